This is an optimization exercise on Yosys and OpenROAD, whose aim is small area and a short achievable clock period, not a production implementation. At most, simulation tests tie the RTL to the original design; equivalence was not proved. Runs are listed by start time; runs that overlapped did not see each other's results, and the first one shown may already differ from the original design. Some runs may be left out. An edit can pass the tests and still lose a function that they never use. No functional check of the RTL was part of runs 5, 6, 8 and 9. No activity file was given, so power comes from the tool's default toggle rates.

### config.mk
export PLATFORM = sky130hd
export DESIGN_NAME = ALU
export DESIGN_NICKNAME = ALU
export VERILOG_FILES = /design/flow/design.v
export SDC_FILE = /design/flow/constraint.sdc
export NUM_CORES = 4
export LEC_CHECK = 0
export CAP_MARGIN = 20
export CORE_MARGIN = 2
export CORE_UTILIZATION = 40
export SLEW_MARGIN = 20
### constraint.sdc
create_clock -name core_clock -period 10.5 [get_ports {CLK}]
set_input_delay 2.1000 -clock core_clock [delete_from_list [all_inputs] [get_ports {CLK}]]
set_output_delay 2.1000 -clock core_clock [all_outputs]
set_load 0.01 [all_outputs]
### design.v
module ALU(
    input logic CLK,
    input logic RST,
    input logic ACT,
    input logic[3:0]  OP,
    input logic[1:0]  MOVI,
    input logic[31:0] REG_A,
    input logic[31:0] REG_B,
    input logic[31:0] MEM,
    input logic[31:0] IMM,
    output logic[31:0] DATA,
    output logic       RDY,
    output logic       VLD
);
    typedef enum logic [1:0] {
        INIT,
        FIRST_STAGE,
        MUL_FIRST_STAGE,
        MUL_SECOND_STAGE
    } state_type;
    state_type state_curr;
    state_type state_next;
    logic[31:0] operand_A;
    logic[31:0] operand_B;
    logic[31:0] norm_res;
    logic[31:0] norm_reg;
    logic[63:0] mult_res;
    logic       mult_req;
    always_comb begin
        case (state_curr)
            INIT:
                if (ACT) begin
                    if (mult_req)
                        state_next = MUL_FIRST_STAGE;
                    else
                        state_next = FIRST_STAGE;
                end else
                     state_next = INIT;
            FIRST_STAGE:      state_next = INIT;
            MUL_FIRST_STAGE:  state_next = MUL_SECOND_STAGE;
            MUL_SECOND_STAGE: state_next = INIT;
        endcase
    end
    always_ff @(posedge CLK) begin
        if (RST) begin
            state_curr  <= INIT;
        end else begin
            state_curr <= state_next;
            if (state_next == MUL_FIRST_STAGE)
                mult_res <= operand_A * operand_B;
            if (state_next == FIRST_STAGE)
                norm_reg <= norm_res;
        end
    end
    always_comb begin
        case (state_curr)
            INIT:             DATA = 32'b0;
            FIRST_STAGE:      DATA = norm_reg;
            MUL_FIRST_STAGE:  DATA = mult_res[31:0];
            MUL_SECOND_STAGE: DATA = mult_res[63:32];
        endcase
    end
    assign operand_A = REG_A;
    assign VLD = (state_curr != INIT) & ~RST;
    assign RDY = state_curr == INIT;
    always_comb begin
        case (MOVI)
            2'b00:   operand_B = REG_B;
            2'b01:   operand_B = MEM;
            2'b10:   operand_B = IMM;
            default: operand_B = '0;
        endcase
    end
    always_comb begin
        norm_res = 32'b0;
        mult_req = 0;
        if (RDY) begin
            case (OP)
                4'b0000: norm_res = operand_A + operand_B;             
                4'b0001: norm_res = operand_A - operand_B;             
                4'b0010: mult_req = 1;                                 
                4'b0011: norm_res = {1'b0, operand_B[31:1]};           
                4'b0100: norm_res = {operand_B[30:0], 1'b0};           
                4'b0101: norm_res = {operand_B[0], operand_B[31:1]};   
                4'b0110: norm_res = {operand_B[30:0], operand_B[31]};  
                4'b0111: norm_res = ~operand_B;                        
                4'b1000: norm_res = operand_A & operand_B;             
                4'b1001: norm_res = operand_A | operand_B;             
                4'b1010: norm_res = operand_A ^ operand_B;             
                4'b1011: norm_res = ~(operand_A & operand_B);          
                4'b1100: norm_res = ~(operand_A | operand_B);          
                4'b1101: norm_res = ~(operand_A ^ operand_B);          
                4'b1110: norm_res = operand_B + 1;                     
                4'b1111: norm_res = operand_B - 1;                     
            endcase
        end
    end
endmodule
### run.sh
#!/bin/bash
# synth_recipe.tcl (not shown) runs the flow's synth.tcl, then flattens the netlist and writes it again
# the make line also repeats each setting of config.mk as NAME=value (left out here)
make -C /OpenROAD-flow-scripts/flow DESIGN_CONFIG=/design/flow/config.mk WORK_HOME=/design/flow/orfs CLKGATE_MAP_FILE= SYNTH_SCRIPT=/design/flow/synth_recipe.tcl finish
==> results of run 1 <==
-- worst max-delay path, delay by kind of cell --
kind,cells,cell delay (ns)
simple gates,2,0.16
buf+inv,8,1.60
mux,1,0.12
fa+ha+maj,9,4.27
compound gates,10,2.02
-- routing by layer --
layer / part of all wire [%] / wire (µm) / GRT usage [%]
met3: 8.5 / 15500 / 5.17
met1: 40 / 72100 / 42.9
met4: 7.4 / 13500 / 18.6
met5: 0.033 / 60 / 0
met2: 45 / 81300 / 51.4
-- metrics by stage --
stage	setup slack (ns)	utilization (%)	TNS, ns
floorplan	0.0117	-	0
global placement	-0.117	46.5	-0.231
CTS	0.152	46.8	0
finish	0.303	46.9	0
detailed placement	-0.195	46.5	-0.408
global route	0.0490	46.9	0
-- Yosys cell counts, types with 5 or more instances --
library cell	n	area, µm²
inv_1	955	3580
fa_1	897	18000
nor2_1	745	2800
nand2_1	575	2160
ha_1	392	4900
clkbuf_1	270	1010
a21oi_1	186	931
o21ai_0	165	826
xnor2_1	110	963
edfxtp_1	96	2880
mux2i_1	56	561
a21o_1	55	413
buf_1	44	165
a22o_1	33	289
mux2_2	33	372
a211oi_1	32	240
nand3_1	32	160
nor3_1	32	160
xor2_1	31	272
a221oi_1	29	254
o22ai_1	27	169
a31oi_1	23	144
o21bai_1	21	158
a22oi_1	20	150
nor2b_1	20	125
nand4_1	19	119
o21ai_1	19	95.1
clkinv_1	18	67.6
o211ai_1	17	128
nand2b_1	15	93.8
or3_1	15	93.8
o21a_1	14	105
a221o_1	12	120
nor4_1	12	75.1
o31ai_1	11	82.6
a311oi_1	9	78.8
o221ai_1	9	78.8
and3_1	8	50.1
o31a_1	8	70.1
a21boi_0	7	52.6
a32oi_1	5	43.8
a41oi_1	5	43.8
inv_2	5	18.8
-- worst paths after layout --
check                              to                startpoint
min          state_curr[0]$_SDFF_PP0_  state_curr[1]$_SDFF_PP0_
min reg2reg  state_curr[0]$_SDFF_PP0_  state_curr[1]$_SDFF_PP0_
max            mult_res[60]$_DFFE_PP_                   MEM[19]
max reg2reg    mult_res[28]$_DFFE_PP_  state_curr[1]$_SDFF_PP0_
-- cells by family after synthesis --
| group | count (synthesis) | synth area share (%) |
|---|---|---|
| buffers and inverters | 1294 | 11.1 |
| XOR/XNOR | 141 | 2.82 |
| flip-flops | 98 | 6.68 |
| multiplexers | 90 | 2.18 |
| adder cells (fa/ha/maj) | 1289 | 52.2 |
| AND/OR/NAND/NOR | 1502 | 13.9 |
| AO/OA/AOI/OAI | 747 | 11.1 |
-- cells in the final DEF (no fill, tap or decap), drive strengths merged, types with 55 or more instances in the layout --
| cell type | instances |
|---|---|
| a21oi | 187 |
| o21ai | 186 |
| a21o | 55 |
| mux2i | 56 |
| buf | 508 |
| xnor2 | 110 |
| inv | 961 |
| edfxtp | 96 |
| clkdlybuf4s50 | 164 |
| fa | 897 |
| ha | 392 |
| nand2 | 575 |
| nor2 | 745 |
-- layout make-up --
type	count	area (µm²)
timing repair buffer	672	6140
fill	10671	57700
inverter	978	3680
clock buffer	10	229
clock inverter	6	50.0
multi-input combinational	3769	36200
sequential	98	2920
antenna	4	10.0
tap	1414	1770
-- timing repair --
action | 4_1_cts | 5_1_grt
gates resized for setup | 0 | 11
setup buffers | 0 | 2
hold buffers | 0 | 0
setup endpoints to repair | 0 | 5
==> flow_summary.toml, run 1 <==
[status]
outcome = "no timing/DRC/antenna violations"

[timing]
relSlewSlack_pct = 27.1
finalCritPeriodShare_pct = 97.1
max_freq_mhz = 98.1
min_period_ns = 10.20
worst_pin_slew_ns = 1.09
drv_slew = 0
setup_violations = 0
finClkSkew_ns = 0.00481
hold_viol = 0
rsz0062_at_grt = "false"
hold_ws_ns = 0.786

[global_route]
grt_max_degree = 61
grt_usage_pct = 32.7
overflow = 0
first_global_vias = 40177
grt_pass1_wl_um = 267000
antenna_found_initial = 7

[die]
die_y_um = 335
start_util_pct = 40.3
rows = 121
placeableCoreArea_um2 = 109000
die_w_um = 335
io_pins = 171
dieArea_um2 = 112000

[place]
gp_congestion = 1.03
port_buffers = 170
place_area_um2 = 50600
dp_hpwl_um = 153000
placed_cells = 6927

[logic_synthesis]
synthFlopType = "edfxtp_1"
syn_inst = 5161
synth_area_um2 = 43800
ys_types = 84
syn_avg_cell_area_um2 = 8.48
async_flop_share_pct = 0
ys_seq_area_share_pct = 6.68
ys_ff_latch = 98
synth-edff-count = 96
yosysWarnings = 1

[clock_network]
htreeDepth = 3
clk_pin_slew_ns = 0.07
cts_max_path_buffers = 2
cts_sinks = 98
numCtsBuffers = 9
cts_tree = "done"
clk_latency_ns = 0.36
cts-root-buf = "clkbuf_16"

[routing]
drc = 0
routed_wl_um = 182000
vias_per_cell = 5.66
routed_wire_length_per_instance_um = 26.2
drtIter0Drc = 3817
first_pass_iters = 10
ant_nets = 0
num_vias = 39328

[final_layout]
stdcell_area_um2 = 51000
syn_to_final_growth_pct = 16.4
drive_gt1_share_pct = 11.2
fin_cells = 6951
nets = 6954
largest_register_ffs = 64

[worst_setup_path]
required_ns = 10.62
cp-start-kind = "primary input"
reg2reg_depth = 5
arrival_ns = 10.31
crit_type = "primary input to register"
crit_slowest_cell = "fa_1"
cp-end-kind = "register"
rrSetupSlack_ns = 7.27
cp_common_cell = "fa_1"
max_stage_delay_ns = 0.58
cp_max_fo = 10

[min_path]
worst_hold_path_type = "register to register"
hold_depth = 3

[run]
cap_violations = 0
Power of run 1 is left out: the tool's default activity adds up to more than one toggle a clock period on the data nets, which glitch-free logic cannot reach.
==> run 2, diff against run 1 <==
==> design.v (replaced) <==
module ALU(
    input logic CLK,
    input logic RST,
    input logic ACT,
    input logic[3:0]  OP,
    input logic[1:0]  MOVI,
    input logic[31:0] REG_A,
    input logic[31:0] REG_B,
    input logic[31:0] MEM,
    input logic[31:0] IMM,
    output logic[31:0] DATA,
    output logic       RDY,
    output logic       VLD
);
    localparam logic [1:0] INIT = 2'd0, FIRST_STAGE = 2'd1,
                           MUL_FIRST_STAGE = 2'd2, MUL_SECOND_STAGE = 2'd3;
    logic [1:0]  state_curr;
    logic [31:0] operand_B;
    assign RDY = state_curr == INIT;
    assign VLD = (state_curr != INIT) & ~RST;
    always_comb begin
        case (MOVI)
            2'b00:   operand_B = REG_B;
            2'b01:   operand_B = MEM;
            2'b10:   operand_B = IMM;
            default: operand_B = '0;
        endcase
    end
    wire is_mul = OP == 4'b0010;
    wire [31:0] a = REG_A;
    wire [31:0] bm = is_mul ? operand_B : 32'b0;
    logic [31:0] e1, e2;
    logic        c0;
    always_comb begin
        e2 = 32'b0;
        c0 = 1'b0;
        case (OP)
            4'b0000: begin e1 = a; e2 = operand_B; end                  
            4'b0001: begin e1 = a; e2 = ~operand_B; c0 = 1'b1; end      
            4'b0010: e1 = 32'b0;                                        
            4'b0011: e1 = {1'b0, operand_B[31:1]};                      
            4'b0100: e1 = {operand_B[30:0], 1'b0};                      
            4'b0101: e1 = {operand_B[0], operand_B[31:1]};              
            4'b0110: e1 = {operand_B[30:0], operand_B[31]};             
            4'b0111: e1 = ~operand_B;                                   
            4'b1000: e1 = a & operand_B;
            4'b1001: e1 = a | operand_B;
            4'b1010: e1 = a ^ operand_B;
            4'b1011: e1 = ~(a & operand_B);
            4'b1100: e1 = ~(a | operand_B);
            4'b1101: e1 = ~(a ^ operand_B);
            4'b1110: begin e1 = operand_B; c0 = 1'b1; end               
            default: begin e1 = operand_B; e2 = 32'hFFFF_FFFF; end      
        endcase
    end
    wire [33:0] bext = {2'b00, bm};
    wire [32:0] bx [0:15];
    wire [15:0] bneg;
    wire [32:0] a2 = {a, 1'b0};
    wire [32:0] a1 = {1'b0, a};
    genvar gi;
    generate
        for (gi = 0; gi < 16; gi = gi + 1) begin : g_booth
            wire b_hi = bext[2*gi+1];
            wire b_md = bext[2*gi];
            wire b_lo;
            if (gi == 0) begin : g_lo0
                assign b_lo = 1'b0;
            end else begin : g_lon
                assign b_lo = bext[2*gi-1];
            end
            wire one = b_md ^ b_lo;
            wire two = (b_hi & ~b_md & ~b_lo) | (~b_hi & b_md & b_lo);
            assign bneg[gi] = b_hi;
            assign bx[gi] = (({33{one}} & a1) | ({33{two}} & a2)) ^ {33{b_hi}};
        end
    endgenerate
    wire [31:0] bh16 = {32{bm[31]}} & a;
    wire s1 = bx[0][20] ^ bx[1][18];
    wire c2 = bx[0][20] & bx[1][18];
    wire s3 = bx[0][21] ^ bx[1][19];
    wire c4 = bx[0][21] & bx[1][19];
    wire s5 = bx[0][22] ^ bx[1][20] ^ bx[2][18];
    wire c6 = (bx[0][22] & bx[1][20]) | (bx[0][22] & bx[2][18]) | (bx[1][20] & bx[2][18]);
    wire s7 = bx[3][16] ^ bx[4][14];
    wire c8 = bx[3][16] & bx[4][14];
    wire s9 = bx[0][23] ^ bx[1][21] ^ bx[2][19];
    wire c10 = (bx[0][23] & bx[1][21]) | (bx[0][23] & bx[2][19]) | (bx[1][21] & bx[2][19]);
    wire s11 = bx[3][17] ^ bx[4][15];
    wire c12 = bx[3][17] & bx[4][15];
    wire s13 = bx[0][24] ^ bx[1][22] ^ bx[2][20];
    wire c14 = (bx[0][24] & bx[1][22]) | (bx[0][24] & bx[2][20]) | (bx[1][22] & bx[2][20]);
    wire s15 = bx[3][18] ^ bx[4][16] ^ bx[5][14];
    wire c16 = (bx[3][18] & bx[4][16]) | (bx[3][18] & bx[5][14]) | (bx[4][16] & bx[5][14]);
    wire s17 = bx[6][12] ^ bx[7][10];
    wire c18 = bx[6][12] & bx[7][10];
    wire s19 = bx[0][25] ^ bx[1][23] ^ bx[2][21];
    wire c20 = (bx[0][25] & bx[1][23]) | (bx[0][25] & bx[2][21]) | (bx[1][23] & bx[2][21]);
    wire s21 = bx[3][19] ^ bx[4][17] ^ bx[5][15];
    wire c22 = (bx[3][19] & bx[4][17]) | (bx[3][19] & bx[5][15]) | (bx[4][17] & bx[5][15]);
    wire s23 = bx[6][13] ^ bx[7][11];
    wire c24 = bx[6][13] & bx[7][11];
    wire s25 = bx[0][26] ^ bx[1][24] ^ bx[2][22];
    wire c26 = (bx[0][26] & bx[1][24]) | (bx[0][26] & bx[2][22]) | (bx[1][24] & bx[2][22]);
    wire s27 = bx[3][20] ^ bx[4][18] ^ bx[5][16];
    wire c28 = (bx[3][20] & bx[4][18]) | (bx[3][20] & bx[5][16]) | (bx[4][18] & bx[5][16]);
    wire s29 = bx[6][14] ^ bx[7][12] ^ bx[8][10];
    wire c30 = (bx[6][14] & bx[7][12]) | (bx[6][14] & bx[8][10]) | (bx[7][12] & bx[8][10]);
    wire s31 = bx[9][8] ^ bx[10][6];
    wire c32 = bx[9][8] & bx[10][6];
    wire s33 = bx[0][27] ^ bx[1][25] ^ bx[2][23];
    wire c34 = (bx[0][27] & bx[1][25]) | (bx[0][27] & bx[2][23]) | (bx[1][25] & bx[2][23]);
    wire s35 = bx[3][21] ^ bx[4][19] ^ bx[5][17];
    wire c36 = (bx[3][21] & bx[4][19]) | (bx[3][21] & bx[5][17]) | (bx[4][19] & bx[5][17]);
    wire s37 = bx[6][15] ^ bx[7][13] ^ bx[8][11];
    wire c38 = (bx[6][15] & bx[7][13]) | (bx[6][15] & bx[8][11]) | (bx[7][13] & bx[8][11]);
    wire s39 = bx[9][9] ^ bx[10][7];
    wire c40 = bx[9][9] & bx[10][7];
    wire s41 = bx[0][28] ^ bx[1][26] ^ bx[2][24];
    wire c42 = (bx[0][28] & bx[1][26]) | (bx[0][28] & bx[2][24]) | (bx[1][26] & bx[2][24]);
    wire s43 = bx[3][22] ^ bx[4][20] ^ bx[5][18];
    wire c44 = (bx[3][22] & bx[4][20]) | (bx[3][22] & bx[5][18]) | (bx[4][20] & bx[5][18]);
    wire s45 = bx[6][16] ^ bx[7][14] ^ bx[8][12];
    wire c46 = (bx[6][16] & bx[7][14]) | (bx[6][16] & bx[8][12]) | (bx[7][14] & bx[8][12]);
    wire s47 = bx[9][10] ^ bx[10][8] ^ bx[11][6];
    wire c48 = (bx[9][10] & bx[10][8]) | (bx[9][10] & bx[11][6]) | (bx[10][8] & bx[11][6]);
    wire s49 = bx[12][4] ^ bx[13][2];
    wire c50 = bx[12][4] & bx[13][2];
    wire s51 = bx[0][29] ^ bx[1][27] ^ bx[2][25];
    wire c52 = (bx[0][29] & bx[1][27]) | (bx[0][29] & bx[2][25]) | (bx[1][27] & bx[2][25]);
    wire s53 = bx[3][23] ^ bx[4][21] ^ bx[5][19];
    wire c54 = (bx[3][23] & bx[4][21]) | (bx[3][23] & bx[5][19]) | (bx[4][21] & bx[5][19]);
    wire s55 = bx[6][17] ^ bx[7][15] ^ bx[8][13];
    wire c56 = (bx[6][17] & bx[7][15]) | (bx[6][17] & bx[8][13]) | (bx[7][15] & bx[8][13]);
    wire s57 = bx[9][11] ^ bx[10][9] ^ bx[11][7];
    wire c58 = (bx[9][11] & bx[10][9]) | (bx[9][11] & bx[11][7]) | (bx[10][9] & bx[11][7]);
    wire s59 = bx[12][5] ^ bx[13][3];
    wire c60 = bx[12][5] & bx[13][3];
    wire s61 = bx[0][30] ^ bx[1][28] ^ bx[2][26];
    wire c62 = (bx[0][30] & bx[1][28]) | (bx[0][30] & bx[2][26]) | (bx[1][28] & bx[2][26]);
    wire s63 = bx[3][24] ^ bx[4][22] ^ bx[5][20];
    wire c64 = (bx[3][24] & bx[4][22]) | (bx[3][24] & bx[5][20]) | (bx[4][22] & bx[5][20]);
    wire s65 = bx[6][18] ^ bx[7][16] ^ bx[8][14];
    wire c66 = (bx[6][18] & bx[7][16]) | (bx[6][18] & bx[8][14]) | (bx[7][16] & bx[8][14]);
    wire s67 = bx[9][12] ^ bx[10][10] ^ bx[11][8];
    wire c68 = (bx[9][12] & bx[10][10]) | (bx[9][12] & bx[11][8]) | (bx[10][10] & bx[11][8]);
    wire s69 = bx[12][6] ^ bx[13][4] ^ bx[14][2];
    wire c70 = (bx[12][6] & bx[13][4]) | (bx[12][6] & bx[14][2]) | (bx[13][4] & bx[14][2]);
    wire s71 = bx[15][0] ^ bneg[15];
    wire c72 = bx[15][0] & bneg[15];
    wire s73 = bx[0][31] ^ bx[1][29] ^ bx[2][27];
    wire c74 = (bx[0][31] & bx[1][29]) | (bx[0][31] & bx[2][27]) | (bx[1][29] & bx[2][27]);
    wire s75 = bx[3][25] ^ bx[4][23] ^ bx[5][21];
    wire c76 = (bx[3][25] & bx[4][23]) | (bx[3][25] & bx[5][21]) | (bx[4][23] & bx[5][21]);
    wire s77 = bx[6][19] ^ bx[7][17] ^ bx[8][15];
    wire c78 = (bx[6][19] & bx[7][17]) | (bx[6][19] & bx[8][15]) | (bx[7][17] & bx[8][15]);
    wire s79 = bx[9][13] ^ bx[10][11] ^ bx[11][9];
    wire c80 = (bx[9][13] & bx[10][11]) | (bx[9][13] & bx[11][9]) | (bx[10][11] & bx[11][9]);
    wire s81 = bx[12][7] ^ bx[13][5] ^ bx[14][3];
    wire c82 = (bx[12][7] & bx[13][5]) | (bx[12][7] & bx[14][3]) | (bx[13][5] & bx[14][3]);
    wire s83 = bx[15][1] ^ e1[31];
    wire c84 = bx[15][1] & e1[31];
    wire s85 = bx[0][32] ^ bx[1][30] ^ bx[2][28];
    wire c86 = (bx[0][32] & bx[1][30]) | (bx[0][32] & bx[2][28]) | (bx[1][30] & bx[2][28]);
    wire s87 = bx[3][26] ^ bx[4][24] ^ bx[5][22];
    wire c88 = (bx[3][26] & bx[4][24]) | (bx[3][26] & bx[5][22]) | (bx[4][24] & bx[5][22]);
    wire s89 = bx[6][20] ^ bx[7][18] ^ bx[8][16];
    wire c90 = (bx[6][20] & bx[7][18]) | (bx[6][20] & bx[8][16]) | (bx[7][18] & bx[8][16]);
    wire s91 = bx[9][14] ^ bx[10][12] ^ bx[11][10];
    wire c92 = (bx[9][14] & bx[10][12]) | (bx[9][14] & bx[11][10]) | (bx[10][12] & bx[11][10]);
    wire s93 = bx[12][8] ^ bx[13][6] ^ bx[14][4];
    wire c94 = (bx[12][8] & bx[13][6]) | (bx[12][8] & bx[14][4]) | (bx[13][6] & bx[14][4]);
    wire s95 = ~(~bneg[0] ^ bx[1][31]);
    wire c96 = ~bneg[0] | bx[1][31];
    wire s97 = bx[2][29] ^ bx[3][27] ^ bx[4][25];
    wire c98 = (bx[2][29] & bx[3][27]) | (bx[2][29] & bx[4][25]) | (bx[3][27] & bx[4][25]);
    wire s99 = bx[5][23] ^ bx[6][21] ^ bx[7][19];
    wire c100 = (bx[5][23] & bx[6][21]) | (bx[5][23] & bx[7][19]) | (bx[6][21] & bx[7][19]);
    wire s101 = bx[8][17] ^ bx[9][15] ^ bx[10][13];
    wire c102 = (bx[8][17] & bx[9][15]) | (bx[8][17] & bx[10][13]) | (bx[9][15] & bx[10][13]);
    wire s103 = bx[11][11] ^ bx[12][9] ^ bx[13][7];
    wire c104 = (bx[11][11] & bx[12][9]) | (bx[11][11] & bx[13][7]) | (bx[12][9] & bx[13][7]);
    wire s105 = ~(bx[1][32] ^ bx[2][30]);
    wire c106 = bx[1][32] | bx[2][30];
    wire s107 = bx[3][28] ^ bx[4][26] ^ bx[5][24];
    wire c108 = (bx[3][28] & bx[4][26]) | (bx[3][28] & bx[5][24]) | (bx[4][26] & bx[5][24]);
    wire s109 = bx[6][22] ^ bx[7][20] ^ bx[8][18];
    wire c110 = (bx[6][22] & bx[7][20]) | (bx[6][22] & bx[8][18]) | (bx[7][20] & bx[8][18]);
    wire s111 = bx[9][16] ^ bx[10][14] ^ bx[11][12];
    wire c112 = (bx[9][16] & bx[10][14]) | (bx[9][16] & bx[11][12]) | (bx[10][14] & bx[11][12]);
    wire s113 = bx[12][10] ^ bx[13][8];
    wire c114 = bx[12][10] & bx[13][8];
    wire s115 = ~bneg[1] ^ bx[2][31] ^ bx[3][29];
    wire c116 = (~bneg[1] & bx[2][31]) | (~bneg[1] & bx[3][29]) | (bx[2][31] & bx[3][29]);
    wire s117 = bx[4][27] ^ bx[5][25] ^ bx[6][23];
    wire c118 = (bx[4][27] & bx[5][25]) | (bx[4][27] & bx[6][23]) | (bx[5][25] & bx[6][23]);
    wire s119 = bx[7][21] ^ bx[8][19] ^ bx[9][17];
    wire c120 = (bx[7][21] & bx[8][19]) | (bx[7][21] & bx[9][17]) | (bx[8][19] & bx[9][17]);
    wire s121 = bx[10][15] ^ bx[11][13] ^ bx[12][11];
    wire c122 = (bx[10][15] & bx[11][13]) | (bx[10][15] & bx[12][11]) | (bx[11][13] & bx[12][11]);
    wire s123 = ~(bx[2][32] ^ bx[3][30]);
    wire c124 = bx[2][32] | bx[3][30];
    wire s125 = bx[4][28] ^ bx[5][26] ^ bx[6][24];
    wire c126 = (bx[4][28] & bx[5][26]) | (bx[4][28] & bx[6][24]) | (bx[5][26] & bx[6][24]);
    wire s127 = bx[7][22] ^ bx[8][20] ^ bx[9][18];
    wire c128 = (bx[7][22] & bx[8][20]) | (bx[7][22] & bx[9][18]) | (bx[8][20] & bx[9][18]);
    wire s129 = bx[10][16] ^ bx[11][14];
    wire c130 = bx[10][16] & bx[11][14];
    wire s131 = ~bneg[2] ^ bx[3][31] ^ bx[4][29];
    wire c132 = (~bneg[2] & bx[3][31]) | (~bneg[2] & bx[4][29]) | (bx[3][31] & bx[4][29]);
    wire s133 = bx[5][27] ^ bx[6][25] ^ bx[7][23];
    wire c134 = (bx[5][27] & bx[6][25]) | (bx[5][27] & bx[7][23]) | (bx[6][25] & bx[7][23]);
    wire s135 = bx[8][21] ^ bx[9][19] ^ bx[10][17];
    wire c136 = (bx[8][21] & bx[9][19]) | (bx[8][21] & bx[10][17]) | (bx[9][19] & bx[10][17]);
    wire s137 = ~(bx[3][32] ^ bx[4][30]);
    wire c138 = bx[3][32] | bx[4][30];
    wire s139 = bx[5][28] ^ bx[6][26] ^ bx[7][24];
    wire c140 = (bx[5][28] & bx[6][26]) | (bx[5][28] & bx[7][24]) | (bx[6][26] & bx[7][24]);
    wire s141 = bx[8][22] ^ bx[9][20];
    wire c142 = bx[8][22] & bx[9][20];
    wire s143 = ~bneg[3] ^ bx[4][31] ^ bx[5][29];
    wire c144 = (~bneg[3] & bx[4][31]) | (~bneg[3] & bx[5][29]) | (bx[4][31] & bx[5][29]);
    wire s145 = bx[6][27] ^ bx[7][25] ^ bx[8][23];
    wire c146 = (bx[6][27] & bx[7][25]) | (bx[6][27] & bx[8][23]) | (bx[7][25] & bx[8][23]);
    wire s147 = ~(bx[4][32] ^ bx[5][30]);
    wire c148 = bx[4][32] | bx[5][30];
    wire s149 = bx[6][28] ^ bx[7][26];
    wire c150 = bx[6][28] & bx[7][26];
    wire s151 = ~bneg[4] ^ bx[5][31] ^ bx[6][29];
    wire c152 = (~bneg[4] & bx[5][31]) | (~bneg[4] & bx[6][29]) | (bx[5][31] & bx[6][29]);
    wire s153 = ~bx[5][32];
    wire c154 = bx[5][32];
    wire s155 = bx[0][12] ^ bx[1][10];
    wire c156 = bx[0][12] & bx[1][10];
    wire s157 = bx[0][13] ^ bx[1][11];
    wire c158 = bx[0][13] & bx[1][11];
    wire s159 = bx[0][14] ^ bx[1][12] ^ bx[2][10];
    wire c160 = (bx[0][14] & bx[1][12]) | (bx[0][14] & bx[2][10]) | (bx[1][12] & bx[2][10]);
    wire s161 = bx[3][8] ^ bx[4][6];
    wire c162 = bx[3][8] & bx[4][6];
    wire s163 = bx[0][15] ^ bx[1][13] ^ bx[2][11];
    wire c164 = (bx[0][15] & bx[1][13]) | (bx[0][15] & bx[2][11]) | (bx[1][13] & bx[2][11]);
    wire s165 = bx[3][9] ^ bx[4][7];
    wire c166 = bx[3][9] & bx[4][7];
    wire s167 = bx[0][16] ^ bx[1][14] ^ bx[2][12];
    wire c168 = (bx[0][16] & bx[1][14]) | (bx[0][16] & bx[2][12]) | (bx[1][14] & bx[2][12]);
    wire s169 = bx[3][10] ^ bx[4][8] ^ bx[5][6];
    wire c170 = (bx[3][10] & bx[4][8]) | (bx[3][10] & bx[5][6]) | (bx[4][8] & bx[5][6]);
    wire s171 = bx[6][4] ^ bx[7][2];
    wire c172 = bx[6][4] & bx[7][2];
    wire s173 = bx[0][17] ^ bx[1][15] ^ bx[2][13];
    wire c174 = (bx[0][17] & bx[1][15]) | (bx[0][17] & bx[2][13]) | (bx[1][15] & bx[2][13]);
    wire s175 = bx[3][11] ^ bx[4][9] ^ bx[5][7];
    wire c176 = (bx[3][11] & bx[4][9]) | (bx[3][11] & bx[5][7]) | (bx[4][9] & bx[5][7]);
    wire s177 = bx[6][5] ^ bx[7][3];
    wire c178 = bx[6][5] & bx[7][3];
    wire s179 = bx[0][18] ^ bx[1][16] ^ bx[2][14];
    wire c180 = (bx[0][18] & bx[1][16]) | (bx[0][18] & bx[2][14]) | (bx[1][16] & bx[2][14]);
    wire s181 = bx[3][12] ^ bx[4][10] ^ bx[5][8];
    wire c182 = (bx[3][12] & bx[4][10]) | (bx[3][12] & bx[5][8]) | (bx[4][10] & bx[5][8]);
    wire s183 = bx[6][6] ^ bx[7][4] ^ bx[8][2];
    wire c184 = (bx[6][6] & bx[7][4]) | (bx[6][6] & bx[8][2]) | (bx[7][4] & bx[8][2]);
    wire s185 = bx[9][0] ^ bneg[9];
    wire c186 = bx[9][0] & bneg[9];
    wire s187 = bx[0][19] ^ bx[1][17] ^ bx[2][15];
    wire c188 = (bx[0][19] & bx[1][17]) | (bx[0][19] & bx[2][15]) | (bx[1][17] & bx[2][15]);
    wire s189 = bx[3][13] ^ bx[4][11] ^ bx[5][9];
    wire c190 = (bx[3][13] & bx[4][11]) | (bx[3][13] & bx[5][9]) | (bx[4][11] & bx[5][9]);
    wire s191 = bx[6][7] ^ bx[7][5] ^ bx[8][3];
    wire c192 = (bx[6][7] & bx[7][5]) | (bx[6][7] & bx[8][3]) | (bx[7][5] & bx[8][3]);
    wire s193 = bx[9][1] ^ e1[19];
    wire c194 = bx[9][1] & e1[19];
    wire s195 = bx[2][16] ^ bx[3][14] ^ bx[4][12];
    wire c196 = (bx[2][16] & bx[3][14]) | (bx[2][16] & bx[4][12]) | (bx[3][14] & bx[4][12]);
    wire s197 = bx[5][10] ^ bx[6][8] ^ bx[7][6];
    wire c198 = (bx[5][10] & bx[6][8]) | (bx[5][10] & bx[7][6]) | (bx[6][8] & bx[7][6]);
    wire s199 = bx[8][4] ^ bx[9][2] ^ bx[10][0];
    wire c200 = (bx[8][4] & bx[9][2]) | (bx[8][4] & bx[10][0]) | (bx[9][2] & bx[10][0]);
    wire s201 = bneg[10] ^ e1[20] ^ e2[20];
    wire c202 = (bneg[10] & e1[20]) | (bneg[10] & e2[20]) | (e1[20] & e2[20]);
    wire s203 = bx[2][17] ^ bx[3][15] ^ bx[4][13];
    wire c204 = (bx[2][17] & bx[3][15]) | (bx[2][17] & bx[4][13]) | (bx[3][15] & bx[4][13]);
    wire s205 = bx[5][11] ^ bx[6][9] ^ bx[7][7];
    wire c206 = (bx[5][11] & bx[6][9]) | (bx[5][11] & bx[7][7]) | (bx[6][9] & bx[7][7]);
    wire s207 = bx[8][5] ^ bx[9][3] ^ bx[10][1];
    wire c208 = (bx[8][5] & bx[9][3]) | (bx[8][5] & bx[10][1]) | (bx[9][3] & bx[10][1]);
    wire s209 = e1[21] ^ e2[21] ^ s3;
    wire c210 = (e1[21] & e2[21]) | (e1[21] & s3) | (e2[21] & s3);
    wire s211 = bx[5][12] ^ bx[6][10] ^ bx[7][8];
    wire c212 = (bx[5][12] & bx[6][10]) | (bx[5][12] & bx[7][8]) | (bx[6][10] & bx[7][8]);
    wire s213 = bx[8][6] ^ bx[9][4] ^ bx[10][2];
    wire c214 = (bx[8][6] & bx[9][4]) | (bx[8][6] & bx[10][2]) | (bx[9][4] & bx[10][2]);
    wire s215 = bx[11][0] ^ bneg[11] ^ e1[22];
    wire c216 = (bx[11][0] & bneg[11]) | (bx[11][0] & e1[22]) | (bneg[11] & e1[22]);
    wire s217 = e2[22] ^ s5 ^ s7;
    wire c218 = (e2[22] & s5) | (e2[22] & s7) | (s5 & s7);
    wire s219 = bx[5][13] ^ bx[6][11] ^ bx[7][9];
    wire c220 = (bx[5][13] & bx[6][11]) | (bx[5][13] & bx[7][9]) | (bx[6][11] & bx[7][9]);
    wire s221 = bx[8][7] ^ bx[9][5] ^ bx[10][3];
    wire c222 = (bx[8][7] & bx[9][5]) | (bx[8][7] & bx[10][3]) | (bx[9][5] & bx[10][3]);
    wire s223 = bx[11][1] ^ e1[23] ^ e2[23];
    wire c224 = (bx[11][1] & e1[23]) | (bx[11][1] & e2[23]) | (e1[23] & e2[23]);
    wire s225 = s9 ^ s11 ^ c6;
    wire c226 = (s9 & s11) | (s9 & c6) | (s11 & c6);
    wire s227 = bx[8][8] ^ bx[9][6] ^ bx[10][4];
    wire c228 = (bx[8][8] & bx[9][6]) | (bx[8][8] & bx[10][4]) | (bx[9][6] & bx[10][4]);
    wire s229 = bx[11][2] ^ bx[12][0] ^ bneg[12];
    wire c230 = (bx[11][2] & bx[12][0]) | (bx[11][2] & bneg[12]) | (bx[12][0] & bneg[12]);
    wire s231 = e1[24] ^ e2[24] ^ s13;
    wire c232 = (e1[24] & e2[24]) | (e1[24] & s13) | (e2[24] & s13);
    wire s233 = s15 ^ s17 ^ c10;
    wire c234 = (s15 & s17) | (s15 & c10) | (s17 & c10);
    wire s235 = bx[8][9] ^ bx[9][7] ^ bx[10][5];
    wire c236 = (bx[8][9] & bx[9][7]) | (bx[8][9] & bx[10][5]) | (bx[9][7] & bx[10][5]);
    wire s237 = bx[11][3] ^ bx[12][1] ^ e1[25];
    wire c238 = (bx[11][3] & bx[12][1]) | (bx[11][3] & e1[25]) | (bx[12][1] & e1[25]);
    wire s239 = e2[25] ^ s19 ^ s21;
    wire c240 = (e2[25] & s19) | (e2[25] & s21) | (s19 & s21);
    wire s241 = s23 ^ c14 ^ c16;
    wire c242 = (s23 & c14) | (s23 & c16) | (c14 & c16);
    wire s243 = bx[11][4] ^ bx[12][2] ^ bx[13][0];
    wire c244 = (bx[11][4] & bx[12][2]) | (bx[11][4] & bx[13][0]) | (bx[12][2] & bx[13][0]);
    wire s245 = bneg[13] ^ e1[26] ^ e2[26];
    wire c246 = (bneg[13] & e1[26]) | (bneg[13] & e2[26]) | (e1[26] & e2[26]);
    wire s247 = s25 ^ s27 ^ s29;
    wire c248 = (s25 & s27) | (s25 & s29) | (s27 & s29);
    wire s249 = s31 ^ c20 ^ c22;
    wire c250 = (s31 & c20) | (s31 & c22) | (c20 & c22);
    wire s251 = bx[11][5] ^ bx[12][3] ^ bx[13][1];
    wire c252 = (bx[11][5] & bx[12][3]) | (bx[11][5] & bx[13][1]) | (bx[12][3] & bx[13][1]);
    wire s253 = e1[27] ^ e2[27] ^ s33;
    wire c254 = (e1[27] & e2[27]) | (e1[27] & s33) | (e2[27] & s33);
    wire s255 = s35 ^ s37 ^ s39;
    wire c256 = (s35 & s37) | (s35 & s39) | (s37 & s39);
    wire s257 = c26 ^ c28 ^ c30;
    wire c258 = (c26 & c28) | (c26 & c30) | (c28 & c30);
    wire s259 = bx[14][0] ^ bneg[14] ^ e1[28];
    wire c260 = (bx[14][0] & bneg[14]) | (bx[14][0] & e1[28]) | (bneg[14] & e1[28]);
    wire s261 = e2[28] ^ s41 ^ s43;
    wire c262 = (e2[28] & s41) | (e2[28] & s43) | (s41 & s43);
    wire s263 = s45 ^ s47 ^ s49;
    wire c264 = (s45 & s47) | (s45 & s49) | (s47 & s49);
    wire s265 = c34 ^ c36 ^ c38;
    wire c266 = (c34 & c36) | (c34 & c38) | (c36 & c38);
    wire s267 = bx[14][1] ^ e1[29] ^ e2[29];
    wire c268 = (bx[14][1] & e1[29]) | (bx[14][1] & e2[29]) | (e1[29] & e2[29]);
    wire s269 = s51 ^ s53 ^ s55;
    wire c270 = (s51 & s53) | (s51 & s55) | (s53 & s55);
    wire s271 = s57 ^ s59 ^ c42;
    wire c272 = (s57 & s59) | (s57 & c42) | (s59 & c42);
    wire s273 = c44 ^ c46 ^ c48;
    wire c274 = (c44 & c46) | (c44 & c48) | (c46 & c48);
    wire s275 = e1[30] ^ e2[30] ^ s61;
    wire c276 = (e1[30] & e2[30]) | (e1[30] & s61) | (e2[30] & s61);
    wire s277 = s63 ^ s65 ^ s67;
    wire c278 = (s63 & s65) | (s63 & s67) | (s65 & s67);
    wire s279 = s69 ^ s71 ^ c52;
    wire c280 = (s69 & s71) | (s69 & c52) | (s71 & c52);
    wire s281 = c54 ^ c56 ^ c58;
    wire c282 = (c54 & c56) | (c54 & c58) | (c56 & c58);
    wire s283 = e2[31] ^ s73 ^ s75;
    wire c284 = (e2[31] & s73) | (e2[31] & s75) | (s73 & s75);
    wire s285 = s77 ^ s79 ^ s81;
    wire c286 = (s77 & s79) | (s77 & s81) | (s79 & s81);
    wire s287 = s83 ^ c62 ^ c64;
    wire c288 = (s83 & c62) | (s83 & c64) | (c62 & c64);
    wire s289 = c66 ^ c68 ^ c70;
    wire c290 = (c66 & c68) | (c66 & c70) | (c68 & c70);
    wire s291 = bx[15][2] ^ bh16[0] ^ s85;
    wire c292 = (bx[15][2] & bh16[0]) | (bx[15][2] & s85) | (bh16[0] & s85);
    wire s293 = s87 ^ s89 ^ s91;
    wire c294 = (s87 & s89) | (s87 & s91) | (s89 & s91);
    wire s295 = s93 ^ c74 ^ c76;
    wire c296 = (s93 & c74) | (s93 & c76) | (c74 & c76);
    wire s297 = c78 ^ c80 ^ c82;
    wire c298 = (c78 & c80) | (c78 & c82) | (c80 & c82);
    wire s299 = bx[14][5] ^ bx[15][3] ^ bh16[1];
    wire c300 = (bx[14][5] & bx[15][3]) | (bx[14][5] & bh16[1]) | (bx[15][3] & bh16[1]);
    wire s301 = s95 ^ s97 ^ s99;
    wire c302 = (s95 & s97) | (s95 & s99) | (s97 & s99);
    wire s303 = s101 ^ s103 ^ c86;
    wire c304 = (s101 & s103) | (s101 & c86) | (s103 & c86);
    wire s305 = c88 ^ c90 ^ c92;
    wire c306 = (c88 & c90) | (c88 & c92) | (c90 & c92);
    wire s307 = bx[14][6] ^ bx[15][4] ^ bh16[2];
    wire c308 = (bx[14][6] & bx[15][4]) | (bx[14][6] & bh16[2]) | (bx[15][4] & bh16[2]);
    wire s309 = s105 ^ s107 ^ s109;
    wire c310 = (s105 & s107) | (s105 & s109) | (s107 & s109);
    wire s311 = s111 ^ s113 ^ c96;
    wire c312 = (s111 & s113) | (s111 & c96) | (s113 & c96);
    wire s313 = c98 ^ c100 ^ c102;
    wire c314 = (c98 & c100) | (c98 & c102) | (c100 & c102);
    wire s315 = bx[13][9] ^ bx[14][7] ^ bx[15][5];
    wire c316 = (bx[13][9] & bx[14][7]) | (bx[13][9] & bx[15][5]) | (bx[14][7] & bx[15][5]);
    wire s317 = bh16[3] ^ s115 ^ s117;
    wire c318 = (bh16[3] & s115) | (bh16[3] & s117) | (s115 & s117);
    wire s319 = s119 ^ s121 ^ c106;
    wire c320 = (s119 & s121) | (s119 & c106) | (s121 & c106);
    wire s321 = c108 ^ c110 ^ c112;
    wire c322 = (c108 & c110) | (c108 & c112) | (c110 & c112);
    wire s323 = bx[12][12] ^ bx[13][10] ^ bx[14][8];
    wire c324 = (bx[12][12] & bx[13][10]) | (bx[12][12] & bx[14][8]) | (bx[13][10] & bx[14][8]);
    wire s325 = bx[15][6] ^ bh16[4] ^ s123;
    wire c326 = (bx[15][6] & bh16[4]) | (bx[15][6] & s123) | (bh16[4] & s123);
    wire s327 = s125 ^ s127 ^ s129;
    wire c328 = (s125 & s127) | (s125 & s129) | (s127 & s129);
    wire s329 = c116 ^ c118 ^ c120;
    wire c330 = (c116 & c118) | (c116 & c120) | (c118 & c120);
    wire s331 = bx[11][15] ^ bx[12][13] ^ bx[13][11];
    wire c332 = (bx[11][15] & bx[12][13]) | (bx[11][15] & bx[13][11]) | (bx[12][13] & bx[13][11]);
    wire s333 = bx[14][9] ^ bx[15][7] ^ bh16[5];
    wire c334 = (bx[14][9] & bx[15][7]) | (bx[14][9] & bh16[5]) | (bx[15][7] & bh16[5]);
    wire s335 = s131 ^ s133 ^ s135;
    wire c336 = (s131 & s133) | (s131 & s135) | (s133 & s135);
    wire s337 = c124 ^ c126 ^ c128;
    wire c338 = (c124 & c126) | (c124 & c128) | (c126 & c128);
    wire s339 = bx[10][18] ^ bx[11][16] ^ bx[12][14];
    wire c340 = (bx[10][18] & bx[11][16]) | (bx[10][18] & bx[12][14]) | (bx[11][16] & bx[12][14]);
    wire s341 = bx[13][12] ^ bx[14][10] ^ bx[15][8];
    wire c342 = (bx[13][12] & bx[14][10]) | (bx[13][12] & bx[15][8]) | (bx[14][10] & bx[15][8]);
    wire s343 = bh16[6] ^ s137 ^ s139;
    wire c344 = (bh16[6] & s137) | (bh16[6] & s139) | (s137 & s139);
    wire s345 = s141 ^ c132 ^ c134;
    wire c346 = (s141 & c132) | (s141 & c134) | (c132 & c134);
    wire s347 = bx[9][21] ^ bx[10][19] ^ bx[11][17];
    wire c348 = (bx[9][21] & bx[10][19]) | (bx[9][21] & bx[11][17]) | (bx[10][19] & bx[11][17]);
    wire s349 = bx[12][15] ^ bx[13][13] ^ bx[14][11];
    wire c350 = (bx[12][15] & bx[13][13]) | (bx[12][15] & bx[14][11]) | (bx[13][13] & bx[14][11]);
    wire s351 = bx[15][9] ^ bh16[7] ^ s143;
    wire c352 = (bx[15][9] & bh16[7]) | (bx[15][9] & s143) | (bh16[7] & s143);
    wire s353 = s145 ^ c138 ^ c140;
    wire c354 = (s145 & c138) | (s145 & c140) | (c138 & c140);
    wire s355 = bx[8][24] ^ bx[9][22] ^ bx[10][20];
    wire c356 = (bx[8][24] & bx[9][22]) | (bx[8][24] & bx[10][20]) | (bx[9][22] & bx[10][20]);
    wire s357 = bx[11][18] ^ bx[12][16] ^ bx[13][14];
    wire c358 = (bx[11][18] & bx[12][16]) | (bx[11][18] & bx[13][14]) | (bx[12][16] & bx[13][14]);
    wire s359 = bx[14][12] ^ bx[15][10] ^ bh16[8];
    wire c360 = (bx[14][12] & bx[15][10]) | (bx[14][12] & bh16[8]) | (bx[15][10] & bh16[8]);
    wire s361 = s147 ^ s149 ^ c144;
    wire c362 = (s147 & s149) | (s147 & c144) | (s149 & c144);
    wire s363 = bx[7][27] ^ bx[8][25] ^ bx[9][23];
    wire c364 = (bx[7][27] & bx[8][25]) | (bx[7][27] & bx[9][23]) | (bx[8][25] & bx[9][23]);
    wire s365 = bx[10][21] ^ bx[11][19] ^ bx[12][17];
    wire c366 = (bx[10][21] & bx[11][19]) | (bx[10][21] & bx[12][17]) | (bx[11][19] & bx[12][17]);
    wire s367 = bx[13][15] ^ bx[14][13] ^ bx[15][11];
    wire c368 = (bx[13][15] & bx[14][13]) | (bx[13][15] & bx[15][11]) | (bx[14][13] & bx[15][11]);
    wire s369 = bh16[9] ^ s151 ^ c148;
    wire c370 = (bh16[9] & s151) | (bh16[9] & c148) | (s151 & c148);
    wire s371 = bx[6][30] ^ bx[7][28] ^ bx[8][26];
    wire c372 = (bx[6][30] & bx[7][28]) | (bx[6][30] & bx[8][26]) | (bx[7][28] & bx[8][26]);
    wire s373 = bx[9][24] ^ bx[10][22] ^ bx[11][20];
    wire c374 = (bx[9][24] & bx[10][22]) | (bx[9][24] & bx[11][20]) | (bx[10][22] & bx[11][20]);
    wire s375 = bx[12][18] ^ bx[13][16] ^ bx[14][14];
    wire c376 = (bx[12][18] & bx[13][16]) | (bx[12][18] & bx[14][14]) | (bx[13][16] & bx[14][14]);
    wire s377 = bx[15][12] ^ bh16[10] ^ s153;
    wire c378 = (bx[15][12] & bh16[10]) | (bx[15][12] & s153) | (bh16[10] & s153);
    wire s379 = ~bneg[5] ^ bx[6][31] ^ bx[7][29];
    wire c380 = (~bneg[5] & bx[6][31]) | (~bneg[5] & bx[7][29]) | (bx[6][31] & bx[7][29]);
    wire s381 = bx[8][27] ^ bx[9][25] ^ bx[10][23];
    wire c382 = (bx[8][27] & bx[9][25]) | (bx[8][27] & bx[10][23]) | (bx[9][25] & bx[10][23]);
    wire s383 = bx[11][21] ^ bx[12][19] ^ bx[13][17];
    wire c384 = (bx[11][21] & bx[12][19]) | (bx[11][21] & bx[13][17]) | (bx[12][19] & bx[13][17]);
    wire s385 = bx[14][15] ^ bx[15][13] ^ bh16[11];
    wire c386 = (bx[14][15] & bx[15][13]) | (bx[14][15] & bh16[11]) | (bx[15][13] & bh16[11]);
    wire s387 = ~(bx[6][32] ^ bx[7][30]);
    wire c388 = bx[6][32] | bx[7][30];
    wire s389 = bx[8][28] ^ bx[9][26] ^ bx[10][24];
    wire c390 = (bx[8][28] & bx[9][26]) | (bx[8][28] & bx[10][24]) | (bx[9][26] & bx[10][24]);
    wire s391 = bx[11][22] ^ bx[12][20] ^ bx[13][18];
    wire c392 = (bx[11][22] & bx[12][20]) | (bx[11][22] & bx[13][18]) | (bx[12][20] & bx[13][18]);
    wire s393 = bx[14][16] ^ bx[15][14];
    wire c394 = bx[14][16] & bx[15][14];
    wire s395 = ~bneg[6] ^ bx[7][31] ^ bx[8][29];
    wire c396 = (~bneg[6] & bx[7][31]) | (~bneg[6] & bx[8][29]) | (bx[7][31] & bx[8][29]);
    wire s397 = bx[9][27] ^ bx[10][25] ^ bx[11][23];
    wire c398 = (bx[9][27] & bx[10][25]) | (bx[9][27] & bx[11][23]) | (bx[10][25] & bx[11][23]);
    wire s399 = bx[12][21] ^ bx[13][19] ^ bx[14][17];
    wire c400 = (bx[12][21] & bx[13][19]) | (bx[12][21] & bx[14][17]) | (bx[13][19] & bx[14][17]);
    wire s401 = ~(bx[7][32] ^ bx[8][30]);
    wire c402 = bx[7][32] | bx[8][30];
    wire s403 = bx[9][28] ^ bx[10][26] ^ bx[11][24];
    wire c404 = (bx[9][28] & bx[10][26]) | (bx[9][28] & bx[11][24]) | (bx[10][26] & bx[11][24]);
    wire s405 = bx[12][22] ^ bx[13][20];
    wire c406 = bx[12][22] & bx[13][20];
    wire s407 = ~bneg[7] ^ bx[8][31] ^ bx[9][29];
    wire c408 = (~bneg[7] & bx[8][31]) | (~bneg[7] & bx[9][29]) | (bx[8][31] & bx[9][29]);
    wire s409 = bx[10][27] ^ bx[11][25] ^ bx[12][23];
    wire c410 = (bx[10][27] & bx[11][25]) | (bx[10][27] & bx[12][23]) | (bx[11][25] & bx[12][23]);
    wire s411 = ~(bx[8][32] ^ bx[9][30]);
    wire c412 = bx[8][32] | bx[9][30];
    wire s413 = bx[10][28] ^ bx[11][26];
    wire c414 = bx[10][28] & bx[11][26];
    wire s415 = ~bneg[8] ^ bx[9][31] ^ bx[10][29];
    wire c416 = (~bneg[8] & bx[9][31]) | (~bneg[8] & bx[10][29]) | (bx[9][31] & bx[10][29]);
    wire s417 = ~bx[9][32];
    wire c418 = bx[9][32];
    wire s419 = bx[0][6] ^ bx[1][4];
    wire c420 = bx[0][6] & bx[1][4];
    wire s421 = bx[0][7] ^ bx[1][5];
    wire c422 = bx[0][7] & bx[1][5];
    wire s423 = bx[0][8] ^ bx[1][6] ^ bx[2][4];
    wire c424 = (bx[0][8] & bx[1][6]) | (bx[0][8] & bx[2][4]) | (bx[1][6] & bx[2][4]);
    wire s425 = bx[3][2] ^ bx[4][0];
    wire c426 = bx[3][2] & bx[4][0];
    wire s427 = bx[0][9] ^ bx[1][7] ^ bx[2][5];
    wire c428 = (bx[0][9] & bx[1][7]) | (bx[0][9] & bx[2][5]) | (bx[1][7] & bx[2][5]);
    wire s429 = bx[3][3] ^ bx[4][1];
    wire c430 = bx[3][3] & bx[4][1];
    wire s431 = bx[0][10] ^ bx[1][8] ^ bx[2][6];
    wire c432 = (bx[0][10] & bx[1][8]) | (bx[0][10] & bx[2][6]) | (bx[1][8] & bx[2][6]);
    wire s433 = bx[3][4] ^ bx[4][2] ^ bx[5][0];
    wire c434 = (bx[3][4] & bx[4][2]) | (bx[3][4] & bx[5][0]) | (bx[4][2] & bx[5][0]);
    wire s435 = bneg[5] ^ e1[10];
    wire c436 = bneg[5] & e1[10];
    wire s437 = bx[0][11] ^ bx[1][9] ^ bx[2][7];
    wire c438 = (bx[0][11] & bx[1][9]) | (bx[0][11] & bx[2][7]) | (bx[1][9] & bx[2][7]);
    wire s439 = bx[3][5] ^ bx[4][3] ^ bx[5][1];
    wire c440 = (bx[3][5] & bx[4][3]) | (bx[3][5] & bx[5][1]) | (bx[4][3] & bx[5][1]);
    wire s441 = e1[11] ^ e2[11];
    wire c442 = e1[11] & e2[11];
    wire s443 = bx[2][8] ^ bx[3][6] ^ bx[4][4];
    wire c444 = (bx[2][8] & bx[3][6]) | (bx[2][8] & bx[4][4]) | (bx[3][6] & bx[4][4]);
    wire s445 = bx[5][2] ^ bx[6][0] ^ bneg[6];
    wire c446 = (bx[5][2] & bx[6][0]) | (bx[5][2] & bneg[6]) | (bx[6][0] & bneg[6]);
    wire s447 = e1[12] ^ e2[12] ^ s155;
    wire c448 = (e1[12] & e2[12]) | (e1[12] & s155) | (e2[12] & s155);
    wire s449 = bx[2][9] ^ bx[3][7] ^ bx[4][5];
    wire c450 = (bx[2][9] & bx[3][7]) | (bx[2][9] & bx[4][5]) | (bx[3][7] & bx[4][5]);
    wire s451 = bx[5][3] ^ bx[6][1] ^ e1[13];
    wire c452 = (bx[5][3] & bx[6][1]) | (bx[5][3] & e1[13]) | (bx[6][1] & e1[13]);
    wire s453 = e2[13] ^ s157 ^ c156;
    wire c454 = (e2[13] & s157) | (e2[13] & c156) | (s157 & c156);
    wire s455 = bx[5][4] ^ bx[6][2] ^ bx[7][0];
    wire c456 = (bx[5][4] & bx[6][2]) | (bx[5][4] & bx[7][0]) | (bx[6][2] & bx[7][0]);
    wire s457 = bneg[7] ^ e1[14] ^ e2[14];
    wire c458 = (bneg[7] & e1[14]) | (bneg[7] & e2[14]) | (e1[14] & e2[14]);
    wire s459 = s159 ^ s161 ^ c158;
    wire c460 = (s159 & s161) | (s159 & c158) | (s161 & c158);
    wire s461 = bx[5][5] ^ bx[6][3] ^ bx[7][1];
    wire c462 = (bx[5][5] & bx[6][3]) | (bx[5][5] & bx[7][1]) | (bx[6][3] & bx[7][1]);
    wire s463 = e1[15] ^ e2[15] ^ s163;
    wire c464 = (e1[15] & e2[15]) | (e1[15] & s163) | (e2[15] & s163);
    wire s465 = s165 ^ c160 ^ c162;
    wire c466 = (s165 & c160) | (s165 & c162) | (c160 & c162);
    wire s467 = bx[8][0] ^ bneg[8] ^ e1[16];
    wire c468 = (bx[8][0] & bneg[8]) | (bx[8][0] & e1[16]) | (bneg[8] & e1[16]);
    wire s469 = e2[16] ^ s167 ^ s169;
    wire c470 = (e2[16] & s167) | (e2[16] & s169) | (s167 & s169);
    wire s471 = s171 ^ c164 ^ c166;
    wire c472 = (s171 & c164) | (s171 & c166) | (c164 & c166);
    wire s473 = bx[8][1] ^ e1[17] ^ e2[17];
    wire c474 = (bx[8][1] & e1[17]) | (bx[8][1] & e2[17]) | (e1[17] & e2[17]);
    wire s475 = s173 ^ s175 ^ s177;
    wire c476 = (s173 & s175) | (s173 & s177) | (s175 & s177);
    wire s477 = c168 ^ c170 ^ c172;
    wire c478 = (c168 & c170) | (c168 & c172) | (c170 & c172);
    wire s479 = e1[18] ^ e2[18] ^ s179;
    wire c480 = (e1[18] & e2[18]) | (e1[18] & s179) | (e2[18] & s179);
    wire s481 = s181 ^ s183 ^ s185;
    wire c482 = (s181 & s183) | (s181 & s185) | (s183 & s185);
    wire s483 = c174 ^ c176 ^ c178;
    wire c484 = (c174 & c176) | (c174 & c178) | (c176 & c178);
    wire s485 = e2[19] ^ s187 ^ s189;
    wire c486 = (e2[19] & s187) | (e2[19] & s189) | (s187 & s189);
    wire s487 = s191 ^ s193 ^ c180;
    wire c488 = (s191 & s193) | (s191 & c180) | (s193 & c180);
    wire s489 = c182 ^ c184 ^ c186;
    wire c490 = (c182 & c184) | (c182 & c186) | (c184 & c186);
    wire s491 = s1 ^ s195 ^ s197;
    wire c492 = (s1 & s195) | (s1 & s197) | (s195 & s197);
    wire s493 = s199 ^ s201 ^ c188;
    wire c494 = (s199 & s201) | (s199 & c188) | (s201 & c188);
    wire s495 = c190 ^ c192 ^ c194;
    wire c496 = (c190 & c192) | (c190 & c194) | (c192 & c194);
    wire s497 = c2 ^ s203 ^ s205;
    wire c498 = (c2 & s203) | (c2 & s205) | (s203 & s205);
    wire s499 = s207 ^ s209 ^ c196;
    wire c500 = (s207 & s209) | (s207 & c196) | (s209 & c196);
    wire s501 = c198 ^ c200 ^ c202;
    wire c502 = (c198 & c200) | (c198 & c202) | (c200 & c202);
    wire s503 = c4 ^ s211 ^ s213;
    wire c504 = (c4 & s211) | (c4 & s213) | (s211 & s213);
    wire s505 = s215 ^ s217 ^ c204;
    wire c506 = (s215 & s217) | (s215 & c204) | (s217 & c204);
    wire s507 = c206 ^ c208 ^ c210;
    wire c508 = (c206 & c208) | (c206 & c210) | (c208 & c210);
    wire s509 = c8 ^ s219 ^ s221;
    wire c510 = (c8 & s219) | (c8 & s221) | (s219 & s221);
    wire s511 = s223 ^ s225 ^ c212;
    wire c512 = (s223 & s225) | (s223 & c212) | (s225 & c212);
    wire s513 = c214 ^ c216 ^ c218;
    wire c514 = (c214 & c216) | (c214 & c218) | (c216 & c218);
    wire s515 = c12 ^ s227 ^ s229;
    wire c516 = (c12 & s227) | (c12 & s229) | (s227 & s229);
    wire s517 = s231 ^ s233 ^ c220;
    wire c518 = (s231 & s233) | (s231 & c220) | (s233 & c220);
    wire s519 = c222 ^ c224 ^ c226;
    wire c520 = (c222 & c224) | (c222 & c226) | (c224 & c226);
    wire s521 = c18 ^ s235 ^ s237;
    wire c522 = (c18 & s235) | (c18 & s237) | (s235 & s237);
    wire s523 = s239 ^ s241 ^ c228;
    wire c524 = (s239 & s241) | (s239 & c228) | (s241 & c228);
    wire s525 = c230 ^ c232 ^ c234;
    wire c526 = (c230 & c232) | (c230 & c234) | (c232 & c234);
    wire s527 = c24 ^ s243 ^ s245;
    wire c528 = (c24 & s243) | (c24 & s245) | (s243 & s245);
    wire s529 = s247 ^ s249 ^ c236;
    wire c530 = (s247 & s249) | (s247 & c236) | (s249 & c236);
    wire s531 = c238 ^ c240 ^ c242;
    wire c532 = (c238 & c240) | (c238 & c242) | (c240 & c242);
    wire s533 = c32 ^ s251 ^ s253;
    wire c534 = (c32 & s251) | (c32 & s253) | (s251 & s253);
    wire s535 = s255 ^ s257 ^ c244;
    wire c536 = (s255 & s257) | (s255 & c244) | (s257 & c244);
    wire s537 = c246 ^ c248 ^ c250;
    wire c538 = (c246 & c248) | (c246 & c250) | (c248 & c250);
    wire s539 = c40 ^ s259 ^ s261;
    wire c540 = (c40 & s259) | (c40 & s261) | (s259 & s261);
    wire s541 = s263 ^ s265 ^ c252;
    wire c542 = (s263 & s265) | (s263 & c252) | (s265 & c252);
    wire s543 = c254 ^ c256 ^ c258;
    wire c544 = (c254 & c256) | (c254 & c258) | (c256 & c258);
    wire s545 = c50 ^ s267 ^ s269;
    wire c546 = (c50 & s267) | (c50 & s269) | (s267 & s269);
    wire s547 = s271 ^ s273 ^ c260;
    wire c548 = (s271 & s273) | (s271 & c260) | (s273 & c260);
    wire s549 = c262 ^ c264 ^ c266;
    wire c550 = (c262 & c264) | (c262 & c266) | (c264 & c266);
    wire s551 = c60 ^ s275 ^ s277;
    wire c552 = (c60 & s275) | (c60 & s277) | (s275 & s277);
    wire s553 = s279 ^ s281 ^ c268;
    wire c554 = (s279 & s281) | (s279 & c268) | (s281 & c268);
    wire s555 = c270 ^ c272 ^ c274;
    wire c556 = (c270 & c272) | (c270 & c274) | (c272 & c274);
    wire s557 = c72 ^ s283 ^ s285;
    wire c558 = (c72 & s283) | (c72 & s285) | (s283 & s285);
    wire s559 = s287 ^ s289 ^ c276;
    wire c560 = (s287 & s289) | (s287 & c276) | (s289 & c276);
    wire s561 = c278 ^ c280 ^ c282;
    wire c562 = (c278 & c280) | (c278 & c282) | (c280 & c282);
    wire s563 = c84 ^ s291 ^ s293;
    wire c564 = (c84 & s291) | (c84 & s293) | (s291 & s293);
    wire s565 = s295 ^ s297 ^ c284;
    wire c566 = (s295 & s297) | (s295 & c284) | (s297 & c284);
    wire s567 = c286 ^ c288 ^ c290;
    wire c568 = (c286 & c288) | (c286 & c290) | (c288 & c290);
    wire s569 = c94 ^ s299 ^ s301;
    wire c570 = (c94 & s299) | (c94 & s301) | (s299 & s301);
    wire s571 = s303 ^ s305 ^ c292;
    wire c572 = (s303 & s305) | (s303 & c292) | (s305 & c292);
    wire s573 = c294 ^ c296 ^ c298;
    wire c574 = (c294 & c296) | (c294 & c298) | (c296 & c298);
    wire s575 = c104 ^ s307 ^ s309;
    wire c576 = (c104 & s307) | (c104 & s309) | (s307 & s309);
    wire s577 = s311 ^ s313 ^ c300;
    wire c578 = (s311 & s313) | (s311 & c300) | (s313 & c300);
    wire s579 = c302 ^ c304 ^ c306;
    wire c580 = (c302 & c304) | (c302 & c306) | (c304 & c306);
    wire s581 = c114 ^ s315 ^ s317;
    wire c582 = (c114 & s315) | (c114 & s317) | (s315 & s317);
    wire s583 = s319 ^ s321 ^ c308;
    wire c584 = (s319 & s321) | (s319 & c308) | (s321 & c308);
    wire s585 = c310 ^ c312 ^ c314;
    wire c586 = (c310 & c312) | (c310 & c314) | (c312 & c314);
    wire s587 = c122 ^ s323 ^ s325;
    wire c588 = (c122 & s323) | (c122 & s325) | (s323 & s325);
    wire s589 = s327 ^ s329 ^ c316;
    wire c590 = (s327 & s329) | (s327 & c316) | (s329 & c316);
    wire s591 = c318 ^ c320 ^ c322;
    wire c592 = (c318 & c320) | (c318 & c322) | (c320 & c322);
    wire s593 = c130 ^ s331 ^ s333;
    wire c594 = (c130 & s331) | (c130 & s333) | (s331 & s333);
    wire s595 = s335 ^ s337 ^ c324;
    wire c596 = (s335 & s337) | (s335 & c324) | (s337 & c324);
    wire s597 = c326 ^ c328 ^ c330;
    wire c598 = (c326 & c328) | (c326 & c330) | (c328 & c330);
    wire s599 = c136 ^ s339 ^ s341;
    wire c600 = (c136 & s339) | (c136 & s341) | (s339 & s341);
    wire s601 = s343 ^ s345 ^ c332;
    wire c602 = (s343 & s345) | (s343 & c332) | (s345 & c332);
    wire s603 = c334 ^ c336 ^ c338;
    wire c604 = (c334 & c336) | (c334 & c338) | (c336 & c338);
    wire s605 = c142 ^ s347 ^ s349;
    wire c606 = (c142 & s347) | (c142 & s349) | (s347 & s349);
    wire s607 = s351 ^ s353 ^ c340;
    wire c608 = (s351 & s353) | (s351 & c340) | (s353 & c340);
    wire s609 = c342 ^ c344 ^ c346;
    wire c610 = (c342 & c344) | (c342 & c346) | (c344 & c346);
    wire s611 = c146 ^ s355 ^ s357;
    wire c612 = (c146 & s355) | (c146 & s357) | (s355 & s357);
    wire s613 = s359 ^ s361 ^ c348;
    wire c614 = (s359 & s361) | (s359 & c348) | (s361 & c348);
    wire s615 = c350 ^ c352 ^ c354;
    wire c616 = (c350 & c352) | (c350 & c354) | (c352 & c354);
    wire s617 = c150 ^ s363 ^ s365;
    wire c618 = (c150 & s363) | (c150 & s365) | (s363 & s365);
    wire s619 = s367 ^ s369 ^ c356;
    wire c620 = (s367 & s369) | (s367 & c356) | (s369 & c356);
    wire s621 = c358 ^ c360 ^ c362;
    wire c622 = (c358 & c360) | (c358 & c362) | (c360 & c362);
    wire s623 = c152 ^ s371 ^ s373;
    wire c624 = (c152 & s371) | (c152 & s373) | (s371 & s373);
    wire s625 = s375 ^ s377 ^ c364;
    wire c626 = (s375 & s377) | (s375 & c364) | (s377 & c364);
    wire s627 = c366 ^ c368 ^ c370;
    wire c628 = (c366 & c368) | (c366 & c370) | (c368 & c370);
    wire s629 = c154 ^ s379 ^ s381;
    wire c630 = (c154 & s379) | (c154 & s381) | (s379 & s381);
    wire s631 = s383 ^ s385 ^ c372;
    wire c632 = (s383 & s385) | (s383 & c372) | (s385 & c372);
    wire s633 = c374 ^ c376 ^ c378;
    wire c634 = (c374 & c376) | (c374 & c378) | (c376 & c378);
    wire s635 = bh16[12] ^ s387 ^ s389;
    wire c636 = (bh16[12] & s387) | (bh16[12] & s389) | (s387 & s389);
    wire s637 = s391 ^ s393 ^ c380;
    wire c638 = (s391 & s393) | (s391 & c380) | (s393 & c380);
    wire s639 = c382 ^ c384 ^ c386;
    wire c640 = (c382 & c384) | (c382 & c386) | (c384 & c386);
    wire s641 = bx[15][15] ^ bh16[13] ^ s395;
    wire c642 = (bx[15][15] & bh16[13]) | (bx[15][15] & s395) | (bh16[13] & s395);
    wire s643 = s397 ^ s399 ^ c388;
    wire c644 = (s397 & s399) | (s397 & c388) | (s399 & c388);
    wire s645 = c390 ^ c392 ^ c394;
    wire c646 = (c390 & c392) | (c390 & c394) | (c392 & c394);
    wire s647 = bx[14][18] ^ bx[15][16] ^ bh16[14];
    wire c648 = (bx[14][18] & bx[15][16]) | (bx[14][18] & bh16[14]) | (bx[15][16] & bh16[14]);
    wire s649 = s401 ^ s403 ^ s405;
    wire c650 = (s401 & s403) | (s401 & s405) | (s403 & s405);
    wire s651 = c396 ^ c398 ^ c400;
    wire c652 = (c396 & c398) | (c396 & c400) | (c398 & c400);
    wire s653 = bx[13][21] ^ bx[14][19] ^ bx[15][17];
    wire c654 = (bx[13][21] & bx[14][19]) | (bx[13][21] & bx[15][17]) | (bx[14][19] & bx[15][17]);
    wire s655 = bh16[15] ^ s407 ^ s409;
    wire c656 = (bh16[15] & s407) | (bh16[15] & s409) | (s407 & s409);
    wire s657 = c402 ^ c404 ^ c406;
    wire c658 = (c402 & c404) | (c402 & c406) | (c404 & c406);
    wire s659 = bx[12][24] ^ bx[13][22] ^ bx[14][20];
    wire c660 = (bx[12][24] & bx[13][22]) | (bx[12][24] & bx[14][20]) | (bx[13][22] & bx[14][20]);
    wire s661 = bx[15][18] ^ bh16[16] ^ s411;
    wire c662 = (bx[15][18] & bh16[16]) | (bx[15][18] & s411) | (bh16[16] & s411);
    wire s663 = s413 ^ c408 ^ c410;
    wire c664 = (s413 & c408) | (s413 & c410) | (c408 & c410);
    wire s665 = bx[11][27] ^ bx[12][25] ^ bx[13][23];
    wire c666 = (bx[11][27] & bx[12][25]) | (bx[11][27] & bx[13][23]) | (bx[12][25] & bx[13][23]);
    wire s667 = bx[14][21] ^ bx[15][19] ^ bh16[17];
    wire c668 = (bx[14][21] & bx[15][19]) | (bx[14][21] & bh16[17]) | (bx[15][19] & bh16[17]);
    wire s669 = s415 ^ c412 ^ c414;
    wire c670 = (s415 & c412) | (s415 & c414) | (c412 & c414);
    wire s671 = bx[10][30] ^ bx[11][28] ^ bx[12][26];
    wire c672 = (bx[10][30] & bx[11][28]) | (bx[10][30] & bx[12][26]) | (bx[11][28] & bx[12][26]);
    wire s673 = bx[13][24] ^ bx[14][22] ^ bx[15][20];
    wire c674 = (bx[13][24] & bx[14][22]) | (bx[13][24] & bx[15][20]) | (bx[14][22] & bx[15][20]);
    wire s675 = bh16[18] ^ s417 ^ c416;
    wire c676 = (bh16[18] & s417) | (bh16[18] & c416) | (s417 & c416);
    wire s677 = ~bneg[9] ^ bx[10][31] ^ bx[11][29];
    wire c678 = (~bneg[9] & bx[10][31]) | (~bneg[9] & bx[11][29]) | (bx[10][31] & bx[11][29]);
    wire s679 = bx[12][27] ^ bx[13][25] ^ bx[14][23];
    wire c680 = (bx[12][27] & bx[13][25]) | (bx[12][27] & bx[14][23]) | (bx[13][25] & bx[14][23]);
    wire s681 = bx[15][21] ^ bh16[19] ^ c418;
    wire c682 = (bx[15][21] & bh16[19]) | (bx[15][21] & c418) | (bh16[19] & c418);
    wire s683 = ~(bx[10][32] ^ bx[11][30]);
    wire c684 = bx[10][32] | bx[11][30];
    wire s685 = bx[12][28] ^ bx[13][26] ^ bx[14][24];
    wire c686 = (bx[12][28] & bx[13][26]) | (bx[12][28] & bx[14][24]) | (bx[13][26] & bx[14][24]);
    wire s687 = bx[15][22] ^ bh16[20];
    wire c688 = bx[15][22] & bh16[20];
    wire s689 = ~bneg[10] ^ bx[11][31] ^ bx[12][29];
    wire c690 = (~bneg[10] & bx[11][31]) | (~bneg[10] & bx[12][29]) | (bx[11][31] & bx[12][29]);
    wire s691 = bx[13][27] ^ bx[14][25] ^ bx[15][23];
    wire c692 = (bx[13][27] & bx[14][25]) | (bx[13][27] & bx[15][23]) | (bx[14][25] & bx[15][23]);
    wire s693 = ~(bx[11][32] ^ bx[12][30]);
    wire c694 = bx[11][32] | bx[12][30];
    wire s695 = bx[13][28] ^ bx[14][26];
    wire c696 = bx[13][28] & bx[14][26];
    wire s697 = ~bneg[11] ^ bx[12][31] ^ bx[13][29];
    wire c698 = (~bneg[11] & bx[12][31]) | (~bneg[11] & bx[13][29]) | (bx[12][31] & bx[13][29]);
    wire s699 = ~bx[12][32];
    wire c700 = bx[12][32];
    wire s701 = bx[0][0] ^ bneg[0];
    wire c702 = bx[0][0] & bneg[0];
    wire s703 = bx[0][2] ^ bx[1][0];
    wire c704 = bx[0][2] & bx[1][0];
    wire s705 = bx[0][3] ^ bx[1][1];
    wire c706 = bx[0][3] & bx[1][1];
    wire s707 = bx[0][4] ^ bx[1][2] ^ bx[2][0];
    wire c708 = (bx[0][4] & bx[1][2]) | (bx[0][4] & bx[2][0]) | (bx[1][2] & bx[2][0]);
    wire s709 = bneg[2] ^ e1[4];
    wire c710 = bneg[2] & e1[4];
    wire s711 = bx[0][5] ^ bx[1][3] ^ bx[2][1];
    wire c712 = (bx[0][5] & bx[1][3]) | (bx[0][5] & bx[2][1]) | (bx[1][3] & bx[2][1]);
    wire s713 = e1[5] ^ e2[5];
    wire c714 = e1[5] & e2[5];
    wire s715 = bx[2][2] ^ bx[3][0] ^ bneg[3];
    wire c716 = (bx[2][2] & bx[3][0]) | (bx[2][2] & bneg[3]) | (bx[3][0] & bneg[3]);
    wire s717 = e1[6] ^ e2[6] ^ s419;
    wire c718 = (e1[6] & e2[6]) | (e1[6] & s419) | (e2[6] & s419);
    wire s719 = bx[2][3] ^ bx[3][1] ^ e1[7];
    wire c720 = (bx[2][3] & bx[3][1]) | (bx[2][3] & e1[7]) | (bx[3][1] & e1[7]);
    wire s721 = e2[7] ^ s421 ^ c420;
    wire c722 = (e2[7] & s421) | (e2[7] & c420) | (s421 & c420);
    wire s723 = bneg[4] ^ e1[8] ^ e2[8];
    wire c724 = (bneg[4] & e1[8]) | (bneg[4] & e2[8]) | (e1[8] & e2[8]);
    wire s725 = s423 ^ s425 ^ c422;
    wire c726 = (s423 & s425) | (s423 & c422) | (s425 & c422);
    wire s727 = e1[9] ^ e2[9] ^ s427;
    wire c728 = (e1[9] & e2[9]) | (e1[9] & s427) | (e2[9] & s427);
    wire s729 = s429 ^ c424 ^ c426;
    wire c730 = (s429 & c424) | (s429 & c426) | (c424 & c426);
    wire s731 = e2[10] ^ s431 ^ s433;
    wire c732 = (e2[10] & s431) | (e2[10] & s433) | (s431 & s433);
    wire s733 = s435 ^ c428 ^ c430;
    wire c734 = (s435 & c428) | (s435 & c430) | (c428 & c430);
    wire s735 = s437 ^ s439 ^ s441;
    wire c736 = (s437 & s439) | (s437 & s441) | (s439 & s441);
    wire s737 = c432 ^ c434 ^ c436;
    wire c738 = (c432 & c434) | (c432 & c436) | (c434 & c436);
    wire s739 = s443 ^ s445 ^ s447;
    wire c740 = (s443 & s445) | (s443 & s447) | (s445 & s447);
    wire s741 = c438 ^ c440 ^ c442;
    wire c742 = (c438 & c440) | (c438 & c442) | (c440 & c442);
    wire s743 = s449 ^ s451 ^ s453;
    wire c744 = (s449 & s451) | (s449 & s453) | (s451 & s453);
    wire s745 = c444 ^ c446 ^ c448;
    wire c746 = (c444 & c446) | (c444 & c448) | (c446 & c448);
    wire s747 = s455 ^ s457 ^ s459;
    wire c748 = (s455 & s457) | (s455 & s459) | (s457 & s459);
    wire s749 = c450 ^ c452 ^ c454;
    wire c750 = (c450 & c452) | (c450 & c454) | (c452 & c454);
    wire s751 = s461 ^ s463 ^ s465;
    wire c752 = (s461 & s463) | (s461 & s465) | (s463 & s465);
    wire s753 = c456 ^ c458 ^ c460;
    wire c754 = (c456 & c458) | (c456 & c460) | (c458 & c460);
    wire s755 = s467 ^ s469 ^ s471;
    wire c756 = (s467 & s469) | (s467 & s471) | (s469 & s471);
    wire s757 = c462 ^ c464 ^ c466;
    wire c758 = (c462 & c464) | (c462 & c466) | (c464 & c466);
    wire s759 = s473 ^ s475 ^ s477;
    wire c760 = (s473 & s475) | (s473 & s477) | (s475 & s477);
    wire s761 = c468 ^ c470 ^ c472;
    wire c762 = (c468 & c470) | (c468 & c472) | (c470 & c472);
    wire s763 = s479 ^ s481 ^ s483;
    wire c764 = (s479 & s481) | (s479 & s483) | (s481 & s483);
    wire s765 = c474 ^ c476 ^ c478;
    wire c766 = (c474 & c476) | (c474 & c478) | (c476 & c478);
    wire s767 = s485 ^ s487 ^ s489;
    wire c768 = (s485 & s487) | (s485 & s489) | (s487 & s489);
    wire s769 = c480 ^ c482 ^ c484;
    wire c770 = (c480 & c482) | (c480 & c484) | (c482 & c484);
    wire s771 = s491 ^ s493 ^ s495;
    wire c772 = (s491 & s493) | (s491 & s495) | (s493 & s495);
    wire s773 = c486 ^ c488 ^ c490;
    wire c774 = (c486 & c488) | (c486 & c490) | (c488 & c490);
    wire s775 = s497 ^ s499 ^ s501;
    wire c776 = (s497 & s499) | (s497 & s501) | (s499 & s501);
    wire s777 = c492 ^ c494 ^ c496;
    wire c778 = (c492 & c494) | (c492 & c496) | (c494 & c496);
    wire s779 = s503 ^ s505 ^ s507;
    wire c780 = (s503 & s505) | (s503 & s507) | (s505 & s507);
    wire s781 = c498 ^ c500 ^ c502;
    wire c782 = (c498 & c500) | (c498 & c502) | (c500 & c502);
    wire s783 = s509 ^ s511 ^ s513;
    wire c784 = (s509 & s511) | (s509 & s513) | (s511 & s513);
    wire s785 = c504 ^ c506 ^ c508;
    wire c786 = (c504 & c506) | (c504 & c508) | (c506 & c508);
    wire s787 = s515 ^ s517 ^ s519;
    wire c788 = (s515 & s517) | (s515 & s519) | (s517 & s519);
    wire s789 = c510 ^ c512 ^ c514;
    wire c790 = (c510 & c512) | (c510 & c514) | (c512 & c514);
    wire s791 = s521 ^ s523 ^ s525;
    wire c792 = (s521 & s523) | (s521 & s525) | (s523 & s525);
    wire s793 = c516 ^ c518 ^ c520;
    wire c794 = (c516 & c518) | (c516 & c520) | (c518 & c520);
    wire s795 = s527 ^ s529 ^ s531;
    wire c796 = (s527 & s529) | (s527 & s531) | (s529 & s531);
    wire s797 = c522 ^ c524 ^ c526;
    wire c798 = (c522 & c524) | (c522 & c526) | (c524 & c526);
    wire s799 = s533 ^ s535 ^ s537;
    wire c800 = (s533 & s535) | (s533 & s537) | (s535 & s537);
    wire s801 = c528 ^ c530 ^ c532;
    wire c802 = (c528 & c530) | (c528 & c532) | (c530 & c532);
    wire s803 = s539 ^ s541 ^ s543;
    wire c804 = (s539 & s541) | (s539 & s543) | (s541 & s543);
    wire s805 = c534 ^ c536 ^ c538;
    wire c806 = (c534 & c536) | (c534 & c538) | (c536 & c538);
    wire s807 = s545 ^ s547 ^ s549;
    wire c808 = (s545 & s547) | (s545 & s549) | (s547 & s549);
    wire s809 = c540 ^ c542 ^ c544;
    wire c810 = (c540 & c542) | (c540 & c544) | (c542 & c544);
    wire s811 = s551 ^ s553 ^ s555;
    wire c812 = (s551 & s553) | (s551 & s555) | (s553 & s555);
    wire s813 = c546 ^ c548 ^ c550;
    wire c814 = (c546 & c548) | (c546 & c550) | (c548 & c550);
    wire s815 = s557 ^ s559 ^ s561;
    wire c816 = (s557 & s559) | (s557 & s561) | (s559 & s561);
    wire s817 = c552 ^ c554 ^ c556;
    wire c818 = (c552 & c554) | (c552 & c556) | (c554 & c556);
    wire s819 = s563 ^ s565 ^ s567;
    wire c820 = (s563 & s565) | (s563 & s567) | (s565 & s567);
    wire s821 = c558 ^ c560 ^ c562;
    wire c822 = (c558 & c560) | (c558 & c562) | (c560 & c562);
    wire s823 = s569 ^ s571 ^ s573;
    wire c824 = (s569 & s571) | (s569 & s573) | (s571 & s573);
    wire s825 = c564 ^ c566 ^ c568;
    wire c826 = (c564 & c566) | (c564 & c568) | (c566 & c568);
    wire s827 = s575 ^ s577 ^ s579;
    wire c828 = (s575 & s577) | (s575 & s579) | (s577 & s579);
    wire s829 = c570 ^ c572 ^ c574;
    wire c830 = (c570 & c572) | (c570 & c574) | (c572 & c574);
    wire s831 = s581 ^ s583 ^ s585;
    wire c832 = (s581 & s583) | (s581 & s585) | (s583 & s585);
    wire s833 = c576 ^ c578 ^ c580;
    wire c834 = (c576 & c578) | (c576 & c580) | (c578 & c580);
    wire s835 = s587 ^ s589 ^ s591;
    wire c836 = (s587 & s589) | (s587 & s591) | (s589 & s591);
    wire s837 = c582 ^ c584 ^ c586;
    wire c838 = (c582 & c584) | (c582 & c586) | (c584 & c586);
    wire s839 = s593 ^ s595 ^ s597;
    wire c840 = (s593 & s595) | (s593 & s597) | (s595 & s597);
    wire s841 = c588 ^ c590 ^ c592;
    wire c842 = (c588 & c590) | (c588 & c592) | (c590 & c592);
    wire s843 = s599 ^ s601 ^ s603;
    wire c844 = (s599 & s601) | (s599 & s603) | (s601 & s603);
    wire s845 = c594 ^ c596 ^ c598;
    wire c846 = (c594 & c596) | (c594 & c598) | (c596 & c598);
    wire s847 = s605 ^ s607 ^ s609;
    wire c848 = (s605 & s607) | (s605 & s609) | (s607 & s609);
    wire s849 = c600 ^ c602 ^ c604;
    wire c850 = (c600 & c602) | (c600 & c604) | (c602 & c604);
    wire s851 = s611 ^ s613 ^ s615;
    wire c852 = (s611 & s613) | (s611 & s615) | (s613 & s615);
    wire s853 = c606 ^ c608 ^ c610;
    wire c854 = (c606 & c608) | (c606 & c610) | (c608 & c610);
    wire s855 = s617 ^ s619 ^ s621;
    wire c856 = (s617 & s619) | (s617 & s621) | (s619 & s621);
    wire s857 = c612 ^ c614 ^ c616;
    wire c858 = (c612 & c614) | (c612 & c616) | (c614 & c616);
    wire s859 = s623 ^ s625 ^ s627;
    wire c860 = (s623 & s625) | (s623 & s627) | (s625 & s627);
    wire s861 = c618 ^ c620 ^ c622;
    wire c862 = (c618 & c620) | (c618 & c622) | (c620 & c622);
    wire s863 = s629 ^ s631 ^ s633;
    wire c864 = (s629 & s631) | (s629 & s633) | (s631 & s633);
    wire s865 = c624 ^ c626 ^ c628;
    wire c866 = (c624 & c626) | (c624 & c628) | (c626 & c628);
    wire s867 = s635 ^ s637 ^ s639;
    wire c868 = (s635 & s637) | (s635 & s639) | (s637 & s639);
    wire s869 = c630 ^ c632 ^ c634;
    wire c870 = (c630 & c632) | (c630 & c634) | (c632 & c634);
    wire s871 = s641 ^ s643 ^ s645;
    wire c872 = (s641 & s643) | (s641 & s645) | (s643 & s645);
    wire s873 = c636 ^ c638 ^ c640;
    wire c874 = (c636 & c638) | (c636 & c640) | (c638 & c640);
    wire s875 = s647 ^ s649 ^ s651;
    wire c876 = (s647 & s649) | (s647 & s651) | (s649 & s651);
    wire s877 = c642 ^ c644 ^ c646;
    wire c878 = (c642 & c644) | (c642 & c646) | (c644 & c646);
    wire s879 = s653 ^ s655 ^ s657;
    wire c880 = (s653 & s655) | (s653 & s657) | (s655 & s657);
    wire s881 = c648 ^ c650 ^ c652;
    wire c882 = (c648 & c650) | (c648 & c652) | (c650 & c652);
    wire s883 = s659 ^ s661 ^ s663;
    wire c884 = (s659 & s661) | (s659 & s663) | (s661 & s663);
    wire s885 = c654 ^ c656 ^ c658;
    wire c886 = (c654 & c656) | (c654 & c658) | (c656 & c658);
    wire s887 = s665 ^ s667 ^ s669;
    wire c888 = (s665 & s667) | (s665 & s669) | (s667 & s669);
    wire s889 = c660 ^ c662 ^ c664;
    wire c890 = (c660 & c662) | (c660 & c664) | (c662 & c664);
    wire s891 = s671 ^ s673 ^ s675;
    wire c892 = (s671 & s673) | (s671 & s675) | (s673 & s675);
    wire s893 = c666 ^ c668 ^ c670;
    wire c894 = (c666 & c668) | (c666 & c670) | (c668 & c670);
    wire s895 = s677 ^ s679 ^ s681;
    wire c896 = (s677 & s679) | (s677 & s681) | (s679 & s681);
    wire s897 = c672 ^ c674 ^ c676;
    wire c898 = (c672 & c674) | (c672 & c676) | (c674 & c676);
    wire s899 = s683 ^ s685 ^ s687;
    wire c900 = (s683 & s685) | (s683 & s687) | (s685 & s687);
    wire s901 = c678 ^ c680 ^ c682;
    wire c902 = (c678 & c680) | (c678 & c682) | (c680 & c682);
    wire s903 = bh16[21] ^ s689 ^ s691;
    wire c904 = (bh16[21] & s689) | (bh16[21] & s691) | (s689 & s691);
    wire s905 = c684 ^ c686 ^ c688;
    wire c906 = (c684 & c686) | (c684 & c688) | (c686 & c688);
    wire s907 = bx[15][24] ^ bh16[22] ^ s693;
    wire c908 = (bx[15][24] & bh16[22]) | (bx[15][24] & s693) | (bh16[22] & s693);
    wire s909 = s695 ^ c690 ^ c692;
    wire c910 = (s695 & c690) | (s695 & c692) | (c690 & c692);
    wire s911 = bx[14][27] ^ bx[15][25] ^ bh16[23];
    wire c912 = (bx[14][27] & bx[15][25]) | (bx[14][27] & bh16[23]) | (bx[15][25] & bh16[23]);
    wire s913 = s697 ^ c694 ^ c696;
    wire c914 = (s697 & c694) | (s697 & c696) | (c694 & c696);
    wire s915 = bx[13][30] ^ bx[14][28] ^ bx[15][26];
    wire c916 = (bx[13][30] & bx[14][28]) | (bx[13][30] & bx[15][26]) | (bx[14][28] & bx[15][26]);
    wire s917 = bh16[24] ^ s699 ^ c698;
    wire c918 = (bh16[24] & s699) | (bh16[24] & c698) | (s699 & c698);
    wire s919 = ~bneg[12] ^ bx[13][31] ^ bx[14][29];
    wire c920 = (~bneg[12] & bx[13][31]) | (~bneg[12] & bx[14][29]) | (bx[13][31] & bx[14][29]);
    wire s921 = bx[15][27] ^ bh16[25] ^ c700;
    wire c922 = (bx[15][27] & bh16[25]) | (bx[15][27] & c700) | (bh16[25] & c700);
    wire s923 = ~(bx[13][32] ^ bx[14][30]);
    wire c924 = bx[13][32] | bx[14][30];
    wire s925 = bx[15][28] ^ bh16[26];
    wire c926 = bx[15][28] & bh16[26];
    wire s927 = ~bneg[13] ^ bx[14][31] ^ bx[15][29];
    wire c928 = (~bneg[13] & bx[14][31]) | (~bneg[13] & bx[15][29]) | (bx[14][31] & bx[15][29]);
    wire s929 = ~bx[14][32];
    wire c930 = bx[14][32];
    wire s931 = e1[0] ^ e2[0];
    wire c932 = e1[0] & e2[0];
    wire s933 = bx[0][1] ^ e1[1] ^ e2[1];
    wire c934 = (bx[0][1] & e1[1]) | (bx[0][1] & e2[1]) | (e1[1] & e2[1]);
    wire s935 = bneg[1] ^ e1[2] ^ e2[2];
    wire c936 = (bneg[1] & e1[2]) | (bneg[1] & e2[2]) | (e1[2] & e2[2]);
    wire s937 = e1[3] ^ e2[3] ^ s705;
    wire c938 = (e1[3] & e2[3]) | (e1[3] & s705) | (e2[3] & s705);
    wire s939 = e2[4] ^ s707 ^ s709;
    wire c940 = (e2[4] & s707) | (e2[4] & s709) | (s707 & s709);
    wire s941 = s711 ^ s713 ^ c708;
    wire c942 = (s711 & s713) | (s711 & c708) | (s713 & c708);
    wire s943 = s715 ^ s717 ^ c712;
    wire c944 = (s715 & s717) | (s715 & c712) | (s717 & c712);
    wire s945 = s719 ^ s721 ^ c716;
    wire c946 = (s719 & s721) | (s719 & c716) | (s721 & c716);
    wire s947 = s723 ^ s725 ^ c720;
    wire c948 = (s723 & s725) | (s723 & c720) | (s725 & c720);
    wire s949 = s727 ^ s729 ^ c724;
    wire c950 = (s727 & s729) | (s727 & c724) | (s729 & c724);
    wire s951 = s731 ^ s733 ^ c728;
    wire c952 = (s731 & s733) | (s731 & c728) | (s733 & c728);
    wire s953 = s735 ^ s737 ^ c732;
    wire c954 = (s735 & s737) | (s735 & c732) | (s737 & c732);
    wire s955 = s739 ^ s741 ^ c736;
    wire c956 = (s739 & s741) | (s739 & c736) | (s741 & c736);
    wire s957 = s743 ^ s745 ^ c740;
    wire c958 = (s743 & s745) | (s743 & c740) | (s745 & c740);
    wire s959 = s747 ^ s749 ^ c744;
    wire c960 = (s747 & s749) | (s747 & c744) | (s749 & c744);
    wire s961 = s751 ^ s753 ^ c748;
    wire c962 = (s751 & s753) | (s751 & c748) | (s753 & c748);
    wire s963 = s755 ^ s757 ^ c752;
    wire c964 = (s755 & s757) | (s755 & c752) | (s757 & c752);
    wire s965 = s759 ^ s761 ^ c756;
    wire c966 = (s759 & s761) | (s759 & c756) | (s761 & c756);
    wire s967 = s763 ^ s765 ^ c760;
    wire c968 = (s763 & s765) | (s763 & c760) | (s765 & c760);
    wire s969 = s767 ^ s769 ^ c764;
    wire c970 = (s767 & s769) | (s767 & c764) | (s769 & c764);
    wire s971 = s771 ^ s773 ^ c768;
    wire c972 = (s771 & s773) | (s771 & c768) | (s773 & c768);
    wire s973 = s775 ^ s777 ^ c772;
    wire c974 = (s775 & s777) | (s775 & c772) | (s777 & c772);
    wire s975 = s779 ^ s781 ^ c776;
    wire c976 = (s779 & s781) | (s779 & c776) | (s781 & c776);
    wire s977 = s783 ^ s785 ^ c780;
    wire c978 = (s783 & s785) | (s783 & c780) | (s785 & c780);
    wire s979 = s787 ^ s789 ^ c784;
    wire c980 = (s787 & s789) | (s787 & c784) | (s789 & c784);
    wire s981 = s791 ^ s793 ^ c788;
    wire c982 = (s791 & s793) | (s791 & c788) | (s793 & c788);
    wire s983 = s795 ^ s797 ^ c792;
    wire c984 = (s795 & s797) | (s795 & c792) | (s797 & c792);
    wire s985 = s799 ^ s801 ^ c796;
    wire c986 = (s799 & s801) | (s799 & c796) | (s801 & c796);
    wire s987 = s803 ^ s805 ^ c800;
    wire c988 = (s803 & s805) | (s803 & c800) | (s805 & c800);
    wire s989 = s807 ^ s809 ^ c804;
    wire c990 = (s807 & s809) | (s807 & c804) | (s809 & c804);
    wire s991 = s811 ^ s813 ^ c808;
    wire c992 = (s811 & s813) | (s811 & c808) | (s813 & c808);
    wire s993 = s815 ^ s817 ^ c812;
    wire c994 = (s815 & s817) | (s815 & c812) | (s817 & c812);
    wire s995 = s819 ^ s821 ^ c816;
    wire c996 = (s819 & s821) | (s819 & c816) | (s821 & c816);
    wire s997 = s823 ^ s825 ^ c820;
    wire c998 = (s823 & s825) | (s823 & c820) | (s825 & c820);
    wire s999 = s827 ^ s829 ^ c824;
    wire c1000 = (s827 & s829) | (s827 & c824) | (s829 & c824);
    wire s1001 = s831 ^ s833 ^ c828;
    wire c1002 = (s831 & s833) | (s831 & c828) | (s833 & c828);
    wire s1003 = s835 ^ s837 ^ c832;
    wire c1004 = (s835 & s837) | (s835 & c832) | (s837 & c832);
    wire s1005 = s839 ^ s841 ^ c836;
    wire c1006 = (s839 & s841) | (s839 & c836) | (s841 & c836);
    wire s1007 = s843 ^ s845 ^ c840;
    wire c1008 = (s843 & s845) | (s843 & c840) | (s845 & c840);
    wire s1009 = s847 ^ s849 ^ c844;
    wire c1010 = (s847 & s849) | (s847 & c844) | (s849 & c844);
    wire s1011 = s851 ^ s853 ^ c848;
    wire c1012 = (s851 & s853) | (s851 & c848) | (s853 & c848);
    wire s1013 = s855 ^ s857 ^ c852;
    wire c1014 = (s855 & s857) | (s855 & c852) | (s857 & c852);
    wire s1015 = s859 ^ s861 ^ c856;
    wire c1016 = (s859 & s861) | (s859 & c856) | (s861 & c856);
    wire s1017 = s863 ^ s865 ^ c860;
    wire c1018 = (s863 & s865) | (s863 & c860) | (s865 & c860);
    wire s1019 = s867 ^ s869 ^ c864;
    wire c1020 = (s867 & s869) | (s867 & c864) | (s869 & c864);
    wire s1021 = s871 ^ s873 ^ c868;
    wire c1022 = (s871 & s873) | (s871 & c868) | (s873 & c868);
    wire s1023 = s875 ^ s877 ^ c872;
    wire c1024 = (s875 & s877) | (s875 & c872) | (s877 & c872);
    wire s1025 = s879 ^ s881 ^ c876;
    wire c1026 = (s879 & s881) | (s879 & c876) | (s881 & c876);
    wire s1027 = s883 ^ s885 ^ c880;
    wire c1028 = (s883 & s885) | (s883 & c880) | (s885 & c880);
    wire s1029 = s887 ^ s889 ^ c884;
    wire c1030 = (s887 & s889) | (s887 & c884) | (s889 & c884);
    wire s1031 = s891 ^ s893 ^ c888;
    wire c1032 = (s891 & s893) | (s891 & c888) | (s893 & c888);
    wire s1033 = s895 ^ s897 ^ c892;
    wire c1034 = (s895 & s897) | (s895 & c892) | (s897 & c892);
    wire s1035 = s899 ^ s901 ^ c896;
    wire c1036 = (s899 & s901) | (s899 & c896) | (s901 & c896);
    wire s1037 = s903 ^ s905 ^ c900;
    wire c1038 = (s903 & s905) | (s903 & c900) | (s905 & c900);
    wire s1039 = s907 ^ s909 ^ c904;
    wire c1040 = (s907 & s909) | (s907 & c904) | (s909 & c904);
    wire s1041 = s911 ^ s913 ^ c908;
    wire c1042 = (s911 & s913) | (s911 & c908) | (s913 & c908);
    wire s1043 = s915 ^ s917 ^ c912;
    wire c1044 = (s915 & s917) | (s915 & c912) | (s917 & c912);
    wire s1045 = s919 ^ s921 ^ c916;
    wire c1046 = (s919 & s921) | (s919 & c916) | (s921 & c916);
    wire s1047 = s923 ^ s925 ^ c920;
    wire c1048 = (s923 & s925) | (s923 & c920) | (s925 & c920);
    wire s1049 = bh16[27] ^ s927 ^ c924;
    wire c1050 = (bh16[27] & s927) | (bh16[27] & c924) | (s927 & c924);
    wire s1051 = bx[15][30] ^ bh16[28] ^ s929;
    wire c1052 = (bx[15][30] & bh16[28]) | (bx[15][30] & s929) | (bh16[28] & s929);
    wire s1053 = ~bneg[14] ^ bx[15][31] ^ bh16[29];
    wire c1054 = (~bneg[14] & bx[15][31]) | (~bneg[14] & bh16[29]) | (bx[15][31] & bh16[29]);
    wire s1055 = ~bx[15][32];
    wire c1056 = bx[15][32];
    wire s1057 = c0 ^ s701;
    wire c1058 = c0 & s701;
    wire s1059 = c702 ^ s933 ^ c932;
    wire c1060 = (c702 & s933) | (c702 & c932) | (s933 & c932);
    wire s1061 = s703 ^ s935 ^ c934;
    wire c1062 = (s703 & s935) | (s703 & c934) | (s935 & c934);
    wire s1063 = c704 ^ s937 ^ c936;
    wire c1064 = (c704 & s937) | (c704 & c936) | (s937 & c936);
    wire s1065 = c706 ^ s939 ^ c938;
    wire c1066 = (c706 & s939) | (c706 & c938) | (s939 & c938);
    wire s1067 = c710 ^ s941 ^ c940;
    wire c1068 = (c710 & s941) | (c710 & c940) | (s941 & c940);
    wire s1069 = c714 ^ s943 ^ c942;
    wire c1070 = (c714 & s943) | (c714 & c942) | (s943 & c942);
    wire s1071 = c718 ^ s945 ^ c944;
    wire c1072 = (c718 & s945) | (c718 & c944) | (s945 & c944);
    wire s1073 = c722 ^ s947 ^ c946;
    wire c1074 = (c722 & s947) | (c722 & c946) | (s947 & c946);
    wire s1075 = c726 ^ s949 ^ c948;
    wire c1076 = (c726 & s949) | (c726 & c948) | (s949 & c948);
    wire s1077 = c730 ^ s951 ^ c950;
    wire c1078 = (c730 & s951) | (c730 & c950) | (s951 & c950);
    wire s1079 = c734 ^ s953 ^ c952;
    wire c1080 = (c734 & s953) | (c734 & c952) | (s953 & c952);
    wire s1081 = c738 ^ s955 ^ c954;
    wire c1082 = (c738 & s955) | (c738 & c954) | (s955 & c954);
    wire s1083 = c742 ^ s957 ^ c956;
    wire c1084 = (c742 & s957) | (c742 & c956) | (s957 & c956);
    wire s1085 = c746 ^ s959 ^ c958;
    wire c1086 = (c746 & s959) | (c746 & c958) | (s959 & c958);
    wire s1087 = c750 ^ s961 ^ c960;
    wire c1088 = (c750 & s961) | (c750 & c960) | (s961 & c960);
    wire s1089 = c754 ^ s963 ^ c962;
    wire c1090 = (c754 & s963) | (c754 & c962) | (s963 & c962);
    wire s1091 = c758 ^ s965 ^ c964;
    wire c1092 = (c758 & s965) | (c758 & c964) | (s965 & c964);
    wire s1093 = c762 ^ s967 ^ c966;
    wire c1094 = (c762 & s967) | (c762 & c966) | (s967 & c966);
    wire s1095 = c766 ^ s969 ^ c968;
    wire c1096 = (c766 & s969) | (c766 & c968) | (s969 & c968);
    wire s1097 = c770 ^ s971 ^ c970;
    wire c1098 = (c770 & s971) | (c770 & c970) | (s971 & c970);
    wire s1099 = c774 ^ s973 ^ c972;
    wire c1100 = (c774 & s973) | (c774 & c972) | (s973 & c972);
    wire s1101 = c778 ^ s975 ^ c974;
    wire c1102 = (c778 & s975) | (c778 & c974) | (s975 & c974);
    wire s1103 = c782 ^ s977 ^ c976;
    wire c1104 = (c782 & s977) | (c782 & c976) | (s977 & c976);
    wire s1105 = c786 ^ s979 ^ c978;
    wire c1106 = (c786 & s979) | (c786 & c978) | (s979 & c978);
    wire s1107 = c790 ^ s981 ^ c980;
    wire c1108 = (c790 & s981) | (c790 & c980) | (s981 & c980);
    wire s1109 = c794 ^ s983 ^ c982;
    wire c1110 = (c794 & s983) | (c794 & c982) | (s983 & c982);
    wire s1111 = c798 ^ s985 ^ c984;
    wire c1112 = (c798 & s985) | (c798 & c984) | (s985 & c984);
    wire s1113 = c802 ^ s987 ^ c986;
    wire c1114 = (c802 & s987) | (c802 & c986) | (s987 & c986);
    wire s1115 = c806 ^ s989 ^ c988;
    wire c1116 = (c806 & s989) | (c806 & c988) | (s989 & c988);
    wire s1117 = c810 ^ s991 ^ c990;
    wire c1118 = (c810 & s991) | (c810 & c990) | (s991 & c990);
    wire s1119 = c814 ^ s993 ^ c992;
    wire c1120 = (c814 & s993) | (c814 & c992) | (s993 & c992);
    wire s1121 = c818 ^ s995 ^ c994;
    wire c1122 = (c818 & s995) | (c818 & c994) | (s995 & c994);
    wire s1123 = c822 ^ s997 ^ c996;
    wire c1124 = (c822 & s997) | (c822 & c996) | (s997 & c996);
    wire s1125 = c826 ^ s999 ^ c998;
    wire c1126 = (c826 & s999) | (c826 & c998) | (s999 & c998);
    wire s1127 = c830 ^ s1001 ^ c1000;
    wire c1128 = (c830 & s1001) | (c830 & c1000) | (s1001 & c1000);
    wire s1129 = c834 ^ s1003 ^ c1002;
    wire c1130 = (c834 & s1003) | (c834 & c1002) | (s1003 & c1002);
    wire s1131 = c838 ^ s1005 ^ c1004;
    wire c1132 = (c838 & s1005) | (c838 & c1004) | (s1005 & c1004);
    wire s1133 = c842 ^ s1007 ^ c1006;
    wire c1134 = (c842 & s1007) | (c842 & c1006) | (s1007 & c1006);
    wire s1135 = c846 ^ s1009 ^ c1008;
    wire c1136 = (c846 & s1009) | (c846 & c1008) | (s1009 & c1008);
    wire s1137 = c850 ^ s1011 ^ c1010;
    wire c1138 = (c850 & s1011) | (c850 & c1010) | (s1011 & c1010);
    wire s1139 = c854 ^ s1013 ^ c1012;
    wire c1140 = (c854 & s1013) | (c854 & c1012) | (s1013 & c1012);
    wire s1141 = c858 ^ s1015 ^ c1014;
    wire c1142 = (c858 & s1015) | (c858 & c1014) | (s1015 & c1014);
    wire s1143 = c862 ^ s1017 ^ c1016;
    wire c1144 = (c862 & s1017) | (c862 & c1016) | (s1017 & c1016);
    wire s1145 = c866 ^ s1019 ^ c1018;
    wire c1146 = (c866 & s1019) | (c866 & c1018) | (s1019 & c1018);
    wire s1147 = c870 ^ s1021 ^ c1020;
    wire c1148 = (c870 & s1021) | (c870 & c1020) | (s1021 & c1020);
    wire s1149 = c874 ^ s1023 ^ c1022;
    wire c1150 = (c874 & s1023) | (c874 & c1022) | (s1023 & c1022);
    wire s1151 = c878 ^ s1025 ^ c1024;
    wire c1152 = (c878 & s1025) | (c878 & c1024) | (s1025 & c1024);
    wire s1153 = c882 ^ s1027 ^ c1026;
    wire c1154 = (c882 & s1027) | (c882 & c1026) | (s1027 & c1026);
    wire s1155 = c886 ^ s1029 ^ c1028;
    wire c1156 = (c886 & s1029) | (c886 & c1028) | (s1029 & c1028);
    wire s1157 = c890 ^ s1031 ^ c1030;
    wire c1158 = (c890 & s1031) | (c890 & c1030) | (s1031 & c1030);
    wire s1159 = c894 ^ s1033 ^ c1032;
    wire c1160 = (c894 & s1033) | (c894 & c1032) | (s1033 & c1032);
    wire s1161 = c898 ^ s1035 ^ c1034;
    wire c1162 = (c898 & s1035) | (c898 & c1034) | (s1035 & c1034);
    wire s1163 = c902 ^ s1037 ^ c1036;
    wire c1164 = (c902 & s1037) | (c902 & c1036) | (s1037 & c1036);
    wire s1165 = c906 ^ s1039 ^ c1038;
    wire c1166 = (c906 & s1039) | (c906 & c1038) | (s1039 & c1038);
    wire s1167 = c910 ^ s1041 ^ c1040;
    wire c1168 = (c910 & s1041) | (c910 & c1040) | (s1041 & c1040);
    wire s1169 = c914 ^ s1043 ^ c1042;
    wire c1170 = (c914 & s1043) | (c914 & c1042) | (s1043 & c1042);
    wire s1171 = c918 ^ s1045 ^ c1044;
    wire c1172 = (c918 & s1045) | (c918 & c1044) | (s1045 & c1044);
    wire s1173 = c922 ^ s1047 ^ c1046;
    wire c1174 = (c922 & s1047) | (c922 & c1046) | (s1047 & c1046);
    wire s1175 = c926 ^ s1049 ^ c1048;
    wire c1176 = (c926 & s1049) | (c926 & c1048) | (s1049 & c1048);
    wire s1177 = c928 ^ s1051 ^ c1050;
    wire c1178 = (c928 & s1051) | (c928 & c1050) | (s1051 & c1050);
    wire s1179 = c930 ^ s1053 ^ c1052;
    wire c1180 = (c930 & s1053) | (c930 & c1052) | (s1053 & c1052);
    wire s1181 = bh16[30] ^ s1055 ^ c1054;
    wire c1182 = (bh16[30] & s1055) | (bh16[30] & c1054) | (s1055 & c1054);
    wire s1183 = ~bneg[15] ^ bh16[31] ^ c1056;
    wire c1184 = (~bneg[15] & bh16[31]) | (~bneg[15] & c1056) | (bh16[31] & c1056);
    wire [63:0] tree_s = {s1183, s1181, s1179, s1177, s1175, s1173, s1171, s1169, s1167, s1165, s1163, s1161, s1159, s1157, s1155, s1153, s1151, s1149, s1147, s1145, s1143, s1141, s1139, s1137, s1135, s1133, s1131, s1129, s1127, s1125, s1123, s1121, s1119, s1117, s1115, s1113, s1111, s1109, s1107, s1105, s1103, s1101, s1099, s1097, s1095, s1093, s1091, s1089, s1087, s1085, s1083, s1081, s1079, s1077, s1075, s1073, s1071, s1069, s1067, s1065, s1063, s1061, s1059, s931};
    wire [63:0] tree_c = {c1182, c1180, c1178, c1176, c1174, c1172, c1170, c1168, c1166, c1164, c1162, c1160, c1158, c1156, c1154, c1152, c1150, c1148, c1146, c1144, c1142, c1140, c1138, c1136, c1134, c1132, c1130, c1128, c1126, c1124, c1122, c1120, c1118, c1116, c1114, c1112, c1110, c1108, c1106, c1104, c1102, c1100, c1098, c1096, c1094, c1092, c1090, c1088, c1086, c1084, c1082, c1080, c1078, c1076, c1074, c1072, c1070, c1068, c1066, c1064, c1062, c1060, c1058, s1057};
    logic [31:0] s_lo, c_lo, s_hi, c_hi;
    logic        cy;
    always_ff @(posedge CLK) begin
        if (RST)
            state_curr <= INIT;
        else begin
            case (state_curr)
                INIT:             if (ACT) state_curr <= is_mul ? MUL_FIRST_STAGE : FIRST_STAGE;
                FIRST_STAGE:      state_curr <= INIT;
                MUL_FIRST_STAGE:  state_curr <= MUL_SECOND_STAGE;
                default:          state_curr <= INIT;
            endcase
        end
    end
    wire sel_hi = state_curr == MUL_SECOND_STAGE;
    wire [32:0] osum = {1'b0, sel_hi ? s_hi : s_lo} + {1'b0, sel_hi ? c_hi : c_lo} + {32'b0, sel_hi & cy};
    always_ff @(posedge CLK) begin
        s_lo <= tree_s[31:0];
        c_lo <= tree_c[31:0];
        if (RDY) begin
            s_hi <= tree_s[63:32];
            c_hi <= tree_c[63:32];
        end
        cy <= osum[32];
    end
    assign DATA = osum[31:0];
endmodule
--- a/config.mk
+++ b/config.mk
@@ -8,4 +8,5 @@
 export CAP_MARGIN = 20
 export CORE_MARGIN = 2
 export CORE_UTILIZATION = 40
+export SETUP_SLACK_MARGIN = 2.5
 export SLEW_MARGIN = 20
==> run 2 against run 1 <==
Compared with the run above: synthesized area decreased by 19%; die area decreased by 19%; final cell count decreased by 26%; worst setup slack improved by 2.2 ns; global-route usage increased by 4.3 points; non-clock buffer count decreased by 338; fmax increased by 28%; via count decreased by 16%; highest routed layer unchanged.
==> flow_summary.toml, run 2 <==
[die]
dieArea_um2 = 90800
die_w_um = 301
start_util_pct = 40.2
die_y_um = 301
rows = 109
io_pins = 171
placeableCoreArea_um2 = 88000

[timing]
relSlewSlack_pct = 23.7
drv_slew = 0
finalCritPeriodShare_pct = 75.8
min_period_ns = 7.96
rsz0062_at_grt = "true"
timing.setup.tns_ns = 0
setup_violations = 0
max_freq_mhz = 126
finClkSkew_ns = 0.0226
hold_viol = 0
layout_setup_ws_ns = 2.54
worst_pin_slew_ns = 1.14

[worst_setup_path]
cp_cell_sequence = "buf_2 -> buf_6 -> mux2i_1 -> o21ai_2 -> inv_1 -> nor2_4 -> buf_4 -> xor2_1 -> fa_1 -> fa_1 -> inv_1 -> fa_1 -> inv_1 -> fa_1 -> fa_1 -> inv_1 -> fa_1"
crit_slowest_cell = "fa_1"
cp-startpoint = "MOVI[0]"
cp-start-kind = "primary input"
crit_family = "adder cells"
cp-end-kind = "register"
crit_type = "primary input to register"
path_buf_inv = 7
r2r-end = "cy$_DFF_P_"
cp_max_fo = 32
rrSetupSlack_ns = 6.15
crit_end = "s_hi[0]$_DFFE_PP_"
crit_cells = 17
arrival_ns = 8.18
required_ns = 10.72
r2r-start = "state_curr[0]$_SDFFE_PP0P_"
cp_common_cell = "fa_1"
reg2reg_depth = 11
max_stage_delay_ns = 0.56

[logic_synthesis]
ys_types = 88
yosys.area.top_type = "fa_1"
syn_inst = 3975
ys_ff_latch = 131
yosysMostFrequentCell = "fa_1"
netlist_top_cells_count = "fa_1 (528), inv_1 (464), xnor2_1 (415)"
yosysTopAreaCellShare_pct = 29.9
synth_area_leaders = "fa_1 (30%), xnor2_1 (10%), a22oi_1 (6.9%)"
yosysWarnings = 1
ys_seq_area_share_pct = 9.22
async_flop_share_pct = 0
syn_avg_cell_area_um2 = 8.90
synth-edff-count = 64
synthFlopType = "dfxtp_1"
synth_area_um2 = 35400

[clock_network]
numCtsBuffers = 17
hold_buffers = 0
clk_pin_slew_ns = 0.09
cts_tree = "done"
htreeDepth = 4
cts_max_path_buffers = 2
clk_latency_ns = 0.47
cts-root-buf = "clkbuf_16"
cts_sinks = 131

[global_route]
antenna_found_initial = 22
grt_max_degree = 85
overflow = 0
grt_usage_pct = 37.0
first_global_vias = 32564
grt_pass1_wl_um = 240000

[final_layout]
layout_commonest_cell = "fa_1"
nFillCells = 8609
drive_gt1_share_pct = 10.4
finish.utilization_pct = 44.1
final_cell_mix = "fa_1 (528), inv_1 (463), xnor2_1 (415)"
nets = 4745
syn_to_final_growth_pct = 9.63

[routing]
vias_per_cell = 6.48
drtIter0Drc = 5840
first_pass_iters = 9
routed_wire_length_per_instance_um = 33.2
drc = 0
num_vias = 33191
routed_wl_um = 170000
ant_nets = 0

[power]
irDropWorstVdd_v = 0.000130
power_mw = 4.51
p_per_area_nw_per_um2 = 116
leakagePower_nw = 13.7

[place]
port_buffers = 170
preCtsSetupSlack_ns = 1.63
gp_congestion = 1.03
dp_hpwl_um = 121000

[run]
cap_violations = 0

[min_path]
worst_hold_path_type = "register to register"
hold_depth = 1

[status]
outcome = "no timing/DRC/antenna violations"
## run 2: cell families (layout without fill, tap and decap cells)
logic type                 Yosys count  after routing  share of synthesized area, %
AOI/OAI and AO/OA                 1085           1089                          21.9
xor gates and xnor gates           489            489                          12.1
adders and majority gates          676            676                          35.1
buffers and inverters              890            856                          10.8
DFF                                131            131                          9.22
muxes                              114            114                          3.48
other                                0             10                             0
and+or+nand+nor                    590            590                          7.34
## run 2: how the worst min path moves through the flow
| stage | endpoint | start |
|---|---|---|
| floorplan | state_curr[0]$_SDFFE_PP0P_ | state_curr[0]$_SDFFE_PP0P_ |
| global placement | state_curr[0]$_SDFFE_PP0P_ | state_curr[0]$_SDFFE_PP0P_ |
| detailed placement | state_curr[1]$_SDFFE_PP0P_ | state_curr[0]$_SDFFE_PP0P_ |
| CTS | state_curr[0]$_SDFFE_PP0P_ | state_curr[0]$_SDFFE_PP0P_ |
| global route | state_curr[0]$_SDFFE_PP0P_ | state_curr[0]$_SDFFE_PP0P_ |
| finish | state_curr[0]$_SDFFE_PP0P_ | state_curr[0]$_SDFFE_PP0P_ |
## run 2: worst reg2reg max path, delay by kind of cell, from the launching register on
kind,cells,cell delay [ns]
simple gates,1,0.42
buf+inv,1,0.61
compound gates,7,2.03
flops,1,0.37
fa+ha+maj,1,0.35
mux,1,0.48
## run 2: layout make-up
type                       instances  area, µm²  share of cell area [%]
antenna                           10       25.0                  0.0645
clock buffer                      17        425                    1.10
clock inverter                    15        179                   0.461
inverter                         490       1850                    4.77
multi-input combinational       2958      28600                    73.7
sequential                       131       3260                    8.41
tap                             1165       1460                    3.76
timing repair buffer             334       3000                    7.74
## run 2: what timing repair did
action | 4_1_cts | 5_1_grt
setup buffers | 5 | 22
setup endpoints to repair | 52 | 64
cloned | 1 | 3
gates resized for setup | 14 | 25
endpoints found under the hold margin | 0 | 0
pin swaps | 2 | 6
## run 2: routing by layer
layer | track usage [%] | vias to the layer above | wire (µm)
met5 | 0 | - | 222
met4 | 25.5 | 28 | 15100
met3 | 14.8 | 769 | 26000
met2 | 50.7 | 2839 | 66600
met1 | 47.4 | 16137 | 61900
li1 | - | 13418 | -
## run 2: report_power, final
| part | internal, mW | switching [mW] |
|---|---|---|
| clock | 0.323 | 0.321 |
| combinational | 1.15 | 1.78 |
| sequential | 0.768 | 0.166 |
| total | 2.24 | 2.27 |
## run 2: stage by stage
| stage | cell area (µm²) | instances | hold WS (ns) |
|---|---|---|---|
| 2_1_floorplan | 35400 | 3975 | 0.459 |
| 3_3_place_gp | 37700 | 5046 | 0.559 |
| 3_5_place_dp | 37700 | 5047 | 0.566 |
| 4_1_cts | 38400 | 5085 | 0.578 |
| 5_1_grt | 38800 | 5113 | 0.613 |
| 6_report | 38800 | 5120 | 0.579 |
==> run 3, diff against run 2 <==
--- a/config.mk
+++ b/config.mk
@@ -8,5 +8,4 @@
 export CAP_MARGIN = 20
 export CORE_MARGIN = 2
 export CORE_UTILIZATION = 40
-export SETUP_SLACK_MARGIN = 2.5
 export SLEW_MARGIN = 20
==> run 3 against run 2 <==
Compared with the run above: global-route usage shrank 0.076 points; first-iteration DRC count shrank 5.0%; highest routed layer unchanged; synthesized area is the same; hold slack lost 0.0011 ns; power shrank 0.60%; still clean on timing, DRC and antenna; routed wire length shrank 0.96%.
==> flow_summary.toml, run 3 <==
[logic_synthesis]
ys_seq_area_share_pct = 9.22
yosysTopAreaCellShare_pct = 29.9
ys_types = 88
synthFlopType = "dfxtp_1"
synth_area_leaders = "fa_1 (30%), xnor2_1 (10%), a22oi_1 (6.9%)"
syn_inst = 3975
syn_avg_cell_area_um2 = 8.90
ys_ff_latch = 131
async_flop_share_pct = 0
yosys.area.top_type = "fa_1"
synth-edff-count = 64
yosysWarnings = 1
synth_area_um2 = 35400
yosysMostFrequentCell = "fa_1"
netlist_top_cells_count = "fa_1 (528), inv_1 (464), xnor2_1 (415)"

[place]
preCtsSetupSlack_ns = 1.63
port_buffers = 170
dp_hpwl_um = 121000
placed_cells = 5047
gp_congestion = 1.03
place_area_um2 = 37700

[worst_setup_path]
cp-end-kind = "register"
crit_slowest_cell = "nand2_1"
cp_cell_sequence = "clkdlybuf4s50_1 -> buf_4 -> nor3_4 -> buf_4 -> nand2_1 -> o21ai_0 -> a21oi_1 -> a311o_1 -> fa_1 -> fa_1 -> fa_1 -> fa_1 -> fa_1 -> inv_1 -> fa_1"
crit_type = "primary input to register"
required_ns = 10.73
r2r-start = "state_curr[0]$_SDFFE_PP0P_"
crit_family = "adder cells"
arrival_ns = 8.82
cp_max_fo = 42
cp-start-kind = "primary input"
max_stage_delay_ns = 0.84
cp_common_cell = "fa_1"
r2r-end = "cy$_DFF_P_"
path_buf_inv = 4
reg2reg_depth = 11
rrSetupSlack_ns = 6.18

[timing]
worst_pin_slew_ns = 1.30
drv_slew = 0
finClkSkew_ns = 0.0231
setup_violations = 0
finalCritPeriodShare_pct = 81.8
hold_viol = 0
relSlewSlack_pct = 13.4
min_period_ns = 8.59
timing.setup.tns_ns = 0
max_freq_mhz = 116
layout_setup_ws_ns = 1.91
rsz0062_at_grt = "false"

[power]
leakagePower_nw = 13.5
irDropWorstVdd_v = 0.000130
p_per_area_nw_per_um2 = 117

[final_layout]
syn_to_final_growth_pct = 8.29
nFillCells = 8624
multiInputGateArea_um2 = 28400
layout.area.seq_um2 = 3260
fin_cells = 5086
drive_gt1_share_pct = 9.45
nets = 4714
finish.utilization_pct = 43.5
stdcell_area_um2 = 38300
final_cell_mix = "fa_1 (528), inv_1 (464), xnor2_1 (415)"
layout_commonest_cell = "fa_1"

[routing]
routed_wl_um = 168000
first_pass_iters = 10
num_vias = 32775
drc = 0
drtIter0Drc = 5547
routed_wire_length_per_instance_um = 33.1
ant_nets = 0
vias_per_cell = 6.44

[die]
rows = 109
die_y_um = 301
die_w_um = 301
start_util_pct = 40.2
io_pins = 171
dieArea_um2 = 90800
placeableCoreArea_um2 = 88000

[clock_network]
hold_buffers = 0
postCtsSetupBuffers = 0
numCtsBuffers = 17
cts_max_path_buffers = 2
clk_latency_ns = 0.48
cts-root-buf = "clkbuf_16"
post_cts_resize_count = 0
cts_sinks = 131
htreeDepth = 4
clk_pin_slew_ns = 0.09
cts_tree = "done"

[global_route]
overflow = 0
grt_pass1_wl_um = 239000
antenna_found_initial = 17
grt_max_degree = 85
first_global_vias = 32443
grt_usage_pct = 37.0

[min_path]
worst_hold_path_type = "register to register"
whs_endpoint = "state_curr[0]$_SDFFE_PP0P_"
hold_depth = 1
min_from = "state_curr[0]$_SDFFE_PP0P_"

[status]
outcome = "no timing/DRC/antenna violations"

[run]
cap_violations = 0
==> run 3: cell count changes in the layout (fill, tap and decap cells not counted), sizes merged, moves of 2 or more <==
| cell | delta |
|---|---|
| clkbuf | -2 |
| o21ai | -2 |
| diode | -3 |
| buf | -25 |
==> run 3: how the worst max path moves through the flow <==
stage | to | start | cells after the start | slack [ns]
detailed placement | s_hi[0]$_DFFE_PP_ | MOVI[0] | 18 | 1.63
global route | s_hi[0]$_DFFE_PP_ | MOVI[0] | 18 | 1.81
CTS | s_hi[0]$_DFFE_PP_ | MOVI[0] | 18 | 2.14
floorplan | s_hi[0]$_DFFE_PP_ | MOVI[0] | 23 | 3.12
finish | s_hi[0]$_DFFE_PP_ | OP[3] | 15 | 1.91
global placement | s_hi[3]$_DFFE_PP_ | MOVI[0] | 19 | 1.67
==> run 3: logic make-up (layout without fill, tap and decap cells) <==
logic type	Yosys count	after routing	share of synthesized area, %
compound gates	1085	1085	21.9
other cells	0	7	0
xor+xnor	489	489	12.1
simple gates	590	590	7.34
buf+inv	890	829	10.8
fa+ha+maj	676	676	35.1
flops	131	131	9.22
mux	114	114	3.48
==> run 3: cell type report <==
cell class	count	share of cell area (%)
Clock inverter	15	0.467
Tap cell	1165	3.81
Sequential cell	131	8.52
Inverter	490	4.81
Timing Repair Buffer	307	7.05
Antenna cell	7	0.0457
Multi-Input combinational cell	2954	74.2
Clock buffer	17	1.11
==> run 3: metrics by stage <==
| stage | hold slack [ns] | power [mW] |
|---|---|---|
| 3_5_place_dp | 0.566 | 3.77 |
| 5_1_grt | 0.613 | 4.79 |
| 3_3_place_gp | 0.559 | 3.75 |
| 4_1_cts | 0.578 | 4.43 |
| 2_1_floorplan | 0.459 | 2.69 |
| 6_report | 0.577 | 4.48 |
==> run 3: layer usage <==
layer  global-route usage, %  vias up  wire length, µm
li1                        -    13341                -
met1                    47.3    16116            62400
met2                    50.6     2625            66400
met3                    14.6      671            25100
met4                    25.5       22            14100
met5                       0        -              160
==> run 3: power by group <==
part / internal [mW] / switching (mW) / leakage, nW
clock: 0.323 / 0.322 / 0.297
combinational: 1.14 / 1.76 / 12.0
sequential: 0.768 / 0.164 / 1.22
## Run 4: large edit since run 3, in outline
design.v: 1291 -> 1238 lines; modules unchanged: 0
  ALU: edited, 1291 -> 1238 lines, shown in part
==> module ALU, changes in run 4, first 44 of 2374 lines <==
@@ -29,14 +29,15 @@
     wire is_mul = OP == 4'b0010;
     wire [31:0] a = REG_A;
     wire [31:0] bm = is_mul ? operand_B : 32'b0;
-    logic [31:0] e1, e2;
+    wire addsub = (OP == 4'b0000) | (OP == 4'b0001);
+    wire is_dec = OP == 4'b1111;
+    logic [31:0] e1;
     logic        c0;
     always_comb begin
-        e2 = 32'b0;
         c0 = 1'b0;
         case (OP)
-            4'b0000: begin e1 = a; e2 = operand_B; end                  
-            4'b0001: begin e1 = a; e2 = ~operand_B; c0 = 1'b1; end      
+            4'b0000: e1 = operand_B;                                    
+            4'b0001: begin e1 = ~operand_B; c0 = 1'b1; end              
             4'b0010: e1 = 32'b0;                                        
             4'b0011: e1 = {1'b0, operand_B[31:1]};                      
             4'b0100: e1 = {operand_B[30:0], 1'b0};                      
@@ -50,7 +51,7 @@
             4'b1100: e1 = ~(a | operand_B);
             4'b1101: e1 = ~(a ^ operand_B);
             4'b1110: begin e1 = operand_B; c0 = 1'b1; end               
-            default: begin e1 = operand_B; e2 = 32'hFFFF_FFFF; end      
+            default: e1 = operand_B;                                    
         endcase
     end
     wire [33:0] bext = {2'b00, bm};
@@ -58,7 +59,7 @@
     wire [15:0] bneg;
     wire [32:0] a2 = {a, 1'b0};
     wire [32:0] a1 = {1'b0, a};
-    genvar gi;
+    genvar gi, gj;
     generate
         for (gi = 0; gi < 16; gi = gi + 1) begin : g_booth
             wire b_hi = bext[2*gi+1];
@@ -69,1199 +70,1145 @@
             end else begin : g_lon
                 assign b_lo = bext[2*gi-1];
             end
-            wire one = b_md ^ b_lo;
-            wire two = (b_hi & ~b_md & ~b_lo) | (~b_hi & b_md & b_lo);
--- a/config.mk
+++ b/config.mk
@@ -8,4 +8,5 @@
 export CAP_MARGIN = 20
 export CORE_MARGIN = 2
 export CORE_UTILIZATION = 40
+export SETUP_SLACK_MARGIN = 4
 export SLEW_MARGIN = 20
==> run 4 against run 3 <==
Compared with the run above: global-route usage is 2.1 points lower; die area is 4.5% lower; critical path depth up 5; hold slack gained 0.070 ns; first-iteration DRC count decreased by 7.0%; worst setup slack improved by 1.7 ns; sequential cell count unchanged; non-clock buffer count increased by 337; sequential power down 11%; clock-buffer cell count is 2 higher; register-to-register slack gained 0.87 ns; highest routed layer unchanged.
==> flow_summary.toml, run 4 <==
[worst_setup_path]
cp-startpoint = "MOVI[0]"
r2r-start = "state_curr[0]$_SDFFE_PP0P_"
cp_max_fo = 5
crit_type = "primary input to register"
cp-end-kind = "register"
arrival_ns = 7.36
cp-start-kind = "primary input"
required_ns = 10.94

[clock_network]
htreeDepth = 4
cts_tree = "done"
clk_latency_ns = 0.53
clk_pin_slew_ns = 0.06
numCtsBuffers = 17
cts-root-buf = "clkbuf_16"
cts_max_path_buffers = 2
cts_sinks = 131

[die]
rows = 106
die_y_um = 294
die_w_um = 294
io_pins = 171
start_util_pct = 40.4
dieArea_um2 = 86700
placeableCoreArea_um2 = 83600

[routing]
ant_nets = 0
vias_per_cell = 6.43
routed_wl_um = 152000
drc = 0
routed_wire_length_per_instance_um = 30.1
drtIter0Drc = 5159
num_vias = 32534
first_pass_iters = 7

[timing]
hold_viol = 0
finalCritPeriodShare_pct = 65.9
min_period_ns = 6.92
setup_violations = 0
rsz0062_at_grt = "true"
max_freq_mhz = 145
relSlewSlack_pct = 10.5
layout_setup_ws_ns = 3.58
worst_pin_slew_ns = 1.34
drv_slew = 0
finClkSkew_ns = 0.0268
timing.setup.tns_ns = 0

[place]
place_area_um2 = 36400
dp_hpwl_um = 96100
port_buffers = 170
gp_congestion = 0.956
preCtsSetupSlack_ns = 1.97

[logic_synthesis]
ys_seq_area_share_pct = 9.67
synth_area_um2 = 33800
yosysTopAreaCellShare_pct = 29.3
netlist_top_cells_count = "a22oi_1 (516), fa_1 (494), xnor2_1 (453)"
synthFlopType = "dfxtp_1"
yosys.area.top_type = "fa_1"
synth_area_leaders = "fa_1 (29%), xnor2_1 (12%), a22oi_1 (11%)"
syn_avg_cell_area_um2 = 9.15
syn_inst = 3691
synth-edff-count = 64
ys_ff_latch = 131
yosysMostFrequentCell = "a22oi_1"
yosysWarnings = 1
async_flop_share_pct = 0
ys_types = 88

[min_path]
worst_hold_path_type = "register to register"
min_from = "state_curr[0]$_SDFFE_PP0P_"

[final_layout]
nets = 4742
stdcell_area_um2 = 43400
drive_gt1_share_pct = 26.5
layout_commonest_cell = "a22oi_1"
syn_to_final_growth_pct = 28.7
final_cell_mix = "a22oi_1 (449), xnor2_1 (413), fa_1 (411)"

[power]
leakagePower_nw = 16.0
p_per_area_nw_per_um2 = 103
irDropWorstVdd_v = 0.000123
power_mw = 4.48

[global_route]
grt_pass1_wl_um = 220000
overflow = 0
first_global_vias = 32677
grt_usage_pct = 34.8
grt_max_degree = 51
antenna_found_initial = 6

[status]
outcome = "no timing/DRC/antenna violations"

[run]
cap_violations = 0
-- run 4: cell count changes after synthesis, moves of 23 or more --
cell,change
o21ai_0,-37
a21oi_1,-44
inv_1,-32
nor2_1,-48
xnor2_1,+38
a311o_1,-23
o22ai_1,-81
a22oi_1,+193
nand2_1,-84
nor3_1,-39
fa_1,-34
-- run 4: critical path, stage by stage --
cell and delay, ns:
buf_12 0.13, nor2b_4 0.20, buf_6 0.14, buf_6 0.10, o2bb2ai_4 0.17, buf_6 0.15
buf_6 0.10, nand3_4 0.07, a21oi_4 0.20, buf_12 0.15, buf_4 0.12, a22oi_1 0.10
xnor2_1 0.35, fa_1 0.51, fa_1 0.51, fa_1 0.54, fa_1 0.45, fa_2 0.66
inv_2 0.06, fa_2 0.52
-- run 4: area by class of cell --
cell class / count / area (µm²)
Sequential cell: 131 / 3270
Clock inverter: 13 / 123
Inverter: 462 / 1860
Timing Repair Buffer: 644 / 7200
Fill cell: 7371 / 40100
Tap cell: 1080 / 1350
Multi-Input combinational cell: 2706 / 29100
Antenna cell: 5 / 12.5
Clock buffer: 19 / 464
-- run 4: timing repair --
item | 4_1_cts | 5_1_grt
gates cloned | 19 | 8
gates resized for setup | 466 | 213
hold buffers | 0 | 0
pin swaps | 212 | 131
endpoints found under the setup margin | 131 | 99
buffers inserted | 273 | 52
-- run 4: path summary, 6_finish.rpt --
kind | depth (start not counted) | endpoint | slack [ns]
worst max register to register | 15 | cy$_DFF_P_ | 7.05
worst min-delay path | 2 | state_curr[0]$_SDFFE_PP0P_ | 0.65
worst min register to register | 2 | state_curr[0]$_SDFFE_PP0P_ | 0.65
worst max-delay path | 20 | s_lo[30]$_DFF_P_ | 3.58
-- run 4: metal layers --
| metal | vias to the layer above | GRT usage (%) | wire length [µm] |
|---|---|---|---|
| li1 | 13107 | - | - |
| met4 | 4 | 23.5 | 12800 |
| met2 | 2694 | 50.9 | 63500 |
| met3 | 766 | 14.4 | 21700 |
| met5 | - | 0.227 | 61 |
| met1 | 15963 | 41.8 | 54300 |
-- run 4: logic make-up after synthesis --
family	share of synthesized area (%)
AOI/OAI and AO/OA	21.5
xor gates and xnor gates	14.3
adders and majority gates	34.8
buffers and inverters	10.9
DFF	9.67
muxes	3.52
and+or+nand+nor	5.31
-- run 4: through the flow --
| step | instances | utilization [%] | hold slack [ns] |
|---|---|---|---|
| 2_1_floorplan | 3691 | - | 0.458 |
| 3_3_place_gp | 4670 | 43.6 | 0.595 |
| 3_5_place_dp | 4670 | 43.6 | 0.600 |
| 4_1_cts | 4994 | 50.2 | 0.631 |
| 5_1_grt | 5056 | 52.0 | 0.649 |
| 6_report | 5060 | 52.0 | 0.648 |
-- run 4: where the power goes --
group / leakage, nW / total (mW) / switching [mW] / internal [mW]
Clock: 0.278 / 0.647 / 0.299 / 0.348
Combinational: 14.5 / 3.01 / 1.73 / 1.28
Sequential: 1.23 / 0.826 / 0.0623 / 0.764
Total: 16.0 / 4.48 / 2.09 / 2.39
==> run 5, diff against run 4 <==
==> design.v (replaced) <==
module ALU(
    input logic CLK,
    input logic RST,
    input logic ACT,
    input logic[3:0]  OP,
    input logic[1:0]  MOVI,
    input logic[31:0] REG_A,
    input logic[31:0] REG_B,
    input logic[31:0] MEM,
    input logic[31:0] IMM,
    output logic[31:0] DATA,
    output logic       RDY,
    output logic       VLD
);
    logic        st_first, st_mul1, st_mul2;
    logic [31:0] operand_B;
    assign RDY = ~(st_first | st_mul1 | st_mul2);
    assign VLD = ~RDY & ~RST;
    always_comb begin
        case (MOVI)
            2'b00:   operand_B = REG_B;
            2'b01:   operand_B = MEM;
            2'b10:   operand_B = IMM;
            default: operand_B = '0;
        endcase
    end
    wire is_mul = OP == 4'b0010;
    wire [31:0] a = REG_A;
    wire [31:0] bm = is_mul ? operand_B : 32'b0;
    wire addsub = (OP == 4'b0000) | (OP == 4'b0001);
    wire is_dec = OP == 4'b1111;
    logic [31:0] e1;
    logic        c0;
    always_comb begin
        c0 = 1'b0;
        case (OP)
            4'b0000: e1 = operand_B;                                    
            4'b0001: begin e1 = ~operand_B; c0 = 1'b1; end              
            4'b0010: e1 = 32'b0;                                        
            4'b0011: e1 = {1'b0, operand_B[31:1]};                      
            4'b0100: e1 = {operand_B[30:0], 1'b0};                      
            4'b0101: e1 = {operand_B[0], operand_B[31:1]};              
            4'b0110: e1 = {operand_B[30:0], operand_B[31]};             
            4'b0111: e1 = ~operand_B;                                   
            4'b1000: e1 = a & operand_B;
            4'b1001: e1 = a | operand_B;
            4'b1010: e1 = a ^ operand_B;
            4'b1011: e1 = ~(a & operand_B);
            4'b1100: e1 = ~(a | operand_B);
            4'b1101: e1 = ~(a ^ operand_B);
            4'b1110: begin e1 = operand_B; c0 = 1'b1; end               
            default: e1 = operand_B;                                    
        endcase
    end
    wire [33:0] bext = {2'b00, bm};
    wire [32:0] bx [0:15];
    wire [15:0] bneg;
    wire [32:0] a2 = {a, 1'b0};
    wire [32:0] a1 = {1'b0, a};
    genvar gi, gj;
    generate
        for (gi = 0; gi < 16; gi = gi + 1) begin : g_booth
            wire b_hi = bext[2*gi+1];
            wire b_md = bext[2*gi];
            wire b_lo;
            if (gi == 0) begin : g_lo0
                assign b_lo = 1'b0;
            end else begin : g_lon
                assign b_lo = bext[2*gi-1];
            end
            wire one, two;
            if (gi == 0) begin : g_d0
                assign one = b_md | addsub;
                assign two = b_hi & ~b_md;
                assign bneg[gi] = b_hi | is_dec;
            end else begin : g_dn
                assign one = b_md ^ b_lo;
                assign two = (b_hi & ~b_md & ~b_lo) | (~b_hi & b_md & b_lo);
                assign bneg[gi] = b_hi;
            end
            for (gj = 0; gj < 33; gj = gj + 1) begin : g_sel
                alu_bsel u_sel (.a1(a1[gj]), .a2(a2[gj]), .one(one), .two(two), .neg(bneg[gi]), .x(bx[gi][gj]));
            end
        end
    endgenerate
    wire [31:0] bh16 = {32{bm[31]}} & a;
    wire negbit0 = bm[1];
    wire s1, c2;
    alu_ha u_s1 (.a(bx[0][22]), .b(bx[1][20]), .s(s1), .co(c2));
    wire s3, c4;
    alu_ha u_s3 (.a(bx[0][23]), .b(bx[1][21]), .s(s3), .co(c4));
    wire s5, c6;
    alu_fa u_s5 (.a(bx[0][24]), .b(bx[1][22]), .c(bx[2][20]), .s(s5), .co(c6));
    wire s7, c8;
    alu_ha u_s7 (.a(bx[3][18]), .b(bx[4][16]), .s(s7), .co(c8));
    wire s9, c10;
    alu_fa u_s9 (.a(bx[0][25]), .b(bx[1][23]), .c(bx[2][21]), .s(s9), .co(c10));
    wire s11, c12;
    alu_ha u_s11 (.a(bx[3][19]), .b(bx[4][17]), .s(s11), .co(c12));
    wire s13, c14;
    alu_fa u_s13 (.a(bx[0][26]), .b(bx[1][24]), .c(bx[2][22]), .s(s13), .co(c14));
    wire s15, c16;
    alu_fa u_s15 (.a(bx[3][20]), .b(bx[4][18]), .c(bx[5][16]), .s(s15), .co(c16));
    wire s17, c18;
    alu_ha u_s17 (.a(bx[6][14]), .b(bx[7][12]), .s(s17), .co(c18));
    wire s19, c20;
    alu_fa u_s19 (.a(bx[0][27]), .b(bx[1][25]), .c(bx[2][23]), .s(s19), .co(c20));
    wire s21, c22;
    alu_fa u_s21 (.a(bx[3][21]), .b(bx[4][19]), .c(bx[5][17]), .s(s21), .co(c22));
    wire s23, c24;
    alu_ha u_s23 (.a(bx[6][15]), .b(bx[7][13]), .s(s23), .co(c24));
    wire s25, c26;
    alu_fa u_s25 (.a(bx[0][28]), .b(bx[1][26]), .c(bx[2][24]), .s(s25), .co(c26));
    wire s27, c28;
    alu_fa u_s27 (.a(bx[3][22]), .b(bx[4][20]), .c(bx[5][18]), .s(s27), .co(c28));
    wire s29, c30;
    alu_fa u_s29 (.a(bx[6][16]), .b(bx[7][14]), .c(bx[8][12]), .s(s29), .co(c30));
    wire s31, c32;
    alu_ha u_s31 (.a(bx[9][10]), .b(bx[10][8]), .s(s31), .co(c32));
    wire s33, c34;
    alu_fa u_s33 (.a(bx[0][29]), .b(bx[1][27]), .c(bx[2][25]), .s(s33), .co(c34));
    wire s35, c36;
    alu_fa u_s35 (.a(bx[3][23]), .b(bx[4][21]), .c(bx[5][19]), .s(s35), .co(c36));
    wire s37, c38;
    alu_fa u_s37 (.a(bx[6][17]), .b(bx[7][15]), .c(bx[8][13]), .s(s37), .co(c38));
    wire s39, c40;
    alu_ha u_s39 (.a(bx[9][11]), .b(bx[10][9]), .s(s39), .co(c40));
    wire s41, c42;
    alu_fa u_s41 (.a(bx[0][30]), .b(bx[1][28]), .c(bx[2][26]), .s(s41), .co(c42));
    wire s43, c44;
    alu_fa u_s43 (.a(bx[3][24]), .b(bx[4][22]), .c(bx[5][20]), .s(s43), .co(c44));
    wire s45, c46;
    alu_fa u_s45 (.a(bx[6][18]), .b(bx[7][16]), .c(bx[8][14]), .s(s45), .co(c46));
    wire s47, c48;
    alu_fa u_s47 (.a(bx[9][12]), .b(bx[10][10]), .c(bx[11][8]), .s(s47), .co(c48));
    wire s49, c50;
    alu_ha u_s49 (.a(bx[12][6]), .b(bx[13][4]), .s(s49), .co(c50));
    wire s51, c52;
    alu_fa u_s51 (.a(bx[0][31]), .b(bx[1][29]), .c(bx[2][27]), .s(s51), .co(c52));
    wire s53, c54;
    alu_fa u_s53 (.a(bx[3][25]), .b(bx[4][23]), .c(bx[5][21]), .s(s53), .co(c54));
    wire s55, c56;
    alu_fa u_s55 (.a(bx[6][19]), .b(bx[7][17]), .c(bx[8][15]), .s(s55), .co(c56));
    wire s57, c58;
    alu_fa u_s57 (.a(bx[9][13]), .b(bx[10][11]), .c(bx[11][9]), .s(s57), .co(c58));
    wire s59, c60;
    alu_ha u_s59 (.a(bx[12][7]), .b(bx[13][5]), .s(s59), .co(c60));
    wire s61, c62;
    alu_fa u_s61 (.a(bx[0][32]), .b(bx[1][30]), .c(bx[2][28]), .s(s61), .co(c62));
    wire s63, c64;
    alu_fa u_s63 (.a(bx[3][26]), .b(bx[4][24]), .c(bx[5][22]), .s(s63), .co(c64));
    wire s65, c66;
    alu_fa u_s65 (.a(bx[6][20]), .b(bx[7][18]), .c(bx[8][16]), .s(s65), .co(c66));
    wire s67, c68;
    alu_fa u_s67 (.a(bx[9][14]), .b(bx[10][12]), .c(bx[11][10]), .s(s67), .co(c68));
    wire s69, c70;
    alu_ha u_s69 (.a(bx[12][8]), .b(bx[13][6]), .s(s69), .co(c70));
    wire s71 = ~(~bneg[0] ^ bx[1][31]);
    wire c72 = ~bneg[0] | bx[1][31];
    wire s73, c74;
    alu_fa u_s73 (.a(bx[2][29]), .b(bx[3][27]), .c(bx[4][25]), .s(s73), .co(c74));
    wire s75, c76;
    alu_fa u_s75 (.a(bx[5][23]), .b(bx[6][21]), .c(bx[7][19]), .s(s75), .co(c76));
    wire s77, c78;
    alu_fa u_s77 (.a(bx[8][17]), .b(bx[9][15]), .c(bx[10][13]), .s(s77), .co(c78));
    wire s79, c80;
    alu_fa u_s79 (.a(bx[11][11]), .b(bx[12][9]), .c(bx[13][7]), .s(s79), .co(c80));
    wire s81 = ~(bx[1][32] ^ bx[2][30]);
    wire c82 = bx[1][32] | bx[2][30];
    wire s83, c84;
    alu_fa u_s83 (.a(bx[3][28]), .b(bx[4][26]), .c(bx[5][24]), .s(s83), .co(c84));
    wire s85, c86;
    alu_fa u_s85 (.a(bx[6][22]), .b(bx[7][20]), .c(bx[8][18]), .s(s85), .co(c86));
    wire s87, c88;
    alu_fa u_s87 (.a(bx[9][16]), .b(bx[10][14]), .c(bx[11][12]), .s(s87), .co(c88));
    wire s89, c90;
    alu_ha u_s89 (.a(bx[12][10]), .b(bx[13][8]), .s(s89), .co(c90));
    wire s91, c92;
    alu_fa u_s91 (.a(~bneg[1]), .b(bx[2][31]), .c(bx[3][29]), .s(s91), .co(c92));
    wire s93, c94;
    alu_fa u_s93 (.a(bx[4][27]), .b(bx[5][25]), .c(bx[6][23]), .s(s93), .co(c94));
    wire s95, c96;
    alu_fa u_s95 (.a(bx[7][21]), .b(bx[8][19]), .c(bx[9][17]), .s(s95), .co(c96));
    wire s97, c98;
    alu_fa u_s97 (.a(bx[10][15]), .b(bx[11][13]), .c(bx[12][11]), .s(s97), .co(c98));
    wire s99 = ~(bx[2][32] ^ bx[3][30]);
    wire c100 = bx[2][32] | bx[3][30];
    wire s101, c102;
    alu_fa u_s101 (.a(bx[4][28]), .b(bx[5][26]), .c(bx[6][24]), .s(s101), .co(c102));
    wire s103, c104;
    alu_fa u_s103 (.a(bx[7][22]), .b(bx[8][20]), .c(bx[9][18]), .s(s103), .co(c104));
    wire s105, c106;
    alu_ha u_s105 (.a(bx[10][16]), .b(bx[11][14]), .s(s105), .co(c106));
    wire s107, c108;
    alu_fa u_s107 (.a(~bneg[2]), .b(bx[3][31]), .c(bx[4][29]), .s(s107), .co(c108));
    wire s109, c110;
    alu_fa u_s109 (.a(bx[5][27]), .b(bx[6][25]), .c(bx[7][23]), .s(s109), .co(c110));
    wire s111, c112;
    alu_fa u_s111 (.a(bx[8][21]), .b(bx[9][19]), .c(bx[10][17]), .s(s111), .co(c112));
    wire s113 = ~(bx[3][32] ^ bx[4][30]);
    wire c114 = bx[3][32] | bx[4][30];
    wire s115, c116;
    alu_fa u_s115 (.a(bx[5][28]), .b(bx[6][26]), .c(bx[7][24]), .s(s115), .co(c116));
    wire s117, c118;
    alu_ha u_s117 (.a(bx[8][22]), .b(bx[9][20]), .s(s117), .co(c118));
    wire s119, c120;
    alu_fa u_s119 (.a(~bneg[3]), .b(bx[4][31]), .c(bx[5][29]), .s(s119), .co(c120));
    wire s121, c122;
    alu_fa u_s121 (.a(bx[6][27]), .b(bx[7][25]), .c(bx[8][23]), .s(s121), .co(c122));
    wire s123 = ~(bx[4][32] ^ bx[5][30]);
    wire c124 = bx[4][32] | bx[5][30];
    wire s125, c126;
    alu_ha u_s125 (.a(bx[6][28]), .b(bx[7][26]), .s(s125), .co(c126));
    wire s127, c128;
    alu_fa u_s127 (.a(~bneg[4]), .b(bx[5][31]), .c(bx[6][29]), .s(s127), .co(c128));
    wire s129 = ~bx[5][32];
    wire c130 = bx[5][32];
    wire s131, c132;
    alu_ha u_s131 (.a(bx[0][14]), .b(bx[1][12]), .s(s131), .co(c132));
    wire s133, c134;
    alu_ha u_s133 (.a(bx[0][15]), .b(bx[1][13]), .s(s133), .co(c134));
    wire s135, c136;
    alu_fa u_s135 (.a(bx[0][16]), .b(bx[1][14]), .c(bx[2][12]), .s(s135), .co(c136));
    wire s137, c138;
    alu_ha u_s137 (.a(bx[3][10]), .b(bx[4][8]), .s(s137), .co(c138));
    wire s139, c140;
    alu_fa u_s139 (.a(bx[0][17]), .b(bx[1][15]), .c(bx[2][13]), .s(s139), .co(c140));
    wire s141, c142;
    alu_ha u_s141 (.a(bx[3][11]), .b(bx[4][9]), .s(s141), .co(c142));
    wire s143, c144;
    alu_fa u_s143 (.a(bx[0][18]), .b(bx[1][16]), .c(bx[2][14]), .s(s143), .co(c144));
    wire s145, c146;
    alu_fa u_s145 (.a(bx[3][12]), .b(bx[4][10]), .c(bx[5][8]), .s(s145), .co(c146));
    wire s147, c148;
    alu_ha u_s147 (.a(bx[6][6]), .b(bx[7][4]), .s(s147), .co(c148));
    wire s149, c150;
    alu_fa u_s149 (.a(bx[0][19]), .b(bx[1][17]), .c(bx[2][15]), .s(s149), .co(c150));
    wire s151, c152;
    alu_fa u_s151 (.a(bx[3][13]), .b(bx[4][11]), .c(bx[5][9]), .s(s151), .co(c152));
    wire s153, c154;
    alu_ha u_s153 (.a(bx[6][7]), .b(bx[7][5]), .s(s153), .co(c154));
    wire s155, c156;
    alu_fa u_s155 (.a(bx[0][20]), .b(bx[1][18]), .c(bx[2][16]), .s(s155), .co(c156));
    wire s157, c158;
    alu_fa u_s157 (.a(bx[3][14]), .b(bx[4][12]), .c(bx[5][10]), .s(s157), .co(c158));
    wire s159, c160;
    alu_fa u_s159 (.a(bx[6][8]), .b(bx[7][6]), .c(bx[8][4]), .s(s159), .co(c160));
    wire s161, c162;
    alu_ha u_s161 (.a(bx[9][2]), .b(bx[10][0]), .s(s161), .co(c162));
    wire s163, c164;
    alu_fa u_s163 (.a(bx[0][21]), .b(bx[1][19]), .c(bx[2][17]), .s(s163), .co(c164));
    wire s165, c166;
    alu_fa u_s165 (.a(bx[3][15]), .b(bx[4][13]), .c(bx[5][11]), .s(s165), .co(c166));
    wire s167, c168;
    alu_fa u_s167 (.a(bx[6][9]), .b(bx[7][7]), .c(bx[8][5]), .s(s167), .co(c168));
    wire s169, c170;
    alu_ha u_s169 (.a(bx[9][3]), .b(bx[10][1]), .s(s169), .co(c170));
    wire s171, c172;
    alu_fa u_s171 (.a(bx[2][18]), .b(bx[3][16]), .c(bx[4][14]), .s(s171), .co(c172));
    wire s173, c174;
    alu_fa u_s173 (.a(bx[5][12]), .b(bx[6][10]), .c(bx[7][8]), .s(s173), .co(c174));
    wire s175, c176;
    alu_fa u_s175 (.a(bx[8][6]), .b(bx[9][4]), .c(bx[10][2]), .s(s175), .co(c176));
    wire s177, c178;
    alu_fa u_s177 (.a(bx[11][0]), .b(bneg[11]), .c(e1[22]), .s(s177), .co(c178));
    wire s179, c180;
    alu_fa u_s179 (.a(bx[2][19]), .b(bx[3][17]), .c(bx[4][15]), .s(s179), .co(c180));
    wire s181, c182;
    alu_fa u_s181 (.a(bx[5][13]), .b(bx[6][11]), .c(bx[7][9]), .s(s181), .co(c182));
    wire s183, c184;
    alu_fa u_s183 (.a(bx[8][7]), .b(bx[9][5]), .c(bx[10][3]), .s(s183), .co(c184));
    wire s185, c186;
    alu_fa u_s185 (.a(bx[11][1]), .b(e1[23]), .c(s3), .s(s185), .co(c186));
    wire s187, c188;
    alu_fa u_s187 (.a(bx[5][14]), .b(bx[6][12]), .c(bx[7][10]), .s(s187), .co(c188));
    wire s189, c190;
    alu_fa u_s189 (.a(bx[8][8]), .b(bx[9][6]), .c(bx[10][4]), .s(s189), .co(c190));
    wire s191, c192;
    alu_fa u_s191 (.a(bx[11][2]), .b(bx[12][0]), .c(bneg[12]), .s(s191), .co(c192));
    wire s193, c194;
    alu_fa u_s193 (.a(e1[24]), .b(s5), .c(s7), .s(s193), .co(c194));
    wire s195, c196;
    alu_fa u_s195 (.a(bx[5][15]), .b(bx[6][13]), .c(bx[7][11]), .s(s195), .co(c196));
    wire s197, c198;
    alu_fa u_s197 (.a(bx[8][9]), .b(bx[9][7]), .c(bx[10][5]), .s(s197), .co(c198));
    wire s199, c200;
    alu_fa u_s199 (.a(bx[11][3]), .b(bx[12][1]), .c(e1[25]), .s(s199), .co(c200));
    wire s201, c202;
    alu_fa u_s201 (.a(s9), .b(s11), .c(c6), .s(s201), .co(c202));
    wire s203, c204;
    alu_fa u_s203 (.a(bx[8][10]), .b(bx[9][8]), .c(bx[10][6]), .s(s203), .co(c204));
    wire s205, c206;
    alu_fa u_s205 (.a(bx[11][4]), .b(bx[12][2]), .c(bx[13][0]), .s(s205), .co(c206));
    wire s207, c208;
    alu_fa u_s207 (.a(bneg[13]), .b(e1[26]), .c(s13), .s(s207), .co(c208));
    wire s209, c210;
    alu_fa u_s209 (.a(s15), .b(s17), .c(c10), .s(s209), .co(c210));
    wire s211, c212;
    alu_fa u_s211 (.a(bx[8][11]), .b(bx[9][9]), .c(bx[10][7]), .s(s211), .co(c212));
    wire s213, c214;
    alu_fa u_s213 (.a(bx[11][5]), .b(bx[12][3]), .c(bx[13][1]), .s(s213), .co(c214));
    wire s215, c216;
    alu_fa u_s215 (.a(e1[27]), .b(s19), .c(s21), .s(s215), .co(c216));
    wire s217, c218;
    alu_fa u_s217 (.a(s23), .b(c14), .c(c16), .s(s217), .co(c218));
    wire s219, c220;
    alu_fa u_s219 (.a(bx[11][6]), .b(bx[12][4]), .c(bx[13][2]), .s(s219), .co(c220));
    wire s221, c222;
    alu_fa u_s221 (.a(bx[14][0]), .b(bneg[14]), .c(e1[28]), .s(s221), .co(c222));
    wire s223, c224;
    alu_fa u_s223 (.a(s25), .b(s27), .c(s29), .s(s223), .co(c224));
    wire s225, c226;
    alu_fa u_s225 (.a(s31), .b(c20), .c(c22), .s(s225), .co(c226));
    wire s227, c228;
    alu_fa u_s227 (.a(bx[11][7]), .b(bx[12][5]), .c(bx[13][3]), .s(s227), .co(c228));
    wire s229, c230;
    alu_fa u_s229 (.a(bx[14][1]), .b(e1[29]), .c(s33), .s(s229), .co(c230));
    wire s231, c232;
    alu_fa u_s231 (.a(s35), .b(s37), .c(s39), .s(s231), .co(c232));
    wire s233, c234;
    alu_fa u_s233 (.a(c26), .b(c28), .c(c30), .s(s233), .co(c234));
    wire s235, c236;
    alu_fa u_s235 (.a(bx[14][2]), .b(bx[15][0]), .c(bneg[15]), .s(s235), .co(c236));
    wire s237, c238;
    alu_fa u_s237 (.a(e1[30]), .b(s41), .c(s43), .s(s237), .co(c238));
    wire s239, c240;
    alu_fa u_s239 (.a(s45), .b(s47), .c(s49), .s(s239), .co(c240));
    wire s241, c242;
    alu_fa u_s241 (.a(c34), .b(c36), .c(c38), .s(s241), .co(c242));
    wire s243, c244;
    alu_fa u_s243 (.a(bx[14][3]), .b(bx[15][1]), .c(e1[31]), .s(s243), .co(c244));
    wire s245, c246;
    alu_fa u_s245 (.a(s51), .b(s53), .c(s55), .s(s245), .co(c246));
    wire s247, c248;
    alu_fa u_s247 (.a(s57), .b(s59), .c(c42), .s(s247), .co(c248));
    wire s249, c250;
    alu_fa u_s249 (.a(c44), .b(c46), .c(c48), .s(s249), .co(c250));
    wire s251, c252;
    alu_fa u_s251 (.a(bx[14][4]), .b(bx[15][2]), .c(bh16[0]), .s(s251), .co(c252));
    wire s253, c254;
    alu_fa u_s253 (.a(s61), .b(s63), .c(s65), .s(s253), .co(c254));
    wire s255, c256;
    alu_fa u_s255 (.a(s67), .b(s69), .c(c52), .s(s255), .co(c256));
    wire s257, c258;
    alu_fa u_s257 (.a(c54), .b(c56), .c(c58), .s(s257), .co(c258));
    wire s259, c260;
    alu_fa u_s259 (.a(bx[14][5]), .b(bx[15][3]), .c(bh16[1]), .s(s259), .co(c260));
    wire s261, c262;
    alu_fa u_s261 (.a(s71), .b(s73), .c(s75), .s(s261), .co(c262));
    wire s263, c264;
    alu_fa u_s263 (.a(s77), .b(s79), .c(c62), .s(s263), .co(c264));
    wire s265, c266;
    alu_fa u_s265 (.a(c64), .b(c66), .c(c68), .s(s265), .co(c266));
    wire s267, c268;
    alu_fa u_s267 (.a(bx[14][6]), .b(bx[15][4]), .c(bh16[2]), .s(s267), .co(c268));
    wire s269, c270;
    alu_fa u_s269 (.a(s81), .b(s83), .c(s85), .s(s269), .co(c270));
    wire s271, c272;
    alu_fa u_s271 (.a(s87), .b(s89), .c(c72), .s(s271), .co(c272));
    wire s273, c274;
    alu_fa u_s273 (.a(c74), .b(c76), .c(c78), .s(s273), .co(c274));
    wire s275, c276;
    alu_fa u_s275 (.a(bx[13][9]), .b(bx[14][7]), .c(bx[15][5]), .s(s275), .co(c276));
    wire s277, c278;
    alu_fa u_s277 (.a(bh16[3]), .b(s91), .c(s93), .s(s277), .co(c278));
    wire s279, c280;
    alu_fa u_s279 (.a(s95), .b(s97), .c(c82), .s(s279), .co(c280));
    wire s281, c282;
    alu_fa u_s281 (.a(c84), .b(c86), .c(c88), .s(s281), .co(c282));
    wire s283, c284;
    alu_fa u_s283 (.a(bx[12][12]), .b(bx[13][10]), .c(bx[14][8]), .s(s283), .co(c284));
    wire s285, c286;
    alu_fa u_s285 (.a(bx[15][6]), .b(bh16[4]), .c(s99), .s(s285), .co(c286));
    wire s287, c288;
    alu_fa u_s287 (.a(s101), .b(s103), .c(s105), .s(s287), .co(c288));
    wire s289, c290;
    alu_fa u_s289 (.a(c92), .b(c94), .c(c96), .s(s289), .co(c290));
    wire s291, c292;
    alu_fa u_s291 (.a(bx[11][15]), .b(bx[12][13]), .c(bx[13][11]), .s(s291), .co(c292));
    wire s293, c294;
    alu_fa u_s293 (.a(bx[14][9]), .b(bx[15][7]), .c(bh16[5]), .s(s293), .co(c294));
    wire s295, c296;
    alu_fa u_s295 (.a(s107), .b(s109), .c(s111), .s(s295), .co(c296));
    wire s297, c298;
    alu_fa u_s297 (.a(c100), .b(c102), .c(c104), .s(s297), .co(c298));
    wire s299, c300;
    alu_fa u_s299 (.a(bx[10][18]), .b(bx[11][16]), .c(bx[12][14]), .s(s299), .co(c300));
    wire s301, c302;
    alu_fa u_s301 (.a(bx[13][12]), .b(bx[14][10]), .c(bx[15][8]), .s(s301), .co(c302));
    wire s303, c304;
    alu_fa u_s303 (.a(bh16[6]), .b(s113), .c(s115), .s(s303), .co(c304));
    wire s305, c306;
    alu_fa u_s305 (.a(s117), .b(c108), .c(c110), .s(s305), .co(c306));
    wire s307, c308;
    alu_fa u_s307 (.a(bx[9][21]), .b(bx[10][19]), .c(bx[11][17]), .s(s307), .co(c308));
    wire s309, c310;
    alu_fa u_s309 (.a(bx[12][15]), .b(bx[13][13]), .c(bx[14][11]), .s(s309), .co(c310));
    wire s311, c312;
    alu_fa u_s311 (.a(bx[15][9]), .b(bh16[7]), .c(s119), .s(s311), .co(c312));
    wire s313, c314;
    alu_fa u_s313 (.a(s121), .b(c114), .c(c116), .s(s313), .co(c314));
    wire s315, c316;
    alu_fa u_s315 (.a(bx[8][24]), .b(bx[9][22]), .c(bx[10][20]), .s(s315), .co(c316));
    wire s317, c318;
    alu_fa u_s317 (.a(bx[11][18]), .b(bx[12][16]), .c(bx[13][14]), .s(s317), .co(c318));
    wire s319, c320;
    alu_fa u_s319 (.a(bx[14][12]), .b(bx[15][10]), .c(bh16[8]), .s(s319), .co(c320));
    wire s321, c322;
    alu_fa u_s321 (.a(s123), .b(s125), .c(c120), .s(s321), .co(c322));
    wire s323, c324;
    alu_fa u_s323 (.a(bx[7][27]), .b(bx[8][25]), .c(bx[9][23]), .s(s323), .co(c324));
    wire s325, c326;
    alu_fa u_s325 (.a(bx[10][21]), .b(bx[11][19]), .c(bx[12][17]), .s(s325), .co(c326));
    wire s327, c328;
    alu_fa u_s327 (.a(bx[13][15]), .b(bx[14][13]), .c(bx[15][11]), .s(s327), .co(c328));
    wire s329, c330;
    alu_fa u_s329 (.a(bh16[9]), .b(s127), .c(c124), .s(s329), .co(c330));
    wire s331, c332;
    alu_fa u_s331 (.a(bx[6][30]), .b(bx[7][28]), .c(bx[8][26]), .s(s331), .co(c332));
    wire s333, c334;
    alu_fa u_s333 (.a(bx[9][24]), .b(bx[10][22]), .c(bx[11][20]), .s(s333), .co(c334));
    wire s335, c336;
    alu_fa u_s335 (.a(bx[12][18]), .b(bx[13][16]), .c(bx[14][14]), .s(s335), .co(c336));
    wire s337, c338;
    alu_fa u_s337 (.a(bx[15][12]), .b(bh16[10]), .c(s129), .s(s337), .co(c338));
    wire s339, c340;
    alu_fa u_s339 (.a(~bneg[5]), .b(bx[6][31]), .c(bx[7][29]), .s(s339), .co(c340));
    wire s341, c342;
    alu_fa u_s341 (.a(bx[8][27]), .b(bx[9][25]), .c(bx[10][23]), .s(s341), .co(c342));
    wire s343, c344;
    alu_fa u_s343 (.a(bx[11][21]), .b(bx[12][19]), .c(bx[13][17]), .s(s343), .co(c344));
    wire s345, c346;
    alu_fa u_s345 (.a(bx[14][15]), .b(bx[15][13]), .c(bh16[11]), .s(s345), .co(c346));
    wire s347 = ~(bx[6][32] ^ bx[7][30]);
    wire c348 = bx[6][32] | bx[7][30];
    wire s349, c350;
    alu_fa u_s349 (.a(bx[8][28]), .b(bx[9][26]), .c(bx[10][24]), .s(s349), .co(c350));
    wire s351, c352;
    alu_fa u_s351 (.a(bx[11][22]), .b(bx[12][20]), .c(bx[13][18]), .s(s351), .co(c352));
    wire s353, c354;
    alu_ha u_s353 (.a(bx[14][16]), .b(bx[15][14]), .s(s353), .co(c354));
    wire s355, c356;
    alu_fa u_s355 (.a(~bneg[6]), .b(bx[7][31]), .c(bx[8][29]), .s(s355), .co(c356));
    wire s357, c358;
    alu_fa u_s357 (.a(bx[9][27]), .b(bx[10][25]), .c(bx[11][23]), .s(s357), .co(c358));
    wire s359, c360;
    alu_fa u_s359 (.a(bx[12][21]), .b(bx[13][19]), .c(bx[14][17]), .s(s359), .co(c360));
    wire s361 = ~(bx[7][32] ^ bx[8][30]);
    wire c362 = bx[7][32] | bx[8][30];
    wire s363, c364;
    alu_fa u_s363 (.a(bx[9][28]), .b(bx[10][26]), .c(bx[11][24]), .s(s363), .co(c364));
    wire s365, c366;
    alu_ha u_s365 (.a(bx[12][22]), .b(bx[13][20]), .s(s365), .co(c366));
    wire s367, c368;
    alu_fa u_s367 (.a(~bneg[7]), .b(bx[8][31]), .c(bx[9][29]), .s(s367), .co(c368));
    wire s369, c370;
    alu_fa u_s369 (.a(bx[10][27]), .b(bx[11][25]), .c(bx[12][23]), .s(s369), .co(c370));
    wire s371 = ~(bx[8][32] ^ bx[9][30]);
    wire c372 = bx[8][32] | bx[9][30];
    wire s373, c374;
    alu_ha u_s373 (.a(bx[10][28]), .b(bx[11][26]), .s(s373), .co(c374));
    wire s375, c376;
    alu_fa u_s375 (.a(~bneg[8]), .b(bx[9][31]), .c(bx[10][29]), .s(s375), .co(c376));
    wire s377 = ~bx[9][32];
    wire c378 = bx[9][32];
    wire s379, c380;
    alu_ha u_s379 (.a(bx[0][8]), .b(bx[1][6]), .s(s379), .co(c380));
    wire s381, c382;
    alu_ha u_s381 (.a(bx[0][9]), .b(bx[1][7]), .s(s381), .co(c382));
    wire s383, c384;
    alu_fa u_s383 (.a(bx[0][10]), .b(bx[1][8]), .c(bx[2][6]), .s(s383), .co(c384));
    wire s385, c386;
    alu_ha u_s385 (.a(bx[3][4]), .b(bx[4][2]), .s(s385), .co(c386));
    wire s387, c388;
    alu_fa u_s387 (.a(bx[0][11]), .b(bx[1][9]), .c(bx[2][7]), .s(s387), .co(c388));
    wire s389, c390;
    alu_ha u_s389 (.a(bx[3][5]), .b(bx[4][3]), .s(s389), .co(c390));
    wire s391, c392;
    alu_fa u_s391 (.a(bx[0][12]), .b(bx[1][10]), .c(bx[2][8]), .s(s391), .co(c392));
    wire s393, c394;
    alu_fa u_s393 (.a(bx[3][6]), .b(bx[4][4]), .c(bx[5][2]), .s(s393), .co(c394));
    wire s395, c396;
    alu_ha u_s395 (.a(bx[6][0]), .b(bneg[6]), .s(s395), .co(c396));
    wire s397, c398;
    alu_fa u_s397 (.a(bx[0][13]), .b(bx[1][11]), .c(bx[2][9]), .s(s397), .co(c398));
    wire s399, c400;
    alu_fa u_s399 (.a(bx[3][7]), .b(bx[4][5]), .c(bx[5][3]), .s(s399), .co(c400));
    wire s401, c402;
    alu_ha u_s401 (.a(bx[6][1]), .b(e1[13]), .s(s401), .co(c402));
    wire s403, c404;
    alu_fa u_s403 (.a(bx[2][10]), .b(bx[3][8]), .c(bx[4][6]), .s(s403), .co(c404));
    wire s405, c406;
    alu_fa u_s405 (.a(bx[5][4]), .b(bx[6][2]), .c(bx[7][0]), .s(s405), .co(c406));
    wire s407, c408;
    alu_fa u_s407 (.a(bneg[7]), .b(e1[14]), .c(s131), .s(s407), .co(c408));
    wire s409, c410;
    alu_fa u_s409 (.a(bx[2][11]), .b(bx[3][9]), .c(bx[4][7]), .s(s409), .co(c410));
    wire s411, c412;
    alu_fa u_s411 (.a(bx[5][5]), .b(bx[6][3]), .c(bx[7][1]), .s(s411), .co(c412));
    wire s413, c414;
    alu_fa u_s413 (.a(e1[15]), .b(s133), .c(c132), .s(s413), .co(c414));
    wire s415, c416;
    alu_fa u_s415 (.a(bx[5][6]), .b(bx[6][4]), .c(bx[7][2]), .s(s415), .co(c416));
    wire s417, c418;
    alu_fa u_s417 (.a(bx[8][0]), .b(bneg[8]), .c(e1[16]), .s(s417), .co(c418));
    wire s419, c420;
    alu_fa u_s419 (.a(s135), .b(s137), .c(c134), .s(s419), .co(c420));
    wire s421, c422;
    alu_fa u_s421 (.a(bx[5][7]), .b(bx[6][5]), .c(bx[7][3]), .s(s421), .co(c422));
    wire s423, c424;
    alu_fa u_s423 (.a(bx[8][1]), .b(e1[17]), .c(s139), .s(s423), .co(c424));
    wire s425, c426;
    alu_fa u_s425 (.a(s141), .b(c136), .c(c138), .s(s425), .co(c426));
    wire s427, c428;
    alu_fa u_s427 (.a(bx[8][2]), .b(bx[9][0]), .c(bneg[9]), .s(s427), .co(c428));
    wire s429, c430;
    alu_fa u_s429 (.a(e1[18]), .b(s143), .c(s145), .s(s429), .co(c430));
    wire s431, c432;
    alu_fa u_s431 (.a(s147), .b(c140), .c(c142), .s(s431), .co(c432));
    wire s433, c434;
    alu_fa u_s433 (.a(bx[8][3]), .b(bx[9][1]), .c(e1[19]), .s(s433), .co(c434));
    wire s435, c436;
    alu_fa u_s435 (.a(s149), .b(s151), .c(s153), .s(s435), .co(c436));
    wire s437, c438;
    alu_fa u_s437 (.a(c144), .b(c146), .c(c148), .s(s437), .co(c438));
    wire s439, c440;
    alu_fa u_s439 (.a(bneg[10]), .b(e1[20]), .c(s155), .s(s439), .co(c440));
    wire s441, c442;
    alu_fa u_s441 (.a(s157), .b(s159), .c(s161), .s(s441), .co(c442));
    wire s443, c444;
    alu_fa u_s443 (.a(c150), .b(c152), .c(c154), .s(s443), .co(c444));
    wire s445, c446;
    alu_fa u_s445 (.a(e1[21]), .b(s163), .c(s165), .s(s445), .co(c446));
    wire s447, c448;
    alu_fa u_s447 (.a(s167), .b(s169), .c(c156), .s(s447), .co(c448));
    wire s449, c450;
    alu_fa u_s449 (.a(c158), .b(c160), .c(c162), .s(s449), .co(c450));
    wire s451, c452;
    alu_fa u_s451 (.a(s1), .b(s171), .c(s173), .s(s451), .co(c452));
    wire s453, c454;
    alu_fa u_s453 (.a(s175), .b(s177), .c(c164), .s(s453), .co(c454));
    wire s455, c456;
    alu_fa u_s455 (.a(c166), .b(c168), .c(c170), .s(s455), .co(c456));
    wire s457, c458;
    alu_fa u_s457 (.a(c2), .b(s179), .c(s181), .s(s457), .co(c458));
    wire s459, c460;
    alu_fa u_s459 (.a(s183), .b(s185), .c(c172), .s(s459), .co(c460));
    wire s461, c462;
    alu_fa u_s461 (.a(c174), .b(c176), .c(c178), .s(s461), .co(c462));
    wire s463, c464;
    alu_fa u_s463 (.a(c4), .b(s187), .c(s189), .s(s463), .co(c464));
    wire s465, c466;
    alu_fa u_s465 (.a(s191), .b(s193), .c(c180), .s(s465), .co(c466));
    wire s467, c468;
    alu_fa u_s467 (.a(c182), .b(c184), .c(c186), .s(s467), .co(c468));
    wire s469, c470;
    alu_fa u_s469 (.a(c8), .b(s195), .c(s197), .s(s469), .co(c470));
    wire s471, c472;
    alu_fa u_s471 (.a(s199), .b(s201), .c(c188), .s(s471), .co(c472));
    wire s473, c474;
    alu_fa u_s473 (.a(c190), .b(c192), .c(c194), .s(s473), .co(c474));
    wire s475, c476;
    alu_fa u_s475 (.a(c12), .b(s203), .c(s205), .s(s475), .co(c476));
    wire s477, c478;
    alu_fa u_s477 (.a(s207), .b(s209), .c(c196), .s(s477), .co(c478));
    wire s479, c480;
    alu_fa u_s479 (.a(c198), .b(c200), .c(c202), .s(s479), .co(c480));
    wire s481, c482;
    alu_fa u_s481 (.a(c18), .b(s211), .c(s213), .s(s481), .co(c482));
    wire s483, c484;
    alu_fa u_s483 (.a(s215), .b(s217), .c(c204), .s(s483), .co(c484));
    wire s485, c486;
    alu_fa u_s485 (.a(c206), .b(c208), .c(c210), .s(s485), .co(c486));
    wire s487, c488;
    alu_fa u_s487 (.a(c24), .b(s219), .c(s221), .s(s487), .co(c488));
    wire s489, c490;
    alu_fa u_s489 (.a(s223), .b(s225), .c(c212), .s(s489), .co(c490));
    wire s491, c492;
    alu_fa u_s491 (.a(c214), .b(c216), .c(c218), .s(s491), .co(c492));
    wire s493, c494;
    alu_fa u_s493 (.a(c32), .b(s227), .c(s229), .s(s493), .co(c494));
    wire s495, c496;
    alu_fa u_s495 (.a(s231), .b(s233), .c(c220), .s(s495), .co(c496));
    wire s497, c498;
    alu_fa u_s497 (.a(c222), .b(c224), .c(c226), .s(s497), .co(c498));
    wire s499, c500;
    alu_fa u_s499 (.a(c40), .b(s235), .c(s237), .s(s499), .co(c500));
    wire s501, c502;
    alu_fa u_s501 (.a(s239), .b(s241), .c(c228), .s(s501), .co(c502));
    wire s503, c504;
    alu_fa u_s503 (.a(c230), .b(c232), .c(c234), .s(s503), .co(c504));
    wire s505, c506;
    alu_fa u_s505 (.a(c50), .b(s243), .c(s245), .s(s505), .co(c506));
    wire s507, c508;
    alu_fa u_s507 (.a(s247), .b(s249), .c(c236), .s(s507), .co(c508));
    wire s509, c510;
    alu_fa u_s509 (.a(c238), .b(c240), .c(c242), .s(s509), .co(c510));
    wire s511, c512;
    alu_fa u_s511 (.a(c60), .b(s251), .c(s253), .s(s511), .co(c512));
    wire s513, c514;
    alu_fa u_s513 (.a(s255), .b(s257), .c(c244), .s(s513), .co(c514));
    wire s515, c516;
    alu_fa u_s515 (.a(c246), .b(c248), .c(c250), .s(s515), .co(c516));
    wire s517, c518;
    alu_fa u_s517 (.a(c70), .b(s259), .c(s261), .s(s517), .co(c518));
    wire s519, c520;
    alu_fa u_s519 (.a(s263), .b(s265), .c(c252), .s(s519), .co(c520));
    wire s521, c522;
    alu_fa u_s521 (.a(c254), .b(c256), .c(c258), .s(s521), .co(c522));
    wire s523, c524;
    alu_fa u_s523 (.a(c80), .b(s267), .c(s269), .s(s523), .co(c524));
    wire s525, c526;
    alu_fa u_s525 (.a(s271), .b(s273), .c(c260), .s(s525), .co(c526));
    wire s527, c528;
    alu_fa u_s527 (.a(c262), .b(c264), .c(c266), .s(s527), .co(c528));
    wire s529, c530;
    alu_fa u_s529 (.a(c90), .b(s275), .c(s277), .s(s529), .co(c530));
    wire s531, c532;
    alu_fa u_s531 (.a(s279), .b(s281), .c(c268), .s(s531), .co(c532));
    wire s533, c534;
    alu_fa u_s533 (.a(c270), .b(c272), .c(c274), .s(s533), .co(c534));
    wire s535, c536;
    alu_fa u_s535 (.a(c98), .b(s283), .c(s285), .s(s535), .co(c536));
    wire s537, c538;
    alu_fa u_s537 (.a(s287), .b(s289), .c(c276), .s(s537), .co(c538));
    wire s539, c540;
    alu_fa u_s539 (.a(c278), .b(c280), .c(c282), .s(s539), .co(c540));
    wire s541, c542;
    alu_fa u_s541 (.a(c106), .b(s291), .c(s293), .s(s541), .co(c542));
    wire s543, c544;
    alu_fa u_s543 (.a(s295), .b(s297), .c(c284), .s(s543), .co(c544));
    wire s545, c546;
    alu_fa u_s545 (.a(c286), .b(c288), .c(c290), .s(s545), .co(c546));
    wire s547, c548;
    alu_fa u_s547 (.a(c112), .b(s299), .c(s301), .s(s547), .co(c548));
    wire s549, c550;
    alu_fa u_s549 (.a(s303), .b(s305), .c(c292), .s(s549), .co(c550));
    wire s551, c552;
    alu_fa u_s551 (.a(c294), .b(c296), .c(c298), .s(s551), .co(c552));
    wire s553, c554;
    alu_fa u_s553 (.a(c118), .b(s307), .c(s309), .s(s553), .co(c554));
    wire s555, c556;
    alu_fa u_s555 (.a(s311), .b(s313), .c(c300), .s(s555), .co(c556));
    wire s557, c558;
    alu_fa u_s557 (.a(c302), .b(c304), .c(c306), .s(s557), .co(c558));
    wire s559, c560;
    alu_fa u_s559 (.a(c122), .b(s315), .c(s317), .s(s559), .co(c560));
    wire s561, c562;
    alu_fa u_s561 (.a(s319), .b(s321), .c(c308), .s(s561), .co(c562));
    wire s563, c564;
    alu_fa u_s563 (.a(c310), .b(c312), .c(c314), .s(s563), .co(c564));
    wire s565, c566;
    alu_fa u_s565 (.a(c126), .b(s323), .c(s325), .s(s565), .co(c566));
    wire s567, c568;
    alu_fa u_s567 (.a(s327), .b(s329), .c(c316), .s(s567), .co(c568));
    wire s569, c570;
    alu_fa u_s569 (.a(c318), .b(c320), .c(c322), .s(s569), .co(c570));
    wire s571, c572;
    alu_fa u_s571 (.a(c128), .b(s331), .c(s333), .s(s571), .co(c572));
    wire s573, c574;
    alu_fa u_s573 (.a(s335), .b(s337), .c(c324), .s(s573), .co(c574));
    wire s575, c576;
    alu_fa u_s575 (.a(c326), .b(c328), .c(c330), .s(s575), .co(c576));
    wire s577, c578;
    alu_fa u_s577 (.a(c130), .b(s339), .c(s341), .s(s577), .co(c578));
    wire s579, c580;
    alu_fa u_s579 (.a(s343), .b(s345), .c(c332), .s(s579), .co(c580));
    wire s581, c582;
    alu_fa u_s581 (.a(c334), .b(c336), .c(c338), .s(s581), .co(c582));
    wire s583, c584;
    alu_fa u_s583 (.a(bh16[12]), .b(s347), .c(s349), .s(s583), .co(c584));
    wire s585, c586;
    alu_fa u_s585 (.a(s351), .b(s353), .c(c340), .s(s585), .co(c586));
    wire s587, c588;
    alu_fa u_s587 (.a(c342), .b(c344), .c(c346), .s(s587), .co(c588));
    wire s589, c590;
    alu_fa u_s589 (.a(bx[15][15]), .b(bh16[13]), .c(s355), .s(s589), .co(c590));
    wire s591, c592;
    alu_fa u_s591 (.a(s357), .b(s359), .c(c348), .s(s591), .co(c592));
    wire s593, c594;
    alu_fa u_s593 (.a(c350), .b(c352), .c(c354), .s(s593), .co(c594));
    wire s595, c596;
    alu_fa u_s595 (.a(bx[14][18]), .b(bx[15][16]), .c(bh16[14]), .s(s595), .co(c596));
    wire s597, c598;
    alu_fa u_s597 (.a(s361), .b(s363), .c(s365), .s(s597), .co(c598));
    wire s599, c600;
    alu_fa u_s599 (.a(c356), .b(c358), .c(c360), .s(s599), .co(c600));
    wire s601, c602;
    alu_fa u_s601 (.a(bx[13][21]), .b(bx[14][19]), .c(bx[15][17]), .s(s601), .co(c602));
    wire s603, c604;
    alu_fa u_s603 (.a(bh16[15]), .b(s367), .c(s369), .s(s603), .co(c604));
    wire s605, c606;
    alu_fa u_s605 (.a(c362), .b(c364), .c(c366), .s(s605), .co(c606));
    wire s607, c608;
    alu_fa u_s607 (.a(bx[12][24]), .b(bx[13][22]), .c(bx[14][20]), .s(s607), .co(c608));
    wire s609, c610;
    alu_fa u_s609 (.a(bx[15][18]), .b(bh16[16]), .c(s371), .s(s609), .co(c610));
    wire s611, c612;
    alu_fa u_s611 (.a(s373), .b(c368), .c(c370), .s(s611), .co(c612));
    wire s613, c614;
    alu_fa u_s613 (.a(bx[11][27]), .b(bx[12][25]), .c(bx[13][23]), .s(s613), .co(c614));
    wire s615, c616;
    alu_fa u_s615 (.a(bx[14][21]), .b(bx[15][19]), .c(bh16[17]), .s(s615), .co(c616));
    wire s617, c618;
    alu_fa u_s617 (.a(s375), .b(c372), .c(c374), .s(s617), .co(c618));
    wire s619, c620;
    alu_fa u_s619 (.a(bx[10][30]), .b(bx[11][28]), .c(bx[12][26]), .s(s619), .co(c620));
    wire s621, c622;
    alu_fa u_s621 (.a(bx[13][24]), .b(bx[14][22]), .c(bx[15][20]), .s(s621), .co(c622));
    wire s623, c624;
    alu_fa u_s623 (.a(bh16[18]), .b(s377), .c(c376), .s(s623), .co(c624));
    wire s625, c626;
    alu_fa u_s625 (.a(~bneg[9]), .b(bx[10][31]), .c(bx[11][29]), .s(s625), .co(c626));
    wire s627, c628;
    alu_fa u_s627 (.a(bx[12][27]), .b(bx[13][25]), .c(bx[14][23]), .s(s627), .co(c628));
    wire s629, c630;
    alu_fa u_s629 (.a(bx[15][21]), .b(bh16[19]), .c(c378), .s(s629), .co(c630));
    wire s631 = ~(bx[10][32] ^ bx[11][30]);
    wire c632 = bx[10][32] | bx[11][30];
    wire s633, c634;
    alu_fa u_s633 (.a(bx[12][28]), .b(bx[13][26]), .c(bx[14][24]), .s(s633), .co(c634));
    wire s635, c636;
    alu_ha u_s635 (.a(bx[15][22]), .b(bh16[20]), .s(s635), .co(c636));
    wire s637, c638;
    alu_fa u_s637 (.a(~bneg[10]), .b(bx[11][31]), .c(bx[12][29]), .s(s637), .co(c638));
    wire s639, c640;
    alu_fa u_s639 (.a(bx[13][27]), .b(bx[14][25]), .c(bx[15][23]), .s(s639), .co(c640));
    wire s641 = ~(bx[11][32] ^ bx[12][30]);
    wire c642 = bx[11][32] | bx[12][30];
    wire s643, c644;
    alu_ha u_s643 (.a(bx[13][28]), .b(bx[14][26]), .s(s643), .co(c644));
    wire s645, c646;
    alu_fa u_s645 (.a(~bneg[11]), .b(bx[12][31]), .c(bx[13][29]), .s(s645), .co(c646));
    wire s647 = ~bx[12][32];
    wire c648 = bx[12][32];
    wire s649, c650;
    alu_ha u_s649 (.a(bx[0][4]), .b(bx[1][2]), .s(s649), .co(c650));
    wire s651, c652;
    alu_ha u_s651 (.a(bx[0][5]), .b(bx[1][3]), .s(s651), .co(c652));
    wire s653, c654;
    alu_fa u_s653 (.a(bx[0][6]), .b(bx[1][4]), .c(bx[2][2]), .s(s653), .co(c654));
    wire s655, c656;
    alu_ha u_s655 (.a(bx[3][0]), .b(bneg[3]), .s(s655), .co(c656));
    wire s657, c658;
    alu_fa u_s657 (.a(bx[0][7]), .b(bx[1][5]), .c(bx[2][3]), .s(s657), .co(c658));
    wire s659, c660;
    alu_ha u_s659 (.a(bx[3][1]), .b(e1[7]), .s(s659), .co(c660));
    wire s661, c662;
    alu_fa u_s661 (.a(bx[2][4]), .b(bx[3][2]), .c(bx[4][0]), .s(s661), .co(c662));
    wire s663, c664;
    alu_fa u_s663 (.a(bneg[4]), .b(e1[8]), .c(s379), .s(s663), .co(c664));
    wire s665, c666;
    alu_fa u_s665 (.a(bx[2][5]), .b(bx[3][3]), .c(bx[4][1]), .s(s665), .co(c666));
    wire s667, c668;
    alu_fa u_s667 (.a(e1[9]), .b(s381), .c(c380), .s(s667), .co(c668));
    wire s669, c670;
    alu_fa u_s669 (.a(bx[5][0]), .b(bneg[5]), .c(e1[10]), .s(s669), .co(c670));
    wire s671, c672;
    alu_fa u_s671 (.a(s383), .b(s385), .c(c382), .s(s671), .co(c672));
    wire s673, c674;
    alu_fa u_s673 (.a(bx[5][1]), .b(e1[11]), .c(s387), .s(s673), .co(c674));
    wire s675, c676;
    alu_fa u_s675 (.a(s389), .b(c384), .c(c386), .s(s675), .co(c676));
    wire s677, c678;
    alu_fa u_s677 (.a(e1[12]), .b(s391), .c(s393), .s(s677), .co(c678));
    wire s679, c680;
    alu_fa u_s679 (.a(s395), .b(c388), .c(c390), .s(s679), .co(c680));
    wire s681, c682;
    alu_fa u_s681 (.a(s397), .b(s399), .c(s401), .s(s681), .co(c682));
    wire s683, c684;
    alu_fa u_s683 (.a(c392), .b(c394), .c(c396), .s(s683), .co(c684));
    wire s685, c686;
    alu_fa u_s685 (.a(s403), .b(s405), .c(s407), .s(s685), .co(c686));
    wire s687, c688;
    alu_fa u_s687 (.a(c398), .b(c400), .c(c402), .s(s687), .co(c688));
    wire s689, c690;
    alu_fa u_s689 (.a(s409), .b(s411), .c(s413), .s(s689), .co(c690));
    wire s691, c692;
    alu_fa u_s691 (.a(c404), .b(c406), .c(c408), .s(s691), .co(c692));
    wire s693, c694;
    alu_fa u_s693 (.a(s415), .b(s417), .c(s419), .s(s693), .co(c694));
    wire s695, c696;
    alu_fa u_s695 (.a(c410), .b(c412), .c(c414), .s(s695), .co(c696));
    wire s697, c698;
    alu_fa u_s697 (.a(s421), .b(s423), .c(s425), .s(s697), .co(c698));
    wire s699, c700;
    alu_fa u_s699 (.a(c416), .b(c418), .c(c420), .s(s699), .co(c700));
    wire s701, c702;
    alu_fa u_s701 (.a(s427), .b(s429), .c(s431), .s(s701), .co(c702));
    wire s703, c704;
    alu_fa u_s703 (.a(c422), .b(c424), .c(c426), .s(s703), .co(c704));
    wire s705, c706;
    alu_fa u_s705 (.a(s433), .b(s435), .c(s437), .s(s705), .co(c706));
    wire s707, c708;
    alu_fa u_s707 (.a(c428), .b(c430), .c(c432), .s(s707), .co(c708));
    wire s709, c710;
    alu_fa u_s709 (.a(s439), .b(s441), .c(s443), .s(s709), .co(c710));
    wire s711, c712;
    alu_fa u_s711 (.a(c434), .b(c436), .c(c438), .s(s711), .co(c712));
    wire s713, c714;
    alu_fa u_s713 (.a(s445), .b(s447), .c(s449), .s(s713), .co(c714));
    wire s715, c716;
    alu_fa u_s715 (.a(c440), .b(c442), .c(c444), .s(s715), .co(c716));
    wire s717, c718;
    alu_fa u_s717 (.a(s451), .b(s453), .c(s455), .s(s717), .co(c718));
    wire s719, c720;
    alu_fa u_s719 (.a(c446), .b(c448), .c(c450), .s(s719), .co(c720));
    wire s721, c722;
    alu_fa u_s721 (.a(s457), .b(s459), .c(s461), .s(s721), .co(c722));
    wire s723, c724;
    alu_fa u_s723 (.a(c452), .b(c454), .c(c456), .s(s723), .co(c724));
    wire s725, c726;
    alu_fa u_s725 (.a(s463), .b(s465), .c(s467), .s(s725), .co(c726));
    wire s727, c728;
    alu_fa u_s727 (.a(c458), .b(c460), .c(c462), .s(s727), .co(c728));
    wire s729, c730;
    alu_fa u_s729 (.a(s469), .b(s471), .c(s473), .s(s729), .co(c730));
    wire s731, c732;
    alu_fa u_s731 (.a(c464), .b(c466), .c(c468), .s(s731), .co(c732));
    wire s733, c734;
    alu_fa u_s733 (.a(s475), .b(s477), .c(s479), .s(s733), .co(c734));
    wire s735, c736;
    alu_fa u_s735 (.a(c470), .b(c472), .c(c474), .s(s735), .co(c736));
    wire s737, c738;
    alu_fa u_s737 (.a(s481), .b(s483), .c(s485), .s(s737), .co(c738));
    wire s739, c740;
    alu_fa u_s739 (.a(c476), .b(c478), .c(c480), .s(s739), .co(c740));
    wire s741, c742;
    alu_fa u_s741 (.a(s487), .b(s489), .c(s491), .s(s741), .co(c742));
    wire s743, c744;
    alu_fa u_s743 (.a(c482), .b(c484), .c(c486), .s(s743), .co(c744));
    wire s745, c746;
    alu_fa u_s745 (.a(s493), .b(s495), .c(s497), .s(s745), .co(c746));
    wire s747, c748;
    alu_fa u_s747 (.a(c488), .b(c490), .c(c492), .s(s747), .co(c748));
    wire s749, c750;
    alu_fa u_s749 (.a(s499), .b(s501), .c(s503), .s(s749), .co(c750));
    wire s751, c752;
    alu_fa u_s751 (.a(c494), .b(c496), .c(c498), .s(s751), .co(c752));
    wire s753, c754;
    alu_fa u_s753 (.a(s505), .b(s507), .c(s509), .s(s753), .co(c754));
    wire s755, c756;
    alu_fa u_s755 (.a(c500), .b(c502), .c(c504), .s(s755), .co(c756));
    wire s757, c758;
    alu_fa u_s757 (.a(s511), .b(s513), .c(s515), .s(s757), .co(c758));
    wire s759, c760;
    alu_fa u_s759 (.a(c506), .b(c508), .c(c510), .s(s759), .co(c760));
    wire s761, c762;
    alu_fa u_s761 (.a(s517), .b(s519), .c(s521), .s(s761), .co(c762));
    wire s763, c764;
    alu_fa u_s763 (.a(c512), .b(c514), .c(c516), .s(s763), .co(c764));
    wire s765, c766;
    alu_fa u_s765 (.a(s523), .b(s525), .c(s527), .s(s765), .co(c766));
    wire s767, c768;
    alu_fa u_s767 (.a(c518), .b(c520), .c(c522), .s(s767), .co(c768));
    wire s769, c770;
    alu_fa u_s769 (.a(s529), .b(s531), .c(s533), .s(s769), .co(c770));
    wire s771, c772;
    alu_fa u_s771 (.a(c524), .b(c526), .c(c528), .s(s771), .co(c772));
    wire s773, c774;
    alu_fa u_s773 (.a(s535), .b(s537), .c(s539), .s(s773), .co(c774));
    wire s775, c776;
    alu_fa u_s775 (.a(c530), .b(c532), .c(c534), .s(s775), .co(c776));
    wire s777, c778;
    alu_fa u_s777 (.a(s541), .b(s543), .c(s545), .s(s777), .co(c778));
    wire s779, c780;
    alu_fa u_s779 (.a(c536), .b(c538), .c(c540), .s(s779), .co(c780));
    wire s781, c782;
    alu_fa u_s781 (.a(s547), .b(s549), .c(s551), .s(s781), .co(c782));
    wire s783, c784;
    alu_fa u_s783 (.a(c542), .b(c544), .c(c546), .s(s783), .co(c784));
    wire s785, c786;
    alu_fa u_s785 (.a(s553), .b(s555), .c(s557), .s(s785), .co(c786));
    wire s787, c788;
    alu_fa u_s787 (.a(c548), .b(c550), .c(c552), .s(s787), .co(c788));
    wire s789, c790;
    alu_fa u_s789 (.a(s559), .b(s561), .c(s563), .s(s789), .co(c790));
    wire s791, c792;
    alu_fa u_s791 (.a(c554), .b(c556), .c(c558), .s(s791), .co(c792));
    wire s793, c794;
    alu_fa u_s793 (.a(s565), .b(s567), .c(s569), .s(s793), .co(c794));
    wire s795, c796;
    alu_fa u_s795 (.a(c560), .b(c562), .c(c564), .s(s795), .co(c796));
    wire s797, c798;
    alu_fa u_s797 (.a(s571), .b(s573), .c(s575), .s(s797), .co(c798));
    wire s799, c800;
    alu_fa u_s799 (.a(c566), .b(c568), .c(c570), .s(s799), .co(c800));
    wire s801, c802;
    alu_fa u_s801 (.a(s577), .b(s579), .c(s581), .s(s801), .co(c802));
    wire s803, c804;
    alu_fa u_s803 (.a(c572), .b(c574), .c(c576), .s(s803), .co(c804));
    wire s805, c806;
    alu_fa u_s805 (.a(s583), .b(s585), .c(s587), .s(s805), .co(c806));
    wire s807, c808;
    alu_fa u_s807 (.a(c578), .b(c580), .c(c582), .s(s807), .co(c808));
    wire s809, c810;
    alu_fa u_s809 (.a(s589), .b(s591), .c(s593), .s(s809), .co(c810));
    wire s811, c812;
    alu_fa u_s811 (.a(c584), .b(c586), .c(c588), .s(s811), .co(c812));
    wire s813, c814;
    alu_fa u_s813 (.a(s595), .b(s597), .c(s599), .s(s813), .co(c814));
    wire s815, c816;
    alu_fa u_s815 (.a(c590), .b(c592), .c(c594), .s(s815), .co(c816));
    wire s817, c818;
    alu_fa u_s817 (.a(s601), .b(s603), .c(s605), .s(s817), .co(c818));
    wire s819, c820;
    alu_fa u_s819 (.a(c596), .b(c598), .c(c600), .s(s819), .co(c820));
    wire s821, c822;
    alu_fa u_s821 (.a(s607), .b(s609), .c(s611), .s(s821), .co(c822));
    wire s823, c824;
    alu_fa u_s823 (.a(c602), .b(c604), .c(c606), .s(s823), .co(c824));
    wire s825, c826;
    alu_fa u_s825 (.a(s613), .b(s615), .c(s617), .s(s825), .co(c826));
    wire s827, c828;
    alu_fa u_s827 (.a(c608), .b(c610), .c(c612), .s(s827), .co(c828));
    wire s829, c830;
    alu_fa u_s829 (.a(s619), .b(s621), .c(s623), .s(s829), .co(c830));
    wire s831, c832;
    alu_fa u_s831 (.a(c614), .b(c616), .c(c618), .s(s831), .co(c832));
    wire s833, c834;
    alu_fa u_s833 (.a(s625), .b(s627), .c(s629), .s(s833), .co(c834));
    wire s835, c836;
    alu_fa u_s835 (.a(c620), .b(c622), .c(c624), .s(s835), .co(c836));
    wire s837, c838;
    alu_fa u_s837 (.a(s631), .b(s633), .c(s635), .s(s837), .co(c838));
    wire s839, c840;
    alu_fa u_s839 (.a(c626), .b(c628), .c(c630), .s(s839), .co(c840));
    wire s841, c842;
    alu_fa u_s841 (.a(bh16[21]), .b(s637), .c(s639), .s(s841), .co(c842));
    wire s843, c844;
    alu_fa u_s843 (.a(c632), .b(c634), .c(c636), .s(s843), .co(c844));
    wire s845, c846;
    alu_fa u_s845 (.a(bx[15][24]), .b(bh16[22]), .c(s641), .s(s845), .co(c846));
    wire s847, c848;
    alu_fa u_s847 (.a(s643), .b(c638), .c(c640), .s(s847), .co(c848));
    wire s849, c850;
    alu_fa u_s849 (.a(bx[14][27]), .b(bx[15][25]), .c(bh16[23]), .s(s849), .co(c850));
    wire s851, c852;
    alu_fa u_s851 (.a(s645), .b(c642), .c(c644), .s(s851), .co(c852));
    wire s853, c854;
    alu_fa u_s853 (.a(bx[13][30]), .b(bx[14][28]), .c(bx[15][26]), .s(s853), .co(c854));
    wire s855, c856;
    alu_fa u_s855 (.a(bh16[24]), .b(s647), .c(c646), .s(s855), .co(c856));
    wire s857, c858;
    alu_fa u_s857 (.a(~bneg[12]), .b(bx[13][31]), .c(bx[14][29]), .s(s857), .co(c858));
    wire s859, c860;
    alu_fa u_s859 (.a(bx[15][27]), .b(bh16[25]), .c(c648), .s(s859), .co(c860));
    wire s861 = ~(bx[13][32] ^ bx[14][30]);
    wire c862 = bx[13][32] | bx[14][30];
    wire s863, c864;
    alu_ha u_s863 (.a(bx[15][28]), .b(bh16[26]), .s(s863), .co(c864));
    wire s865, c866;
    alu_fa u_s865 (.a(~bneg[13]), .b(bx[14][31]), .c(bx[15][29]), .s(s865), .co(c866));
    wire s867 = ~bx[14][32];
    wire c868 = bx[14][32];
    wire s869, c870;
    alu_ha u_s869 (.a(bx[0][0]), .b(negbit0), .s(s869), .co(c870));
    wire s871, c872;
    alu_ha u_s871 (.a(bx[0][2]), .b(bx[1][0]), .s(s871), .co(c872));
    wire s873, c874;
    alu_ha u_s873 (.a(bx[0][3]), .b(bx[1][1]), .s(s873), .co(c874));
    wire s875, c876;
    alu_fa u_s875 (.a(bx[2][0]), .b(bneg[2]), .c(e1[4]), .s(s875), .co(c876));
    wire s877, c878;
    alu_fa u_s877 (.a(bx[2][1]), .b(e1[5]), .c(s651), .s(s877), .co(c878));
    wire s879, c880;
    alu_fa u_s879 (.a(e1[6]), .b(s653), .c(s655), .s(s879), .co(c880));
    wire s881, c882;
    alu_fa u_s881 (.a(s657), .b(s659), .c(c654), .s(s881), .co(c882));
    wire s883, c884;
    alu_fa u_s883 (.a(s661), .b(s663), .c(c658), .s(s883), .co(c884));
    wire s885, c886;
    alu_fa u_s885 (.a(s665), .b(s667), .c(c662), .s(s885), .co(c886));
    wire s887, c888;
    alu_fa u_s887 (.a(s669), .b(s671), .c(c666), .s(s887), .co(c888));
    wire s889, c890;
    alu_fa u_s889 (.a(s673), .b(s675), .c(c670), .s(s889), .co(c890));
    wire s891, c892;
    alu_fa u_s891 (.a(s677), .b(s679), .c(c674), .s(s891), .co(c892));
    wire s893, c894;
    alu_fa u_s893 (.a(s681), .b(s683), .c(c678), .s(s893), .co(c894));
    wire s895, c896;
    alu_fa u_s895 (.a(s685), .b(s687), .c(c682), .s(s895), .co(c896));
    wire s897, c898;
    alu_fa u_s897 (.a(s689), .b(s691), .c(c686), .s(s897), .co(c898));
    wire s899, c900;
    alu_fa u_s899 (.a(s693), .b(s695), .c(c690), .s(s899), .co(c900));
    wire s901, c902;
    alu_fa u_s901 (.a(s697), .b(s699), .c(c694), .s(s901), .co(c902));
    wire s903, c904;
    alu_fa u_s903 (.a(s701), .b(s703), .c(c698), .s(s903), .co(c904));
    wire s905, c906;
    alu_fa u_s905 (.a(s705), .b(s707), .c(c702), .s(s905), .co(c906));
    wire s907, c908;
    alu_fa u_s907 (.a(s709), .b(s711), .c(c706), .s(s907), .co(c908));
    wire s909, c910;
    alu_fa u_s909 (.a(s713), .b(s715), .c(c710), .s(s909), .co(c910));
    wire s911, c912;
    alu_fa u_s911 (.a(s717), .b(s719), .c(c714), .s(s911), .co(c912));
    wire s913, c914;
    alu_fa u_s913 (.a(s721), .b(s723), .c(c718), .s(s913), .co(c914));
    wire s915, c916;
    alu_fa u_s915 (.a(s725), .b(s727), .c(c722), .s(s915), .co(c916));
    wire s917, c918;
    alu_fa u_s917 (.a(s729), .b(s731), .c(c726), .s(s917), .co(c918));
    wire s919, c920;
    alu_fa u_s919 (.a(s733), .b(s735), .c(c730), .s(s919), .co(c920));
    wire s921, c922;
    alu_fa u_s921 (.a(s737), .b(s739), .c(c734), .s(s921), .co(c922));
    wire s923, c924;
    alu_fa u_s923 (.a(s741), .b(s743), .c(c738), .s(s923), .co(c924));
    wire s925, c926;
    alu_fa u_s925 (.a(s745), .b(s747), .c(c742), .s(s925), .co(c926));
    wire s927, c928;
    alu_fa u_s927 (.a(s749), .b(s751), .c(c746), .s(s927), .co(c928));
    wire s929, c930;
    alu_fa u_s929 (.a(s753), .b(s755), .c(c750), .s(s929), .co(c930));
    wire s931, c932;
    alu_fa u_s931 (.a(s757), .b(s759), .c(c754), .s(s931), .co(c932));
    wire s933, c934;
    alu_fa u_s933 (.a(s761), .b(s763), .c(c758), .s(s933), .co(c934));
    wire s935, c936;
    alu_fa u_s935 (.a(s765), .b(s767), .c(c762), .s(s935), .co(c936));
    wire s937, c938;
    alu_fa u_s937 (.a(s769), .b(s771), .c(c766), .s(s937), .co(c938));
    wire s939, c940;
    alu_fa u_s939 (.a(s773), .b(s775), .c(c770), .s(s939), .co(c940));
    wire s941, c942;
    alu_fa u_s941 (.a(s777), .b(s779), .c(c774), .s(s941), .co(c942));
    wire s943, c944;
    alu_fa u_s943 (.a(s781), .b(s783), .c(c778), .s(s943), .co(c944));
    wire s945, c946;
    alu_fa u_s945 (.a(s785), .b(s787), .c(c782), .s(s945), .co(c946));
    wire s947, c948;
    alu_fa u_s947 (.a(s789), .b(s791), .c(c786), .s(s947), .co(c948));
    wire s949, c950;
    alu_fa u_s949 (.a(s793), .b(s795), .c(c790), .s(s949), .co(c950));
    wire s951, c952;
    alu_fa u_s951 (.a(s797), .b(s799), .c(c794), .s(s951), .co(c952));
    wire s953, c954;
    alu_fa u_s953 (.a(s801), .b(s803), .c(c798), .s(s953), .co(c954));
    wire s955, c956;
    alu_fa u_s955 (.a(s805), .b(s807), .c(c802), .s(s955), .co(c956));
    wire s957, c958;
    alu_fa u_s957 (.a(s809), .b(s811), .c(c806), .s(s957), .co(c958));
    wire s959, c960;
    alu_fa u_s959 (.a(s813), .b(s815), .c(c810), .s(s959), .co(c960));
    wire s961, c962;
    alu_fa u_s961 (.a(s817), .b(s819), .c(c814), .s(s961), .co(c962));
    wire s963, c964;
    alu_fa u_s963 (.a(s821), .b(s823), .c(c818), .s(s963), .co(c964));
    wire s965, c966;
    alu_fa u_s965 (.a(s825), .b(s827), .c(c822), .s(s965), .co(c966));
    wire s967, c968;
    alu_fa u_s967 (.a(s829), .b(s831), .c(c826), .s(s967), .co(c968));
    wire s969, c970;
    alu_fa u_s969 (.a(s833), .b(s835), .c(c830), .s(s969), .co(c970));
    wire s971, c972;
    alu_fa u_s971 (.a(s837), .b(s839), .c(c834), .s(s971), .co(c972));
    wire s973, c974;
    alu_fa u_s973 (.a(s841), .b(s843), .c(c838), .s(s973), .co(c974));
    wire s975, c976;
    alu_fa u_s975 (.a(s845), .b(s847), .c(c842), .s(s975), .co(c976));
    wire s977, c978;
    alu_fa u_s977 (.a(s849), .b(s851), .c(c846), .s(s977), .co(c978));
    wire s979, c980;
    alu_fa u_s979 (.a(s853), .b(s855), .c(c850), .s(s979), .co(c980));
    wire s981, c982;
    alu_fa u_s981 (.a(s857), .b(s859), .c(c854), .s(s981), .co(c982));
    wire s983, c984;
    alu_fa u_s983 (.a(s861), .b(s863), .c(c858), .s(s983), .co(c984));
    wire s985, c986;
    alu_fa u_s985 (.a(bh16[27]), .b(s865), .c(c862), .s(s985), .co(c986));
    wire s987, c988;
    alu_fa u_s987 (.a(bx[15][30]), .b(bh16[28]), .c(s867), .s(s987), .co(c988));
    wire s989, c990;
    alu_fa u_s989 (.a(~bneg[14]), .b(bx[15][31]), .c(bh16[29]), .s(s989), .co(c990));
    wire s991 = ~bx[15][32];
    wire c992 = bx[15][32];
    wire s993, c994;
    alu_ha u_s993 (.a(e1[0]), .b(c0), .s(s993), .co(c994));
    wire s995, c996;
    alu_fa u_s995 (.a(bx[0][1]), .b(e1[1]), .c(c870), .s(s995), .co(c996));
    wire s997, c998;
    alu_fa u_s997 (.a(bneg[1]), .b(e1[2]), .c(s871), .s(s997), .co(c998));
    wire s999, c1000;
    alu_fa u_s999 (.a(e1[3]), .b(s873), .c(c872), .s(s999), .co(c1000));
    wire s1001, c1002;
    alu_fa u_s1001 (.a(s649), .b(s875), .c(c874), .s(s1001), .co(c1002));
    wire s1003, c1004;
    alu_fa u_s1003 (.a(c650), .b(s877), .c(c876), .s(s1003), .co(c1004));
    wire s1005, c1006;
    alu_fa u_s1005 (.a(c652), .b(s879), .c(c878), .s(s1005), .co(c1006));
    wire s1007, c1008;
    alu_fa u_s1007 (.a(c656), .b(s881), .c(c880), .s(s1007), .co(c1008));
    wire s1009, c1010;
    alu_fa u_s1009 (.a(c660), .b(s883), .c(c882), .s(s1009), .co(c1010));
    wire s1011, c1012;
    alu_fa u_s1011 (.a(c664), .b(s885), .c(c884), .s(s1011), .co(c1012));
    wire s1013, c1014;
    alu_fa u_s1013 (.a(c668), .b(s887), .c(c886), .s(s1013), .co(c1014));
    wire s1015, c1016;
    alu_fa u_s1015 (.a(c672), .b(s889), .c(c888), .s(s1015), .co(c1016));
    wire s1017, c1018;
    alu_fa u_s1017 (.a(c676), .b(s891), .c(c890), .s(s1017), .co(c1018));
    wire s1019, c1020;
    alu_fa u_s1019 (.a(c680), .b(s893), .c(c892), .s(s1019), .co(c1020));
    wire s1021, c1022;
    alu_fa u_s1021 (.a(c684), .b(s895), .c(c894), .s(s1021), .co(c1022));
    wire s1023, c1024;
    alu_fa u_s1023 (.a(c688), .b(s897), .c(c896), .s(s1023), .co(c1024));
    wire s1025, c1026;
    alu_fa u_s1025 (.a(c692), .b(s899), .c(c898), .s(s1025), .co(c1026));
    wire s1027, c1028;
    alu_fa u_s1027 (.a(c696), .b(s901), .c(c900), .s(s1027), .co(c1028));
    wire s1029, c1030;
    alu_fa u_s1029 (.a(c700), .b(s903), .c(c902), .s(s1029), .co(c1030));
    wire s1031, c1032;
    alu_fa u_s1031 (.a(c704), .b(s905), .c(c904), .s(s1031), .co(c1032));
    wire s1033, c1034;
    alu_fa u_s1033 (.a(c708), .b(s907), .c(c906), .s(s1033), .co(c1034));
    wire s1035, c1036;
    alu_fa u_s1035 (.a(c712), .b(s909), .c(c908), .s(s1035), .co(c1036));
    wire s1037, c1038;
    alu_fa u_s1037 (.a(c716), .b(s911), .c(c910), .s(s1037), .co(c1038));
    wire s1039, c1040;
    alu_fa u_s1039 (.a(c720), .b(s913), .c(c912), .s(s1039), .co(c1040));
    wire s1041, c1042;
    alu_fa u_s1041 (.a(c724), .b(s915), .c(c914), .s(s1041), .co(c1042));
    wire s1043, c1044;
    alu_fa u_s1043 (.a(c728), .b(s917), .c(c916), .s(s1043), .co(c1044));
    wire s1045, c1046;
    alu_fa u_s1045 (.a(c732), .b(s919), .c(c918), .s(s1045), .co(c1046));
    wire s1047, c1048;
    alu_fa u_s1047 (.a(c736), .b(s921), .c(c920), .s(s1047), .co(c1048));
    wire s1049, c1050;
    alu_fa u_s1049 (.a(c740), .b(s923), .c(c922), .s(s1049), .co(c1050));
    wire s1051, c1052;
    alu_fa u_s1051 (.a(c744), .b(s925), .c(c924), .s(s1051), .co(c1052));
    wire s1053, c1054;
    alu_fa u_s1053 (.a(c748), .b(s927), .c(c926), .s(s1053), .co(c1054));
    wire s1055, c1056;
    alu_fa u_s1055 (.a(c752), .b(s929), .c(c928), .s(s1055), .co(c1056));
    wire s1057, c1058;
    alu_fa u_s1057 (.a(c756), .b(s931), .c(c930), .s(s1057), .co(c1058));
    wire s1059, c1060;
    alu_fa u_s1059 (.a(c760), .b(s933), .c(c932), .s(s1059), .co(c1060));
    wire s1061, c1062;
    alu_fa u_s1061 (.a(c764), .b(s935), .c(c934), .s(s1061), .co(c1062));
    wire s1063, c1064;
    alu_fa u_s1063 (.a(c768), .b(s937), .c(c936), .s(s1063), .co(c1064));
    wire s1065, c1066;
    alu_fa u_s1065 (.a(c772), .b(s939), .c(c938), .s(s1065), .co(c1066));
    wire s1067, c1068;
    alu_fa u_s1067 (.a(c776), .b(s941), .c(c940), .s(s1067), .co(c1068));
    wire s1069, c1070;
    alu_fa u_s1069 (.a(c780), .b(s943), .c(c942), .s(s1069), .co(c1070));
    wire s1071, c1072;
    alu_fa u_s1071 (.a(c784), .b(s945), .c(c944), .s(s1071), .co(c1072));
    wire s1073, c1074;
    alu_fa u_s1073 (.a(c788), .b(s947), .c(c946), .s(s1073), .co(c1074));
    wire s1075, c1076;
    alu_fa u_s1075 (.a(c792), .b(s949), .c(c948), .s(s1075), .co(c1076));
    wire s1077, c1078;
    alu_fa u_s1077 (.a(c796), .b(s951), .c(c950), .s(s1077), .co(c1078));
    wire s1079, c1080;
    alu_fa u_s1079 (.a(c800), .b(s953), .c(c952), .s(s1079), .co(c1080));
    wire s1081, c1082;
    alu_fa u_s1081 (.a(c804), .b(s955), .c(c954), .s(s1081), .co(c1082));
    wire s1083, c1084;
    alu_fa u_s1083 (.a(c808), .b(s957), .c(c956), .s(s1083), .co(c1084));
    wire s1085, c1086;
    alu_fa u_s1085 (.a(c812), .b(s959), .c(c958), .s(s1085), .co(c1086));
    wire s1087, c1088;
    alu_fa u_s1087 (.a(c816), .b(s961), .c(c960), .s(s1087), .co(c1088));
    wire s1089, c1090;
    alu_fa u_s1089 (.a(c820), .b(s963), .c(c962), .s(s1089), .co(c1090));
    wire s1091, c1092;
    alu_fa u_s1091 (.a(c824), .b(s965), .c(c964), .s(s1091), .co(c1092));
    wire s1093, c1094;
    alu_fa u_s1093 (.a(c828), .b(s967), .c(c966), .s(s1093), .co(c1094));
    wire s1095, c1096;
    alu_fa u_s1095 (.a(c832), .b(s969), .c(c968), .s(s1095), .co(c1096));
    wire s1097, c1098;
    alu_fa u_s1097 (.a(c836), .b(s971), .c(c970), .s(s1097), .co(c1098));
    wire s1099, c1100;
    alu_fa u_s1099 (.a(c840), .b(s973), .c(c972), .s(s1099), .co(c1100));
    wire s1101, c1102;
    alu_fa u_s1101 (.a(c844), .b(s975), .c(c974), .s(s1101), .co(c1102));
    wire s1103, c1104;
    alu_fa u_s1103 (.a(c848), .b(s977), .c(c976), .s(s1103), .co(c1104));
    wire s1105, c1106;
    alu_fa u_s1105 (.a(c852), .b(s979), .c(c978), .s(s1105), .co(c1106));
    wire s1107, c1108;
    alu_fa u_s1107 (.a(c856), .b(s981), .c(c980), .s(s1107), .co(c1108));
    wire s1109, c1110;
    alu_fa u_s1109 (.a(c860), .b(s983), .c(c982), .s(s1109), .co(c1110));
    wire s1111, c1112;
    alu_fa u_s1111 (.a(c864), .b(s985), .c(c984), .s(s1111), .co(c1112));
    wire s1113, c1114;
    alu_fa u_s1113 (.a(c866), .b(s987), .c(c986), .s(s1113), .co(c1114));
    wire s1115, c1116;
    alu_fa u_s1115 (.a(c868), .b(s989), .c(c988), .s(s1115), .co(c1116));
    wire s1117, c1118;
    alu_fa u_s1117 (.a(bh16[30]), .b(s991), .c(c990), .s(s1117), .co(c1118));
    wire s1119, c1120;
    alu_fa u_s1119 (.a(~bneg[15]), .b(bh16[31]), .c(c992), .s(s1119), .co(c1120));
    wire [63:0] tree_s = {s1119, s1117, s1115, s1113, s1111, s1109, s1107, s1105, s1103, s1101, s1099, s1097, s1095, s1093, s1091, s1089, s1087, s1085, s1083, s1081, s1079, s1077, s1075, s1073, s1071, s1069, s1067, s1065, s1063, s1061, s1059, s1057, s1055, s1053, s1051, s1049, s1047, s1045, s1043, s1041, s1039, s1037, s1035, s1033, s1031, s1029, s1027, s1025, s1023, s1021, s1019, s1017, s1015, s1013, s1011, s1009, s1007, s1005, s1003, s1001, s999, s997, s995, s869};
    wire [63:0] tree_c = {c1118, c1116, c1114, c1112, c1110, c1108, c1106, c1104, c1102, c1100, c1098, c1096, c1094, c1092, c1090, c1088, c1086, c1084, c1082, c1080, c1078, c1076, c1074, c1072, c1070, c1068, c1066, c1064, c1062, c1060, c1058, c1056, c1054, c1052, c1050, c1048, c1046, c1044, c1042, c1040, c1038, c1036, c1034, c1032, c1030, c1028, c1026, c1024, c1022, c1020, c1018, c1016, c1014, c1012, c1010, c1008, c1006, c1004, c1002, c1000, c998, c996, c994, s993};
    logic [31:0] s_lo, c_lo, s_hi, c_hi;
    logic        cy;
    always_ff @(posedge CLK) begin
        if (RST) begin
            st_first <= 1'b0;
            st_mul1  <= 1'b0;
            st_mul2  <= 1'b0;
        end else begin
            st_first <= RDY & ACT & ~is_mul;
            st_mul1  <= RDY & ACT & is_mul;
            st_mul2  <= st_mul1;
        end
    end
    wire sel_hi = st_mul2;
    wire [32:0] osum = {1'b0, sel_hi ? s_hi : s_lo} + {1'b0, sel_hi ? c_hi : c_lo} + {32'b0, sel_hi & cy};
    always_ff @(posedge CLK) begin
        s_lo <= tree_s[31:0];
        c_lo <= tree_c[31:0];
        if (RDY) begin
            s_hi <= tree_s[63:32];
            c_hi <= tree_c[63:32];
        end
        cy <= osum[32];
    end
    assign DATA = osum[31:0];
endmodule
module alu_fa(input logic a, input logic b, input logic c, output logic s, output logic co);
    assign s = a ^ b ^ c;
    assign co = (a & b) | (a & c) | (b & c);
endmodule
module alu_bsel(input logic a1, input logic a2, input logic one, input logic two, input logic neg, output logic x);
    assign x = ((one & a1) | (two & a2)) ^ neg;
endmodule
module alu_ha(input logic a, input logic b, output logic s, output logic co);
    assign s = a ^ b;
    assign co = a & b;
endmodule
--- a/config.mk
+++ b/config.mk
@@ -8,5 +8,7 @@
 export CAP_MARGIN = 20
 export CORE_MARGIN = 2
 export CORE_UTILIZATION = 40
-export SETUP_SLACK_MARGIN = 4
+export SETUP_SLACK_MARGIN = 2.5
 export SLEW_MARGIN = 20
+export SYNTH_HIERARCHICAL = 1
+export SYNTH_MINIMUM_KEEP_SIZE = 0
==> run 5 against run 4 <==
Compared with the run above: synthesized area decreased by 0.12%; still clean on timing, DRC and antenna; combinational power decreased by 9.6%; hold slack got worse by 0.18 ns; largest power group unchanged; critical endpoint unchanged; non-clock buffer count decreased by 269; highest routed layer unchanged; final area decreased by 10%; sequential power increased by 16%; worst setup slack got worse by 0.95 ns; sequential cell count increased by 1; power decreased by 3.9%; final cell count decreased by 12%; routed wire length decreased by 5.1%; die area decreased by 0.12%.
==> flow_summary.toml, run 5 <==
[status]
outcome = "no timing/DRC/antenna violations"

[clock_network]
numCtsBuffers = 17
cts-root-buf = "clkbuf_16"
cts_tree = "done"
cts_max_path_buffers = 2
htreeDepth = 4
cts_sinks = 132
hold_buffers = 0
clk_latency_ns = 0.50
clk_pin_slew_ns = 0.06

[power]
leakagePower_nw = 14.7
pwr-share-comb_pct = 63.1
seqPwrFrac_pct = 22.2
power_mw = 4.31
irDropWorstVdd_v = 0.000128
netSwitchingFraction_pct = 46.8
p_per_area_nw_per_um2 = 111
p_switching_mw = 2.02
clockPowerShare_pct = 14.7
p_int_mw = 2.29

[logic_synthesis]
ys_types = 71
ys_ff_latch = 132
yosys.area.top_type = "fa_1"
syn_avg_cell_area_um2 = 10.9
synth_area_leaders = "fa_1 (30%), a22oi_2 (20%), xnor2_1 (14%)"
ys_seq_area_share_pct = 9.74
syn_inst = 3079
yosysMostFrequentCell = "xnor2_1"
synthFlopType = "dfxtp_1"
yosysTopAreaCellShare_pct = 29.9
synth-edff-count = 64
netlist_top_cells_count = "xnor2_1 (548), a22oi_2 (528), fa_1 (503)"
yosysWarnings = 7
async_flop_share_pct = 0
synth_area_um2 = 33700

[final_layout]
final_cell_mix = "xnor2_1 (548), a22oi_2 (528), fa_1 (489)"
drive_gt1_share_pct = 28.2
stdcell_area_um2 = 38900
syn_to_final_growth_pct = 15.5
layout_commonest_cell = "xnor2_1"
nets = 4171

[worst_setup_path]
arrival_ns = 8.24
cp-startpoint = "REG_B[19]"
required_ns = 10.87
cp-start-kind = "primary input"
cp-end-kind = "register"
r2r-start = "st_mul2$_SDFF_PP0_"
cp_max_fo = 22
crit_type = "primary input to register"
crit_end = "s_lo[30]$_DFF_P_"
reg2reg_depth = 13
r2r-end = "cy$_DFF_P_"
rrSetupSlack_ns = 5.96

[routing]
routed_wire_length_per_instance_um = 32.3
drc = 0
num_vias = 28839
routed_wl_um = 145000
vias_per_cell = 6.44
ant_nets = 0
drtIter0Drc = 3428
first_pass_iters = 9

[global_route]
antenna_found_initial = 11
grt_usage_pct = 33.5
overflow = 0
first_global_vias = 28772
grt_max_degree = 67
grt_pass1_wl_um = 208000

[timing]
hold_viol = 0
setup_violations = 0
finClkSkew_ns = 0.00925
worst_pin_slew_ns = 1.13
rsz0062_at_grt = "false"
max_freq_mhz = 127
finalCritPeriodShare_pct = 74.9
relSlewSlack_pct = 24.3
drv_slew = 0
timing.setup.tns_ns = 0
min_period_ns = 7.87

[place]
place_area_um2 = 37800
port_buffers = 170
dp_hpwl_um = 110000
gp_congestion = 1.04

[run]
cap_violations = 0

[die]
io_pins = 171
placeableCoreArea_um2 = 83600
start_util_pct = 40.4
dieArea_um2 = 86600
die_w_um = 294
rows = 106
die_y_um = 294

[min_path]
worst_hold_path_type = "register to register"
==> run 5: metal layers <==
| layer | track usage [%] | wire length [µm] | vias to the layer above |
|---|---|---|---|
| met5 | 0 | 69 | - |
| met4 | 17.9 | 8920 | 10 |
| met3 | 10.3 | 16900 | 404 |
| met2 | 49.7 | 62100 | 1925 |
| met1 | 43.6 | 56500 | 14722 |
| li1 | - | - | 11778 |
==> run 5: Yosys stat by module (local to each module, per instance) <==
module    flip-flops and latches  times used  cell area (µm²)  cells
alu_fa                         0         501             20.0      1
alu_bsel                       0         528             21.3      2
ALU                          132           1            11900   1479
alu_ha                         0          43             12.5      1
==> run 5: metrics by stage <==
step                hold WS [ns]  setup slack, ns  utilization (%)  std cells
finish                     0.471             2.63             46.6       4477
global route               0.489             2.51             46.6       4475
CTS                        0.472             2.51             46.1       4440
detailed placement         0.463             1.78             45.2       4396
global placement           0.457             1.82             45.2       4395
floorplan                  0.439             1.99                -       3110
==> run 5: power groups by stage <==
stage	sequential, mW	clock, mW	combinational (mW)
after global routing	0.956	0.656	2.95
after CTS	0.929	0.642	2.68
final	0.955	0.632	2.72
after global placement	0.936	0	2.62
after detailed placement	0.939	0	2.67
after floorplan	0.806	0	1.78
==> run 5: kinds of logic after synthesis <==
family	Yosys count	share of synthesized area, %
AO/OA/AOI/OAI	970	28.3
flip-flops	132	9.74
AND/OR/NAND/NOR	373	4.63
adder cells (fa/ha/maj)	652	35.4
XOR/XNOR	558	14.5
buffers and inverters	264	3.37
multiplexers	129	4.07
other	1	0.0111
==> run 5: worst min-delay path by stage <==
stage	startpoint	end	slack, ns	depth (start not counted)
after global routing	st_mul1$_SDFF_PP0_	st_mul2$_SDFF_PP0_	0.49	1
final	st_mul1$_SDFF_PP0_	st_mul2$_SDFF_PP0_	0.47	1
after detailed placement	st_mul1$_SDFF_PP0_	st_mul2$_SDFF_PP0_	0.46	1
after floorplan	st_mul1$_SDFF_PP0_	st_mul2$_SDFF_PP0_	0.44	1
after CTS	st_mul1$_SDFF_PP0_	st_mul2$_SDFF_PP0_	0.47	1
after global placement	st_mul1$_SDFF_PP0_	st_mul2$_SDFF_PP0_	0.46	1
==> run 5: repair_timing <==
item                                    4_1_cts  5_1_grt
setup buffers                                12       35
endpoints found under the setup margin       35       73
pin swaps                                     5        7
gates resized for setup                       0       13
==> run 5: final cells by class <==
| type | count | area [µm²] |
|---|---|---|
| fill | 7834 | 44600 |
| multi-input combinational | 2714 | 29900 |
| sequential | 132 | 3290 |
| timing repair buffer | 375 | 3260 |
| tap | 1080 | 1350 |
| inverter | 142 | 544 |
| clock buffer | 19 | 464 |
| clock inverter | 13 | 130 |
| antenna | 2 | 5.00 |
==> run 5: worst max-delay path, cell delays in order <==
cell	delay (ns)
clkdlybuf4s50_1	0.46
mux2i_1	0.06
nor2_1	0.10
a21oi_1	0.15
nor2_1	0.69
nand2_1	0.52
inv_2	0.76
xnor2_1	0.21
fa_1	0.66
fa_1	0.47
fa_1	0.57
fa_1	0.45
fa_1	0.60
fa_2	0.45
==> run 6, diff against run 5 <==
==> design.v (replaced) <==
module ALU(
    input logic CLK,
    input logic RST,
    input logic ACT,
    input logic[3:0]  OP,
    input logic[1:0]  MOVI,
    input logic[31:0] REG_A,
    input logic[31:0] REG_B,
    input logic[31:0] MEM,
    input logic[31:0] IMM,
    output logic[31:0] DATA,
    output logic       RDY,
    output logic       VLD
);
    logic        st_first, st_mul1, st_mul2;
    logic [31:0] operand_B;
    assign RDY = ~(st_first | st_mul1 | st_mul2);
    assign VLD = ~RDY & ~RST;
    always_comb begin
        case (MOVI)
            2'b00:   operand_B = REG_B;
            2'b01:   operand_B = MEM;
            2'b10:   operand_B = IMM;
            default: operand_B = '0;
        endcase
    end
    wire is_mul = OP == 4'b0010;
    wire addsub = (OP == 4'b0000) | (OP == 4'b0001);
    wire is_dec = OP == 4'b1111;
    logic [31:0] e1;
    logic        c0;
    always_comb begin
        c0 = 1'b0;
        case (OP)
            4'b0000: e1 = operand_B;                                    
            4'b0001: begin e1 = ~operand_B; c0 = 1'b1; end              
            4'b0010: e1 = 32'b0;                                        
            4'b0011: e1 = {1'b0, operand_B[31:1]};                      
            4'b0100: e1 = {operand_B[30:0], 1'b0};                      
            4'b0101: e1 = {operand_B[0], operand_B[31:1]};              
            4'b0110: e1 = {operand_B[30:0], operand_B[31]};             
            4'b0111: e1 = ~operand_B;                                   
            4'b1000: e1 = REG_A & operand_B;
            4'b1001: e1 = REG_A | operand_B;
            4'b1010: e1 = REG_A ^ operand_B;
            4'b1011: e1 = ~(REG_A & operand_B);
            4'b1100: e1 = ~(REG_A | operand_B);
            4'b1101: e1 = ~(REG_A ^ operand_B);
            4'b1110: begin e1 = operand_B; c0 = 1'b1; end               
            default: e1 = operand_B;                                    
        endcase
    end
    wire [15:0] d_lo = is_mul ? operand_B[15:0] : {15'b0, addsub};
    function automatic logic [15:0] negs(input logic [15:0] c);
        for (int i = 0; i < 8; i++) begin
            negs[2*i]   = c[2*i+1];
            negs[2*i+1] = 1'b0;
        end
    endfunction
    function automatic logic [23:0] benc(input logic [16:0] w);
        logic [7:0] one, two, neg;
        for (int i = 0; i < 8; i++) begin
            one[i] = w[2*i+1] ^ w[2*i];
            two[i] = (w[2*i+2] & ~w[2*i+1] & ~w[2*i]) | (~w[2*i+2] & w[2*i+1] & w[2*i]);
            neg[i] = w[2*i+2];
        end
        benc = {one, two, neg};
    endfunction
    wire [23:0] enc_lo = benc({d_lo, 1'b0});
    wire [23:0] enc_hi = benc(operand_B[31:15]);
    wire [7:0] dh_one_w = enc_hi[23:16], dh_two_w = enc_hi[15:8], dh_neg_w = enc_hi[7:0];
    wire [15:0] qa1 = REG_A[15:0];
    wire [15:0] qa2 = {REG_A[14:0], 1'b0};
    wire [15:0] qx [0:7];
    genvar qi, qj;
    generate
        for (qi = 0; qi < 8; qi = qi + 1) begin : g_qsel
            for (qj = 0; qj < 16 - 2*qi; qj = qj + 1) begin : g_qb
                alu_bsel u_qsel (.a1(qa1[qj]), .a2(qa2[qj]), .one(dh_one_w[qi]), .two(dh_two_w[qi]), .neg(dh_neg_w[qi]), .x(qx[qi][qj]));
            end
        end
    endgenerate
    function automatic logic [15:0] negs8(input logic [7:0] n);
        for (int i = 0; i < 8; i++) begin
            negs8[2*i]   = n[i];
            negs8[2*i+1] = 1'b0;
        end
    endfunction
    logic [31:0] a_reg;
    logic [7:0]  dg_one, dg_two, dg_neg, dh_one, dh_two, dh_neg;
    logic [31:0] xa;
    logic [15:0] zh;
    logic        cb0, b31_q;
    wire [32:0] bx [0:7];
    wire [7:0]  bneg;
    wire [32:0] a2 = {a_reg, 1'b0};
    wire [32:0] a1 = {1'b0, a_reg};
    genvar gi, gj;
    generate
        for (gi = 0; gi < 8; gi = gi + 1) begin : g_booth
            wire one = dg_one[gi];
            wire two = dg_two[gi];
            assign bneg[gi] = dg_neg[gi];
            for (gj = 0; gj < 33; gj = gj + 1) begin : g_sel
                alu_bsel u_sel (.a1(a1[gj]), .a2(a2[gj]), .one(one), .two(two), .neg(bneg[gi]), .x(bx[gi][gj]));
            end
        end
    endgenerate
    wire [31:0] zr = ({32{b31_q}} & a_reg) | {16'b0, zh};
    wire s1, c2;
    alu_ha u_s1 (.a(bx[0][10]), .b(bx[1][8]), .s(s1), .co(c2));
    wire s3, c4;
    alu_fa u_s3 (.a(bx[0][11]), .b(bx[1][9]), .c(bx[2][7]), .s(s3), .co(c4));
    wire s5, c6;
    alu_fa u_s5 (.a(bx[0][12]), .b(bx[1][10]), .c(bx[2][8]), .s(s5), .co(c6));
    wire s7, c8;
    alu_ha u_s7 (.a(bx[3][6]), .b(bx[4][4]), .s(s7), .co(c8));
    wire s9, c10;
    alu_fa u_s9 (.a(bx[0][13]), .b(bx[1][11]), .c(bx[2][9]), .s(s9), .co(c10));
    wire s11, c12;
    alu_fa u_s11 (.a(bx[3][7]), .b(bx[4][5]), .c(bx[5][3]), .s(s11), .co(c12));
    wire s13, c14;
    alu_fa u_s13 (.a(bx[0][14]), .b(bx[1][12]), .c(bx[2][10]), .s(s13), .co(c14));
    wire s15, c16;
    alu_fa u_s15 (.a(bx[3][8]), .b(bx[4][6]), .c(bx[5][4]), .s(s15), .co(c16));
    wire s17, c18;
    alu_ha u_s17 (.a(bx[6][2]), .b(bx[7][0]), .s(s17), .co(c18));
    wire s19, c20;
    alu_fa u_s19 (.a(bx[0][15]), .b(bx[1][13]), .c(bx[2][11]), .s(s19), .co(c20));
    wire s21, c22;
    alu_fa u_s21 (.a(bx[3][9]), .b(bx[4][7]), .c(bx[5][5]), .s(s21), .co(c22));
    wire s23, c24;
    alu_fa u_s23 (.a(bx[6][3]), .b(bx[7][1]), .c(xa[15]), .s(s23), .co(c24));
    wire s25, c26;
    alu_fa u_s25 (.a(bx[0][16]), .b(bx[1][14]), .c(bx[2][12]), .s(s25), .co(c26));
    wire s27, c28;
    alu_fa u_s27 (.a(bx[3][10]), .b(bx[4][8]), .c(bx[5][6]), .s(s27), .co(c28));
    wire s29, c30;
    alu_fa u_s29 (.a(bx[6][4]), .b(bx[7][2]), .c(xa[16]), .s(s29), .co(c30));
    wire s31, c32;
    alu_fa u_s31 (.a(bx[0][17]), .b(bx[1][15]), .c(bx[2][13]), .s(s31), .co(c32));
    wire s33, c34;
    alu_fa u_s33 (.a(bx[3][11]), .b(bx[4][9]), .c(bx[5][7]), .s(s33), .co(c34));
    wire s35, c36;
    alu_fa u_s35 (.a(bx[6][5]), .b(bx[7][3]), .c(xa[17]), .s(s35), .co(c36));
    wire s37, c38;
    alu_fa u_s37 (.a(bx[0][18]), .b(bx[1][16]), .c(bx[2][14]), .s(s37), .co(c38));
    wire s39, c40;
    alu_fa u_s39 (.a(bx[3][12]), .b(bx[4][10]), .c(bx[5][8]), .s(s39), .co(c40));
    wire s41, c42;
    alu_fa u_s41 (.a(bx[6][6]), .b(bx[7][4]), .c(xa[18]), .s(s41), .co(c42));
    wire s43, c44;
    alu_fa u_s43 (.a(bx[0][19]), .b(bx[1][17]), .c(bx[2][15]), .s(s43), .co(c44));
    wire s45, c46;
    alu_fa u_s45 (.a(bx[3][13]), .b(bx[4][11]), .c(bx[5][9]), .s(s45), .co(c46));
    wire s47, c48;
    alu_fa u_s47 (.a(bx[6][7]), .b(bx[7][5]), .c(xa[19]), .s(s47), .co(c48));
    wire s49, c50;
    alu_fa u_s49 (.a(bx[0][20]), .b(bx[1][18]), .c(bx[2][16]), .s(s49), .co(c50));
    wire s51, c52;
    alu_fa u_s51 (.a(bx[3][14]), .b(bx[4][12]), .c(bx[5][10]), .s(s51), .co(c52));
    wire s53, c54;
    alu_fa u_s53 (.a(bx[6][8]), .b(bx[7][6]), .c(xa[20]), .s(s53), .co(c54));
    wire s55, c56;
    alu_fa u_s55 (.a(bx[0][21]), .b(bx[1][19]), .c(bx[2][17]), .s(s55), .co(c56));
    wire s57, c58;
    alu_fa u_s57 (.a(bx[3][15]), .b(bx[4][13]), .c(bx[5][11]), .s(s57), .co(c58));
    wire s59, c60;
    alu_fa u_s59 (.a(bx[6][9]), .b(bx[7][7]), .c(xa[21]), .s(s59), .co(c60));
    wire s61, c62;
    alu_fa u_s61 (.a(bx[0][22]), .b(bx[1][20]), .c(bx[2][18]), .s(s61), .co(c62));
    wire s63, c64;
    alu_fa u_s63 (.a(bx[3][16]), .b(bx[4][14]), .c(bx[5][12]), .s(s63), .co(c64));
    wire s65, c66;
    alu_fa u_s65 (.a(bx[6][10]), .b(bx[7][8]), .c(xa[22]), .s(s65), .co(c66));
    wire s67, c68;
    alu_fa u_s67 (.a(bx[0][23]), .b(bx[1][21]), .c(bx[2][19]), .s(s67), .co(c68));
    wire s69, c70;
    alu_fa u_s69 (.a(bx[3][17]), .b(bx[4][15]), .c(bx[5][13]), .s(s69), .co(c70));
    wire s71, c72;
    alu_fa u_s71 (.a(bx[6][11]), .b(bx[7][9]), .c(xa[23]), .s(s71), .co(c72));
    wire s73, c74;
    alu_fa u_s73 (.a(bx[0][24]), .b(bx[1][22]), .c(bx[2][20]), .s(s73), .co(c74));
    wire s75, c76;
    alu_fa u_s75 (.a(bx[3][18]), .b(bx[4][16]), .c(bx[5][14]), .s(s75), .co(c76));
    wire s77, c78;
    alu_fa u_s77 (.a(bx[6][12]), .b(bx[7][10]), .c(xa[24]), .s(s77), .co(c78));
    wire s79, c80;
    alu_fa u_s79 (.a(bx[0][25]), .b(bx[1][23]), .c(bx[2][21]), .s(s79), .co(c80));
    wire s81, c82;
    alu_fa u_s81 (.a(bx[3][19]), .b(bx[4][17]), .c(bx[5][15]), .s(s81), .co(c82));
    wire s83, c84;
    alu_fa u_s83 (.a(bx[6][13]), .b(bx[7][11]), .c(xa[25]), .s(s83), .co(c84));
    wire s85, c86;
    alu_fa u_s85 (.a(bx[0][26]), .b(bx[1][24]), .c(bx[2][22]), .s(s85), .co(c86));
    wire s87, c88;
    alu_fa u_s87 (.a(bx[3][20]), .b(bx[4][18]), .c(bx[5][16]), .s(s87), .co(c88));
    wire s89, c90;
    alu_fa u_s89 (.a(bx[6][14]), .b(bx[7][12]), .c(xa[26]), .s(s89), .co(c90));
    wire s91, c92;
    alu_fa u_s91 (.a(bx[0][27]), .b(bx[1][25]), .c(bx[2][23]), .s(s91), .co(c92));
    wire s93, c94;
    alu_fa u_s93 (.a(bx[3][21]), .b(bx[4][19]), .c(bx[5][17]), .s(s93), .co(c94));
    wire s95, c96;
    alu_fa u_s95 (.a(bx[6][15]), .b(bx[7][13]), .c(xa[27]), .s(s95), .co(c96));
    wire s97, c98;
    alu_fa u_s97 (.a(bx[0][28]), .b(bx[1][26]), .c(bx[2][24]), .s(s97), .co(c98));
    wire s99, c100;
    alu_fa u_s99 (.a(bx[3][22]), .b(bx[4][20]), .c(bx[5][18]), .s(s99), .co(c100));
    wire s101, c102;
    alu_fa u_s101 (.a(bx[6][16]), .b(bx[7][14]), .c(xa[28]), .s(s101), .co(c102));
    wire s103, c104;
    alu_fa u_s103 (.a(bx[0][29]), .b(bx[1][27]), .c(bx[2][25]), .s(s103), .co(c104));
    wire s105, c106;
    alu_fa u_s105 (.a(bx[3][23]), .b(bx[4][21]), .c(bx[5][19]), .s(s105), .co(c106));
    wire s107, c108;
    alu_fa u_s107 (.a(bx[6][17]), .b(bx[7][15]), .c(xa[29]), .s(s107), .co(c108));
    wire s109, c110;
    alu_fa u_s109 (.a(bx[0][30]), .b(bx[1][28]), .c(bx[2][26]), .s(s109), .co(c110));
    wire s111, c112;
    alu_fa u_s111 (.a(bx[3][24]), .b(bx[4][22]), .c(bx[5][20]), .s(s111), .co(c112));
    wire s113, c114;
    alu_fa u_s113 (.a(bx[6][18]), .b(bx[7][16]), .c(xa[30]), .s(s113), .co(c114));
    wire s115, c116;
    alu_fa u_s115 (.a(bx[0][31]), .b(bx[1][29]), .c(bx[2][27]), .s(s115), .co(c116));
    wire s117, c118;
    alu_fa u_s117 (.a(bx[3][25]), .b(bx[4][23]), .c(bx[5][21]), .s(s117), .co(c118));
    wire s119, c120;
    alu_fa u_s119 (.a(bx[6][19]), .b(bx[7][17]), .c(xa[31]), .s(s119), .co(c120));
    wire s121, c122;
    alu_fa u_s121 (.a(bx[0][32]), .b(bx[1][30]), .c(bx[2][28]), .s(s121), .co(c122));
    wire s123, c124;
    alu_fa u_s123 (.a(bx[3][26]), .b(bx[4][24]), .c(bx[5][22]), .s(s123), .co(c124));
    wire s125, c126;
    alu_fa u_s125 (.a(bx[6][20]), .b(bx[7][18]), .c(zr[0]), .s(s125), .co(c126));
    wire s127, c128;
    alu_fa u_s127 (.a(bx[1][31]), .b(bx[2][29]), .c(bx[3][27]), .s(s127), .co(c128));
    wire s129, c130;
    alu_fa u_s129 (.a(bx[4][25]), .b(bx[5][23]), .c(bx[6][21]), .s(s129), .co(c130));
    wire s131, c132;
    alu_fa u_s131 (.a(bx[7][19]), .b(zr[1]), .c(bneg[0]), .s(s131), .co(c132));
    wire s133, c134;
    alu_fa u_s133 (.a(bx[1][32]), .b(bx[2][30]), .c(bx[3][28]), .s(s133), .co(c134));
    wire s135, c136;
    alu_fa u_s135 (.a(bx[4][26]), .b(bx[5][24]), .c(bx[6][22]), .s(s135), .co(c136));
    wire s137, c138;
    alu_fa u_s137 (.a(bx[7][20]), .b(zr[2]), .c(bneg[0]), .s(s137), .co(c138));
    wire s139, c140;
    alu_fa u_s139 (.a(~bneg[1]), .b(bx[2][31]), .c(bx[3][29]), .s(s139), .co(c140));
    wire s141, c142;
    alu_fa u_s141 (.a(bx[4][27]), .b(bx[5][25]), .c(bx[6][23]), .s(s141), .co(c142));
    wire s143, c144;
    alu_fa u_s143 (.a(bx[7][21]), .b(zr[3]), .c(~bneg[0]), .s(s143), .co(c144));
    wire s145 = ~(bx[2][32] ^ bx[3][30]);
    wire c146 = bx[2][32] | bx[3][30];
    wire s147, c148;
    alu_fa u_s147 (.a(bx[4][28]), .b(bx[5][26]), .c(bx[6][24]), .s(s147), .co(c148));
    wire s149, c150;
    alu_ha u_s149 (.a(bx[7][22]), .b(zr[4]), .s(s149), .co(c150));
    wire s151, c152;
    alu_fa u_s151 (.a(~bneg[2]), .b(bx[3][31]), .c(bx[4][29]), .s(s151), .co(c152));
    wire s153, c154;
    alu_fa u_s153 (.a(bx[5][27]), .b(bx[6][25]), .c(bx[7][23]), .s(s153), .co(c154));
    wire s155 = ~(bx[3][32] ^ bx[4][30]);
    wire c156 = bx[3][32] | bx[4][30];
    wire s157, c158;
    alu_ha u_s157 (.a(bx[5][28]), .b(bx[6][26]), .s(s157), .co(c158));
    wire s159, c160;
    alu_fa u_s159 (.a(~bneg[3]), .b(bx[4][31]), .c(bx[5][29]), .s(s159), .co(c160));
    wire s161 = ~bx[4][32];
    wire c162 = bx[4][32];
    wire s163, c164;
    alu_ha u_s163 (.a(bx[0][6]), .b(bx[1][4]), .s(s163), .co(c164));
    wire s165, c166;
    alu_fa u_s165 (.a(bx[0][7]), .b(bx[1][5]), .c(bx[2][3]), .s(s165), .co(c166));
    wire s167, c168;
    alu_fa u_s167 (.a(bx[0][8]), .b(bx[1][6]), .c(bx[2][4]), .s(s167), .co(c168));
    wire s169, c170;
    alu_ha u_s169 (.a(bx[3][2]), .b(bx[4][0]), .s(s169), .co(c170));
    wire s171, c172;
    alu_fa u_s171 (.a(bx[0][9]), .b(bx[1][7]), .c(bx[2][5]), .s(s171), .co(c172));
    wire s173, c174;
    alu_fa u_s173 (.a(bx[3][3]), .b(bx[4][1]), .c(xa[9]), .s(s173), .co(c174));
    wire s175, c176;
    alu_fa u_s175 (.a(bx[2][6]), .b(bx[3][4]), .c(bx[4][2]), .s(s175), .co(c176));
    wire s177, c178;
    alu_fa u_s177 (.a(bx[5][0]), .b(xa[10]), .c(s1), .s(s177), .co(c178));
    wire s179, c180;
    alu_fa u_s179 (.a(bx[3][5]), .b(bx[4][3]), .c(bx[5][1]), .s(s179), .co(c180));
    wire s181, c182;
    alu_fa u_s181 (.a(xa[11]), .b(s3), .c(c2), .s(s181), .co(c182));
    wire s183, c184;
    alu_fa u_s183 (.a(bx[5][2]), .b(bx[6][0]), .c(xa[12]), .s(s183), .co(c184));
    wire s185, c186;
    alu_fa u_s185 (.a(s5), .b(s7), .c(c4), .s(s185), .co(c186));
    wire s187, c188;
    alu_fa u_s187 (.a(bx[6][1]), .b(xa[13]), .c(s9), .s(s187), .co(c188));
    wire s189, c190;
    alu_fa u_s189 (.a(s11), .b(c6), .c(c8), .s(s189), .co(c190));
    wire s191, c192;
    alu_fa u_s191 (.a(xa[14]), .b(s13), .c(s15), .s(s191), .co(c192));
    wire s193, c194;
    alu_fa u_s193 (.a(s17), .b(c10), .c(c12), .s(s193), .co(c194));
    wire s195, c196;
    alu_fa u_s195 (.a(s19), .b(s21), .c(s23), .s(s195), .co(c196));
    wire s197, c198;
    alu_fa u_s197 (.a(c14), .b(c16), .c(c18), .s(s197), .co(c198));
    wire s199, c200;
    alu_fa u_s199 (.a(s25), .b(s27), .c(s29), .s(s199), .co(c200));
    wire s201, c202;
    alu_fa u_s201 (.a(c20), .b(c22), .c(c24), .s(s201), .co(c202));
    wire s203, c204;
    alu_fa u_s203 (.a(s31), .b(s33), .c(s35), .s(s203), .co(c204));
    wire s205, c206;
    alu_fa u_s205 (.a(c26), .b(c28), .c(c30), .s(s205), .co(c206));
    wire s207, c208;
    alu_fa u_s207 (.a(s37), .b(s39), .c(s41), .s(s207), .co(c208));
    wire s209, c210;
    alu_fa u_s209 (.a(c32), .b(c34), .c(c36), .s(s209), .co(c210));
    wire s211, c212;
    alu_fa u_s211 (.a(s43), .b(s45), .c(s47), .s(s211), .co(c212));
    wire s213, c214;
    alu_fa u_s213 (.a(c38), .b(c40), .c(c42), .s(s213), .co(c214));
    wire s215, c216;
    alu_fa u_s215 (.a(s49), .b(s51), .c(s53), .s(s215), .co(c216));
    wire s217, c218;
    alu_fa u_s217 (.a(c44), .b(c46), .c(c48), .s(s217), .co(c218));
    wire s219, c220;
    alu_fa u_s219 (.a(s55), .b(s57), .c(s59), .s(s219), .co(c220));
    wire s221, c222;
    alu_fa u_s221 (.a(c50), .b(c52), .c(c54), .s(s221), .co(c222));
    wire s223, c224;
    alu_fa u_s223 (.a(s61), .b(s63), .c(s65), .s(s223), .co(c224));
    wire s225, c226;
    alu_fa u_s225 (.a(c56), .b(c58), .c(c60), .s(s225), .co(c226));
    wire s227, c228;
    alu_fa u_s227 (.a(s67), .b(s69), .c(s71), .s(s227), .co(c228));
    wire s229, c230;
    alu_fa u_s229 (.a(c62), .b(c64), .c(c66), .s(s229), .co(c230));
    wire s231, c232;
    alu_fa u_s231 (.a(s73), .b(s75), .c(s77), .s(s231), .co(c232));
    wire s233, c234;
    alu_fa u_s233 (.a(c68), .b(c70), .c(c72), .s(s233), .co(c234));
    wire s235, c236;
    alu_fa u_s235 (.a(s79), .b(s81), .c(s83), .s(s235), .co(c236));
    wire s237, c238;
    alu_fa u_s237 (.a(c74), .b(c76), .c(c78), .s(s237), .co(c238));
    wire s239, c240;
    alu_fa u_s239 (.a(s85), .b(s87), .c(s89), .s(s239), .co(c240));
    wire s241, c242;
    alu_fa u_s241 (.a(c80), .b(c82), .c(c84), .s(s241), .co(c242));
    wire s243, c244;
    alu_fa u_s243 (.a(s91), .b(s93), .c(s95), .s(s243), .co(c244));
    wire s245, c246;
    alu_fa u_s245 (.a(c86), .b(c88), .c(c90), .s(s245), .co(c246));
    wire s247, c248;
    alu_fa u_s247 (.a(s97), .b(s99), .c(s101), .s(s247), .co(c248));
    wire s249, c250;
    alu_fa u_s249 (.a(c92), .b(c94), .c(c96), .s(s249), .co(c250));
    wire s251, c252;
    alu_fa u_s251 (.a(s103), .b(s105), .c(s107), .s(s251), .co(c252));
    wire s253, c254;
    alu_fa u_s253 (.a(c98), .b(c100), .c(c102), .s(s253), .co(c254));
    wire s255, c256;
    alu_fa u_s255 (.a(s109), .b(s111), .c(s113), .s(s255), .co(c256));
    wire s257, c258;
    alu_fa u_s257 (.a(c104), .b(c106), .c(c108), .s(s257), .co(c258));
    wire s259, c260;
    alu_fa u_s259 (.a(s115), .b(s117), .c(s119), .s(s259), .co(c260));
    wire s261, c262;
    alu_fa u_s261 (.a(c110), .b(c112), .c(c114), .s(s261), .co(c262));
    wire s263, c264;
    alu_fa u_s263 (.a(s121), .b(s123), .c(s125), .s(s263), .co(c264));
    wire s265, c266;
    alu_fa u_s265 (.a(c116), .b(c118), .c(c120), .s(s265), .co(c266));
    wire s267, c268;
    alu_fa u_s267 (.a(s127), .b(s129), .c(s131), .s(s267), .co(c268));
    wire s269, c270;
    alu_fa u_s269 (.a(c122), .b(c124), .c(c126), .s(s269), .co(c270));
    wire s271, c272;
    alu_fa u_s271 (.a(s133), .b(s135), .c(s137), .s(s271), .co(c272));
    wire s273, c274;
    alu_fa u_s273 (.a(c128), .b(c130), .c(c132), .s(s273), .co(c274));
    wire s275, c276;
    alu_fa u_s275 (.a(s139), .b(s141), .c(s143), .s(s275), .co(c276));
    wire s277, c278;
    alu_fa u_s277 (.a(c134), .b(c136), .c(c138), .s(s277), .co(c278));
    wire s279, c280;
    alu_fa u_s279 (.a(s145), .b(s147), .c(s149), .s(s279), .co(c280));
    wire s281, c282;
    alu_fa u_s281 (.a(c140), .b(c142), .c(c144), .s(s281), .co(c282));
    wire s283, c284;
    alu_fa u_s283 (.a(zr[5]), .b(s151), .c(s153), .s(s283), .co(c284));
    wire s285, c286;
    alu_fa u_s285 (.a(c146), .b(c148), .c(c150), .s(s285), .co(c286));
    wire s287, c288;
    alu_fa u_s287 (.a(bx[7][24]), .b(zr[6]), .c(s155), .s(s287), .co(c288));
    wire s289, c290;
    alu_fa u_s289 (.a(s157), .b(c152), .c(c154), .s(s289), .co(c290));
    wire s291, c292;
    alu_fa u_s291 (.a(bx[6][27]), .b(bx[7][25]), .c(zr[7]), .s(s291), .co(c292));
    wire s293, c294;
    alu_fa u_s293 (.a(s159), .b(c156), .c(c158), .s(s293), .co(c294));
    wire s295, c296;
    alu_fa u_s295 (.a(bx[5][30]), .b(bx[6][28]), .c(bx[7][26]), .s(s295), .co(c296));
    wire s297, c298;
    alu_fa u_s297 (.a(zr[8]), .b(s161), .c(c160), .s(s297), .co(c298));
    wire s299, c300;
    alu_fa u_s299 (.a(~bneg[4]), .b(bx[5][31]), .c(bx[6][29]), .s(s299), .co(c300));
    wire s301, c302;
    alu_fa u_s301 (.a(bx[7][27]), .b(zr[9]), .c(c162), .s(s301), .co(c302));
    wire s303 = ~(bx[5][32] ^ bx[6][30]);
    wire c304 = bx[5][32] | bx[6][30];
    wire s305, c306;
    alu_ha u_s305 (.a(bx[7][28]), .b(zr[10]), .s(s305), .co(c306));
    wire s307, c308;
    alu_fa u_s307 (.a(~bneg[5]), .b(bx[6][31]), .c(bx[7][29]), .s(s307), .co(c308));
    wire s309 = ~bx[6][32];
    wire c310 = bx[6][32];
    wire s311, c312;
    alu_ha u_s311 (.a(bx[0][4]), .b(bx[1][2]), .s(s311), .co(c312));
    wire s313, c314;
    alu_fa u_s313 (.a(bx[0][5]), .b(bx[1][3]), .c(bx[2][1]), .s(s313), .co(c314));
    wire s315, c316;
    alu_fa u_s315 (.a(bx[2][2]), .b(bx[3][0]), .c(xa[6]), .s(s315), .co(c316));
    wire s317, c318;
    alu_fa u_s317 (.a(bx[3][1]), .b(xa[7]), .c(s165), .s(s317), .co(c318));
    wire s319, c320;
    alu_fa u_s319 (.a(xa[8]), .b(s167), .c(s169), .s(s319), .co(c320));
    wire s321, c322;
    alu_fa u_s321 (.a(s171), .b(s173), .c(c168), .s(s321), .co(c322));
    wire s323, c324;
    alu_fa u_s323 (.a(s175), .b(s177), .c(c172), .s(s323), .co(c324));
    wire s325, c326;
    alu_fa u_s325 (.a(s179), .b(s181), .c(c176), .s(s325), .co(c326));
    wire s327, c328;
    alu_fa u_s327 (.a(s183), .b(s185), .c(c180), .s(s327), .co(c328));
    wire s329, c330;
    alu_fa u_s329 (.a(s187), .b(s189), .c(c184), .s(s329), .co(c330));
    wire s331, c332;
    alu_fa u_s331 (.a(s191), .b(s193), .c(c188), .s(s331), .co(c332));
    wire s333, c334;
    alu_fa u_s333 (.a(s195), .b(s197), .c(c192), .s(s333), .co(c334));
    wire s335, c336;
    alu_fa u_s335 (.a(s199), .b(s201), .c(c196), .s(s335), .co(c336));
    wire s337, c338;
    alu_fa u_s337 (.a(s203), .b(s205), .c(c200), .s(s337), .co(c338));
    wire s339, c340;
    alu_fa u_s339 (.a(s207), .b(s209), .c(c204), .s(s339), .co(c340));
    wire s341, c342;
    alu_fa u_s341 (.a(s211), .b(s213), .c(c208), .s(s341), .co(c342));
    wire s343, c344;
    alu_fa u_s343 (.a(s215), .b(s217), .c(c212), .s(s343), .co(c344));
    wire s345, c346;
    alu_fa u_s345 (.a(s219), .b(s221), .c(c216), .s(s345), .co(c346));
    wire s347, c348;
    alu_fa u_s347 (.a(s223), .b(s225), .c(c220), .s(s347), .co(c348));
    wire s349, c350;
    alu_fa u_s349 (.a(s227), .b(s229), .c(c224), .s(s349), .co(c350));
    wire s351, c352;
    alu_fa u_s351 (.a(s231), .b(s233), .c(c228), .s(s351), .co(c352));
    wire s353, c354;
    alu_fa u_s353 (.a(s235), .b(s237), .c(c232), .s(s353), .co(c354));
    wire s355, c356;
    alu_fa u_s355 (.a(s239), .b(s241), .c(c236), .s(s355), .co(c356));
    wire s357, c358;
    alu_fa u_s357 (.a(s243), .b(s245), .c(c240), .s(s357), .co(c358));
    wire s359, c360;
    alu_fa u_s359 (.a(s247), .b(s249), .c(c244), .s(s359), .co(c360));
    wire s361, c362;
    alu_fa u_s361 (.a(s251), .b(s253), .c(c248), .s(s361), .co(c362));
    wire s363, c364;
    alu_fa u_s363 (.a(s255), .b(s257), .c(c252), .s(s363), .co(c364));
    wire s365, c366;
    alu_fa u_s365 (.a(s259), .b(s261), .c(c256), .s(s365), .co(c366));
    wire s367, c368;
    alu_fa u_s367 (.a(s263), .b(s265), .c(c260), .s(s367), .co(c368));
    wire s369, c370;
    alu_fa u_s369 (.a(s267), .b(s269), .c(c264), .s(s369), .co(c370));
    wire s371, c372;
    alu_fa u_s371 (.a(s271), .b(s273), .c(c268), .s(s371), .co(c372));
    wire s373, c374;
    alu_fa u_s373 (.a(s275), .b(s277), .c(c272), .s(s373), .co(c374));
    wire s375, c376;
    alu_fa u_s375 (.a(s279), .b(s281), .c(c276), .s(s375), .co(c376));
    wire s377, c378;
    alu_fa u_s377 (.a(s283), .b(s285), .c(c280), .s(s377), .co(c378));
    wire s379, c380;
    alu_fa u_s379 (.a(s287), .b(s289), .c(c284), .s(s379), .co(c380));
    wire s381, c382;
    alu_fa u_s381 (.a(s291), .b(s293), .c(c288), .s(s381), .co(c382));
    wire s383, c384;
    alu_fa u_s383 (.a(s295), .b(s297), .c(c292), .s(s383), .co(c384));
    wire s385, c386;
    alu_fa u_s385 (.a(s299), .b(s301), .c(c296), .s(s385), .co(c386));
    wire s387, c388;
    alu_fa u_s387 (.a(s303), .b(s305), .c(c300), .s(s387), .co(c388));
    wire s389, c390;
    alu_fa u_s389 (.a(zr[11]), .b(s307), .c(c304), .s(s389), .co(c390));
    wire s391, c392;
    alu_fa u_s391 (.a(bx[7][30]), .b(zr[12]), .c(s309), .s(s391), .co(c392));
    wire s393, c394;
    alu_fa u_s393 (.a(~bneg[6]), .b(bx[7][31]), .c(zr[13]), .s(s393), .co(c394));
    wire s395 = ~bx[7][32];
    wire c396 = bx[7][32];
    wire s397, c398;
    alu_ha u_s397 (.a(bx[0][0]), .b(xa[0]), .s(s397), .co(c398));
    wire s399, c400;
    alu_ha u_s399 (.a(bx[0][1]), .b(xa[1]), .s(s399), .co(c400));
    wire s401, c402;
    alu_fa u_s401 (.a(bx[0][2]), .b(bx[1][0]), .c(xa[2]), .s(s401), .co(c402));
    wire s403, c404;
    alu_fa u_s403 (.a(bx[0][3]), .b(bx[1][1]), .c(xa[3]), .s(s403), .co(c404));
    wire s405, c406;
    alu_fa u_s405 (.a(bx[2][0]), .b(xa[4]), .c(s311), .s(s405), .co(c406));
    wire s407, c408;
    alu_fa u_s407 (.a(xa[5]), .b(s313), .c(c312), .s(s407), .co(c408));
    wire s409, c410;
    alu_fa u_s409 (.a(s163), .b(s315), .c(c314), .s(s409), .co(c410));
    wire s411, c412;
    alu_fa u_s411 (.a(c164), .b(s317), .c(c316), .s(s411), .co(c412));
    wire s413, c414;
    alu_fa u_s413 (.a(c166), .b(s319), .c(c318), .s(s413), .co(c414));
    wire s415, c416;
    alu_fa u_s415 (.a(c170), .b(s321), .c(c320), .s(s415), .co(c416));
    wire s417, c418;
    alu_fa u_s417 (.a(c174), .b(s323), .c(c322), .s(s417), .co(c418));
    wire s419, c420;
    alu_fa u_s419 (.a(c178), .b(s325), .c(c324), .s(s419), .co(c420));
    wire s421, c422;
    alu_fa u_s421 (.a(c182), .b(s327), .c(c326), .s(s421), .co(c422));
    wire s423, c424;
    alu_fa u_s423 (.a(c186), .b(s329), .c(c328), .s(s423), .co(c424));
    wire s425, c426;
    alu_fa u_s425 (.a(c190), .b(s331), .c(c330), .s(s425), .co(c426));
    wire s427, c428;
    alu_fa u_s427 (.a(c194), .b(s333), .c(c332), .s(s427), .co(c428));
    wire s429, c430;
    alu_fa u_s429 (.a(c198), .b(s335), .c(c334), .s(s429), .co(c430));
    wire s431, c432;
    alu_fa u_s431 (.a(c202), .b(s337), .c(c336), .s(s431), .co(c432));
    wire s433, c434;
    alu_fa u_s433 (.a(c206), .b(s339), .c(c338), .s(s433), .co(c434));
    wire s435, c436;
    alu_fa u_s435 (.a(c210), .b(s341), .c(c340), .s(s435), .co(c436));
    wire s437, c438;
    alu_fa u_s437 (.a(c214), .b(s343), .c(c342), .s(s437), .co(c438));
    wire s439, c440;
    alu_fa u_s439 (.a(c218), .b(s345), .c(c344), .s(s439), .co(c440));
    wire s441, c442;
    alu_fa u_s441 (.a(c222), .b(s347), .c(c346), .s(s441), .co(c442));
    wire s443, c444;
    alu_fa u_s443 (.a(c226), .b(s349), .c(c348), .s(s443), .co(c444));
    wire s445, c446;
    alu_fa u_s445 (.a(c230), .b(s351), .c(c350), .s(s445), .co(c446));
    wire s447, c448;
    alu_fa u_s447 (.a(c234), .b(s353), .c(c352), .s(s447), .co(c448));
    wire s449, c450;
    alu_fa u_s449 (.a(c238), .b(s355), .c(c354), .s(s449), .co(c450));
    wire s451, c452;
    alu_fa u_s451 (.a(c242), .b(s357), .c(c356), .s(s451), .co(c452));
    wire s453, c454;
    alu_fa u_s453 (.a(c246), .b(s359), .c(c358), .s(s453), .co(c454));
    wire s455, c456;
    alu_fa u_s455 (.a(c250), .b(s361), .c(c360), .s(s455), .co(c456));
    wire s457, c458;
    alu_fa u_s457 (.a(c254), .b(s363), .c(c362), .s(s457), .co(c458));
    wire s459, c460;
    alu_fa u_s459 (.a(c258), .b(s365), .c(c364), .s(s459), .co(c460));
    wire s461, c462;
    alu_fa u_s461 (.a(c262), .b(s367), .c(c366), .s(s461), .co(c462));
    wire s463, c464;
    alu_fa u_s463 (.a(c266), .b(s369), .c(c368), .s(s463), .co(c464));
    wire s465, c466;
    alu_fa u_s465 (.a(c270), .b(s371), .c(c370), .s(s465), .co(c466));
    wire s467, c468;
    alu_fa u_s467 (.a(c274), .b(s373), .c(c372), .s(s467), .co(c468));
    wire s469, c470;
    alu_fa u_s469 (.a(c278), .b(s375), .c(c374), .s(s469), .co(c470));
    wire s471, c472;
    alu_fa u_s471 (.a(c282), .b(s377), .c(c376), .s(s471), .co(c472));
    wire s473, c474;
    alu_fa u_s473 (.a(c286), .b(s379), .c(c378), .s(s473), .co(c474));
    wire s475, c476;
    alu_fa u_s475 (.a(c290), .b(s381), .c(c380), .s(s475), .co(c476));
    wire s477, c478;
    alu_fa u_s477 (.a(c294), .b(s383), .c(c382), .s(s477), .co(c478));
    wire s479, c480;
    alu_fa u_s479 (.a(c298), .b(s385), .c(c384), .s(s479), .co(c480));
    wire s481, c482;
    alu_fa u_s481 (.a(c302), .b(s387), .c(c386), .s(s481), .co(c482));
    wire s483, c484;
    alu_fa u_s483 (.a(c306), .b(s389), .c(c388), .s(s483), .co(c484));
    wire s485, c486;
    alu_fa u_s485 (.a(c308), .b(s391), .c(c390), .s(s485), .co(c486));
    wire s487, c488;
    alu_fa u_s487 (.a(c310), .b(s393), .c(c392), .s(s487), .co(c488));
    wire s489, c490;
    alu_fa u_s489 (.a(zr[14]), .b(s395), .c(c394), .s(s489), .co(c490));
    wire s491, c492;
    alu_fa u_s491 (.a(~bneg[7]), .b(zr[15]), .c(c396), .s(s491), .co(c492));
    wire s493 = ~zr[16];
    wire c494 = zr[16];
    wire s495 = ~zr[17];
    wire c496 = zr[17];
    wire s497 = ~zr[18];
    wire c498 = zr[18];
    wire s499 = ~zr[19];
    wire c500 = zr[19];
    wire s501 = ~zr[20];
    wire c502 = zr[20];
    wire s503 = ~zr[21];
    wire c504 = zr[21];
    wire s505 = ~zr[22];
    wire c506 = zr[22];
    wire s507 = ~zr[23];
    wire c508 = zr[23];
    wire s509 = ~zr[24];
    wire c510 = zr[24];
    wire s511 = ~zr[25];
    wire c512 = zr[25];
    wire s513 = ~zr[26];
    wire c514 = zr[26];
    wire s515 = ~zr[27];
    wire c516 = zr[27];
    wire s517 = ~zr[28];
    wire c518 = zr[28];
    wire s519 = ~zr[29];
    wire c520 = zr[29];
    wire s521 = ~zr[30];
    wire c522 = zr[30];
    wire s523 = ~zr[31];
    wire c524 = zr[31];
    wire s525, c526;
    alu_ha u_s525 (.a(qx[0][10]), .b(qx[1][8]), .s(s525), .co(c526));
    wire s527, c528;
    alu_ha u_s527 (.a(qx[0][11]), .b(qx[1][9]), .s(s527), .co(c528));
    wire s529, c530;
    alu_fa u_s529 (.a(qx[0][12]), .b(qx[1][10]), .c(qx[2][8]), .s(s529), .co(c530));
    wire s531, c532;
    alu_ha u_s531 (.a(qx[3][6]), .b(qx[4][4]), .s(s531), .co(c532));
    wire s533, c534;
    alu_fa u_s533 (.a(qx[0][13]), .b(qx[1][11]), .c(qx[2][9]), .s(s533), .co(c534));
    wire s535, c536;
    alu_ha u_s535 (.a(qx[3][7]), .b(qx[4][5]), .s(s535), .co(c536));
    wire s537, c538;
    alu_fa u_s537 (.a(qx[0][14]), .b(qx[1][12]), .c(qx[2][10]), .s(s537), .co(c538));
    wire s539, c540;
    alu_fa u_s539 (.a(qx[3][8]), .b(qx[4][6]), .c(qx[5][4]), .s(s539), .co(c540));
    wire s541, c542;
    alu_ha u_s541 (.a(qx[6][2]), .b(qx[7][0]), .s(s541), .co(c542));
    wire s543, c544;
    alu_fa u_s543 (.a(qx[0][15]), .b(qx[1][13]), .c(qx[2][11]), .s(s543), .co(c544));
    wire s545, c546;
    alu_fa u_s545 (.a(qx[3][9]), .b(qx[4][7]), .c(qx[5][5]), .s(s545), .co(c546));
    wire s547, c548;
    alu_ha u_s547 (.a(qx[6][3]), .b(qx[7][1]), .s(s547), .co(c548));
    wire s549, c550;
    alu_ha u_s549 (.a(qx[0][6]), .b(qx[1][4]), .s(s549), .co(c550));
    wire s551, c552;
    alu_ha u_s551 (.a(qx[0][7]), .b(qx[1][5]), .s(s551), .co(c552));
    wire s553, c554;
    alu_fa u_s553 (.a(qx[0][8]), .b(qx[1][6]), .c(qx[2][4]), .s(s553), .co(c554));
    wire s555, c556;
    alu_ha u_s555 (.a(qx[3][2]), .b(qx[4][0]), .s(s555), .co(c556));
    wire s557, c558;
    alu_fa u_s557 (.a(qx[0][9]), .b(qx[1][7]), .c(qx[2][5]), .s(s557), .co(c558));
    wire s559, c560;
    alu_ha u_s559 (.a(qx[3][3]), .b(qx[4][1]), .s(s559), .co(c560));
    wire s561, c562;
    alu_fa u_s561 (.a(qx[2][6]), .b(qx[3][4]), .c(qx[4][2]), .s(s561), .co(c562));
    wire s563, c564;
    alu_fa u_s563 (.a(qx[5][0]), .b(dh_neg_w[5]), .c(s525), .s(s563), .co(c564));
    wire s565, c566;
    alu_fa u_s565 (.a(qx[2][7]), .b(qx[3][5]), .c(qx[4][3]), .s(s565), .co(c566));
    wire s567, c568;
    alu_fa u_s567 (.a(qx[5][1]), .b(s527), .c(c526), .s(s567), .co(c568));
    wire s569, c570;
    alu_fa u_s569 (.a(qx[5][2]), .b(qx[6][0]), .c(dh_neg_w[6]), .s(s569), .co(c570));
    wire s571, c572;
    alu_fa u_s571 (.a(s529), .b(s531), .c(c528), .s(s571), .co(c572));
    wire s573, c574;
    alu_fa u_s573 (.a(qx[5][3]), .b(qx[6][1]), .c(s533), .s(s573), .co(c574));
    wire s575, c576;
    alu_fa u_s575 (.a(s535), .b(c530), .c(c532), .s(s575), .co(c576));
    wire s577, c578;
    alu_fa u_s577 (.a(dh_neg_w[7]), .b(s537), .c(s539), .s(s577), .co(c578));
    wire s579, c580;
    alu_fa u_s579 (.a(s541), .b(c534), .c(c536), .s(s579), .co(c580));
    wire s581, c582;
    alu_fa u_s581 (.a(s543), .b(s545), .c(s547), .s(s581), .co(c582));
    wire s583, c584;
    alu_fa u_s583 (.a(c538), .b(c540), .c(c542), .s(s583), .co(c584));
    wire s585, c586;
    alu_ha u_s585 (.a(qx[0][4]), .b(qx[1][2]), .s(s585), .co(c586));
    wire s587, c588;
    alu_ha u_s587 (.a(qx[0][5]), .b(qx[1][3]), .s(s587), .co(c588));
    wire s589, c590;
    alu_fa u_s589 (.a(qx[2][2]), .b(qx[3][0]), .c(dh_neg_w[3]), .s(s589), .co(c590));
    wire s591, c592;
    alu_fa u_s591 (.a(qx[2][3]), .b(qx[3][1]), .c(s551), .s(s591), .co(c592));
    wire s593, c594;
    alu_fa u_s593 (.a(dh_neg_w[4]), .b(s553), .c(s555), .s(s593), .co(c594));
    wire s595, c596;
    alu_fa u_s595 (.a(s557), .b(s559), .c(c554), .s(s595), .co(c596));
    wire s597, c598;
    alu_fa u_s597 (.a(s561), .b(s563), .c(c558), .s(s597), .co(c598));
    wire s599, c600;
    alu_fa u_s599 (.a(s565), .b(s567), .c(c562), .s(s599), .co(c600));
    wire s601, c602;
    alu_fa u_s601 (.a(s569), .b(s571), .c(c566), .s(s601), .co(c602));
    wire s603, c604;
    alu_fa u_s603 (.a(s573), .b(s575), .c(c570), .s(s603), .co(c604));
    wire s605, c606;
    alu_fa u_s605 (.a(s577), .b(s579), .c(c574), .s(s605), .co(c606));
    wire s607, c608;
    alu_fa u_s607 (.a(s581), .b(s583), .c(c578), .s(s607), .co(c608));
    wire s609, c610;
    alu_ha u_s609 (.a(qx[0][2]), .b(qx[1][0]), .s(s609), .co(c610));
    wire s611, c612;
    alu_ha u_s611 (.a(qx[0][3]), .b(qx[1][1]), .s(s611), .co(c612));
    wire s613, c614;
    alu_fa u_s613 (.a(qx[2][0]), .b(dh_neg_w[2]), .c(s585), .s(s613), .co(c614));
    wire s615, c616;
    alu_fa u_s615 (.a(qx[2][1]), .b(s587), .c(c586), .s(s615), .co(c616));
    wire s617, c618;
    alu_fa u_s617 (.a(s549), .b(s589), .c(c588), .s(s617), .co(c618));
    wire s619, c620;
    alu_fa u_s619 (.a(c550), .b(s591), .c(c590), .s(s619), .co(c620));
    wire s621, c622;
    alu_fa u_s621 (.a(c552), .b(s593), .c(c592), .s(s621), .co(c622));
    wire s623, c624;
    alu_fa u_s623 (.a(c556), .b(s595), .c(c594), .s(s623), .co(c624));
    wire s625, c626;
    alu_fa u_s625 (.a(c560), .b(s597), .c(c596), .s(s625), .co(c626));
    wire s627, c628;
    alu_fa u_s627 (.a(c564), .b(s599), .c(c598), .s(s627), .co(c628));
    wire s629, c630;
    alu_fa u_s629 (.a(c568), .b(s601), .c(c600), .s(s629), .co(c630));
    wire s631, c632;
    alu_fa u_s631 (.a(c572), .b(s603), .c(c602), .s(s631), .co(c632));
    wire s633, c634;
    alu_fa u_s633 (.a(c576), .b(s605), .c(c604), .s(s633), .co(c634));
    wire s635, c636;
    alu_fa u_s635 (.a(c580), .b(s607), .c(c606), .s(s635), .co(c636));
    wire [15:0] q = {s635, s633, s631, s629, s627, s625, s623, s621, s619, s617, s615, s613, s611, dh_neg_w[1], qx[0][1], qx[0][0]} + {c634, c632, c630, c628, c626, c624, c622, c620, c618, c616, c614, c612, c610, s609, 1'b0, dh_neg_w[0]};
    wire [63:0] tree_s = {s523, s521, s519, s517, s515, s513, s511, s509, s507, s505, s503, s501, s499, s497, s495, s493, s491, s489, s487, s485, s483, s481, s479, s477, s475, s473, s471, s469, s467, s465, s463, s461, s459, s457, s455, s453, s451, s449, s447, s445, s443, s441, s439, s437, s435, s433, s431, s429, s427, s425, s423, s421, s419, s417, s415, s413, s411, s409, s407, s405, s403, s401, s399, cb0};
    wire [63:0] tree_c = {c522, c520, c518, c516, c514, c512, c510, c508, c506, c504, c502, c500, c498, c496, c494, c492, c490, c488, c486, c484, c482, c480, c478, c476, c474, c472, c470, c468, c466, c464, c462, c460, c458, c456, c454, c452, c450, c448, c446, c444, c442, c440, c438, c436, c434, c432, c430, c428, c426, c424, c422, c420, c418, c416, c414, c412, c410, c408, c406, c404, c402, c400, c398, s397};
    wire [63:0] sum = tree_s + tree_c;
    always_ff @(posedge CLK) begin
        if (RST) begin
            st_first <= 1'b0;
            st_mul1  <= 1'b0;
            st_mul2  <= 1'b0;
        end else begin
            st_first <= RDY & ACT & ~is_mul;
            st_mul1  <= RDY & ACT & is_mul;
            st_mul2  <= st_mul1;
        end
    end
    always_ff @(posedge CLK) begin
        if (RDY)
            a_reg <= REG_A;
        {dh_one, dh_two, dh_neg} <= enc_hi;
        if (RDY)
            {dg_one, dg_two, dg_neg} <= {enc_lo[23:1], enc_lo[0] | is_dec};
        else
            {dg_one, dg_two, dg_neg} <= {dh_one, dh_two, dh_neg};
        b31_q  <= RDY & is_mul & operand_B[31];
        xa     <= RDY ? (e1 | (is_mul ? {q, negs(operand_B[15:0])} : 32'b0))
                      : {sum[47:32], negs8(dh_neg)};
        zh     <= RDY ? 16'b0 : sum[63:48];
        cb0    <= RDY & c0;
    end
    assign DATA = st_mul2 ? sum[47:16] : sum[31:0];
endmodule
module alu_fa(input logic a, input logic b, input logic c, output logic s, output logic co);
    assign s = a ^ b ^ c;
    assign co = (a & b) | (a & c) | (b & c);
endmodule
module alu_bsel(input logic a1, input logic a2, input logic one, input logic two, input logic neg, output logic x);
    assign x = ((one & a1) | (two & a2)) ^ neg;
endmodule
module alu_ha(input logic a, input logic b, output logic s, output logic co);
    assign s = a ^ b;
    assign co = a & b;
endmodule
--- a/config.mk
+++ b/config.mk
@@ -8,7 +8,7 @@
 export CAP_MARGIN = 20
 export CORE_MARGIN = 2
 export CORE_UTILIZATION = 40
-export SETUP_SLACK_MARGIN = 2.5
+export SETUP_SLACK_MARGIN = 1.0
 export SLEW_MARGIN = 20
 export SYNTH_HIERARCHICAL = 1
 export SYNTH_MINIMUM_KEEP_SIZE = 0
==> run 6 against run 5 <==
Compared with the run above: global-route usage decreased by 2.3 points; worst setup slack got worse by 1.6 ns; fmax shrank 17%; largest cell class unchanged.
==> flow_summary.toml, run 6 <==
[clock_network]
numCtsBuffers = 17
hold_buffers = 0
cts_sinks = 133
htreeDepth = 4
cts_tree = "done"
clk_pin_slew_ns = 0.08
cts-root-buf = "clkbuf_16"
cts_max_path_buffers = 2
clk_latency_ns = 0.48

[logic_synthesis]
synth-edff-count = 32
ys_types = 81
syn_avg_cell_area_um2 = 9.50
netlist_top_cells_count = "xnor2_1 (388), a22oi_2 (336), fa_1 (272)"
yosysMostFrequentCell = "xnor2_1"
syn_inst = 2770
ys_seq_area_share_pct = 11.3
yosys.area.top_type = "fa_1"
synth_area_leaders = "fa_1 (21%), a22oi_2 (16%), xnor2_1 (13%)"
synthFlopType = "dfxtp_1"
yosysWarnings = 7
async_flop_share_pct = 0
synth_area_um2 = 26300
yosysTopAreaCellShare_pct = 20.7
ys_ff_latch = 133

[worst_setup_path]
rrSetupSlack_ns = 3.82
reg2reg_depth = 17
cp-start-kind = "register"
crit_end = "DATA[28]"
crit_type = "register to output port"
crit_family = "adder cells"
crit_cells = 19
cp_common_cell = "fa_1"
r2r-end = "zh[13]$_SDFF_PP0_"
cp_max_fo = 18
r2r-start = "a_reg[25]$_DFFE_PP_"
cp-startpoint = "dg_neg[6]$_DFF_P_"
cp-end-kind = "output port"
path_buf_inv = 3
cp_cell_sequence = "buf_4 -> xnor2_1 -> fa_1 -> fa_1 -> fa_1 -> fa_1 -> ha_1 -> nand2_1 -> nor3_1 -> nand3_1 -> a2111oi_4 -> o2111ai_1 -> a21boi_2 -> buf_4 -> nor2_1 -> xnor2_2 -> nand2_1 -> o21ai_0 -> clkdlybuf4s50_1"
max_stage_delay_ns = 0.63
required_ns = 8.40
arrival_ns = 7.37
crit_slowest_cell = "dfxtp_4"

[place]
port_buffers = 170
gp_congestion = 0.988
placed_cells = 3831
preCtsSetupSlack_ns = 0.772
dp_hpwl_um = 81900

[routing]
num_vias = 24452
routed_wire_length_per_instance_um = 27.2
drtIter0Drc = 2916
first_pass_iters = 6
vias_per_cell = 6.26
routed_wl_um = 106000
drc = 0
ant_nets = 0

[global_route]
first_global_vias = 24292
overflow = 0
antenna_found_initial = 3
grt_pass1_wl_um = 158000
grt_usage_pct = 31.2
grtUsageMet1_pct = 42.3
grt_max_degree = 60
grt_util_met3_pct = 6.62
grtUsageMet2_pct = 47.7
gr-max-usage-layer = "met2"

[die]
io_pins = 171
dieArea_um2 = 67800
start_util_pct = 40.2
rows = 94
die_w_um = 260
die_y_um = 260
placeableCoreArea_um2 = 65400

[final_layout]
final_cell_mix = "xnor2_1 (384), a22oi_2 (336), fa_1 (272)"
multiInputGateArea_um2 = 22600
fin_cells = 3904
drive_gt1_share_pct = 19.8
layout.area.seq_um2 = 3060
layout_commonest_cell = "xnor2_1"
nets = 3605
nFillCells = 6294
syn_to_final_growth_pct = 17.1

[timing]
layout_setup_ws_ns = 1.03
drv_slew = 0
timing.setup.tns_ns = 0
relSlewSlack_pct = 20.1
min_period_ns = 9.47
hold_viol = 0
setup_violations = 0
max_freq_mhz = 106
rsz0062_at_grt = "true"
finalCritPeriodShare_pct = 90.2
finClkSkew_ns = 0.0230
worst_pin_slew_ns = 1.19

[run]
cap_violations = 0

[status]
outcome = "no timing/DRC/antenna violations"

[min_path]
worst_hold_path_type = "register to register"
## run 6: cell types whose count changed after synthesis, moves of 19 or more
cell,change
buf_4,-33
o21ai_0,+59
mux2_2,-57
a22oi_2,-192
xnor2_1,-160
ha_1,+21
fa_1,-231
a21oi_1,+89
edfxtp_1,-32
xor2_1,+19
nand2_1,+67
dfxtp_1,+33
## run 6: repair_timing
action,4_1_cts,5_1_grt
hold endpoints to repair,0,0
buffers inserted,26,14
resized for setup,18,7
pin swaps,0,1
setup endpoints to repair,5,6
## run 6: stage by stage
| step | hold slack, ns | cell area [µm²] | util [%] |
|---|---|---|---|
| finish | 0.426 | 30800 | 47.1 |
| global route | 0.456 | 30800 | 47.1 |
| CTS | 0.430 | 30700 | 46.9 |
| detailed placement | 0.437 | 29700 | 45.4 |
| global placement | 0.440 | 29600 | 45.3 |
| floorplan | 0.392 | 26400 | - |
## run 6: area by class of cell
class                   count  share of cell area, %
well taps                 864                   3.51
inverters                 131                   1.60
clock buffers              19                   1.54
clock inverters            13                  0.467
diodes                      1                0.00812
flip-flops and latches    133                   9.92
multi-input cells        2418                   73.2
repair buffers            325                   9.74
## run 6: how the worst min path moves through the flow
stage,from,endpoint,slack (ns),cells after the start
floorplan,dh_two[0]$_DFF_P_,dg_two[0]$_DFF_P_,0.39,2
global placement,dh_two[0]$_DFF_P_,dg_two[0]$_DFF_P_,0.44,2
CTS,dh_two[0]$_DFF_P_,dg_two[0]$_DFF_P_,0.43,2
finish,dh_two[0]$_DFF_P_,dg_two[0]$_DFF_P_,0.43,2
detailed placement,dh_two[0]$_DFF_P_,dg_two[0]$_DFF_P_,0.44,2
global route,dh_two[0]$_DFF_P_,dg_two[0]$_DFF_P_,0.46,2
## run 6: kinds of logic (layout without fill, tap and decap cells)
logic type | after synthesis | after routing | synth area share, %
AO/OA/AOI/OAI | 995 | 995 | 32.1
AND/OR/NAND/NOR | 476 | 476 | 7.81
adder cells (fa/ha/maj) | 442 | 442 | 28.8
XOR/XNOR | 417 | 417 | 13.9
buffers and inverters | 242 | 488 | 3.54
flip-flops | 133 | 133 | 11.3
multiplexers | 64 | 64 | 2.49
other | 1 | 25 | 0.0143
## run 6: per-module statistics from Yosys, one instance, submodules excluded
module	cell area, µm²	cells
alu_bsel	21.3	2
alu_fa	20.0	1
ALU	13400	1802
alu_ha	12.5	1
## run 6: per-layer routing
metal / wire (µm) / up-vias
met2: 46100 / 1468
met4: 5020 / 2
met3: 10500 / 255
li1: - / 10630
met1: 44500 / 12097
met5: 12 / -
## run 6: worst reg2reg max path, stage by stage, from the launching register on
cell	delay, ns
edfxtp_1	0.86
buf_4	0.31
a22oi_2	0.08
xnor2_1	0.33
fa_1	0.49
fa_1	0.50
fa_1	0.59
fa_1	0.47
ha_1	0.40
a21o_1	0.23
a221o_1	0.37
a211oi_1	0.30
o41a_1	0.30
a21oi_1	0.17
o21ai_0	0.57
o221ai_1	0.27
xnor2_1	0.24
nor2_1	0.08
Power of run 6 is not shown: the default activity estimate is doubtful for this run.
==> run 7, diff against run 6 <==
==> design.v: back to that of run 4 <==
--- a/config.mk
+++ b/config.mk
@@ -8,7 +8,5 @@
 export CAP_MARGIN = 20
 export CORE_MARGIN = 2
 export CORE_UTILIZATION = 40
-export SETUP_SLACK_MARGIN = 1.0
+export SETUP_SLACK_MARGIN = 2.5
 export SLEW_MARGIN = 20
-export SYNTH_HIERARCHICAL = 1
-export SYNTH_MINIMUM_KEEP_SIZE = 0
==> run 7 against run 6 <==
Compared with the run above: core utilization decreased by 3.1 points; worst setup slack improved by 1.6 ns; synthesized cell count increased by 33%; clock-buffer cell count decreased by 2; hold slack improved by 0.23 ns; non-clock buffer count decreased by 17; final area increased by 19%; global-route usage increased by 0.96 points; first-iteration DRC count increased by 35%; register-to-register slack improved by 2.0 ns; highest routed layer unchanged.
==> flow_summary.toml, run 7 <==
[status]
outcome = "no timing/DRC/antenna violations"

[logic_synthesis]
async_flop_share_pct = 0
yosysMostFrequentCell = "a22oi_1"
synth-edff-count = 64
yosys.area.top_type = "fa_1"
yosysWarnings = 1
synth_area_leaders = "fa_1 (29%), xnor2_1 (12%), a22oi_1 (11%)"
yosysTopAreaCellShare_pct = 29.3
synthFlopType = "dfxtp_1"
ys_ff_latch = 131
synth_area_um2 = 33800
netlist_top_cells_count = "a22oi_1 (516), fa_1 (494), xnor2_1 (453)"
ys_seq_area_share_pct = 9.67
syn_avg_cell_area_um2 = 9.15
syn_inst = 3691
ys_types = 88

[final_layout]
nets = 4402
drive_gt1_share_pct = 10.4
finish.utilization_pct = 44.0
nFillCells = 8209
syn_to_final_growth_pct = 8.89
fin_cells = 4716
layout_commonest_cell = "a22oi_1"
final_cell_mix = "a22oi_1 (516), fa_1 (494), xnor2_1 (453)"

[global_route]
grt_pass1_wl_um = 203000
overflow = 0
grt_max_degree = 75
antenna_found_initial = 7
first_global_vias = 30025
grt_usage_pct = 32.1

[power]
p_per_area_nw_per_um2 = 112
leakagePower_nw = 13.1
irDropWorstVdd_v = 0.000132

[min_path]
min_from = "state_curr[1]$_SDFFE_PP0P_"
worst_hold_path_type = "register to register"
hold_depth = 2
whs_endpoint = "state_curr[0]$_SDFFE_PP0P_"

[clock_network]
htreeDepth = 4
numCtsBuffers = 17
cts_sinks = 131
cts_max_path_buffers = 2
cts_tree = "done"
cts-root-buf = "clkbuf_16"
clk_pin_slew_ns = 0.07
hold_buffers = 0
clk_latency_ns = 0.51

[timing]
finClkSkew_ns = 0.0207
hold_ws_ns = 0.659
max_freq_mhz = 127
drv_slew = 0
timing.setup.tns_ns = 0
rsz0062_at_grt = "false"
min_period_ns = 7.87
worst_pin_slew_ns = 1.32
relSlewSlack_pct = 11.5
setup_violations = 0
finalCritPeriodShare_pct = 74.9
hold_viol = 0

[die]
rows = 106
dieArea_um2 = 86700
placeableCoreArea_um2 = 83600
io_pins = 171
start_util_pct = 40.4
die_w_um = 294
die_y_um = 294

[worst_setup_path]
cp-end-kind = "register"
cp_cell_sequence = "clkbuf_4 -> nor2b_4 -> nand2_1 -> o21ai_2 -> nand3_1 -> a21oi_4 -> a22oi_1 -> xnor2_1 -> fa_1 -> fa_1 -> fa_1 -> fa_1 -> fa_1 -> inv_1 -> fa_1"
crit_type = "primary input to register"
arrival_ns = 8.23
path_buf_inv = 2
r2r-start = "state_curr[0]$_SDFFE_PP0P_"
cp-start-kind = "primary input"
crit_family = "adder cells"
r2r-end = "cy$_DFF_P_"
crit_slowest_cell = "a21oi_4"
cp_max_fo = 23
rrSetupSlack_ns = 5.81
reg2reg_depth = 12
max_stage_delay_ns = 0.75
required_ns = 10.86
cp_common_cell = "fa_1"

[routing]
ant_nets = 0
drc = 0
first_pass_iters = 7
drtIter0Drc = 3938
num_vias = 29679
routed_wl_um = 139000
vias_per_cell = 6.29
routed_wire_length_per_instance_um = 29.6

[place]
gp_congestion = 1.00
dp_hpwl_um = 98700
placed_cells = 4672
port_buffers = 170

[run]
cap_violations = 0
[run 7: layout make-up]
cell class	count	area, µm²	area share (%)
multi-input combinational	2702	27100	73.7
sequential	131	3260	8.88
timing repair buffer	308	2730	7.42
inverter	462	1750	4.77
tap	1080	1350	3.68
clock buffer	17	425	1.16
clock inverter	15	151	0.412
antenna	1	2.50	0.00681
[run 7: kinds of logic after synthesis]
group           count (synthesis)  share of synthesized area (%)
xor+xnor                      545                           14.3
mux                           110                           3.52
simple gates                  402                           5.31
fa+ha+maj                     643                           34.8
buf+inv                       861                           10.9
flops                         131                           9.67
compound gates                999                           21.5
[run 7: worst max-delay path by stage]
stage                 start                end  slack, ns  cells after the start
finish              MOVI[0]   s_lo[29]$_DFF_P_       2.63                     15
global route        MOVI[0]   s_lo[28]$_DFF_P_       2.50                     15
CTS                   OP[1]  s_hi[7]$_DFFE_PP_       2.49                     13
detailed placement  MOVI[0]   s_lo[25]$_DFF_P_       1.92                     17
global placement    MOVI[0]   s_lo[25]$_DFF_P_       1.97                     17
floorplan           MOVI[1]  s_hi[2]$_DFFE_PP_       3.42                     20
[run 7: layer usage]
layer,up-vias,routed length [µm],track usage [%]
li1,12361,-,-
met1,14684,53300,41.6
met2,2116,58900,47.6
met3,508,17200,8.60
met4,10,9960,19.8
met5,-,64,0
[run 7: repair_timing]
action / 4_1_cts / 5_1_grt
cloned: 0 / 3
endpoints found under the setup margin: 7 / 46
gates resized for setup: 2 / 14
buffers inserted: 0 / 6
pin swaps: 0 / 4
[run 7: power breakdown]
part	total, mW	internal (mW)	switching, mW
clock	0.610	0.318	0.292
sequential	0.826	0.764	0.0623
combinational	2.67	1.08	1.59
[run 7: worst min-delay path, stage by stage, from the launching register on]
cell and delay (ns):
dfxtp_1 0.41, a21oi_1 0.16, nor3_1 0.05
[run 7: stage by stage]
step	setup slack, ns	area, µm²	power (mW)
after CTS	2.49	36500	4.09
after detailed placement	1.92	36000	3.46
after global placement	1.97	36000	3.43
final	2.63	36800	4.10
after global routing	2.50	36800	4.43
after floorplan	3.42	33800	2.59
==> run 8, diff against run 7 <==
==> design.v: back to that of run 6 <==
--- a/config.mk
+++ b/config.mk
@@ -8,5 +8,6 @@
 export CAP_MARGIN = 20
 export CORE_MARGIN = 2
 export CORE_UTILIZATION = 40
-export SETUP_SLACK_MARGIN = 2.5
 export SLEW_MARGIN = 20
+export SYNTH_HIERARCHICAL = 1
+export SYNTH_MINIMUM_KEEP_SIZE = 5
==> run 8 against run 7 <==
Compared with the run above: synthesized area fell by 24%; first-iteration DRC count down 17%; critical path depth increased by 6; highest routed layer unchanged.
==> flow_summary.toml, run 8 <==
[place]
place_area_um2 = 27900
dp_hpwl_um = 83200
gp_congestion = 1.02
preCtsSetupSlack_ns = 1.01
port_buffers = 170

[die]
placeableCoreArea_um2 = 63100
die_w_um = 257
rows = 92
die_y_um = 257
io_pins = 171
start_util_pct = 40.5
dieArea_um2 = 65800

[timing]
hold_viol = 0
min_period_ns = 10.15
finalCritPeriodShare_pct = 96.6
relSlewSlack_pct = 25.3
timing.setup.tns_ns = 0
layout_setup_ws_ns = 0.354
max_freq_mhz = 98.6
worst_pin_slew_ns = 1.12
finClkSkew_ns = 0.0181
setup_violations = 0
drv_slew = 0
rsz0062_at_grt = "false"

[final_layout]
drive_gt1_share_pct = 5.87
final_cell_mix = "xnor2_1 (354), a22oi_1 (321), fa_1 (272)"
nFillCells = 6232
stdcell_area_um2 = 28600
layout_commonest_cell = "xnor2_1"
nets = 3612
antenna_cells = 0
syn_to_final_growth_pct = 11.9

[routing]
num_vias = 24654
drc = 0
drtIter0Drc = 3287
vias_per_cell = 6.33
routed_wl_um = 108000
routed_wire_length_per_instance_um = 27.7
first_pass_iters = 6
ant_nets = 0

[logic_synthesis]
netlist_top_cells_count = "xnor2_1 (354), a22oi_1 (321), fa_1 (272)"
syn_inst = 3033
ys_ff_latch = 133
synth_area_um2 = 25500
synthFlopType = "dfxtp_1"
ys_types = 75
yosysTopAreaCellShare_pct = 21.3
synth-edff-count = 32
yosysWarnings = 7
yosysMostFrequentCell = "xnor2_1"
yosys.area.top_type = "fa_1"
ys_seq_area_share_pct = 11.7
async_flop_share_pct = 0
synth_area_leaders = "fa_1 (21%), xnor2_1 (12%), a22oi_1 (9.4%)"
syn_avg_cell_area_um2 = 8.41

[clock_network]
post_cts_resize_count = 0
cts_tree = "done"
htreeDepth = 4
cts_max_path_buffers = 2
clk_pin_slew_ns = 0.07
cts_sinks = 133
hold_buffers = 0
clk_latency_ns = 0.49
cts-root-buf = "clkbuf_16"
numCtsBuffers = 17
postCtsSetupBuffers = 0

[worst_setup_path]
reg2reg_depth = 16
cp-start-kind = "register"
cp_max_fo = 24
r2r-start = "dg_two[2]$_DFF_P_"
cp-end-kind = "output port"
crit_end = "DATA[26]"
arrival_ns = 8.05
cp-startpoint = "dg_two[2]$_DFF_P_"
crit_type = "register to output port"
rrSetupSlack_ns = 3.20
required_ns = 8.40
r2r-end = "zh[12]$_SDFF_PP0_"

[run]
cap_violations = 0

[global_route]
grt_max_degree = 63
antenna_found_initial = 7
overflow = 0
grt_usage_pct = 32.2
first_global_vias = 24405
grt_pass1_wl_um = 160000

[status]
outcome = "no timing/DRC/antenna violations"

[min_path]
worst_hold_path_type = "register to register"
-- run 8: modules after synthesis, one instance, submodules excluded --
module	area [µm²]	flops+latches	cells
alu_fa	20.0	0	1
ALU	20100	133	2762
-- run 8: kinds of logic (layout without fill, tap and decap cells) --
group / Yosys count / after routing / share of synthesized area, %
compound gates: 1045 / 1045 / 27.4
xor+xnor: 379 / 379 / 13.1
fa+ha+maj: 441 / 441 / 29.6
buf+inv: 415 / 429 / 6.21
flops: 133 / 133 / 11.7
mux: 67 / 67 / 2.68
simple gates: 553 / 553 / 9.32
-- run 8: area by class of cell --
| type | count | area [µm²] | share of cell area, % |
|---|---|---|---|
| clock buffer | 17 | 425 | 1.49 |
| clock inverter | 15 | 201 | 0.705 |
| timing repair buffer | 271 | 2440 | 8.54 |
| inverter | 126 | 478 | 1.67 |
| multi-input combinational | 2485 | 21000 | 73.4 |
| tap | 846 | 1060 | 3.71 |
| sequential | 133 | 2990 | 10.5 |
-- run 8: metal layers --
metal	part of all wire [%]	vias to the layer above	GRT usage (%)
met5	0.15	-	1.61
met4	5.4	4	15.9
met3	10	257	7.19
met2	42	1557	47.6
met1	42	12037	44.1
li1	-	10799	-
-- run 8: worst max-delay path: stages (launching register included) --
cell and delay, ns:
dfxtp_1 1.04, buf_4 0.33, a22oi_1 0.10, xnor2_1 0.23, fa_1 0.50, fa_1 0.52, fa_1 0.58, fa_1 0.44
ha_1 0.38, a21o_1 0.23, a21o_1 0.18, a21oi_1 0.23, o21ai_0 0.15, a31oi_1 0.59, inv_1 0.09, a31oi_1 0.27
o21a_1 0.19, o21ai_0 0.28, xnor2_1 0.25, buf_4 0.20, mux2_2 0.26, clkdlybuf4s50_1 0.48
-- run 8: per-stage QoR --
step	hold slack (ns)	util, %	instances
2_1_floorplan	0.392	-	3033
3_3_place_gp	0.442	44.3	3860
3_5_place_dp	0.437	44.3	3861
4_1_cts	0.455	45.3	3893
5_1_grt	0.478	45.3	3893
6_report	0.451	45.3	3893
-- run 8: worst min-delay path by stage --
stage / cells after the start / endpoint / start
floorplan: 2 / dg_two[0]$_DFF_P_ / dh_two[0]$_DFF_P_
global placement: 1 / dg_two[1]$_DFF_P_ / dh_two[1]$_DFF_P_
detailed placement: 2 / dg_one[0]$_DFF_P_ / dh_one[0]$_DFF_P_
CTS: 2 / dg_one[0]$_DFF_P_ / dh_one[0]$_DFF_P_
global route: 2 / dg_one[0]$_DFF_P_ / dh_one[0]$_DFF_P_
finish: 2 / dg_two[0]$_DFF_P_ / dh_two[0]$_DFF_P_
Power of run 8 is not shown: the default activity estimate is doubtful for this run.
==> run 9, diff against run 8 <==
==> flow/run.sh (new file) <==
#!/bin/bash
# The standard layout, with plain buffers (not delay cells) on the ports.
cp standard.sh standard_sh_copy.log
export BUFFER_PORTS_ARGS="-buffer_cell sky130_fd_sc_hd__buf_2"
bash standard.sh > standard.log 2>&1
==> standard.sh (new file) <==
#!/bin/bash
# synth_recipe.tcl (not shown) runs the flow's synth.tcl, then flattens the netlist and writes it again
# the make line also repeats each setting of config.mk as NAME=value (left out here)
make -C /OpenROAD-flow-scripts/flow DESIGN_CONFIG=/design/flow/config.mk WORK_HOME=/design/flow/orfs CLKGATE_MAP_FILE= SYNTH_SCRIPT=/design/flow/synth_recipe.tcl "${@:-finish}"
removed: run.sh
==> run 9 against run 8 <==
Compared with the run above: global-route usage barely moved; core utilization shrank 1.6 points; hold slack got worse by 0.023 ns; critical endpoint is now DATA[31]; first-iteration DRC count up 12%; final area is 3.5% lower; sequential cell count did not move; fmax is 0.22% higher; synthesized cell count unchanged.
==> flow_summary.toml, run 9 <==
[worst_setup_path]
crit_type = "register to output port"
max_stage_delay_ns = 1.05
crit_slowest_cell = "dfxtp_1"
cp_common_cell = "fa_1"
cp_cell_sequence = "buf_4 -> a22oi_1 -> xnor2_1 -> fa_1 -> fa_1 -> fa_1 -> fa_1 -> ha_1 -> and2_1 -> nand3_1 -> nor2_1 -> nand2_1 -> a211oi_1 -> o2111ai_1 -> a2111oi_0 -> buf_4 -> nor2_1 -> xnor2_1 -> mux2_2 -> buf_2"
cp-start-kind = "register"
required_ns = 8.40
arrival_ns = 8.02
path_buf_inv = 3
crit_family = "adder cells"
cp_max_fo = 25
cp-end-kind = "output port"

[clock_network]
hold_buffers = 0
numCtsBuffers = 17
cts_max_path_buffers = 2
post_cts_resize_count = 0
htreeDepth = 4
postCtsSetupBuffers = 0
clk_pin_slew_ns = 0.07
cts_sinks = 133
clk_latency_ns = 0.48
cts-root-buf = "clkbuf_16"
cts_tree = "done"

[timing]
setup_violations = 0
rsz0062_at_grt = "false"
hold_viol = 0
worst_pin_slew_ns = 1.17
drv_slew = 0
finalCritPeriodShare_pct = 96.4
timing.setup.tns_ns = 0
max_freq_mhz = 98.8
min_period_ns = 10.12
relSlewSlack_pct = 22.2
finClkSkew_ns = 0.0129

[place]
dp_hpwl_um = 80800
placed_cells = 3846
gp_congestion = 1.04
port_buffers = 170

[die]
placeableCoreArea_um2 = 63100
dieArea_um2 = 65800
io_pins = 171
die_w_um = 257
rows = 92
start_util_pct = 40.5
die_y_um = 257

[routing]
drc = 0
ant_nets = 0
drtIter0Drc = 3668
num_vias = 25163
routed_wire_length_per_instance_um = 27.9
routed_wl_um = 108000
vias_per_cell = 6.48
first_pass_iters = 9

[final_layout]
syn_to_final_growth_pct = 8.06
final_cell_mix = "xnor2_1 (354), a22oi_1 (321), fa_1 (272)"
fin_cells = 3881
nets = 3597
layout_commonest_cell = "xnor2_1"
drive_gt1_share_pct = 10.9

[global_route]
overflow = 0
grt_usage_pct = 32.2
antenna_found_initial = 4
grt_pass1_wl_um = 160000
first_global_vias = 24518
grt_max_degree = 63

[logic_synthesis]
synth_area_leaders = "fa_1 (21%), xnor2_1 (12%), a22oi_1 (9.4%)"
netlist_top_cells_count = "xnor2_1 (354), a22oi_1 (321), fa_1 (272)"
syn_avg_cell_area_um2 = 8.41
synthFlopType = "dfxtp_1"
synth_area_um2 = 25500
yosysTopAreaCellShare_pct = 21.3
yosys.area.top_type = "fa_1"
ys_seq_area_share_pct = 11.7
async_flop_share_pct = 0
syn_inst = 3033
ys_types = 75
yosysWarnings = 7
synth-edff-count = 32
ys_ff_latch = 133
yosysMostFrequentCell = "xnor2_1"

[run]
cap_violations = 0

[status]
outcome = "no timing/DRC/antenna violations"

[min_path]
worst_hold_path_type = "register to register"
-- run 9: per-stage QoR --
stage,instance area (µm²),setup slack (ns),util (%),hold slack [ns]
after CTS,27600,0.545,43.7,0.433
after global routing,27600,0.0166,43.7,0.464
final,27600,0.376,43.7,0.428
after detailed placement,27000,0.903,42.8,0.428
after floorplan,25500,2.70,-,0.392
after global placement,27000,0.728,42.8,0.408
-- run 9: path summary, 6_finish.rpt --
check / from / to / slack (ns) / depth (start not counted)
worst max-delay path: dg_two[1]$_DFF_P_ / DATA[31] / 0.38 / 20
worst min-delay path: dh_two[0]$_DFF_P_ / dg_two[0]$_DFF_P_ / 0.43 / 2
worst max register to register: dg_two[1]$_DFF_P_ / xa[31]$_DFF_P_ / 2.97 / 20
worst min register to register: dh_two[0]$_DFF_P_ / dg_two[0]$_DFF_P_ / 0.43 / 2
-- run 9: layer usage --
layer | vias to the layer above | global-route usage [%] | part of all wire (%)
li1 | 10774 | - | -
met1 | 12236 | 43.5 | 41
met2 | 1816 | 48.2 | 42
met3 | 337 | 7.39 | 11
met4 | 0 | 16.4 | 5.7
met5 | - | 0 | 0
-- run 9: Yosys stat by module (local to each module, per instance) --
module / cells / cell area (µm²) / copies in the design
ALU: 2762 / 20100 / 1
alu_fa: 1 / 20.0 / 271
-- run 9: worst register-to-register path, delay by kind of cell, from the launching register on --
kind / cells / cell delay [ns]
adders and majority gates: 5 / 2.49
AOI/OAI and AO/OA: 5 / 1.63
DFF: 1 / 1.05
xor gates and xnor gates: 2 / 0.94
and+or+nand+nor: 6 / 0.77
buffers and inverters: 2 / 0.56
-- run 9: cells by family (layout without fill, tap and decap cells) --
logic type / count (synthesis) / after routing / share of synthesized area, %
mux: 67 / 67 / 2.68
compound gates: 1045 / 1045 / 27.4
xor+xnor: 379 / 379 / 13.1
buf+inv: 415 / 414 / 6.21
simple gates: 553 / 553 / 9.32
fa+ha+maj: 441 / 441 / 29.6
flops: 133 / 133 / 11.7
other cells: 0 / 3 / 0
-- run 9: cell type report --
class                   count  area [µm²]
clock buffers              18         450
flip-flops and latches    133        2990
fillers                  6341       35500
inverters                 126         478
multi-input cells        2485       21000
clock inverters            14         128
repair buffers            256        1500
well taps                 846        1060
diodes                      3        7.51
Power of run 9 is not shown: the default activity estimate is doubtful for this run.
--- run 10: outline of the changes from run 9 ---
design.v: 787 -> 1237 lines; modules unchanged: 0
  ALU: edited, 776 -> 1237 lines, shown in part
  removed: alu_fa, alu_bsel, alu_ha
==> module ALU, changes in run 10, first 36 of 1930 lines <==
@@ -25,728 +25,1192 @@
         endcase
     end
     wire is_mul = OP == 4'b0010;
-    wire addsub = (OP == 4'b0000) | (OP == 4'b0001);
+    wire is_add = OP == 4'b0000;
+    wire is_sub = OP == 4'b0001;
+    wire is_inc = OP == 4'b1110;
     wire is_dec = OP == 4'b1111;
+    wire [31:0] a = REG_A;
+    wire [31:0] b = operand_B;
     logic [31:0] e1;
     logic        c0;
     always_comb begin
         c0 = 1'b0;
         case (OP)
-            4'b0000: e1 = operand_B;                                    
-            4'b0001: begin e1 = ~operand_B; c0 = 1'b1; end              
+            4'b0000: e1 = a;                                            
+            4'b0001: e1 = a;                                            
             4'b0010: e1 = 32'b0;                                        
-            4'b0011: e1 = {1'b0, operand_B[31:1]};                      
-            4'b0100: e1 = {operand_B[30:0], 1'b0};                      
-            4'b0101: e1 = {operand_B[0], operand_B[31:1]};              
-            4'b0110: e1 = {operand_B[30:0], operand_B[31]};             
-            4'b0111: e1 = ~operand_B;                                   
-            4'b1000: e1 = REG_A & operand_B;
-            4'b1001: e1 = REG_A | operand_B;
-            4'b1010: e1 = REG_A ^ operand_B;
-            4'b1011: e1 = ~(REG_A & operand_B);
-            4'b1100: e1 = ~(REG_A | operand_B);
-            4'b1101: e1 = ~(REG_A ^ operand_B);
-            4'b1110: begin e1 = operand_B; c0 = 1'b1; end               
-            default: e1 = operand_B;                                    
+            4'b0011: e1 = {1'b0, b[31:1]};                              
+            4'b0100: e1 = {b[30:0], 1'b0};                              
==> flow/run.sh (replaced) <==
#!/bin/bash
# The standard layout, with plain buffers (not delay cells) on the ports.
export BUFFER_PORTS_ARGS="-buffer_cell sky130_fd_sc_hd__buf_2"
bash standard.sh > standard.log 2>&1
--- a/config.mk
+++ b/config.mk
@@ -8,6 +8,5 @@
 export CAP_MARGIN = 20
 export CORE_MARGIN = 2
 export CORE_UTILIZATION = 40
+export SETUP_SLACK_MARGIN = 2.5
 export SLEW_MARGIN = 20
-export SYNTH_HIERARCHICAL = 1
-export SYNTH_MINIMUM_KEEP_SIZE = 5
==> run 10 against run 9 <==
Compared with the run above: die area up 26%; critical path depth down 3; register-to-register slack better by 3.1 ns; sequential cell count down 1; fmax up 28%; first-iteration DRC count down 0.46%; final area up 25%; global-route usage down 0.79 points; via count up 14%; synthesized cell count up 19%; highest routed layer is now met5.
==> flow_summary.toml, run 10 <==
[power]
p_per_area_nw_per_um2 = 115
irDropWorstVdd_v = 0.0000937
leakagePower_nw = 12.9

[routing]
ant_nets = 0
drc = 0
routed_wire_length_per_instance_um = 28.4
drtIter0Drc = 3651
vias_per_cell = 6.23
routed_wl_um = 130000
first_pass_iters = 7
num_vias = 28630

[worst_setup_path]
crit_type = "primary input to register"
r2r-start = "st_mul2$_SDFF_PP0_"
cp_common_cell = "fa_1"
reg2reg_depth = 11
rrSetupSlack_ns = 6.08
r2r-end = "cy$_DFF_P_"
cp-start-kind = "primary input"
crit_slowest_cell = "nand2_1"
cp-end-kind = "register"
cp_cell_sequence = "buf_2 -> nand2b_2 -> nor3_4 -> buf_4 -> nand2_1 -> buf_4 -> o22ai_1 -> xor2_1 -> fa_1 -> inv_1 -> fa_1 -> inv_1 -> fa_1 -> fa_1 -> fa_1 -> inv_1 -> fa_1"
arrival_ns = 8.15
required_ns = 10.74
max_stage_delay_ns = 0.70
cp_max_fo = 20

[clock_network]
cts-root-buf = "clkbuf_16"
hold_buffers = 0
htreeDepth = 4
cts_max_path_buffers = 2
clk_latency_ns = 0.50
numCtsBuffers = 17
cts_sinks = 132
clk_pin_slew_ns = 0.07
cts_tree = "done"

[timing]
rsz0062_at_grt = "false"
worst_pin_slew_ns = 1.22
drv_slew = 0
setup_violations = 0
relSlewSlack_pct = 18.4
timing.setup.tns_ns = 0
layout_setup_ws_ns = 2.59
max_freq_mhz = 126
finClkSkew_ns = 0.0224
finalCritPeriodShare_pct = 75.4
hold_viol = 0
min_period_ns = 7.91

[final_layout]
layout_commonest_cell = "o22ai_1"
stdcell_area_um2 = 34400
nets = 4295
syn_to_final_growth_pct = 6.78
fin_cells = 4592
finish.utilization_pct = 42.9
nFillCells = 7884
drive_gt1_share_pct = 13.3
final_cell_mix = "o22ai_1 (506), fa_1 (494), inv_1 (463)"

[die]
die_w_um = 288
die_y_um = 288
placeableCoreArea_um2 = 80000
dieArea_um2 = 82700
start_util_pct = 40.2
rows = 104
io_pins = 171

[place]
dp_hpwl_um = 91400
gp_congestion = 0.977
placed_cells = 4552
preCtsSetupSlack_ns = 1.99
port_buffers = 170
place_area_um2 = 33700

[logic_synthesis]
syn_avg_cell_area_um2 = 8.95
synth_area_um2 = 32200
async_flop_share_pct = 0
syn_inst = 3595
yosys.area.top_type = "fa_1"
yosysTopAreaCellShare_pct = 30.7
ys_seq_area_share_pct = 10.2
ys_ff_latch = 132
yosysMostFrequentCell = "o22ai_1"
ys_types = 76
netlist_top_cells_count = "o22ai_1 (506), fa_1 (494), inv_1 (463)"
yosysWarnings = 1
synth-edff-count = 64
synthFlopType = "dfxtp_1"
synth_area_leaders = "fa_1 (31%), xnor2_1 (13%), o22ai_1 (9.8%)"

[min_path]
whs_endpoint = "st_mul2$_SDFF_PP0_"
hold_depth = 1
min_from = "st_mul1$_SDFF_PP0_"
worst_hold_path_type = "register to register"

[global_route]
grt_max_degree = 68
grt_usage_pct = 31.4
antenna_found_initial = 7
grt_pass1_wl_um = 191000
first_global_vias = 29073
overflow = 0

[run]
cap_violations = 0

[status]
outcome = "no timing/DRC/antenna violations"
-- run 10: through the flow --
stage | power [mW] | hold WS [ns]
4_1_cts | 3.91 | 0.473
3_3_place_gp | 3.22 | 0.465
3_5_place_dp | 3.26 | 0.463
6_report | 3.94 | 0.477
2_1_floorplan | 2.50 | 0.439
5_1_grt | 4.22 | 0.484
-- run 10: how the worst max path moves through the flow --
stage | startpoint | endpoint | cells past startpoint
floorplan | st_mul2$_SDFF_PP0_ | VLD | 3
global placement | MOVI[1] | s_hi[1]$_DFFE_PP_ | 16
detailed placement | MOVI[1] | s_hi[1]$_DFFE_PP_ | 16
CTS | OP[0] | s_hi[7]$_DFFE_PP_ | 17
global route | OP[0] | s_hi[8]$_DFFE_PP_ | 17
finish | OP[0] | s_hi[7]$_DFFE_PP_ | 17
-- run 10: logic make-up (layout without fill, tap and decap cells) --
family | after synthesis | count (layout) | share of synthesized area, %
AO/OA/AOI/OAI | 888 | 888 | 17.7
XOR/XNOR | 560 | 560 | 15.2
adder cells (fa/ha/maj) | 642 | 642 | 36.5
buffers and inverters | 856 | 790 | 11.1
flip-flops | 132 | 132 | 10.2
multiplexers | 102 | 102 | 3.43
other | 0 | 3 | 0
AND/OR/NAND/NOR | 415 | 415 | 5.76
-- run 10: area by class of cell --
class	count	area, µm²	share of cell area, %
Clock inverter	14	148	0.430
Antenna cell	3	7.51	0.0219
Clock buffer	18	450	1.31
Inverter	479	1800	5.23
Tap cell	1060	1330	3.86
Timing Repair Buffer	279	1670	4.86
Sequential cell	132	3280	9.56
Multi-Input combinational cell	2607	25700	74.7
-- run 10: critical path, delay by kind of cell --
kind / cells / cell delay, ns
XOR/XNOR: 1 / 0.11
AO/OA/AOI/OAI: 1 / 0.21
AND/OR/NAND/NOR: 3 / 1.56
buffers and inverters: 6 / 1.17
adder cells (fa/ha/maj): 6 / 2.98
-- run 10: per-layer routing --
layer / vias up / track usage (%) / wire [µm]
li1: 11852 / - / -
met1: 14026 / 39.1 / 48400
met2: 2183 / 45.3 / 53900
met3: 559 / 12.5 / 18600
met4: 10 / 19.8 / 9260
met5: - / 0 / 62
-- run 10: power by group --
part / internal, mW / switching, mW
Combinational: 0.901 / 1.57
Clock: 0.332 / 0.298
Sequential: 0.763 / 0.0728
-- run 10: timing repair --
| item | CTS | global route |
|---|---|---|
| resized for setup | 0 | 2 |
| buffers inserted | 3 | 0 |
| setup endpoints to repair | 1 | 4 |
| pin swaps | 0 | 0 |
==> run 11, diff against run 10 <==
==> run.sh (new file) <==
#!/bin/bash
# synth_recipe.tcl (not shown) runs the flow's synth.tcl, then flattens the netlist and writes it again
# the make line also repeats each setting of config.mk as NAME=value (left out here)
make -C /OpenROAD-flow-scripts/flow DESIGN_CONFIG=/design/flow/config.mk WORK_HOME=/design/flow/orfs CLKGATE_MAP_FILE= SYNTH_SCRIPT=/design/flow/synth_recipe.tcl finish
removed: flow/run.sh
removed: standard.sh
==> run 11 against run 10 <==
Compared with the run above: first-iteration DRC count up 9.9%; register-to-register slack better by 0.19 ns; critical path depth fell by 4; worst setup slack improved by 0.041 ns; sequential share of layout area decreased by 0.23 points; power rose by 2.8%; clock-buffer cell count down 1; via count down 0.49%; combinational power increased by 5%; global-route usage fell by 0.27 points; critical path type unchanged.
==> flow_summary.toml, run 11 <==
[timing]
finClkSkew_ns = 0.00851
worst_pin_slew_ns = 1.24
max_freq_mhz = 127
finalCritPeriodShare_pct = 75.0
min_period_ns = 7.87
setup_violations = 0
timing.setup.tns_ns = 0
rsz0062_at_grt = "false"
drv_slew = 0
relSlewSlack_pct = 16.7
hold_viol = 0

[clock_network]
cts-root-buf = "clkbuf_16"
clk_latency_ns = 0.49
numCtsBuffers = 17
cts_sinks = 132
hold_buffers = 0
htreeDepth = 4
clk_pin_slew_ns = 0.07
cts_max_path_buffers = 2
cts_tree = "done"

[logic_synthesis]
synth_area_um2 = 32200
ys_types = 76
async_flop_share_pct = 0
synthFlopType = "dfxtp_1"
ys_seq_area_share_pct = 10.2
yosysTopAreaCellShare_pct = 30.7
syn_avg_cell_area_um2 = 8.95
yosysMostFrequentCell = "o22ai_1"
synth_area_leaders = "fa_1 (31%), xnor2_1 (13%), o22ai_1 (9.8%)"
syn_inst = 3595
ys_ff_latch = 132
yosysWarnings = 1
netlist_top_cells_count = "o22ai_1 (506), fa_1 (494), inv_1 (463)"
synth-edff-count = 64
yosys.area.top_type = "fa_1"

[die]
rows = 104
die_w_um = 288
start_util_pct = 40.2
placeableCoreArea_um2 = 80000
die_y_um = 288
io_pins = 171
dieArea_um2 = 82700

[power]
clockPowerShare_pct = 15.6
seqPwrFrac_pct = 20.5
p_per_area_nw_per_um2 = 115
power_mw = 4.05
netSwitchingFraction_pct = 46.6
p_switching_mw = 1.88
pwr-share-comb_pct = 63.9
p_int_mw = 2.16
irDropWorstVdd_v = 0.000129
leakagePower_nw = 12.8

[place]
port_buffers = 170
placed_cells = 4557
gp_congestion = 0.969
dp_hpwl_um = 91100

[routing]
drtIter0Drc = 4014
routed_wl_um = 129000
ant_nets = 0
vias_per_cell = 6.20
num_vias = 28489
drc = 0
routed_wire_length_per_instance_um = 28.1
first_pass_iters = 7

[min_path]
hold_depth = 1
worst_hold_path_type = "register to register"

[final_layout]
nets = 4301
drive_gt1_share_pct = 8.63
nFillCells = 7850
layout_commonest_cell = "o22ai_1"
final_cell_mix = "o22ai_1 (506), fa_1 (494), inv_1 (463)"
syn_to_final_growth_pct = 9.43
fin_cells = 4596

[global_route]
grt_pass1_wl_um = 191000
grt_max_degree = 68
antenna_found_initial = 1
grt_usage_pct = 31.2
overflow = 0
first_global_vias = 29095

[run]
cap_violations = 0

[worst_setup_path]
arrival_ns = 8.10
cp_max_fo = 23
required_ns = 10.73
cp-start-kind = "primary input"
cp-end-kind = "register"
crit_type = "primary input to register"
reg2reg_depth = 9
rrSetupSlack_ns = 6.27

[status]
outcome = "no timing/DRC/antenna violations"
run 11: logic make-up (layout without fill, tap and decap cells):
kind of cell	Yosys count	count (layout)	synth area share (%)
and+or+nand+nor	415	415	5.76
DFF	132	132	10.2
buffers and inverters	856	795	11.1
AOI/OAI and AO/OA	888	889	17.7
xor gates and xnor gates	560	560	15.2
muxes	102	102	3.43
other	0	1	0
adders and majority gates	642	642	36.5
run 11: metrics by stage:
step           worst slack, ns  util (%)  cell area (µm²)  hold WS, ns
6_report                  2.63      44.0            35200        0.469
4_1_cts                   2.69      43.9            35100        0.471
2_1_floorplan             2.77         -            32200        0.439
3_3_place_gp              2.07      43.2            34600        0.458
3_5_place_dp              1.98      43.2            34600        0.464
5_1_grt                   2.57      44.0            35200        0.486
run 11: layer usage:
layer	up-vias	wire (µm)	GRT usage, %	part of all wire (%)
met5	-	13	0	0.010
met4	2	8420	18.2	6.5
met3	489	17500	11.3	14
met2	2107	54600	45.7	42
met1	14042	48400	39.5	38
li1	11849	-	-	-
run 11: layout make-up:
cell class,count,area (µm²),share of cell area (%)
antenna,1,2.50,0.00711
clock buffer,17,425,1.21
clock inverter,15,164,0.466
inverter,479,1800,5.11
multi-input combinational,2608,25700,72.9
sequential,132,3280,9.33
tap,1060,1330,3.77
timing repair buffer,284,2540,7.20
run 11: worst paths after layout:
kind	startpoint	end
setup / recovery	REG_A[17]	s_hi[0]$_DFFE_PP_
hold / removal	st_mul1$_SDFF_PP0_	st_mul2$_SDFF_PP0_
setup reg to reg	st_mul2$_SDFF_PP0_	cy$_DFF_P_
hold reg to reg	st_mul1$_SDFF_PP0_	st_mul2$_SDFF_PP0_
run 11: timing repair:
item | in CTS | in global routing
gates cloned | 0 | 1
setup endpoints to repair | 1 | 17
pin swaps | 0 | 1
setup buffers | 0 | 5
gates resized for setup | 1 | 1
run 11: power by group through the flow:
stage          Combinational (mW)  Clock, mW  Sequential [mW]
6_report                     2.59      0.629            0.831
5_1_grt                      2.83      0.654            0.843
4_1_cts                      2.56      0.642            0.832
3_5_place_dp                 2.54          0            0.842
3_3_place_gp                 2.51          0            0.840
2_1_floorplan                1.70          0            0.797
run 11: critical path: stages:
cell,delay (ns)
clkdlybuf4s50_1,0.65
nand2_1,0.82
clkinv_2,0.83
xnor2_1,0.51
fa_1,0.49
fa_1,0.60
inv_1,0.07
fa_1,0.52
inv_1,0.04
fa_1,0.40
fa_1,0.55
inv_1,0.05
fa_1,0.45
--- run 12: outline of the changes from run 11 ---
design.v: 1237 -> 1248 lines; modules unchanged: 0
  ALU: edited, 1237 -> 1237 lines, shown in part
  alu_fa: new, 4 lines
  alu_bsel: new, 3 lines
  alu_ha: new, 4 lines
==> module ALU as of run 12, first 51 of 1237 lines <==
module ALU(
    input logic CLK,
    input logic RST,
    input logic ACT,
    input logic[3:0]  OP,
    input logic[1:0]  MOVI,
    input logic[31:0] REG_A,
    input logic[31:0] REG_B,
    input logic[31:0] MEM,
    input logic[31:0] IMM,
    output logic[31:0] DATA,
    output logic       RDY,
    output logic       VLD
);
    logic        st_first, st_mul1, st_mul2;
    logic [31:0] operand_B;
    assign RDY = ~(st_first | st_mul1 | st_mul2);
    assign VLD = ~RDY & ~RST;
    always_comb begin
        case (MOVI)
            2'b00:   operand_B = REG_B;
            2'b01:   operand_B = MEM;
            2'b10:   operand_B = IMM;
            default: operand_B = '0;
        endcase
    end
    wire is_mul = OP == 4'b0010;
    wire is_add = OP == 4'b0000;
    wire is_sub = OP == 4'b0001;
    wire is_inc = OP == 4'b1110;
    wire is_dec = OP == 4'b1111;
    wire [31:0] a = REG_A;
    wire [31:0] b = operand_B;
    logic [31:0] e1;
    logic        c0;
    always_comb begin
        c0 = 1'b0;
        case (OP)
            4'b0000: e1 = a;                                            
            4'b0001: e1 = a;                                            
            4'b0010: e1 = 32'b0;                                        
            4'b0011: e1 = {1'b0, b[31:1]};                              
            4'b0100: e1 = {b[30:0], 1'b0};                              
            4'b0101: e1 = {b[0], b[31:1]};                              
            4'b0110: e1 = {b[30:0], b[31]};                             
            4'b0111: e1 = ~b;                                           
            4'b1000: e1 = a & b;
            4'b1001: e1 = a | b;
            4'b1010: e1 = a ^ b;
            4'b1011: e1 = ~(a & b);
            4'b1100: e1 = ~(a | b);
==> module alu_fa as of run 12 <==
module alu_fa(input logic a, input logic b, input logic c, output logic s, output logic co);
    assign s = a ^ b ^ c;
    assign co = (a & b) | (a & c) | (b & c);
endmodule
==> module alu_bsel as of run 12 <==
module alu_bsel(input logic a1, input logic a2, input logic one, input logic two, input logic neg, output logic x);
    assign x = ((one & a1) | (two & a2)) ^ neg;
endmodule
==> module alu_ha as of run 12 <==
module alu_ha(input logic a, input logic b, output logic s, output logic co);
    assign s = a ^ b;
    assign co = a & b;
endmodule
removed: run.sh
==> flow/run.sh (new file) <==
#!/bin/bash
# The standard layout, with plain buffers (not delay cells) on the ports.
export BUFFER_PORTS_ARGS="-buffer_cell sky130_fd_sc_hd__buf_2"
bash standard.sh > standard.log 2>&1
==> standard.sh (new file) <==
#!/bin/bash
# synth_recipe.tcl (not shown) runs the flow's synth.tcl, then flattens the netlist and writes it again
# the make line also repeats each setting of config.mk as NAME=value (left out here)
make -C /OpenROAD-flow-scripts/flow DESIGN_CONFIG=/design/flow/config.mk WORK_HOME=/design/flow/orfs CLKGATE_MAP_FILE= SYNTH_SCRIPT=/design/flow/synth_recipe.tcl "${@:-finish}"
--- a/config.mk
+++ b/config.mk
@@ -8,5 +8,8 @@
 export CAP_MARGIN = 20
 export CORE_MARGIN = 2
 export CORE_UTILIZATION = 40
-export SETUP_SLACK_MARGIN = 2.5
+export SETUP_SLACK_MARGIN = 3.0
 export SLEW_MARGIN = 20
+export SYNTH_HIERARCHICAL = 1
+export SYNTH_MINIMUM_KEEP_SIZE = 5
+export TNS_END_PERCENT = 0
==> run 12 against run 11 <==
Compared with the run above: final area fell by 5.6%; critical path type unchanged; worst setup slack improved by 0.26 ns; highest routed layer unchanged; still clean on timing, DRC and antenna; core utilization fell by 0.89 points; critical endpoint is now c_hi[0]$_DFFE_PP_; global-route usage fell by 0.27 points; sequential cell count did not move; final cell count fell by 8.8%.
==> flow_summary.toml, run 12 <==
[final_layout]
layout.area.seq_um2 = 3290
nets = 3921
layout_commonest_cell = "o22ai_1"
nFillCells = 7542
multiInputGateArea_um2 = 25900
stdcell_area_um2 = 33200
finish.utilization_pct = 43.1
drive_gt1_share_pct = 14.9
syn_to_final_growth_pct = 7.36
final_cell_mix = "o22ai_1 (510), fa_1 (503), xnor2_1 (496)"

[die]
io_pins = 171
placeableCoreArea_um2 = 77100
die_w_um = 282
start_util_pct = 40.2
dieArea_um2 = 79600
die_y_um = 282
rows = 102

[logic_synthesis]
synthFlopType = "dfxtp_1"
yosysWarnings = 7
syn_avg_cell_area_um2 = 9.57
ys_seq_area_share_pct = 10.6
syn_inst = 3235
netlist_top_cells_count = "o22ai_1 (510), fa_1 (503), xnor2_1 (496)"
yosysMostFrequentCell = "o22ai_1"
async_flop_share_pct = 0
synth-edff-count = 64
synth_area_um2 = 31000
synth_area_leaders = "fa_1 (33%), xnor2_1 (14%), o22ai_1 (10%)"
ys_ff_latch = 132
ys_types = 73
yosysTopAreaCellShare_pct = 32.5
yosys.area.top_type = "fa_1"

[clock_network]
clk_latency_ns = 0.49
clk_pin_slew_ns = 0.07
htreeDepth = 4
cts_sinks = 132
cts-root-buf = "clkbuf_16"
cts_tree = "done"
numCtsBuffers = 17
cts_max_path_buffers = 2

[power]
clockPowerShare_pct = 16.5
p_int_mw = 2.15
irDropWorstVdd_v = 0.000116
pwr-share-comb_pct = 62.6
p_switching_mw = 1.84
seqPwrFrac_pct = 20.9
netSwitchingFraction_pct = 46.2
p_per_area_nw_per_um2 = 120
leakagePower_nw = 14.0

[place]
port_buffers = 170
gp_congestion = 0.982
place_area_um2 = 32400
dp_hpwl_um = 84800

[timing]
drv_slew = 0
max_freq_mhz = 131
relSlewSlack_pct = 18.7
finalCritPeriodShare_pct = 72.5
timing.setup.tns_ns = 0
setup_violations = 0
min_period_ns = 7.61
hold_viol = 0
finClkSkew_ns = 0.0207
rsz0062_at_grt = "true"
hold_ws_ns = 0.507
worst_pin_slew_ns = 1.22

[worst_setup_path]
crit_slowest_cell = "nor2_1"
cp-start-kind = "primary input"
max_stage_delay_ns = 0.85
cp-end-kind = "register"
arrival_ns = 7.84
cp_max_fo = 29
crit_type = "primary input to register"
required_ns = 10.73
cp_common_cell = "fa_1"
cp_cell_sequence = "buf_2 -> buf_4 -> mux2i_1 -> nor2_1 -> a21oi_4 -> buf_4 -> ha_1 -> o21bai_1 -> a221oi_1 -> o21ai_0 -> fa_1 -> fa_1 -> fa_1 -> fa_1 -> fa_1"

[routing]
ant_nets = 0
drtIter0Drc = 3496
num_vias = 27116
drc = 0
routed_wl_um = 125000
first_pass_iters = 8
vias_per_cell = 6.47
routed_wire_length_per_instance_um = 29.7

[global_route]
grt_max_degree = 67
grt_pass1_wl_um = 181000
first_global_vias = 27666
grt_usage_pct = 30.9
overflow = 0
antenna_found_initial = 1

[status]
outcome = "no timing/DRC/antenna violations"

[min_path]
worst_hold_path_type = "register to register"

[run]
cap_violations = 0
==> run 12: kinds of logic (layout without fill, tap and decap cells) <==
kind of cell	after synthesis	count (layout)	share of synthesized area (%)
compound gates	890	893	18.5
mux	120	120	4.13
xor+xnor	555	555	15.7
flops	132	132	10.6
other cells	0	1	0
fa+ha+maj	647	647	38.4
simple gates	380	380	5.29
buf+inv	511	423	7.46
==> run 12: final cells by class <==
| cell class | instances | area share [%] |
|---|---|---|
| clock inverters | 13 | 0.546 |
| repair buffers | 276 | 5.06 |
| inverters | 115 | 1.30 |
| flip-flops and latches | 132 | 9.89 |
| clock buffers | 19 | 1.30 |
| diodes | 1 | 0.00753 |
| multi-input cells | 2595 | 78.0 |
| well taps | 1040 | 3.92 |
==> run 12: modules after synthesis, one instance, submodules excluded <==
module | area (µm²) | cells inside | copies in the design | flops+latches
ALU | 20900 | 2734 | 1 | 132
alu_fa | 20.0 | 1 | 501 | 0
==> run 12: power by group through the flow <==
stage                     registers, mW  logic (mW)  clock network [mW]
after detailed placement          0.846        2.44                   0
after global routing              0.848        2.73               0.685
after global placement            0.842        2.42                   0
final                             0.836        2.50               0.659
after floorplan                   0.800        1.80                   0
after CTS                         0.835        2.46               0.662
==> run 12: path summary, 6_finish.rpt <==
| path | cells after the start | slack, ns | endpoint | from |
|---|---|---|---|---|
| hold / removal | 1 | 0.51 | st_mul2$_SDFF_PP0_ | st_mul1$_SDFF_PP0_ |
| setup reg to reg | 11 | 6.24 | cy$_DFF_P_ | st_mul2$_SDFF_PP0_ |
| hold reg to reg | 1 | 0.51 | st_mul2$_SDFF_PP0_ | st_mul1$_SDFF_PP0_ |
| setup / recovery | 15 | 2.89 | c_hi[0]$_DFFE_PP_ | MOVI[1] |
==> run 12: critical path: cells and delay by family <==
family	cells	cell delay, ns
adders and majority gates	6	2.79
muxes	1	0.17
buffers and inverters	3	0.95
and+or+nand+nor	1	0.85
AOI/OAI and AO/OA	4	0.94
==> run 12: routing by layer <==
metal  vias to the layer above  part of all wire [%]  global-route usage (%)
met5                         -                 0.047                       0
met4                         4                   6.7                    16.0
met3                       557                    14                    11.9
met2                      2108                    42                    46.0
met1                     13381                    37                    38.9
li1                      11066                     -                       -
==> run 12: repair_timing <==
item                       in CTS  in global routing
pin swaps                       0                  1
hold buffers                    0                  0
resized for setup               4                 17
setup endpoints to repair      42                 65
setup buffers                   3                  6
gates cloned                    0                  3
==> run 12: stage by stage <==
stage / setup WS (ns) / instances / power [mW]
floorplan: 3.75 / 3235 / 2.60
global placement: 2.23 / 4145 / 3.26
detailed placement: 2.21 / 4145 / 3.29
CTS: 2.84 / 4180 / 3.96
global route: 2.79 / 4190 / 4.26
finish: 2.89 / 4191 / 3.99
==> run 13, diff against run 12 <==
--- a/config.mk
+++ b/config.mk
@@ -12,4 +12,3 @@
 export SLEW_MARGIN = 20
 export SYNTH_HIERARCHICAL = 1
 export SYNTH_MINIMUM_KEEP_SIZE = 5
-export TNS_END_PERCENT = 0
==> run 13 against run 12 <==
Compared with the run above: die area unchanged; critical path type unchanged; still clean; sequential power about the same; hold slack got worse by 0.0022 ns; clock power about the same; largest power group unchanged; clock skew increased by 0.00098 ns; largest cell class unchanged; global-route usage increased by 0.48 points; sequential cell count unchanged; non-clock buffer count increased by 24; first-iteration DRC count increased by 3.0%; clock-buffer cell count unchanged; core utilization increased by 0.31 points.
==> flow_summary.toml, run 13 <==
[logic_synthesis]
ys_types = 73
netlist_top_cells_count = "o22ai_1 (510), fa_1 (503), xnor2_1 (496)"
yosysWarnings = 7
synthFlopType = "dfxtp_1"
async_flop_share_pct = 0
yosys.area.top_type = "fa_1"
ys_ff_latch = 132
synth_area_um2 = 31000
yosysTopAreaCellShare_pct = 32.5
yosysMostFrequentCell = "o22ai_1"
synth_area_leaders = "fa_1 (33%), xnor2_1 (14%), o22ai_1 (10%)"
synth-edff-count = 64
syn_avg_cell_area_um2 = 9.57
syn_inst = 3235
ys_seq_area_share_pct = 10.6

[timing]
timing.setup.tns_ns = 0
drv_slew = 0
relSlewSlack_pct = 22.3
worst_pin_slew_ns = 1.15
max_freq_mhz = 136
min_period_ns = 7.35
setup_violations = 0
finalCritPeriodShare_pct = 70.0
hold_ws_ns = 0.505
finClkSkew_ns = 0.0217
rsz0062_at_grt = "false"
hold_viol = 0

[power]
p_int_mw = 2.16
seqPwrFrac_pct = 20.8
p_switching_mw = 1.85
leakagePower_nw = 14.1
p_per_area_nw_per_um2 = 120
pwr-share-comb_pct = 62.8
power_mw = 4.02
irDropWorstVdd_v = 0.000117
clockPowerShare_pct = 16.4
netSwitchingFraction_pct = 46.2

[clock_network]
clk_pin_slew_ns = 0.07
cts_tree = "done"
hold_buffers = 0
clk_latency_ns = 0.49
cts_sinks = 132
cts-root-buf = "clkbuf_16"
numCtsBuffers = 17
cts_max_path_buffers = 2
htreeDepth = 4

[final_layout]
syn_to_final_growth_pct = 8.14
nets = 3947
layout_commonest_cell = "o22ai_1"
finish.utilization_pct = 43.4
stdcell_area_um2 = 33500
final_cell_mix = "o22ai_1 (510), fa_1 (503), xnor2_1 (496)"
drive_gt1_share_pct = 15.6

[die]
dieArea_um2 = 79600
io_pins = 171
die_y_um = 282
start_util_pct = 40.2
rows = 102
placeableCoreArea_um2 = 77100
die_w_um = 282

[worst_setup_path]
arrival_ns = 7.73
required_ns = 10.87
cp-end-kind = "register"
rrSetupSlack_ns = 6.24
crit_type = "primary input to register"
cp-start-kind = "primary input"
cp_cell_sequence = "buf_2 -> buf_4 -> mux2i_1 -> nor2_1 -> a21oi_4 -> buf_4 -> o22ai_1 -> xnor2_1 -> fa_1 -> fa_1 -> fa_1 -> fa_1 -> fa_1 -> fa_1"
crit_slowest_cell = "a21oi_4"
r2r-start = "st_mul2$_SDFF_PP0_"
r2r-end = "cy$_DFF_P_"
max_stage_delay_ns = 0.75
reg2reg_depth = 11
cp_common_cell = "fa_1"
cp_max_fo = 29

[routing]
first_pass_iters = 6
vias_per_cell = 6.48
routed_wire_length_per_instance_um = 30.0
drtIter0Drc = 3601
num_vias = 27340
drc = 0
ant_nets = 0
routed_wl_um = 126000

[min_path]
hold_depth = 1
worst_hold_path_type = "register to register"
whs_endpoint = "st_mul2$_SDFF_PP0_"
min_from = "st_mul1$_SDFF_PP0_"

[global_route]
grt_pass1_wl_um = 184000
first_global_vias = 27664
grt_usage_pct = 31.4
grt_max_degree = 67
antenna_found_initial = 2
overflow = 0

[place]
place_area_um2 = 32400
dp_hpwl_um = 84800
port_buffers = 170
gp_congestion = 0.982

[status]
outcome = "no timing/DRC/antenna violations"

[run]
cap_violations = 0
## run 13: area by class of cell
cell class / count / area [µm²]
clock buffer: 19 / 433
timing repair buffer: 300 / 1920
sequential: 132 / 3290
antenna: 1 / 2.50
tap: 1040 / 1300
multi-input combinational: 2597 / 25900
inverter: 115 / 432
clock inverter: 13 / 181
fill: 7525 / 43600
## run 13: power groups by stage
stage	clock network, mW	registers, mW	logic, mW
4_1_cts	0.662	0.835	2.47
6_report	0.659	0.837	2.52
3_5_place_dp	0	0.846	2.44
2_1_floorplan	0	0.800	1.80
3_3_place_gp	0	0.842	2.42
5_1_grt	0.685	0.847	2.75
## run 13: what timing repair did
item	CTS	global route
pin swaps	0	2
setup endpoints to repair	42	55
setup buffers	3	30
gates cloned	2	3
resized for setup	13	5
## run 13: metal layers
layer  track usage [%]  share of wire (%)  up-vias
met1              39.1                 37    13508
li1                  -                  -    11111
met3              12.4                 14      519
met2              46.4                 42     2196
met5              1.22               0.16        -
met4              17.2                6.8        6
## run 13: logic make-up after synthesis
group | share of synthesized area [%]
AO/OA/AOI/OAI | 18.5
adder cells (fa/ha/maj) | 38.4
XOR/XNOR | 15.7
buffers and inverters | 7.46
AND/OR/NAND/NOR | 5.29
flip-flops | 10.6
multiplexers | 4.13
## run 13: worst max-delay path, delay by kind of cell
family	cells	cell delay [ns]
multiplexers	1	0.24
XOR/XNOR	1	0.19
AO/OA/AOI/OAI	2	0.88
buffers and inverters	3	1.04
AND/OR/NAND/NOR	1	0.09
adder cells (fa/ha/maj)	6	3.12
## run 13: per-stage QoR
| stage | cells | worst slack (ns) |
|---|---|---|
| floorplan | 3235 | 3.75 |
| global placement | 4145 | 2.23 |
| detailed placement | 4145 | 2.21 |
| CTS | 4182 | 2.98 |
| global route | 4216 | 3.04 |
| finish | 4217 | 3.15 |
## run 13: how the worst max path moves through the flow
stage | from | end | slack [ns] | cells after the start
global route | MOVI[1] | s_lo[30]$_DFF_P_ | 3.04 | 14
global placement | OP[3] | s_lo[28]$_DFF_P_ | 2.23 | 13
CTS | OP[3] | s_lo[28]$_DFF_P_ | 2.98 | 14
detailed placement | OP[3] | s_lo[28]$_DFF_P_ | 2.21 | 13
floorplan | MOVI[1] | s_lo[24]$_DFF_P_ | 3.75 | 16
finish | MOVI[1] | s_lo[30]$_DFF_P_ | 3.15 | 14
## run 13: modules after synthesis, one instance, submodules excluded
module | flops+latches | times used | cells | area [µm²]
ALU | 132 | 1 | 2734 | 20900
alu_fa | 0 | 501 | 1 | 20.0
==> run 14, diff against run 13 <==
--- a/config.mk
+++ b/config.mk
@@ -8,7 +8,7 @@
 export CAP_MARGIN = 20
 export CORE_MARGIN = 2
 export CORE_UTILIZATION = 40
-export SETUP_SLACK_MARGIN = 3.0
+export SETUP_SLACK_MARGIN = 4.0
 export SLEW_MARGIN = 20
 export SYNTH_HIERARCHICAL = 1
 export SYNTH_MINIMUM_KEEP_SIZE = 5
==> run 14 against run 13 <==
Compared with the run above: non-clock buffer count is 144 higher; die area stayed put; global-route usage is 2.2 points higher; hold slack better by 0.026 ns; register-to-register slack better by 0.44 ns; combinational power is 8.3% higher; first-iteration DRC count is 30% higher; largest power group unchanged; sequential cell count stayed put; clock power is 5.6% higher; synthesized area stayed put; final cell count is 3.7% higher; still clean.
==> flow_summary.toml, run 14 <==
[timing]
hold_viol = 0
max_freq_mhz = 151
setup_violations = 0
finClkSkew_ns = 0.0280
drv_slew = 0
rsz0062_at_grt = "true"
timing.setup.tns_ns = 0
relSlewSlack_pct = 19.2
worst_pin_slew_ns = 1.20
finalCritPeriodShare_pct = 63.2
min_period_ns = 6.63
layout_setup_ws_ns = 3.87

[clock_network]
clk_pin_slew_ns = 0.08
hold_buffers = 0
cts_max_path_buffers = 2
htreeDepth = 4
numCtsBuffers = 17
cts_tree = "done"
cts-root-buf = "clkbuf_16"
clk_latency_ns = 0.49
cts_sinks = 132

[worst_setup_path]
arrival_ns = 6.85
max_stage_delay_ns = 0.59
required_ns = 10.72
crit_type = "primary input to register"
cp-start-kind = "primary input"
cp-end-kind = "register"
cp_cell_sequence = "buf_2 -> nand2b_4 -> nor3_4 -> buf_4 -> buf_4 -> buf_16 -> buf_12 -> nand2_4 -> o22ai_2 -> xnor2_1 -> fa_1 -> fa_1 -> fa_1 -> fa_2 -> fa_1 -> fa_1"
cp_common_cell = "fa_1"
crit_slowest_cell = "fa_1"
cp_max_fo = 8

[logic_synthesis]
synth_area_um2 = 31000
synth-edff-count = 64
yosys.area.top_type = "fa_1"
ys_types = 73
yosysWarnings = 7
synth_area_leaders = "fa_1 (33%), xnor2_1 (14%), o22ai_1 (10%)"
async_flop_share_pct = 0
ys_ff_latch = 132
yosysTopAreaCellShare_pct = 32.5
yosysMostFrequentCell = "o22ai_1"
netlist_top_cells_count = "o22ai_1 (510), fa_1 (503), xnor2_1 (496)"
ys_seq_area_share_pct = 10.6
syn_avg_cell_area_um2 = 9.57
syn_inst = 3235
synthFlopType = "dfxtp_1"

[die]
die_w_um = 282
rows = 102
io_pins = 171
dieArea_um2 = 79600
die_y_um = 282
start_util_pct = 40.2
placeableCoreArea_um2 = 77100

[place]
place_area_um2 = 32500
dp_hpwl_um = 85400
port_buffers = 170
preCtsSetupSlack_ns = 2.14
gp_congestion = 0.972

[final_layout]
nets = 4104
drive_gt1_share_pct = 22.7
antenna_cells = 0
finish.utilization_pct = 47.9
stdcell_area_um2 = 36900
layout_commonest_cell = "fa_1"
nFillCells = 7082
final_cell_mix = "fa_1 (496), o22ai_1 (475), xnor2_1 (474)"
syn_to_final_growth_pct = 19.3

[routing]
ant_nets = 0
vias_per_cell = 6.69
first_pass_iters = 7
drc = 0
routed_wire_length_per_instance_um = 31.8
drtIter0Drc = 4690
num_vias = 29251
routed_wl_um = 139000

[global_route]
grt_max_degree = 67
overflow = 0
antenna_found_initial = 4
first_global_vias = 28101
grt_util_met3_pct = 16.7
gr-max-usage-layer = "met2"
grtUsageMet1_pct = 40.0
grt_usage_pct = 33.6
grt_pass1_wl_um = 194000
grtUsageMet2_pct = 47.9

[min_path]
worst_hold_path_type = "register to register"

[power]
leakagePower_nw = 15.7
irDropWorstVdd_v = 0.000131
p_per_area_nw_per_um2 = 115

[run]
cap_violations = 0

[status]
outcome = "no timing/DRC/antenna violations"
==> run 14: what timing repair did <==
action	CTS	global route
buffers inserted	87	68
gates cloned	20	15
pin swaps	17	73
setup endpoints to repair	122	70
gates resized for setup	162	197
==> run 14: per-module statistics from Yosys, one instance, submodules excluded <==
| module | flip-flops and latches | times used | cells | area, µm² |
|---|---|---|---|---|
| alu_fa | 0 | 501 | 1 | 20.0 |
| ALU | 132 | 1 | 2734 | 20900 |
==> run 14: per-layer routing <==
| metal | share of wire (%) | wire (µm) |
|---|---|---|
| met5 | 0.13 | 178 |
| met4 | 9.0 | 12500 |
| met3 | 16 | 22400 |
| met2 | 40 | 56300 |
| met1 | 34 | 47700 |
==> run 14: final cells by class <==
type	count	area, µm²	share of cell area, %
Clock inverter	14	226	0.614
Sequential cell	132	3290	8.90
Timing Repair Buffer	444	4210	11.4
Inverter	115	439	1.19
Multi-Input combinational cell	2610	27000	73.2
Clock buffer	18	429	1.16
Tap cell	1040	1300	3.53
==> run 14: metrics by stage <==
stage                     hold slack, ns  cells  power, mW
after floorplan                    0.455   3235       2.62
after global placement             0.481   4151       3.26
after detailed placement           0.484   4151       3.29
after CTS                          0.498   4290       4.12
after global routing               0.523   4373       4.50
final                              0.531   4373       4.26
==> run 14: kinds of logic after synthesis <==
group | Yosys count | share of synthesized area, %
compound gates | 890 | 18.5
fa+ha+maj | 647 | 38.4
xor+xnor | 555 | 15.7
buf+inv | 511 | 7.46
simple gates | 380 | 5.29
flops | 132 | 10.6
mux | 120 | 4.13
==> run 14: power breakdown <==
group          switching, mW  internal [mW]  total (mW)
logic                   1.63           1.11        2.73
clock network          0.271          0.425       0.696
registers             0.0632          0.766       0.829
==> run 14: worst max-delay path, delay by kind of cell <==
family	cells	cell delay [ns]
compound gates	1	0.22
xor+xnor	1	0.17
fa+ha+maj	6	2.98
buf+inv	5	0.75
simple gates	3	0.60
==> run 14: worst paths after layout <==
kind,slack [ns],endpoint,startpoint,depth (start not counted)
worst min register to register,0.53,st_mul2$_SDFF_PP0_,st_mul1$_SDFF_PP0_,1
worst max register to register,6.68,cy$_DFF_P_,st_mul2$_SDFF_PP0_,13
worst min-delay path,0.53,st_mul2$_SDFF_PP0_,st_mul1$_SDFF_PP0_,1
worst max-delay path,3.87,s_hi[1]$_DFFE_PP_,OP[0],16
==> run 15, diff against run 14 <==
--- a/config.mk
+++ b/config.mk
@@ -8,7 +8,7 @@
 export CAP_MARGIN = 20
 export CORE_MARGIN = 2
 export CORE_UTILIZATION = 40
-export SETUP_SLACK_MARGIN = 4.0
+export SETUP_SLACK_MARGIN = 3.5
 export SLEW_MARGIN = 20
 export SYNTH_HIERARCHICAL = 1
 export SYNTH_MINIMUM_KEEP_SIZE = 5
==> run 15 against run 14 <==
Compared with the run above: power decreased by 4.5%; core utilization decreased by 3.7 points; clock skew decreased by 0.011 ns; sequential power increased by 0.8%; clock-buffer cell count increased by 1; fmax decreased by 5.0%; largest cell class unchanged.
==> flow_summary.toml, run 15 <==
[die]
start_util_pct = 40.2
die_y_um = 282
die_w_um = 282
dieArea_um2 = 79600
placeableCoreArea_um2 = 77100
rows = 102
io_pins = 171

[logic_synthesis]
ys_seq_area_share_pct = 10.6
yosysTopAreaCellShare_pct = 32.5
synth-edff-count = 64
synthFlopType = "dfxtp_1"
yosys.area.top_type = "fa_1"
yosysWarnings = 7
syn_inst = 3235
yosysMostFrequentCell = "o22ai_1"
netlist_top_cells_count = "o22ai_1 (510), fa_1 (503), xnor2_1 (496)"
ys_ff_latch = 132
async_flop_share_pct = 0
syn_avg_cell_area_um2 = 9.57
ys_types = 73
synth_area_um2 = 31000
synth_area_leaders = "fa_1 (33%), xnor2_1 (14%), o22ai_1 (10%)"

[timing]
timing.setup.tns_ns = 0
finClkSkew_ns = 0.0169
hold_viol = 0
min_period_ns = 6.98
setup_violations = 0
worst_pin_slew_ns = 1.22
finalCritPeriodShare_pct = 66.5
max_freq_mhz = 143
rsz0062_at_grt = "true"
relSlewSlack_pct = 17.6
layout_setup_ws_ns = 3.52
hold_ws_ns = 0.508
drv_slew = 0

[routing]
drtIter0Drc = 3720
drc = 0
routed_wire_length_per_instance_um = 31.0
vias_per_cell = 6.55
num_vias = 27829
first_pass_iters = 8
ant_nets = 0
routed_wl_um = 132000

[clock_network]
hold_buffers = 0
htreeDepth = 4
cts_sinks = 132
cts_tree = "done"
cts-root-buf = "clkbuf_16"
clk_pin_slew_ns = 0.07
clk_latency_ns = 0.48
cts_max_path_buffers = 2
numCtsBuffers = 17

[worst_setup_path]
cp-start-kind = "primary input"
crit_type = "primary input to register"
arrival_ns = 7.20
rrSetupSlack_ns = 6.49
max_stage_delay_ns = 0.71
required_ns = 10.72
r2r-end = "cy$_DFF_P_"
cp-end-kind = "register"
cp_cell_sequence = "buf_2 -> nand2_1 -> o21ai_1 -> nand2_2 -> o22ai_1 -> xnor2_1 -> fa_1 -> fa_1 -> fa_1 -> fa_1 -> fa_1 -> fa_1"
reg2reg_depth = 11
crit_slowest_cell = "o21ai_1"
r2r-start = "st_mul2$_SDFF_PP0_"
cp_max_fo = 14
cp_common_cell = "fa_1"

[final_layout]
final_cell_mix = "o22ai_1 (509), fa_1 (503), xnor2_1 (495)"
layout_commonest_cell = "o22ai_1"
finish.utilization_pct = 44.2
fin_cells = 4251
nFillCells = 7474
syn_to_final_growth_pct = 10.1
nets = 3978
drive_gt1_share_pct = 16.7

[min_path]
whs_endpoint = "st_mul2$_SDFF_PP0_"
worst_hold_path_type = "register to register"
hold_depth = 1
min_from = "st_mul1$_SDFF_PP0_"

[global_route]
grt_max_degree = 67
first_global_vias = 28000
grt_pass1_wl_um = 191000
grt_usage_pct = 33.0
antenna_found_initial = 5
overflow = 0

[power]
p_per_area_nw_per_um2 = 119
irDropWorstVdd_v = 0.000118
leakagePower_nw = 14.4

[run]
cap_violations = 0

[place]
port_buffers = 170
placed_cells = 4145
gp_congestion = 0.982
dp_hpwl_um = 84800
preCtsSetupSlack_ns = 2.21

[status]
outcome = "no timing/DRC/antenna violations"
run 15: cell counts after synthesis:
Identical to the previous run, type by type.
run 15: worst max-delay path by stage:
stage          startpoint                end
2_1_floorplan     MOVI[1]   s_lo[24]$_DFF_P_
3_3_place_gp        OP[3]   s_lo[28]$_DFF_P_
3_5_place_dp        OP[3]   s_lo[28]$_DFF_P_
4_1_cts             OP[0]  s_hi[2]$_DFFE_PP_
5_1_grt         REG_A[23]  s_hi[1]$_DFFE_PP_
6_report        REG_A[23]  s_hi[1]$_DFFE_PP_
run 15: timing repair:
| action | CTS | global route |
|---|---|---|
| pin swaps | 4 | 1 |
| gates cloned | 8 | 3 |
| setup endpoints to repair | 77 | 53 |
| resized for setup | 30 | 46 |
| setup buffers | 55 | 4 |
run 15: where the power goes:
| part | internal, mW | switching, mW |
|---|---|---|
| Clock | 0.396 | 0.264 |
| Combinational | 1.02 | 1.55 |
| Sequential | 0.766 | 0.0698 |
| Total | 2.18 | 1.89 |
run 15: cell families after synthesis:
logic type,synth area share [%]
muxes,4.13
DFF,10.6
adders and majority gates,38.4
AOI/OAI and AO/OA,18.5
buffers and inverters,7.46
and+or+nand+nor,5.29
xor gates and xnor gates,15.7
run 15: stage by stage:
step | cell area (µm²) | total power [mW]
floorplan | 31000 | 2.60
global placement | 32400 | 3.26
detailed placement | 32400 | 3.29
CTS | 33800 | 4.02
global route | 34100 | 4.33
finish | 34100 | 4.07
run 15: area by class of cell:
class                      instances  area (µm²)  area share, %
antenna                            4        10.0         0.0294
clock buffer                      19         433           1.27
clock inverter                    13         181          0.533
inverter                         115         435           1.28
multi-input combinational       2602       26100           76.7
sequential                       132        3290           9.65
tap                             1040        1300           3.82
timing repair buffer             326        2290           6.71
run 15: per-module statistics from Yosys (local to each module, per instance):
module	cells inside	times used	flip-flops and latches	cell area, µm²
ALU	2734	1	132	20900
alu_fa	1	501	0	20.0
run 15: metal layers:
metal  up-vias  share of wire (%)  global-route usage [%]
met1     13703                 36                    40.0
met3       601                 15                    15.1
met4         4                7.8                    20.6
met5         -               0.11                    1.16
met2      2330                 41                    47.2
li1      11191                  -                       -
run 15: critical path, delay by kind of cell:
family	cells	cell delay [ns]
buffers and inverters	1	0.23
xor gates and xnor gates	1	0.17
AOI/OAI and AO/OA	2	1.01
and+or+nand+nor	2	0.61
adders and majority gates	6	3.06
==> run 16, diff against run 15 <==
--- a/config.mk
+++ b/config.mk
@@ -7,7 +7,8 @@
 export LEC_CHECK = 0
 export CAP_MARGIN = 20
 export CORE_MARGIN = 2
-export CORE_UTILIZATION = 40
+export CORE_UTILIZATION = 55
+export PLACE_DENSITY = 0.7
 export SETUP_SLACK_MARGIN = 3.5
 export SLEW_MARGIN = 20
 export SYNTH_HIERARCHICAL = 1
==> run 16 against run 15 <==
Compared with the run above: still clean; synthesized cell count did not move; synthesized area did not move; worst setup slack lost 0.022 ns; die area decreased by 27%; routed wire length grew 1.8%; core utilization increased by 16 points; via count increased by 4.2%; global-route usage increased by 13 points; critical path depth is 2 higher; first-iteration DRC count increased by 17%; clock skew down 0.0045 ns; final cell count is 6.8% lower; largest cell class unchanged; largest power group unchanged; highest routed layer unchanged.
==> flow_summary.toml, run 16 <==
[status]
outcome = "no timing/DRC/antenna violations"

[place]
port_buffers = 170
placed_cells = 3857
dp_hpwl_um = 83600
preCtsSetupSlack_ns = 1.82
gp_congestion = 0.996

[global_route]
grt_max_degree = 67
overflow = 0
antenna_found_initial = 7
grt_pass1_wl_um = 193000
grt_usage_pct = 46.2
first_global_vias = 29473

[logic_synthesis]
synth_area_um2 = 31000
async_flop_share_pct = 0
netlist_top_cells_count = "o22ai_1 (510), fa_1 (503), xnor2_1 (496)"
ys_ff_latch = 132
synth-edff-count = 64
synth_area_leaders = "fa_1 (33%), xnor2_1 (14%), o22ai_1 (10%)"
yosys.area.top_type = "fa_1"
synthFlopType = "dfxtp_1"
syn_avg_cell_area_um2 = 9.57
ys_seq_area_share_pct = 10.6
yosysTopAreaCellShare_pct = 32.5
ys_types = 73
yosysWarnings = 7
syn_inst = 3235
yosysMostFrequentCell = "o22ai_1"

[clock_network]
cts_tree = "done"
htreeDepth = 4
clk_latency_ns = 0.49
numCtsBuffers = 17
hold_buffers = 0
cts-root-buf = "clkbuf_16"
cts_sinks = 132
cts_max_path_buffers = 2
clk_pin_slew_ns = 0.07

[worst_setup_path]
cp-startpoint = "MOVI[1]"
r2r-start = "st_mul2$_SDFF_PP0_"
cp-start-kind = "primary input"
cp-end-kind = "register"
arrival_ns = 7.22
cp_max_fo = 32
crit_type = "primary input to register"
required_ns = 10.72

[timing]
relSlewSlack_pct = 14.5
finalCritPeriodShare_pct = 66.7
timing.setup.tns_ns = 0
setup_violations = 0
layout_setup_ws_ns = 3.50
drv_slew = 0
finClkSkew_ns = 0.0124
max_freq_mhz = 143
hold_viol = 0
rsz0062_at_grt = "true"
worst_pin_slew_ns = 1.28
min_period_ns = 7.00

[final_layout]
finish.utilization_pct = 60.6
layout_commonest_cell = "o22ai_1"
drive_gt1_share_pct = 16.8
nets = 3983
syn_to_final_growth_pct = 8.55
fin_cells = 3962
final_cell_mix = "o22ai_1 (508), fa_1 (503), xnor2_1 (496)"

[power]
p_per_area_nw_per_um2 = 120
clockPowerShare_pct = 13.9
power_mw = 4.04
leakagePower_nw = 14.3
pwr-share-comb_pct = 65.6
netSwitchingFraction_pct = 47.9
p_int_mw = 2.11
seqPwrFrac_pct = 20.6
p_switching_mw = 1.93
irDropWorstVdd_v = 0.000119

[routing]
routed_wl_um = 134000
first_pass_iters = 8
vias_per_cell = 7.32
drc = 0
drtIter0Drc = 4357
routed_wire_length_per_instance_um = 33.9
ant_nets = 0
num_vias = 29006

[die]
die_y_um = 241
placeableCoreArea_um2 = 55400
die_w_um = 241
io_pins = 171
rows = 86
start_util_pct = 55.9
dieArea_um2 = 58200

[min_path]
worst_hold_path_type = "register to register"
min_from = "st_mul1$_SDFF_PP0_"

[run]
cap_violations = 0
[run 16: cell counts after synthesis]
No cell type changed its count.
[run 16: layer usage]
metal / wire, µm / up-vias / track usage, %
met5: 322 / - / 1.35
li1: - / 11213 / -
met3: 23200 / 890 / 23.9
met2: 54000 / 2842 / 64.8
met1: 43900 / 14045 / 53.4
met4: 12900 / 16 / 35.0
[run 16: area by class of cell]
cell class	count	area, µm²
clock inverter	14	91.3
multi-input combinational	2609	26100
timing repair buffer	324	2290
sequential	132	3290
clock buffer	18	429
inverter	115	432
fill	4650	21800
tap	748	936
antenna	2	5.00
[run 16: cells by family (layout without fill, tap and decap cells)]
| kind of cell | count (synthesis) | count (layout) | share of synthesized area (%) |
|---|---|---|---|
| xor gates and xnor gates | 555 | 555 | 15.7 |
| other | 0 | 2 | 0 |
| and+or+nand+nor | 380 | 380 | 5.29 |
| DFF | 132 | 132 | 10.6 |
| adders and majority gates | 647 | 647 | 38.4 |
| buffers and inverters | 511 | 471 | 7.46 |
| AOI/OAI and AO/OA | 890 | 907 | 18.5 |
| muxes | 120 | 120 | 4.13 |
[run 16: power by group through the flow]
stage	clock [mW]	sequential, mW	combinational (mW)
2_1_floorplan	0	0.800	1.80
3_3_place_gp	0	0.833	2.39
3_5_place_dp	0	0.838	2.46
4_1_cts	0.560	0.828	2.55
5_1_grt	0.580	0.843	2.82
6_report	0.559	0.832	2.65
[run 16: through the flow]
stage               instance area (µm²)  hold slack (ns)
floorplan                         31000            0.455
global placement                  32100            0.487
detailed placement                32100            0.495
CTS                               33300            0.509
global route                      33600            0.525
finish                            33600            0.507
[run 16: final timing paths]
| kind | cells past startpoint | end | slack, ns |
|---|---|---|---|
| worst max-delay path | 14 | s_hi[3]$_DFFE_PP_ | 3.50 |
| worst min-delay path | 1 | st_mul2$_SDFF_PP0_ | 0.51 |
| worst max register to register | 11 | cy$_DFF_P_ | 6.44 |
| worst min register to register | 1 | st_mul2$_SDFF_PP0_ | 0.51 |
[run 16: critical path, stage by stage]
cell and delay [ns]:
buf_2 0.15, buf_12 0.25, mux2i_1 0.11, nor2_1 0.64, a21oi_4 0.16, buf_4 0.29
o22ai_1 0.22, xnor2_1 0.18, fa_1 0.51, fa_1 0.54, fa_1 0.58, fa_1 0.47
fa_1 0.58, fa_1 0.42
[run 16: repair_timing]
action / in CTS / in global routing
gates cloned: 15 / 3
gates resized for setup: 37 / 36
setup endpoints to repair: 84 / 50
setup buffers: 43 / 10
pin swaps: 1 / 1
[run 16: Yosys stat by module (local to each module, per instance)]
| module | copies in the design | area, µm² | cells inside | flops+latches |
|---|---|---|---|---|
| ALU | 1 | 20900 | 2734 | 132 |
| alu_fa | 501 | 20.0 | 1 | 0 |
==> run 17, diff against run 16 <==
--- a/config.mk
+++ b/config.mk
@@ -7,9 +7,8 @@
 export LEC_CHECK = 0
 export CAP_MARGIN = 20
 export CORE_MARGIN = 2
-export CORE_UTILIZATION = 55
-export PLACE_DENSITY = 0.7
-export SETUP_SLACK_MARGIN = 3.5
+export CORE_UTILIZATION = 40
+export SETUP_SLACK_MARGIN = 3.25
 export SLEW_MARGIN = 20
 export SYNTH_HIERARCHICAL = 1
 export SYNTH_MINIMUM_KEEP_SIZE = 5
==> run 17 against run 16 <==
Compared with the run above: via count down 4.3%; highest routed layer unchanged; power up 0.39%; sequential share of layout area about the same; largest power group unchanged; hold slack worse by 0.0026 ns.
==> flow_summary.toml, run 17 <==
[status]
outcome = "no timing/DRC/antenna violations"

[final_layout]
stdcell_area_um2 = 33700
syn_to_final_growth_pct = 9.03
fin_cells = 4240
final_cell_mix = "o22ai_1 (510), fa_1 (503), xnor2_1 (496)"
nets = 3968
drive_gt1_share_pct = 16.3
layout_commonest_cell = "o22ai_1"

[clock_network]
htreeDepth = 4
cts_sinks = 132
cts-root-buf = "clkbuf_16"
cts_tree = "done"
clk_latency_ns = 0.48
cts_max_path_buffers = 2
numCtsBuffers = 17
clk_pin_slew_ns = 0.07

[logic_synthesis]
yosys.area.top_type = "fa_1"
yosysMostFrequentCell = "o22ai_1"
netlist_top_cells_count = "o22ai_1 (510), fa_1 (503), xnor2_1 (496)"
synth_area_leaders = "fa_1 (33%), xnor2_1 (14%), o22ai_1 (10%)"
yosysWarnings = 7
synthFlopType = "dfxtp_1"
yosysTopAreaCellShare_pct = 32.5
synth_top_family_by_area = "adder cells"
syn_inst = 3235
synth-edff-count = 64
async_flop_share_pct = 0
ys_ff_latch = 132
synth.mux.area_fraction_pct = 4.13
synth_xor_area_share_pct = 15.7
ys_types = 73
syn_avg_cell_area_um2 = 9.57
synth_compound_area_share_pct = 18.5
ys_seq_area_share_pct = 10.6
post_synth_and_or_nand_nor_area_fraction_pct = 5.29
synth_area_um2 = 31000
yosys.area_share.adder_pct = 38.4

[worst_setup_path]
cp_max_fo = 38
cp_cell_sequence = "buf_2 -> nand2b_1 -> nor3_4 -> clkbuf_8 -> o21ai_2 -> buf_4 -> o22ai_1 -> xnor2_1 -> fa_1 -> fa_1 -> fa_1 -> fa_1 -> fa_1 -> fa_1"
crit_family = "adder cells"
cp_common_cell = "fa_1"
max_stage_delay_ns = 0.58
required_ns = 10.72
crit_slowest_cell = "fa_1"
rrSetupSlack_ns = 6.33
path_buf_inv = 3
cp-end-kind = "register"
cp-start-kind = "primary input"
crit_type = "primary input to register"
arrival_ns = 7.39

[power]
irDropWorstVdd_v = 0.000118
p_per_area_nw_per_um2 = 120
leakagePower_nw = 14.2

[routing]
first_pass_iters = 9
routed_wl_um = 131000
routed_wire_length_per_instance_um = 30.9
vias_per_cell = 6.55
drtIter0Drc = 3740
num_vias = 27772
drc = 0
ant_nets = 0

[place]
port_buffers = 170
dp_hpwl_um = 84800
gp_congestion = 0.982
place_area_um2 = 32400
preCtsSetupSlack_ns = 2.21
placed_cells = 4145

[global_route]
grt_usage_pct = 32.4
grt_max_degree = 67
first_global_vias = 27946
antenna_found_initial = 3
grt_pass1_wl_um = 188000
overflow = 0

[die]
placeableCoreArea_um2 = 77100
io_pins = 171
dieArea_um2 = 79600
die_y_um = 282
start_util_pct = 40.2
die_w_um = 282
rows = 102

[timing]
min_period_ns = 7.17
finalCritPeriodShare_pct = 68.3
relSlewSlack_pct = 14.1
hold_viol = 0
hold_ws_ns = 0.504
timing.setup.tns_ns = 0
finClkSkew_ns = 0.0159
worst_pin_slew_ns = 1.27
rsz0062_at_grt = "false"
setup_violations = 0
max_freq_mhz = 140
layout_setup_ws_ns = 3.33
drv_slew = 0

[min_path]
worst_hold_path_type = "register to register"

[run]
cap_violations = 0
[run 17: changes by cell type in the layout (fill, tap and decap cells not counted), moves of 7 or more]
cell / previous run / this run
nand2_2: 13 / 29
a21oi_2: 16 / 9
nand2_1: 95 / 87
nand2_4: 13 / 5
[run 17: cell families (layout without fill, tap and decap cells)]
family,Yosys count,count (layout)
xor gates and xnor gates,555,555
DFF,132,132
muxes,120,120
adders and majority gates,647,647
AOI/OAI and AO/OA,890,898
buffers and inverters,511,465
and+or+nand+nor,380,380
other,0,3
[run 17: path summary, 6_finish.rpt]
path / start / end / depth (start not counted)
max: OP[0] / s_hi[5]$_DFFE_PP_ / 14
min: st_mul1$_SDFF_PP0_ / st_mul2$_SDFF_PP0_ / 1
max reg2reg: st_mul2$_SDFF_PP0_ / cy$_DFF_P_ / 11
min reg2reg: st_mul1$_SDFF_PP0_ / st_mul2$_SDFF_PP0_ / 1
[run 17: per-layer routing]
layer / part of all wire, % / GRT usage [%] / up-vias
li1: - / - / 11155
met1: 36 / 39.3 / 13669
met2: 41 / 46.4 / 2316
met3: 15 / 14.5 / 626
met4: 8.0 / 21.0 / 6
met5: 0.11 / 1.22 / -
[run 17: power by group]
group	leakage [nW]	total, mW	switching, mW	internal [mW]
combinational	12.7	2.56	1.55	1.01
sequential	1.24	0.837	0.0706	0.766
clock	0.301	0.658	0.262	0.396
total	14.2	4.05	1.88	2.18
[run 17: stage by stage]
step / utilization [%] / power [mW]
floorplan: - / 2.60
global placement: 42.1 / 3.26
detailed placement: 42.1 / 3.29
CTS: 43.5 / 4.00
global route: 43.8 / 4.31
finish: 43.8 / 4.05
[run 17: area by class of cell]
type,instances,area [µm²]
well taps,1040,1300
multi-input cells,2600,26000
diodes,3,7.51
inverters,115,432
clock inverters,13,181
fillers,7517,43300
clock buffers,19,433
repair buffers,318,2140
flip-flops and latches,132,3290
[run 17: modules after synthesis (local to each module, per instance)]
module  flops+latches  cells  copies in the design
ALU               132   2734                     1
alu_fa              0      1                   501
[run 17: repair_timing]
item                       4_1_cts  5_1_grt
setup endpoints to repair       68       52
hold buffers                     0        0
cloned                           6        2
gates resized for setup         21       10
pin swaps                        2        2
buffers inserted                41       11
==> run 18, diff against run 17 <==
--- a/config.mk
+++ b/config.mk
@@ -8,7 +8,7 @@
 export CAP_MARGIN = 20
 export CORE_MARGIN = 2
 export CORE_UTILIZATION = 40
-export SETUP_SLACK_MARGIN = 3.25
+export SETUP_SLACK_MARGIN = 3.75
 export SLEW_MARGIN = 20
 export SYNTH_HIERARCHICAL = 1
 export SYNTH_MINIMUM_KEEP_SIZE = 5
==> run 18 against run 17 <==
Compared with the run above: sequential share of layout area decreased by 0.23 points; power increased by 1.0%; synthesized cell count unchanged; via count decreased by 1.2%; critical path depth unchanged; fmax increased by 6.1%; clock-buffer cell count increased by 1; hold slack about the same; first-iteration DRC count increased by 3.6%; register-to-register slack improved by 0.30 ns; critical endpoint is now s_hi[0]$_DFFE_PP_.
==> flow_summary.toml, run 18 <==
[run]
cap_violations = 0

[timing]
finalCritPeriodShare_pct = 64.3
finClkSkew_ns = 0.0155
max_freq_mhz = 148
relSlewSlack_pct = 11.5
hold_viol = 0
min_period_ns = 6.75
worst_pin_slew_ns = 1.31
setup_violations = 0
timing.setup.tns_ns = 0
drv_slew = 0
rsz0062_at_grt = "true"

[die]
placeableCoreArea_um2 = 77100
start_util_pct = 40.2
rows = 102
dieArea_um2 = 79600
die_w_um = 282
die_y_um = 282
io_pins = 171

[worst_setup_path]
cp-end-kind = "register"
cp-start-kind = "primary input"
crit_type = "primary input to register"
cp_max_fo = 18
arrival_ns = 6.98
r2r-start = "st_mul2$_SDFF_PP0_"
cp-startpoint = "MOVI[1]"
required_ns = 10.73

[place]
placed_cells = 4142
gp_congestion = 0.958
port_buffers = 170
dp_hpwl_um = 83600

[logic_synthesis]
async_flop_share_pct = 0
yosys.area.top_type = "fa_1"
netlist_top_cells_count = "o22ai_1 (510), fa_1 (503), xnor2_1 (496)"
syn_avg_cell_area_um2 = 9.57
ys_types = 73
ys_seq_area_share_pct = 10.6
synth_area_leaders = "fa_1 (33%), xnor2_1 (14%), o22ai_1 (10%)"
synth_area_um2 = 31000
yosysWarnings = 7
synthFlopType = "dfxtp_1"
synth-edff-count = 64
ys_ff_latch = 132
syn_inst = 3235
yosysTopAreaCellShare_pct = 32.5
yosysMostFrequentCell = "o22ai_1"

[routing]
vias_per_cell = 6.45
drc = 0
routed_wl_um = 128000
routed_wire_length_per_instance_um = 30.2
first_pass_iters = 10
ant_nets = 0
drtIter0Drc = 3874
num_vias = 27433

[global_route]
first_global_vias = 27964
grt_max_degree = 67
overflow = 0
grt_pass1_wl_um = 188000
grt_usage_pct = 32.2
antenna_found_initial = 2

[clock_network]
numCtsBuffers = 17
cts_sinks = 132
cts-root-buf = "clkbuf_16"
clk_pin_slew_ns = 0.07
htreeDepth = 4
cts_max_path_buffers = 2
hold_buffers = 0
clk_latency_ns = 0.48
cts_tree = "done"

[final_layout]
nets = 3984
layout_commonest_cell = "o22ai_1"
syn_to_final_growth_pct = 11.7
final_cell_mix = "o22ai_1 (506), fa_1 (503), xnor2_1 (494)"
fin_cells = 4253
drive_gt1_share_pct = 17.2
nFillCells = 7379
layout.area.seq_um2 = 3290
antenna_cells = 0
multiInputGateArea_um2 = 26200

[status]
outcome = "no timing/DRC/antenna violations"

[min_path]
min_from = "st_mul1$_SDFF_PP0_"
worst_hold_path_type = "register to register"

[power]
irDropWorstVdd_v = 0.000130
leakagePower_nw = 14.6
p_per_area_nw_per_um2 = 118
-- run 18: timing repair --
action                                 4_1_cts  5_1_grt
gates cloned                                13        5
pin swaps                                    3       13
buffers inserted                            42       19
gates resized for setup                     79       90
endpoints found under the hold margin        0        0
setup endpoints to repair                   96       57
-- run 18: kinds of logic after synthesis --
| kind of cell | share of synthesized area [%] |
|---|---|
| AO/OA/AOI/OAI | 18.5 |
| XOR/XNOR | 15.7 |
| adder cells (fa/ha/maj) | 38.4 |
| buffers and inverters | 7.46 |
| flip-flops | 10.6 |
| multiplexers | 4.13 |
| AND/OR/NAND/NOR | 5.29 |
-- run 18: report_power, final --
part           total (mW)  switching (mW)  leakage (nW)  internal, mW
Sequential          0.833          0.0665          1.24         0.766
Combinational        2.60            1.55          13.0          1.04
Clock               0.667           0.263         0.301         0.404
-- run 18: final cells by class --
class | instances | share of cell area (%)
repair buffers | 332 | 7.87
inverters | 115 | 1.26
flip-flops and latches | 132 | 9.51
clock buffers | 20 | 1.29
clock inverters | 12 | 0.521
well taps | 1040 | 3.76
multi-input cells | 2602 | 75.8
-- run 18: worst paths after layout --
path         depth (start not counted)  slack (ns)                  to
max                                 14        3.75   s_hi[0]$_DFFE_PP_
max reg2reg                         12        6.63          cy$_DFF_P_
min reg2reg                          1        0.50  st_mul2$_SDFF_PP0_
min                                  1        0.50  st_mul2$_SDFF_PP0_
-- run 18: Yosys stat by module (local to each module, per instance) --
module | flops+latches | area, µm² | times used
ALU | 132 | 20900 | 1
alu_fa | 0 | 20.0 | 501
-- run 18: worst max-delay path, stage by stage --
cell and delay, ns:
buf_6 0.17, clkbuf_16 0.21, mux2i_2 0.29, nor2_4 0.14, a21oi_4 0.26, buf_8 0.27
o22ai_1 0.13, xnor2_1 0.30, fa_1 0.51, fa_1 0.58, fa_1 0.45, fa_1 0.54
fa_1 0.58, fa_1 0.41
-- run 18: metrics by stage --
step	worst slack (ns)	total power, mW	util, %	cell area (µm²)	hold WS [ns]
3_5_place_dp	2.16	3.28	42.0	32400	0.486
4_1_cts	3.75	4.03	44.0	33900	0.502
2_1_floorplan	3.76	2.60	-	31000	0.455
3_3_place_gp	2.22	3.25	42.0	32400	0.489
5_1_grt	3.73	4.36	44.8	34600	0.521
6_report	3.75	4.09	44.8	34600	0.504
-- run 18: per-layer routing --
metal | global-route usage [%] | vias to the layer above | part of all wire [%]
met5 | 0 | - | 0.014
met4 | 20.8 | 2 | 7.7
met3 | 12.4 | 534 | 14
met2 | 47.1 | 2253 | 42
met1 | 39.5 | 13435 | 36
li1 | - | 11209 | -
==> run 19, diff against run 18 <==
--- a/config.mk
+++ b/config.mk
@@ -5,10 +5,10 @@
 export SDC_FILE = /design/flow/constraint.sdc
 export NUM_CORES = 4
 export LEC_CHECK = 0
-export CAP_MARGIN = 20
+export CAP_MARGIN = 10
 export CORE_MARGIN = 2
 export CORE_UTILIZATION = 40
 export SETUP_SLACK_MARGIN = 3.75
-export SLEW_MARGIN = 20
+export SLEW_MARGIN = 10
 export SYNTH_HIERARCHICAL = 1
 export SYNTH_MINIMUM_KEEP_SIZE = 5
==> run 19 against run 18 <==
Compared with the run above: largest cell class unchanged; final cell count unchanged; non-clock buffer count unchanged; largest power group unchanged; critical path depth unchanged; clock-buffer cell count unchanged; first-iteration DRC count unchanged; clock skew unchanged; worst setup slack unchanged; sequential power about the same.
==> flow_summary.toml, run 19 <==
[logic_synthesis]
ys_seq_area_share_pct = 10.6
yosys.area.top_type = "fa_1"
synth_area_um2 = 31000
ys_ff_latch = 132
syn_avg_cell_area_um2 = 9.57
yosysTopAreaCellShare_pct = 32.5
synth-edff-count = 64
synthFlopType = "dfxtp_1"
synth_area_leaders = "fa_1 (33%), xnor2_1 (14%), o22ai_1 (10%)"
async_flop_share_pct = 0
syn_inst = 3235
netlist_top_cells_count = "o22ai_1 (510), fa_1 (503), xnor2_1 (496)"
ys_types = 73
yosysWarnings = 7
yosysMostFrequentCell = "o22ai_1"

[routing]
ant_nets = 0
first_pass_iters = 10
wl_met3_um = 18600
top_layer = "met5"
vias_per_cell = 6.45
num_vias = 27433
routed_wire_length_per_instance_um = 30.2
wl_met2_um = 53800
drtIter0Drc = 3874
wl_met1_um = 46000
drc = 0
routed_wl_um = 128000

[final_layout]
stdcell_area_um2 = 34600
syn_to_final_growth_pct = 11.7
drive_gt1_share_pct = 17.2
layout_commonest_cell = "o22ai_1"
nFillCells = 7379
finish.utilization_pct = 44.8
antenna_cells = 0
fin_cells = 4253
nets = 3984
final_cell_mix = "o22ai_1 (506), fa_1 (503), xnor2_1 (494)"

[timing]
drv_slew = 0
finClkSkew_ns = 0.0155
timing.setup.tns_ns = 0
relSlewSlack_pct = 11.5
min_period_ns = 6.75
max_freq_mhz = 148
rsz0062_at_grt = "true"
worst_pin_slew_ns = 1.31
hold_viol = 0
setup_violations = 0
finalCritPeriodShare_pct = 64.3

[clock_network]
cts_sinks = 132
cts-root-buf = "clkbuf_16"
cts_max_path_buffers = 2
clk_pin_slew_ns = 0.07
clk_latency_ns = 0.48
htreeDepth = 4
numCtsBuffers = 17
hold_buffers = 0
cts_tree = "done"

[worst_setup_path]
cp_max_fo = 18
arrival_ns = 6.98
cp-end-kind = "register"
required_ns = 10.73
cp-start-kind = "primary input"
crit_type = "primary input to register"

[die]
start_util_pct = 40.2
die_y_um = 282
placeableCoreArea_um2 = 77100
io_pins = 171
rows = 102
dieArea_um2 = 79600
die_w_um = 282

[global_route]
antenna_found_initial = 2
first_global_vias = 27964
grt_max_degree = 67
grt_pass1_wl_um = 188000
grt_usage_pct = 32.2
overflow = 0

[place]
dp_hpwl_um = 83600
place_area_um2 = 32400
placed_cells = 4142
port_buffers = 170
gp_congestion = 0.958

[power]
p_per_area_nw_per_um2 = 118
leakagePower_nw = 14.6
irDropWorstVdd_v = 0.000130
power_mw = 4.09

[status]
outcome = "no timing/DRC/antenna violations"

[min_path]
worst_hold_path_type = "register to register"

[run]
cap_violations = 0
run 19: cell counts in the layout (fill, tap and decap cells not counted):
No cell type changed its count.
run 19: cells by family after synthesis:
kind of cell / count (synthesis) / synth area share, %
buf+inv: 511 / 7.46
xor+xnor: 555 / 15.7
mux: 120 / 4.13
compound gates: 890 / 18.5
fa+ha+maj: 647 / 38.4
simple gates: 380 / 5.29
flops: 132 / 10.6
run 19: final timing paths:
kind / from / end / slack (ns) / depth (start not counted)
setup / recovery: MOVI[1] / s_hi[0]$_DFFE_PP_ / 3.75 / 14
hold / removal: st_mul1$_SDFF_PP0_ / st_mul2$_SDFF_PP0_ / 0.50 / 1
setup reg to reg: st_mul2$_SDFF_PP0_ / cy$_DFF_P_ / 6.63 / 12
hold reg to reg: st_mul1$_SDFF_PP0_ / st_mul2$_SDFF_PP0_ / 0.50 / 1
run 19: layout make-up:
class	instances	area, µm²	share of cell area, %
clock buffer	20	447	1.29
clock inverter	12	180	0.521
inverter	115	435	1.26
multi-input combinational	2602	26200	75.8
sequential	132	3290	9.51
tap	1040	1300	3.76
timing repair buffer	332	2720	7.87
run 19: through the flow:
step / worst slack, ns / hold WS (ns)
floorplan: 3.76 / 0.455
global placement: 2.22 / 0.489
detailed placement: 2.16 / 0.486
CTS: 3.75 / 0.502
global route: 3.73 / 0.521
finish: 3.75 / 0.504
run 19: worst max-delay path, cell delays in order:
cell	delay [ns]
buf_6	0.17
clkbuf_16	0.21
mux2i_2	0.29
nor2_4	0.14
a21oi_4	0.26
buf_8	0.27
o22ai_1	0.13
xnor2_1	0.30
fa_1	0.51
fa_1	0.58
fa_1	0.45
fa_1	0.54
fa_1	0.58
fa_1	0.41
run 19: per-module statistics from Yosys, one instance, submodules excluded:
| module | cells | area, µm² | copies in the design |
|---|---|---|---|
| alu_fa | 1 | 20.0 | 501 |
| ALU | 2734 | 20900 | 1 |
run 19: per-layer routing:
layer	track usage (%)	up-vias
met4	20.8	2
met3	12.4	534
met5	0	-
li1	-	11209
met2	47.1	2253
met1	39.5	13435
run 19: where the power goes:
group | switching, mW | internal [mW] | leakage (nW)
clock | 0.263 | 0.404 | 0.301
sequential | 0.0665 | 0.766 | 1.24
combinational | 1.55 | 1.04 | 13.0
total | 1.88 | 2.21 | 14.6
run 19: what timing repair did:
item                       CTS  global route
setup buffers               42            19
resized for setup           79            90
pin swaps                    3            13
gates cloned                13             5
setup endpoints to repair   96            57

[separate check: timing with driven ports]
No port has a modelled driver above. Below, the same layouts with a new extraction and two added sets of constraints. Step 1: set_driving_cell puts a clkbuf_16 on CLK and a buf_2 on each other input, an assumption about the parent block. Step 2, shift: input delay + t, output delay - t, t = (earliest + latest rising clock arrival at the registers) / 2. This alone moves slack from input paths to output paths. a / b / c = ideal / step 1 / step 2; a / b = the first two.
run	t, ns	setup WS [ns]	hold slack, ns	worst setup path after step 2	worst data-port slew with drivers (ns)
run 1	0.408	0.303 / 0.321 / -0.087	0.786 / 0.786 / 0.786	input to register	0.07
run 2	0.522	2.543 / 2.584 / 2.062	0.579 / 0.579 / 0.579	input to register	0.08
run 3	0.526	1.910 / 1.934 / 1.408	0.577 / 0.577 / 0.577	input to register	0.07
run 4	0.583	3.582 / 3.597 / 3.014	0.648 / 0.648 / 0.648	input to register	0.08
run 5	0.552	2.632 / 2.668 / 2.117	0.471 / 0.471 / 0.471	input to register	0.06
run 6	0.526	1.031 / 0.975 / 1.165	0.426 / 0.426 / 0.426	input to register	0.05
run 7	0.554	2.633 / 2.674 / 2.120	0.659 / 0.659 / 0.659	input to register	0.12
run 8	0.537	0.354 / 0.293 / 0.830	0.451 / 0.451 / 0.451	register to output	0.04
run 9	0.534	0.376 / 0.311 / 0.788	0.428 / 0.428 / 0.428	input to register	0.04
run 10	0.544	2.587 / 2.625 / 2.081	0.477 / 0.477 / 0.477	input to register	0.08
run 11	0.544	2.629 / 2.663 / 2.118	0.469 / 0.469 / 0.469	input to register	0.07
run 12	0.528	2.892 / 2.921 / 2.394	0.507 / 0.507 / 0.507	input to register	0.07
run 13	0.530	3.145 / 3.175 / 2.645	0.505 / 0.505 / 0.505	input to register	0.07
run 14	0.530	3.869 / 3.905 / 3.375	0.531 / 0.531 / 0.531	input to register	0.15
run 15	0.534	3.521 / 3.525 / 2.991	0.508 / 0.508 / 0.508	input to register	0.07
run 16	0.544	3.499 / 3.523 / 2.979	0.507 / 0.507 / 0.507	input to register	0.05
run 17	0.532	3.333 / 3.369 / 2.838	0.504 / 0.504 / 0.504	input to register	0.07
run 18	0.519	3.746 / 3.758 / 3.239	0.504 / 0.504 / 0.504	input to register	0.08
run 19	0.519	3.746 / 3.758 / 3.239	0.504 / 0.504 / 0.504	input to register	0.08
With both steps, setup timing fails in run 1, where it was met with ideal ports. For run 4, which loses most, drivers alone change the setup slack by +0.015 ns; drivers and shift together by -0.568 ns.
